This is an optimization exercise on Yosys and OpenROAD, whose aim is small area and a short achievable clock period, not a production implementation.
At most, simulation tests tie the RTL to the original design; equivalence was not proved.
The runs stand in the order in which they began. Some may have run side by side, so a run need not build on the results above it, and the first need not be the original design.
The series may have gaps, and a smaller design here may also do less where the tests do not look.
Only the layout flow was run in runs 3 to 13, 15 and 16; the RTL was not checked for function there.
Power and IR drop assume default switching activity.

`flow/config.mk`:
```
export PLATFORM = sky130hd
export DESIGN_NAME = maf_top
export DESIGN_NICKNAME = maf_top
export VERILOG_FILES = /design/flow/design.v
export SDC_FILE = /design/flow/constraint.sdc
export NUM_CORES = 4
export LEC_CHECK = 0
export CAP_MARGIN = 20
export CORE_MARGIN = 2
export CORE_UTILIZATION = 40
export SLEW_MARGIN = 20
```
`flow/constraint.sdc`:
```
create_clock -name core_clock -period 60.0 [get_ports {clk}]
set_input_delay 12.0000 -clock core_clock [delete_from_list [all_inputs] [get_ports {clk}]]
set_output_delay 12.0000 -clock core_clock [all_outputs]
set_load 0.01 [all_outputs]
```
`flow/design.v`:
```
`timescale 1ns/1ps
module DATAP #(parameter bits = 32)(
    input clk,
    input [1:0] func,
    input [bits-1:0] A,B,C,
    output [bits*2-1:0] result,  
    output reg [1:0] func_reg,
    output reg [bits*2-1:0] mult_out_reg,
    output reg [bits-1:0] c_reg
);
wire [bits-1:0] mux_ps1, mux_ps2;
wire [bits*2-1:0] mult_out;
always@(posedge clk) begin
    func_reg <= func;
    mult_out_reg <= mult_out;
    c_reg <= C;
end
MUX #(bits) MUX_PS1(
.A(1'b1),
.B(B),
.sel(func[0]),
.out(mux_ps1)
);
ARRAY_MULTIPLIER #(bits) MULT(
.a(A),
.b(mux_ps1),
.p(mult_out)
);
wire mux_ps2_sel;
wire [bits*2-1:0] mux_ps2_ext;
assign mux_ps2_ext = { {bits{mux_ps2[bits-1]}}, mux_ps2 };
MUX #(bits) MUX_PS2(
.A(1'b0),
.B(c_reg),
.sel(mux_ps2_sel),
.out(mux_ps2)
);
CLA #(bits*2) ADDER(
.A(mult_out_reg),
.B(mux_ps2_ext),
.Cin(1'b0),
.Sum(result),
.Cout()
);
nor(mux_ps2_sel, func_reg[1], func_reg[0]);
endmodule
module MUX #(parameter bits = 32)(
    input [bits-1:0] A, B,
    input sel,
    output [bits-1:0] out
);
assign out = sel ? A : B;
endmodule
module ARRAY_MULTIPLIER #(parameter bits = 32) (
    input [bits-1:0] a, b,
    output [bits*2-1:0] p
);
wire [bits-1:0]     carries [bits-1:1];
wire [bits*2-1:0]   sums [bits-1:1];
assign p[0] = a[0] & b[0];  
genvar i,j;
generate
    for(i=1; i < bits; i=i+1) begin : GEN_PARTIALS
        for(j=0; j < bits; j=j+1) begin: GEN_ADDERS   
            if(i==1) begin 
                if(j==0) begin
                    ADD_HALF INSTF_HA_FIRST (
                        .a(a[i]&b[j]),
                        .b(a[i-1]&b[i]),
                        .sum(p[i]),
                        .cout(carries[i][j])
                    );            
                end 
                else if(j==(bits-1)) begin
                    ADD_HALF INSTF_HA_LAST (
                        .a(a[i]&b[j]),
                        .b(carries[i][j-1]),
                        .sum(sums[i][j]),
                        .cout(carries[i][j])  
                    );
                end  
                else begin
                    FULL_ADDER INSTF_FA (
                        .a(a[i]&b[j]),
                        .b(a[i-1]&b[j+1]),
                        .cin(carries[i][j-1]),
                        .sum(sums[i][j]),
                        .cout(carries[i][j])       
                    );
                end
            end  
            else if(i==(bits-1)) begin
                if(j==0) begin 
                    ADD_HALF INSTL_HA_FIRST (
                        .a(sums[i-1][j+1]),
                        .b(a[i]&b[j]),
                        .sum(p[i+j]),
                        .cout(carries[i][j]) 
                    );                
                end
                else if(j==(bits-1)) begin
                    FULL_ADDER INSTL_FA_LAST (
                        .a(carries[i-1][j]),
                        .b(a[i]&b[j]),
                        .cin(carries[i][j-1]),
                        .sum(p[i+j]),
                        .cout(p[i+j+1])
                    );
                end
                else begin
                    FULL_ADDER INSTL_FA (
                        .a(sums[i-1][j+1]),
                        .b(a[i]&b[j]),
                        .cin(carries[i][j-1]),                  
                        .sum(p[i+j]),
                        .cout(carries[i][j])
                    );                
                end
            end  
            else begin
                if(j==0) begin
                    ADD_HALF INSTB_HA_FIRST (
                        .a(sums[i-1][j+1]),
                        .b(a[i]&b[j]),
                        .sum(p[i]),
                        .cout(carries[i][j])
                    );
                end
                else if(j==(bits-1)) begin
                    FULL_ADDER INSTB_FA_LAST (
                        .a(carries[i-1][j]),
                        .b(a[i]&b[j]),
                        .cin(carries[i][j-1]),
                        .sum(sums[i][j]),                    
                        .cout(carries[i][j])
                    );
                end
                else begin
                    FULL_ADDER INSTB_FA (
                        .a(sums[i-1][j+1]),
                        .b(a[i]&b[j]),
                        .cin(carries[i][j-1]),
                        .sum(sums[i][j]),
                        .cout(carries[i][j])                        
                    );          
                end
            end  
        end  
    end  
endgenerate
endmodule
module ADD_HALF(
    output cout,
    output sum,
    input a,
    input b
);
    xor(sum, a, b);
    and(cout, a, b);
endmodule
module PFA(
    input A, B, Cin,
    output P, G, S
);
    assign P = A ^ B;    
    assign G = A & B;    
    assign S = Cin ^ P;  
endmodule
module FULL_ADDER(
    input a,b,cin,
    output cout,sum
);
wire half1_cout, half1_sum, half2_cout;
ADD_HALF HALF1(
.cout(half1_cout),
.sum(half1_sum),
.a(a),
.b(b)
);
ADD_HALF HALF2(
.cout(half2_cout),
.sum(sum),
.a(cin),
.b(half1_sum)
);
or(cout, half2_cout, half1_cout);
endmodule
module CARRY_GEN(
    input G, P, Cin,
    output Cout    
);
assign Cout = G | P&Cin;  
endmodule
module CLA #(parameter bits = 64) (  
input [bits-1:0] A, B,  
input Cin,   
output [bits-1:0] Sum,  
output Cout  
);
wire [bits-1:0]P_in, G_in;  
wire [bits-1:0]carries;  
assign Cout = carries[bits-1];  
PFA PFA0(
.A(A[0]),
.B(B[0]),
.Cin(Cin),
.P(P_in[0]),
.G(G_in[0]),
.S(Sum[0])
);
genvar i;
generate  
    for(i=1; i<bits; i=i+1) begin : PFAS
        PFA PFA_I(
            .A(A[i]),
            .B(B[i]),
            .Cin(carries[i-1]),
            .P(P_in[i]),
            .G(G_in[i]),
            .S(Sum[i])        
        );    
    end
endgenerate
CLL #(.bits(bits)) CLL_INST(
.Cin(Cin),
.P(P_in),
.G(G_in),
.Cout(carries)
);
endmodule
module CLL #(parameter bits = 8) (
    input Cin,
    input [bits-1: 0] P, G, 
    output [bits-1: 0] Cout
);
CARRY_GEN INST0(
        .G(G[0]),
        .P(P[0]),
        .Cin(Cin),
        .Cout(Cout[0])        
);
genvar i;
generate  
    for(i=1; i < bits; i=i+1) begin : CARRIES
        CARRY_GEN INST_I(
        .G(G[i]),
        .P(P[i]),
        .Cin(Cout[i-1]),
        .Cout(Cout[i])        
        );
    end
endgenerate
endmodule
`timescale 1ns/1ps
module maf_top (
    input         clk,
    input  [1:0]  func,
    input  [31:0] A,
    input  [31:0] B,
    input  [31:0] C,
    output [63:0] result
);
DATAP #(32) DP (
    .clk(clk),
    .func(func),
    .A(A),
    .B(B),
    .C(C),
    .result(result),
    .func_reg(),
    .mult_out_reg(),
    .c_reg()
);
endmodule
```
`flow/run.sh`:
```
#!/bin/bash
# synth_recipe.tcl (not shown) runs the flow's synth.tcl, then flattens the netlist and writes it again
# the make line also repeats each setting of config.mk as NAME=value (left out here)
make -C /OpenROAD-flow-scripts/flow DESIGN_CONFIG=/design/flow/config.mk WORK_HOME=/design/flow/orfs CLKGATE_MAP_FILE= SYNTH_SCRIPT=/design/flow/synth_recipe.tcl finish
```
==> flow_metrics.env, run 1 <==
export IMPL_final_nets=3704
export IMPL_crit_type="in2reg"
export IMPL_synth_most_common_cell="fa_1"
export IMPL_numCtsBuffers=9
export IMPL_final_area_mm2=0.03356
export IMPL_synth_simple_area_share=0.2164
export IMPL_post_route_period_util=0.9473
export IMPL_relSlewSlack=0.3143
export IMPL_netlist_area_mm2=0.03123
export IMPL_synth_seq_area_share=0.06283
export IMPL_yosys_area_top_type="fa_1"
export IMPL_drc_errors=0
export IMPL_via_count=16950
export IMPL_h_tree_depth=3
export IMPL_drv_cap=0
export IMPL_arrival_ps=57180
export IMPL_crit_path_start_kind="input port"
export IMPL_ys_types=17
export IMPL_rsz0062_at_grt="no"
export IMPL_ys_ff_latch=98
export IMPL_start_util=0.4038
export IMPL_dr_pass1_iters=6
export IMPL_clk_pin_slew_worst_paths_ps=70
export IMPL_die_y_um=283.4
export IMPL_postCtsSetupBuffers=0
export IMPL_grt_overflow_total=0
export IMPL_async_flop_share=0
export IMPL_wl_per_cell_um=16.72
export IMPL_grt_pass1_vias=21370
export IMPL_hold_path_startpoint="C[2]"
export IMPL_ant_nets=0
export IMPL_muxShareOfSynthArea=0
export IMPL_synth_avg_cell_area_um2=12.11
export IMPL_holdCritPathClass="in2reg"
export IMPL_setup_viol_count_final=0
export IMPL_synth_edf_count=0
export IMPL_routed_wl_mm=60.10
export IMPL_synth_compound_area_share=0.0003206
export IMPL_synthAdderAreaFrac=0.6684
export IMPL_tightestPinTransition_ps=1024
export IMPL_finalHoldViolations=0
export IMPL_min_path_cells=1
export IMPL_yosys_warnings=2
export IMPL_grt_pass1_wl_mm=110.4
export IMPL_vias_per_cell=4.716
export IMPL_path_buf_inv=6
export IMPL_cp_required_ps=60340
export IMPL_ys_top_cells_by_count="fa_1, and2_1, clkbuf_1, dfxtp_1, nor2b_1"
export IMPL_hold_path_end="DP.c_reg[2]"
export IMPL_ios=163
export IMPL_row_count=102
export IMPL_slowest_delay_ps=620
export IMPL_grt_use_total=0.1710
export IMPL_fmax_ghz=0.01759
export IMPL_hpwl_mm=53.67
export IMPL_crit_fanout=30
export IMPL_core_area_mm2=0.07734
export IMPL_port_buffers=162
export IMPL_slew_viol_final=0
export IMPL_synthCells=2579
export IMPL_cts_root_buf="clkbuf_16"
export IMPL_yosysTopAreaCellShare=0.6552
export IMPL_synthToLayoutAreaGrowth_pct=7.481
export IMPL_slowest_stage="fa_1"
export IMPL_cts_tree="built"
export IMPL_first_iter_violations=422
export IMPL_antenna_found_initial=10
export IMPL_cts_sinks=98
export IMPL_dieArea_mm2=0.08032
export IMPL_ys_flop_type="dfxtp_1"
export IMPL_grt_max_degree=33
export IMPL_timing_critical_path_mode_cell="fa_1"
export IMPL_globalplace_congestion=0.7706
export IMPL_clock_path_buffers=2
export IMPL_post_cts_resize_count=0
export IMPL_status="complete, no violations"
export IMPL_critPathTopFamily="adder cells"
export IMPL_drive_gt1_frac=0.03446
export IMPL_crit_path_end_kind="flip-flop"
export IMPL_largest_reg_flops=64
export IMPL_setup_tns_final_ps=0
export IMPL_dpl_cell_area_mm2=0.03325
export IMPL_post_route_min_period_ps=56840
export IMPL_synth_top_cells_by_area="fa_1, and2_1, dfxtp_1, nor2b_1, buf_4"
export IMPL_cts_hold_buffers=0
export IMPL_synth_top_family_by_area="adder cells"
export IMPL_die_x_um=283.4
export IMPL_synth_xor_area_frac=0.0005610
layout make-up:
type	count	area, µm²
Tap cell	1040	1301
Inverter	72	270.3
Multi-Input combinational cell	2149	27700
Clock inverter	6	52.55
Timing Repair Buffer	220	2052
Sequential cell	98	1962
Antenna cell	1	2.502
Fill cell	7306	43780
Clock buffer	9	225.2
worst max-delay path by stage:
stage               slack, ps             endpoint  depth (start not counted)    start
floorplan                4790  DP.mult_out_reg[62]                        100  func[0]
global placement         2720  DP.mult_out_reg[62]                        100     A[0]
detailed placement       2280  DP.mult_out_reg[62]                        100     A[0]
CTS                      2720  DP.mult_out_reg[62]                        100     A[0]
global route             1340  DP.mult_out_reg[62]                        100     A[0]
finish                   3160  DP.mult_out_reg[62]                        100     A[0]
cells by family (layout without fill, tap and decap cells):
kind of cell | count (synthesis) | after routing
DFF | 98 | 98
and+or+nand+nor | 1090 | 1090
other | 0 | 1
adders and majority gates | 1055 | 1055
xor gates and xnor gates | 2 | 2
buffers and inverters | 332 | 307
AOI/OAI and AO/OA | 2 | 2
routing by layer:
layer | vias up | global-route usage | share of wire
li1 | 7401 | - | -
met5 | - | 0 | 0.00043
met1 | 9302 | 0.2154 | 0.40
met4 | 4 | 0.03082 | 0.016
met3 | 48 | 0.02267 | 0.030
met2 | 198 | 0.3161 | 0.56
layout by cell type, fill, tap and decap left out:
cell             count
fa_1              1022
ha_1                33
inv_8                2
clkbuf_16            9
xor2_1               1
nor2b_4              8
buf_4               58
inv_1               71
nor2b_1             85
xnor2_1              1
clkinvlp_4           4
nor2_2               2
o21ai_0              1
diode_2              1
and2_1             956
dfxtp_1             98
clkdlybuf4s50_1    161
nand2_1             36
o21ai_1              1
nor2b_2              3
buf_2                1
inv_2                1
per-stage QoR:
stage,hold slack (ps),worst slack (ps),util,std cells
after floorplan,12030,4790,-,2579
after global placement,12460,2717,0.4299,3579
after detailed placement,12450,2282,0.4299,3579
after CTS,12010,2718,0.4335,3594
after global routing,12010,1343,0.4339,3594
final,12050,3160,0.4340,3595
Power of run 1 is left out: the tool's default activity adds up to more than one toggle a clock period on the data nets, which glitch-free logic cannot reach.
## Run 2: large edit since run 1, in outline
flow/design.v: 274 -> 2535 lines; modules unchanged: 0
  MAF_DP: new, 2508 lines, shown in part
  MAF_FA: new, 4 lines
  MAF_HA: new, 4 lines
  maf_top: edited, 20 -> 17 lines
  removed: DATAP, MUX, ARRAY_MULTIPLIER, ADD_HALF, PFA, FULL_ADDER, CARRY_GEN, CLA, CLL
==> module MAF_DP as of run 2, first 42 of 2508 lines <==
module MAF_DP (
    input         clk,
    input  [1:0]  func,
    input  [31:0] A,
    input  [31:0] B,
    input  [31:0] C,
    output [63:0] result
);
wire f0 = func[0];
wire en = func[0] | func[1];
wire [33:0] bp;
assign bp[0] = B[0] | f0;
assign bp[31:1] = B[31:1] & {31{~f0}};
assign bp[33:32] = 2'b00;
wire [32:0] ax = {1'b0, A};
wire one0 = bp[0] ^ 1'b0;
wire two0 = (bp[1] & ~bp[0] & ~1'b0) | (~bp[1] & bp[0] & 1'b0);
wire neg0 = bp[1];
wire [32:0] pp0;
assign pp0[0] = ((one0 & A[0]) | (two0 & 1'b0)) ^ neg0;
assign pp0[1] = ((one0 & A[1]) | (two0 & A[0])) ^ neg0;
assign pp0[2] = ((one0 & A[2]) | (two0 & A[1])) ^ neg0;
assign pp0[3] = ((one0 & A[3]) | (two0 & A[2])) ^ neg0;
assign pp0[4] = ((one0 & A[4]) | (two0 & A[3])) ^ neg0;
assign pp0[5] = ((one0 & A[5]) | (two0 & A[4])) ^ neg0;
assign pp0[6] = ((one0 & A[6]) | (two0 & A[5])) ^ neg0;
assign pp0[7] = ((one0 & A[7]) | (two0 & A[6])) ^ neg0;
assign pp0[8] = ((one0 & A[8]) | (two0 & A[7])) ^ neg0;
assign pp0[9] = ((one0 & A[9]) | (two0 & A[8])) ^ neg0;
assign pp0[10] = ((one0 & A[10]) | (two0 & A[9])) ^ neg0;
assign pp0[11] = ((one0 & A[11]) | (two0 & A[10])) ^ neg0;
assign pp0[12] = ((one0 & A[12]) | (two0 & A[11])) ^ neg0;
assign pp0[13] = ((one0 & A[13]) | (two0 & A[12])) ^ neg0;
assign pp0[14] = ((one0 & A[14]) | (two0 & A[13])) ^ neg0;
assign pp0[15] = ((one0 & A[15]) | (two0 & A[14])) ^ neg0;
assign pp0[16] = ((one0 & A[16]) | (two0 & A[15])) ^ neg0;
assign pp0[17] = ((one0 & A[17]) | (two0 & A[16])) ^ neg0;
assign pp0[18] = ((one0 & A[18]) | (two0 & A[17])) ^ neg0;
assign pp0[19] = ((one0 & A[19]) | (two0 & A[18])) ^ neg0;
assign pp0[20] = ((one0 & A[20]) | (two0 & A[19])) ^ neg0;
assign pp0[21] = ((one0 & A[21]) | (two0 & A[20])) ^ neg0;
assign pp0[22] = ((one0 & A[22]) | (two0 & A[21])) ^ neg0;
==> module MAF_FA as of run 2 <==
module MAF_FA (input a, b, c, output s, co);
assign s = a ^ b ^ c;
assign co = (a & b) | (a & c) | (b & c);
endmodule
==> module MAF_HA as of run 2 <==
module MAF_HA (input a, b, output s, co);
assign s = a ^ b;
assign co = a & b;
endmodule
==> module maf_top as of run 2 <==
module maf_top (
    input         clk,
    input  [1:0]  func,
    input  [31:0] A,
    input  [31:0] B,
    input  [31:0] C,
    output [63:0] result
);
MAF_DP DP (
    .clk(clk),
    .func(func),
    .A(A),
    .B(B),
    .C(C),
    .result(result)
);
endmodule
--- a/flow/config.mk
+++ b/flow/config.mk
@@ -11 +11,2 @@
 export SLEW_MARGIN = 20
+export SYNTH_HIERARCHICAL = 1
==> flow_metrics.env, run 2 <==
export IMPL_status="complete, no violations"
export IMPL_numCtsBuffers=9
export IMPL_async_flop_share=0
export IMPL_drv_cap=0
export IMPL_drc_errors=0
export IMPL_cts_hold_buffers=0
export IMPL_crit_path_start_kind="input port"
export IMPL_yosys_area_top_type="fa_1"
export IMPL_crit_path_end_kind="flip-flop"
export IMPL_synthCells=2609
export IMPL_final_nets=3246
export IMPL_globalplace_congestion=0.8864
export IMPL_tightestPinTransition_ps=890.2
export IMPL_setup_viol_count_final=0
export IMPL_cts_sinks=100
export IMPL_p_seq_frac=0.096
export IMPL_p_clk_frac=0.038
export IMPL_multiInputGateArea_mm2=0.02309
export IMPL_yosysTopAreaCellShare=0.3978
export IMPL_synth_edf_count=0
export IMPL_via_count=21830
export IMPL_cts_tree="built"
export IMPL_final_cell_mix="xnor2_1, fa_1, a22oi_1, clkdlybuf4s50_1, dfxtp_1"
export IMPL_cp_required_ps=60290
export IMPL_synth_top_cells_by_area="fa_1, xnor2_1, a22oi_1, dfxtp_1, clkbuf_1"
export IMPL_grt_pass1_vias=23730
export IMPL_finalHoldViolations=0
export IMPL_setup_tns_final_ps=0
export IMPL_ys_ff_latch=100
export IMPL_regArea_mm2=0.002002
export IMPL_netlist_area_mm2=0.02632
export IMPL_fmax_ghz=0.05870
export IMPL_holdCritPathClass="in2reg"
export IMPL_power_leakage_nw=10.48
export IMPL_hpwl_mm=62.72
export IMPL_postCtsSetupBuffers=0
export IMPL_post_route_min_period_ps=17030
export IMPL_hold_path_startpoint="C[1]"
export IMPL_swShare=0.5004
export IMPL_cts_root_buf="clkbuf_16"
export IMPL_drive_gt1_frac=0.06727
export IMPL_relSlewSlack=0.4029
export IMPL_ys_flop_type="dfxtp_1"
export IMPL_clk_pin_slew_worst_paths_ps=90
export IMPL_total_power_mw=1.672
export IMPL_post_cts_resize_count=0
export IMPL_yosys_warnings=7
export IMPL_ys_top_cells_by_count="xnor2_1, fa_1, a22oi_1, clkbuf_1, dfxtp_1"
export IMPL_intPower_uw=835.3
export IMPL_crit_type="in2reg"
export IMPL_synth_most_common_cell="xnor2_1"
export IMPL_synth_avg_cell_area_um2=10.09
export IMPL_ios=163
export IMPL_grt_pass1_wl_mm=145.4
export IMPL_comb_power_share=0.866
export IMPL_grt_overflow_total=0
export IMPL_dr_pass1_iters=8
export IMPL_synth_seq_area_share=0.07606
export IMPL_start_util=0.4025
export IMPL_rsz0062_at_grt="no"
export IMPL_crit_fanout=32
export IMPL_core_area_mm2=0.06539
export IMPL_dieArea_mm2=0.06787
export IMPL_arrival_ps=17320
export IMPL_power_density_mw_per_mm2=57.74
export IMPL_routed_wl_mm=95.60
export IMPL_synthToLayoutAreaGrowth_pct=10.00
export IMPL_h_tree_depth=3
export IMPL_num_antenna_cells=0
export IMPL_die_y_um=260.5
export IMPL_grt_max_degree=40
export IMPL_final_common_cell="xnor2_1"
export IMPL_port_buffers=162
export IMPL_antenna_found_initial=0
export IMPL_fillCellCount=6157
export IMPL_first_iter_violations=2318
export IMPL_clock_path_buffers=2
export IMPL_row_count=94
export IMPL_peakVddDrop_v=0.00004741
export IMPL_post_route_period_util=0.2839
export IMPL_ant_nets=0
export IMPL_vias_per_cell=6.382
export IMPL_slew_viol_final=0
export IMPL_worstSetupStartpoint="B[3]"
export IMPL_grt_use_total=0.2841
export IMPL_wl_per_cell_um=27.94
export IMPL_p_switching_uw=836.5
export IMPL_min_path_cells=3
export IMPL_die_x_um=260.5
export IMPL_ys_types=52
## run 2: changes by cell type after synthesis, sizes merged, moves of 49 or more
cell    previous run  this run
and2             956        20
xnor2              1       546
fa              1022       523
a22oi              0       467
clkbuf           159       259
nor2               2        55
a21oi              0        50
nand2             36        85
## run 2: metrics by stage
stage / utilization / area (µm²) / std cells / setup WS (ps) / hold WS [ps]
floorplan: - / 26320 / 2609 / 43350 / 12330
global placement: 0.4380 / 28640 / 3405 / 42600 / 12740
detailed placement: 0.4380 / 28640 / 3405 / 42590 / 12740
CTS: 0.4428 / 28950 / 3421 / 43020 / 12420
global route: 0.4428 / 28950 / 3421 / 42820 / 12480
finish: 0.4428 / 28950 / 3421 / 42970 / 12440
## run 2: power groups by stage
stage               Combinational [mW]  Clock (mW)  Sequential [mW]
global placement                  1.42           0            0.161
finish                            1.45      0.0635            0.160
detailed placement                1.46           0            0.162
floorplan                        0.909           0            0.151
global route                      1.62      0.0678            0.163
CTS                               1.47      0.0660            0.160
## run 2: kinds of logic after synthesis
logic type	Yosys count	share of synthesized area
DFF	100	0.07606
AOI/OAI and AO/OA	650	0.1800
and+or+nand+nor	294	0.05800
muxes	31	0.01179
adders and majority gates	595	0.4320
xor gates and xnor gates	564	0.1877
buffers and inverters	375	0.05448
## run 2: per-layer routing
metal / vias up / global-route usage / part of all wire
met5: - / 0.004274 / 0
met2: 1526 / 0.4626 / 0.47
li1: 8773 / - / -
met4: 0 / 0.1384 / 0.049
met3: 353 / 0.06381 / 0.11
met1: 11180 / 0.3564 / 0.37
## run 2: Yosys stat by module (local to each module, per instance), a selection
| module | flops+latches | copies in the design | cells |
|---|---|---|---|
| MAF_HA | 0 | 19 | 1 |
| MAF_DP | 100 | 1 | 2067 |
| MAF_FA | 0 | 523 | 1 |
## run 2: final timing paths
path	endpoint	slack, ps
max	DP.ry31	42970
min	DP.rx1	12440
## run 2: final cells by class
type / instances / area share
Multi-Input combinational cell: 2134 / 0.7974
Timing Repair Buffer: 246 / 0.07753
Sequential cell: 100 / 0.06914
Tap cell: 864 / 0.03734
Inverter: 61 / 0.007908
Clock buffer: 9 / 0.007779
Clock inverter: 7 / 0.002895
## run 2: critical path, cell delays in order
cell             delay [ps]
clkdlybuf4s50_1         540
or3b_2                  530
a21oi_2                 150
buf_4                   470
a22oi_1                 210
xnor2_1                 200
fa_1                    550
fa_1                    480
fa_1                    430
fa_1                    430
fa_1                    470
fa_1                    400
fa_1                    440
==> run 3: too many edits to list; what changed since run 2 <==
flow/design.v: 2535 -> 2401 lines; modules unchanged: 3
  MAF_DP: edited, 2508 -> 2374 lines, shown in part
==> module MAF_DP as of run 3, first 41 of 2374 lines <==
module MAF_DP (
    input         clk,
    input  [1:0]  func,
    input  [31:0] A,
    input  [31:0] B,
    input  [31:0] C,
    output [63:0] result
);
wire f0 = func[0];
wire en = func[0] | func[1];
wire [33:0] bp;
assign bp[0] = B[0] | f0;
assign bp[31:1] = B[31:1] & {31{~f0}};
assign bp[33:32] = 2'b00;
wire one0 = bp[0] ^ 1'b0;
wire two0 = (bp[1] & ~bp[0] & ~1'b0) | (~bp[1] & bp[0] & 1'b0);
wire neg0 = bp[1];
wire [32:0] pp0;
assign pp0[0] = ((one0 & A[0]) | (two0 & 1'b0)) ^ neg0;
assign pp0[1] = ((one0 & A[1]) | (two0 & A[0])) ^ neg0;
assign pp0[2] = ((one0 & A[2]) | (two0 & A[1])) ^ neg0;
assign pp0[3] = ((one0 & A[3]) | (two0 & A[2])) ^ neg0;
assign pp0[4] = ((one0 & A[4]) | (two0 & A[3])) ^ neg0;
assign pp0[5] = ((one0 & A[5]) | (two0 & A[4])) ^ neg0;
assign pp0[6] = ((one0 & A[6]) | (two0 & A[5])) ^ neg0;
assign pp0[7] = ((one0 & A[7]) | (two0 & A[6])) ^ neg0;
assign pp0[8] = ((one0 & A[8]) | (two0 & A[7])) ^ neg0;
assign pp0[9] = ((one0 & A[9]) | (two0 & A[8])) ^ neg0;
assign pp0[10] = ((one0 & A[10]) | (two0 & A[9])) ^ neg0;
assign pp0[11] = ((one0 & A[11]) | (two0 & A[10])) ^ neg0;
assign pp0[12] = ((one0 & A[12]) | (two0 & A[11])) ^ neg0;
assign pp0[13] = ((one0 & A[13]) | (two0 & A[12])) ^ neg0;
assign pp0[14] = ((one0 & A[14]) | (two0 & A[13])) ^ neg0;
assign pp0[15] = ((one0 & A[15]) | (two0 & A[14])) ^ neg0;
assign pp0[16] = ((one0 & A[16]) | (two0 & A[15])) ^ neg0;
assign pp0[17] = ((one0 & A[17]) | (two0 & A[16])) ^ neg0;
assign pp0[18] = ((one0 & A[18]) | (two0 & A[17])) ^ neg0;
assign pp0[19] = ((one0 & A[19]) | (two0 & A[18])) ^ neg0;
assign pp0[20] = ((one0 & A[20]) | (two0 & A[19])) ^ neg0;
assign pp0[21] = ((one0 & A[21]) | (two0 & A[20])) ^ neg0;
assign pp0[22] = ((one0 & A[22]) | (two0 & A[21])) ^ neg0;
removed: flow/run.sh
==> flow/flow/run.sh (new file) <==
#!/bin/bash
# The standard layout, with the port buffers made of buf_2 cells instead of
# the default choice (a delay buffer). Every port still gets its buffer.
set -euo pipefail
bash standard.sh BUFFER_PORTS_ARGS="-buffer_cell sky130_fd_sc_hd__buf_2" finish > standard_flow.log 2>&1
==> flow/standard.sh (new file) <==
#!/bin/bash
# synth_recipe.tcl (not shown) runs the flow's synth.tcl, then flattens the netlist and writes it again
# the make line also repeats each setting of config.mk as NAME=value (left out here)
make -C /OpenROAD-flow-scripts/flow DESIGN_CONFIG=/design/flow/config.mk WORK_HOME=/design/flow/orfs CLKGATE_MAP_FILE= SYNTH_SCRIPT=/design/flow/synth_recipe.tcl "${@:-finish}"
==> flow_metrics.env, run 3 <==
export IMPL_core_area_mm2=0.06575
export IMPL_h_tree_depth=4
export IMPL_tightestPinTransition_ps=1151
export IMPL_yosysTopAreaCellShare=0.3857
export IMPL_ys_flop_type="dfxtp_1"
export IMPL_comb_power_share=0.803
export IMPL_p_seq_frac=0.112
export IMPL_synth_top_family_by_area="adder cells"
export IMPL_synth_seq_area_share=0.09192
export IMPL_postCtsSetupBuffers=0
export IMPL_cp_required_ps=60380
export IMPL_first_iter_violations=2455
export IMPL_antenna_found_initial=5
export IMPL_min_path_cells=4
export IMPL_hold_path_end="DP.rx0"
export IMPL_port_buffers=162
export IMPL_synth_most_common_cell="xnor2_1"
export IMPL_crit_path_start_kind="input port"
export IMPL_relSlewSlack=0.2329
export IMPL_fillCellCount=6160
export IMPL_synthAdderAreaFrac=0.4399
export IMPL_ys_top_cells_by_count="xnor2_1, fa_1, a22oi_1, clkbuf_1, dfxtp_1"
export IMPL_synth_simple_area_share=0.05048
export IMPL_synth_top_cells_by_area="fa_1, xnor2_1, a22oi_1, dfxtp_1, ha_1"
export IMPL_globalplace_congestion=0.9177
export IMPL_start_util=0.4042
export IMPL_final_nets=3238
export IMPL_p_switching_uw=711.7
export IMPL_clk_pin_slew_worst_paths_ps=60
export IMPL_final_cell_mix="xnor2_1, fa_1, a22oi_1, buf_2, dfxtp_1"
export IMPL_finalHoldViolations=0
export IMPL_cts_hold_buffers=0
export IMPL_clock_path_buffers=2
export IMPL_ios=163
export IMPL_cts_tree="built"
export IMPL_post_cts_resize_count=0
export IMPL_grt_max_degree=50
export IMPL_swShare=0.4863
export IMPL_dpl_cell_area_mm2=0.02804
export IMPL_synth_avg_cell_area_um2=10.36
export IMPL_dr_pass1_iters=7
export IMPL_crit_path_end_kind="flip-flop"
export IMPL_wl_per_cell_um=27.98
export IMPL_setup_viol_count_final=0
export IMPL_status="complete, no violations"
export IMPL_ant_nets=0
export IMPL_ys_types=57
export IMPL_grt_pass1_wl_mm=143.8
export IMPL_final_area_mm2=0.02876
export IMPL_via_count=21530
export IMPL_final_common_cell="xnor2_1"
export IMPL_yosys_area_top_type="fa_1"
export IMPL_post_route_period_util=0.2749
export IMPL_hpwl_mm=59.78
export IMPL_cts_root_buf="clkbuf_16"
export IMPL_drv_cap=0
export IMPL_synth_edf_count=0
export IMPL_ys_ff_latch=122
export IMPL_netlist_area_mm2=0.02657
export IMPL_vias_per_cell=6.349
export IMPL_grt_use_total=0.2823
export IMPL_crit_fanout=49
export IMPL_intPower_uw=751.8
export IMPL_holdCritPathClass="in2reg"
export IMPL_slew_viol_final=0
export IMPL_yosys_warnings=12
export IMPL_drc_errors=0
export IMPL_fmax_ghz=0.06064
export IMPL_synth_xor_area_frac=0.1800
export IMPL_arrival_ps=16870
export IMPL_grt_pass1_vias=23510
export IMPL_peakVddDrop_v=0.00004116
export IMPL_synthToLayoutAreaGrowth_pct=8.231
export IMPL_muxShareOfSynthArea=0.01168
export IMPL_power_leakage_nw=10.92
export IMPL_dieArea_mm2=0.06851
export IMPL_rsz0062_at_grt="no"
export IMPL_routed_wl_mm=94.88
export IMPL_synth_compound_area_share=0.1721
export IMPL_setup_tns_final_ps=0
export IMPL_async_flop_share=0
export IMPL_numCtsBuffers=17
export IMPL_grt_overflow_total=0
export IMPL_die_x_um=261.7
export IMPL_synthCells=2566
export IMPL_crit_type="in2reg"
export IMPL_power_density_mw_per_mm2=50.89
export IMPL_post_route_min_period_ps=16490
export IMPL_drive_gt1_frac=0.1354
export IMPL_hold_path_startpoint="C[0]"
export IMPL_row_count=94
export IMPL_p_clk_frac=0.085
export IMPL_cts_sinks=122
export IMPL_die_y_um=261.7
[run 3: layout make-up]
cell class / instances / area [µm²] / share of cell area
inverters: 66 / 247.7 / 0.008614
flip-flops and latches: 122 / 2442 / 0.08492
clock inverters: 14 / 244.0 / 0.008484
clock buffers: 18 / 439.2 / 0.01527
repair buffers: 231 / 1349 / 0.04690
diodes: 2 / 5.005 / 0.0001740
multi-input cells: 2074 / 22950 / 0.7980
well taps: 864 / 1081 / 0.03759
[run 3: routing by layer]
| layer | routed length [µm] | global-route usage |
|---|---|---|
| met5 | 60 | 0 |
| met1 | 35870 | 0.3624 |
| met2 | 42520 | 0.4400 |
| met4 | 4926 | 0.1406 |
| met3 | 11510 | 0.07571 |
[run 3: per-module statistics from Yosys, one instance, submodules excluded, a selection]
module	flops+latches	area (µm²)	times used
MAF_DP	122	15840	1
MAF_FA	0	20.02	506
MAF_HA	0	12.51	48
[run 3: how the worst max path moves through the flow]
| stage | slack, ps | from | depth (start not counted) | end |
|---|---|---|---|---|
| final | 43510 | func[0] | 12 | DP.rx42 |
| after floorplan | 43790 | B[3] | 11 | DP.ry32 |
| after global routing | 43290 | func[0] | 12 | DP.rx42 |
| after detailed placement | 43000 | func[0] | 12 | DP.rx42 |
| after global placement | 43070 | func[0] | 12 | DP.rx42 |
| after CTS | 43540 | DP.rx7 | 12 | result[49] |
[run 3: cell families (layout without fill, tap and decap cells)]
| family | count (synthesis) | count (layout) |
|---|---|---|
| AO/OA/AOI/OAI | 613 | 613 |
| multiplexers | 31 | 31 |
| adder cells (fa/ha/maj) | 627 | 627 |
| other | 1 | 7 |
| XOR/XNOR | 546 | 546 |
| buffers and inverters | 374 | 329 |
| AND/OR/NAND/NOR | 252 | 252 |
| flip-flops | 122 | 122 |
[run 3: metrics by stage]
| stage | instances | power [mW] | hold slack, ps | utilization | setup WS, ps |
|---|---|---|---|---|---|
| 6_report | 3391 | 1.464 | 12030 | 0.4374 | 43510 |
| 5_1_grt | 3389 | 1.638 | 12060 | 0.4374 | 43290 |
| 2_1_floorplan | 2570 | 0.9696 | 12330 | - | 43790 |
| 3_5_place_dp | 3356 | 1.357 | 12390 | 0.4265 | 43000 |
| 4_1_cts | 3388 | 1.493 | 11990 | 0.4369 | 43540 |
| 3_3_place_gp | 3356 | 1.320 | 12390 | 0.4265 | 43070 |
[run 3: power groups by stage]
stage	Combinational (mW)	Sequential, mW	Clock [mW]
after floorplan	0.809	0.161	0
after global placement	1.15	0.167	0
after detailed placement	1.19	0.166	0
after CTS	1.20	0.165	0.128
after global routing	1.34	0.168	0.129
final	1.18	0.164	0.124
[run 3: critical path, stage by stage]
cell and delay [ps]:
buf_2 100, buf_4 400, nand2b_1 360, inv_2 420, buf_4 570, and2_1 210, ha_1 250, fa_1 580
fa_1 450, fa_1 570, fa_1 440, fa_1 450
## Run 4: large edit since run 3, in outline
flow/design.v: 2401 -> 2383 lines; modules unchanged: 3
  MAF_DP: edited, 2374 -> 2356 lines, shown in part
==> module MAF_DP, changes in run 4, first 38 of 2885 lines <==
@@ -608,1133 +608,1119 @@
 wire s1, c2;
-MAF_HA hs1 (.a(cx[22]), .b(neg11), .s(s1), .co(c2));
+MAF_FA fs1 (.a(cx[0]), .b(neg0), .c(pp0[0]), .s(s1), .co(c2));
 wire s3, c4;
-MAF_HA hs3 (.a(cx[23]), .b(pp0[23]), .s(s3), .co(c4));
+MAF_FA fs3 (.a(cx[1]), .b(pp0[1]), .c(c2), .s(s3), .co(c4));
 wire s5, c6;
-MAF_FA fs5 (.a(cx[24]), .b(neg12), .c(pp0[24]), .s(s5), .co(c6));
+MAF_FA fs5 (.a(cx[2]), .b(neg1), .c(pp0[2]), .s(s5), .co(c6));
 wire s7, c8;
-MAF_HA hs7 (.a(pp1[22]), .b(pp2[20]), .s(s7), .co(c8));
+MAF_FA fs7 (.a(pp1[0]), .b(s5), .c(c4), .s(s7), .co(c8));
 wire s9, c10;
-MAF_FA fs9 (.a(cx[25]), .b(pp0[25]), .c(pp1[23]), .s(s9), .co(c10));
+MAF_FA fs9 (.a(cx[3]), .b(pp0[3]), .c(pp1[1]), .s(s9), .co(c10));
 wire s11, c12;
-MAF_HA hs11 (.a(pp2[21]), .b(pp3[19]), .s(s11), .co(c12));
+MAF_FA fs11 (.a(c6), .b(s9), .c(c8), .s(s11), .co(c12));
 wire s13, c14;
-MAF_FA fs13 (.a(cx[26]), .b(neg13), .c(pp0[26]), .s(s13), .co(c14));
+MAF_FA fs13 (.a(cx[4]), .b(neg2), .c(pp0[4]), .s(s13), .co(c14));
 wire s15, c16;
-MAF_FA fs15 (.a(pp1[24]), .b(pp2[22]), .c(pp3[20]), .s(s15), .co(c16));
+MAF_FA fs15 (.a(pp1[2]), .b(pp2[0]), .c(s13), .s(s15), .co(c16));
 wire s17, c18;
-MAF_HA hs17 (.a(pp4[18]), .b(pp5[16]), .s(s17), .co(c18));
+MAF_FA fs17 (.a(c10), .b(s15), .c(c12), .s(s17), .co(c18));
 wire s19, c20;
-MAF_FA fs19 (.a(cx[27]), .b(pp0[27]), .c(pp1[25]), .s(s19), .co(c20));
+MAF_FA fs19 (.a(cx[5]), .b(pp0[5]), .c(pp1[3]), .s(s19), .co(c20));
 wire s21, c22;
-MAF_FA fs21 (.a(pp2[23]), .b(pp3[21]), .c(pp4[19]), .s(s21), .co(c22));
+MAF_FA fs21 (.a(pp2[1]), .b(c14), .c(s19), .s(s21), .co(c22));
 wire s23, c24;
-MAF_HA hs23 (.a(pp5[17]), .b(pp6[15]), .s(s23), .co(c24));
+MAF_FA fs23 (.a(c16), .b(s21), .c(c18), .s(s23), .co(c24));
 wire s25, c26;
==> flow_metrics.env, run 4 <==
export IMPL_ys_types=51
export IMPL_num_antenna_cells=0
export IMPL_total_power_mw=1.533
export IMPL_grt_overflow_total=0
export IMPL_setup_viol_count_final=0
export IMPL_cts_hold_buffers=0
export IMPL_postCtsSetupBuffers=0
export IMPL_async_flop_share=0
export IMPL_synth_edf_count=0
export IMPL_multiInputGateArea_mm2=0.02227
export IMPL_arrival_ps=17680
export IMPL_drv_cap=0
export IMPL_hpwl_mm=57.14
export IMPL_power_density_mw_per_mm2=57.01
export IMPL_yosys_area_top_type="fa_1"
export IMPL_p_clk_frac=0.042
export IMPL_vias_per_cell=6.273
export IMPL_p_seq_frac=0.098
export IMPL_dr_pass1_iters=7
export IMPL_crit_type="in2reg"
export IMPL_synthToLayoutAreaGrowth_pct=6.639
export IMPL_cts_sinks=87
export IMPL_grt_pass1_wl_mm=138.2
export IMPL_holdCritPathClass="in2reg"
export IMPL_p_switching_uw=773.0
export IMPL_met3_usage=0.07475
export IMPL_grt_max_degree=50
export IMPL_drc_errors=0
export IMPL_intPower_uw=759.9
export IMPL_grt_util_met1=0.3802
export IMPL_start_util=0.4020
export IMPL_tightestPinTransition_ps=1166
export IMPL_power_leakage_nw=9.843
export IMPL_yosys_warnings=7
export IMPL_ys_flop_type="dfxtp_1"
export IMPL_post_cts_resize_count=0
export IMPL_globalplace_congestion=0.9185
export IMPL_place_inst=3181
export IMPL_grt_pass1_vias=22250
export IMPL_ys_ff_latch=87
export IMPL_synth_avg_cell_area_um2=10.42
export IMPL_core_area_mm2=0.06274
export IMPL_port_buffers=162
export IMPL_busiest_layer="met2"
export IMPL_crit_path_start_kind="input port"
export IMPL_routed_wl_mm=90.41
export IMPL_fillCellCount=6025
export IMPL_netlist_area_mm2=0.02522
export IMPL_finalHoldViolations=0
export IMPL_clock_path_buffers=2
export IMPL_rsz0062_at_grt="no"
export IMPL_antenna_found_initial=2
export IMPL_relSlewSlack=0.2228
export IMPL_ios=163
export IMPL_die_y_um=255.1
export IMPL_slew_viol_final=0
export IMPL_swShare=0.5043
export IMPL_clk_pin_slew_worst_paths_ps=70
export IMPL_wl_per_cell_um=28.28
export IMPL_synthCells=2419
export IMPL_stdcell_count=3197
export IMPL_post_route_period_util=0.2901
export IMPL_regArea_mm2=0.001742
export IMPL_comb_power_share=0.860
export IMPL_synth_top_cells_by_area="fa_1, xnor2_1, a22oi_1, dfxtp_1, clkbuf_1"
export IMPL_crit_fanout=49
export IMPL_status="complete, no violations"
export IMPL_synth_seq_area_share=0.06907
export IMPL_synth_most_common_cell="xnor2_1"
export IMPL_setup_tns_final_ps=0
export IMPL_final_common_cell="xnor2_1"
export IMPL_first_iter_violations=2351
export IMPL_post_route_min_period_ps=17410
export IMPL_yosysTopAreaCellShare=0.4271
export IMPL_cp_required_ps=60280
export IMPL_h_tree_depth=3
export IMPL_fmax_ghz=0.05744
export IMPL_peakVddDrop_v=0.00006592
export IMPL_cts_root_buf="clkbuf_16"
export IMPL_via_count=20050
export IMPL_grt_use_met2=0.4332
export IMPL_ant_nets=0
export IMPL_final_nets=3030
export IMPL_numCtsBuffers=9
export IMPL_grt_use_total=0.2846
export IMPL_die_x_um=255.1
export IMPL_drive_gt1_frac=0.1365
export IMPL_ys_top_cells_by_count="xnor2_1, fa_1, a22oi_1, clkbuf_1, dfxtp_1"
export IMPL_dieArea_mm2=0.06507
export IMPL_dp_slack_ps=42320
export IMPL_setup_ws_ps=42590
export IMPL_crit_path_end_kind="flip-flop"
export IMPL_cts_tree="built"
export IMPL_min_path_cells=3
export IMPL_row_count=92
export IMPL_final_cell_mix="xnor2_1, fa_1, a22oi_1, buf_2, dfxtp_1"
run 4: cell count changes in the layout (fill, tap and decap cells not counted), sizes merged, moves of 10 or more:
| cell | change |
|---|---|
| dfxtp | -35 |
| and2 | -10 |
| nor2 | -22 |
| ha | -68 |
| fa | +26 |
| a21oi | -26 |
run 4: cells by family after synthesis:
group | synth area share
AOI/OAI and AO/OA | 0.1683
xor gates and xnor gates | 0.1931
adders and majority gates | 0.4504
buffers and inverters | 0.05716
DFF | 0.06907
muxes | 0.01231
and+or+nand+nor | 0.04967
run 4: worst paths after layout:
path / from / end / slack [ps]
max: func[0] / DP.rx36 / 42590
min: C[0] / DP.rx0 / 12080
run 4: through the flow:
stage	util	hold slack, ps	cell area [µm²]
after global placement	0.4239	12390	26590
after CTS	0.4286	12080	26890
final	0.4286	12080	26890
after detailed placement	0.4239	12400	26590
after global routing	0.4286	12140	26890
after floorplan	-	12330	25220
run 4: modules after synthesis, one instance, submodules excluded, excerpt:
module / flip-flops and latches / area (µm²) / times used
MAF_DP: 87 / 14410 / 1
MAF_FA: 0 / 20.02 / 536
MAF_HA: 0 / 12.51 / 6
run 4: cell type report:
type                       count  area share
timing repair buffer         224     0.04746
clock inverter                 7    0.002652
tap                          846     0.03936
inverter                      67    0.009352
clock buffer                   9    0.008375
sequential                    87     0.06477
multi-input combinational   1957      0.8280
run 4: routing by layer:
metal,wire [µm],share of wire,up-vias
met2,40410,0.45,1488
li1,-,-,7974
met5,71,0.00079,-
met4,4160,0.046,6
met1,35030,0.39,10280
met3,10750,0.12,306
run 4: power by group through the flow:
stage	clock network [mW]	logic, mW	registers [mW]
after floorplan	0	0.915	0.144
after global placement	0	1.30	0.151
after detailed placement	0	1.33	0.152
after CTS	0.0649	1.35	0.151
after global routing	0.0660	1.52	0.154
final	0.0638	1.32	0.151
run 4: worst max-delay path, stage by stage:
cell and delay [ps]:
buf_2 100, buf_4 400, nor2_4 1010, a22oi_1 200, xnor2_1 220, fa_1 500, fa_1 530, fa_1 470
fa_1 410, fa_1 470, fa_1 480, fa_1 420, fa_1 430
--- run 5: outline of the changes from run 4 ---
flow/design.v: 2383 -> 2401 lines; modules unchanged: 3
  MAF_DP: edited, 2356 -> 2374 lines, shown in part
==> module MAF_DP, changes in run 5, first 38 of 2890 lines <==
@@ -608,1119 +608,1133 @@
 wire s1, c2;
-MAF_FA fs1 (.a(cx[0]), .b(neg0), .c(pp0[0]), .s(s1), .co(c2));
+MAF_HA hs1 (.a(cx[22]), .b(neg11), .s(s1), .co(c2));
 wire s3, c4;
-MAF_FA fs3 (.a(cx[1]), .b(pp0[1]), .c(c2), .s(s3), .co(c4));
+MAF_HA hs3 (.a(cx[23]), .b(pp0[23]), .s(s3), .co(c4));
 wire s5, c6;
-MAF_FA fs5 (.a(cx[2]), .b(neg1), .c(pp0[2]), .s(s5), .co(c6));
+MAF_FA fs5 (.a(cx[24]), .b(neg12), .c(pp0[24]), .s(s5), .co(c6));
 wire s7, c8;
-MAF_FA fs7 (.a(pp1[0]), .b(s5), .c(c4), .s(s7), .co(c8));
+MAF_HA hs7 (.a(pp1[22]), .b(pp2[20]), .s(s7), .co(c8));
 wire s9, c10;
-MAF_FA fs9 (.a(cx[3]), .b(pp0[3]), .c(pp1[1]), .s(s9), .co(c10));
+MAF_FA fs9 (.a(cx[25]), .b(pp0[25]), .c(pp1[23]), .s(s9), .co(c10));
 wire s11, c12;
-MAF_FA fs11 (.a(c6), .b(s9), .c(c8), .s(s11), .co(c12));
+MAF_HA hs11 (.a(pp2[21]), .b(pp3[19]), .s(s11), .co(c12));
 wire s13, c14;
-MAF_FA fs13 (.a(cx[4]), .b(neg2), .c(pp0[4]), .s(s13), .co(c14));
+MAF_FA fs13 (.a(cx[26]), .b(neg13), .c(pp0[26]), .s(s13), .co(c14));
 wire s15, c16;
-MAF_FA fs15 (.a(pp1[2]), .b(pp2[0]), .c(s13), .s(s15), .co(c16));
+MAF_FA fs15 (.a(pp1[24]), .b(pp2[22]), .c(pp3[20]), .s(s15), .co(c16));
 wire s17, c18;
-MAF_FA fs17 (.a(c10), .b(s15), .c(c12), .s(s17), .co(c18));
+MAF_HA hs17 (.a(pp4[18]), .b(pp5[16]), .s(s17), .co(c18));
 wire s19, c20;
-MAF_FA fs19 (.a(cx[5]), .b(pp0[5]), .c(pp1[3]), .s(s19), .co(c20));
+MAF_FA fs19 (.a(cx[27]), .b(pp0[27]), .c(pp1[25]), .s(s19), .co(c20));
 wire s21, c22;
-MAF_FA fs21 (.a(pp2[1]), .b(c14), .c(s19), .s(s21), .co(c22));
+MAF_FA fs21 (.a(pp2[23]), .b(pp3[21]), .c(pp4[19]), .s(s21), .co(c22));
 wire s23, c24;
-MAF_FA fs23 (.a(c16), .b(s21), .c(c18), .s(s23), .co(c24));
+MAF_HA hs23 (.a(pp5[17]), .b(pp6[15]), .s(s23), .co(c24));
 wire s25, c26;
--- a/flow/config.mk
+++ b/flow/config.mk
@@ -9,3 +9,4 @@
 export CORE_MARGIN = 2
-export CORE_UTILIZATION = 40
+export CORE_UTILIZATION = 70
+export PLACE_DENSITY = 0.8
 export SLEW_MARGIN = 20
==> flow_metrics.env, run 5 <==
export IMPL_status="complete, no violations"
export IMPL_power_leakage_nw=10.86
export IMPL_synth_seq_area_share=0.09178
export IMPL_clock_path_buffers=2
export IMPL_whs_ps=12030
export IMPL_grt_max_degree=50
export IMPL_via_count=21950
export IMPL_synth_top_cells_by_area="fa_1, xnor2_1, a22oi_1, dfxtp_1, ha_1"
export IMPL_drc_errors=0
export IMPL_first_iter_violations=3357
export IMPL_cts_hold_buffers=0
export IMPL_die_x_um=199.0
export IMPL_dr_pass1_iters=8
export IMPL_start_util=0.7082
export IMPL_yosys_warnings=7
export IMPL_wl_per_cell_um=29.28
export IMPL_total_power_mw=1.449
export IMPL_slowest_stage="a21oi_2"
export IMPL_dieArea_mm2=0.03959
export IMPL_ys_types=58
export IMPL_row_count=71
export IMPL_peakVddDrop_v=0.00004184
export IMPL_crit_path_start_kind="input port"
export IMPL_setup_ws_ps=43280
export IMPL_arrival_ps=17080
export IMPL_fillCellCount=2615
export IMPL_grt_use_total=0.4647
export IMPL_antenna_found_initial=8
export IMPL_post_route_min_period_ps=16720
export IMPL_final_util=0.7489
export IMPL_cts_tree="built"
export IMPL_power_density_mw_per_mm2=51.49
export IMPL_routed_wl_mm=88.36
export IMPL_final_nets=3214
export IMPL_dp_slack_ps=42980
export IMPL_drive_gt1_frac=0.1309
export IMPL_cp_cell_sequence="buf_2 > or3b_2 > a21oi_2 > buf_4 > a22oi_1 > xnor2_1 > fa_1 > fa_1 > fa_1 > fa_1 > fa_1 > fa_1"
export IMPL_die_y_um=199.0
export IMPL_crit_path_end_kind="flip-flop"
export IMPL_grt_pass1_wl_mm=135.7
export IMPL_synth_most_common_cell="xnor2_1"
export IMPL_drv_cap=0
export IMPL_globalplace_congestion=0.9816
export IMPL_final_common_cell="xnor2_1"
export IMPL_clk_pin_slew_worst_paths_ps=60
export IMPL_setup_tns_final_ps=0
export IMPL_hold_path_startpoint="C[0]"
export IMPL_yosys_area_top_type="fa_1"
export IMPL_synth_avg_cell_area_um2=10.39
export IMPL_fmax_ghz=0.05981
export IMPL_synthCells=2561
export IMPL_slew_viol_final=0
export IMPL_yosysTopAreaCellShare=0.3852
export IMPL_post_cts_resize_count=0
export IMPL_postCtsSetupBuffers=0
export IMPL_worstSetupStartpoint="B[9]"
export IMPL_grt_overflow_total=0
export IMPL_crit_fanout=20
export IMPL_setup_viol_count_final=0
export IMPL_cts_sinks=122
export IMPL_holdCritPathClass="in2reg"
export IMPL_tightestPinTransition_ps=1096
export IMPL_ant_nets=0
export IMPL_timing_critical_path_mode_cell="fa_1"
export IMPL_vias_per_cell=7.273
export IMPL_cp_required_ps=60360
export IMPL_ios=163
export IMPL_h_tree_depth=4
export IMPL_ys_ff_latch=122
export IMPL_grt_pass1_vias=23700
export IMPL_synthToLayoutAreaGrowth_pct=5.760
export IMPL_ys_flop_type="dfxtp_1"
export IMPL_hpwl_mm=57.06
export IMPL_port_buffers=162
export IMPL_numCtsBuffers=17
export IMPL_final_cell_mix="xnor2_1, fa_1, a22oi_1, buf_2, dfxtp_1"
export IMPL_relSlewSlack=0.2673
export IMPL_core_area_mm2=0.03758
export IMPL_post_route_period_util=0.2786
export IMPL_slowest_delay_ps=760
export IMPL_netlist_area_mm2=0.02661
export IMPL_synth_edf_count=0
export IMPL_cts_root_buf="clkbuf_16"
export IMPL_async_flop_share=0
export IMPL_ys_top_cells_by_count="xnor2_1, fa_1, a22oi_1, clkbuf_1, dfxtp_1"
export IMPL_rsz0062_at_grt="no"
export IMPL_finalHoldViolations=0
export IMPL_crit_type="in2reg"
[run 5: cell count changes after synthesis, moves of 7 or more]
cell | before | now
dfxtp_1 | 87 | 122
a21o_1 | 4 | 15
nand2_1 | 67 | 48
o21a_1 | 1 | 10
xnor2_1 | 542 | 535
and2_1 | 16 | 35
fa_1 | 538 | 512
a21oi_1 | 18 | 39
nor3_1 | 3 | 11
ha_1 | 47 | 110
nor2_1 | 33 | 47
[run 5: layer usage]
metal	up-vias	GRT usage	wire (µm)
met5	-	0.006386	90
met4	14	0.2576	5515
met3	551	0.1740	14150
met2	2020	0.6919	38400
met1	10800	0.5864	30210
li1	8568	-	-
[run 5: path summary, 6_finish.rpt]
path | end | slack (ps) | depth (start not counted)
min | DP.rx0 | 12030 | 4
max | DP.ry30 | 43280 | 12
[run 5: report_power, final]
part,total [mW],internal [mW],switching [mW]
sequential,0.169,0.149,0.0198
clock,0.106,0.0617,0.0445
combinational,1.17,0.526,0.647
[run 5: critical path, delay by kind of cell]
kind	cells	cell delay [ps]
xor+xnor	1	190
simple gates	1	480
buf+inv	2	630
fa+ha+maj	6	2850
compound gates	2	910
[run 5: cell families (layout without fill, tap and decap cells)]
family / Yosys count / after routing / share of synthesized area
xor+xnor: 548 / 548 / 0.1804
mux: 31 / 31 / 0.01166
simple gates: 255 / 255 / 0.05346
other cells: 0 / 2 / 0
flops: 122 / 122 / 0.09178
fa+ha+maj: 622 / 622 / 0.4369
compound gates: 609 / 609 / 0.1721
buf+inv: 374 / 318 / 0.05374
[run 5: cell type report]
type                            count  area (µm²)  share of cell area
Antenna cell                        2       5.005           0.0001778
Timing Repair Buffer              220        1249             0.04437
Sequential cell                   122        2442             0.08678
Tap cell                          511       639.4             0.02272
Multi-Input combinational cell   2065       22990              0.8168
Clock buffer                       20       446.7             0.01587
Inverter                           67       251.5            0.008936
Clock inverter                     11       121.4            0.004312
[run 5: metrics by stage]
stage,area (µm²),std cells
after floorplan,26610,2561
after global placement,27570,2985
after CTS,28140,3016
after detailed placement,27570,2985
after global routing,28140,3018
final,28140,3018
[run 5: Yosys stat by module (local to each module, per instance), excerpt]
| module | times used | cell area [µm²] | flops+latches |
|---|---|---|---|
| MAF_DP | 1 | 15940 | 122 |
| MAF_HA | 43 | 12.51 | 0 |
| MAF_FA | 506 | 20.02 | 0 |
==> run 6, diff against run 5 <==
--- a/flow/config.mk
+++ b/flow/config.mk
@@ -9,4 +9,4 @@
 export CORE_MARGIN = 2
-export CORE_UTILIZATION = 70
-export PLACE_DENSITY = 0.8
+export CORE_UTILIZATION = 55
+export PLACE_DENSITY = 0.7
 export SLEW_MARGIN = 20
==> flow_metrics.env, run 6 <==
export IMPL_globalplace_congestion=0.9570
export IMPL_met3_usage=0.1541
export IMPL_power_leakage_nw=10.87
export IMPL_rsz0062_at_grt="no"
export IMPL_synthCells=2561
export IMPL_hold_path_end="DP.rx63"
export IMPL_routed_wl_mm=89.43
export IMPL_dp_slack_ps=43190
export IMPL_setup_tns_final_ps=0
export IMPL_synth_top_cells_by_area="fa_1, xnor2_1, a22oi_1, dfxtp_1, ha_1"
export IMPL_cts_tree="built"
export IMPL_grt_pass1_vias=23780
export IMPL_post_route_period_util=0.2748
export IMPL_slowest_stage="a2111oi_4"
export IMPL_synth_avg_cell_area_um2=10.39
export IMPL_cp_required_ps=48000
export IMPL_row_count=80
export IMPL_dieArea_mm2=0.05016
export IMPL_cp_cell_sequence="ha_1 > and4_4 > nand3_2 > nand4bb_4 > a2111oi_4 > o211ai_1 > a21o_1 > a21oi_2 > o221a_2 > o21ai_1 > a21oi_1 > buf_2"
export IMPL_relSlewSlack=0.1991
export IMPL_grt_overflow_total=0
export IMPL_post_cts_resize_count=0
export IMPL_slew_viol_final=0
export IMPL_start_util=0.5573
export IMPL_synth_most_common_cell="xnor2_1"
export IMPL_antenna_found_initial=11
export IMPL_via_count=21590
export IMPL_hpwl_mm=57.78
export IMPL_async_flop_share=0
export IMPL_grt_util_met1=0.4575
export IMPL_final_nets=3211
export IMPL_tightestPinTransition_ps=1199
export IMPL_drv_cap=0
export IMPL_fillCellCount=3893
export IMPL_port_buffers=162
export IMPL_min_path_cells=3
export IMPL_post_route_min_period_ps=16490
export IMPL_crit_type="reg2out"
export IMPL_slowest_delay_ps=850
export IMPL_core_area_mm2=0.04775
export IMPL_ys_ff_latch=122
export IMPL_postCtsSetupBuffers=0
export IMPL_clk_pin_slew_worst_paths_ps=80
export IMPL_arrival_ps=4490
export IMPL_crit_path_start_kind="flip-flop"
export IMPL_crit_fanout=4
export IMPL_synth_seq_area_share=0.09178
export IMPL_die_x_um=224.0
export IMPL_grt_use_met2=0.5513
export IMPL_drive_gt1_frac=0.1310
export IMPL_peakVddDrop_v=0.00004656
export IMPL_synthToLayoutAreaGrowth_pct=6.338
export IMPL_stdcell_count=3122
export IMPL_power_density_mw_per_mm2=52.01
export IMPL_yosysTopAreaCellShare=0.3852
export IMPL_grt_use_total=0.3678
export IMPL_cts_root_buf="clkbuf_16"
export IMPL_ys_types=58
export IMPL_setup_ws_ps=43510
export IMPL_final_common_cell="xnor2_1"
export IMPL_ys_top_cells_by_count="xnor2_1, fa_1, a22oi_1, clkbuf_1, dfxtp_1"
export IMPL_first_iter_violations=2920
export IMPL_yosys_area_top_type="fa_1"
export IMPL_hold_path_startpoint="B[31]"
export IMPL_wl_per_cell_um=28.65
export IMPL_holdCritPathClass="in2reg"
export IMPL_numCtsBuffers=17
export IMPL_clock_path_buffers=2
export IMPL_total_power_mw=1.472
export IMPL_grt_pass1_wl_mm=138.8
export IMPL_cts_sinks=122
export IMPL_ys_flop_type="dfxtp_1"
export IMPL_drc_errors=0
export IMPL_dr_pass1_iters=11
export IMPL_status="complete, no violations"
export IMPL_vias_per_cell=6.915
export IMPL_ios=163
export IMPL_h_tree_depth=4
export IMPL_setup_viol_count_final=0
export IMPL_cts_hold_buffers=0
export IMPL_crit_path_end_kind="primary output"
export IMPL_ant_nets=0
export IMPL_die_y_um=224.0
export IMPL_finalHoldViolations=0
export IMPL_synth_edf_count=0
export IMPL_netlist_area_mm2=0.02661
export IMPL_yosys_warnings=7
export IMPL_fmax_ghz=0.06064
export IMPL_place_inst=3086
export IMPL_busiest_layer="met2"
export IMPL_grt_max_degree=50
export IMPL_final_cell_mix="xnor2_1, fa_1, a22oi_1, buf_2, dfxtp_1"
## run 6: cell counts after synthesis
No cell type changed its count.
## run 6: cell type report
cell class	count	area [µm²]	area share
diodes	4	10.01	0.0003537
clock buffers	18	439.2	0.01552
clock inverters	14	192.7	0.006809
inverters	67	251.5	0.008888
multi-input cells	2065	22970	0.8116
flip-flops and latches	122	2442	0.08631
well taps	615	769.5	0.02719
repair buffers	217	1226	0.04333
## run 6: where the power goes
part           switching (mW)  internal (mW)  leakage (nW)  total, mW
clock network          0.0461         0.0704         0.303      0.117
logic                   0.654          0.533          9.54       1.19
registers              0.0187          0.149          1.03      0.168
total                   0.719          0.753          10.9       1.47
## run 6: through the flow
stage                       util  cell area, µm²  hold slack [ps]
after detailed placement  0.5792           27660            12390
after global placement    0.5792           27660            12390
after CTS                 0.5925           28290            11960
after floorplan                -           26610            12330
final                     0.5927           28300            11980
after global routing      0.5925           28290            12030
## run 6: Yosys stat by module (local to each module, per instance), a selection
module	flops+latches	cells inside
MAF_DP	122	2012
MAF_FA	0	1
MAF_HA	0	1
## run 6: routing by layer
| metal | wire length [µm] | up-vias | part of all wire |
|---|---|---|---|
| met2 | 39270 | 1741 | 0.44 |
| met3 | 13080 | 444 | 0.15 |
| met5 | 118 | - | 0.0013 |
| li1 | - | 8565 | - |
| met1 | 32230 | 10820 | 0.36 |
| met4 | 4736 | 18 | 0.053 |
## run 6: critical path: cells and delay by family, from the launching register on
family | cells | cell delay [ps]
compound gates | 7 | 2450
simple gates | 3 | 680
fa+ha+maj | 1 | 400
flops | 1 | 300
buf+inv | 1 | 150
## run 6: kinds of logic after synthesis
logic type,count (synthesis),share of synthesized area
compound gates,609,0.1721
xor+xnor,548,0.1804
fa+ha+maj,622,0.4369
buf+inv,374,0.05374
flops,122,0.09178
mux,31,0.01166
simple gates,255,0.05346
## run 6: worst max-delay path by stage
stage | startpoint | end | cells past startpoint
6_report | DP.rx21 | result[62] | 12
5_1_grt | DP.ry21 | result[61] | 12
4_1_cts | DP.rx21 | result[62] | 12
3_5_place_dp | func[0] | DP.ry33 | 10
3_3_place_gp | func[0] | DP.ry30 | 10
2_1_floorplan | B[3] | DP.ry33 | 11
==> run 7, diff against run 6 <==
--- a/flow/design.v
+++ b/flow/design.v
@@ -607,2 +607,3 @@
 assign pp15[32] = ((one15 & 1'b0) | (two15 & A[31])) ^ neg15;
+wire b31 = bp[31];
 wire [31:0] cx = C & {32{en}};
@@ -859,3 +860,3 @@
 wire s251, c252;
-MAF_FA fs251 (.a(pp14[4]), .b(pp15[2]), .c((A[0] & bp[31])), .s(s251), .co(c252));
+MAF_FA fs251 (.a(pp14[4]), .b(pp15[2]), .c((A[0] & b31)), .s(s251), .co(c252));
 wire s253, c254;
@@ -867,3 +868,3 @@
 wire s259, c260;
-MAF_FA fs259 (.a(pp14[5]), .b(pp15[3]), .c((A[1] & bp[31])), .s(s259), .co(c260));
+MAF_FA fs259 (.a(pp14[5]), .b(pp15[3]), .c((A[1] & b31)), .s(s259), .co(c260));
 wire s261, c262;
@@ -875,3 +876,3 @@
 wire s267, c268;
-MAF_FA fs267 (.a(pp14[6]), .b(pp15[4]), .c((A[2] & bp[31])), .s(s267), .co(c268));
+MAF_FA fs267 (.a(pp14[6]), .b(pp15[4]), .c((A[2] & b31)), .s(s267), .co(c268));
 wire s269, c270;
@@ -885,3 +886,3 @@
 wire s277, c278;
-MAF_FA fs277 (.a((A[3] & bp[31])), .b(c90), .c(c82), .s(s277), .co(c278));
+MAF_FA fs277 (.a((A[3] & b31)), .b(c90), .c(c82), .s(s277), .co(c278));
 wire s279, c280;
@@ -893,3 +894,3 @@
 wire s285, c286;
-MAF_FA fs285 (.a(pp15[6]), .b((A[4] & bp[31])), .c(s99), .s(s285), .co(c286));
+MAF_FA fs285 (.a(pp15[6]), .b((A[4] & b31)), .c(s99), .s(s285), .co(c286));
 wire s287, c288;
@@ -901,3 +902,3 @@
 wire s293, c294;
-MAF_FA fs293 (.a(pp14[9]), .b(pp15[7]), .c((A[5] & bp[31])), .s(s293), .co(c294));
+MAF_FA fs293 (.a(pp14[9]), .b(pp15[7]), .c((A[5] & b31)), .s(s293), .co(c294));
 wire s295, c296;
@@ -911,3 +912,3 @@
 wire s303, c304;
-MAF_FA fs303 (.a((A[6] & bp[31])), .b(s113), .c(s117), .s(s303), .co(c304));
+MAF_FA fs303 (.a((A[6] & b31)), .b(s113), .c(s117), .s(s303), .co(c304));
 wire s305, c306;
@@ -919,3 +920,3 @@
 wire s311, c312;
-MAF_FA fs311 (.a(pp15[9]), .b((A[7] & bp[31])), .c(c118), .s(s311), .co(c312));
+MAF_FA fs311 (.a(pp15[9]), .b((A[7] & b31)), .c(c118), .s(s311), .co(c312));
 wire s313, c314;
@@ -927,3 +928,3 @@
 wire s319, c320;
-MAF_FA fs319 (.a(pp14[12]), .b(pp15[10]), .c((A[8] & bp[31])), .s(s319), .co(c320));
+MAF_FA fs319 (.a(pp14[12]), .b(pp15[10]), .c((A[8] & b31)), .s(s319), .co(c320));
 wire s321, c322;
@@ -937,3 +938,3 @@
 wire s329, c330;
-MAF_FA fs329 (.a((A[9] & bp[31])), .b(c126), .c(c124), .s(s329), .co(c330));
+MAF_FA fs329 (.a((A[9] & b31)), .b(c126), .c(c124), .s(s329), .co(c330));
 wire s331, c332;
@@ -945,3 +946,3 @@
 wire s337, c338;
-MAF_FA fs337 (.a(pp15[12]), .b((A[10] & bp[31])), .c(s129), .s(s337), .co(c338));
+MAF_FA fs337 (.a(pp15[12]), .b((A[10] & b31)), .c(s129), .s(s337), .co(c338));
 wire s339, c340;
@@ -1185,3 +1186,3 @@
 wire s577, c578;
-MAF_FA fs577 (.a((A[11] & bp[31])), .b(c332), .c(c334), .s(s577), .co(c578));
+MAF_FA fs577 (.a((A[11] & b31)), .b(c332), .c(c334), .s(s577), .co(c578));
 wire s579, c580;
@@ -1191,3 +1192,3 @@
 wire s583, c584;
-MAF_FA fs583 (.a((A[12] & bp[31])), .b(s347), .c(s353), .s(s583), .co(c584));
+MAF_FA fs583 (.a((A[12] & b31)), .b(s347), .c(s353), .s(s583), .co(c584));
 wire s585, c586;
@@ -1197,3 +1198,3 @@
 wire s589, c590;
-MAF_FA fs589 (.a(pp15[15]), .b((A[13] & bp[31])), .c(c354), .s(s589), .co(c590));
+MAF_FA fs589 (.a(pp15[15]), .b((A[13] & b31)), .c(c354), .s(s589), .co(c590));
 wire s591, c592;
@@ -1203,3 +1204,3 @@
 wire s595, c596;
-MAF_FA fs595 (.a(pp14[18]), .b(pp15[16]), .c((A[14] & bp[31])), .s(s595), .co(c596));
+MAF_FA fs595 (.a(pp14[18]), .b(pp15[16]), .c((A[14] & b31)), .s(s595), .co(c596));
 wire s597, c598;
@@ -1211,3 +1212,3 @@
 wire s603, c604;
-MAF_FA fs603 (.a((A[15] & bp[31])), .b(c366), .c(c362), .s(s603), .co(c604));
+MAF_FA fs603 (.a((A[15] & b31)), .b(c366), .c(c362), .s(s603), .co(c604));
 wire s605, c606;
@@ -1217,3 +1218,3 @@
 wire s609, c610;
-MAF_FA fs609 (.a(pp15[18]), .b((A[16] & bp[31])), .c(s371), .s(s609), .co(c610));
+MAF_FA fs609 (.a(pp15[18]), .b((A[16] & b31)), .c(s371), .s(s609), .co(c610));
 wire s611, c612;
@@ -1223,3 +1224,3 @@
 wire s615, c616;
-MAF_FA fs615 (.a(pp14[21]), .b(pp15[19]), .c((A[17] & bp[31])), .s(s615), .co(c616));
+MAF_FA fs615 (.a(pp14[21]), .b(pp15[19]), .c((A[17] & b31)), .s(s615), .co(c616));
 wire s617, c618;
@@ -1231,3 +1232,3 @@
 wire s623, c624;
-MAF_FA fs623 (.a((A[18] & bp[31])), .b(s377), .c(c376), .s(s623), .co(c624));
+MAF_FA fs623 (.a((A[18] & b31)), .b(s377), .c(c376), .s(s623), .co(c624));
 wire s625, c626;
@@ -1237,3 +1238,3 @@
 wire s629, c630;
-MAF_FA fs629 (.a(pp14[23]), .b(pp15[21]), .c((A[19] & bp[31])), .s(s629), .co(c630));
+MAF_FA fs629 (.a(pp14[23]), .b(pp15[21]), .c((A[19] & b31)), .s(s629), .co(c630));
 wire s631 = ~(pp10[32] ^ pp11[30]);
@@ -1243,3 +1244,3 @@
 wire s635, c636;
-MAF_HA hs635 (.a(pp15[22]), .b((A[20] & bp[31])), .s(s635), .co(c636));
+MAF_HA hs635 (.a(pp15[22]), .b((A[20] & b31)), .s(s635), .co(c636));
 wire s637, c638;
@@ -1449,3 +1450,3 @@
 wire s841, c842;
-MAF_FA fs841 (.a((A[21] & bp[31])), .b(c636), .c(c632), .s(s841), .co(c842));
+MAF_FA fs841 (.a((A[21] & b31)), .b(c636), .c(c632), .s(s841), .co(c842));
 wire s843, c844;
@@ -1453,3 +1454,3 @@
 wire s845, c846;
-MAF_FA fs845 (.a(pp15[24]), .b((A[22] & bp[31])), .c(s641), .s(s845), .co(c846));
+MAF_FA fs845 (.a(pp15[24]), .b((A[22] & b31)), .c(s641), .s(s845), .co(c846));
 wire s847, c848;
@@ -1457,3 +1458,3 @@
 wire s849, c850;
-MAF_FA fs849 (.a(pp14[27]), .b(pp15[25]), .c((A[23] & bp[31])), .s(s849), .co(c850));
+MAF_FA fs849 (.a(pp14[27]), .b(pp15[25]), .c((A[23] & b31)), .s(s849), .co(c850));
 wire s851, c852;
@@ -1463,3 +1464,3 @@
 wire s855, c856;
-MAF_FA fs855 (.a((A[24] & bp[31])), .b(s647), .c(c646), .s(s855), .co(c856));
+MAF_FA fs855 (.a((A[24] & b31)), .b(s647), .c(c646), .s(s855), .co(c856));
 wire s857, c858;
@@ -1467,3 +1468,3 @@
 wire s859, c860;
-MAF_FA fs859 (.a(pp14[29]), .b(pp15[27]), .c((A[25] & bp[31])), .s(s859), .co(c860));
+MAF_FA fs859 (.a(pp14[29]), .b(pp15[27]), .c((A[25] & b31)), .s(s859), .co(c860));
 wire s861 = ~(pp13[32] ^ pp14[30]);
@@ -1471,3 +1472,3 @@
 wire s863, c864;
-MAF_HA hs863 (.a(pp15[28]), .b((A[26] & bp[31])), .s(s863), .co(c864));
+MAF_HA hs863 (.a(pp15[28]), .b((A[26] & b31)), .s(s863), .co(c864));
 wire s865, c866;
@@ -1591,5 +1592,5 @@
 wire s983, c984;
-MAF_FA fs983 (.a((A[27] & bp[31])), .b(c864), .c(c862), .s(s983), .co(c984));
+MAF_FA fs983 (.a((A[27] & b31)), .b(c864), .c(c862), .s(s983), .co(c984));
 wire s985, c986;
-MAF_FA fs985 (.a(pp15[30]), .b((A[28] & bp[31])), .c(s867), .s(s985), .co(c986));
+MAF_FA fs985 (.a(pp15[30]), .b((A[28] & b31)), .c(s867), .s(s985), .co(c986));
 wire s987, c988;
@@ -1721,7 +1722,7 @@
 wire s1113, c1114;
-MAF_FA fs1113 (.a((A[29] & bp[31])), .b(c986), .c(s987), .s(s1113), .co(c1114));
+MAF_FA fs1113 (.a((A[29] & b31)), .b(c986), .c(s987), .s(s1113), .co(c1114));
 wire s1115, c1116;
-MAF_FA fs1115 (.a((A[30] & bp[31])), .b(s989), .c(c988), .s(s1115), .co(c1116));
+MAF_FA fs1115 (.a((A[30] & b31)), .b(s989), .c(c988), .s(s1115), .co(c1116));
 wire s1117, c1118;
-MAF_FA fs1117 (.a(~neg15), .b(c990), .c((A[31] & bp[31])), .s(s1117), .co(c1118));
+MAF_FA fs1117 (.a(~neg15), .b(c990), .c((A[31] & b31)), .s(s1117), .co(c1118));
 wire s1119, c1120;
--- a/flow/config.mk
+++ b/flow/config.mk
@@ -7,7 +7,6 @@
 export LEC_CHECK = 0
-export CAP_MARGIN = 20
+export CAP_MARGIN = 60
 export CORE_MARGIN = 2
-export CORE_UTILIZATION = 55
-export PLACE_DENSITY = 0.7
-export SLEW_MARGIN = 20
+export CORE_UTILIZATION = 40
+export SLEW_MARGIN = 60
 export SYNTH_HIERARCHICAL = 1
==> flow_metrics.env, run 7 <==
export IMPL_postCtsSetupBuffers=0
export IMPL_cts_sinks=122
export IMPL_port_buffers=162
export IMPL_synth_xor_area_frac=0.1804
export IMPL_crit_fanout=32
export IMPL_via_count=21440
export IMPL_fmax_ghz=0.06128
export IMPL_slew_viol_final=0
export IMPL_synth_seq_area_share=0.09178
export IMPL_core_area_mm2=0.06586
export IMPL_post_route_period_util=0.2720
export IMPL_synth_top_cells_by_area="fa_1, xnor2_1, a22oi_1, dfxtp_1, ha_1"
export IMPL_globalplace_congestion=0.9006
export IMPL_synth_compound_area_share=0.1721
export IMPL_synth_edf_count=0
export IMPL_holdCritPathClass="in2reg"
export IMPL_grt_max_degree=50
export IMPL_final_nets=3225
export IMPL_ys_top_cells_by_count="xnor2_1, fa_1, a22oi_1, clkbuf_1, dfxtp_1"
export IMPL_ios=163
export IMPL_clk_pin_slew_worst_paths_ps=70
export IMPL_dr_pass1_iters=6
export IMPL_die_x_um=261.9
export IMPL_num_antenna_cells=0
export IMPL_numCtsBuffers=17
export IMPL_row_count=94
export IMPL_h_tree_depth=4
export IMPL_relSlewSlack=0.5683
export IMPL_power_density_mw_per_mm2=49.87
export IMPL_arrival_ps=16690
export IMPL_yosys_warnings=7
export IMPL_power_leakage_nw=10.97
export IMPL_antenna_found_initial=2
export IMPL_ys_ff_latch=122
export IMPL_p_seq_frac=0.115
export IMPL_yosys_area_top_type="fa_1"
export IMPL_min_path_cells=4
export IMPL_ant_nets=0
export IMPL_cp_required_ps=60370
export IMPL_ys_flop_type="dfxtp_1"
export IMPL_grt_pass1_vias=23470
export IMPL_status="complete, no violations"
export IMPL_final_common_cell="xnor2_1"
export IMPL_die_y_um=261.9
export IMPL_cts_root_buf="clkbuf_16"
export IMPL_yosysTopAreaCellShare=0.3852
export IMPL_post_route_min_period_ps=16320
export IMPL_setup_viol_count_final=0
export IMPL_muxShareOfSynthArea=0.01166
export IMPL_start_util=0.4040
export IMPL_dieArea_mm2=0.06860
export IMPL_comb_power_share=0.813
export IMPL_async_flop_share=0
export IMPL_final_cell_mix="xnor2_1, fa_1, a22oi_1, buf_2, dfxtp_1"
export IMPL_intPower_uw=734.9
export IMPL_cts_tree="built"
export IMPL_synthAdderAreaFrac=0.4369
export IMPL_rsz0062_at_grt="no"
export IMPL_ys_types=58
export IMPL_tightestPinTransition_ps=647.6
export IMPL_netlist_area_mm2=0.02661
export IMPL_grt_use_total=0.2816
export IMPL_first_iter_violations=2347
export IMPL_crit_path_start_kind="input port"
export IMPL_drc_errors=0
export IMPL_dpl_cell_area_mm2=0.02815
export IMPL_grt_pass1_wl_mm=143.8
export IMPL_grt_overflow_total=0
export IMPL_peakVddDrop_v=0.00003714
export IMPL_synthCells=2561
export IMPL_crit_type="in2reg"
export IMPL_synth_simple_area_share=0.05346
export IMPL_vias_per_cell=6.347
export IMPL_clock_path_buffers=2
export IMPL_routed_wl_mm=94.81
export IMPL_swShare=0.4889
export IMPL_synth_top_family_by_area="adder cells"
export IMPL_synth_most_common_cell="xnor2_1"
export IMPL_p_clk_frac=0.071
export IMPL_drive_gt1_frac=0.1352
export IMPL_wl_per_cell_um=28.07
export IMPL_finalHoldViolations=0
export IMPL_final_area_mm2=0.02883
export IMPL_crit_path_end_kind="flip-flop"
export IMPL_cts_hold_buffers=0
export IMPL_setup_tns_final_ps=0
export IMPL_drv_cap=0
export IMPL_p_switching_uw=703.0
export IMPL_synth_avg_cell_area_um2=10.39
export IMPL_post_cts_resize_count=0
export IMPL_synthToLayoutAreaGrowth_pct=8.351
export IMPL_hpwl_mm=60.37
run 7: changes by cell type after synthesis, sizes merged:
cell,previous run,this run
buf,55,59
clkbuf,252,248
run 7: logic make-up after synthesis:
group           count (synthesis)
fa+ha+maj                     622
compound gates                609
xor+xnor                      548
buf+inv                       374
simple gates                  255
flops                         122
mux                            31
run 7: per-stage QoR:
stage	utilization	hold WS (ps)	std cells	worst slack, ps	power [mW]
2_1_floorplan	-	12330	2561	43770	0.9805
3_5_place_dp	0.4275	12390	3346	43320	1.351
3_3_place_gp	0.4256	12390	3344	43290	1.324
4_1_cts	0.4360	12000	3375	43860	1.462
5_1_grt	0.4378	12090	3378	43560	1.609
6_report	0.4378	12040	3378	43680	1.438
run 7: cell type report:
| class | instances | area (µm²) |
|---|---|---|
| clock inverters | 7 | 67.56 |
| well taps | 864 | 1081 |
| clock buffers | 22 | 494.2 |
| fillers | 6232 | 37030 |
| flip-flops and latches | 122 | 2442 |
| inverters | 67 | 254.0 |
| multi-input cells | 2065 | 22970 |
| repair buffers | 231 | 1528 |
run 7: final timing paths:
kind              from       to
setup / recovery  B[9]  DP.ry34
hold / removal    C[0]   DP.rx0
run 7: critical path: stages:
cell,delay (ps)
buf_2,140
or3b_2,480
a21oi_2,160
buf_4,400
a22oi_1,180
xnor2_1,490
fa_1,530
fa_1,560
fa_1,440
fa_1,390
fa_1,510
fa_1,400
run 7: Yosys stat by module (local to each module, per instance), excerpt:
module	times used	flip-flops and latches	cells
MAF_DP	1	122	2012
MAF_FA	506	0	1
MAF_HA	43	0	1
run 7: power groups by stage:
stage,clock (mW),sequential [mW],combinational (mW)
2_1_floorplan,0,0.161,0.819
3_3_place_gp,0,0.168,1.16
3_5_place_dp,0,0.168,1.18
4_1_cts,0.105,0.166,1.19
5_1_grt,0.108,0.170,1.33
6_report,0.103,0.166,1.17
run 7: routing by layer:
| layer | track usage | routed length, µm | up-vias |
|---|---|---|---|
| met1 | 0.3664 | 36400 | 10920 |
| li1 | - | - | 8576 |
| met3 | 0.08835 | 11990 | 353 |
| met4 | 0.1409 | 4666 | 4 |
| met2 | 0.4236 | 41730 | 1588 |
| met5 | 0 | 27 | - |
--- run 8: outline of the changes from run 7 ---
flow/design.v: 2402 -> 2403 lines; modules unchanged: 3
  MAF_DP: edited, 2375 -> 2372 lines, shown in part
  MAF_BENC: new, 4 lines
==> module MAF_DP, changes in run 8, first 37 of 1332 lines <==
@@ -10,599 +10,596 @@
 wire en = func[0] | func[1];
-wire [33:0] bp;
-assign bp[0] = B[0] | f0;
-assign bp[31:1] = B[31:1] & {31{~f0}};
-assign bp[33:32] = 2'b00;
-wire one0 = bp[0] ^ 1'b0;
-wire two0 = (bp[1] & ~bp[0] & ~1'b0) | (~bp[1] & bp[0] & 1'b0);
-wire neg0 = bp[1];
+wire [31:0] M = {B[31:1] & {31{~f0}}, B[0] | f0};
+wire [33:0] ab = {2'b00, A};
+wire one0, two0;
+wire neg0 = ab[1];
+MAF_BENC e0 (.b1(ab[1]), .b0(ab[0]), .bm(1'b0), .one(one0), .two(two0));
 wire [32:0] pp0;
-assign pp0[0] = ((one0 & A[0]) | (two0 & 1'b0)) ^ neg0;
-assign pp0[1] = ((one0 & A[1]) | (two0 & A[0])) ^ neg0;
-assign pp0[2] = ((one0 & A[2]) | (two0 & A[1])) ^ neg0;
-assign pp0[3] = ((one0 & A[3]) | (two0 & A[2])) ^ neg0;
-assign pp0[4] = ((one0 & A[4]) | (two0 & A[3])) ^ neg0;
-assign pp0[5] = ((one0 & A[5]) | (two0 & A[4])) ^ neg0;
-assign pp0[6] = ((one0 & A[6]) | (two0 & A[5])) ^ neg0;
-assign pp0[7] = ((one0 & A[7]) | (two0 & A[6])) ^ neg0;
-assign pp0[8] = ((one0 & A[8]) | (two0 & A[7])) ^ neg0;
-assign pp0[9] = ((one0 & A[9]) | (two0 & A[8])) ^ neg0;
-assign pp0[10] = ((one0 & A[10]) | (two0 & A[9])) ^ neg0;
-assign pp0[11] = ((one0 & A[11]) | (two0 & A[10])) ^ neg0;
-assign pp0[12] = ((one0 & A[12]) | (two0 & A[11])) ^ neg0;
-assign pp0[13] = ((one0 & A[13]) | (two0 & A[12])) ^ neg0;
-assign pp0[14] = ((one0 & A[14]) | (two0 & A[13])) ^ neg0;
-assign pp0[15] = ((one0 & A[15]) | (two0 & A[14])) ^ neg0;
-assign pp0[16] = ((one0 & A[16]) | (two0 & A[15])) ^ neg0;
-assign pp0[17] = ((one0 & A[17]) | (two0 & A[16])) ^ neg0;
-assign pp0[18] = ((one0 & A[18]) | (two0 & A[17])) ^ neg0;
-assign pp0[19] = ((one0 & A[19]) | (two0 & A[18])) ^ neg0;
-assign pp0[20] = ((one0 & A[20]) | (two0 & A[19])) ^ neg0;
-assign pp0[21] = ((one0 & A[21]) | (two0 & A[20])) ^ neg0;
==> module MAF_BENC as of run 8 <==
module MAF_BENC (input b1, b0, bm, output one, two);
assign one = b0 ^ bm;
assign two = (b1 & ~b0 & ~bm) | (~b1 & b0 & bm);
endmodule
--- a/flow/config.mk
+++ b/flow/config.mk
@@ -9,3 +9,4 @@
 export CORE_MARGIN = 2
-export CORE_UTILIZATION = 40
+export CORE_UTILIZATION = 55
+export PLACE_DENSITY = 0.7
 export SLEW_MARGIN = 60
==> flow_metrics.env, run 8 <==
export IMPL_status="complete, no violations"
export IMPL_p_switching_uw=759.0
export IMPL_cp_cell_sequence="buf_2 > buf_6 > nand2_1 > o22ai_4 > buf_4 > a22oi_1 > xnor2_1 > fa_1 > fa_1 > fa_1 > fa_1 > fa_1 > fa_1"
export IMPL_first_iter_violations=2707
export IMPL_wl_met3_mm=11.62
export IMPL_cts_tree="built"
export IMPL_synth_top_family_by_area="adder cells"
export IMPL_clk_pin_slew_worst_paths_ps=50
export IMPL_wl_per_cell_um=27.82
export IMPL_crit_path_start_kind="input port"
export IMPL_p_clk_frac=0.076
export IMPL_ant_nets=0
export IMPL_tightestPinTransition_ps=634.9
export IMPL_synth_compound_area_share=0.1710
export IMPL_power_leakage_nw=10.60
export IMPL_netlist_area_mm2=0.02651
export IMPL_grt_pass1_wl_mm=137.3
export IMPL_synthAdderAreaFrac=0.4385
export IMPL_globalplace_congestion=0.9168
export IMPL_antenna_found_initial=3
export IMPL_grt_overflow_total=0
export IMPL_wl_met1_mm=30.96
export IMPL_postCtsSetupBuffers=0
export IMPL_drc_errors=0
export IMPL_peakVddDrop_v=0.00004110
export IMPL_swShare=0.4860
export IMPL_h_tree_depth=4
export IMPL_synth_xor_area_frac=0.1939
export IMPL_holdCritPathClass="in2reg"
export IMPL_final_common_cell="xnor2_1"
export IMPL_intPower_uw=802.7
export IMPL_async_flop_share=0
export IMPL_port_buffers=162
export IMPL_post_cts_resize_count=0
export IMPL_crit_path_end_kind="flip-flop"
export IMPL_slowest_stage="fa_1"
export IMPL_wl_met2_mm=39.67
export IMPL_slowest_delay_ps=530
export IMPL_dr_max_layer_used="met4"
export IMPL_synth_top_cells_by_area="fa_1, xnor2_1, a22oi_1, dfxtp_1, ha_1"
export IMPL_rsz0062_at_grt="no"
export IMPL_cts_hold_buffers=0
export IMPL_die_x_um=223.6
export IMPL_cp_required_ps=60360
export IMPL_critPathTopFamily="adder cells"
export IMPL_crit_type="in2reg"
export IMPL_power_density_mw_per_mm2=54.38
export IMPL_hpwl_mm=59.72
export IMPL_dieArea_mm2=0.04998
export IMPL_synth_simple_area_share=0.05139
export IMPL_muxShareOfSynthArea=0
export IMPL_synthToLayoutAreaGrowth_pct=8.310
export IMPL_hold_path_startpoint="C[0]"
export IMPL_ios=163
export IMPL_ys_types=51
export IMPL_setup_tns_final_ps=0
export IMPL_final_nets=3248
export IMPL_grt_pass1_vias=23190
export IMPL_yosys_warnings=7
export IMPL_numCtsBuffers=17
export IMPL_ys_top_cells_by_count="xnor2_1, fa_1, a22oi_1, clkbuf_1, dfxtp_1"
export IMPL_path_buf_inv=3
export IMPL_cts_root_buf="clkbuf_16"
export IMPL_comb_power_share=0.815
export IMPL_synthCells=2557
export IMPL_cts_sinks=122
export IMPL_final_cell_mix="xnor2_1, fa_1, a22oi_1, buf_2, dfxtp_1"
export IMPL_dr_pass1_iters=9
export IMPL_arrival_ps=16910
export IMPL_post_route_period_util=0.2758
export IMPL_core_area_mm2=0.04765
export IMPL_p_seq_frac=0.109
export IMPL_row_count=80
export IMPL_yosys_area_top_type="fa_1"
export IMPL_drive_gt1_frac=0.1438
export IMPL_synth_seq_area_share=0.09211
export IMPL_total_power_mw=1.562
export IMPL_relSlewSlack=0.5767
export IMPL_clock_path_buffers=2
export IMPL_synth_most_common_cell="xnor2_1"
export IMPL_min_path_cells=4
export IMPL_setup_viol_count_final=0
export IMPL_synth_avg_cell_area_um2=10.37
export IMPL_via_count=21370
export IMPL_start_util=0.5565
export IMPL_routed_wl_mm=87.84
export IMPL_drv_cap=0
export IMPL_vias_per_cell=6.769
export IMPL_fmax_ghz=0.06043
export IMPL_hold_path_end="DP.rx0"
export IMPL_post_route_min_period_ps=16550
export IMPL_slew_viol_final=0
export IMPL_cp_depth=13
export IMPL_grt_use_total=0.3660
export IMPL_crit_fanout=38
export IMPL_ys_ff_latch=122
export IMPL_die_y_um=223.6
export IMPL_ys_flop_type="dfxtp_1"
export IMPL_finalHoldViolations=0
export IMPL_yosysTopAreaCellShare=0.3866
export IMPL_grt_max_degree=43
export IMPL_synth_edf_count=0
export IMPL_timing_critical_path_mode_cell="fa_1"
==> run 8: layout make-up <==
| type | instances | area [µm²] |
|---|---|---|
| repair buffers | 253 | 1588 |
| multi-input cells | 2070 | 23020 |
| well taps | 615 | 769.5 |
| flip-flops and latches | 122 | 2442 |
| clock inverters | 8 | 190.2 |
| inverters | 63 | 236.5 |
| clock buffers | 23 | 467.9 |
| diodes | 3 | 7.507 |
| fillers | 3951 | 18930 |
==> run 8: how the worst max path moves through the flow <==
stage	end	slack, ps	from
2_1_floorplan	DP.ry33	44030	func[0]
3_3_place_gp	DP.ry35	42760	A[19]
3_5_place_dp	DP.ry34	43040	A[17]
4_1_cts	DP.ry34	43560	A[17]
5_1_grt	DP.ry37	43370	A[21]
6_report	DP.ry34	43450	A[15]
==> run 8: power by group through the flow <==
stage | Sequential, mW | Clock [mW] | Combinational, mW
CTS | 0.170 | 0.122 | 1.30
global route | 0.174 | 0.125 | 1.46
global placement | 0.171 | 0 | 1.23
detailed placement | 0.172 | 0 | 1.29
finish | 0.170 | 0.119 | 1.27
floorplan | 0.166 | 0 | 0.880
==> run 8: cell families after synthesis <==
group,after synthesis
compound gates,601
xor+xnor,587
fa+ha+maj,622
buf+inv,367
flops,122
other cells,1
simple gates,257
==> run 8: stage by stage <==
step | cell area (µm²) | util | setup slack, ps | hold slack, ps | std cells
floorplan | 26520 | - | 44030 | 12240 | 2559
global placement | 27780 | 0.5830 | 42760 | 12400 | 3109
detailed placement | 28010 | 0.5878 | 43040 | 12400 | 3121
CTS | 28660 | 0.6016 | 43560 | 12000 | 3152
global route | 28720 | 0.6027 | 43370 | 12030 | 3157
finish | 28720 | 0.6027 | 43450 | 12030 | 3157
==> run 8: routing by layer <==
layer  up-vias  global-route usage
met5         -                   0
met4         0              0.2112
met3       376              0.1184
met2      1756              0.5663
met1     10680              0.4522
li1       8556                   -
==> run 8: modules after synthesis, one instance, submodules excluded, a selection <==
module    flip-flops and latches  area, µm²  cells  copies in the design
MAF_BENC                       0      31.28      4                    16
MAF_DP                       122      15350   1944                     1
MAF_FA                         0      20.02      1                   506
MAF_HA                         0      12.51      1                    43
==> run 9, diff against run 8 <==
--- a/flow/config.mk
+++ b/flow/config.mk
@@ -10,2 +10,3 @@
 export CORE_UTILIZATION = 55
+export CTS_BUF_LIST = sky130_fd_sc_hd__clkbuf_4 sky130_fd_sc_hd__clkbuf_8
 export PLACE_DENSITY = 0.7
==> flow_metrics.env, run 9 <==
export IMPL_yosysTopAreaCellShare=0.3866
export IMPL_status="complete, no violations"
export IMPL_synthCells=2557
export IMPL_h_tree_depth=4
export IMPL_multiInputGateArea_mm2=0.02302
export IMPL_cts_sinks=122
export IMPL_grt_pass1_wl_mm=136.7
export IMPL_first_iter_violations=2622
export IMPL_grt_max_degree=43
export IMPL_final_cell_mix="xnor2_1, fa_1, a22oi_1, buf_2, dfxtp_1"
export IMPL_tightestPinTransition_ps=627.9
export IMPL_dieArea_mm2=0.04998
export IMPL_arrival_ps=16900
export IMPL_vias_per_cell=6.720
export IMPL_post_route_period_util=0.2743
export IMPL_synth_seq_area_share=0.09211
export IMPL_yosys_warnings=7
export IMPL_power_density_mw_per_mm2=53.77
export IMPL_ys_ff_latch=122
export IMPL_postCtsSetupBuffers=0
export IMPL_via_count=21220
export IMPL_synth_most_common_cell="xnor2_1"
export IMPL_relSlewSlack=0.5814
export IMPL_cts_root_buf="clkbuf_8"
export IMPL_die_y_um=223.6
export IMPL_grt_use_total=0.3650
export IMPL_ant_nets=0
export IMPL_setup_tns_final_ps=0
export IMPL_ys_flop_type="dfxtp_1"
export IMPL_setup_viol_count_final=0
export IMPL_core_area_mm2=0.04765
export IMPL_hpwl_mm=59.72
export IMPL_final_common_cell="xnor2_1"
export IMPL_globalplace_congestion=0.9168
export IMPL_drc_errors=0
export IMPL_ys_types=51
export IMPL_holdCritPathClass="in2reg"
export IMPL_routed_wl_mm=87.66
export IMPL_die_x_um=223.6
export IMPL_port_buffers=162
export IMPL_regArea_mm2=0.002442
export IMPL_peakVddDrop_v=0.00004673
export IMPL_crit_path_end_kind="flip-flop"
export IMPL_numCtsBuffers=17
export IMPL_drv_cap=0
export IMPL_whs_ps=11960
export IMPL_ys_top_cells_by_count="xnor2_1, fa_1, a22oi_1, clkbuf_1, dfxtp_1"
export IMPL_post_cts_resize_count=0
export IMPL_async_flop_share=0
export IMPL_drive_gt1_frac=0.1457
export IMPL_crit_path_start_kind="input port"
export IMPL_slew_viol_final=0
export IMPL_row_count=80
export IMPL_synthToLayoutAreaGrowth_pct=7.673
export IMPL_final_nets=3248
export IMPL_start_util=0.5565
export IMPL_synth_edf_count=0
export IMPL_crit_fanout=38
export IMPL_netlist_area_mm2=0.02651
export IMPL_cts_hold_buffers=0
export IMPL_synth_avg_cell_area_um2=10.37
export IMPL_final_area_mm2=0.02855
export IMPL_ios=163
export IMPL_cts_tree="built"
export IMPL_fillCellCount=3973
export IMPL_total_power_mw=1.535
export IMPL_dr_pass1_iters=7
export IMPL_fmax_ghz=0.06076
export IMPL_rsz0062_at_grt="no"
export IMPL_antenna_found_initial=3
export IMPL_dpl_cell_area_mm2=0.02801
export IMPL_power_leakage_nw=10.53
export IMPL_clock_path_buffers=2
export IMPL_grt_overflow_total=0
export IMPL_grt_pass1_vias=23210
export IMPL_synth_top_cells_by_area="fa_1, xnor2_1, a22oi_1, dfxtp_1, ha_1"
export IMPL_cp_required_ps=60440
export IMPL_min_path_cells=4
export IMPL_crit_type="in2reg"
export IMPL_clk_pin_slew_worst_paths_ps=70
export IMPL_post_route_min_period_ps=16460
export IMPL_finalHoldViolations=0
export IMPL_wl_per_cell_um=27.77
export IMPL_yosys_area_top_type="fa_1"
## run 9: cell counts after synthesis
Identical to the previous run, type by type.
## run 9: kinds of logic (layout without fill, tap and decap cells)
group	after synthesis	after routing	share of synthesized area
fa+ha+maj	622	622	0.4385
other cells	1	6	0.0001414
flops	122	122	0.09211
xor+xnor	587	587	0.1939
buf+inv	367	347	0.05295
compound gates	601	601	0.1710
simple gates	257	257	0.05139
## run 9: final cells by class
type	instances	area share
multi-input combinational	2070	0.8064
sequential	122	0.08555
timing repair buffer	253	0.05570
tap	615	0.02695
clock buffer	23	0.01021
inverter	63	0.008283
clock inverter	8	0.006662
antenna	3	0.0002630
## run 9: routing by layer
metal	wire length [µm]	GRT usage	vias to the layer above
li1	-	-	8544
met1	30580	0.4479	10600
met2	39510	0.5649	1687
met3	11770	0.1213	386
met4	5803	0.2125	0
met5	0	0	-
## run 9: worst paths after layout
check | start | end
max | A[15] | DP.ry34
min | C[0] | DP.rx0
## run 9: metrics by stage
stage	util	std cells	worst slack, ps
detailed placement	0.5878	3121	43040
global placement	0.5830	3109	42760
floorplan	-	2559	44030
global route	0.5992	3157	43460
CTS	0.5979	3152	43480
finish	0.5992	3157	43540
## run 9: critical path: stages
cell and delay (ps):
buf_2 80, buf_6 450, nand2_1 200, o22ai_4 480
buf_4 410, a22oi_1 170, xnor2_1 190, fa_1 480
fa_1 500, fa_1 510, fa_1 420, fa_1 530
fa_1 410
## run 9: report_power, final
part | internal [mW] | switching, mW | total, mW | leakage [nW]
clock | 0.0573 | 0.0363 | 0.0936 | 0.248
combinational | 0.569 | 0.702 | 1.27 | 9.25
sequential | 0.153 | 0.0161 | 0.170 | 1.03
total | 0.780 | 0.755 | 1.53 | 10.5
## run 9: Yosys stat by module (local to each module, per instance), a selection
module	area, µm²	times used
MAF_BENC	31.28	16
MAF_FA	20.02	506
MAF_DP	15350	1
MAF_HA	12.51	43
==> run 10, diff against run 9 <==
--- a/flow/design.v
+++ b/flow/design.v
@@ -13,5 +13,4 @@
 wire [33:0] ab = {2'b00, A};
-wire one0, two0;
-wire neg0 = ab[1];
-MAF_BENC e0 (.b1(ab[1]), .b0(ab[0]), .bm(1'b0), .one(one0), .two(two0));
+wire one0, two0, neg0;
+MAF_BENCZ e0 (.b1(ab[1]), .b0(ab[0]), .bm(1'b0), .one(one0), .two(two0), .neg(neg0));
 wire [32:0] pp0;
@@ -50,5 +49,4 @@
 assign pp0[32] = ((one0 & 1'b0) | (two0 & M[31])) ^ neg0;
-wire one1, two1;
-wire neg1 = ab[3];
-MAF_BENC e1 (.b1(ab[3]), .b0(ab[2]), .bm(ab[1]), .one(one1), .two(two1));
+wire one1, two1, neg1;
+MAF_BENCZ e1 (.b1(ab[3]), .b0(ab[2]), .bm(ab[1]), .one(one1), .two(two1), .neg(neg1));
 wire [32:0] pp1;
@@ -87,5 +85,4 @@
 assign pp1[32] = ((one1 & 1'b0) | (two1 & M[31])) ^ neg1;
-wire one2, two2;
-wire neg2 = ab[5];
-MAF_BENC e2 (.b1(ab[5]), .b0(ab[4]), .bm(ab[3]), .one(one2), .two(two2));
+wire one2, two2, neg2;
+MAF_BENCZ e2 (.b1(ab[5]), .b0(ab[4]), .bm(ab[3]), .one(one2), .two(two2), .neg(neg2));
 wire [32:0] pp2;
@@ -124,5 +121,4 @@
 assign pp2[32] = ((one2 & 1'b0) | (two2 & M[31])) ^ neg2;
-wire one3, two3;
-wire neg3 = ab[7];
-MAF_BENC e3 (.b1(ab[7]), .b0(ab[6]), .bm(ab[5]), .one(one3), .two(two3));
+wire one3, two3, neg3;
+MAF_BENCZ e3 (.b1(ab[7]), .b0(ab[6]), .bm(ab[5]), .one(one3), .two(two3), .neg(neg3));
 wire [32:0] pp3;
@@ -161,5 +157,4 @@
 assign pp3[32] = ((one3 & 1'b0) | (two3 & M[31])) ^ neg3;
-wire one4, two4;
-wire neg4 = ab[9];
-MAF_BENC e4 (.b1(ab[9]), .b0(ab[8]), .bm(ab[7]), .one(one4), .two(two4));
+wire one4, two4, neg4;
+MAF_BENCZ e4 (.b1(ab[9]), .b0(ab[8]), .bm(ab[7]), .one(one4), .two(two4), .neg(neg4));
 wire [32:0] pp4;
@@ -198,5 +193,4 @@
 assign pp4[32] = ((one4 & 1'b0) | (two4 & M[31])) ^ neg4;
-wire one5, two5;
-wire neg5 = ab[11];
-MAF_BENC e5 (.b1(ab[11]), .b0(ab[10]), .bm(ab[9]), .one(one5), .two(two5));
+wire one5, two5, neg5;
+MAF_BENCZ e5 (.b1(ab[11]), .b0(ab[10]), .bm(ab[9]), .one(one5), .two(two5), .neg(neg5));
 wire [32:0] pp5;
@@ -235,5 +229,4 @@
 assign pp5[32] = ((one5 & 1'b0) | (two5 & M[31])) ^ neg5;
-wire one6, two6;
-wire neg6 = ab[13];
-MAF_BENC e6 (.b1(ab[13]), .b0(ab[12]), .bm(ab[11]), .one(one6), .two(two6));
+wire one6, two6, neg6;
+MAF_BENCZ e6 (.b1(ab[13]), .b0(ab[12]), .bm(ab[11]), .one(one6), .two(two6), .neg(neg6));
 wire [32:0] pp6;
@@ -272,5 +265,4 @@
 assign pp6[32] = ((one6 & 1'b0) | (two6 & M[31])) ^ neg6;
-wire one7, two7;
-wire neg7 = ab[15];
-MAF_BENC e7 (.b1(ab[15]), .b0(ab[14]), .bm(ab[13]), .one(one7), .two(two7));
+wire one7, two7, neg7;
+MAF_BENCZ e7 (.b1(ab[15]), .b0(ab[14]), .bm(ab[13]), .one(one7), .two(two7), .neg(neg7));
 wire [32:0] pp7;
@@ -309,5 +301,4 @@
 assign pp7[32] = ((one7 & 1'b0) | (two7 & M[31])) ^ neg7;
-wire one8, two8;
-wire neg8 = ab[17];
-MAF_BENC e8 (.b1(ab[17]), .b0(ab[16]), .bm(ab[15]), .one(one8), .two(two8));
+wire one8, two8, neg8;
+MAF_BENCZ e8 (.b1(ab[17]), .b0(ab[16]), .bm(ab[15]), .one(one8), .two(two8), .neg(neg8));
 wire [32:0] pp8;
@@ -346,5 +337,4 @@
 assign pp8[32] = ((one8 & 1'b0) | (two8 & M[31])) ^ neg8;
-wire one9, two9;
-wire neg9 = ab[19];
-MAF_BENC e9 (.b1(ab[19]), .b0(ab[18]), .bm(ab[17]), .one(one9), .two(two9));
+wire one9, two9, neg9;
+MAF_BENCZ e9 (.b1(ab[19]), .b0(ab[18]), .bm(ab[17]), .one(one9), .two(two9), .neg(neg9));
 wire [32:0] pp9;
@@ -383,5 +373,4 @@
 assign pp9[32] = ((one9 & 1'b0) | (two9 & M[31])) ^ neg9;
-wire one10, two10;
-wire neg10 = ab[21];
-MAF_BENC e10 (.b1(ab[21]), .b0(ab[20]), .bm(ab[19]), .one(one10), .two(two10));
+wire one10, two10, neg10;
+MAF_BENCZ e10 (.b1(ab[21]), .b0(ab[20]), .bm(ab[19]), .one(one10), .two(two10), .neg(neg10));
 wire [32:0] pp10;
@@ -420,5 +409,4 @@
 assign pp10[32] = ((one10 & 1'b0) | (two10 & M[31])) ^ neg10;
-wire one11, two11;
-wire neg11 = ab[23];
-MAF_BENC e11 (.b1(ab[23]), .b0(ab[22]), .bm(ab[21]), .one(one11), .two(two11));
+wire one11, two11, neg11;
+MAF_BENCZ e11 (.b1(ab[23]), .b0(ab[22]), .bm(ab[21]), .one(one11), .two(two11), .neg(neg11));
 wire [32:0] pp11;
@@ -457,5 +445,4 @@
 assign pp11[32] = ((one11 & 1'b0) | (two11 & M[31])) ^ neg11;
-wire one12, two12;
-wire neg12 = ab[25];
-MAF_BENC e12 (.b1(ab[25]), .b0(ab[24]), .bm(ab[23]), .one(one12), .two(two12));
+wire one12, two12, neg12;
+MAF_BENCZ e12 (.b1(ab[25]), .b0(ab[24]), .bm(ab[23]), .one(one12), .two(two12), .neg(neg12));
 wire [32:0] pp12;
@@ -494,5 +481,4 @@
 assign pp12[32] = ((one12 & 1'b0) | (two12 & M[31])) ^ neg12;
-wire one13, two13;
-wire neg13 = ab[27];
-MAF_BENC e13 (.b1(ab[27]), .b0(ab[26]), .bm(ab[25]), .one(one13), .two(two13));
+wire one13, two13, neg13;
+MAF_BENCZ e13 (.b1(ab[27]), .b0(ab[26]), .bm(ab[25]), .one(one13), .two(two13), .neg(neg13));
 wire [32:0] pp13;
@@ -531,5 +517,4 @@
 assign pp13[32] = ((one13 & 1'b0) | (two13 & M[31])) ^ neg13;
-wire one14, two14;
-wire neg14 = ab[29];
-MAF_BENC e14 (.b1(ab[29]), .b0(ab[28]), .bm(ab[27]), .one(one14), .two(two14));
+wire one14, two14, neg14;
+MAF_BENCZ e14 (.b1(ab[29]), .b0(ab[28]), .bm(ab[27]), .one(one14), .two(two14), .neg(neg14));
 wire [32:0] pp14;
@@ -568,5 +553,4 @@
 assign pp14[32] = ((one14 & 1'b0) | (two14 & M[31])) ^ neg14;
-wire one15, two15;
-wire neg15 = ab[31];
-MAF_BENC e15 (.b1(ab[31]), .b0(ab[30]), .bm(ab[29]), .one(one15), .two(two15));
+wire one15, two15, neg15;
+MAF_BENCZ e15 (.b1(ab[31]), .b0(ab[30]), .bm(ab[29]), .one(one15), .two(two15), .neg(neg15));
 wire [32:0] pp15;
@@ -2381,2 +2365,7 @@
 endmodule
+module MAF_BENCZ (input b1, b0, bm, output one, two, neg);
+assign one = b0 ^ bm;
+assign two = (b1 & ~b0 & ~bm) | (~b1 & b0 & bm);
+assign neg = b1 & ~(b0 & bm);
+endmodule
 module MAF_HA (input a, b, output s, co);
==> flow_metrics.env, run 10 <==
export IMPL_power_leakage_nw=10.73
export IMPL_p_clk_frac=0.051
export IMPL_port_buffers=162
export IMPL_die_y_um=224.2
export IMPL_synth_avg_cell_area_um2=10.38
export IMPL_post_route_period_util=0.2717
export IMPL_swShare=0.4984
export IMPL_synth_top_cells_by_area="fa_1, xnor2_1, a22oi_1, dfxtp_1, ha_1"
export IMPL_synthCells=2570
export IMPL_grt_use_total=0.3703
export IMPL_cts_root_buf="clkbuf_8"
export IMPL_synthToLayoutAreaGrowth_pct=6.726
export IMPL_die_x_um=224.2
export IMPL_p_switching_uw=797.2
export IMPL_grt_pass1_vias=23610
export IMPL_crit_fanout=4
export IMPL_h_tree_depth=4
export IMPL_peakVddDrop_v=0.00004424
export IMPL_synth_simple_area_share=0.05478
export IMPL_synth_most_common_cell="xnor2_1"
export IMPL_postCtsSetupBuffers=0
export IMPL_synth_top_family_by_area="adder cells"
export IMPL_finalHoldViolations=0
export IMPL_crit_type="reg2out"
export IMPL_cts_tree="built"
export IMPL_tightestPinTransition_ps=651.2
export IMPL_crit_path_start_kind="flip-flop"
export IMPL_crit_path_end_kind="primary output"
export IMPL_core_area_mm2=0.04785
export IMPL_cts_sinks=122
export IMPL_final_common_cell="xnor2_1"
export IMPL_ys_types=56
export IMPL_post_route_min_period_ps=16300
export IMPL_antenna_found_initial=3
export IMPL_async_flop_share=0
export IMPL_clk_pin_slew_worst_paths_ps=70
export IMPL_grt_max_degree=36
export IMPL_p_seq_frac=0.108
export IMPL_first_iter_violations=3085
export IMPL_critPathTopFamily="compound AO/OA/AOI/OAI gates"
export IMPL_synthAdderAreaFrac=0.4433
export IMPL_intPower_uw=802.4
export IMPL_dp_slack_ps=43610
export IMPL_cp_depth=14
export IMPL_hpwl_mm=60.11
export IMPL_comb_power_share=0.841
export IMPL_critPathCapture="result[63]"
export IMPL_final_nets=3272
export IMPL_power_density_mw_per_mm2=56.19
export IMPL_clock_path_buffers=2
export IMPL_dr_pass1_iters=7
export IMPL_vias_per_cell=6.804
export IMPL_grt_pass1_wl_mm=139.1
export IMPL_grt_overflow_total=0
export IMPL_synth_edf_count=0
export IMPL_synth_compound_area_share=0.1701
export IMPL_relSlewSlack=0.5659
export IMPL_ys_flop_type="dfxtp_1"
export IMPL_final_util=0.5950
export IMPL_numCtsBuffers=17
export IMPL_yosysTopAreaCellShare=0.3842
export IMPL_path_buf_inv=3
export IMPL_slowest_stage="fa_1"
export IMPL_muxShareOfSynthArea=0
export IMPL_holdCritPathClass="in2reg"
export IMPL_ys_ff_latch=122
export IMPL_drc_errors=0
export IMPL_drv_cap=0
export IMPL_ios=163
export IMPL_status="complete, no violations"
export IMPL_routed_wl_mm=89.28
export IMPL_synth_xor_area_frac=0.1875
export IMPL_slowest_delay_ps=510
export IMPL_ys_top_cells_by_count="xnor2_1, fa_1, a22oi_1, clkbuf_1, ha_1"
export IMPL_worstSetupStartpoint="DP.rx7"
export IMPL_yosys_area_top_type="fa_1"
export IMPL_cp_required_ps=48000
export IMPL_arrival_ps=4300
export IMPL_start_util=0.5575
export IMPL_regArea_mm2=0.002442
export IMPL_setup_viol_count_final=0
export IMPL_cts_hold_buffers=0
export IMPL_row_count=80
export IMPL_rsz0062_at_grt="no"
export IMPL_globalplace_congestion=0.8937
export IMPL_dieArea_mm2=0.05028
export IMPL_ant_nets=0
export IMPL_synth_seq_area_share=0.09156
export IMPL_via_count=21540
export IMPL_drive_gt1_frac=0.1448
export IMPL_netlist_area_mm2=0.02668
export IMPL_cp_cell_sequence="fa_1 > a211oi_2 > nor3_2 > o21bai_2 > a2111oi_4 > buf_4 > o211ai_1 > buf_2 > a21oi_2 > nor3_2 > o21ai_1 > a21oi_1 > xnor2_1 > buf_2"
export IMPL_fmax_ghz=0.06135
export IMPL_final_cell_mix="xnor2_1, fa_1, a22oi_1, buf_2, ha_1"
export IMPL_slew_viol_final=0
export IMPL_fillCellCount=4010
export IMPL_post_cts_resize_count=0
export IMPL_yosys_warnings=7
export IMPL_multiInputGateArea_mm2=0.02307
export IMPL_setup_ws_ps=43700
export IMPL_wl_per_cell_um=28.21
export IMPL_setup_tns_final_ps=0
run 10: changes by cell type in the layout (fill, tap and decap cells not counted), sizes merged, moves of 4 or more:
| cell | delta |
|---|---|
| nor2 | +5 |
| xor2 | -17 |
| clkbuf | -7 |
| a21o | -4 |
| nor2b | +18 |
| ha | +16 |
run 10: cells by family after synthesis:
group           count (synthesis)
flops                         122
xor+xnor                      571
simple gates                  272
compound gates                599
other cells                     1
fa+ha+maj                     638
buf+inv                       367
run 10: cell type report:
class | instances | area share
Sequential cell | 122 | 0.08579
Inverter | 63 | 0.008306
Tap cell | 615 | 0.02703
Clock buffer | 20 | 0.009449
Antenna cell | 2 | 0.0001758
Clock inverter | 12 | 0.005142
Timing Repair Buffer | 248 | 0.05388
Multi-Input combinational cell | 2083 | 0.8102
run 10: worst min path at each step:
stage	slack, ps	end	depth (start not counted)	from
floorplan	12390	result[0]	1	DP.rx0
global placement	12400	result[0]	1	DP.rx0
detailed placement	12400	result[0]	1	DP.rx0
CTS	11910	DP.rx0	4	C[0]
global route	11960	DP.rx0	4	C[0]
finish	11950	DP.rx0	4	C[0]
run 10: worst min-delay path, delay by kind of cell:
family | cells | cell delay (ps)
adders and majority gates | 2 | 270
and+or+nand+nor | 1 | 150
buffers and inverters | 1 | 70
run 10: power groups by stage:
stage / registers, mW / logic [mW] / clock network (mW)
after floorplan: 0.168 / 0.926 / 0
after global placement: 0.173 / 1.31 / 0
after detailed placement: 0.174 / 1.35 / 0
after CTS: 0.172 / 1.36 / 0.0837
after global routing: 0.176 / 1.52 / 0.0863
final: 0.172 / 1.35 / 0.0815
run 10: through the flow:
step           std cells  hold WS (ps)  area (µm²)  power (mW)
2_1_floorplan       2572         12390       26680       1.095
3_3_place_gp        3126         12400       27930       1.481
3_5_place_dp        3130         12400       28020       1.526
4_1_cts             3162         11910       28440       1.617
5_1_grt             3165         11960       28470       1.785
6_report            3165         11950       28470       1.600
run 10: modules after synthesis (local to each module, per instance), excerpt:
module / cells / flip-flops and latches
MAF_FA: 1 / 0
MAF_BENCZ: 5 / 0
MAF_HA: 1 / 0
MAF_DP: 1941 / 122
run 10: layer usage:
layer,vias up,global-route usage,routed length (µm)
li1,8599,-,-
met1,10760,0.4658,31110
met2,1756,0.5709,40250
met3,422,0.09758,11730
met4,2,0.2335,6171
met5,-,0,13
==> run 11, diff against run 10 <==
--- a/flow/design.v
+++ b/flow/design.v
@@ -14,2 +14,4 @@
 wire one0, two0, neg0;
+wire oneh0, twoh0, negh0;
+MAF_BENCZ eh0 (.b1(ab[1]), .b0(ab[0]), .bm(1'b0), .one(oneh0), .two(twoh0), .neg(negh0));
 MAF_BENCZ e0 (.b1(ab[1]), .b0(ab[0]), .bm(1'b0), .one(one0), .two(two0), .neg(neg0));
@@ -33,19 +35,21 @@
 assign pp0[16] = ((one0 & M[16]) | (two0 & M[15])) ^ neg0;
-assign pp0[17] = ((one0 & M[17]) | (two0 & M[16])) ^ neg0;
-assign pp0[18] = ((one0 & M[18]) | (two0 & M[17])) ^ neg0;
-assign pp0[19] = ((one0 & M[19]) | (two0 & M[18])) ^ neg0;
-assign pp0[20] = ((one0 & M[20]) | (two0 & M[19])) ^ neg0;
-assign pp0[21] = ((one0 & M[21]) | (two0 & M[20])) ^ neg0;
-assign pp0[22] = ((one0 & M[22]) | (two0 & M[21])) ^ neg0;
-assign pp0[23] = ((one0 & M[23]) | (two0 & M[22])) ^ neg0;
-assign pp0[24] = ((one0 & M[24]) | (two0 & M[23])) ^ neg0;
-assign pp0[25] = ((one0 & M[25]) | (two0 & M[24])) ^ neg0;
-assign pp0[26] = ((one0 & M[26]) | (two0 & M[25])) ^ neg0;
-assign pp0[27] = ((one0 & M[27]) | (two0 & M[26])) ^ neg0;
-assign pp0[28] = ((one0 & M[28]) | (two0 & M[27])) ^ neg0;
-assign pp0[29] = ((one0 & M[29]) | (two0 & M[28])) ^ neg0;
-assign pp0[30] = ((one0 & M[30]) | (two0 & M[29])) ^ neg0;
-assign pp0[31] = ((one0 & M[31]) | (two0 & M[30])) ^ neg0;
-assign pp0[32] = ((one0 & 1'b0) | (two0 & M[31])) ^ neg0;
+assign pp0[17] = ((oneh0 & M[17]) | (twoh0 & M[16])) ^ negh0;
+assign pp0[18] = ((oneh0 & M[18]) | (twoh0 & M[17])) ^ negh0;
+assign pp0[19] = ((oneh0 & M[19]) | (twoh0 & M[18])) ^ negh0;
+assign pp0[20] = ((oneh0 & M[20]) | (twoh0 & M[19])) ^ negh0;
+assign pp0[21] = ((oneh0 & M[21]) | (twoh0 & M[20])) ^ negh0;
+assign pp0[22] = ((oneh0 & M[22]) | (twoh0 & M[21])) ^ negh0;
+assign pp0[23] = ((oneh0 & M[23]) | (twoh0 & M[22])) ^ negh0;
+assign pp0[24] = ((oneh0 & M[24]) | (twoh0 & M[23])) ^ negh0;
+assign pp0[25] = ((oneh0 & M[25]) | (twoh0 & M[24])) ^ negh0;
+assign pp0[26] = ((oneh0 & M[26]) | (twoh0 & M[25])) ^ negh0;
+assign pp0[27] = ((oneh0 & M[27]) | (twoh0 & M[26])) ^ negh0;
+assign pp0[28] = ((oneh0 & M[28]) | (twoh0 & M[27])) ^ negh0;
+assign pp0[29] = ((oneh0 & M[29]) | (twoh0 & M[28])) ^ negh0;
+assign pp0[30] = ((oneh0 & M[30]) | (twoh0 & M[29])) ^ negh0;
+assign pp0[31] = ((oneh0 & M[31]) | (twoh0 & M[30])) ^ negh0;
+assign pp0[32] = ((oneh0 & 1'b0) | (twoh0 & M[31])) ^ negh0;
 wire one1, two1, neg1;
+wire oneh1, twoh1, negh1;
+MAF_BENCZ eh1 (.b1(ab[3]), .b0(ab[2]), .bm(ab[1]), .one(oneh1), .two(twoh1), .neg(negh1));
 MAF_BENCZ e1 (.b1(ab[3]), .b0(ab[2]), .bm(ab[1]), .one(one1), .two(two1), .neg(neg1));
@@ -69,19 +73,21 @@
 assign pp1[16] = ((one1 & M[16]) | (two1 & M[15])) ^ neg1;
-assign pp1[17] = ((one1 & M[17]) | (two1 & M[16])) ^ neg1;
-assign pp1[18] = ((one1 & M[18]) | (two1 & M[17])) ^ neg1;
-assign pp1[19] = ((one1 & M[19]) | (two1 & M[18])) ^ neg1;
-assign pp1[20] = ((one1 & M[20]) | (two1 & M[19])) ^ neg1;
-assign pp1[21] = ((one1 & M[21]) | (two1 & M[20])) ^ neg1;
-assign pp1[22] = ((one1 & M[22]) | (two1 & M[21])) ^ neg1;
-assign pp1[23] = ((one1 & M[23]) | (two1 & M[22])) ^ neg1;
-assign pp1[24] = ((one1 & M[24]) | (two1 & M[23])) ^ neg1;
-assign pp1[25] = ((one1 & M[25]) | (two1 & M[24])) ^ neg1;
-assign pp1[26] = ((one1 & M[26]) | (two1 & M[25])) ^ neg1;
-assign pp1[27] = ((one1 & M[27]) | (two1 & M[26])) ^ neg1;
-assign pp1[28] = ((one1 & M[28]) | (two1 & M[27])) ^ neg1;
-assign pp1[29] = ((one1 & M[29]) | (two1 & M[28])) ^ neg1;
-assign pp1[30] = ((one1 & M[30]) | (two1 & M[29])) ^ neg1;
-assign pp1[31] = ((one1 & M[31]) | (two1 & M[30])) ^ neg1;
-assign pp1[32] = ((one1 & 1'b0) | (two1 & M[31])) ^ neg1;
+assign pp1[17] = ((oneh1 & M[17]) | (twoh1 & M[16])) ^ negh1;
+assign pp1[18] = ((oneh1 & M[18]) | (twoh1 & M[17])) ^ negh1;
+assign pp1[19] = ((oneh1 & M[19]) | (twoh1 & M[18])) ^ negh1;
+assign pp1[20] = ((oneh1 & M[20]) | (twoh1 & M[19])) ^ negh1;
+assign pp1[21] = ((oneh1 & M[21]) | (twoh1 & M[20])) ^ negh1;
+assign pp1[22] = ((oneh1 & M[22]) | (twoh1 & M[21])) ^ negh1;
+assign pp1[23] = ((oneh1 & M[23]) | (twoh1 & M[22])) ^ negh1;
+assign pp1[24] = ((oneh1 & M[24]) | (twoh1 & M[23])) ^ negh1;
+assign pp1[25] = ((oneh1 & M[25]) | (twoh1 & M[24])) ^ negh1;
+assign pp1[26] = ((oneh1 & M[26]) | (twoh1 & M[25])) ^ negh1;
+assign pp1[27] = ((oneh1 & M[27]) | (twoh1 & M[26])) ^ negh1;
+assign pp1[28] = ((oneh1 & M[28]) | (twoh1 & M[27])) ^ negh1;
+assign pp1[29] = ((oneh1 & M[29]) | (twoh1 & M[28])) ^ negh1;
+assign pp1[30] = ((oneh1 & M[30]) | (twoh1 & M[29])) ^ negh1;
+assign pp1[31] = ((oneh1 & M[31]) | (twoh1 & M[30])) ^ negh1;
+assign pp1[32] = ((oneh1 & 1'b0) | (twoh1 & M[31])) ^ negh1;
 wire one2, two2, neg2;
+wire oneh2, twoh2, negh2;
+MAF_BENCZ eh2 (.b1(ab[5]), .b0(ab[4]), .bm(ab[3]), .one(oneh2), .two(twoh2), .neg(negh2));
 MAF_BENCZ e2 (.b1(ab[5]), .b0(ab[4]), .bm(ab[3]), .one(one2), .two(two2), .neg(neg2));
@@ -105,19 +111,21 @@
 assign pp2[16] = ((one2 & M[16]) | (two2 & M[15])) ^ neg2;
-assign pp2[17] = ((one2 & M[17]) | (two2 & M[16])) ^ neg2;
-assign pp2[18] = ((one2 & M[18]) | (two2 & M[17])) ^ neg2;
-assign pp2[19] = ((one2 & M[19]) | (two2 & M[18])) ^ neg2;
-assign pp2[20] = ((one2 & M[20]) | (two2 & M[19])) ^ neg2;
-assign pp2[21] = ((one2 & M[21]) | (two2 & M[20])) ^ neg2;
-assign pp2[22] = ((one2 & M[22]) | (two2 & M[21])) ^ neg2;
-assign pp2[23] = ((one2 & M[23]) | (two2 & M[22])) ^ neg2;
-assign pp2[24] = ((one2 & M[24]) | (two2 & M[23])) ^ neg2;
-assign pp2[25] = ((one2 & M[25]) | (two2 & M[24])) ^ neg2;
-assign pp2[26] = ((one2 & M[26]) | (two2 & M[25])) ^ neg2;
-assign pp2[27] = ((one2 & M[27]) | (two2 & M[26])) ^ neg2;
-assign pp2[28] = ((one2 & M[28]) | (two2 & M[27])) ^ neg2;
-assign pp2[29] = ((one2 & M[29]) | (two2 & M[28])) ^ neg2;
-assign pp2[30] = ((one2 & M[30]) | (two2 & M[29])) ^ neg2;
-assign pp2[31] = ((one2 & M[31]) | (two2 & M[30])) ^ neg2;
-assign pp2[32] = ((one2 & 1'b0) | (two2 & M[31])) ^ neg2;
+assign pp2[17] = ((oneh2 & M[17]) | (twoh2 & M[16])) ^ negh2;
+assign pp2[18] = ((oneh2 & M[18]) | (twoh2 & M[17])) ^ negh2;
+assign pp2[19] = ((oneh2 & M[19]) | (twoh2 & M[18])) ^ negh2;
+assign pp2[20] = ((oneh2 & M[20]) | (twoh2 & M[19])) ^ negh2;
+assign pp2[21] = ((oneh2 & M[21]) | (twoh2 & M[20])) ^ negh2;
+assign pp2[22] = ((oneh2 & M[22]) | (twoh2 & M[21])) ^ negh2;
+assign pp2[23] = ((oneh2 & M[23]) | (twoh2 & M[22])) ^ negh2;
+assign pp2[24] = ((oneh2 & M[24]) | (twoh2 & M[23])) ^ negh2;
+assign pp2[25] = ((oneh2 & M[25]) | (twoh2 & M[24])) ^ negh2;
+assign pp2[26] = ((oneh2 & M[26]) | (twoh2 & M[25])) ^ negh2;
+assign pp2[27] = ((oneh2 & M[27]) | (twoh2 & M[26])) ^ negh2;
+assign pp2[28] = ((oneh2 & M[28]) | (twoh2 & M[27])) ^ negh2;
+assign pp2[29] = ((oneh2 & M[29]) | (twoh2 & M[28])) ^ negh2;
+assign pp2[30] = ((oneh2 & M[30]) | (twoh2 & M[29])) ^ negh2;
+assign pp2[31] = ((oneh2 & M[31]) | (twoh2 & M[30])) ^ negh2;
+assign pp2[32] = ((oneh2 & 1'b0) | (twoh2 & M[31])) ^ negh2;
 wire one3, two3, neg3;
+wire oneh3, twoh3, negh3;
+MAF_BENCZ eh3 (.b1(ab[7]), .b0(ab[6]), .bm(ab[5]), .one(oneh3), .two(twoh3), .neg(negh3));
 MAF_BENCZ e3 (.b1(ab[7]), .b0(ab[6]), .bm(ab[5]), .one(one3), .two(two3), .neg(neg3));
@@ -141,19 +149,21 @@
 assign pp3[16] = ((one3 & M[16]) | (two3 & M[15])) ^ neg3;
-assign pp3[17] = ((one3 & M[17]) | (two3 & M[16])) ^ neg3;
-assign pp3[18] = ((one3 & M[18]) | (two3 & M[17])) ^ neg3;
-assign pp3[19] = ((one3 & M[19]) | (two3 & M[18])) ^ neg3;
-assign pp3[20] = ((one3 & M[20]) | (two3 & M[19])) ^ neg3;
-assign pp3[21] = ((one3 & M[21]) | (two3 & M[20])) ^ neg3;
-assign pp3[22] = ((one3 & M[22]) | (two3 & M[21])) ^ neg3;
-assign pp3[23] = ((one3 & M[23]) | (two3 & M[22])) ^ neg3;
-assign pp3[24] = ((one3 & M[24]) | (two3 & M[23])) ^ neg3;
-assign pp3[25] = ((one3 & M[25]) | (two3 & M[24])) ^ neg3;
-assign pp3[26] = ((one3 & M[26]) | (two3 & M[25])) ^ neg3;
-assign pp3[27] = ((one3 & M[27]) | (two3 & M[26])) ^ neg3;
-assign pp3[28] = ((one3 & M[28]) | (two3 & M[27])) ^ neg3;
-assign pp3[29] = ((one3 & M[29]) | (two3 & M[28])) ^ neg3;
-assign pp3[30] = ((one3 & M[30]) | (two3 & M[29])) ^ neg3;
-assign pp3[31] = ((one3 & M[31]) | (two3 & M[30])) ^ neg3;
-assign pp3[32] = ((one3 & 1'b0) | (two3 & M[31])) ^ neg3;
+assign pp3[17] = ((oneh3 & M[17]) | (twoh3 & M[16])) ^ negh3;
+assign pp3[18] = ((oneh3 & M[18]) | (twoh3 & M[17])) ^ negh3;
+assign pp3[19] = ((oneh3 & M[19]) | (twoh3 & M[18])) ^ negh3;
+assign pp3[20] = ((oneh3 & M[20]) | (twoh3 & M[19])) ^ negh3;
+assign pp3[21] = ((oneh3 & M[21]) | (twoh3 & M[20])) ^ negh3;
+assign pp3[22] = ((oneh3 & M[22]) | (twoh3 & M[21])) ^ negh3;
+assign pp3[23] = ((oneh3 & M[23]) | (twoh3 & M[22])) ^ negh3;
+assign pp3[24] = ((oneh3 & M[24]) | (twoh3 & M[23])) ^ negh3;
+assign pp3[25] = ((oneh3 & M[25]) | (twoh3 & M[24])) ^ negh3;
+assign pp3[26] = ((oneh3 & M[26]) | (twoh3 & M[25])) ^ negh3;
+assign pp3[27] = ((oneh3 & M[27]) | (twoh3 & M[26])) ^ negh3;
+assign pp3[28] = ((oneh3 & M[28]) | (twoh3 & M[27])) ^ negh3;
+assign pp3[29] = ((oneh3 & M[29]) | (twoh3 & M[28])) ^ negh3;
+assign pp3[30] = ((oneh3 & M[30]) | (twoh3 & M[29])) ^ negh3;
+assign pp3[31] = ((oneh3 & M[31]) | (twoh3 & M[30])) ^ negh3;
+assign pp3[32] = ((oneh3 & 1'b0) | (twoh3 & M[31])) ^ negh3;
 wire one4, two4, neg4;
+wire oneh4, twoh4, negh4;
+MAF_BENCZ eh4 (.b1(ab[9]), .b0(ab[8]), .bm(ab[7]), .one(oneh4), .two(twoh4), .neg(negh4));
 MAF_BENCZ e4 (.b1(ab[9]), .b0(ab[8]), .bm(ab[7]), .one(one4), .two(two4), .neg(neg4));
@@ -177,19 +187,21 @@
 assign pp4[16] = ((one4 & M[16]) | (two4 & M[15])) ^ neg4;
-assign pp4[17] = ((one4 & M[17]) | (two4 & M[16])) ^ neg4;
-assign pp4[18] = ((one4 & M[18]) | (two4 & M[17])) ^ neg4;
-assign pp4[19] = ((one4 & M[19]) | (two4 & M[18])) ^ neg4;
-assign pp4[20] = ((one4 & M[20]) | (two4 & M[19])) ^ neg4;
-assign pp4[21] = ((one4 & M[21]) | (two4 & M[20])) ^ neg4;
-assign pp4[22] = ((one4 & M[22]) | (two4 & M[21])) ^ neg4;
-assign pp4[23] = ((one4 & M[23]) | (two4 & M[22])) ^ neg4;
-assign pp4[24] = ((one4 & M[24]) | (two4 & M[23])) ^ neg4;
-assign pp4[25] = ((one4 & M[25]) | (two4 & M[24])) ^ neg4;
-assign pp4[26] = ((one4 & M[26]) | (two4 & M[25])) ^ neg4;
-assign pp4[27] = ((one4 & M[27]) | (two4 & M[26])) ^ neg4;
-assign pp4[28] = ((one4 & M[28]) | (two4 & M[27])) ^ neg4;
-assign pp4[29] = ((one4 & M[29]) | (two4 & M[28])) ^ neg4;
-assign pp4[30] = ((one4 & M[30]) | (two4 & M[29])) ^ neg4;
-assign pp4[31] = ((one4 & M[31]) | (two4 & M[30])) ^ neg4;
-assign pp4[32] = ((one4 & 1'b0) | (two4 & M[31])) ^ neg4;
+assign pp4[17] = ((oneh4 & M[17]) | (twoh4 & M[16])) ^ negh4;
+assign pp4[18] = ((oneh4 & M[18]) | (twoh4 & M[17])) ^ negh4;
+assign pp4[19] = ((oneh4 & M[19]) | (twoh4 & M[18])) ^ negh4;
+assign pp4[20] = ((oneh4 & M[20]) | (twoh4 & M[19])) ^ negh4;
+assign pp4[21] = ((oneh4 & M[21]) | (twoh4 & M[20])) ^ negh4;
+assign pp4[22] = ((oneh4 & M[22]) | (twoh4 & M[21])) ^ negh4;
+assign pp4[23] = ((oneh4 & M[23]) | (twoh4 & M[22])) ^ negh4;
+assign pp4[24] = ((oneh4 & M[24]) | (twoh4 & M[23])) ^ negh4;
+assign pp4[25] = ((oneh4 & M[25]) | (twoh4 & M[24])) ^ negh4;
+assign pp4[26] = ((oneh4 & M[26]) | (twoh4 & M[25])) ^ negh4;
+assign pp4[27] = ((oneh4 & M[27]) | (twoh4 & M[26])) ^ negh4;
+assign pp4[28] = ((oneh4 & M[28]) | (twoh4 & M[27])) ^ negh4;
+assign pp4[29] = ((oneh4 & M[29]) | (twoh4 & M[28])) ^ negh4;
+assign pp4[30] = ((oneh4 & M[30]) | (twoh4 & M[29])) ^ negh4;
+assign pp4[31] = ((oneh4 & M[31]) | (twoh4 & M[30])) ^ negh4;
+assign pp4[32] = ((oneh4 & 1'b0) | (twoh4 & M[31])) ^ negh4;
 wire one5, two5, neg5;
+wire oneh5, twoh5, negh5;
+MAF_BENCZ eh5 (.b1(ab[11]), .b0(ab[10]), .bm(ab[9]), .one(oneh5), .two(twoh5), .neg(negh5));
 MAF_BENCZ e5 (.b1(ab[11]), .b0(ab[10]), .bm(ab[9]), .one(one5), .two(two5), .neg(neg5));
@@ -213,19 +225,21 @@
 assign pp5[16] = ((one5 & M[16]) | (two5 & M[15])) ^ neg5;
-assign pp5[17] = ((one5 & M[17]) | (two5 & M[16])) ^ neg5;
-assign pp5[18] = ((one5 & M[18]) | (two5 & M[17])) ^ neg5;
-assign pp5[19] = ((one5 & M[19]) | (two5 & M[18])) ^ neg5;
-assign pp5[20] = ((one5 & M[20]) | (two5 & M[19])) ^ neg5;
-assign pp5[21] = ((one5 & M[21]) | (two5 & M[20])) ^ neg5;
-assign pp5[22] = ((one5 & M[22]) | (two5 & M[21])) ^ neg5;
-assign pp5[23] = ((one5 & M[23]) | (two5 & M[22])) ^ neg5;
-assign pp5[24] = ((one5 & M[24]) | (two5 & M[23])) ^ neg5;
-assign pp5[25] = ((one5 & M[25]) | (two5 & M[24])) ^ neg5;
-assign pp5[26] = ((one5 & M[26]) | (two5 & M[25])) ^ neg5;
-assign pp5[27] = ((one5 & M[27]) | (two5 & M[26])) ^ neg5;
-assign pp5[28] = ((one5 & M[28]) | (two5 & M[27])) ^ neg5;
-assign pp5[29] = ((one5 & M[29]) | (two5 & M[28])) ^ neg5;
-assign pp5[30] = ((one5 & M[30]) | (two5 & M[29])) ^ neg5;
-assign pp5[31] = ((one5 & M[31]) | (two5 & M[30])) ^ neg5;
-assign pp5[32] = ((one5 & 1'b0) | (two5 & M[31])) ^ neg5;
+assign pp5[17] = ((oneh5 & M[17]) | (twoh5 & M[16])) ^ negh5;
+assign pp5[18] = ((oneh5 & M[18]) | (twoh5 & M[17])) ^ negh5;
+assign pp5[19] = ((oneh5 & M[19]) | (twoh5 & M[18])) ^ negh5;
+assign pp5[20] = ((oneh5 & M[20]) | (twoh5 & M[19])) ^ negh5;
+assign pp5[21] = ((oneh5 & M[21]) | (twoh5 & M[20])) ^ negh5;
+assign pp5[22] = ((oneh5 & M[22]) | (twoh5 & M[21])) ^ negh5;
+assign pp5[23] = ((oneh5 & M[23]) | (twoh5 & M[22])) ^ negh5;
+assign pp5[24] = ((oneh5 & M[24]) | (twoh5 & M[23])) ^ negh5;
+assign pp5[25] = ((oneh5 & M[25]) | (twoh5 & M[24])) ^ negh5;
+assign pp5[26] = ((oneh5 & M[26]) | (twoh5 & M[25])) ^ negh5;
+assign pp5[27] = ((oneh5 & M[27]) | (twoh5 & M[26])) ^ negh5;
+assign pp5[28] = ((oneh5 & M[28]) | (twoh5 & M[27])) ^ negh5;
+assign pp5[29] = ((oneh5 & M[29]) | (twoh5 & M[28])) ^ negh5;
+assign pp5[30] = ((oneh5 & M[30]) | (twoh5 & M[29])) ^ negh5;
+assign pp5[31] = ((oneh5 & M[31]) | (twoh5 & M[30])) ^ negh5;
+assign pp5[32] = ((oneh5 & 1'b0) | (twoh5 & M[31])) ^ negh5;
 wire one6, two6, neg6;
+wire oneh6, twoh6, negh6;
+MAF_BENCZ eh6 (.b1(ab[13]), .b0(ab[12]), .bm(ab[11]), .one(oneh6), .two(twoh6), .neg(negh6));
 MAF_BENCZ e6 (.b1(ab[13]), .b0(ab[12]), .bm(ab[11]), .one(one6), .two(two6), .neg(neg6));
@@ -249,19 +263,21 @@
 assign pp6[16] = ((one6 & M[16]) | (two6 & M[15])) ^ neg6;
-assign pp6[17] = ((one6 & M[17]) | (two6 & M[16])) ^ neg6;
-assign pp6[18] = ((one6 & M[18]) | (two6 & M[17])) ^ neg6;
-assign pp6[19] = ((one6 & M[19]) | (two6 & M[18])) ^ neg6;
-assign pp6[20] = ((one6 & M[20]) | (two6 & M[19])) ^ neg6;
-assign pp6[21] = ((one6 & M[21]) | (two6 & M[20])) ^ neg6;
-assign pp6[22] = ((one6 & M[22]) | (two6 & M[21])) ^ neg6;
-assign pp6[23] = ((one6 & M[23]) | (two6 & M[22])) ^ neg6;
-assign pp6[24] = ((one6 & M[24]) | (two6 & M[23])) ^ neg6;
-assign pp6[25] = ((one6 & M[25]) | (two6 & M[24])) ^ neg6;
-assign pp6[26] = ((one6 & M[26]) | (two6 & M[25])) ^ neg6;
-assign pp6[27] = ((one6 & M[27]) | (two6 & M[26])) ^ neg6;
-assign pp6[28] = ((one6 & M[28]) | (two6 & M[27])) ^ neg6;
-assign pp6[29] = ((one6 & M[29]) | (two6 & M[28])) ^ neg6;
-assign pp6[30] = ((one6 & M[30]) | (two6 & M[29])) ^ neg6;
-assign pp6[31] = ((one6 & M[31]) | (two6 & M[30])) ^ neg6;
-assign pp6[32] = ((one6 & 1'b0) | (two6 & M[31])) ^ neg6;
+assign pp6[17] = ((oneh6 & M[17]) | (twoh6 & M[16])) ^ negh6;
+assign pp6[18] = ((oneh6 & M[18]) | (twoh6 & M[17])) ^ negh6;
+assign pp6[19] = ((oneh6 & M[19]) | (twoh6 & M[18])) ^ negh6;
+assign pp6[20] = ((oneh6 & M[20]) | (twoh6 & M[19])) ^ negh6;
+assign pp6[21] = ((oneh6 & M[21]) | (twoh6 & M[20])) ^ negh6;
+assign pp6[22] = ((oneh6 & M[22]) | (twoh6 & M[21])) ^ negh6;
+assign pp6[23] = ((oneh6 & M[23]) | (twoh6 & M[22])) ^ negh6;
+assign pp6[24] = ((oneh6 & M[24]) | (twoh6 & M[23])) ^ negh6;
+assign pp6[25] = ((oneh6 & M[25]) | (twoh6 & M[24])) ^ negh6;
+assign pp6[26] = ((oneh6 & M[26]) | (twoh6 & M[25])) ^ negh6;
+assign pp6[27] = ((oneh6 & M[27]) | (twoh6 & M[26])) ^ negh6;
+assign pp6[28] = ((oneh6 & M[28]) | (twoh6 & M[27])) ^ negh6;
+assign pp6[29] = ((oneh6 & M[29]) | (twoh6 & M[28])) ^ negh6;
+assign pp6[30] = ((oneh6 & M[30]) | (twoh6 & M[29])) ^ negh6;
+assign pp6[31] = ((oneh6 & M[31]) | (twoh6 & M[30])) ^ negh6;
+assign pp6[32] = ((oneh6 & 1'b0) | (twoh6 & M[31])) ^ negh6;
 wire one7, two7, neg7;
+wire oneh7, twoh7, negh7;
+MAF_BENCZ eh7 (.b1(ab[15]), .b0(ab[14]), .bm(ab[13]), .one(oneh7), .two(twoh7), .neg(negh7));
 MAF_BENCZ e7 (.b1(ab[15]), .b0(ab[14]), .bm(ab[13]), .one(one7), .two(two7), .neg(neg7));
@@ -285,19 +301,21 @@
 assign pp7[16] = ((one7 & M[16]) | (two7 & M[15])) ^ neg7;
-assign pp7[17] = ((one7 & M[17]) | (two7 & M[16])) ^ neg7;
-assign pp7[18] = ((one7 & M[18]) | (two7 & M[17])) ^ neg7;
-assign pp7[19] = ((one7 & M[19]) | (two7 & M[18])) ^ neg7;
-assign pp7[20] = ((one7 & M[20]) | (two7 & M[19])) ^ neg7;
-assign pp7[21] = ((one7 & M[21]) | (two7 & M[20])) ^ neg7;
-assign pp7[22] = ((one7 & M[22]) | (two7 & M[21])) ^ neg7;
-assign pp7[23] = ((one7 & M[23]) | (two7 & M[22])) ^ neg7;
-assign pp7[24] = ((one7 & M[24]) | (two7 & M[23])) ^ neg7;
-assign pp7[25] = ((one7 & M[25]) | (two7 & M[24])) ^ neg7;
-assign pp7[26] = ((one7 & M[26]) | (two7 & M[25])) ^ neg7;
-assign pp7[27] = ((one7 & M[27]) | (two7 & M[26])) ^ neg7;
-assign pp7[28] = ((one7 & M[28]) | (two7 & M[27])) ^ neg7;
-assign pp7[29] = ((one7 & M[29]) | (two7 & M[28])) ^ neg7;
-assign pp7[30] = ((one7 & M[30]) | (two7 & M[29])) ^ neg7;
-assign pp7[31] = ((one7 & M[31]) | (two7 & M[30])) ^ neg7;
-assign pp7[32] = ((one7 & 1'b0) | (two7 & M[31])) ^ neg7;
+assign pp7[17] = ((oneh7 & M[17]) | (twoh7 & M[16])) ^ negh7;
+assign pp7[18] = ((oneh7 & M[18]) | (twoh7 & M[17])) ^ negh7;
+assign pp7[19] = ((oneh7 & M[19]) | (twoh7 & M[18])) ^ negh7;
+assign pp7[20] = ((oneh7 & M[20]) | (twoh7 & M[19])) ^ negh7;
+assign pp7[21] = ((oneh7 & M[21]) | (twoh7 & M[20])) ^ negh7;
+assign pp7[22] = ((oneh7 & M[22]) | (twoh7 & M[21])) ^ negh7;
+assign pp7[23] = ((oneh7 & M[23]) | (twoh7 & M[22])) ^ negh7;
+assign pp7[24] = ((oneh7 & M[24]) | (twoh7 & M[23])) ^ negh7;
+assign pp7[25] = ((oneh7 & M[25]) | (twoh7 & M[24])) ^ negh7;
+assign pp7[26] = ((oneh7 & M[26]) | (twoh7 & M[25])) ^ negh7;
+assign pp7[27] = ((oneh7 & M[27]) | (twoh7 & M[26])) ^ negh7;
+assign pp7[28] = ((oneh7 & M[28]) | (twoh7 & M[27])) ^ negh7;
+assign pp7[29] = ((oneh7 & M[29]) | (twoh7 & M[28])) ^ negh7;
+assign pp7[30] = ((oneh7 & M[30]) | (twoh7 & M[29])) ^ negh7;
+assign pp7[31] = ((oneh7 & M[31]) | (twoh7 & M[30])) ^ negh7;
+assign pp7[32] = ((oneh7 & 1'b0) | (twoh7 & M[31])) ^ negh7;
 wire one8, two8, neg8;
+wire oneh8, twoh8, negh8;
+MAF_BENCZ eh8 (.b1(ab[17]), .b0(ab[16]), .bm(ab[15]), .one(oneh8), .two(twoh8), .neg(negh8));
 MAF_BENCZ e8 (.b1(ab[17]), .b0(ab[16]), .bm(ab[15]), .one(one8), .two(two8), .neg(neg8));
@@ -321,19 +339,21 @@
 assign pp8[16] = ((one8 & M[16]) | (two8 & M[15])) ^ neg8;
-assign pp8[17] = ((one8 & M[17]) | (two8 & M[16])) ^ neg8;
-assign pp8[18] = ((one8 & M[18]) | (two8 & M[17])) ^ neg8;
-assign pp8[19] = ((one8 & M[19]) | (two8 & M[18])) ^ neg8;
-assign pp8[20] = ((one8 & M[20]) | (two8 & M[19])) ^ neg8;
-assign pp8[21] = ((one8 & M[21]) | (two8 & M[20])) ^ neg8;
-assign pp8[22] = ((one8 & M[22]) | (two8 & M[21])) ^ neg8;
-assign pp8[23] = ((one8 & M[23]) | (two8 & M[22])) ^ neg8;
-assign pp8[24] = ((one8 & M[24]) | (two8 & M[23])) ^ neg8;
-assign pp8[25] = ((one8 & M[25]) | (two8 & M[24])) ^ neg8;
-assign pp8[26] = ((one8 & M[26]) | (two8 & M[25])) ^ neg8;
-assign pp8[27] = ((one8 & M[27]) | (two8 & M[26])) ^ neg8;
-assign pp8[28] = ((one8 & M[28]) | (two8 & M[27])) ^ neg8;
-assign pp8[29] = ((one8 & M[29]) | (two8 & M[28])) ^ neg8;
-assign pp8[30] = ((one8 & M[30]) | (two8 & M[29])) ^ neg8;
-assign pp8[31] = ((one8 & M[31]) | (two8 & M[30])) ^ neg8;
-assign pp8[32] = ((one8 & 1'b0) | (two8 & M[31])) ^ neg8;
+assign pp8[17] = ((oneh8 & M[17]) | (twoh8 & M[16])) ^ negh8;
+assign pp8[18] = ((oneh8 & M[18]) | (twoh8 & M[17])) ^ negh8;
+assign pp8[19] = ((oneh8 & M[19]) | (twoh8 & M[18])) ^ negh8;
+assign pp8[20] = ((oneh8 & M[20]) | (twoh8 & M[19])) ^ negh8;
+assign pp8[21] = ((oneh8 & M[21]) | (twoh8 & M[20])) ^ negh8;
+assign pp8[22] = ((oneh8 & M[22]) | (twoh8 & M[21])) ^ negh8;
+assign pp8[23] = ((oneh8 & M[23]) | (twoh8 & M[22])) ^ negh8;
+assign pp8[24] = ((oneh8 & M[24]) | (twoh8 & M[23])) ^ negh8;
+assign pp8[25] = ((oneh8 & M[25]) | (twoh8 & M[24])) ^ negh8;
+assign pp8[26] = ((oneh8 & M[26]) | (twoh8 & M[25])) ^ negh8;
+assign pp8[27] = ((oneh8 & M[27]) | (twoh8 & M[26])) ^ negh8;
+assign pp8[28] = ((oneh8 & M[28]) | (twoh8 & M[27])) ^ negh8;
+assign pp8[29] = ((oneh8 & M[29]) | (twoh8 & M[28])) ^ negh8;
+assign pp8[30] = ((oneh8 & M[30]) | (twoh8 & M[29])) ^ negh8;
+assign pp8[31] = ((oneh8 & M[31]) | (twoh8 & M[30])) ^ negh8;
+assign pp8[32] = ((oneh8 & 1'b0) | (twoh8 & M[31])) ^ negh8;
 wire one9, two9, neg9;
+wire oneh9, twoh9, negh9;
+MAF_BENCZ eh9 (.b1(ab[19]), .b0(ab[18]), .bm(ab[17]), .one(oneh9), .two(twoh9), .neg(negh9));
 MAF_BENCZ e9 (.b1(ab[19]), .b0(ab[18]), .bm(ab[17]), .one(one9), .two(two9), .neg(neg9));
@@ -357,19 +377,21 @@
 assign pp9[16] = ((one9 & M[16]) | (two9 & M[15])) ^ neg9;
-assign pp9[17] = ((one9 & M[17]) | (two9 & M[16])) ^ neg9;
-assign pp9[18] = ((one9 & M[18]) | (two9 & M[17])) ^ neg9;
-assign pp9[19] = ((one9 & M[19]) | (two9 & M[18])) ^ neg9;
-assign pp9[20] = ((one9 & M[20]) | (two9 & M[19])) ^ neg9;
-assign pp9[21] = ((one9 & M[21]) | (two9 & M[20])) ^ neg9;
-assign pp9[22] = ((one9 & M[22]) | (two9 & M[21])) ^ neg9;
-assign pp9[23] = ((one9 & M[23]) | (two9 & M[22])) ^ neg9;
-assign pp9[24] = ((one9 & M[24]) | (two9 & M[23])) ^ neg9;
-assign pp9[25] = ((one9 & M[25]) | (two9 & M[24])) ^ neg9;
-assign pp9[26] = ((one9 & M[26]) | (two9 & M[25])) ^ neg9;
-assign pp9[27] = ((one9 & M[27]) | (two9 & M[26])) ^ neg9;
-assign pp9[28] = ((one9 & M[28]) | (two9 & M[27])) ^ neg9;
-assign pp9[29] = ((one9 & M[29]) | (two9 & M[28])) ^ neg9;
-assign pp9[30] = ((one9 & M[30]) | (two9 & M[29])) ^ neg9;
-assign pp9[31] = ((one9 & M[31]) | (two9 & M[30])) ^ neg9;
-assign pp9[32] = ((one9 & 1'b0) | (two9 & M[31])) ^ neg9;
+assign pp9[17] = ((oneh9 & M[17]) | (twoh9 & M[16])) ^ negh9;
+assign pp9[18] = ((oneh9 & M[18]) | (twoh9 & M[17])) ^ negh9;
+assign pp9[19] = ((oneh9 & M[19]) | (twoh9 & M[18])) ^ negh9;
+assign pp9[20] = ((oneh9 & M[20]) | (twoh9 & M[19])) ^ negh9;
+assign pp9[21] = ((oneh9 & M[21]) | (twoh9 & M[20])) ^ negh9;
+assign pp9[22] = ((oneh9 & M[22]) | (twoh9 & M[21])) ^ negh9;
+assign pp9[23] = ((oneh9 & M[23]) | (twoh9 & M[22])) ^ negh9;
+assign pp9[24] = ((oneh9 & M[24]) | (twoh9 & M[23])) ^ negh9;
+assign pp9[25] = ((oneh9 & M[25]) | (twoh9 & M[24])) ^ negh9;
+assign pp9[26] = ((oneh9 & M[26]) | (twoh9 & M[25])) ^ negh9;
+assign pp9[27] = ((oneh9 & M[27]) | (twoh9 & M[26])) ^ negh9;
+assign pp9[28] = ((oneh9 & M[28]) | (twoh9 & M[27])) ^ negh9;
+assign pp9[29] = ((oneh9 & M[29]) | (twoh9 & M[28])) ^ negh9;
+assign pp9[30] = ((oneh9 & M[30]) | (twoh9 & M[29])) ^ negh9;
+assign pp9[31] = ((oneh9 & M[31]) | (twoh9 & M[30])) ^ negh9;
+assign pp9[32] = ((oneh9 & 1'b0) | (twoh9 & M[31])) ^ negh9;
 wire one10, two10, neg10;
+wire oneh10, twoh10, negh10;
+MAF_BENCZ eh10 (.b1(ab[21]), .b0(ab[20]), .bm(ab[19]), .one(oneh10), .two(twoh10), .neg(negh10));
 MAF_BENCZ e10 (.b1(ab[21]), .b0(ab[20]), .bm(ab[19]), .one(one10), .two(two10), .neg(neg10));
@@ -393,19 +415,21 @@
 assign pp10[16] = ((one10 & M[16]) | (two10 & M[15])) ^ neg10;
-assign pp10[17] = ((one10 & M[17]) | (two10 & M[16])) ^ neg10;
-assign pp10[18] = ((one10 & M[18]) | (two10 & M[17])) ^ neg10;
-assign pp10[19] = ((one10 & M[19]) | (two10 & M[18])) ^ neg10;
-assign pp10[20] = ((one10 & M[20]) | (two10 & M[19])) ^ neg10;
-assign pp10[21] = ((one10 & M[21]) | (two10 & M[20])) ^ neg10;
-assign pp10[22] = ((one10 & M[22]) | (two10 & M[21])) ^ neg10;
-assign pp10[23] = ((one10 & M[23]) | (two10 & M[22])) ^ neg10;
-assign pp10[24] = ((one10 & M[24]) | (two10 & M[23])) ^ neg10;
-assign pp10[25] = ((one10 & M[25]) | (two10 & M[24])) ^ neg10;
-assign pp10[26] = ((one10 & M[26]) | (two10 & M[25])) ^ neg10;
-assign pp10[27] = ((one10 & M[27]) | (two10 & M[26])) ^ neg10;
-assign pp10[28] = ((one10 & M[28]) | (two10 & M[27])) ^ neg10;
-assign pp10[29] = ((one10 & M[29]) | (two10 & M[28])) ^ neg10;
-assign pp10[30] = ((one10 & M[30]) | (two10 & M[29])) ^ neg10;
-assign pp10[31] = ((one10 & M[31]) | (two10 & M[30])) ^ neg10;
-assign pp10[32] = ((one10 & 1'b0) | (two10 & M[31])) ^ neg10;
+assign pp10[17] = ((oneh10 & M[17]) | (twoh10 & M[16])) ^ negh10;
+assign pp10[18] = ((oneh10 & M[18]) | (twoh10 & M[17])) ^ negh10;
+assign pp10[19] = ((oneh10 & M[19]) | (twoh10 & M[18])) ^ negh10;
+assign pp10[20] = ((oneh10 & M[20]) | (twoh10 & M[19])) ^ negh10;
+assign pp10[21] = ((oneh10 & M[21]) | (twoh10 & M[20])) ^ negh10;
+assign pp10[22] = ((oneh10 & M[22]) | (twoh10 & M[21])) ^ negh10;
+assign pp10[23] = ((oneh10 & M[23]) | (twoh10 & M[22])) ^ negh10;
+assign pp10[24] = ((oneh10 & M[24]) | (twoh10 & M[23])) ^ negh10;
+assign pp10[25] = ((oneh10 & M[25]) | (twoh10 & M[24])) ^ negh10;
+assign pp10[26] = ((oneh10 & M[26]) | (twoh10 & M[25])) ^ negh10;
+assign pp10[27] = ((oneh10 & M[27]) | (twoh10 & M[26])) ^ negh10;
+assign pp10[28] = ((oneh10 & M[28]) | (twoh10 & M[27])) ^ negh10;
+assign pp10[29] = ((oneh10 & M[29]) | (twoh10 & M[28])) ^ negh10;
+assign pp10[30] = ((oneh10 & M[30]) | (twoh10 & M[29])) ^ negh10;
+assign pp10[31] = ((oneh10 & M[31]) | (twoh10 & M[30])) ^ negh10;
+assign pp10[32] = ((oneh10 & 1'b0) | (twoh10 & M[31])) ^ negh10;
 wire one11, two11, neg11;
+wire oneh11, twoh11, negh11;
+MAF_BENCZ eh11 (.b1(ab[23]), .b0(ab[22]), .bm(ab[21]), .one(oneh11), .two(twoh11), .neg(negh11));
 MAF_BENCZ e11 (.b1(ab[23]), .b0(ab[22]), .bm(ab[21]), .one(one11), .two(two11), .neg(neg11));
@@ -429,19 +453,21 @@
 assign pp11[16] = ((one11 & M[16]) | (two11 & M[15])) ^ neg11;
-assign pp11[17] = ((one11 & M[17]) | (two11 & M[16])) ^ neg11;
-assign pp11[18] = ((one11 & M[18]) | (two11 & M[17])) ^ neg11;
-assign pp11[19] = ((one11 & M[19]) | (two11 & M[18])) ^ neg11;
-assign pp11[20] = ((one11 & M[20]) | (two11 & M[19])) ^ neg11;
-assign pp11[21] = ((one11 & M[21]) | (two11 & M[20])) ^ neg11;
-assign pp11[22] = ((one11 & M[22]) | (two11 & M[21])) ^ neg11;
-assign pp11[23] = ((one11 & M[23]) | (two11 & M[22])) ^ neg11;
-assign pp11[24] = ((one11 & M[24]) | (two11 & M[23])) ^ neg11;
-assign pp11[25] = ((one11 & M[25]) | (two11 & M[24])) ^ neg11;
-assign pp11[26] = ((one11 & M[26]) | (two11 & M[25])) ^ neg11;
-assign pp11[27] = ((one11 & M[27]) | (two11 & M[26])) ^ neg11;
-assign pp11[28] = ((one11 & M[28]) | (two11 & M[27])) ^ neg11;
-assign pp11[29] = ((one11 & M[29]) | (two11 & M[28])) ^ neg11;
-assign pp11[30] = ((one11 & M[30]) | (two11 & M[29])) ^ neg11;
-assign pp11[31] = ((one11 & M[31]) | (two11 & M[30])) ^ neg11;
-assign pp11[32] = ((one11 & 1'b0) | (two11 & M[31])) ^ neg11;
+assign pp11[17] = ((oneh11 & M[17]) | (twoh11 & M[16])) ^ negh11;
+assign pp11[18] = ((oneh11 & M[18]) | (twoh11 & M[17])) ^ negh11;
+assign pp11[19] = ((oneh11 & M[19]) | (twoh11 & M[18])) ^ negh11;
+assign pp11[20] = ((oneh11 & M[20]) | (twoh11 & M[19])) ^ negh11;
+assign pp11[21] = ((oneh11 & M[21]) | (twoh11 & M[20])) ^ negh11;
+assign pp11[22] = ((oneh11 & M[22]) | (twoh11 & M[21])) ^ negh11;
+assign pp11[23] = ((oneh11 & M[23]) | (twoh11 & M[22])) ^ negh11;
+assign pp11[24] = ((oneh11 & M[24]) | (twoh11 & M[23])) ^ negh11;
+assign pp11[25] = ((oneh11 & M[25]) | (twoh11 & M[24])) ^ negh11;
+assign pp11[26] = ((oneh11 & M[26]) | (twoh11 & M[25])) ^ negh11;
+assign pp11[27] = ((oneh11 & M[27]) | (twoh11 & M[26])) ^ negh11;
+assign pp11[28] = ((oneh11 & M[28]) | (twoh11 & M[27])) ^ negh11;
+assign pp11[29] = ((oneh11 & M[29]) | (twoh11 & M[28])) ^ negh11;
+assign pp11[30] = ((oneh11 & M[30]) | (twoh11 & M[29])) ^ negh11;
+assign pp11[31] = ((oneh11 & M[31]) | (twoh11 & M[30])) ^ negh11;
+assign pp11[32] = ((oneh11 & 1'b0) | (twoh11 & M[31])) ^ negh11;
 wire one12, two12, neg12;
+wire oneh12, twoh12, negh12;
+MAF_BENCZ eh12 (.b1(ab[25]), .b0(ab[24]), .bm(ab[23]), .one(oneh12), .two(twoh12), .neg(negh12));
 MAF_BENCZ e12 (.b1(ab[25]), .b0(ab[24]), .bm(ab[23]), .one(one12), .two(two12), .neg(neg12));
@@ -465,19 +491,21 @@
 assign pp12[16] = ((one12 & M[16]) | (two12 & M[15])) ^ neg12;
-assign pp12[17] = ((one12 & M[17]) | (two12 & M[16])) ^ neg12;
-assign pp12[18] = ((one12 & M[18]) | (two12 & M[17])) ^ neg12;
-assign pp12[19] = ((one12 & M[19]) | (two12 & M[18])) ^ neg12;
-assign pp12[20] = ((one12 & M[20]) | (two12 & M[19])) ^ neg12;
-assign pp12[21] = ((one12 & M[21]) | (two12 & M[20])) ^ neg12;
-assign pp12[22] = ((one12 & M[22]) | (two12 & M[21])) ^ neg12;
-assign pp12[23] = ((one12 & M[23]) | (two12 & M[22])) ^ neg12;
-assign pp12[24] = ((one12 & M[24]) | (two12 & M[23])) ^ neg12;
-assign pp12[25] = ((one12 & M[25]) | (two12 & M[24])) ^ neg12;
-assign pp12[26] = ((one12 & M[26]) | (two12 & M[25])) ^ neg12;
-assign pp12[27] = ((one12 & M[27]) | (two12 & M[26])) ^ neg12;
-assign pp12[28] = ((one12 & M[28]) | (two12 & M[27])) ^ neg12;
-assign pp12[29] = ((one12 & M[29]) | (two12 & M[28])) ^ neg12;
-assign pp12[30] = ((one12 & M[30]) | (two12 & M[29])) ^ neg12;
-assign pp12[31] = ((one12 & M[31]) | (two12 & M[30])) ^ neg12;
-assign pp12[32] = ((one12 & 1'b0) | (two12 & M[31])) ^ neg12;
+assign pp12[17] = ((oneh12 & M[17]) | (twoh12 & M[16])) ^ negh12;
+assign pp12[18] = ((oneh12 & M[18]) | (twoh12 & M[17])) ^ negh12;
+assign pp12[19] = ((oneh12 & M[19]) | (twoh12 & M[18])) ^ negh12;
+assign pp12[20] = ((oneh12 & M[20]) | (twoh12 & M[19])) ^ negh12;
+assign pp12[21] = ((oneh12 & M[21]) | (twoh12 & M[20])) ^ negh12;
+assign pp12[22] = ((oneh12 & M[22]) | (twoh12 & M[21])) ^ negh12;
+assign pp12[23] = ((oneh12 & M[23]) | (twoh12 & M[22])) ^ negh12;
+assign pp12[24] = ((oneh12 & M[24]) | (twoh12 & M[23])) ^ negh12;
+assign pp12[25] = ((oneh12 & M[25]) | (twoh12 & M[24])) ^ negh12;
+assign pp12[26] = ((oneh12 & M[26]) | (twoh12 & M[25])) ^ negh12;
+assign pp12[27] = ((oneh12 & M[27]) | (twoh12 & M[26])) ^ negh12;
+assign pp12[28] = ((oneh12 & M[28]) | (twoh12 & M[27])) ^ negh12;
+assign pp12[29] = ((oneh12 & M[29]) | (twoh12 & M[28])) ^ negh12;
+assign pp12[30] = ((oneh12 & M[30]) | (twoh12 & M[29])) ^ negh12;
+assign pp12[31] = ((oneh12 & M[31]) | (twoh12 & M[30])) ^ negh12;
+assign pp12[32] = ((oneh12 & 1'b0) | (twoh12 & M[31])) ^ negh12;
 wire one13, two13, neg13;
+wire oneh13, twoh13, negh13;
+MAF_BENCZ eh13 (.b1(ab[27]), .b0(ab[26]), .bm(ab[25]), .one(oneh13), .two(twoh13), .neg(negh13));
 MAF_BENCZ e13 (.b1(ab[27]), .b0(ab[26]), .bm(ab[25]), .one(one13), .two(two13), .neg(neg13));
@@ -501,19 +529,21 @@
 assign pp13[16] = ((one13 & M[16]) | (two13 & M[15])) ^ neg13;
-assign pp13[17] = ((one13 & M[17]) | (two13 & M[16])) ^ neg13;
-assign pp13[18] = ((one13 & M[18]) | (two13 & M[17])) ^ neg13;
-assign pp13[19] = ((one13 & M[19]) | (two13 & M[18])) ^ neg13;
-assign pp13[20] = ((one13 & M[20]) | (two13 & M[19])) ^ neg13;
-assign pp13[21] = ((one13 & M[21]) | (two13 & M[20])) ^ neg13;
-assign pp13[22] = ((one13 & M[22]) | (two13 & M[21])) ^ neg13;
-assign pp13[23] = ((one13 & M[23]) | (two13 & M[22])) ^ neg13;
-assign pp13[24] = ((one13 & M[24]) | (two13 & M[23])) ^ neg13;
-assign pp13[25] = ((one13 & M[25]) | (two13 & M[24])) ^ neg13;
-assign pp13[26] = ((one13 & M[26]) | (two13 & M[25])) ^ neg13;
-assign pp13[27] = ((one13 & M[27]) | (two13 & M[26])) ^ neg13;
-assign pp13[28] = ((one13 & M[28]) | (two13 & M[27])) ^ neg13;
-assign pp13[29] = ((one13 & M[29]) | (two13 & M[28])) ^ neg13;
-assign pp13[30] = ((one13 & M[30]) | (two13 & M[29])) ^ neg13;
-assign pp13[31] = ((one13 & M[31]) | (two13 & M[30])) ^ neg13;
-assign pp13[32] = ((one13 & 1'b0) | (two13 & M[31])) ^ neg13;
+assign pp13[17] = ((oneh13 & M[17]) | (twoh13 & M[16])) ^ negh13;
+assign pp13[18] = ((oneh13 & M[18]) | (twoh13 & M[17])) ^ negh13;
+assign pp13[19] = ((oneh13 & M[19]) | (twoh13 & M[18])) ^ negh13;
+assign pp13[20] = ((oneh13 & M[20]) | (twoh13 & M[19])) ^ negh13;
+assign pp13[21] = ((oneh13 & M[21]) | (twoh13 & M[20])) ^ negh13;
+assign pp13[22] = ((oneh13 & M[22]) | (twoh13 & M[21])) ^ negh13;
+assign pp13[23] = ((oneh13 & M[23]) | (twoh13 & M[22])) ^ negh13;
+assign pp13[24] = ((oneh13 & M[24]) | (twoh13 & M[23])) ^ negh13;
+assign pp13[25] = ((oneh13 & M[25]) | (twoh13 & M[24])) ^ negh13;
+assign pp13[26] = ((oneh13 & M[26]) | (twoh13 & M[25])) ^ negh13;
+assign pp13[27] = ((oneh13 & M[27]) | (twoh13 & M[26])) ^ negh13;
+assign pp13[28] = ((oneh13 & M[28]) | (twoh13 & M[27])) ^ negh13;
+assign pp13[29] = ((oneh13 & M[29]) | (twoh13 & M[28])) ^ negh13;
+assign pp13[30] = ((oneh13 & M[30]) | (twoh13 & M[29])) ^ negh13;
+assign pp13[31] = ((oneh13 & M[31]) | (twoh13 & M[30])) ^ negh13;
+assign pp13[32] = ((oneh13 & 1'b0) | (twoh13 & M[31])) ^ negh13;
 wire one14, two14, neg14;
+wire oneh14, twoh14, negh14;
+MAF_BENCZ eh14 (.b1(ab[29]), .b0(ab[28]), .bm(ab[27]), .one(oneh14), .two(twoh14), .neg(negh14));
 MAF_BENCZ e14 (.b1(ab[29]), .b0(ab[28]), .bm(ab[27]), .one(one14), .two(two14), .neg(neg14));
@@ -537,19 +567,21 @@
 assign pp14[16] = ((one14 & M[16]) | (two14 & M[15])) ^ neg14;
-assign pp14[17] = ((one14 & M[17]) | (two14 & M[16])) ^ neg14;
-assign pp14[18] = ((one14 & M[18]) | (two14 & M[17])) ^ neg14;
-assign pp14[19] = ((one14 & M[19]) | (two14 & M[18])) ^ neg14;
-assign pp14[20] = ((one14 & M[20]) | (two14 & M[19])) ^ neg14;
-assign pp14[21] = ((one14 & M[21]) | (two14 & M[20])) ^ neg14;
-assign pp14[22] = ((one14 & M[22]) | (two14 & M[21])) ^ neg14;
-assign pp14[23] = ((one14 & M[23]) | (two14 & M[22])) ^ neg14;
-assign pp14[24] = ((one14 & M[24]) | (two14 & M[23])) ^ neg14;
-assign pp14[25] = ((one14 & M[25]) | (two14 & M[24])) ^ neg14;
-assign pp14[26] = ((one14 & M[26]) | (two14 & M[25])) ^ neg14;
-assign pp14[27] = ((one14 & M[27]) | (two14 & M[26])) ^ neg14;
-assign pp14[28] = ((one14 & M[28]) | (two14 & M[27])) ^ neg14;
-assign pp14[29] = ((one14 & M[29]) | (two14 & M[28])) ^ neg14;
-assign pp14[30] = ((one14 & M[30]) | (two14 & M[29])) ^ neg14;
-assign pp14[31] = ((one14 & M[31]) | (two14 & M[30])) ^ neg14;
-assign pp14[32] = ((one14 & 1'b0) | (two14 & M[31])) ^ neg14;
+assign pp14[17] = ((oneh14 & M[17]) | (twoh14 & M[16])) ^ negh14;
+assign pp14[18] = ((oneh14 & M[18]) | (twoh14 & M[17])) ^ negh14;
+assign pp14[19] = ((oneh14 & M[19]) | (twoh14 & M[18])) ^ negh14;
+assign pp14[20] = ((oneh14 & M[20]) | (twoh14 & M[19])) ^ negh14;
+assign pp14[21] = ((oneh14 & M[21]) | (twoh14 & M[20])) ^ negh14;
+assign pp14[22] = ((oneh14 & M[22]) | (twoh14 & M[21])) ^ negh14;
+assign pp14[23] = ((oneh14 & M[23]) | (twoh14 & M[22])) ^ negh14;
+assign pp14[24] = ((oneh14 & M[24]) | (twoh14 & M[23])) ^ negh14;
+assign pp14[25] = ((oneh14 & M[25]) | (twoh14 & M[24])) ^ negh14;
+assign pp14[26] = ((oneh14 & M[26]) | (twoh14 & M[25])) ^ negh14;
+assign pp14[27] = ((oneh14 & M[27]) | (twoh14 & M[26])) ^ negh14;
+assign pp14[28] = ((oneh14 & M[28]) | (twoh14 & M[27])) ^ negh14;
+assign pp14[29] = ((oneh14 & M[29]) | (twoh14 & M[28])) ^ negh14;
+assign pp14[30] = ((oneh14 & M[30]) | (twoh14 & M[29])) ^ negh14;
+assign pp14[31] = ((oneh14 & M[31]) | (twoh14 & M[30])) ^ negh14;
+assign pp14[32] = ((oneh14 & 1'b0) | (twoh14 & M[31])) ^ negh14;
 wire one15, two15, neg15;
+wire oneh15, twoh15, negh15;
+MAF_BENCZ eh15 (.b1(ab[31]), .b0(ab[30]), .bm(ab[29]), .one(oneh15), .two(twoh15), .neg(negh15));
 MAF_BENCZ e15 (.b1(ab[31]), .b0(ab[30]), .bm(ab[29]), .one(one15), .two(two15), .neg(neg15));
@@ -573,18 +605,18 @@
 assign pp15[16] = ((one15 & M[16]) | (two15 & M[15])) ^ neg15;
-assign pp15[17] = ((one15 & M[17]) | (two15 & M[16])) ^ neg15;
-assign pp15[18] = ((one15 & M[18]) | (two15 & M[17])) ^ neg15;
-assign pp15[19] = ((one15 & M[19]) | (two15 & M[18])) ^ neg15;
-assign pp15[20] = ((one15 & M[20]) | (two15 & M[19])) ^ neg15;
-assign pp15[21] = ((one15 & M[21]) | (two15 & M[20])) ^ neg15;
-assign pp15[22] = ((one15 & M[22]) | (two15 & M[21])) ^ neg15;
-assign pp15[23] = ((one15 & M[23]) | (two15 & M[22])) ^ neg15;
-assign pp15[24] = ((one15 & M[24]) | (two15 & M[23])) ^ neg15;
-assign pp15[25] = ((one15 & M[25]) | (two15 & M[24])) ^ neg15;
-assign pp15[26] = ((one15 & M[26]) | (two15 & M[25])) ^ neg15;
-assign pp15[27] = ((one15 & M[27]) | (two15 & M[26])) ^ neg15;
-assign pp15[28] = ((one15 & M[28]) | (two15 & M[27])) ^ neg15;
-assign pp15[29] = ((one15 & M[29]) | (two15 & M[28])) ^ neg15;
-assign pp15[30] = ((one15 & M[30]) | (two15 & M[29])) ^ neg15;
-assign pp15[31] = ((one15 & M[31]) | (two15 & M[30])) ^ neg15;
-assign pp15[32] = ((one15 & 1'b0) | (two15 & M[31])) ^ neg15;
+assign pp15[17] = ((oneh15 & M[17]) | (twoh15 & M[16])) ^ negh15;
+assign pp15[18] = ((oneh15 & M[18]) | (twoh15 & M[17])) ^ negh15;
+assign pp15[19] = ((oneh15 & M[19]) | (twoh15 & M[18])) ^ negh15;
+assign pp15[20] = ((oneh15 & M[20]) | (twoh15 & M[19])) ^ negh15;
+assign pp15[21] = ((oneh15 & M[21]) | (twoh15 & M[20])) ^ negh15;
+assign pp15[22] = ((oneh15 & M[22]) | (twoh15 & M[21])) ^ negh15;
+assign pp15[23] = ((oneh15 & M[23]) | (twoh15 & M[22])) ^ negh15;
+assign pp15[24] = ((oneh15 & M[24]) | (twoh15 & M[23])) ^ negh15;
+assign pp15[25] = ((oneh15 & M[25]) | (twoh15 & M[24])) ^ negh15;
+assign pp15[26] = ((oneh15 & M[26]) | (twoh15 & M[25])) ^ negh15;
+assign pp15[27] = ((oneh15 & M[27]) | (twoh15 & M[26])) ^ negh15;
+assign pp15[28] = ((oneh15 & M[28]) | (twoh15 & M[27])) ^ negh15;
+assign pp15[29] = ((oneh15 & M[29]) | (twoh15 & M[28])) ^ negh15;
+assign pp15[30] = ((oneh15 & M[30]) | (twoh15 & M[29])) ^ negh15;
+assign pp15[31] = ((oneh15 & M[31]) | (twoh15 & M[30])) ^ negh15;
+assign pp15[32] = ((oneh15 & 1'b0) | (twoh15 & M[31])) ^ negh15;
 wire [31:0] cx = C & {32{en}};
==> flow_metrics.env, run 11 <==
export IMPL_yosysTopAreaCellShare=0.3739
export IMPL_synthCells=2668
export IMPL_setup_viol_count_final=0
export IMPL_power_leakage_nw=10.99
export IMPL_drv_cap=0
export IMPL_globalplace_congestion=0.9452
export IMPL_finalHoldViolations=0
export IMPL_wl_per_cell_um=27.30
export IMPL_synth_top_cells_by_area="fa_1, xnor2_1, a22oi_1, dfxtp_1, ha_1"
export IMPL_cts_hold_buffers=0
export IMPL_arrival_ps=4340
export IMPL_grt_pass1_wl_mm=139.1
export IMPL_via_count=21650
export IMPL_tightestPinTransition_ps=593.8
export IMPL_clk_pin_slew_worst_paths_ps=90
export IMPL_start_util=0.5588
export IMPL_crit_fanout=5
export IMPL_cts_tree="built"
export IMPL_grt_overflow_total=0
export IMPL_clock_path_buffers=2
export IMPL_synth_edf_count=0
export IMPL_power_density_mw_per_mm2=54.81
export IMPL_peakVddDrop_v=0.00004426
export IMPL_final_area_mm2=0.02949
export IMPL_die_y_um=227.2
export IMPL_first_iter_violations=2540
export IMPL_synthAdderAreaFrac=0.4387
export IMPL_cts_root_buf="clkbuf_8"
export IMPL_synth_top_family_by_area="adder cells"
export IMPL_drive_gt1_frac=0.1573
export IMPL_cp_cell_sequence="fa_1 > a211oi_1 > nor3_1 > o21bai_2 > a2111oi_4 > buf_4 > o211ai_1 > a21oi_1 > nor3_2 > o21ai_2 > a21oi_2 > xnor2_1 > buf_2"
export IMPL_critPathTopFamily="compound AO/OA/AOI/OAI gates"
export IMPL_slowest_stage="o211ai_1"
export IMPL_dr_pass1_iters=6
export IMPL_port_buffers=162
export IMPL_rsz0062_at_grt="no"
export IMPL_drc_errors=0
export IMPL_ant_nets=0
export IMPL_fmax_ghz=0.06118
export IMPL_synth_simple_area_share=0.06212
export IMPL_setup_tns_final_ps=0
export IMPL_die_x_um=227.2
export IMPL_core_area_mm2=0.04905
export IMPL_dieArea_mm2=0.05164
export IMPL_synth_compound_area_share=0.1734
export IMPL_grt_max_degree=39
export IMPL_grt_use_total=0.3645
export IMPL_postCtsSetupBuffers=0
export IMPL_crit_type="reg2out"
export IMPL_yosys_area_top_type="fa_1"
export IMPL_synth_most_common_cell="xnor2_1"
export IMPL_final_cell_mix="xnor2_1, fa_1, a22oi_1, buf_2, dfxtp_1"
export IMPL_antenna_found_initial=8
export IMPL_holdCritPathClass="in2reg"
export IMPL_critPathCapture="result[63]"
export IMPL_h_tree_depth=4
export IMPL_status="complete, no violations"
export IMPL_slowest_delay_ps=510
export IMPL_cp_required_ps=48000
export IMPL_post_route_period_util=0.2724
export IMPL_crit_path_end_kind="primary output"
export IMPL_grt_pass1_vias=23270
export IMPL_cts_sinks=122
export IMPL_final_common_cell="xnor2_1"
export IMPL_ys_ff_latch=122
export IMPL_final_nets=3372
export IMPL_relSlewSlack=0.6024
export IMPL_synthToLayoutAreaGrowth_pct=7.568
export IMPL_dpl_cell_area_mm2=0.02898
export IMPL_synth_avg_cell_area_um2=10.27
export IMPL_ys_flop_type="dfxtp_1"
export IMPL_crit_path_start_kind="flip-flop"
export IMPL_numCtsBuffers=17
export IMPL_netlist_area_mm2=0.02741
export IMPL_slew_viol_final=0
export IMPL_vias_per_cell=6.554
export IMPL_worstSetupStartpoint="DP.rx7"
export IMPL_post_cts_resize_count=0
export IMPL_path_buf_inv=2
export IMPL_ys_top_cells_by_count="xnor2_1, fa_1, a22oi_1, clkbuf_1, ha_1"
export IMPL_row_count=81
export IMPL_post_route_min_period_ps=16340
export IMPL_synth_seq_area_share=0.08910
export IMPL_async_flop_share=0
export IMPL_yosys_warnings=7
export IMPL_ys_types=48
export IMPL_ios=163
export IMPL_hpwl_mm=66.27
export IMPL_routed_wl_mm=90.19
export IMPL_cp_depth=13
export IMPL_synth_xor_area_frac=0.1831
export IMPL_muxShareOfSynthArea=0
-- run 11: per-stage QoR --
step	worst slack, ps	hold WS [ps]	total power [mW]	instances	util
after global placement	43310	12400	1.497	3235	0.5795
final	43660	11960	1.616	3303	0.6011
after floorplan	43820	12390	1.101	2673	-
after CTS	43550	11900	1.644	3288	0.5989
after global routing	43430	11930	1.814	3303	0.6011
after detailed placement	43550	12400	1.556	3256	0.5908
-- run 11: worst min-delay path by stage --
stage                 from         to  slack (ps)  cells after the start
finish                C[0]     DP.rx0       11960                      4
global route          C[0]     DP.rx0       11930                      4
CTS                   C[0]     DP.rx0       11900                      4
detailed placement  DP.rx4  result[4]       12400                      1
global placement    DP.rx3  result[3]       12400                      1
floorplan           DP.rx0  result[0]       12390                      1
-- run 11: cells by family after synthesis --
group | Yosys count
simple gates | 318
flops | 122
buf+inv | 383
xor+xnor | 573
compound gates | 617
other cells | 1
fa+ha+maj | 654
-- run 11: area by class of cell --
| type | instances | area [µm²] |
|---|---|---|
| flip-flops and latches | 122 | 2442 |
| inverters | 63 | 236.5 |
| clock buffers | 19 | 255.2 |
| well taps | 664 | 830.8 |
| diodes | 7 | 17.52 |
| multi-input cells | 2168 | 24020 |
| repair buffers | 247 | 1540 |
| fillers | 4208 | 19570 |
| clock inverters | 13 | 143.9 |
-- run 11: layer usage --
metal / track usage / share of wire
met4: 0.2359 / 0.070
met1: 0.4473 / 0.36
met5: 0 / 0.00014
met2: 0.5683 / 0.46
met3: 0.09938 / 0.11
-- run 11: per-module statistics from Yosys, one instance, submodules excluded, a selection --
module,area (µm²),copies in the design
MAF_BENCZ,41.29,32
MAF_HA,12.51,43
MAF_DP,15420,1
MAF_FA,20.02,506
-- run 11: power by group --
| group | switching, mW | internal (mW) | total (mW) |
|---|---|---|---|
| clock network | 0.0404 | 0.0386 | 0.0789 |
| logic | 0.751 | 0.614 | 1.36 |
| registers | 0.0164 | 0.156 | 0.172 |
| total | 0.808 | 0.808 | 1.62 |
==> run 12, diff against run 11 <==
--- a/flow/design.v
+++ b/flow/design.v
@@ -14,4 +14,2 @@
 wire one0, two0, neg0;
-wire oneh0, twoh0, negh0;
-MAF_BENCZ eh0 (.b1(ab[1]), .b0(ab[0]), .bm(1'b0), .one(oneh0), .two(twoh0), .neg(negh0));
 MAF_BENCZ e0 (.b1(ab[1]), .b0(ab[0]), .bm(1'b0), .one(one0), .two(two0), .neg(neg0));
@@ -35,21 +33,19 @@
 assign pp0[16] = ((one0 & M[16]) | (two0 & M[15])) ^ neg0;
-assign pp0[17] = ((oneh0 & M[17]) | (twoh0 & M[16])) ^ negh0;
-assign pp0[18] = ((oneh0 & M[18]) | (twoh0 & M[17])) ^ negh0;
-assign pp0[19] = ((oneh0 & M[19]) | (twoh0 & M[18])) ^ negh0;
-assign pp0[20] = ((oneh0 & M[20]) | (twoh0 & M[19])) ^ negh0;
-assign pp0[21] = ((oneh0 & M[21]) | (twoh0 & M[20])) ^ negh0;
-assign pp0[22] = ((oneh0 & M[22]) | (twoh0 & M[21])) ^ negh0;
-assign pp0[23] = ((oneh0 & M[23]) | (twoh0 & M[22])) ^ negh0;
-assign pp0[24] = ((oneh0 & M[24]) | (twoh0 & M[23])) ^ negh0;
-assign pp0[25] = ((oneh0 & M[25]) | (twoh0 & M[24])) ^ negh0;
-assign pp0[26] = ((oneh0 & M[26]) | (twoh0 & M[25])) ^ negh0;
-assign pp0[27] = ((oneh0 & M[27]) | (twoh0 & M[26])) ^ negh0;
-assign pp0[28] = ((oneh0 & M[28]) | (twoh0 & M[27])) ^ negh0;
-assign pp0[29] = ((oneh0 & M[29]) | (twoh0 & M[28])) ^ negh0;
-assign pp0[30] = ((oneh0 & M[30]) | (twoh0 & M[29])) ^ negh0;
-assign pp0[31] = ((oneh0 & M[31]) | (twoh0 & M[30])) ^ negh0;
-assign pp0[32] = ((oneh0 & 1'b0) | (twoh0 & M[31])) ^ negh0;
+assign pp0[17] = ((one0 & M[17]) | (two0 & M[16])) ^ neg0;
+assign pp0[18] = ((one0 & M[18]) | (two0 & M[17])) ^ neg0;
+assign pp0[19] = ((one0 & M[19]) | (two0 & M[18])) ^ neg0;
+assign pp0[20] = ((one0 & M[20]) | (two0 & M[19])) ^ neg0;
+assign pp0[21] = ((one0 & M[21]) | (two0 & M[20])) ^ neg0;
+assign pp0[22] = ((one0 & M[22]) | (two0 & M[21])) ^ neg0;
+assign pp0[23] = ((one0 & M[23]) | (two0 & M[22])) ^ neg0;
+assign pp0[24] = ((one0 & M[24]) | (two0 & M[23])) ^ neg0;
+assign pp0[25] = ((one0 & M[25]) | (two0 & M[24])) ^ neg0;
+assign pp0[26] = ((one0 & M[26]) | (two0 & M[25])) ^ neg0;
+assign pp0[27] = ((one0 & M[27]) | (two0 & M[26])) ^ neg0;
+assign pp0[28] = ((one0 & M[28]) | (two0 & M[27])) ^ neg0;
+assign pp0[29] = ((one0 & M[29]) | (two0 & M[28])) ^ neg0;
+assign pp0[30] = ((one0 & M[30]) | (two0 & M[29])) ^ neg0;
+assign pp0[31] = ((one0 & M[31]) | (two0 & M[30])) ^ neg0;
+assign pp0[32] = ((one0 & 1'b0) | (two0 & M[31])) ^ neg0;
 wire one1, two1, neg1;
-wire oneh1, twoh1, negh1;
-MAF_BENCZ eh1 (.b1(ab[3]), .b0(ab[2]), .bm(ab[1]), .one(oneh1), .two(twoh1), .neg(negh1));
 MAF_BENCZ e1 (.b1(ab[3]), .b0(ab[2]), .bm(ab[1]), .one(one1), .two(two1), .neg(neg1));
@@ -73,21 +69,19 @@
 assign pp1[16] = ((one1 & M[16]) | (two1 & M[15])) ^ neg1;
-assign pp1[17] = ((oneh1 & M[17]) | (twoh1 & M[16])) ^ negh1;
-assign pp1[18] = ((oneh1 & M[18]) | (twoh1 & M[17])) ^ negh1;
-assign pp1[19] = ((oneh1 & M[19]) | (twoh1 & M[18])) ^ negh1;
-assign pp1[20] = ((oneh1 & M[20]) | (twoh1 & M[19])) ^ negh1;
-assign pp1[21] = ((oneh1 & M[21]) | (twoh1 & M[20])) ^ negh1;
-assign pp1[22] = ((oneh1 & M[22]) | (twoh1 & M[21])) ^ negh1;
-assign pp1[23] = ((oneh1 & M[23]) | (twoh1 & M[22])) ^ negh1;
-assign pp1[24] = ((oneh1 & M[24]) | (twoh1 & M[23])) ^ negh1;
-assign pp1[25] = ((oneh1 & M[25]) | (twoh1 & M[24])) ^ negh1;
-assign pp1[26] = ((oneh1 & M[26]) | (twoh1 & M[25])) ^ negh1;
-assign pp1[27] = ((oneh1 & M[27]) | (twoh1 & M[26])) ^ negh1;
-assign pp1[28] = ((oneh1 & M[28]) | (twoh1 & M[27])) ^ negh1;
-assign pp1[29] = ((oneh1 & M[29]) | (twoh1 & M[28])) ^ negh1;
-assign pp1[30] = ((oneh1 & M[30]) | (twoh1 & M[29])) ^ negh1;
-assign pp1[31] = ((oneh1 & M[31]) | (twoh1 & M[30])) ^ negh1;
-assign pp1[32] = ((oneh1 & 1'b0) | (twoh1 & M[31])) ^ negh1;
+assign pp1[17] = ((one1 & M[17]) | (two1 & M[16])) ^ neg1;
+assign pp1[18] = ((one1 & M[18]) | (two1 & M[17])) ^ neg1;
+assign pp1[19] = ((one1 & M[19]) | (two1 & M[18])) ^ neg1;
+assign pp1[20] = ((one1 & M[20]) | (two1 & M[19])) ^ neg1;
+assign pp1[21] = ((one1 & M[21]) | (two1 & M[20])) ^ neg1;
+assign pp1[22] = ((one1 & M[22]) | (two1 & M[21])) ^ neg1;
+assign pp1[23] = ((one1 & M[23]) | (two1 & M[22])) ^ neg1;
+assign pp1[24] = ((one1 & M[24]) | (two1 & M[23])) ^ neg1;
+assign pp1[25] = ((one1 & M[25]) | (two1 & M[24])) ^ neg1;
+assign pp1[26] = ((one1 & M[26]) | (two1 & M[25])) ^ neg1;
+assign pp1[27] = ((one1 & M[27]) | (two1 & M[26])) ^ neg1;
+assign pp1[28] = ((one1 & M[28]) | (two1 & M[27])) ^ neg1;
+assign pp1[29] = ((one1 & M[29]) | (two1 & M[28])) ^ neg1;
+assign pp1[30] = ((one1 & M[30]) | (two1 & M[29])) ^ neg1;
+assign pp1[31] = ((one1 & M[31]) | (two1 & M[30])) ^ neg1;
+assign pp1[32] = ((one1 & 1'b0) | (two1 & M[31])) ^ neg1;
 wire one2, two2, neg2;
-wire oneh2, twoh2, negh2;
-MAF_BENCZ eh2 (.b1(ab[5]), .b0(ab[4]), .bm(ab[3]), .one(oneh2), .two(twoh2), .neg(negh2));
 MAF_BENCZ e2 (.b1(ab[5]), .b0(ab[4]), .bm(ab[3]), .one(one2), .two(two2), .neg(neg2));
@@ -111,21 +105,19 @@
 assign pp2[16] = ((one2 & M[16]) | (two2 & M[15])) ^ neg2;
-assign pp2[17] = ((oneh2 & M[17]) | (twoh2 & M[16])) ^ negh2;
-assign pp2[18] = ((oneh2 & M[18]) | (twoh2 & M[17])) ^ negh2;
-assign pp2[19] = ((oneh2 & M[19]) | (twoh2 & M[18])) ^ negh2;
-assign pp2[20] = ((oneh2 & M[20]) | (twoh2 & M[19])) ^ negh2;
-assign pp2[21] = ((oneh2 & M[21]) | (twoh2 & M[20])) ^ negh2;
-assign pp2[22] = ((oneh2 & M[22]) | (twoh2 & M[21])) ^ negh2;
-assign pp2[23] = ((oneh2 & M[23]) | (twoh2 & M[22])) ^ negh2;
-assign pp2[24] = ((oneh2 & M[24]) | (twoh2 & M[23])) ^ negh2;
-assign pp2[25] = ((oneh2 & M[25]) | (twoh2 & M[24])) ^ negh2;
-assign pp2[26] = ((oneh2 & M[26]) | (twoh2 & M[25])) ^ negh2;
-assign pp2[27] = ((oneh2 & M[27]) | (twoh2 & M[26])) ^ negh2;
-assign pp2[28] = ((oneh2 & M[28]) | (twoh2 & M[27])) ^ negh2;
-assign pp2[29] = ((oneh2 & M[29]) | (twoh2 & M[28])) ^ negh2;
-assign pp2[30] = ((oneh2 & M[30]) | (twoh2 & M[29])) ^ negh2;
-assign pp2[31] = ((oneh2 & M[31]) | (twoh2 & M[30])) ^ negh2;
-assign pp2[32] = ((oneh2 & 1'b0) | (twoh2 & M[31])) ^ negh2;
+assign pp2[17] = ((one2 & M[17]) | (two2 & M[16])) ^ neg2;
+assign pp2[18] = ((one2 & M[18]) | (two2 & M[17])) ^ neg2;
+assign pp2[19] = ((one2 & M[19]) | (two2 & M[18])) ^ neg2;
+assign pp2[20] = ((one2 & M[20]) | (two2 & M[19])) ^ neg2;
+assign pp2[21] = ((one2 & M[21]) | (two2 & M[20])) ^ neg2;
+assign pp2[22] = ((one2 & M[22]) | (two2 & M[21])) ^ neg2;
+assign pp2[23] = ((one2 & M[23]) | (two2 & M[22])) ^ neg2;
+assign pp2[24] = ((one2 & M[24]) | (two2 & M[23])) ^ neg2;
+assign pp2[25] = ((one2 & M[25]) | (two2 & M[24])) ^ neg2;
+assign pp2[26] = ((one2 & M[26]) | (two2 & M[25])) ^ neg2;
+assign pp2[27] = ((one2 & M[27]) | (two2 & M[26])) ^ neg2;
+assign pp2[28] = ((one2 & M[28]) | (two2 & M[27])) ^ neg2;
+assign pp2[29] = ((one2 & M[29]) | (two2 & M[28])) ^ neg2;
+assign pp2[30] = ((one2 & M[30]) | (two2 & M[29])) ^ neg2;
+assign pp2[31] = ((one2 & M[31]) | (two2 & M[30])) ^ neg2;
+assign pp2[32] = ((one2 & 1'b0) | (two2 & M[31])) ^ neg2;
 wire one3, two3, neg3;
-wire oneh3, twoh3, negh3;
-MAF_BENCZ eh3 (.b1(ab[7]), .b0(ab[6]), .bm(ab[5]), .one(oneh3), .two(twoh3), .neg(negh3));
 MAF_BENCZ e3 (.b1(ab[7]), .b0(ab[6]), .bm(ab[5]), .one(one3), .two(two3), .neg(neg3));
@@ -149,21 +141,19 @@
 assign pp3[16] = ((one3 & M[16]) | (two3 & M[15])) ^ neg3;
-assign pp3[17] = ((oneh3 & M[17]) | (twoh3 & M[16])) ^ negh3;
-assign pp3[18] = ((oneh3 & M[18]) | (twoh3 & M[17])) ^ negh3;
-assign pp3[19] = ((oneh3 & M[19]) | (twoh3 & M[18])) ^ negh3;
-assign pp3[20] = ((oneh3 & M[20]) | (twoh3 & M[19])) ^ negh3;
-assign pp3[21] = ((oneh3 & M[21]) | (twoh3 & M[20])) ^ negh3;
-assign pp3[22] = ((oneh3 & M[22]) | (twoh3 & M[21])) ^ negh3;
-assign pp3[23] = ((oneh3 & M[23]) | (twoh3 & M[22])) ^ negh3;
-assign pp3[24] = ((oneh3 & M[24]) | (twoh3 & M[23])) ^ negh3;
-assign pp3[25] = ((oneh3 & M[25]) | (twoh3 & M[24])) ^ negh3;
-assign pp3[26] = ((oneh3 & M[26]) | (twoh3 & M[25])) ^ negh3;
-assign pp3[27] = ((oneh3 & M[27]) | (twoh3 & M[26])) ^ negh3;
-assign pp3[28] = ((oneh3 & M[28]) | (twoh3 & M[27])) ^ negh3;
-assign pp3[29] = ((oneh3 & M[29]) | (twoh3 & M[28])) ^ negh3;
-assign pp3[30] = ((oneh3 & M[30]) | (twoh3 & M[29])) ^ negh3;
-assign pp3[31] = ((oneh3 & M[31]) | (twoh3 & M[30])) ^ negh3;
-assign pp3[32] = ((oneh3 & 1'b0) | (twoh3 & M[31])) ^ negh3;
+assign pp3[17] = ((one3 & M[17]) | (two3 & M[16])) ^ neg3;
+assign pp3[18] = ((one3 & M[18]) | (two3 & M[17])) ^ neg3;
+assign pp3[19] = ((one3 & M[19]) | (two3 & M[18])) ^ neg3;
+assign pp3[20] = ((one3 & M[20]) | (two3 & M[19])) ^ neg3;
+assign pp3[21] = ((one3 & M[21]) | (two3 & M[20])) ^ neg3;
+assign pp3[22] = ((one3 & M[22]) | (two3 & M[21])) ^ neg3;
+assign pp3[23] = ((one3 & M[23]) | (two3 & M[22])) ^ neg3;
+assign pp3[24] = ((one3 & M[24]) | (two3 & M[23])) ^ neg3;
+assign pp3[25] = ((one3 & M[25]) | (two3 & M[24])) ^ neg3;
+assign pp3[26] = ((one3 & M[26]) | (two3 & M[25])) ^ neg3;
+assign pp3[27] = ((one3 & M[27]) | (two3 & M[26])) ^ neg3;
+assign pp3[28] = ((one3 & M[28]) | (two3 & M[27])) ^ neg3;
+assign pp3[29] = ((one3 & M[29]) | (two3 & M[28])) ^ neg3;
+assign pp3[30] = ((one3 & M[30]) | (two3 & M[29])) ^ neg3;
+assign pp3[31] = ((one3 & M[31]) | (two3 & M[30])) ^ neg3;
+assign pp3[32] = ((one3 & 1'b0) | (two3 & M[31])) ^ neg3;
 wire one4, two4, neg4;
-wire oneh4, twoh4, negh4;
-MAF_BENCZ eh4 (.b1(ab[9]), .b0(ab[8]), .bm(ab[7]), .one(oneh4), .two(twoh4), .neg(negh4));
 MAF_BENCZ e4 (.b1(ab[9]), .b0(ab[8]), .bm(ab[7]), .one(one4), .two(two4), .neg(neg4));
@@ -187,21 +177,19 @@
 assign pp4[16] = ((one4 & M[16]) | (two4 & M[15])) ^ neg4;
-assign pp4[17] = ((oneh4 & M[17]) | (twoh4 & M[16])) ^ negh4;
-assign pp4[18] = ((oneh4 & M[18]) | (twoh4 & M[17])) ^ negh4;
-assign pp4[19] = ((oneh4 & M[19]) | (twoh4 & M[18])) ^ negh4;
-assign pp4[20] = ((oneh4 & M[20]) | (twoh4 & M[19])) ^ negh4;
-assign pp4[21] = ((oneh4 & M[21]) | (twoh4 & M[20])) ^ negh4;
-assign pp4[22] = ((oneh4 & M[22]) | (twoh4 & M[21])) ^ negh4;
-assign pp4[23] = ((oneh4 & M[23]) | (twoh4 & M[22])) ^ negh4;
-assign pp4[24] = ((oneh4 & M[24]) | (twoh4 & M[23])) ^ negh4;
-assign pp4[25] = ((oneh4 & M[25]) | (twoh4 & M[24])) ^ negh4;
-assign pp4[26] = ((oneh4 & M[26]) | (twoh4 & M[25])) ^ negh4;
-assign pp4[27] = ((oneh4 & M[27]) | (twoh4 & M[26])) ^ negh4;
-assign pp4[28] = ((oneh4 & M[28]) | (twoh4 & M[27])) ^ negh4;
-assign pp4[29] = ((oneh4 & M[29]) | (twoh4 & M[28])) ^ negh4;
-assign pp4[30] = ((oneh4 & M[30]) | (twoh4 & M[29])) ^ negh4;
-assign pp4[31] = ((oneh4 & M[31]) | (twoh4 & M[30])) ^ negh4;
-assign pp4[32] = ((oneh4 & 1'b0) | (twoh4 & M[31])) ^ negh4;
+assign pp4[17] = ((one4 & M[17]) | (two4 & M[16])) ^ neg4;
+assign pp4[18] = ((one4 & M[18]) | (two4 & M[17])) ^ neg4;
+assign pp4[19] = ((one4 & M[19]) | (two4 & M[18])) ^ neg4;
+assign pp4[20] = ((one4 & M[20]) | (two4 & M[19])) ^ neg4;
+assign pp4[21] = ((one4 & M[21]) | (two4 & M[20])) ^ neg4;
+assign pp4[22] = ((one4 & M[22]) | (two4 & M[21])) ^ neg4;
+assign pp4[23] = ((one4 & M[23]) | (two4 & M[22])) ^ neg4;
+assign pp4[24] = ((one4 & M[24]) | (two4 & M[23])) ^ neg4;
+assign pp4[25] = ((one4 & M[25]) | (two4 & M[24])) ^ neg4;
+assign pp4[26] = ((one4 & M[26]) | (two4 & M[25])) ^ neg4;
+assign pp4[27] = ((one4 & M[27]) | (two4 & M[26])) ^ neg4;
+assign pp4[28] = ((one4 & M[28]) | (two4 & M[27])) ^ neg4;
+assign pp4[29] = ((one4 & M[29]) | (two4 & M[28])) ^ neg4;
+assign pp4[30] = ((one4 & M[30]) | (two4 & M[29])) ^ neg4;
+assign pp4[31] = ((one4 & M[31]) | (two4 & M[30])) ^ neg4;
+assign pp4[32] = ((one4 & 1'b0) | (two4 & M[31])) ^ neg4;
 wire one5, two5, neg5;
-wire oneh5, twoh5, negh5;
-MAF_BENCZ eh5 (.b1(ab[11]), .b0(ab[10]), .bm(ab[9]), .one(oneh5), .two(twoh5), .neg(negh5));
 MAF_BENCZ e5 (.b1(ab[11]), .b0(ab[10]), .bm(ab[9]), .one(one5), .two(two5), .neg(neg5));
@@ -225,21 +213,19 @@
 assign pp5[16] = ((one5 & M[16]) | (two5 & M[15])) ^ neg5;
-assign pp5[17] = ((oneh5 & M[17]) | (twoh5 & M[16])) ^ negh5;
-assign pp5[18] = ((oneh5 & M[18]) | (twoh5 & M[17])) ^ negh5;
-assign pp5[19] = ((oneh5 & M[19]) | (twoh5 & M[18])) ^ negh5;
-assign pp5[20] = ((oneh5 & M[20]) | (twoh5 & M[19])) ^ negh5;
-assign pp5[21] = ((oneh5 & M[21]) | (twoh5 & M[20])) ^ negh5;
-assign pp5[22] = ((oneh5 & M[22]) | (twoh5 & M[21])) ^ negh5;
-assign pp5[23] = ((oneh5 & M[23]) | (twoh5 & M[22])) ^ negh5;
-assign pp5[24] = ((oneh5 & M[24]) | (twoh5 & M[23])) ^ negh5;
-assign pp5[25] = ((oneh5 & M[25]) | (twoh5 & M[24])) ^ negh5;
-assign pp5[26] = ((oneh5 & M[26]) | (twoh5 & M[25])) ^ negh5;
-assign pp5[27] = ((oneh5 & M[27]) | (twoh5 & M[26])) ^ negh5;
-assign pp5[28] = ((oneh5 & M[28]) | (twoh5 & M[27])) ^ negh5;
-assign pp5[29] = ((oneh5 & M[29]) | (twoh5 & M[28])) ^ negh5;
-assign pp5[30] = ((oneh5 & M[30]) | (twoh5 & M[29])) ^ negh5;
-assign pp5[31] = ((oneh5 & M[31]) | (twoh5 & M[30])) ^ negh5;
-assign pp5[32] = ((oneh5 & 1'b0) | (twoh5 & M[31])) ^ negh5;
+assign pp5[17] = ((one5 & M[17]) | (two5 & M[16])) ^ neg5;
+assign pp5[18] = ((one5 & M[18]) | (two5 & M[17])) ^ neg5;
+assign pp5[19] = ((one5 & M[19]) | (two5 & M[18])) ^ neg5;
+assign pp5[20] = ((one5 & M[20]) | (two5 & M[19])) ^ neg5;
+assign pp5[21] = ((one5 & M[21]) | (two5 & M[20])) ^ neg5;
+assign pp5[22] = ((one5 & M[22]) | (two5 & M[21])) ^ neg5;
+assign pp5[23] = ((one5 & M[23]) | (two5 & M[22])) ^ neg5;
+assign pp5[24] = ((one5 & M[24]) | (two5 & M[23])) ^ neg5;
+assign pp5[25] = ((one5 & M[25]) | (two5 & M[24])) ^ neg5;
+assign pp5[26] = ((one5 & M[26]) | (two5 & M[25])) ^ neg5;
+assign pp5[27] = ((one5 & M[27]) | (two5 & M[26])) ^ neg5;
+assign pp5[28] = ((one5 & M[28]) | (two5 & M[27])) ^ neg5;
+assign pp5[29] = ((one5 & M[29]) | (two5 & M[28])) ^ neg5;
+assign pp5[30] = ((one5 & M[30]) | (two5 & M[29])) ^ neg5;
+assign pp5[31] = ((one5 & M[31]) | (two5 & M[30])) ^ neg5;
+assign pp5[32] = ((one5 & 1'b0) | (two5 & M[31])) ^ neg5;
 wire one6, two6, neg6;
-wire oneh6, twoh6, negh6;
-MAF_BENCZ eh6 (.b1(ab[13]), .b0(ab[12]), .bm(ab[11]), .one(oneh6), .two(twoh6), .neg(negh6));
 MAF_BENCZ e6 (.b1(ab[13]), .b0(ab[12]), .bm(ab[11]), .one(one6), .two(two6), .neg(neg6));
@@ -263,21 +249,19 @@
 assign pp6[16] = ((one6 & M[16]) | (two6 & M[15])) ^ neg6;
-assign pp6[17] = ((oneh6 & M[17]) | (twoh6 & M[16])) ^ negh6;
-assign pp6[18] = ((oneh6 & M[18]) | (twoh6 & M[17])) ^ negh6;
-assign pp6[19] = ((oneh6 & M[19]) | (twoh6 & M[18])) ^ negh6;
-assign pp6[20] = ((oneh6 & M[20]) | (twoh6 & M[19])) ^ negh6;
-assign pp6[21] = ((oneh6 & M[21]) | (twoh6 & M[20])) ^ negh6;
-assign pp6[22] = ((oneh6 & M[22]) | (twoh6 & M[21])) ^ negh6;
-assign pp6[23] = ((oneh6 & M[23]) | (twoh6 & M[22])) ^ negh6;
-assign pp6[24] = ((oneh6 & M[24]) | (twoh6 & M[23])) ^ negh6;
-assign pp6[25] = ((oneh6 & M[25]) | (twoh6 & M[24])) ^ negh6;
-assign pp6[26] = ((oneh6 & M[26]) | (twoh6 & M[25])) ^ negh6;
-assign pp6[27] = ((oneh6 & M[27]) | (twoh6 & M[26])) ^ negh6;
-assign pp6[28] = ((oneh6 & M[28]) | (twoh6 & M[27])) ^ negh6;
-assign pp6[29] = ((oneh6 & M[29]) | (twoh6 & M[28])) ^ negh6;
-assign pp6[30] = ((oneh6 & M[30]) | (twoh6 & M[29])) ^ negh6;
-assign pp6[31] = ((oneh6 & M[31]) | (twoh6 & M[30])) ^ negh6;
-assign pp6[32] = ((oneh6 & 1'b0) | (twoh6 & M[31])) ^ negh6;
+assign pp6[17] = ((one6 & M[17]) | (two6 & M[16])) ^ neg6;
+assign pp6[18] = ((one6 & M[18]) | (two6 & M[17])) ^ neg6;
+assign pp6[19] = ((one6 & M[19]) | (two6 & M[18])) ^ neg6;
+assign pp6[20] = ((one6 & M[20]) | (two6 & M[19])) ^ neg6;
+assign pp6[21] = ((one6 & M[21]) | (two6 & M[20])) ^ neg6;
+assign pp6[22] = ((one6 & M[22]) | (two6 & M[21])) ^ neg6;
+assign pp6[23] = ((one6 & M[23]) | (two6 & M[22])) ^ neg6;
+assign pp6[24] = ((one6 & M[24]) | (two6 & M[23])) ^ neg6;
+assign pp6[25] = ((one6 & M[25]) | (two6 & M[24])) ^ neg6;
+assign pp6[26] = ((one6 & M[26]) | (two6 & M[25])) ^ neg6;
+assign pp6[27] = ((one6 & M[27]) | (two6 & M[26])) ^ neg6;
+assign pp6[28] = ((one6 & M[28]) | (two6 & M[27])) ^ neg6;
+assign pp6[29] = ((one6 & M[29]) | (two6 & M[28])) ^ neg6;
+assign pp6[30] = ((one6 & M[30]) | (two6 & M[29])) ^ neg6;
+assign pp6[31] = ((one6 & M[31]) | (two6 & M[30])) ^ neg6;
+assign pp6[32] = ((one6 & 1'b0) | (two6 & M[31])) ^ neg6;
 wire one7, two7, neg7;
-wire oneh7, twoh7, negh7;
-MAF_BENCZ eh7 (.b1(ab[15]), .b0(ab[14]), .bm(ab[13]), .one(oneh7), .two(twoh7), .neg(negh7));
 MAF_BENCZ e7 (.b1(ab[15]), .b0(ab[14]), .bm(ab[13]), .one(one7), .two(two7), .neg(neg7));
@@ -301,21 +285,19 @@
 assign pp7[16] = ((one7 & M[16]) | (two7 & M[15])) ^ neg7;
-assign pp7[17] = ((oneh7 & M[17]) | (twoh7 & M[16])) ^ negh7;
-assign pp7[18] = ((oneh7 & M[18]) | (twoh7 & M[17])) ^ negh7;
-assign pp7[19] = ((oneh7 & M[19]) | (twoh7 & M[18])) ^ negh7;
-assign pp7[20] = ((oneh7 & M[20]) | (twoh7 & M[19])) ^ negh7;
-assign pp7[21] = ((oneh7 & M[21]) | (twoh7 & M[20])) ^ negh7;
-assign pp7[22] = ((oneh7 & M[22]) | (twoh7 & M[21])) ^ negh7;
-assign pp7[23] = ((oneh7 & M[23]) | (twoh7 & M[22])) ^ negh7;
-assign pp7[24] = ((oneh7 & M[24]) | (twoh7 & M[23])) ^ negh7;
-assign pp7[25] = ((oneh7 & M[25]) | (twoh7 & M[24])) ^ negh7;
-assign pp7[26] = ((oneh7 & M[26]) | (twoh7 & M[25])) ^ negh7;
-assign pp7[27] = ((oneh7 & M[27]) | (twoh7 & M[26])) ^ negh7;
-assign pp7[28] = ((oneh7 & M[28]) | (twoh7 & M[27])) ^ negh7;
-assign pp7[29] = ((oneh7 & M[29]) | (twoh7 & M[28])) ^ negh7;
-assign pp7[30] = ((oneh7 & M[30]) | (twoh7 & M[29])) ^ negh7;
-assign pp7[31] = ((oneh7 & M[31]) | (twoh7 & M[30])) ^ negh7;
-assign pp7[32] = ((oneh7 & 1'b0) | (twoh7 & M[31])) ^ negh7;
+assign pp7[17] = ((one7 & M[17]) | (two7 & M[16])) ^ neg7;
+assign pp7[18] = ((one7 & M[18]) | (two7 & M[17])) ^ neg7;
+assign pp7[19] = ((one7 & M[19]) | (two7 & M[18])) ^ neg7;
+assign pp7[20] = ((one7 & M[20]) | (two7 & M[19])) ^ neg7;
+assign pp7[21] = ((one7 & M[21]) | (two7 & M[20])) ^ neg7;
+assign pp7[22] = ((one7 & M[22]) | (two7 & M[21])) ^ neg7;
+assign pp7[23] = ((one7 & M[23]) | (two7 & M[22])) ^ neg7;
+assign pp7[24] = ((one7 & M[24]) | (two7 & M[23])) ^ neg7;
+assign pp7[25] = ((one7 & M[25]) | (two7 & M[24])) ^ neg7;
+assign pp7[26] = ((one7 & M[26]) | (two7 & M[25])) ^ neg7;
+assign pp7[27] = ((one7 & M[27]) | (two7 & M[26])) ^ neg7;
+assign pp7[28] = ((one7 & M[28]) | (two7 & M[27])) ^ neg7;
+assign pp7[29] = ((one7 & M[29]) | (two7 & M[28])) ^ neg7;
+assign pp7[30] = ((one7 & M[30]) | (two7 & M[29])) ^ neg7;
+assign pp7[31] = ((one7 & M[31]) | (two7 & M[30])) ^ neg7;
+assign pp7[32] = ((one7 & 1'b0) | (two7 & M[31])) ^ neg7;
 wire one8, two8, neg8;
-wire oneh8, twoh8, negh8;
-MAF_BENCZ eh8 (.b1(ab[17]), .b0(ab[16]), .bm(ab[15]), .one(oneh8), .two(twoh8), .neg(negh8));
 MAF_BENCZ e8 (.b1(ab[17]), .b0(ab[16]), .bm(ab[15]), .one(one8), .two(two8), .neg(neg8));
@@ -339,21 +321,19 @@
 assign pp8[16] = ((one8 & M[16]) | (two8 & M[15])) ^ neg8;
-assign pp8[17] = ((oneh8 & M[17]) | (twoh8 & M[16])) ^ negh8;
-assign pp8[18] = ((oneh8 & M[18]) | (twoh8 & M[17])) ^ negh8;
-assign pp8[19] = ((oneh8 & M[19]) | (twoh8 & M[18])) ^ negh8;
-assign pp8[20] = ((oneh8 & M[20]) | (twoh8 & M[19])) ^ negh8;
-assign pp8[21] = ((oneh8 & M[21]) | (twoh8 & M[20])) ^ negh8;
-assign pp8[22] = ((oneh8 & M[22]) | (twoh8 & M[21])) ^ negh8;
-assign pp8[23] = ((oneh8 & M[23]) | (twoh8 & M[22])) ^ negh8;
-assign pp8[24] = ((oneh8 & M[24]) | (twoh8 & M[23])) ^ negh8;
-assign pp8[25] = ((oneh8 & M[25]) | (twoh8 & M[24])) ^ negh8;
-assign pp8[26] = ((oneh8 & M[26]) | (twoh8 & M[25])) ^ negh8;
-assign pp8[27] = ((oneh8 & M[27]) | (twoh8 & M[26])) ^ negh8;
-assign pp8[28] = ((oneh8 & M[28]) | (twoh8 & M[27])) ^ negh8;
-assign pp8[29] = ((oneh8 & M[29]) | (twoh8 & M[28])) ^ negh8;
-assign pp8[30] = ((oneh8 & M[30]) | (twoh8 & M[29])) ^ negh8;
-assign pp8[31] = ((oneh8 & M[31]) | (twoh8 & M[30])) ^ negh8;
-assign pp8[32] = ((oneh8 & 1'b0) | (twoh8 & M[31])) ^ negh8;
+assign pp8[17] = ((one8 & M[17]) | (two8 & M[16])) ^ neg8;
+assign pp8[18] = ((one8 & M[18]) | (two8 & M[17])) ^ neg8;
+assign pp8[19] = ((one8 & M[19]) | (two8 & M[18])) ^ neg8;
+assign pp8[20] = ((one8 & M[20]) | (two8 & M[19])) ^ neg8;
+assign pp8[21] = ((one8 & M[21]) | (two8 & M[20])) ^ neg8;
+assign pp8[22] = ((one8 & M[22]) | (two8 & M[21])) ^ neg8;
+assign pp8[23] = ((one8 & M[23]) | (two8 & M[22])) ^ neg8;
+assign pp8[24] = ((one8 & M[24]) | (two8 & M[23])) ^ neg8;
+assign pp8[25] = ((one8 & M[25]) | (two8 & M[24])) ^ neg8;
+assign pp8[26] = ((one8 & M[26]) | (two8 & M[25])) ^ neg8;
+assign pp8[27] = ((one8 & M[27]) | (two8 & M[26])) ^ neg8;
+assign pp8[28] = ((one8 & M[28]) | (two8 & M[27])) ^ neg8;
+assign pp8[29] = ((one8 & M[29]) | (two8 & M[28])) ^ neg8;
+assign pp8[30] = ((one8 & M[30]) | (two8 & M[29])) ^ neg8;
+assign pp8[31] = ((one8 & M[31]) | (two8 & M[30])) ^ neg8;
+assign pp8[32] = ((one8 & 1'b0) | (two8 & M[31])) ^ neg8;
 wire one9, two9, neg9;
-wire oneh9, twoh9, negh9;
-MAF_BENCZ eh9 (.b1(ab[19]), .b0(ab[18]), .bm(ab[17]), .one(oneh9), .two(twoh9), .neg(negh9));
 MAF_BENCZ e9 (.b1(ab[19]), .b0(ab[18]), .bm(ab[17]), .one(one9), .two(two9), .neg(neg9));
@@ -377,21 +357,19 @@
 assign pp9[16] = ((one9 & M[16]) | (two9 & M[15])) ^ neg9;
-assign pp9[17] = ((oneh9 & M[17]) | (twoh9 & M[16])) ^ negh9;
-assign pp9[18] = ((oneh9 & M[18]) | (twoh9 & M[17])) ^ negh9;
-assign pp9[19] = ((oneh9 & M[19]) | (twoh9 & M[18])) ^ negh9;
-assign pp9[20] = ((oneh9 & M[20]) | (twoh9 & M[19])) ^ negh9;
-assign pp9[21] = ((oneh9 & M[21]) | (twoh9 & M[20])) ^ negh9;
-assign pp9[22] = ((oneh9 & M[22]) | (twoh9 & M[21])) ^ negh9;
-assign pp9[23] = ((oneh9 & M[23]) | (twoh9 & M[22])) ^ negh9;
-assign pp9[24] = ((oneh9 & M[24]) | (twoh9 & M[23])) ^ negh9;
-assign pp9[25] = ((oneh9 & M[25]) | (twoh9 & M[24])) ^ negh9;
-assign pp9[26] = ((oneh9 & M[26]) | (twoh9 & M[25])) ^ negh9;
-assign pp9[27] = ((oneh9 & M[27]) | (twoh9 & M[26])) ^ negh9;
-assign pp9[28] = ((oneh9 & M[28]) | (twoh9 & M[27])) ^ negh9;
-assign pp9[29] = ((oneh9 & M[29]) | (twoh9 & M[28])) ^ negh9;
-assign pp9[30] = ((oneh9 & M[30]) | (twoh9 & M[29])) ^ negh9;
-assign pp9[31] = ((oneh9 & M[31]) | (twoh9 & M[30])) ^ negh9;
-assign pp9[32] = ((oneh9 & 1'b0) | (twoh9 & M[31])) ^ negh9;
+assign pp9[17] = ((one9 & M[17]) | (two9 & M[16])) ^ neg9;
+assign pp9[18] = ((one9 & M[18]) | (two9 & M[17])) ^ neg9;
+assign pp9[19] = ((one9 & M[19]) | (two9 & M[18])) ^ neg9;
+assign pp9[20] = ((one9 & M[20]) | (two9 & M[19])) ^ neg9;
+assign pp9[21] = ((one9 & M[21]) | (two9 & M[20])) ^ neg9;
+assign pp9[22] = ((one9 & M[22]) | (two9 & M[21])) ^ neg9;
+assign pp9[23] = ((one9 & M[23]) | (two9 & M[22])) ^ neg9;
+assign pp9[24] = ((one9 & M[24]) | (two9 & M[23])) ^ neg9;
+assign pp9[25] = ((one9 & M[25]) | (two9 & M[24])) ^ neg9;
+assign pp9[26] = ((one9 & M[26]) | (two9 & M[25])) ^ neg9;
+assign pp9[27] = ((one9 & M[27]) | (two9 & M[26])) ^ neg9;
+assign pp9[28] = ((one9 & M[28]) | (two9 & M[27])) ^ neg9;
+assign pp9[29] = ((one9 & M[29]) | (two9 & M[28])) ^ neg9;
+assign pp9[30] = ((one9 & M[30]) | (two9 & M[29])) ^ neg9;
+assign pp9[31] = ((one9 & M[31]) | (two9 & M[30])) ^ neg9;
+assign pp9[32] = ((one9 & 1'b0) | (two9 & M[31])) ^ neg9;
 wire one10, two10, neg10;
-wire oneh10, twoh10, negh10;
-MAF_BENCZ eh10 (.b1(ab[21]), .b0(ab[20]), .bm(ab[19]), .one(oneh10), .two(twoh10), .neg(negh10));
 MAF_BENCZ e10 (.b1(ab[21]), .b0(ab[20]), .bm(ab[19]), .one(one10), .two(two10), .neg(neg10));
@@ -415,21 +393,19 @@
 assign pp10[16] = ((one10 & M[16]) | (two10 & M[15])) ^ neg10;
-assign pp10[17] = ((oneh10 & M[17]) | (twoh10 & M[16])) ^ negh10;
-assign pp10[18] = ((oneh10 & M[18]) | (twoh10 & M[17])) ^ negh10;
-assign pp10[19] = ((oneh10 & M[19]) | (twoh10 & M[18])) ^ negh10;
-assign pp10[20] = ((oneh10 & M[20]) | (twoh10 & M[19])) ^ negh10;
-assign pp10[21] = ((oneh10 & M[21]) | (twoh10 & M[20])) ^ negh10;
-assign pp10[22] = ((oneh10 & M[22]) | (twoh10 & M[21])) ^ negh10;
-assign pp10[23] = ((oneh10 & M[23]) | (twoh10 & M[22])) ^ negh10;
-assign pp10[24] = ((oneh10 & M[24]) | (twoh10 & M[23])) ^ negh10;
-assign pp10[25] = ((oneh10 & M[25]) | (twoh10 & M[24])) ^ negh10;
-assign pp10[26] = ((oneh10 & M[26]) | (twoh10 & M[25])) ^ negh10;
-assign pp10[27] = ((oneh10 & M[27]) | (twoh10 & M[26])) ^ negh10;
-assign pp10[28] = ((oneh10 & M[28]) | (twoh10 & M[27])) ^ negh10;
-assign pp10[29] = ((oneh10 & M[29]) | (twoh10 & M[28])) ^ negh10;
-assign pp10[30] = ((oneh10 & M[30]) | (twoh10 & M[29])) ^ negh10;
-assign pp10[31] = ((oneh10 & M[31]) | (twoh10 & M[30])) ^ negh10;
-assign pp10[32] = ((oneh10 & 1'b0) | (twoh10 & M[31])) ^ negh10;
+assign pp10[17] = ((one10 & M[17]) | (two10 & M[16])) ^ neg10;
+assign pp10[18] = ((one10 & M[18]) | (two10 & M[17])) ^ neg10;
+assign pp10[19] = ((one10 & M[19]) | (two10 & M[18])) ^ neg10;
+assign pp10[20] = ((one10 & M[20]) | (two10 & M[19])) ^ neg10;
+assign pp10[21] = ((one10 & M[21]) | (two10 & M[20])) ^ neg10;
+assign pp10[22] = ((one10 & M[22]) | (two10 & M[21])) ^ neg10;
+assign pp10[23] = ((one10 & M[23]) | (two10 & M[22])) ^ neg10;
+assign pp10[24] = ((one10 & M[24]) | (two10 & M[23])) ^ neg10;
+assign pp10[25] = ((one10 & M[25]) | (two10 & M[24])) ^ neg10;
+assign pp10[26] = ((one10 & M[26]) | (two10 & M[25])) ^ neg10;
+assign pp10[27] = ((one10 & M[27]) | (two10 & M[26])) ^ neg10;
+assign pp10[28] = ((one10 & M[28]) | (two10 & M[27])) ^ neg10;
+assign pp10[29] = ((one10 & M[29]) | (two10 & M[28])) ^ neg10;
+assign pp10[30] = ((one10 & M[30]) | (two10 & M[29])) ^ neg10;
+assign pp10[31] = ((one10 & M[31]) | (two10 & M[30])) ^ neg10;
+assign pp10[32] = ((one10 & 1'b0) | (two10 & M[31])) ^ neg10;
 wire one11, two11, neg11;
-wire oneh11, twoh11, negh11;
-MAF_BENCZ eh11 (.b1(ab[23]), .b0(ab[22]), .bm(ab[21]), .one(oneh11), .two(twoh11), .neg(negh11));
 MAF_BENCZ e11 (.b1(ab[23]), .b0(ab[22]), .bm(ab[21]), .one(one11), .two(two11), .neg(neg11));
@@ -453,21 +429,19 @@
 assign pp11[16] = ((one11 & M[16]) | (two11 & M[15])) ^ neg11;
-assign pp11[17] = ((oneh11 & M[17]) | (twoh11 & M[16])) ^ negh11;
-assign pp11[18] = ((oneh11 & M[18]) | (twoh11 & M[17])) ^ negh11;
-assign pp11[19] = ((oneh11 & M[19]) | (twoh11 & M[18])) ^ negh11;
-assign pp11[20] = ((oneh11 & M[20]) | (twoh11 & M[19])) ^ negh11;
-assign pp11[21] = ((oneh11 & M[21]) | (twoh11 & M[20])) ^ negh11;
-assign pp11[22] = ((oneh11 & M[22]) | (twoh11 & M[21])) ^ negh11;
-assign pp11[23] = ((oneh11 & M[23]) | (twoh11 & M[22])) ^ negh11;
-assign pp11[24] = ((oneh11 & M[24]) | (twoh11 & M[23])) ^ negh11;
-assign pp11[25] = ((oneh11 & M[25]) | (twoh11 & M[24])) ^ negh11;
-assign pp11[26] = ((oneh11 & M[26]) | (twoh11 & M[25])) ^ negh11;
-assign pp11[27] = ((oneh11 & M[27]) | (twoh11 & M[26])) ^ negh11;
-assign pp11[28] = ((oneh11 & M[28]) | (twoh11 & M[27])) ^ negh11;
-assign pp11[29] = ((oneh11 & M[29]) | (twoh11 & M[28])) ^ negh11;
-assign pp11[30] = ((oneh11 & M[30]) | (twoh11 & M[29])) ^ negh11;
-assign pp11[31] = ((oneh11 & M[31]) | (twoh11 & M[30])) ^ negh11;
-assign pp11[32] = ((oneh11 & 1'b0) | (twoh11 & M[31])) ^ negh11;
+assign pp11[17] = ((one11 & M[17]) | (two11 & M[16])) ^ neg11;
+assign pp11[18] = ((one11 & M[18]) | (two11 & M[17])) ^ neg11;
+assign pp11[19] = ((one11 & M[19]) | (two11 & M[18])) ^ neg11;
+assign pp11[20] = ((one11 & M[20]) | (two11 & M[19])) ^ neg11;
+assign pp11[21] = ((one11 & M[21]) | (two11 & M[20])) ^ neg11;
+assign pp11[22] = ((one11 & M[22]) | (two11 & M[21])) ^ neg11;
+assign pp11[23] = ((one11 & M[23]) | (two11 & M[22])) ^ neg11;
+assign pp11[24] = ((one11 & M[24]) | (two11 & M[23])) ^ neg11;
+assign pp11[25] = ((one11 & M[25]) | (two11 & M[24])) ^ neg11;
+assign pp11[26] = ((one11 & M[26]) | (two11 & M[25])) ^ neg11;
+assign pp11[27] = ((one11 & M[27]) | (two11 & M[26])) ^ neg11;
+assign pp11[28] = ((one11 & M[28]) | (two11 & M[27])) ^ neg11;
+assign pp11[29] = ((one11 & M[29]) | (two11 & M[28])) ^ neg11;
+assign pp11[30] = ((one11 & M[30]) | (two11 & M[29])) ^ neg11;
+assign pp11[31] = ((one11 & M[31]) | (two11 & M[30])) ^ neg11;
+assign pp11[32] = ((one11 & 1'b0) | (two11 & M[31])) ^ neg11;
 wire one12, two12, neg12;
-wire oneh12, twoh12, negh12;
-MAF_BENCZ eh12 (.b1(ab[25]), .b0(ab[24]), .bm(ab[23]), .one(oneh12), .two(twoh12), .neg(negh12));
 MAF_BENCZ e12 (.b1(ab[25]), .b0(ab[24]), .bm(ab[23]), .one(one12), .two(two12), .neg(neg12));
@@ -491,21 +465,19 @@
 assign pp12[16] = ((one12 & M[16]) | (two12 & M[15])) ^ neg12;
-assign pp12[17] = ((oneh12 & M[17]) | (twoh12 & M[16])) ^ negh12;
-assign pp12[18] = ((oneh12 & M[18]) | (twoh12 & M[17])) ^ negh12;
-assign pp12[19] = ((oneh12 & M[19]) | (twoh12 & M[18])) ^ negh12;
-assign pp12[20] = ((oneh12 & M[20]) | (twoh12 & M[19])) ^ negh12;
-assign pp12[21] = ((oneh12 & M[21]) | (twoh12 & M[20])) ^ negh12;
-assign pp12[22] = ((oneh12 & M[22]) | (twoh12 & M[21])) ^ negh12;
-assign pp12[23] = ((oneh12 & M[23]) | (twoh12 & M[22])) ^ negh12;
-assign pp12[24] = ((oneh12 & M[24]) | (twoh12 & M[23])) ^ negh12;
-assign pp12[25] = ((oneh12 & M[25]) | (twoh12 & M[24])) ^ negh12;
-assign pp12[26] = ((oneh12 & M[26]) | (twoh12 & M[25])) ^ negh12;
-assign pp12[27] = ((oneh12 & M[27]) | (twoh12 & M[26])) ^ negh12;
-assign pp12[28] = ((oneh12 & M[28]) | (twoh12 & M[27])) ^ negh12;
-assign pp12[29] = ((oneh12 & M[29]) | (twoh12 & M[28])) ^ negh12;
-assign pp12[30] = ((oneh12 & M[30]) | (twoh12 & M[29])) ^ negh12;
-assign pp12[31] = ((oneh12 & M[31]) | (twoh12 & M[30])) ^ negh12;
-assign pp12[32] = ((oneh12 & 1'b0) | (twoh12 & M[31])) ^ negh12;
+assign pp12[17] = ((one12 & M[17]) | (two12 & M[16])) ^ neg12;
+assign pp12[18] = ((one12 & M[18]) | (two12 & M[17])) ^ neg12;
+assign pp12[19] = ((one12 & M[19]) | (two12 & M[18])) ^ neg12;
+assign pp12[20] = ((one12 & M[20]) | (two12 & M[19])) ^ neg12;
+assign pp12[21] = ((one12 & M[21]) | (two12 & M[20])) ^ neg12;
+assign pp12[22] = ((one12 & M[22]) | (two12 & M[21])) ^ neg12;
+assign pp12[23] = ((one12 & M[23]) | (two12 & M[22])) ^ neg12;
+assign pp12[24] = ((one12 & M[24]) | (two12 & M[23])) ^ neg12;
+assign pp12[25] = ((one12 & M[25]) | (two12 & M[24])) ^ neg12;
+assign pp12[26] = ((one12 & M[26]) | (two12 & M[25])) ^ neg12;
+assign pp12[27] = ((one12 & M[27]) | (two12 & M[26])) ^ neg12;
+assign pp12[28] = ((one12 & M[28]) | (two12 & M[27])) ^ neg12;
+assign pp12[29] = ((one12 & M[29]) | (two12 & M[28])) ^ neg12;
+assign pp12[30] = ((one12 & M[30]) | (two12 & M[29])) ^ neg12;
+assign pp12[31] = ((one12 & M[31]) | (two12 & M[30])) ^ neg12;
+assign pp12[32] = ((one12 & 1'b0) | (two12 & M[31])) ^ neg12;
 wire one13, two13, neg13;
-wire oneh13, twoh13, negh13;
-MAF_BENCZ eh13 (.b1(ab[27]), .b0(ab[26]), .bm(ab[25]), .one(oneh13), .two(twoh13), .neg(negh13));
 MAF_BENCZ e13 (.b1(ab[27]), .b0(ab[26]), .bm(ab[25]), .one(one13), .two(two13), .neg(neg13));
@@ -529,21 +501,19 @@
 assign pp13[16] = ((one13 & M[16]) | (two13 & M[15])) ^ neg13;
-assign pp13[17] = ((oneh13 & M[17]) | (twoh13 & M[16])) ^ negh13;
-assign pp13[18] = ((oneh13 & M[18]) | (twoh13 & M[17])) ^ negh13;
-assign pp13[19] = ((oneh13 & M[19]) | (twoh13 & M[18])) ^ negh13;
-assign pp13[20] = ((oneh13 & M[20]) | (twoh13 & M[19])) ^ negh13;
-assign pp13[21] = ((oneh13 & M[21]) | (twoh13 & M[20])) ^ negh13;
-assign pp13[22] = ((oneh13 & M[22]) | (twoh13 & M[21])) ^ negh13;
-assign pp13[23] = ((oneh13 & M[23]) | (twoh13 & M[22])) ^ negh13;
-assign pp13[24] = ((oneh13 & M[24]) | (twoh13 & M[23])) ^ negh13;
-assign pp13[25] = ((oneh13 & M[25]) | (twoh13 & M[24])) ^ negh13;
-assign pp13[26] = ((oneh13 & M[26]) | (twoh13 & M[25])) ^ negh13;
-assign pp13[27] = ((oneh13 & M[27]) | (twoh13 & M[26])) ^ negh13;
-assign pp13[28] = ((oneh13 & M[28]) | (twoh13 & M[27])) ^ negh13;
-assign pp13[29] = ((oneh13 & M[29]) | (twoh13 & M[28])) ^ negh13;
-assign pp13[30] = ((oneh13 & M[30]) | (twoh13 & M[29])) ^ negh13;
-assign pp13[31] = ((oneh13 & M[31]) | (twoh13 & M[30])) ^ negh13;
-assign pp13[32] = ((oneh13 & 1'b0) | (twoh13 & M[31])) ^ negh13;
+assign pp13[17] = ((one13 & M[17]) | (two13 & M[16])) ^ neg13;
+assign pp13[18] = ((one13 & M[18]) | (two13 & M[17])) ^ neg13;
+assign pp13[19] = ((one13 & M[19]) | (two13 & M[18])) ^ neg13;
+assign pp13[20] = ((one13 & M[20]) | (two13 & M[19])) ^ neg13;
+assign pp13[21] = ((one13 & M[21]) | (two13 & M[20])) ^ neg13;
+assign pp13[22] = ((one13 & M[22]) | (two13 & M[21])) ^ neg13;
+assign pp13[23] = ((one13 & M[23]) | (two13 & M[22])) ^ neg13;
+assign pp13[24] = ((one13 & M[24]) | (two13 & M[23])) ^ neg13;
+assign pp13[25] = ((one13 & M[25]) | (two13 & M[24])) ^ neg13;
+assign pp13[26] = ((one13 & M[26]) | (two13 & M[25])) ^ neg13;
+assign pp13[27] = ((one13 & M[27]) | (two13 & M[26])) ^ neg13;
+assign pp13[28] = ((one13 & M[28]) | (two13 & M[27])) ^ neg13;
+assign pp13[29] = ((one13 & M[29]) | (two13 & M[28])) ^ neg13;
+assign pp13[30] = ((one13 & M[30]) | (two13 & M[29])) ^ neg13;
+assign pp13[31] = ((one13 & M[31]) | (two13 & M[30])) ^ neg13;
+assign pp13[32] = ((one13 & 1'b0) | (two13 & M[31])) ^ neg13;
 wire one14, two14, neg14;
-wire oneh14, twoh14, negh14;
-MAF_BENCZ eh14 (.b1(ab[29]), .b0(ab[28]), .bm(ab[27]), .one(oneh14), .two(twoh14), .neg(negh14));
 MAF_BENCZ e14 (.b1(ab[29]), .b0(ab[28]), .bm(ab[27]), .one(one14), .two(two14), .neg(neg14));
@@ -567,21 +537,19 @@
 assign pp14[16] = ((one14 & M[16]) | (two14 & M[15])) ^ neg14;
-assign pp14[17] = ((oneh14 & M[17]) | (twoh14 & M[16])) ^ negh14;
-assign pp14[18] = ((oneh14 & M[18]) | (twoh14 & M[17])) ^ negh14;
-assign pp14[19] = ((oneh14 & M[19]) | (twoh14 & M[18])) ^ negh14;
-assign pp14[20] = ((oneh14 & M[20]) | (twoh14 & M[19])) ^ negh14;
-assign pp14[21] = ((oneh14 & M[21]) | (twoh14 & M[20])) ^ negh14;
-assign pp14[22] = ((oneh14 & M[22]) | (twoh14 & M[21])) ^ negh14;
-assign pp14[23] = ((oneh14 & M[23]) | (twoh14 & M[22])) ^ negh14;
-assign pp14[24] = ((oneh14 & M[24]) | (twoh14 & M[23])) ^ negh14;
-assign pp14[25] = ((oneh14 & M[25]) | (twoh14 & M[24])) ^ negh14;
-assign pp14[26] = ((oneh14 & M[26]) | (twoh14 & M[25])) ^ negh14;
-assign pp14[27] = ((oneh14 & M[27]) | (twoh14 & M[26])) ^ negh14;
-assign pp14[28] = ((oneh14 & M[28]) | (twoh14 & M[27])) ^ negh14;
-assign pp14[29] = ((oneh14 & M[29]) | (twoh14 & M[28])) ^ negh14;
-assign pp14[30] = ((oneh14 & M[30]) | (twoh14 & M[29])) ^ negh14;
-assign pp14[31] = ((oneh14 & M[31]) | (twoh14 & M[30])) ^ negh14;
-assign pp14[32] = ((oneh14 & 1'b0) | (twoh14 & M[31])) ^ negh14;
+assign pp14[17] = ((one14 & M[17]) | (two14 & M[16])) ^ neg14;
+assign pp14[18] = ((one14 & M[18]) | (two14 & M[17])) ^ neg14;
+assign pp14[19] = ((one14 & M[19]) | (two14 & M[18])) ^ neg14;
+assign pp14[20] = ((one14 & M[20]) | (two14 & M[19])) ^ neg14;
+assign pp14[21] = ((one14 & M[21]) | (two14 & M[20])) ^ neg14;
+assign pp14[22] = ((one14 & M[22]) | (two14 & M[21])) ^ neg14;
+assign pp14[23] = ((one14 & M[23]) | (two14 & M[22])) ^ neg14;
+assign pp14[24] = ((one14 & M[24]) | (two14 & M[23])) ^ neg14;
+assign pp14[25] = ((one14 & M[25]) | (two14 & M[24])) ^ neg14;
+assign pp14[26] = ((one14 & M[26]) | (two14 & M[25])) ^ neg14;
+assign pp14[27] = ((one14 & M[27]) | (two14 & M[26])) ^ neg14;
+assign pp14[28] = ((one14 & M[28]) | (two14 & M[27])) ^ neg14;
+assign pp14[29] = ((one14 & M[29]) | (two14 & M[28])) ^ neg14;
+assign pp14[30] = ((one14 & M[30]) | (two14 & M[29])) ^ neg14;
+assign pp14[31] = ((one14 & M[31]) | (two14 & M[30])) ^ neg14;
+assign pp14[32] = ((one14 & 1'b0) | (two14 & M[31])) ^ neg14;
 wire one15, two15, neg15;
-wire oneh15, twoh15, negh15;
-MAF_BENCZ eh15 (.b1(ab[31]), .b0(ab[30]), .bm(ab[29]), .one(oneh15), .two(twoh15), .neg(negh15));
 MAF_BENCZ e15 (.b1(ab[31]), .b0(ab[30]), .bm(ab[29]), .one(one15), .two(two15), .neg(neg15));
@@ -605,18 +573,18 @@
 assign pp15[16] = ((one15 & M[16]) | (two15 & M[15])) ^ neg15;
-assign pp15[17] = ((oneh15 & M[17]) | (twoh15 & M[16])) ^ negh15;
-assign pp15[18] = ((oneh15 & M[18]) | (twoh15 & M[17])) ^ negh15;
-assign pp15[19] = ((oneh15 & M[19]) | (twoh15 & M[18])) ^ negh15;
-assign pp15[20] = ((oneh15 & M[20]) | (twoh15 & M[19])) ^ negh15;
-assign pp15[21] = ((oneh15 & M[21]) | (twoh15 & M[20])) ^ negh15;
-assign pp15[22] = ((oneh15 & M[22]) | (twoh15 & M[21])) ^ negh15;
-assign pp15[23] = ((oneh15 & M[23]) | (twoh15 & M[22])) ^ negh15;
-assign pp15[24] = ((oneh15 & M[24]) | (twoh15 & M[23])) ^ negh15;
-assign pp15[25] = ((oneh15 & M[25]) | (twoh15 & M[24])) ^ negh15;
-assign pp15[26] = ((oneh15 & M[26]) | (twoh15 & M[25])) ^ negh15;
-assign pp15[27] = ((oneh15 & M[27]) | (twoh15 & M[26])) ^ negh15;
-assign pp15[28] = ((oneh15 & M[28]) | (twoh15 & M[27])) ^ negh15;
-assign pp15[29] = ((oneh15 & M[29]) | (twoh15 & M[28])) ^ negh15;
-assign pp15[30] = ((oneh15 & M[30]) | (twoh15 & M[29])) ^ negh15;
-assign pp15[31] = ((oneh15 & M[31]) | (twoh15 & M[30])) ^ negh15;
-assign pp15[32] = ((oneh15 & 1'b0) | (twoh15 & M[31])) ^ negh15;
+assign pp15[17] = ((one15 & M[17]) | (two15 & M[16])) ^ neg15;
+assign pp15[18] = ((one15 & M[18]) | (two15 & M[17])) ^ neg15;
+assign pp15[19] = ((one15 & M[19]) | (two15 & M[18])) ^ neg15;
+assign pp15[20] = ((one15 & M[20]) | (two15 & M[19])) ^ neg15;
+assign pp15[21] = ((one15 & M[21]) | (two15 & M[20])) ^ neg15;
+assign pp15[22] = ((one15 & M[22]) | (two15 & M[21])) ^ neg15;
+assign pp15[23] = ((one15 & M[23]) | (two15 & M[22])) ^ neg15;
+assign pp15[24] = ((one15 & M[24]) | (two15 & M[23])) ^ neg15;
+assign pp15[25] = ((one15 & M[25]) | (two15 & M[24])) ^ neg15;
+assign pp15[26] = ((one15 & M[26]) | (two15 & M[25])) ^ neg15;
+assign pp15[27] = ((one15 & M[27]) | (two15 & M[26])) ^ neg15;
+assign pp15[28] = ((one15 & M[28]) | (two15 & M[27])) ^ neg15;
+assign pp15[29] = ((one15 & M[29]) | (two15 & M[28])) ^ neg15;
+assign pp15[30] = ((one15 & M[30]) | (two15 & M[29])) ^ neg15;
+assign pp15[31] = ((one15 & M[31]) | (two15 & M[30])) ^ neg15;
+assign pp15[32] = ((one15 & 1'b0) | (two15 & M[31])) ^ neg15;
 wire [31:0] cx = C & {32{en}};
@@ -1754,2 +1722,116 @@
 MAF_FA fs1131 (.a(c1002), .b(s1003), .c(c1130), .s(s1131), .co(c1132));
+wire pg_p7, pg_g7;
+MAF_HA hpg7 (.a(c1004), .b(s1005), .s(pg_p7), .co(pg_g7));
+wire pg_p8, pg_g8;
+MAF_HA hpg8 (.a(c1006), .b(s1007), .s(pg_p8), .co(pg_g8));
+wire pg_p9, pg_g9;
+MAF_HA hpg9 (.a(c1008), .b(s1009), .s(pg_p9), .co(pg_g9));
+wire pg_p10, pg_g10;
+MAF_HA hpg10 (.a(c1010), .b(s1011), .s(pg_p10), .co(pg_g10));
+wire pg_p11, pg_g11;
+MAF_HA hpg11 (.a(c1012), .b(s1013), .s(pg_p11), .co(pg_g11));
+wire pg_p12, pg_g12;
+MAF_HA hpg12 (.a(c1014), .b(s1015), .s(pg_p12), .co(pg_g12));
+wire pg_p13, pg_g13;
+MAF_HA hpg13 (.a(c1016), .b(s1017), .s(pg_p13), .co(pg_g13));
+wire pg_p14, pg_g14;
+MAF_HA hpg14 (.a(c1018), .b(s1019), .s(pg_p14), .co(pg_g14));
+wire pg_p15, pg_g15;
+MAF_HA hpg15 (.a(c1020), .b(s1021), .s(pg_p15), .co(pg_g15));
+wire pg_p16, pg_g16;
+MAF_HA hpg16 (.a(c1022), .b(s1023), .s(pg_p16), .co(pg_g16));
+wire pg_p17, pg_g17;
+MAF_HA hpg17 (.a(c1024), .b(s1025), .s(pg_p17), .co(pg_g17));
+wire pg_p18, pg_g18;
+MAF_HA hpg18 (.a(c1026), .b(s1027), .s(pg_p18), .co(pg_g18));
+wire pg_p19, pg_g19;
+MAF_HA hpg19 (.a(c1028), .b(s1029), .s(pg_p19), .co(pg_g19));
+wire pg_p20, pg_g20;
+MAF_HA hpg20 (.a(c1030), .b(s1031), .s(pg_p20), .co(pg_g20));
+wire pg_p21, pg_g21;
+MAF_HA hpg21 (.a(c1032), .b(s1033), .s(pg_p21), .co(pg_g21));
+wire pg_p22, pg_g22;
+MAF_HA hpg22 (.a(c1034), .b(s1035), .s(pg_p22), .co(pg_g22));
+wire pg_p23, pg_g23;
+MAF_HA hpg23 (.a(c1036), .b(s1037), .s(pg_p23), .co(pg_g23));
+wire pg_p24, pg_g24;
+MAF_HA hpg24 (.a(c1038), .b(s1039), .s(pg_p24), .co(pg_g24));
+wire pg_p25, pg_g25;
+MAF_HA hpg25 (.a(c1040), .b(s1041), .s(pg_p25), .co(pg_g25));
+wire pg_p26, pg_g26;
+MAF_HA hpg26 (.a(c1042), .b(s1043), .s(pg_p26), .co(pg_g26));
+wire pg_p27, pg_g27;
+MAF_HA hpg27 (.a(c1044), .b(s1045), .s(pg_p27), .co(pg_g27));
+wire pg_p28, pg_g28;
+MAF_HA hpg28 (.a(c1046), .b(s1047), .s(pg_p28), .co(pg_g28));
+wire pg_p29, pg_g29;
+MAF_HA hpg29 (.a(c1048), .b(s1049), .s(pg_p29), .co(pg_g29));
+wire pg_p30, pg_g30;
+MAF_HA hpg30 (.a(c1050), .b(s1051), .s(pg_p30), .co(pg_g30));
+wire pg_p31, pg_g31;
+MAF_HA hpg31 (.a(c1052), .b(s1053), .s(pg_p31), .co(pg_g31));
+wire pg_p32, pg_g32;
+MAF_HA hpg32 (.a(c1054), .b(s1055), .s(pg_p32), .co(pg_g32));
+wire pg_p33, pg_g33;
+MAF_HA hpg33 (.a(c1056), .b(s1057), .s(pg_p33), .co(pg_g33));
+wire pg_p34, pg_g34;
+MAF_HA hpg34 (.a(c1058), .b(s1059), .s(pg_p34), .co(pg_g34));
+wire pg_p35, pg_g35;
+MAF_HA hpg35 (.a(c1060), .b(s1061), .s(pg_p35), .co(pg_g35));
+wire pg_p36, pg_g36;
+MAF_HA hpg36 (.a(c1062), .b(s1063), .s(pg_p36), .co(pg_g36));
+wire pg_p37, pg_g37;
+MAF_HA hpg37 (.a(c1064), .b(s1065), .s(pg_p37), .co(pg_g37));
+wire pg_p38, pg_g38;
+MAF_HA hpg38 (.a(c1066), .b(s1067), .s(pg_p38), .co(pg_g38));
+wire pg_p39, pg_g39;
+MAF_HA hpg39 (.a(c1068), .b(s1069), .s(pg_p39), .co(pg_g39));
+wire pg_p40, pg_g40;
+MAF_HA hpg40 (.a(c1070), .b(s1071), .s(pg_p40), .co(pg_g40));
+wire pg_p41, pg_g41;
+MAF_HA hpg41 (.a(c1072), .b(s1073), .s(pg_p41), .co(pg_g41));
+wire pg_p42, pg_g42;
+MAF_HA hpg42 (.a(s1075), .b(c1074), .s(pg_p42), .co(pg_g42));
+wire pg_p43, pg_g43;
+MAF_HA hpg43 (.a(s1077), .b(c1076), .s(pg_p43), .co(pg_g43));
+wire pg_p44, pg_g44;
+MAF_HA hpg44 (.a(c1078), .b(s1079), .s(pg_p44), .co(pg_g44));
+wire pg_p45, pg_g45;
+MAF_HA hpg45 (.a(s1081), .b(c1080), .s(pg_p45), .co(pg_g45));
+wire pg_p46, pg_g46;
+MAF_HA hpg46 (.a(s1083), .b(c1082), .s(pg_p46), .co(pg_g46));
+wire pg_p47, pg_g47;
+MAF_HA hpg47 (.a(c1084), .b(s1085), .s(pg_p47), .co(pg_g47));
+wire pg_p48, pg_g48;
+MAF_HA hpg48 (.a(c1086), .b(s1087), .s(pg_p48), .co(pg_g48));
+wire pg_p49, pg_g49;
+MAF_HA hpg49 (.a(c1088), .b(s1089), .s(pg_p49), .co(pg_g49));
+wire pg_p50, pg_g50;
+MAF_HA hpg50 (.a(c1090), .b(s1091), .s(pg_p50), .co(pg_g50));
+wire pg_p51, pg_g51;
+MAF_HA hpg51 (.a(s1093), .b(c1092), .s(pg_p51), .co(pg_g51));
+wire pg_p52, pg_g52;
+MAF_HA hpg52 (.a(s1095), .b(c1094), .s(pg_p52), .co(pg_g52));
+wire pg_p53, pg_g53;
+MAF_HA hpg53 (.a(s1097), .b(c1096), .s(pg_p53), .co(pg_g53));
+wire pg_p54, pg_g54;
+MAF_HA hpg54 (.a(c1098), .b(s1099), .s(pg_p54), .co(pg_g54));
+wire pg_p55, pg_g55;
+MAF_HA hpg55 (.a(c1100), .b(s1101), .s(pg_p55), .co(pg_g55));
+wire pg_p56, pg_g56;
+MAF_HA hpg56 (.a(c1102), .b(s1103), .s(pg_p56), .co(pg_g56));
+wire pg_p57, pg_g57;
+MAF_HA hpg57 (.a(s1105), .b(c1104), .s(pg_p57), .co(pg_g57));
+wire pg_p58, pg_g58;
+MAF_HA hpg58 (.a(s1107), .b(c1106), .s(pg_p58), .co(pg_g58));
+wire pg_p59, pg_g59;
+MAF_HA hpg59 (.a(s1109), .b(c1108), .s(pg_p59), .co(pg_g59));
+wire pg_p60, pg_g60;
+MAF_HA hpg60 (.a(s1111), .b(c1110), .s(pg_p60), .co(pg_g60));
+wire pg_p61, pg_g61;
+MAF_HA hpg61 (.a(s1113), .b(c1112), .s(pg_p61), .co(pg_g61));
+wire pg_p62, pg_g62;
+MAF_HA hpg62 (.a(s1115), .b(c1114), .s(pg_p62), .co(pg_g62));
+wire pg_p63, pg_g63;
+MAF_HA hpg63 (.a(s1117), .b(c1116), .s(pg_p63), .co(pg_g63));
 reg rx0;
@@ -1884,116 +1966,116 @@
     rx6 <= s1131;
-    rx7 <= c1004;
-    ry7 <= s1005;
-    rx8 <= c1006;
-    ry8 <= s1007;
-    rx9 <= c1008;
-    ry9 <= s1009;
-    rx10 <= c1010;
-    ry10 <= s1011;
-    rx11 <= c1012;
-    ry11 <= s1013;
-    rx12 <= c1014;
-    ry12 <= s1015;
-    rx13 <= c1016;
-    ry13 <= s1017;
-    rx14 <= c1018;
-    ry14 <= s1019;
-    rx15 <= c1020;
-    ry15 <= s1021;
-    rx16 <= c1022;
-    ry16 <= s1023;
-    rx17 <= c1024;
-    ry17 <= s1025;
-    rx18 <= c1026;
-    ry18 <= s1027;
-    rx19 <= c1028;
-    ry19 <= s1029;
-    rx20 <= c1030;
-    ry20 <= s1031;
-    rx21 <= c1032;
-    ry21 <= s1033;
-    rx22 <= c1034;
-    ry22 <= s1035;
-    rx23 <= c1036;
-    ry23 <= s1037;
-    rx24 <= c1038;
-    ry24 <= s1039;
-    rx25 <= c1040;
-    ry25 <= s1041;
-    rx26 <= c1042;
-    ry26 <= s1043;
-    rx27 <= c1044;
-    ry27 <= s1045;
-    rx28 <= c1046;
-    ry28 <= s1047;
-    rx29 <= c1048;
-    ry29 <= s1049;
-    rx30 <= c1050;
-    ry30 <= s1051;
-    rx31 <= c1052;
-    ry31 <= s1053;
-    rx32 <= c1054;
-    ry32 <= s1055;
-    rx33 <= c1056;
-    ry33 <= s1057;
-    rx34 <= c1058;
-    ry34 <= s1059;
-    rx35 <= c1060;
-    ry35 <= s1061;
-    rx36 <= c1062;
-    ry36 <= s1063;
-    rx37 <= c1064;
-    ry37 <= s1065;
-    rx38 <= c1066;
-    ry38 <= s1067;
-    rx39 <= c1068;
-    ry39 <= s1069;
-    rx40 <= c1070;
-    ry40 <= s1071;
-    rx41 <= c1072;
-    ry41 <= s1073;
-    rx42 <= s1075;
-    ry42 <= c1074;
-    rx43 <= s1077;
-    ry43 <= c1076;
-    rx44 <= c1078;
-    ry44 <= s1079;
-    rx45 <= s1081;
-    ry45 <= c1080;
-    rx46 <= s1083;
-    ry46 <= c1082;
-    rx47 <= c1084;
-    ry47 <= s1085;
-    rx48 <= c1086;
-    ry48 <= s1087;
-    rx49 <= c1088;
-    ry49 <= s1089;
-    rx50 <= c1090;
-    ry50 <= s1091;
-    rx51 <= s1093;
-    ry51 <= c1092;
-    rx52 <= s1095;
-    ry52 <= c1094;
-    rx53 <= s1097;
-    ry53 <= c1096;
-    rx54 <= c1098;
-    ry54 <= s1099;
-    rx55 <= c1100;
-    ry55 <= s1101;
-    rx56 <= c1102;
-    ry56 <= s1103;
-    rx57 <= s1105;
-    ry57 <= c1104;
-    rx58 <= s1107;
-    ry58 <= c1106;
-    rx59 <= s1109;
-    ry59 <= c1108;
-    rx60 <= s1111;
-    ry60 <= c1110;
-    rx61 <= s1113;
-    ry61 <= c1112;
-    rx62 <= s1115;
-    ry62 <= c1114;
-    rx63 <= s1117;
-    ry63 <= c1116;
+    rx7 <= pg_p7;
+    ry7 <= pg_g7;
+    rx8 <= pg_p8;
+    ry8 <= pg_g8;
+    rx9 <= pg_p9;
+    ry9 <= pg_g9;
+    rx10 <= pg_p10;
+    ry10 <= pg_g10;
+    rx11 <= pg_p11;
+    ry11 <= pg_g11;
+    rx12 <= pg_p12;
+    ry12 <= pg_g12;
+    rx13 <= pg_p13;
+    ry13 <= pg_g13;
+    rx14 <= pg_p14;
+    ry14 <= pg_g14;
+    rx15 <= pg_p15;
+    ry15 <= pg_g15;
+    rx16 <= pg_p16;
+    ry16 <= pg_g16;
+    rx17 <= pg_p17;
+    ry17 <= pg_g17;
+    rx18 <= pg_p18;
+    ry18 <= pg_g18;
+    rx19 <= pg_p19;
+    ry19 <= pg_g19;
+    rx20 <= pg_p20;
+    ry20 <= pg_g20;
+    rx21 <= pg_p21;
+    ry21 <= pg_g21;
+    rx22 <= pg_p22;
+    ry22 <= pg_g22;
+    rx23 <= pg_p23;
+    ry23 <= pg_g23;
+    rx24 <= pg_p24;
+    ry24 <= pg_g24;
+    rx25 <= pg_p25;
+    ry25 <= pg_g25;
+    rx26 <= pg_p26;
+    ry26 <= pg_g26;
+    rx27 <= pg_p27;
+    ry27 <= pg_g27;
+    rx28 <= pg_p28;
+    ry28 <= pg_g28;
+    rx29 <= pg_p29;
+    ry29 <= pg_g29;
+    rx30 <= pg_p30;
+    ry30 <= pg_g30;
+    rx31 <= pg_p31;
+    ry31 <= pg_g31;
+    rx32 <= pg_p32;
+    ry32 <= pg_g32;
+    rx33 <= pg_p33;
+    ry33 <= pg_g33;
+    rx34 <= pg_p34;
+    ry34 <= pg_g34;
+    rx35 <= pg_p35;
+    ry35 <= pg_g35;
+    rx36 <= pg_p36;
+    ry36 <= pg_g36;
+    rx37 <= pg_p37;
+    ry37 <= pg_g37;
+    rx38 <= pg_p38;
+    ry38 <= pg_g38;
+    rx39 <= pg_p39;
+    ry39 <= pg_g39;
+    rx40 <= pg_p40;
+    ry40 <= pg_g40;
+    rx41 <= pg_p41;
+    ry41 <= pg_g41;
+    rx42 <= pg_p42;
+    ry42 <= pg_g42;
+    rx43 <= pg_p43;
+    ry43 <= pg_g43;
+    rx44 <= pg_p44;
+    ry44 <= pg_g44;
+    rx45 <= pg_p45;
+    ry45 <= pg_g45;
+    rx46 <= pg_p46;
+    ry46 <= pg_g46;
+    rx47 <= pg_p47;
+    ry47 <= pg_g47;
+    rx48 <= pg_p48;
+    ry48 <= pg_g48;
+    rx49 <= pg_p49;
+    ry49 <= pg_g49;
+    rx50 <= pg_p50;
+    ry50 <= pg_g50;
+    rx51 <= pg_p51;
+    ry51 <= pg_g51;
+    rx52 <= pg_p52;
+    ry52 <= pg_g52;
+    rx53 <= pg_p53;
+    ry53 <= pg_g53;
+    rx54 <= pg_p54;
+    ry54 <= pg_g54;
+    rx55 <= pg_p55;
+    ry55 <= pg_g55;
+    rx56 <= pg_p56;
+    ry56 <= pg_g56;
+    rx57 <= pg_p57;
+    ry57 <= pg_g57;
+    rx58 <= pg_p58;
+    ry58 <= pg_g58;
+    rx59 <= pg_p59;
+    ry59 <= pg_g59;
+    rx60 <= pg_p60;
+    ry60 <= pg_g60;
+    rx61 <= pg_p61;
+    ry61 <= pg_g61;
+    rx62 <= pg_p62;
+    ry62 <= pg_g62;
+    rx63 <= pg_p63;
+    ry63 <= pg_g63;
     rc7 <= c1132;
@@ -2004,3 +2086,3 @@
 assign result[6:0] = X[6:0];
-wire [63:0] g0 = X & Y, p0 = X ^ Y;
+wire [63:0] g0 = Y, p0 = X;
 wire ag1 = g0[7] | (p0[7] & ci);
==> flow_metrics.env, run 12 <==
export IMPL_crit_path_start_kind="flip-flop"
export IMPL_vias_per_cell=6.868
export IMPL_fmax_ghz=0.06094
export IMPL_die_y_um=224.0
export IMPL_cts_hold_buffers=0
export IMPL_post_route_period_util=0.2735
export IMPL_ant_nets=0
export IMPL_post_route_min_period_ps=16410
export IMPL_die_x_um=224.0
export IMPL_p_seq_frac=0.116
export IMPL_synth_avg_cell_area_um2=10.36
export IMPL_stdcell_count=3164
export IMPL_grt_overflow_total=0
export IMPL_ios=163
export IMPL_yosysTopAreaCellShare=0.3804
export IMPL_p_switching_uw=851.6
export IMPL_grt_pass1_wl_mm=140.0
export IMPL_postCtsSetupBuffers=0
export IMPL_crit_fanout=4
export IMPL_comb_power_share=0.836
export IMPL_grt_max_degree=36
export IMPL_setup_tns_final_ps=0
export IMPL_tightestPinTransition_ps=629.0
export IMPL_peakVddDrop_v=0.00005657
export IMPL_netlist_area_mm2=0.02663
export IMPL_dieArea_mm2=0.05020
export IMPL_dr_pass1_iters=9
export IMPL_finalHoldViolations=0
export IMPL_power_density_mw_per_mm2=60.69
export IMPL_antenna_found_initial=2
export IMPL_crit_path_end_kind="primary output"
export IMPL_holdCritPathClass="in2reg"
export IMPL_core_area_mm2=0.04775
export IMPL_relSlewSlack=0.5807
export IMPL_rsz0062_at_grt="no"
export IMPL_port_buffers=162
export IMPL_synth_most_common_cell="xnor2_1"
export IMPL_synth_edf_count=0
export IMPL_synthToLayoutAreaGrowth_pct=7.127
export IMPL_status="complete, no violations"
export IMPL_hold_path_startpoint="C[0]"
export IMPL_cts_tree="built"
export IMPL_setup_viol_count_final=0
export IMPL_final_cell_mix="xnor2_1, fa_1, a22oi_1, buf_2, ha_1"
export IMPL_clock_path_buffers=2
export IMPL_p_clk_frac=0.048
export IMPL_h_tree_depth=4
export IMPL_hpwl_mm=59.09
export IMPL_drive_gt1_frac=0.1422
export IMPL_start_util=0.5578
export IMPL_place_inst=3128
export IMPL_ys_types=56
export IMPL_post_cts_resize_count=0
export IMPL_async_flop_share=0
export IMPL_worstSetupStartpoint="DP.rx7"
export IMPL_final_nets=3273
export IMPL_grt_pass1_vias=23660
export IMPL_crit_type="reg2out"
export IMPL_globalplace_congestion=0.9271
export IMPL_yosys_area_top_type="fa_1"
export IMPL_first_iter_violations=3044
export IMPL_cts_root_buf="clkbuf_8"
export IMPL_swShare=0.4918
export IMPL_numCtsBuffers=17
export IMPL_cp_required_ps=48000
export IMPL_slew_viol_final=0
export IMPL_cts_sinks=121
export IMPL_row_count=80
export IMPL_grt_use_total=0.3744
export IMPL_clk_pin_slew_worst_paths_ps=80
export IMPL_via_count=21730
export IMPL_ys_top_cells_by_count="xnor2_1, fa_1, a22oi_1, clkbuf_1, ha_1"
export IMPL_arrival_ps=4410
export IMPL_synth_top_cells_by_area="fa_1, xnor2_1, a22oi_1, dfxtp_1, ha_1"
export IMPL_drc_errors=0
export IMPL_drv_cap=0
export IMPL_ys_ff_latch=121
export IMPL_final_common_cell="xnor2_1"
export IMPL_wl_per_cell_um=28.69
export IMPL_critPathCapture="result[63]"
export IMPL_synth_seq_area_share=0.09096
export IMPL_ys_flop_type="dfxtp_1"
export IMPL_intPower_uw=879.9
export IMPL_synthCells=2571
export IMPL_routed_wl_mm=90.78
export IMPL_yosys_warnings=7
export IMPL_power_leakage_nw=10.76
## run 12: cell types whose count changed after synthesis, sizes merged, moves of 8 or more
cell    before  now
clkbuf     271  293
xor2        39   12
buf         49   12
xnor2      534  559
nand2b      37   20
ha         142  134
inv         63   52
o22ai       33   16
nor2b      101   85
nand2       84   65
## run 12: how the worst min path moves through the flow
| stage | end | slack, ps | cells past startpoint |
|---|---|---|---|
| finish | DP.rx0 | 11920 | 4 |
| global route | DP.rx0 | 11910 | 4 |
| CTS | DP.rx0 | 11880 | 4 |
| detailed placement | result[0] | 12410 | 1 |
| global placement | result[0] | 12400 | 1 |
| floorplan | result[0] | 12390 | 1 |
## run 12: layout make-up
class,count,area [µm²]
multi-input cells,2095,23140
diodes,3,7.507
flip-flops and latches,121,2422
clock buffers,19,255.2
clock inverters,12,175.2
fillers,4049,19220
repair buffers,247,1562
well taps,615,769.5
inverters,52,195.2
## run 12: per-module statistics from Yosys, one instance, submodules excluded, a selection
module	copies in the design	cells
MAF_DP	1	1885
MAF_FA	506	1
MAF_HA	100	1
MAF_BENCZ	16	5
## run 12: critical path, stage by stage, from the launching register on
cell	delay, ps
dfxtp_1	310
ha_1	190
o211ai_1	460
a21oi_1	280
o21ai_2	430
a31oi_2	270
nor4_2	580
or3_4	300
o31a_4	170
o21ai_4	80
or4_2	530
nand3_1	90
buf_2	130
## run 12: stage by stage
| stage | util | power [mW] | hold slack, ps | instance area, µm² | worst slack, ps |
|---|---|---|---|---|---|
| 2_1_floorplan | - | 1.186 | 12390 | 26640 | 43640 |
| 3_3_place_gp | 0.5842 | 1.587 | 12400 | 27890 | 43090 |
| 3_5_place_dp | 0.5870 | 1.666 | 12410 | 28030 | 43310 |
| 4_1_cts | 0.5960 | 1.760 | 11880 | 28460 | 43600 |
| 5_1_grt | 0.5975 | 1.974 | 11910 | 28530 | 43480 |
| 6_report | 0.5975 | 1.731 | 11920 | 28530 | 43590 |
## run 12: power groups by stage
stage	logic, mW	registers [mW]	clock network, mW
floorplan	0.993	0.193	0
global placement	1.39	0.201	0
detailed placement	1.46	0.202	0
CTS	1.47	0.200	0.0854
global route	1.68	0.206	0.0889
finish	1.45	0.201	0.0834
## run 12: kinds of logic after synthesis
family,share of synthesized area
compound gates,0.1715
xor+xnor,0.1878
fa+ha+maj,0.4433
buf+inv,0.05135
flops,0.09096
other cells,0.0001408
simple gates,0.05492
## run 12: layer usage
layer	vias up	wire, µm	global-route usage
met4	0	7520	0.2585
met5	-	0	0.001955
met2	1772	40150	0.5636
li1	8635	-	-
met1	10790	30920	0.4581
met3	531	12180	0.1200
==> run 13, diff against run 12 <==
--- a/flow/config.mk
+++ b/flow/config.mk
@@ -9,5 +9,7 @@
 export CORE_MARGIN = 2
-export CORE_UTILIZATION = 55
+export CORE_UTILIZATION = 65
 export CTS_BUF_LIST = sky130_fd_sc_hd__clkbuf_4 sky130_fd_sc_hd__clkbuf_8
-export PLACE_DENSITY = 0.7
+export CTS_CLUSTER_DIAMETER = 100
+export CTS_CLUSTER_SIZE = 30
+export PLACE_DENSITY = 0.78
 export SLEW_MARGIN = 60
==> flow_metrics.env, run 13 <==
export IMPL_ant_nets=0
export IMPL_tightestPinTransition_ps=621.2
export IMPL_synth_avg_cell_area_um2=10.36
export IMPL_slew_viol_final=0
export IMPL_crit_fanout=4
export IMPL_drive_gt1_frac=0.1436
export IMPL_cts_root_buf="clkbuf_8"
export IMPL_port_buffers=162
export IMPL_synth_seq_area_share=0.09096
export IMPL_crit_type="reg2out"
export IMPL_num_antenna_cells=0
export IMPL_peakVddDrop_v=0.00005778
export IMPL_start_util=0.6552
export IMPL_yosys_area_top_type="fa_1"
export IMPL_p_seq_frac=0.116
export IMPL_synthToLayoutAreaGrowth_pct=6.705
export IMPL_async_flop_share=0
export IMPL_core_area_mm2=0.04065
export IMPL_vias_per_cell=7.114
export IMPL_grt_pass1_vias=24130
export IMPL_comb_power_share=0.837
export IMPL_grt_overflow_total=0
export IMPL_wl_per_cell_um=28.60
export IMPL_power_density_mw_per_mm2=61.32
export IMPL_h_tree_depth=4
export IMPL_cp_cell_sequence="ha_1 > o211ai_1 > a21oi_1 > o21ai_2 > a31oi_2 > nor4_2 > or3_4 > o31a_4 > o21ai_4 > or4_2 > nand3_1 > buf_2"
export IMPL_grt_max_degree=36
export IMPL_yosys_warnings=7
export IMPL_dr_pass1_iters=10
export IMPL_dieArea_mm2=0.04261
export IMPL_drc_errors=0
export IMPL_final_cell_mix="xnor2_1, fa_1, a22oi_1, buf_2, ha_1"
export IMPL_intPower_uw=884.8
export IMPL_ys_ff_latch=121
export IMPL_cts_hold_buffers=0
export IMPL_routed_wl_mm=88.08
export IMPL_netlist_area_mm2=0.02663
export IMPL_finalHoldViolations=0
export IMPL_wl_met1_mm=28.95
export IMPL_synth_edf_count=0
export IMPL_ys_top_cells_by_count="xnor2_1, fa_1, a22oi_1, clkbuf_1, ha_1"
export IMPL_hold_path_end="DP.rx1"
export IMPL_slowest_delay_ps=570
export IMPL_setup_tns_final_ps=0
export IMPL_status="complete, no violations"
export IMPL_ys_types=56
export IMPL_synth_top_cells_by_area="fa_1, xnor2_1, a22oi_1, dfxtp_1, ha_1"
export IMPL_drv_cap=0
export IMPL_die_y_um=206.4
export IMPL_swShare=0.4922
export IMPL_grt_use_total=0.4353
export IMPL_rsz0062_at_grt="no"
export IMPL_via_count=21910
export IMPL_place_inst=3045
export IMPL_grt_pass1_wl_mm=137.3
export IMPL_path_buf_inv=1
export IMPL_die_x_um=206.4
export IMPL_first_iter_violations=3441
export IMPL_synth_most_common_cell="xnor2_1"
export IMPL_power_leakage_nw=10.76
export IMPL_ios=163
export IMPL_worstSetupStartpoint="DP.rx7"
export IMPL_stdcell_count=3080
export IMPL_hold_path_startpoint="C[1]"
export IMPL_antenna_found_initial=0
export IMPL_clock_path_buffers=2
export IMPL_slowest_stage="nor4_2"
export IMPL_relSlewSlack=0.5859
export IMPL_cts_sinks=121
export IMPL_wl_met3_mm=13.18
export IMPL_cts_tree="built"
export IMPL_final_common_cell="xnor2_1"
export IMPL_post_cts_resize_count=0
export IMPL_arrival_ps=4230
export IMPL_crit_path_end_kind="primary output"
export IMPL_critPathTopFamily="compound AO/OA/AOI/OAI gates"
export IMPL_postCtsSetupBuffers=0
export IMPL_setup_viol_count_final=0
export IMPL_crit_path_start_kind="flip-flop"
export IMPL_cp_required_ps=48000
export IMPL_p_clk_frac=0.048
export IMPL_globalplace_congestion=0.9415
export IMPL_yosysTopAreaCellShare=0.3804
export IMPL_final_nets=3274
export IMPL_hpwl_mm=58.66
export IMPL_dr_max_layer_used="met4"
export IMPL_synthCells=2571
export IMPL_holdCritPathClass="in2reg"
export IMPL_numCtsBuffers=17
export IMPL_fmax_ghz=0.06161
export IMPL_clk_pin_slew_worst_paths_ps=80
export IMPL_ys_flop_type="dfxtp_1"
export IMPL_p_switching_uw=857.7
export IMPL_row_count=74
export IMPL_wl_met2_mm=38.64
export IMPL_post_route_min_period_ps=16230
export IMPL_min_path_cells=4
export IMPL_post_route_period_util=0.2705
[run 13: changes by cell type in the layout (fill, tap and decap cells not counted), sizes merged]
cell and change:
bufinv -1, clkinv +2, buf +1, clkinvlp -2, diode -3, inv +2
[run 13: cell families (layout without fill, tap and decap cells)]
family / after synthesis / count (layout) / synth area share
AO/OA/AOI/OAI: 606 / 606 / 0.1715
AND/OR/NAND/NOR: 275 / 275 / 0.05492
buffers and inverters: 357 / 332 / 0.05135
XOR/XNOR: 571 / 571 / 0.1878
other: 1 / 3 / 0.0001408
adder cells (fa/ha/maj): 640 / 640 / 0.4433
flip-flops: 121 / 121 / 0.09096
[run 13: final cells by class]
class                           instances  area, µm²
Multi-Input combinational cell       2095      23150
Fill cell                            3024      12230
Sequential cell                       121       2422
Timing Repair Buffer                  248       1555
Tap cell                              532      665.6
Clock buffer                           19      261.5
Inverter                               52      195.2
Clock inverter                         13      168.9
[run 13: layer usage]
layer,GRT usage,vias to the layer above
met5,0.002381,-
met4,0.2931,0
met3,0.1589,590
met2,0.6516,2029
met1,0.5260,10670
li1,-,8625
[run 13: Yosys stat by module (local to each module, per instance), excerpt]
module | cells | copies in the design | flops+latches | cell area (µm²)
MAF_BENCZ | 5 | 16 | 0 | 41.29
MAF_DP | 1885 | 1 | 121 | 14590
MAF_HA | 1 | 100 | 0 | 12.51
MAF_FA | 1 | 506 | 0 | 20.02
[run 13: power groups by stage]
| stage | registers [mW] | logic, mW | clock network, mW |
|---|---|---|---|
| 2_1_floorplan | 0.193 | 0.993 | 0 |
| 3_3_place_gp | 0.201 | 1.36 | 0 |
| 3_5_place_dp | 0.202 | 1.45 | 0 |
| 4_1_cts | 0.201 | 1.47 | 0.0853 |
| 5_1_grt | 0.206 | 1.68 | 0.0890 |
| 6_report | 0.201 | 1.46 | 0.0832 |
[run 13: metrics by stage]
stage / utilization / total power [mW] / worst slack, ps / hold WS (ps) / instance area [µm²]
after detailed placement: 0.6871 / 1.655 / 43350 / 12400 / 27930
after global placement: 0.6839 / 1.566 / 43280 / 12400 / 27800
after CTS: 0.6977 / 1.757 / 43790 / 11940 / 28360
final: 0.6991 / 1.743 / 43770 / 11980 / 28420
after global routing: 0.6991 / 1.976 / 43480 / 12020 / 28420
after floorplan: - / 1.186 / 43640 / 12390 / 26640
[run 13: how the worst max path moves through the flow]
stage,slack [ps],cells past startpoint,end
finish,43770,12,result[63]
global route,43480,12,result[52]
CTS,43790,12,result[52]
detailed placement,43350,13,DP.rx35
global placement,43280,12,DP.rx37
floorplan,43640,12,DP.rx34
==> run 14, diff against run 13 <==
--- a/flow/design.v
+++ b/flow/design.v
@@ -1722,116 +1722,2 @@
 MAF_FA fs1131 (.a(c1002), .b(s1003), .c(c1130), .s(s1131), .co(c1132));
-wire pg_p7, pg_g7;
-MAF_HA hpg7 (.a(c1004), .b(s1005), .s(pg_p7), .co(pg_g7));
-wire pg_p8, pg_g8;
-MAF_HA hpg8 (.a(c1006), .b(s1007), .s(pg_p8), .co(pg_g8));
-wire pg_p9, pg_g9;
-MAF_HA hpg9 (.a(c1008), .b(s1009), .s(pg_p9), .co(pg_g9));
-wire pg_p10, pg_g10;
-MAF_HA hpg10 (.a(c1010), .b(s1011), .s(pg_p10), .co(pg_g10));
-wire pg_p11, pg_g11;
-MAF_HA hpg11 (.a(c1012), .b(s1013), .s(pg_p11), .co(pg_g11));
-wire pg_p12, pg_g12;
-MAF_HA hpg12 (.a(c1014), .b(s1015), .s(pg_p12), .co(pg_g12));
-wire pg_p13, pg_g13;
-MAF_HA hpg13 (.a(c1016), .b(s1017), .s(pg_p13), .co(pg_g13));
-wire pg_p14, pg_g14;
-MAF_HA hpg14 (.a(c1018), .b(s1019), .s(pg_p14), .co(pg_g14));
-wire pg_p15, pg_g15;
-MAF_HA hpg15 (.a(c1020), .b(s1021), .s(pg_p15), .co(pg_g15));
-wire pg_p16, pg_g16;
-MAF_HA hpg16 (.a(c1022), .b(s1023), .s(pg_p16), .co(pg_g16));
-wire pg_p17, pg_g17;
-MAF_HA hpg17 (.a(c1024), .b(s1025), .s(pg_p17), .co(pg_g17));
-wire pg_p18, pg_g18;
-MAF_HA hpg18 (.a(c1026), .b(s1027), .s(pg_p18), .co(pg_g18));
-wire pg_p19, pg_g19;
-MAF_HA hpg19 (.a(c1028), .b(s1029), .s(pg_p19), .co(pg_g19));
-wire pg_p20, pg_g20;
-MAF_HA hpg20 (.a(c1030), .b(s1031), .s(pg_p20), .co(pg_g20));
-wire pg_p21, pg_g21;
-MAF_HA hpg21 (.a(c1032), .b(s1033), .s(pg_p21), .co(pg_g21));
-wire pg_p22, pg_g22;
-MAF_HA hpg22 (.a(c1034), .b(s1035), .s(pg_p22), .co(pg_g22));
-wire pg_p23, pg_g23;
-MAF_HA hpg23 (.a(c1036), .b(s1037), .s(pg_p23), .co(pg_g23));
-wire pg_p24, pg_g24;
-MAF_HA hpg24 (.a(c1038), .b(s1039), .s(pg_p24), .co(pg_g24));
-wire pg_p25, pg_g25;
-MAF_HA hpg25 (.a(c1040), .b(s1041), .s(pg_p25), .co(pg_g25));
-wire pg_p26, pg_g26;
-MAF_HA hpg26 (.a(c1042), .b(s1043), .s(pg_p26), .co(pg_g26));
-wire pg_p27, pg_g27;
-MAF_HA hpg27 (.a(c1044), .b(s1045), .s(pg_p27), .co(pg_g27));
-wire pg_p28, pg_g28;
-MAF_HA hpg28 (.a(c1046), .b(s1047), .s(pg_p28), .co(pg_g28));
-wire pg_p29, pg_g29;
-MAF_HA hpg29 (.a(c1048), .b(s1049), .s(pg_p29), .co(pg_g29));
-wire pg_p30, pg_g30;
-MAF_HA hpg30 (.a(c1050), .b(s1051), .s(pg_p30), .co(pg_g30));
-wire pg_p31, pg_g31;
-MAF_HA hpg31 (.a(c1052), .b(s1053), .s(pg_p31), .co(pg_g31));
-wire pg_p32, pg_g32;
-MAF_HA hpg32 (.a(c1054), .b(s1055), .s(pg_p32), .co(pg_g32));
-wire pg_p33, pg_g33;
-MAF_HA hpg33 (.a(c1056), .b(s1057), .s(pg_p33), .co(pg_g33));
-wire pg_p34, pg_g34;
-MAF_HA hpg34 (.a(c1058), .b(s1059), .s(pg_p34), .co(pg_g34));
-wire pg_p35, pg_g35;
-MAF_HA hpg35 (.a(c1060), .b(s1061), .s(pg_p35), .co(pg_g35));
-wire pg_p36, pg_g36;
-MAF_HA hpg36 (.a(c1062), .b(s1063), .s(pg_p36), .co(pg_g36));
-wire pg_p37, pg_g37;
-MAF_HA hpg37 (.a(c1064), .b(s1065), .s(pg_p37), .co(pg_g37));
-wire pg_p38, pg_g38;
-MAF_HA hpg38 (.a(c1066), .b(s1067), .s(pg_p38), .co(pg_g38));
-wire pg_p39, pg_g39;
-MAF_HA hpg39 (.a(c1068), .b(s1069), .s(pg_p39), .co(pg_g39));
-wire pg_p40, pg_g40;
-MAF_HA hpg40 (.a(c1070), .b(s1071), .s(pg_p40), .co(pg_g40));
-wire pg_p41, pg_g41;
-MAF_HA hpg41 (.a(c1072), .b(s1073), .s(pg_p41), .co(pg_g41));
-wire pg_p42, pg_g42;
-MAF_HA hpg42 (.a(s1075), .b(c1074), .s(pg_p42), .co(pg_g42));
-wire pg_p43, pg_g43;
-MAF_HA hpg43 (.a(s1077), .b(c1076), .s(pg_p43), .co(pg_g43));
-wire pg_p44, pg_g44;
-MAF_HA hpg44 (.a(c1078), .b(s1079), .s(pg_p44), .co(pg_g44));
-wire pg_p45, pg_g45;
-MAF_HA hpg45 (.a(s1081), .b(c1080), .s(pg_p45), .co(pg_g45));
-wire pg_p46, pg_g46;
-MAF_HA hpg46 (.a(s1083), .b(c1082), .s(pg_p46), .co(pg_g46));
-wire pg_p47, pg_g47;
-MAF_HA hpg47 (.a(c1084), .b(s1085), .s(pg_p47), .co(pg_g47));
-wire pg_p48, pg_g48;
-MAF_HA hpg48 (.a(c1086), .b(s1087), .s(pg_p48), .co(pg_g48));
-wire pg_p49, pg_g49;
-MAF_HA hpg49 (.a(c1088), .b(s1089), .s(pg_p49), .co(pg_g49));
-wire pg_p50, pg_g50;
-MAF_HA hpg50 (.a(c1090), .b(s1091), .s(pg_p50), .co(pg_g50));
-wire pg_p51, pg_g51;
-MAF_HA hpg51 (.a(s1093), .b(c1092), .s(pg_p51), .co(pg_g51));
-wire pg_p52, pg_g52;
-MAF_HA hpg52 (.a(s1095), .b(c1094), .s(pg_p52), .co(pg_g52));
-wire pg_p53, pg_g53;
-MAF_HA hpg53 (.a(s1097), .b(c1096), .s(pg_p53), .co(pg_g53));
-wire pg_p54, pg_g54;
-MAF_HA hpg54 (.a(c1098), .b(s1099), .s(pg_p54), .co(pg_g54));
-wire pg_p55, pg_g55;
-MAF_HA hpg55 (.a(c1100), .b(s1101), .s(pg_p55), .co(pg_g55));
-wire pg_p56, pg_g56;
-MAF_HA hpg56 (.a(c1102), .b(s1103), .s(pg_p56), .co(pg_g56));
-wire pg_p57, pg_g57;
-MAF_HA hpg57 (.a(s1105), .b(c1104), .s(pg_p57), .co(pg_g57));
-wire pg_p58, pg_g58;
-MAF_HA hpg58 (.a(s1107), .b(c1106), .s(pg_p58), .co(pg_g58));
-wire pg_p59, pg_g59;
-MAF_HA hpg59 (.a(s1109), .b(c1108), .s(pg_p59), .co(pg_g59));
-wire pg_p60, pg_g60;
-MAF_HA hpg60 (.a(s1111), .b(c1110), .s(pg_p60), .co(pg_g60));
-wire pg_p61, pg_g61;
-MAF_HA hpg61 (.a(s1113), .b(c1112), .s(pg_p61), .co(pg_g61));
-wire pg_p62, pg_g62;
-MAF_HA hpg62 (.a(s1115), .b(c1114), .s(pg_p62), .co(pg_g62));
-wire pg_p63, pg_g63;
-MAF_HA hpg63 (.a(s1117), .b(c1116), .s(pg_p63), .co(pg_g63));
 reg rx0;
@@ -1966,116 +1852,116 @@
     rx6 <= s1131;
-    rx7 <= pg_p7;
-    ry7 <= pg_g7;
-    rx8 <= pg_p8;
-    ry8 <= pg_g8;
-    rx9 <= pg_p9;
-    ry9 <= pg_g9;
-    rx10 <= pg_p10;
-    ry10 <= pg_g10;
-    rx11 <= pg_p11;
-    ry11 <= pg_g11;
-    rx12 <= pg_p12;
-    ry12 <= pg_g12;
-    rx13 <= pg_p13;
-    ry13 <= pg_g13;
-    rx14 <= pg_p14;
-    ry14 <= pg_g14;
-    rx15 <= pg_p15;
-    ry15 <= pg_g15;
-    rx16 <= pg_p16;
-    ry16 <= pg_g16;
-    rx17 <= pg_p17;
-    ry17 <= pg_g17;
-    rx18 <= pg_p18;
-    ry18 <= pg_g18;
-    rx19 <= pg_p19;
-    ry19 <= pg_g19;
-    rx20 <= pg_p20;
-    ry20 <= pg_g20;
-    rx21 <= pg_p21;
-    ry21 <= pg_g21;
-    rx22 <= pg_p22;
-    ry22 <= pg_g22;
-    rx23 <= pg_p23;
-    ry23 <= pg_g23;
-    rx24 <= pg_p24;
-    ry24 <= pg_g24;
-    rx25 <= pg_p25;
-    ry25 <= pg_g25;
-    rx26 <= pg_p26;
-    ry26 <= pg_g26;
-    rx27 <= pg_p27;
-    ry27 <= pg_g27;
-    rx28 <= pg_p28;
-    ry28 <= pg_g28;
-    rx29 <= pg_p29;
-    ry29 <= pg_g29;
-    rx30 <= pg_p30;
-    ry30 <= pg_g30;
-    rx31 <= pg_p31;
-    ry31 <= pg_g31;
-    rx32 <= pg_p32;
-    ry32 <= pg_g32;
-    rx33 <= pg_p33;
-    ry33 <= pg_g33;
-    rx34 <= pg_p34;
-    ry34 <= pg_g34;
-    rx35 <= pg_p35;
-    ry35 <= pg_g35;
-    rx36 <= pg_p36;
-    ry36 <= pg_g36;
-    rx37 <= pg_p37;
-    ry37 <= pg_g37;
-    rx38 <= pg_p38;
-    ry38 <= pg_g38;
-    rx39 <= pg_p39;
-    ry39 <= pg_g39;
-    rx40 <= pg_p40;
-    ry40 <= pg_g40;
-    rx41 <= pg_p41;
-    ry41 <= pg_g41;
-    rx42 <= pg_p42;
-    ry42 <= pg_g42;
-    rx43 <= pg_p43;
-    ry43 <= pg_g43;
-    rx44 <= pg_p44;
-    ry44 <= pg_g44;
-    rx45 <= pg_p45;
-    ry45 <= pg_g45;
-    rx46 <= pg_p46;
-    ry46 <= pg_g46;
-    rx47 <= pg_p47;
-    ry47 <= pg_g47;
-    rx48 <= pg_p48;
-    ry48 <= pg_g48;
-    rx49 <= pg_p49;
-    ry49 <= pg_g49;
-    rx50 <= pg_p50;
-    ry50 <= pg_g50;
-    rx51 <= pg_p51;
-    ry51 <= pg_g51;
-    rx52 <= pg_p52;
-    ry52 <= pg_g52;
-    rx53 <= pg_p53;
-    ry53 <= pg_g53;
-    rx54 <= pg_p54;
-    ry54 <= pg_g54;
-    rx55 <= pg_p55;
-    ry55 <= pg_g55;
-    rx56 <= pg_p56;
-    ry56 <= pg_g56;
-    rx57 <= pg_p57;
-    ry57 <= pg_g57;
-    rx58 <= pg_p58;
-    ry58 <= pg_g58;
-    rx59 <= pg_p59;
-    ry59 <= pg_g59;
-    rx60 <= pg_p60;
-    ry60 <= pg_g60;
-    rx61 <= pg_p61;
-    ry61 <= pg_g61;
-    rx62 <= pg_p62;
-    ry62 <= pg_g62;
-    rx63 <= pg_p63;
-    ry63 <= pg_g63;
+    rx7 <= c1004;
+    ry7 <= s1005;
+    rx8 <= c1006;
+    ry8 <= s1007;
+    rx9 <= c1008;
+    ry9 <= s1009;
+    rx10 <= c1010;
+    ry10 <= s1011;
+    rx11 <= c1012;
+    ry11 <= s1013;
+    rx12 <= c1014;
+    ry12 <= s1015;
+    rx13 <= c1016;
+    ry13 <= s1017;
+    rx14 <= c1018;
+    ry14 <= s1019;
+    rx15 <= c1020;
+    ry15 <= s1021;
+    rx16 <= c1022;
+    ry16 <= s1023;
+    rx17 <= c1024;
+    ry17 <= s1025;
+    rx18 <= c1026;
+    ry18 <= s1027;
+    rx19 <= c1028;
+    ry19 <= s1029;
+    rx20 <= c1030;
+    ry20 <= s1031;
+    rx21 <= c1032;
+    ry21 <= s1033;
+    rx22 <= c1034;
+    ry22 <= s1035;
+    rx23 <= c1036;
+    ry23 <= s1037;
+    rx24 <= c1038;
+    ry24 <= s1039;
+    rx25 <= c1040;
+    ry25 <= s1041;
+    rx26 <= c1042;
+    ry26 <= s1043;
+    rx27 <= c1044;
+    ry27 <= s1045;
+    rx28 <= c1046;
+    ry28 <= s1047;
+    rx29 <= c1048;
+    ry29 <= s1049;
+    rx30 <= c1050;
+    ry30 <= s1051;
+    rx31 <= c1052;
+    ry31 <= s1053;
+    rx32 <= c1054;
+    ry32 <= s1055;
+    rx33 <= c1056;
+    ry33 <= s1057;
+    rx34 <= c1058;
+    ry34 <= s1059;
+    rx35 <= c1060;
+    ry35 <= s1061;
+    rx36 <= c1062;
+    ry36 <= s1063;
+    rx37 <= c1064;
+    ry37 <= s1065;
+    rx38 <= c1066;
+    ry38 <= s1067;
+    rx39 <= c1068;
+    ry39 <= s1069;
+    rx40 <= c1070;
+    ry40 <= s1071;
+    rx41 <= c1072;
+    ry41 <= s1073;
+    rx42 <= s1075;
+    ry42 <= c1074;
+    rx43 <= s1077;
+    ry43 <= c1076;
+    rx44 <= c1078;
+    ry44 <= s1079;
+    rx45 <= s1081;
+    ry45 <= c1080;
+    rx46 <= s1083;
+    ry46 <= c1082;
+    rx47 <= c1084;
+    ry47 <= s1085;
+    rx48 <= c1086;
+    ry48 <= s1087;
+    rx49 <= c1088;
+    ry49 <= s1089;
+    rx50 <= c1090;
+    ry50 <= s1091;
+    rx51 <= s1093;
+    ry51 <= c1092;
+    rx52 <= s1095;
+    ry52 <= c1094;
+    rx53 <= s1097;
+    ry53 <= c1096;
+    rx54 <= c1098;
+    ry54 <= s1099;
+    rx55 <= c1100;
+    ry55 <= s1101;
+    rx56 <= c1102;
+    ry56 <= s1103;
+    rx57 <= s1105;
+    ry57 <= c1104;
+    rx58 <= s1107;
+    ry58 <= c1106;
+    rx59 <= s1109;
+    ry59 <= c1108;
+    rx60 <= s1111;
+    ry60 <= c1110;
+    rx61 <= s1113;
+    ry61 <= c1112;
+    rx62 <= s1115;
+    ry62 <= c1114;
+    rx63 <= s1117;
+    ry63 <= c1116;
     rc7 <= c1132;
@@ -2086,3 +1972,3 @@
 assign result[6:0] = X[6:0];
-wire [63:0] g0 = Y, p0 = X;
+wire [63:0] g0 = X & Y, p0 = X ^ Y;
 wire ag1 = g0[7] | (p0[7] & ci);
@@ -2475,6 +2361,2 @@
 endmodule
-module MAF_BENC (input b1, b0, bm, output one, two);
-assign one = b0 ^ bm;
-assign two = (b1 & ~b0 & ~bm) | (~b1 & b0 & bm);
-endmodule
 module MAF_BENCZ (input b1, b0, bm, output one, two, neg);
--- a/flow/config.mk
+++ b/flow/config.mk
@@ -9,7 +9,5 @@
 export CORE_MARGIN = 2
-export CORE_UTILIZATION = 65
+export CORE_UTILIZATION = 55
 export CTS_BUF_LIST = sky130_fd_sc_hd__clkbuf_4 sky130_fd_sc_hd__clkbuf_8
-export CTS_CLUSTER_DIAMETER = 100
-export CTS_CLUSTER_SIZE = 30
-export PLACE_DENSITY = 0.78
+export PLACE_DENSITY = 0.7
 export SLEW_MARGIN = 60
==> flow_metrics.env, run 14 <==
export IMPL_power_leakage_nw=10.73
export IMPL_path_buf_inv=3
export IMPL_grt_max_degree=36
export IMPL_muxShareOfSynthArea=0
export IMPL_synth_compound_area_share=0.1701
export IMPL_hpwl_mm=60.11
export IMPL_setup_ws_ps=43700
export IMPL_final_area_mm2=0.02847
export IMPL_final_cell_mix="xnor2_1, fa_1, a22oi_1, buf_2, ha_1"
export IMPL_power_density_mw_per_mm2=56.19
export IMPL_port_buffers=162
export IMPL_tightestPinTransition_ps=651.2
export IMPL_slowest_delay_ps=510
export IMPL_die_y_um=224.2
export IMPL_cp_required_ps=48000
export IMPL_drive_gt1_frac=0.1448
export IMPL_cts_sinks=122
export IMPL_final_util=0.5950
export IMPL_clk_pin_slew_worst_paths_ps=70
export IMPL_synth_seq_area_share=0.09156
export IMPL_hold_path_end="DP.rx0"
export IMPL_ys_flop_type="dfxtp_1"
export IMPL_netlist_area_mm2=0.02668
export IMPL_clock_path_buffers=2
export IMPL_antenna_found_initial=3
export IMPL_synth_xor_area_frac=0.1875
export IMPL_yosys_warnings=7
export IMPL_dpl_cell_area_mm2=0.02802
export IMPL_final_nets=3272
export IMPL_ys_top_cells_by_count="xnor2_1, fa_1, a22oi_1, clkbuf_1, ha_1"
export IMPL_vias_per_cell=6.804
export IMPL_wl_met1_mm=31.11
export IMPL_slew_viol_final=0
export IMPL_row_count=80
export IMPL_crit_path_start_kind="flip-flop"
export IMPL_post_route_min_period_ps=16300
export IMPL_wl_met3_mm=11.73
export IMPL_slowest_stage="fa_1"
export IMPL_hold_path_startpoint="C[0]"
export IMPL_status="complete, no violations"
export IMPL_core_area_mm2=0.04785
export IMPL_yosysTopAreaCellShare=0.3842
export IMPL_synth_simple_area_share=0.05478
export IMPL_ant_nets=0
export IMPL_whs_ps=11950
export IMPL_grt_pass1_vias=23610
export IMPL_ys_types=56
export IMPL_ys_ff_latch=122
export IMPL_cts_root_buf="clkbuf_8"
export IMPL_synthCells=2570
export IMPL_rsz0062_at_grt="no"
export IMPL_peakVddDrop_v=0.00004424
export IMPL_cts_tree="built"
export IMPL_crit_fanout=4
export IMPL_cp_cell_sequence="fa_1 > a211oi_2 > nor3_2 > o21bai_2 > a2111oi_4 > buf_4 > o211ai_1 > buf_2 > a21oi_2 > nor3_2 > o21ai_1 > a21oi_1 > xnor2_1 > buf_2"
export IMPL_wl_met2_mm=40.25
export IMPL_synth_top_cells_by_area="fa_1, xnor2_1, a22oi_1, dfxtp_1, ha_1"
export IMPL_min_path_cells=4
export IMPL_final_common_cell="xnor2_1"
export IMPL_critPathTopFamily="compound AO/OA/AOI/OAI gates"
export IMPL_grt_overflow_total=0
export IMPL_dr_pass1_iters=7
export IMPL_drc_errors=0
export IMPL_drv_cap=0
export IMPL_grt_pass1_wl_mm=139.1
export IMPL_synth_edf_count=0
export IMPL_arrival_ps=4300
export IMPL_first_iter_violations=3085
export IMPL_grt_use_total=0.3703
export IMPL_total_power_mw=1.600
export IMPL_dp_slack_ps=43610
export IMPL_relSlewSlack=0.5659
export IMPL_ios=163
export IMPL_cts_hold_buffers=0
export IMPL_place_inst=3130
export IMPL_dieArea_mm2=0.05028
export IMPL_post_cts_resize_count=0
export IMPL_finalHoldViolations=0
export IMPL_synthAdderAreaFrac=0.4433
export IMPL_h_tree_depth=4
export IMPL_holdCritPathClass="in2reg"
export IMPL_synth_top_family_by_area="adder cells"
export IMPL_crit_type="reg2out"
export IMPL_die_x_um=224.2
export IMPL_dr_max_layer_used="met5"
export IMPL_start_util=0.5575
export IMPL_wl_per_cell_um=28.21
export IMPL_stdcell_count=3165
export IMPL_synthToLayoutAreaGrowth_pct=6.726
export IMPL_yosys_area_top_type="fa_1"
export IMPL_routed_wl_mm=89.28
export IMPL_synth_most_common_cell="xnor2_1"
export IMPL_post_route_period_util=0.2717
export IMPL_crit_path_end_kind="primary output"
export IMPL_fmax_ghz=0.06135
export IMPL_synth_avg_cell_area_um2=10.38
export IMPL_globalplace_congestion=0.8937
export IMPL_postCtsSetupBuffers=0
export IMPL_setup_tns_final_ps=0
export IMPL_setup_viol_count_final=0
export IMPL_via_count=21540
export IMPL_async_flop_share=0
export IMPL_numCtsBuffers=17
==> run 14: modules after synthesis (local to each module, per instance), a selection <==
module     cell area [µm²]  copies in the design  flops+latches
MAF_DP               15350                     1            122
MAF_BENCZ            41.29                    16              0
MAF_HA               12.51                    43              0
MAF_FA               20.02                   506              0
==> run 14: area by class of cell <==
| cell class | instances | area (µm²) |
|---|---|---|
| Multi-Input combinational cell | 2083 | 23070 |
| Fill cell | 4010 | 19380 |
| Sequential cell | 122 | 2442 |
| Timing Repair Buffer | 248 | 1534 |
| Tap cell | 615 | 769.5 |
| Clock buffer | 20 | 269.0 |
| Inverter | 63 | 236.5 |
| Clock inverter | 12 | 146.4 |
| Antenna cell | 2 | 5.005 |
==> run 14: worst max-delay path by stage <==
stage | start | endpoint | slack (ps) | cells after the start
finish | DP.rx7 | result[63] | 43700 | 14
global route | DP.rx7 | result[63] | 43520 | 14
CTS | DP.rx7 | result[63] | 43730 | 14
detailed placement | A[21] | DP.ry34 | 43610 | 11
global placement | A[21] | DP.ry37 | 43420 | 11
floorplan | A[10] | DP.ry34 | 43900 | 11
==> run 14: tightest hold or removal path: stages <==
cell and delay, ps:
buf_2 70, nor2b_1 150, ha_1 150, ha_1 120
==> run 14: cell families after synthesis <==
family / after synthesis
adder cells (fa/ha/maj): 638
other: 1
flip-flops: 122
AND/OR/NAND/NOR: 272
buffers and inverters: 367
XOR/XNOR: 571
AO/OA/AOI/OAI: 599
==> run 14: routing by layer <==
layer | GRT usage | vias up
met4 | 0.2335 | 2
met2 | 0.5709 | 1756
met5 | 0 | -
met1 | 0.4658 | 10760
li1 | - | 8599
met3 | 0.09758 | 422
==> run 14: where the power goes <==
group          total, mW  switching, mW  internal (mW)
registers          0.172         0.0161          0.156
clock network     0.0815         0.0382         0.0433
logic               1.35          0.743          0.603
## Run 15: large edit since run 14, in outline
flow/design.v: 2388 -> 2370 lines; modules unchanged: 4
  MAF_DP: edited, 2356 -> 2338 lines, shown in part
==> module MAF_DP, changes in run 15, first 38 of 2890 lines <==
@@ -590,1133 +590,1119 @@
 wire s1, c2;
-MAF_HA hs1 (.a(cx[22]), .b(neg11), .s(s1), .co(c2));
+MAF_FA fs1 (.a(cx[0]), .b(neg0), .c(pp0[0]), .s(s1), .co(c2));
 wire s3, c4;
-MAF_HA hs3 (.a(cx[23]), .b(pp0[23]), .s(s3), .co(c4));
+MAF_FA fs3 (.a(cx[1]), .b(pp0[1]), .c(c2), .s(s3), .co(c4));
 wire s5, c6;
-MAF_FA fs5 (.a(cx[24]), .b(neg12), .c(pp0[24]), .s(s5), .co(c6));
+MAF_FA fs5 (.a(cx[2]), .b(neg1), .c(pp0[2]), .s(s5), .co(c6));
 wire s7, c8;
-MAF_HA hs7 (.a(pp1[22]), .b(pp2[20]), .s(s7), .co(c8));
+MAF_FA fs7 (.a(pp1[0]), .b(s5), .c(c4), .s(s7), .co(c8));
 wire s9, c10;
-MAF_FA fs9 (.a(cx[25]), .b(pp0[25]), .c(pp1[23]), .s(s9), .co(c10));
+MAF_FA fs9 (.a(cx[3]), .b(pp0[3]), .c(pp1[1]), .s(s9), .co(c10));
 wire s11, c12;
-MAF_HA hs11 (.a(pp2[21]), .b(pp3[19]), .s(s11), .co(c12));
+MAF_FA fs11 (.a(c6), .b(s9), .c(c8), .s(s11), .co(c12));
 wire s13, c14;
-MAF_FA fs13 (.a(cx[26]), .b(neg13), .c(pp0[26]), .s(s13), .co(c14));
+MAF_FA fs13 (.a(cx[4]), .b(neg2), .c(pp0[4]), .s(s13), .co(c14));
 wire s15, c16;
-MAF_FA fs15 (.a(pp1[24]), .b(pp2[22]), .c(pp3[20]), .s(s15), .co(c16));
+MAF_FA fs15 (.a(pp1[2]), .b(pp2[0]), .c(s13), .s(s15), .co(c16));
 wire s17, c18;
-MAF_HA hs17 (.a(pp4[18]), .b(pp5[16]), .s(s17), .co(c18));
+MAF_FA fs17 (.a(c10), .b(s15), .c(c12), .s(s17), .co(c18));
 wire s19, c20;
-MAF_FA fs19 (.a(cx[27]), .b(pp0[27]), .c(pp1[25]), .s(s19), .co(c20));
+MAF_FA fs19 (.a(cx[5]), .b(pp0[5]), .c(pp1[3]), .s(s19), .co(c20));
 wire s21, c22;
-MAF_FA fs21 (.a(pp2[23]), .b(pp3[21]), .c(pp4[19]), .s(s21), .co(c22));
+MAF_FA fs21 (.a(pp2[1]), .b(c14), .c(s19), .s(s21), .co(c22));
 wire s23, c24;
-MAF_HA hs23 (.a(pp5[17]), .b(pp6[15]), .s(s23), .co(c24));
+MAF_FA fs23 (.a(c16), .b(s21), .c(c18), .s(s23), .co(c24));
 wire s25, c26;
==> flow_metrics.env, run 15 <==
export IMPL_status="complete, no violations"
export IMPL_synth_top_cells_by_area="fa_1, xnor2_1, a22oi_1, dfxtp_1, clkbuf_1"
export IMPL_grt_pass1_wl_mm=131.3
export IMPL_core_area_mm2=0.04548
export IMPL_h_tree_depth=3
export IMPL_slew_viol_final=0
export IMPL_async_flop_share=0
export IMPL_critPathCapture="DP.rx34"
export IMPL_fillCellCount=3876
export IMPL_dpl_cell_area_mm2=0.02669
export IMPL_synthCells=2441
export IMPL_crit_path_start_kind="input port"
export IMPL_ys_top_cells_by_count="xnor2_1, fa_1, a22oi_1, clkbuf_1, dfxtp_1"
export IMPL_post_route_min_period_ps=16890
export IMPL_post_cts_resize_count=0
export IMPL_final_cell_mix="xnor2_1, fa_1, a22oi_1, buf_2, dfxtp_1"
export IMPL_synth_avg_cell_area_um2=10.40
export IMPL_cts_tree="built"
export IMPL_yosysTopAreaCellShare=0.4243
export IMPL_rsz0062_at_grt="no"
export IMPL_relSlewSlack=0.5988
export IMPL_numCtsBuffers=9
export IMPL_via_count=20390
export IMPL_cts_hold_buffers=0
export IMPL_cts_root_buf="clkbuf_8"
export IMPL_first_iter_violations=2838
export IMPL_synth_edf_count=0
export IMPL_num_antenna_cells=0
export IMPL_setup_viol_count_final=0
export IMPL_dr_pass1_iters=8
export IMPL_stdcell_count=2999
export IMPL_synth_most_common_cell="xnor2_1"
export IMPL_finalHoldViolations=0
export IMPL_final_util=0.5912
export IMPL_tightestPinTransition_ps=601.8
export IMPL_final_area_mm2=0.02689
export IMPL_final_nets=3094
export IMPL_grt_overflow_total=0
export IMPL_cp_required_ps=60370
export IMPL_ant_nets=0
export IMPL_holdCritPathClass="in2reg"
export IMPL_ys_flop_type="dfxtp_1"
export IMPL_worstSetupStartpoint="func[0]"
export IMPL_ys_types=52
export IMPL_vias_per_cell=6.798
export IMPL_ios=163
export IMPL_antenna_found_initial=1
export IMPL_fmax_ghz=0.05920
export IMPL_final_common_cell="xnor2_1"
export IMPL_yosys_area_top_type="fa_1"
export IMPL_clk_pin_slew_worst_paths_ps=120
export IMPL_arrival_ps=17260
export IMPL_post_route_period_util=0.2815
export IMPL_postCtsSetupBuffers=0
export IMPL_synth_seq_area_share=0.06861
export IMPL_yosys_warnings=7
export IMPL_grt_max_degree=36
export IMPL_setup_tns_final_ps=0
export IMPL_grt_use_total=0.3682
export IMPL_wl_per_cell_um=28.41
export IMPL_clock_path_buffers=2
export IMPL_drc_errors=0
export IMPL_die_y_um=218.8
export IMPL_netlist_area_mm2=0.02538
export IMPL_hpwl_mm=55.89
export IMPL_die_x_um=218.8
export IMPL_drive_gt1_frac=0.1421
export IMPL_grt_pass1_vias=22220
export IMPL_cts_sinks=87
export IMPL_dieArea_mm2=0.04789
export IMPL_crit_path_end_kind="flip-flop"
export IMPL_place_inst=2983
export IMPL_synthToLayoutAreaGrowth_pct=5.915
export IMPL_drv_cap=0
export IMPL_port_buffers=162
export IMPL_routed_wl_mm=85.21
export IMPL_crit_fanout=33
export IMPL_ys_ff_latch=87
export IMPL_row_count=78
export IMPL_start_util=0.5582
export IMPL_globalplace_congestion=0.9397
export IMPL_crit_type="in2reg"
-- run 15: area by class of cell --
cell class	instances	area, µm²	area share
multi-input cells	1981	22440	0.8347
flip-flops and latches	87	1742	0.06478
repair buffers	246	1503	0.05589
well taps	600	750.7	0.02792
inverters	69	259.0	0.009633
clock buffers	9	123.9	0.004607
clock inverters	7	65.06	0.002420
-- run 15: how the worst min path moves through the flow --
stage,start,endpoint,slack (ps),cells after the start
floorplan,C[0],DP.rx0,12360,2
global placement,DP.rx6,result[6],12400,1
detailed placement,DP.rx7,result[7],12400,1
CTS,C[1],DP.rx1,11990,3
global route,C[0],DP.rx0,12030,3
finish,C[1],DP.rx1,12000,3
-- run 15: per-stage QoR --
step	hold WS [ps]	setup slack [ps]
floorplan	12360	43130
global placement	12400	42580
detailed placement	12400	42590
CTS	11990	43140
global route	12030	42990
finish	12000	43110
-- run 15: cell families (layout without fill, tap and decap cells) --
kind of cell / count (synthesis) / in the layout / synth area share
fa+ha+maj: 601 / 601 / 0.4553
xor+xnor: 573 / 573 / 0.1977
compound gates: 556 / 556 / 0.1688
buf+inv: 375 / 331 / 0.05678
simple gates: 248 / 248 / 0.05259
flops: 87 / 87 / 0.06861
other cells: 1 / 3 / 0.0001477
-- run 15: critical path, cell delays in order --
cell	delay, ps
buf_2	100
buf_6	210
nor2b_2	160
buf_4	450
a22oi_1	200
xnor2_1	220
fa_1	450
fa_1	420
fa_1	440
fa_1	400
fa_1	390
fa_1	470
fa_1	420
fa_1	390
fa_1	430
-- run 15: metal layers --
metal / up-vias / GRT usage / routed length, µm
li1: 8065 / - / -
met1: 10230 / 0.4717 / 29620
met2: 1693 / 0.5655 / 38790
met3: 400 / 0.09536 / 11090
met4: 2 / 0.2167 / 5689
met5: - / 0 / 8
-- run 15: modules after synthesis, one instance, submodules excluded, a selection --
module     times used  flip-flops and latches
MAF_FA            536                       0
MAF_DP              1                      87
MAF_HA              6                       0
MAF_BENCZ          16                       0
Power of run 15 is not shown: the default activity estimate is doubtful for this run.
==> run 16, diff against run 15 <==
--- a/flow/design.v
+++ b/flow/design.v
@@ -639,3 +639,3 @@
 wire s49, c50;
-MAF_FA fs49 (.a(c38), .b(s47), .c(c40), .s(s49), .co(c50));
+MAF_HA hs49 (.a(c38), .b(s47), .s(s49), .co(c50));
 wire s51, c52;
@@ -649,3 +649,3 @@
 wire s59, c60;
-MAF_HA hs59 (.a(c48), .b(s57), .s(s59), .co(c60));
+MAF_FA fs59 (.a(c48), .b(s57), .c(c50), .s(s59), .co(c60));
 wire s61, c62;
@@ -687,3 +687,3 @@
 wire s97, c98;
-MAF_FA fs97 (.a(c82), .b(s95), .c(c84), .s(s97), .co(c98));
+MAF_HA hs97 (.a(c82), .b(s95), .s(s97), .co(c98));
 wire s99, c100;
@@ -789,3 +789,3 @@
 wire s199, c200;
-MAF_FA fs199 (.a(c178), .b(s197), .c(c180), .s(s199), .co(c200));
+MAF_HA hs199 (.a(c178), .b(s197), .s(s199), .co(c200));
 wire s201, c202;
@@ -809,3 +809,3 @@
 wire s219, c220;
-MAF_HA hs219 (.a(c198), .b(s217), .s(s219), .co(c220));
+MAF_FA fs219 (.a(c198), .b(s217), .c(c200), .s(s219), .co(c220));
 wire s221, c222;
@@ -831,3 +831,3 @@
 wire s241, c242;
-MAF_FA fs241 (.a(c218), .b(s239), .c(c220), .s(s241), .co(c242));
+MAF_HA hs241 (.a(c218), .b(s239), .s(s241), .co(c242));
 wire s243, c244;
@@ -877,3 +877,3 @@
 wire s287, c288;
-MAF_FA fs287 (.a(c262), .b(s285), .c(c264), .s(s287), .co(c288));
+MAF_HA hs287 (.a(c262), .b(s285), .s(s287), .co(c288));
 wire s289, c290;
@@ -901,3 +901,3 @@
 wire s311, c312;
-MAF_HA hs311 (.a(c286), .b(s309), .s(s311), .co(c312));
+MAF_FA fs311 (.a(c286), .b(s309), .c(c288), .s(s311), .co(c312));
 wire s313, c314;
@@ -927,3 +927,3 @@
 wire s337, c338;
-MAF_FA fs337 (.a(c310), .b(s335), .c(c312), .s(s337), .co(c338));
+MAF_HA hs337 (.a(c310), .b(s335), .s(s337), .co(c338));
 wire s339, c340;
@@ -1039,3 +1039,3 @@
 wire s449, c450;
-MAF_FA fs449 (.a(c418), .b(s447), .c(c420), .s(s449), .co(c450));
+MAF_HA hs449 (.a(c418), .b(s447), .s(s449), .co(c450));
 wire s451, c452;
@@ -1101,3 +1101,3 @@
 wire s511, c512;
-MAF_FA fs511 (.a(c478), .b(s509), .c(c480), .s(s511), .co(c512));
+MAF_HA hs511 (.a(c478), .b(s509), .s(s511), .co(c512));
 wire s513 = ~(~cx[31] ^ pp0[31]);
@@ -1197,3 +1197,3 @@
 wire s607, c608;
-MAF_FA fs607 (.a(c574), .b(s605), .c(c576), .s(s607), .co(c608));
+MAF_HA hs607 (.a(c574), .b(s605), .s(s607), .co(c608));
 wire s609 = ~(pp1[32] ^ pp2[30]);
@@ -1229,3 +1229,3 @@
 wire s639, c640;
-MAF_FA fs639 (.a(c606), .b(s637), .c(c608), .s(s639), .co(c640));
+MAF_HA hs639 (.a(c606), .b(s637), .s(s639), .co(c640));
 wire s641, c642;
@@ -1289,3 +1289,3 @@
 wire s699, c700;
-MAF_FA fs699 (.a(c668), .b(s697), .c(c670), .s(s699), .co(c700));
+MAF_HA hs699 (.a(c668), .b(s697), .s(s699), .co(c700));
 wire s701, c702;
@@ -1345,3 +1345,3 @@
 wire s755, c756;
-MAF_FA fs755 (.a(c726), .b(s753), .c(c728), .s(s755), .co(c756));
+MAF_HA hs755 (.a(c726), .b(s753), .s(s755), .co(c756));
 wire s757, c758;
@@ -1397,3 +1397,3 @@
 wire s807, c808;
-MAF_FA fs807 (.a(c780), .b(s805), .c(c782), .s(s807), .co(c808));
+MAF_HA hs807 (.a(c780), .b(s805), .s(s807), .co(c808));
 wire s809, c810;
@@ -1445,3 +1445,3 @@
 wire s855, c856;
-MAF_FA fs855 (.a(c830), .b(s853), .c(c832), .s(s855), .co(c856));
+MAF_HA hs855 (.a(c830), .b(s853), .s(s855), .co(c856));
 wire s857, c858;
@@ -1717,4 +1717,4 @@
 reg rx8;
+reg ry8;
 reg rx9;
-reg ry9;
 reg rx10;
@@ -1722,2 +1722,3 @@
 reg rx12;
+reg ry12;
 reg rx13;
@@ -1729,10 +1730,12 @@
 reg rx18;
+reg ry18;
 reg rx19;
-reg ry19;
 reg rx20;
+reg ry20;
 reg rx21;
 reg rx22;
+reg ry22;
 reg rx23;
-reg ry23;
 reg rx24;
+reg ry24;
 reg rx25;
@@ -1742,2 +1745,3 @@
 reg rx28;
+reg ry28;
 reg rx29;
@@ -1745,2 +1749,3 @@
 reg rx30;
+reg ry30;
 reg rx31;
@@ -1750,3 +1755,5 @@
 reg rx33;
+reg ry33;
 reg rx34;
+reg ry34;
 reg rx35;
@@ -1754,2 +1761,3 @@
 reg rx36;
+reg ry36;
 reg rx37;
@@ -1757,2 +1765,3 @@
 reg rx38;
+reg ry38;
 reg rx39;
@@ -1760,2 +1769,3 @@
 reg rx40;
+reg ry40;
 reg rx41;
@@ -1763,2 +1773,3 @@
 reg rx42;
+reg ry42;
 reg rx43;
@@ -1805,4 +1816,4 @@
     rx8 <= s49;
+    ry8 <= c40;
     rx9 <= s59;
-    ry9 <= c50;
     rx10 <= s71;
@@ -1810,2 +1821,3 @@
     rx12 <= s97;
+    ry12 <= c84;
     rx13 <= s111;
@@ -1817,10 +1829,12 @@
     rx18 <= s199;
+    ry18 <= c180;
     rx19 <= s219;
-    ry19 <= c200;
     rx20 <= s241;
+    ry20 <= c220;
     rx21 <= s263;
     rx22 <= s287;
+    ry22 <= c264;
     rx23 <= s311;
-    ry23 <= c288;
     rx24 <= s337;
+    ry24 <= c312;
     rx25 <= s363;
@@ -1830,25 +1844,33 @@
     rx28 <= s449;
-    rx29 <= s479;
-    ry29 <= c450;
-    rx30 <= s511;
-    rx31 <= s543;
-    ry31 <= c512;
+    ry28 <= c420;
+    rx29 <= c450;
+    ry29 <= s479;
+    rx30 <= c480;
+    ry30 <= s511;
+    rx31 <= c512;
+    ry31 <= s543;
     rx32 <= s575;
     ry32 <= c544;
-    rx33 <= s607;
-    rx34 <= s639;
-    rx35 <= s669;
-    ry35 <= c640;
+    rx33 <= c576;
+    ry33 <= s607;
+    rx34 <= c608;
+    ry34 <= s639;
+    rx35 <= c640;
+    ry35 <= s669;
     rx36 <= s699;
-    rx37 <= s727;
-    ry37 <= c700;
+    ry36 <= c670;
+    rx37 <= c700;
+    ry37 <= s727;
     rx38 <= s755;
-    rx39 <= s781;
-    ry39 <= c756;
+    ry38 <= c728;
+    rx39 <= c756;
+    ry39 <= s781;
     rx40 <= s807;
-    rx41 <= s831;
-    ry41 <= c808;
+    ry40 <= c782;
+    rx41 <= c808;
+    ry41 <= s831;
     rx42 <= s855;
-    rx43 <= s877;
-    ry43 <= c856;
+    ry42 <= c832;
+    rx43 <= c856;
+    ry43 <= s877;
     rx44 <= s899;
@@ -1885,3 +1907,3 @@
 wire [63:0] X = {rx63, rx62, rx61, rx60, rx59, rx58, rx57, rx56, rx55, rx54, rx53, rx52, rx51, rx50, rx49, rx48, rx47, rx46, rx45, rx44, rx43, rx42, rx41, rx40, rx39, rx38, rx37, rx36, rx35, rx34, rx33, rx32, rx31, rx30, rx29, rx28, rx27, rx26, rx25, rx24, rx23, rx22, rx21, rx20, rx19, rx18, rx17, rx16, rx15, rx14, rx13, rx12, rx11, rx10, rx9, rx8, rx7, rx6, rx5, rx4, rx3, rx2, rx1, rx0};
-wire [63:0] Y = {ry63, 1'b0, ry61, 1'b0, ry59, 1'b0, ry57, 1'b0, ry55, 1'b0, ry53, 1'b0, ry51, 1'b0, ry49, 1'b0, ry47, 1'b0, ry45, 1'b0, ry43, 1'b0, ry41, 1'b0, ry39, 1'b0, ry37, 1'b0, ry35, 1'b0, 1'b0, ry32, ry31, 1'b0, ry29, 1'b0, 1'b0, ry26, 1'b0, 1'b0, ry23, 1'b0, 1'b0, 1'b0, ry19, 1'b0, 1'b0, 1'b0, ry15, 1'b0, 1'b0, 1'b0, 1'b0, 1'b0, ry9, 1'b0, 1'b0, 1'b0, 1'b0, 1'b0, 1'b0, 1'b0, 1'b0, 1'b0};
+wire [63:0] Y = {ry63, 1'b0, ry61, 1'b0, ry59, 1'b0, ry57, 1'b0, ry55, 1'b0, ry53, 1'b0, ry51, 1'b0, ry49, 1'b0, ry47, 1'b0, ry45, 1'b0, ry43, ry42, ry41, ry40, ry39, ry38, ry37, ry36, ry35, ry34, ry33, ry32, ry31, ry30, ry29, ry28, 1'b0, ry26, 1'b0, ry24, 1'b0, ry22, 1'b0, ry20, 1'b0, ry18, 1'b0, 1'b0, ry15, 1'b0, 1'b0, ry12, 1'b0, 1'b0, 1'b0, ry8, 1'b0, 1'b0, 1'b0, 1'b0, 1'b0, 1'b0, 1'b0, 1'b0};
 wire ci = 1'b0;
==> flow_metrics.env, run 16 <==
export IMPL_status="complete, no violations"
export IMPL_busiest_layer="met2"
export IMPL_grt_use_met2=0.5451
export IMPL_dieArea_mm2=0.04881
export IMPL_wl_per_cell_um=28.48
export IMPL_cts_tree="built"
export IMPL_final_cell_mix="xnor2_1, fa_1, a22oi_1, buf_2, dfxtp_1"
export IMPL_crit_type="in2reg"
export IMPL_ys_types=53
export IMPL_ys_flop_type="dfxtp_1"
export IMPL_cp_cell_sequence="buf_2 > nand2b_1 > o22ai_4 > buf_4 > buf_4 > a22oi_1 > xnor2_1 > fa_1 > fa_1 > fa_1 > fa_1 > fa_1 > fa_1 > fa_1"
export IMPL_slowest_stage="fa_1"
export IMPL_stdcell_count=3061
export IMPL_swShare=0.5020
export IMPL_cts_hold_buffers=0
export IMPL_vias_per_cell=6.808
export IMPL_port_buffers=162
export IMPL_dp_slack_ps=43150
export IMPL_yosysTopAreaCellShare=0.4076
export IMPL_grt_pass1_vias=22700
export IMPL_clk_pin_slew_worst_paths_ps=120
export IMPL_min_path_cells=3
export IMPL_relSlewSlack=0.5751
export IMPL_place_inst=3042
export IMPL_arrival_ps=16800
export IMPL_drive_gt1_frac=0.1419
export IMPL_p_seq_frac=0.099
export IMPL_path_buf_inv=3
export IMPL_ios=163
export IMPL_synth_top_cells_by_area="fa_1, xnor2_1, a22oi_1, dfxtp_1, clkbuf_1"
export IMPL_crit_path_start_kind="input port"
export IMPL_h_tree_depth=3
export IMPL_intPower_uw=831.1
export IMPL_slowest_delay_ps=580
export IMPL_post_cts_resize_count=0
export IMPL_drv_cap=0
export IMPL_synthToLayoutAreaGrowth_pct=6.149
export IMPL_fillCellCount=3909
export IMPL_clock_path_buffers=2
export IMPL_synth_edf_count=0
export IMPL_final_nets=3159
export IMPL_grt_overflow_total=0
export IMPL_timing_critical_path_mode_cell="fa_1"
export IMPL_synth_avg_cell_area_um2=10.38
export IMPL_power_leakage_nw=10.12
export IMPL_start_util=0.5571
export IMPL_synthAdderAreaFrac=0.4487
export IMPL_p_switching_uw=837.8
export IMPL_cp_required_ps=60370
export IMPL_grt_pass1_wl_mm=135.4
export IMPL_comb_power_share=0.871
export IMPL_hold_path_startpoint="C[1]"
export IMPL_synth_seq_area_share=0.07580
export IMPL_met3_usage=0.1155
export IMPL_grt_util_met1=0.4702
export IMPL_ys_top_cells_by_count="xnor2_1, fa_1, a22oi_1, clkbuf_1, dfxtp_1"
export IMPL_cts_sinks=98
export IMPL_setup_tns_final_ps=0
export IMPL_cts_root_buf="clkbuf_8"
export IMPL_crit_path_end_kind="flip-flop"
export IMPL_row_count=79
export IMPL_setup_ws_ps=43580
export IMPL_ys_ff_latch=98
export IMPL_tightestPinTransition_ps=637.3
export IMPL_drc_errors=0
export IMPL_setup_viol_count_final=0
export IMPL_antenna_found_initial=2
export IMPL_first_iter_violations=2619
export IMPL_dr_pass1_iters=7
export IMPL_yosys_warnings=7
export IMPL_netlist_area_mm2=0.02588
export IMPL_synth_simple_area_share=0.05289
export IMPL_final_common_cell="xnor2_1"
export IMPL_total_power_mw=1.669
export IMPL_async_flop_share=0
export IMPL_hold_path_end="DP.rx1"
export IMPL_fmax_ghz=0.06089
export IMPL_synth_most_common_cell="xnor2_1"
export IMPL_holdCritPathClass="in2reg"
export IMPL_grt_use_total=0.3617
export IMPL_synth_top_family_by_area="adder cells"
export IMPL_die_y_um=220.9
export IMPL_ant_nets=0
export IMPL_whs_ps=12030
export IMPL_grt_max_degree=36
export IMPL_muxShareOfSynthArea=0
export IMPL_synthCells=2494
export IMPL_core_area_mm2=0.04646
export IMPL_rsz0062_at_grt="no"
export IMPL_peakVddDrop_v=0.00006875
export IMPL_post_route_min_period_ps=16420
export IMPL_routed_wl_mm=87.17
export IMPL_power_density_mw_per_mm2=60.75
export IMPL_synth_xor_area_frac=0.1939
export IMPL_synth_compound_area_share=0.1730
export IMPL_yosys_area_top_type="fa_1"
export IMPL_slew_viol_final=0
export IMPL_critPathTopFamily="adder cells"
export IMPL_finalHoldViolations=0
export IMPL_numCtsBuffers=9
export IMPL_globalplace_congestion=0.9240
export IMPL_via_count=20840
export IMPL_postCtsSetupBuffers=0
export IMPL_crit_fanout=12
export IMPL_die_x_um=220.9
export IMPL_p_clk_frac=0.030
export IMPL_post_route_period_util=0.2737
export IMPL_hpwl_mm=58.88
-- run 16: cell types whose count changed in the layout (fill, tap and decap cells not counted), sizes merged, moves of 3 or more --
cell,previous run,this run
a21oi,4,15
and4,1,5
xor2,14,11
a211oi,2,5
xnor2,559,562
fa,538,527
dfxtp,87,98
nor2b,79,83
nor3,1,10
ha,63,85
nand3,11,4
a21o,1,6
a211o,0,3
-- run 16: how the worst max path moves through the flow --
stage | startpoint | endpoint | slack (ps) | cells past startpoint
4_1_cts | A[21] | DP.rx44 | 43680 | 14
6_report | A[21] | DP.rx44 | 43580 | 14
2_1_floorplan | A[2] | DP.rx27 | 43590 | 12
3_3_place_gp | func[0] | DP.rx7 | 42920 | 12
3_5_place_dp | A[21] | DP.rx44 | 43150 | 14
5_1_grt | A[21] | DP.rx44 | 43460 | 14
-- run 16: per-layer routing --
layer | share of wire | vias up
met1 | 0.36 | 10410
met3 | 0.14 | 384
li1 | - | 8303
met4 | 0.058 | 0
met2 | 0.44 | 1744
met5 | 0 | -
-- run 16: cell type report --
| class | instances | area [µm²] | area share |
|---|---|---|---|
| multi-input cells | 2023 | 22770 | 0.8289 |
| flip-flops and latches | 98 | 1962 | 0.07141 |
| repair buffers | 246 | 1508 | 0.05488 |
| well taps | 607 | 759.5 | 0.02764 |
| inverters | 70 | 262.8 | 0.009564 |
| clock buffers | 10 | 131.4 | 0.004782 |
| clock inverters | 6 | 75.07 | 0.002733 |
| diodes | 1 | 2.502 | 0.00009109 |
-- run 16: per-module statistics from Yosys, one instance, submodules excluded, excerpt --
module | flops+latches | copies in the design | area (µm²)
MAF_BENCZ | 0 | 16 | 41.29
MAF_HA | 0 | 17 | 12.51
MAF_FA | 0 | 525 | 20.02
MAF_DP | 98 | 1 | 14500
-- run 16: kinds of logic after synthesis --
group,after synthesis
other,1
XOR/XNOR,573
flip-flops,98
buffers and inverters,375
AO/OA/AOI/OAI,583
AND/OR/NAND/NOR,252
adder cells (fa/ha/maj),612
-- run 16: per-stage QoR --
stage | instance area [µm²] | util
after floorplan | 25890 | -
after global placement | 27130 | 0.5840
after detailed placement | 27240 | 0.5863
after CTS | 27440 | 0.5907
after global routing | 27470 | 0.5914
final | 27470 | 0.5914
-- run 16: power by group through the flow --
stage	sequential, mW	clock (mW)	combinational [mW]
after floorplan	0.158	0	1.01
after global placement	0.165	0	1.40
after detailed placement	0.166	0	1.46
after CTS	0.165	0.0520	1.48
after global routing	0.168	0.0538	1.66
final	0.165	0.0508	1.45
==> run 17, diff against run 16 <==
--- a/flow/design.v
+++ b/flow/design.v
@@ -687,3 +687,3 @@
 wire s97, c98;
-MAF_HA hs97 (.a(c82), .b(s95), .s(s97), .co(c98));
+MAF_FA fs97 (.a(c82), .b(s95), .c(c84), .s(s97), .co(c98));
 wire s99, c100;
@@ -701,3 +701,3 @@
 wire s111, c112;
-MAF_FA fs111 (.a(c96), .b(s109), .c(c98), .s(s111), .co(c112));
+MAF_HA hs111 (.a(c96), .b(s109), .s(s111), .co(c112));
 wire s113, c114;
@@ -733,3 +733,3 @@
 wire s143, c144;
-MAF_HA hs143 (.a(c126), .b(s141), .s(s143), .co(c144));
+MAF_FA fs143 (.a(c126), .b(s141), .c(c128), .s(s143), .co(c144));
 wire s145, c146;
@@ -769,3 +769,3 @@
 wire s179, c180;
-MAF_FA fs179 (.a(c160), .b(s177), .c(c162), .s(s179), .co(c180));
+MAF_HA hs179 (.a(c160), .b(s177), .s(s179), .co(c180));
 wire s181, c182;
@@ -789,3 +789,3 @@
 wire s199, c200;
-MAF_HA hs199 (.a(c178), .b(s197), .s(s199), .co(c200));
+MAF_FA fs199 (.a(c178), .b(s197), .c(c180), .s(s199), .co(c200));
 wire s201, c202;
@@ -877,3 +877,3 @@
 wire s287, c288;
-MAF_HA hs287 (.a(c262), .b(s285), .s(s287), .co(c288));
+MAF_FA fs287 (.a(c262), .b(s285), .c(c264), .s(s287), .co(c288));
 wire s289, c290;
@@ -901,3 +901,3 @@
 wire s311, c312;
-MAF_FA fs311 (.a(c286), .b(s309), .c(c288), .s(s311), .co(c312));
+MAF_HA hs311 (.a(c286), .b(s309), .s(s311), .co(c312));
 wire s313, c314;
@@ -927,3 +927,3 @@
 wire s337, c338;
-MAF_HA hs337 (.a(c310), .b(s335), .s(s337), .co(c338));
+MAF_FA fs337 (.a(c310), .b(s335), .c(c312), .s(s337), .co(c338));
 wire s339, c340;
@@ -953,3 +953,3 @@
 wire s363, c364;
-MAF_FA fs363 (.a(c336), .b(s361), .c(c338), .s(s363), .co(c364));
+MAF_HA hs363 (.a(c336), .b(s361), .s(s363), .co(c364));
 wire s365, c366;
@@ -981,3 +981,3 @@
 wire s391, c392;
-MAF_HA hs391 (.a(c362), .b(s389), .s(s391), .co(c392));
+MAF_FA fs391 (.a(c362), .b(s389), .c(c364), .s(s391), .co(c392));
 wire s393, c394;
@@ -1009,3 +1009,3 @@
 wire s419, c420;
-MAF_FA fs419 (.a(c390), .b(s417), .c(c392), .s(s419), .co(c420));
+MAF_HA hs419 (.a(c390), .b(s417), .s(s419), .co(c420));
 wire s421, c422;
@@ -1039,3 +1039,3 @@
 wire s449, c450;
-MAF_HA hs449 (.a(c418), .b(s447), .s(s449), .co(c450));
+MAF_FA fs449 (.a(c418), .b(s447), .c(c420), .s(s449), .co(c450));
 wire s451, c452;
@@ -1197,3 +1197,3 @@
 wire s607, c608;
-MAF_HA hs607 (.a(c574), .b(s605), .s(s607), .co(c608));
+MAF_FA fs607 (.a(c574), .b(s605), .c(c576), .s(s607), .co(c608));
 wire s609 = ~(pp1[32] ^ pp2[30]);
@@ -1445,3 +1445,3 @@
 wire s855, c856;
-MAF_HA hs855 (.a(c830), .b(s853), .s(s855), .co(c856));
+MAF_FA fs855 (.a(c830), .b(s853), .c(c832), .s(s855), .co(c856));
 wire s857, c858;
@@ -1722,11 +1722,10 @@
 reg rx12;
-reg ry12;
 reg rx13;
+reg ry13;
 reg rx14;
 reg rx15;
-reg ry15;
 reg rx16;
 reg rx17;
+reg ry17;
 reg rx18;
-reg ry18;
 reg rx19;
@@ -1736,12 +1735,11 @@
 reg rx22;
-reg ry22;
 reg rx23;
+reg ry23;
 reg rx24;
-reg ry24;
 reg rx25;
+reg ry25;
 reg rx26;
-reg ry26;
 reg rx27;
+reg ry27;
 reg rx28;
-reg ry28;
 reg rx29;
@@ -1755,3 +1753,2 @@
 reg rx33;
-reg ry33;
 reg rx34;
@@ -1773,3 +1770,2 @@
 reg rx42;
-reg ry42;
 reg rx43;
@@ -1821,11 +1817,10 @@
     rx12 <= s97;
-    ry12 <= c84;
     rx13 <= s111;
+    ry13 <= c98;
     rx14 <= s127;
     rx15 <= s143;
-    ry15 <= c128;
     rx16 <= s161;
     rx17 <= s179;
+    ry17 <= c162;
     rx18 <= s199;
-    ry18 <= c180;
     rx19 <= s219;
@@ -1835,14 +1830,13 @@
     rx22 <= s287;
-    ry22 <= c264;
     rx23 <= s311;
+    ry23 <= c288;
     rx24 <= s337;
-    ry24 <= c312;
     rx25 <= s363;
+    ry25 <= c338;
     rx26 <= s391;
-    ry26 <= c364;
     rx27 <= s419;
+    ry27 <= c392;
     rx28 <= s449;
-    ry28 <= c420;
-    rx29 <= c450;
-    ry29 <= s479;
+    rx29 <= s479;
+    ry29 <= c450;
     rx30 <= c480;
@@ -1853,6 +1847,5 @@
     ry32 <= c544;
-    rx33 <= c576;
-    ry33 <= s607;
-    rx34 <= c608;
-    ry34 <= s639;
+    rx33 <= s607;
+    rx34 <= s639;
+    ry34 <= c608;
     rx35 <= c640;
@@ -1872,5 +1865,4 @@
     rx42 <= s855;
-    ry42 <= c832;
-    rx43 <= c856;
-    ry43 <= s877;
+    rx43 <= s877;
+    ry43 <= c856;
     rx44 <= s899;
@@ -1907,3 +1899,3 @@
 wire [63:0] X = {rx63, rx62, rx61, rx60, rx59, rx58, rx57, rx56, rx55, rx54, rx53, rx52, rx51, rx50, rx49, rx48, rx47, rx46, rx45, rx44, rx43, rx42, rx41, rx40, rx39, rx38, rx37, rx36, rx35, rx34, rx33, rx32, rx31, rx30, rx29, rx28, rx27, rx26, rx25, rx24, rx23, rx22, rx21, rx20, rx19, rx18, rx17, rx16, rx15, rx14, rx13, rx12, rx11, rx10, rx9, rx8, rx7, rx6, rx5, rx4, rx3, rx2, rx1, rx0};
-wire [63:0] Y = {ry63, 1'b0, ry61, 1'b0, ry59, 1'b0, ry57, 1'b0, ry55, 1'b0, ry53, 1'b0, ry51, 1'b0, ry49, 1'b0, ry47, 1'b0, ry45, 1'b0, ry43, ry42, ry41, ry40, ry39, ry38, ry37, ry36, ry35, ry34, ry33, ry32, ry31, ry30, ry29, ry28, 1'b0, ry26, 1'b0, ry24, 1'b0, ry22, 1'b0, ry20, 1'b0, ry18, 1'b0, 1'b0, ry15, 1'b0, 1'b0, ry12, 1'b0, 1'b0, 1'b0, ry8, 1'b0, 1'b0, 1'b0, 1'b0, 1'b0, 1'b0, 1'b0, 1'b0};
+wire [63:0] Y = {ry63, 1'b0, ry61, 1'b0, ry59, 1'b0, ry57, 1'b0, ry55, 1'b0, ry53, 1'b0, ry51, 1'b0, ry49, 1'b0, ry47, 1'b0, ry45, 1'b0, ry43, 1'b0, ry41, ry40, ry39, ry38, ry37, ry36, ry35, ry34, 1'b0, ry32, ry31, ry30, ry29, 1'b0, ry27, 1'b0, ry25, 1'b0, ry23, 1'b0, 1'b0, ry20, 1'b0, 1'b0, ry17, 1'b0, 1'b0, 1'b0, ry13, 1'b0, 1'b0, 1'b0, 1'b0, ry8, 1'b0, 1'b0, 1'b0, 1'b0, 1'b0, 1'b0, 1'b0, 1'b0};
 wire ci = 1'b0;
==> flow_metrics.env, run 17 <==
export IMPL_cp_cell_sequence="buf_2 > nand2_1 > o22ai_4 > buf_4 > a22oi_1 > xnor2_1 > fa_1 > fa_1 > fa_1 > fa_1 > fa_1 > ha_1 > fa_1 > fa_1"
export IMPL_dieArea_mm2=0.04816
export IMPL_holdCritPathClass="in2reg"
export IMPL_routed_wl_mm=85.21
export IMPL_clock_path_buffers=2
export IMPL_dp_slack_ps=43140
export IMPL_synth_avg_cell_area_um2=10.40
export IMPL_rsz0062_at_grt="no"
export IMPL_critPathTopFamily="adder cells"
export IMPL_post_cts_resize_count=0
export IMPL_path_buf_inv=2
export IMPL_crit_path_start_kind="input port"
export IMPL_globalplace_congestion=0.9477
export IMPL_drive_gt1_frac=0.1411
export IMPL_first_iter_violations=2574
export IMPL_cp_required_ps=60390
export IMPL_swShare=0.5030
export IMPL_grt_pass1_vias=22580
export IMPL_wl_per_cell_um=28.30
export IMPL_start_util=0.5602
export IMPL_setup_viol_count_final=0
export IMPL_post_route_period_util=0.2721
export IMPL_antenna_found_initial=1
export IMPL_numCtsBuffers=9
export IMPL_drv_cap=0
export IMPL_p_switching_uw=848.4
export IMPL_hpwl_mm=55.76
export IMPL_ys_flop_type="dfxtp_1"
export IMPL_power_leakage_nw=9.934
export IMPL_async_flop_share=0
export IMPL_setup_tns_final_ps=0
export IMPL_crit_path_end_kind="flip-flop"
export IMPL_synth_top_cells_by_area="fa_1, xnor2_1, a22oi_1, dfxtp_1, clkbuf_1"
export IMPL_status="complete, no violations"
export IMPL_cts_sinks=94
export IMPL_synth_edf_count=0
export IMPL_postCtsSetupBuffers=0
export IMPL_ys_types=44
export IMPL_slowest_delay_ps=510
export IMPL_core_area_mm2=0.04558
export IMPL_fmax_ghz=0.06125
export IMPL_p_clk_frac=0.032
export IMPL_setup_ws_ps=43670
export IMPL_dr_pass1_iters=9
export IMPL_timing_critical_path_mode_cell="fa_1"
export IMPL_cts_tree="built"
export IMPL_h_tree_depth=3
export IMPL_netlist_area_mm2=0.02553
export IMPL_arrival_ps=16720
export IMPL_ys_ff_latch=94
export IMPL_crit_type="in2reg"
export IMPL_grt_max_degree=36
export IMPL_cts_hold_buffers=0
export IMPL_yosys_area_top_type="fa_1"
export IMPL_whs_ps=11960
export IMPL_intPower_uw=838.3
export IMPL_ios=163
export IMPL_synth_seq_area_share=0.07370
export IMPL_power_density_mw_per_mm2=62.28
export IMPL_hold_path_end="DP.rx0"
export IMPL_finalHoldViolations=0
export IMPL_slowest_stage="fa_1"
export IMPL_hold_path_startpoint="C[0]"
export IMPL_drc_errors=0
export IMPL_grt_overflow_total=0
export IMPL_via_count=20570
export IMPL_yosysTopAreaCellShare=0.4156
export IMPL_post_route_min_period_ps=16330
export IMPL_synthToLayoutAreaGrowth_pct=6.072
export IMPL_final_nets=3112
export IMPL_comb_power_share=0.872
export IMPL_die_y_um=219.5
export IMPL_crit_fanout=32
export IMPL_p_seq_frac=0.096
export IMPL_cts_root_buf="clkbuf_8"
export IMPL_synthCells=2454
export IMPL_peakVddDrop_v=0.00004495
export IMPL_row_count=78
export IMPL_grt_pass1_wl_mm=131.5
export IMPL_ant_nets=0
export IMPL_tightestPinTransition_ps=570.0
export IMPL_ys_top_cells_by_count="xnor2_1, fa_1, a22oi_1, clkbuf_1, dfxtp_1"
export IMPL_vias_per_cell=6.832
export IMPL_relSlewSlack=0.6200
export IMPL_slew_viol_final=0
export IMPL_grt_use_total=0.3664
export IMPL_port_buffers=162
export IMPL_final_cell_mix="xnor2_1, fa_1, a22oi_1, buf_2, dfxtp_1"
export IMPL_clk_pin_slew_worst_paths_ps=120
export IMPL_synth_most_common_cell="xnor2_1"
export IMPL_die_x_um=219.5
export IMPL_yosys_warnings=7
export IMPL_min_path_cells=3
export IMPL_final_common_cell="xnor2_1"
## run 17: power by group through the flow
stage / sequential [mW] / combinational (mW) / clock (mW)
6_report: 0.162 / 1.47 / 0.0541
3_5_place_dp: 0.163 / 1.49 / 0
5_1_grt: 0.165 / 1.70 / 0.0576
4_1_cts: 0.162 / 1.50 / 0.0553
2_1_floorplan: 0.155 / 1.01 / 0
3_3_place_gp: 0.163 / 1.43 / 0
## run 17: Yosys stat by module (local to each module, per instance), excerpt
module / cell area [µm²] / flops+latches / cells inside / copies in the design
MAF_BENCZ: 41.29 / 0 / 5 / 16
MAF_HA: 12.51 / 0 / 1 / 13
MAF_DP: 14120 / 94 / 1832 / 1
MAF_FA: 20.02 / 0 / 1 / 529
## run 17: tightest hold or removal path, cell delays in order
cell and delay, ps:
buf_2 70, nor2b_1 180, fa_1 180
## run 17: worst max-delay path by stage
stage / to / slack (ps) / cells after the start / start
after floorplan: DP.rx28 / 43450 / 13 / A[2]
after global placement: DP.rx33 / 42940 / 13 / func[0]
after detailed placement: DP.rx33 / 43140 / 13 / func[0]
after CTS: DP.rx33 / 43670 / 13 / func[0]
after global routing: DP.rx22 / 43550 / 14 / A[13]
final: DP.rx22 / 43670 / 14 / A[13]
## run 17: logic make-up after synthesis
group	after synthesis	share of synthesized area
AOI/OAI and AO/OA	562	0.1682
xor gates and xnor gates	573	0.1966
adders and majority gates	608	0.4538
buffers and inverters	364	0.05469
DFF	94	0.07370
other	1	0.0001469
and+or+nand+nor	252	0.05293
## run 17: metrics by stage
stage | utilization | area [µm²] | cells | power [mW]
6_report | 0.5942 | 27080 | 3011 | 1.687
5_1_grt | 0.5942 | 27080 | 3011 | 1.918
4_1_cts | 0.5941 | 27080 | 3010 | 1.719
3_5_place_dp | 0.5892 | 26850 | 2994 | 1.651
3_3_place_gp | 0.5871 | 26760 | 2993 | 1.594
2_1_floorplan | - | 25540 | 2456 | 1.167
## run 17: routing by layer
layer | part of all wire | track usage
met1 | 0.34 | 0.4484
met2 | 0.46 | 0.5714
met3 | 0.13 | 0.1056
met4 | 0.072 | 0.2300
met5 | 0 | 0
## run 17: area by class of cell
| class | instances | area (µm²) |
|---|---|---|
| flip-flops and latches | 94 | 1882 |
| clock inverters | 6 | 92.59 |
| multi-input cells | 1998 | 22520 |
| diodes | 1 | 2.502 |
| fillers | 3764 | 18490 |
| inverters | 59 | 221.5 |
| repair buffers | 243 | 1485 |
| clock buffers | 10 | 131.4 |
| well taps | 600 | 750.7 |
==> run 18, diff against run 17 <==
==> flow/flow/run.sh (replaced) <==
#!/bin/bash
# The standard layout, with the port buffers made of buf_1 cells instead of
# the default choice (a delay buffer). Every port still gets its buffer.
set -euo pipefail
bash standard.sh BUFFER_PORTS_ARGS="-buffer_cell sky130_fd_sc_hd__buf_1" finish > standard_flow.log 2>&1
==> flow_metrics.env, run 18 <==
export IMPL_status="complete, no violations"
export IMPL_clk_pin_slew_worst_paths_ps=120
export IMPL_whs_ps=11950
export IMPL_hold_path_startpoint="C[0]"
export IMPL_drive_gt1_frac=0.07664
export IMPL_swShare=0.5073
export IMPL_dp_slack_ps=42930
export IMPL_cts_root_buf="clkbuf_8"
export IMPL_intPower_uw=821.7
export IMPL_yosys_warnings=7
export IMPL_crit_fanout=17
export IMPL_crit_path_end_kind="flip-flop"
export IMPL_num_antenna_cells=0
export IMPL_hold_path_end="DP.rx0"
export IMPL_ios=163
export IMPL_die_y_um=219.5
export IMPL_drv_cap=0
export IMPL_antenna_found_initial=2
export IMPL_relSlewSlack=0.5902
export IMPL_synth_simple_area_share=0.05293
export IMPL_ys_types=44
export IMPL_slew_viol_final=0
export IMPL_final_util=0.5907
export IMPL_first_iter_violations=2585
export IMPL_postCtsSetupBuffers=0
export IMPL_final_cell_mix="xnor2_1, fa_1, a22oi_1, buf_1, dfxtp_1"
export IMPL_comb_power_share=0.870
export IMPL_muxShareOfSynthArea=0
export IMPL_port_buffers=162
export IMPL_synth_edf_count=0
export IMPL_crit_type="in2reg"
export IMPL_cts_tree="built"
export IMPL_p_clk_frac=0.033
export IMPL_rsz0062_at_grt="no"
export IMPL_numCtsBuffers=9
export IMPL_dr_pass1_iters=10
export IMPL_routed_wl_mm=86.62
export IMPL_clock_path_buffers=2
export IMPL_final_nets=3116
export IMPL_drc_errors=0
export IMPL_ys_top_cells_by_count="xnor2_1, fa_1, a22oi_1, clkbuf_1, dfxtp_1"
export IMPL_dpl_cell_area_mm2=0.02668
export IMPL_yosys_area_top_type="fa_1"
export IMPL_start_util=0.5602
export IMPL_holdCritPathClass="in2reg"
export IMPL_via_count=20620
export IMPL_die_x_um=219.5
export IMPL_grt_max_degree=36
export IMPL_synthToLayoutAreaGrowth_pct=5.435
export IMPL_setup_ws_ps=43400
export IMPL_post_route_min_period_ps=16600
export IMPL_grt_pass1_vias=22980
export IMPL_fillCellCount=3776
export IMPL_row_count=78
export IMPL_yosysTopAreaCellShare=0.4156
export IMPL_vias_per_cell=6.842
export IMPL_post_cts_resize_count=0
export IMPL_synth_top_cells_by_area="fa_1, xnor2_1, a22oi_1, dfxtp_1, clkbuf_1"
export IMPL_total_power_mw=1.668
export IMPL_core_area_mm2=0.04558
export IMPL_ant_nets=0
export IMPL_min_path_cells=3
export IMPL_setup_tns_final_ps=0
export IMPL_peakVddDrop_v=0.00005470
export IMPL_p_switching_uw=846.0
export IMPL_dieArea_mm2=0.04816
export IMPL_wl_per_cell_um=28.74
export IMPL_async_flop_share=0
export IMPL_synth_most_common_cell="xnor2_1"
export IMPL_grt_overflow_total=0
export IMPL_p_seq_frac=0.097
export IMPL_netlist_area_mm2=0.02553
export IMPL_synthCells=2454
export IMPL_post_route_period_util=0.2767
export IMPL_h_tree_depth=3
export IMPL_setup_viol_count_final=0
export IMPL_grt_pass1_wl_mm=133.9
export IMPL_synth_avg_cell_area_um2=10.40
export IMPL_tightestPinTransition_ps=610.6
export IMPL_ys_ff_latch=94
export IMPL_synth_compound_area_share=0.1682
export IMPL_power_density_mw_per_mm2=61.95
export IMPL_crit_path_start_kind="input port"
export IMPL_synthAdderAreaFrac=0.4538
export IMPL_synth_top_family_by_area="adder cells"
export IMPL_arrival_ps=16980
export IMPL_final_common_cell="xnor2_1"
export IMPL_grt_use_total=0.3735
export IMPL_synth_xor_area_frac=0.1966
export IMPL_final_area_mm2=0.02692
export IMPL_cts_sinks=94
export IMPL_power_leakage_nw=9.516
export IMPL_stdcell_count=3014
export IMPL_cp_required_ps=60380
export IMPL_synth_seq_area_share=0.07370
export IMPL_ys_flop_type="dfxtp_1"
export IMPL_hpwl_mm=55.94
export IMPL_cts_hold_buffers=0
export IMPL_globalplace_congestion=0.9428
export IMPL_place_inst=2997
export IMPL_fmax_ghz=0.06023
export IMPL_finalHoldViolations=0
## run 18: cell counts after synthesis
No cell type changed its count.
## run 18: cells by family after synthesis
| group | count (synthesis) |
|---|---|
| fa+ha+maj | 608 |
| simple gates | 252 |
| other cells | 1 |
| flops | 94 |
| compound gates | 562 |
| buf+inv | 364 |
| xor+xnor | 573 |
## run 18: worst max-delay path by stage
| stage | from | to | cells after the start | slack, ps |
|---|---|---|---|---|
| floorplan | A[2] | DP.rx28 | 13 | 43450 |
| global placement | func[0] | DP.rx22 | 13 | 42930 |
| detailed placement | A[13] | DP.rx22 | 14 | 42930 |
| CTS | A[13] | DP.rx42 | 13 | 43470 |
| global route | A[15] | DP.rx22 | 14 | 43230 |
| finish | A[15] | DP.rx22 | 14 | 43400 |
## run 18: Yosys stat by module (local to each module, per instance), excerpt
module	flops+latches	cell area, µm²
MAF_HA	0	12.51
MAF_BENCZ	0	41.29
MAF_FA	0	20.02
MAF_DP	94	14120
## run 18: final cells by class
class | instances | area [µm²] | share of cell area
clock buffers | 10 | 131.4 | 0.004880
clock inverters | 6 | 93.84 | 0.003486
multi-input cells | 1998 | 22520 | 0.8367
flip-flops and latches | 94 | 1882 | 0.06990
inverters | 59 | 221.5 | 0.008227
repair buffers | 247 | 1316 | 0.04890
well taps | 600 | 750.7 | 0.02789
## run 18: critical path, cell delays in order
cell      delay (ps)
buf_1            430
nand2b_1         180
o22ai_4          410
buf_4            330
a22oi_1          140
xnor2_1          190
fa_1             460
fa_1             460
fa_1             390
fa_1             510
fa_1             420
ha_1             200
fa_1             380
fa_1             440
## run 18: metal layers
metal / share of wire / vias to the layer above / wire length, µm / GRT usage
li1: - / 8128 / - / -
met1: 0.34 / 10330 / 29880 / 0.4572
met2: 0.46 / 1711 / 39610 / 0.5822
met3: 0.13 / 452 / 11210 / 0.1106
met4: 0.068 / 2 / 5903 / 0.2302
met5: 0.00014 / - / 12 / 0
## run 18: power groups by stage
stage / clock (mW) / sequential, mW / combinational, mW
finish: 0.0552 / 0.161 / 1.45
detailed placement: 0 / 0.163 / 1.46
floorplan: 0 / 0.155 / 1.01
global route: 0.0583 / 0.165 / 1.67
global placement: 0 / 0.162 / 1.41
CTS: 0.0565 / 0.162 / 1.48

-- port drivers added, routing unchanged --
The flow's constraints put no driver on any port. The routed layouts listed below were extracted and timed again, unchanged, in two steps.
Step 1, drivers: a clkbuf_16 drives clk and a buf_2 each remaining input, both assumed.
Step 2 adds t to the input delays and takes it off the output delays; t is the mean of the earliest and latest rising clock arrival at the registers after step 1. Input paths then give back, and output paths get back, about the clock's delay inside the block.
Three values: ideal, step 1, step 2; two values: the first two.
| run | t (ns) | setup WS [ns] | worst hold slack (ns) | cell pins on the clock port's net |
|---|---|---|---|---|
| run 1 | 0.449 | 3.160 / 3.188 / 2.739 | 12.046 / 12.025 / 12.474 | 1 |
| run 2 | 0.460 | 42.965 / 43.005 / 42.545 | 12.441 / 12.405 / 12.762 | 1 |
| run 3 | 0.561 | 43.508 / 43.503 / 42.985 | 12.025 / 11.988 / 12.409 | 1 |
| run 4 | 0.453 | 42.592 / 42.627 / 42.174 | 12.076 / 12.051 / 12.409 | 1 |
| run 5 | 0.530 | 43.282 / 43.240 / 42.709 | 12.030 / 11.998 / 12.413 | 1 |
| run 6 | 0.566 | 43.510 / 43.449 / 43.054 | 11.984 / 11.942 / 12.407 | 1 |
| run 7 | 0.548 | 43.682 / 43.719 / 43.172 | 12.039 / 11.999 / 12.407 | 1 |
| run 8 | 0.547 | 43.453 / 43.488 / 42.941 | 12.034 / 11.995 / 12.415 | 1 |
| run 9 | 0.619 | 43.541 / 43.571 / 42.952 | 11.956 / 11.923 / 12.420 | 1 |
| run 10 | 0.620 | 43.699 / 43.645 / 43.574 | 11.952 / 11.924 / 12.422 | 1 |
| run 11 | 0.609 | 43.656 / 43.597 / 43.423 | 11.956 / 11.921 / 12.438 | 1 |
| run 12 | 0.622 | 43.589 / 43.534 / 43.231 | 11.916 / 11.884 / 12.429 | 1 |
| run 13 | 0.616 | 43.769 / 43.715 / 43.227 | 11.978 / 11.949 / 12.431 | 1 |
| run 14 | 0.620 | 43.699 / 43.645 / 43.574 | 11.952 / 11.924 / 12.422 | 1 |
| run 15 | 0.533 | 43.109 / 43.147 / 42.614 | 12.002 / 11.967 / 12.446 | 1 |
| run 16 | 0.546 | 43.576 / 43.529 / 42.983 | 12.032 / 12.002 / 12.452 | 1 |
| run 17 | 0.544 | 43.674 / 43.708 / 43.164 | 11.965 / 11.934 / 12.435 | 1 |
| run 18 | 0.545 | 43.397 / 43.425 / 42.880 | 11.952 / 11.919 / 12.436 | 1 |
After both steps every run listed still meets setup and hold. For run 16, which loses most, drivers alone change the setup slack by -0.047 ns; drivers and shift together by -0.593 ns.
